Source: an optimization exercise on an open RTL-to-GDS flow (aim: small area and a short achievable clock period). Production flows keep margins and buffers that such runs may drop. At most, simulation tests tie the RTL to the original design; equivalence was not proved. Runs are listed by start time; runs that overlapped did not see each other's results, and the first one shown may already differ from the original design. Not every run is shown, and edits may drop behaviour that the tests do not exercise. The RTL of runs 1 to 12, 16 to 20, 24, 25, 30, 34 and 35 was laid out without a check of its function. The clock cells of runs 14 to 46 come from the design's own scripts or RTL, not from TritonCTS. The clock input has no modelled driver; a real chip could not lean on it and would need a root buffer or a full tree.

==> design.v <==
`timescale 1ns / 1ps
module systolic_pe #(
    parameter SUM_WIDTH = 4  
)(
    input  wire clk,
    input  wire reset,
    input  wire valid_in,           
    input  wire in_bit,             
    input  wire weight_bit,         
    input  wire [SUM_WIDTH-1:0] partial_sum_in,  
    output reg  [SUM_WIDTH-1:0] partial_sum_out, 
    output reg  valid_out           
);
    wire xnor_bit;
    assign xnor_bit = ~(in_bit ^ weight_bit);
    always @(posedge clk) begin
        if (reset) begin
            partial_sum_out <= 0;
            valid_out       <= 0;
        end else begin
            if (valid_in) begin
                partial_sum_out <= partial_sum_in + xnor_bit;  
            end
            valid_out <= valid_in;  
        end
    end
endmodule
`timescale 1ns / 1ps
module systolic_chain_3x3 #(
    parameter SUM_WIDTH = 4  
)(
    input  wire clk,
    input  wire reset,
    input  wire valid_in,
    input  wire [8:0] patch_bits,    
    input  wire [8:0] weight_bits,   
    output wire [SUM_WIDTH-1:0] popcount,  
    output wire valid_out
);
    wire [SUM_WIDTH-1:0] psum [0:9];
    wire [9:0] vld;
    reg  [8:0] skew [0:8];
    wire [8:0] pe_bits;
    assign psum[0] = {SUM_WIDTH{1'b0}};  
    assign vld[0]  = valid_in;
    integer k;
    always @(posedge clk) begin
        skew[0] <= patch_bits;
        for (k = 1; k < 9; k = k + 1)
            skew[k] <= skew[k-1];
    end
    genvar i;
    generate
        for (i = 0; i < 9; i = i + 1) begin : PE_CHAIN
            if (i == 0) begin : NO_SKEW
                assign pe_bits[i] = patch_bits[i];
            end else begin : SKEW
                assign pe_bits[i] = skew[i-1][i];
            end
            systolic_pe #(.SUM_WIDTH(SUM_WIDTH)) pe_inst (
                .clk(clk),
                .reset(reset),
                .valid_in(vld[i]),
                .in_bit(pe_bits[i]),
                .weight_bit(weight_bits[i]),
                .partial_sum_in(psum[i]),
                .partial_sum_out(psum[i+1]),
                .valid_out(vld[i+1])
            );
        end
    endgenerate
    assign popcount = psum[9];  
    assign valid_out = vld[9];  
endmodule
`timescale 1ns / 1ps
module patch_extractor_28x28 #(
    parameter IMG_WIDTH   = 28,
    parameter IMG_HEIGHT  = 28,
    parameter KERNEL_SIZE = 3
)(
    input  wire clk,
    input  wire reset,
    input  wire pixel_in,
    input  wire valid_in,
    output reg  [KERNEL_SIZE*KERNEL_SIZE-1:0] patch_out,
    output reg  valid_out
);
    localparam PATCH_SIZE = KERNEL_SIZE*KERNEL_SIZE;
    reg [IMG_WIDTH-1:0] linebuf1;    
    reg [IMG_WIDTH-1:0] linebuf2;    
    integer col_count;
    integer row_count;
    reg [KERNEL_SIZE-1:0] window_row0;
    reg [KERNEL_SIZE-1:0] window_row1;
    reg [KERNEL_SIZE-1:0] window_row2;
    wire [KERNEL_SIZE-1:0] next_row0 = {window_row0[KERNEL_SIZE-2:0], pixel_in};
    wire [KERNEL_SIZE-1:0] next_row1 = {window_row1[KERNEL_SIZE-2:0], linebuf1[col_count]};
    wire [KERNEL_SIZE-1:0] next_row2 = {window_row2[KERNEL_SIZE-2:0], linebuf2[col_count]};
    always @(posedge clk) begin
        if (reset) begin
            linebuf1    <= 0;
            linebuf2    <= 0;
            col_count   <= 0;
            row_count   <= 0;
            window_row0 <= 0;
            window_row1 <= 0;
            window_row2 <= 0;
            patch_out   <= 0;
            valid_out   <= 0;
        end else if (valid_in) begin
            linebuf1[col_count] <= pixel_in;
            linebuf2[col_count] <= linebuf1[col_count];
            window_row0 <= next_row0;
            window_row1 <= next_row1;
            window_row2 <= next_row2;
            patch_out <= {next_row2, next_row1, next_row0};
            if (col_count == IMG_WIDTH-1) begin
                col_count <= 0;
                if (row_count == IMG_HEIGHT-1)
                    row_count <= 0;
                else
                    row_count <= row_count + 1;
            end else begin
                col_count <= col_count + 1;
            end
            if (row_count >= KERNEL_SIZE-1 && col_count >= KERNEL_SIZE-1)
                valid_out <= 1'b1;
            else
                valid_out <= 1'b0;
        end else begin
            valid_out <= 1'b0;
        end
    end
endmodule
`timescale 1ns / 1ps
module bcnn_conv3x3_top #(
    parameter IMG_WIDTH   = 28,
    parameter IMG_HEIGHT  = 28,
    parameter KERNEL_SIZE = 3,
    parameter SUM_WIDTH   = 4
)(
    input  wire clk,
    input  wire reset,
    input  wire pixel_in,
    input  wire valid_in,
    input  wire [KERNEL_SIZE*KERNEL_SIZE-1:0] weight_bits,
    output wire [SUM_WIDTH-1:0] popcount,
    output wire valid_out
);
    wire [KERNEL_SIZE*KERNEL_SIZE-1:0] patch_bits;
    wire patch_valid;
    patch_extractor_28x28 #(
        .IMG_WIDTH(IMG_WIDTH),
        .IMG_HEIGHT(IMG_HEIGHT),
        .KERNEL_SIZE(KERNEL_SIZE)
    ) patch_extractor_inst (
        .clk(clk),
        .reset(reset),
        .pixel_in(pixel_in),
        .valid_in(valid_in),
        .patch_out(patch_bits),
        .valid_out(patch_valid)
    );
    systolic_chain_3x3 #(
        .SUM_WIDTH(SUM_WIDTH)
    ) systolic_chain_inst (
        .clk(clk),
        .reset(reset),
        .valid_in(patch_valid),
        .patch_bits(patch_bits),
        .weight_bits(weight_bits),
        .popcount(popcount),
        .valid_out(valid_out)
    );
endmodule
`timescale 1ns / 1ps
module threshold_activation #(
    parameter SUM_WIDTH = 4      
)(
    input  wire clk,
    input  wire reset,
    input  wire valid_in,
    input  wire [SUM_WIDTH-1:0] popcount,
    input  wire [SUM_WIDTH-1:0] threshold,
    output reg  activation,      
    output reg  valid_out
);
    always @(posedge clk) begin
        if (reset) begin
            activation <= 1'b0;
            valid_out  <= 1'b0;
        end else begin
            if (valid_in) begin
                activation <= (popcount >= threshold);
            end
            valid_out <= valid_in;  
        end
    end
endmodule
`timescale 1ns / 1ps
module maxpool2x2_bin #(
    parameter IN_WIDTH  = 26,
    parameter IN_HEIGHT = 26
)(
    input  wire clk,
    input  wire reset,
    input  wire valid_in,
    input  wire pixel_in,
    output reg  pixel_out,
    output reg  valid_out
);
    reg [IN_WIDTH-1:0] linebuf;      
    integer row_count;
    integer col_count;
    reg left_pixel;                  
    reg top_left;                    
    wire top_right = linebuf[col_count];
    always @(posedge clk) begin
        if (reset) begin
            row_count  <= 0;
            col_count  <= 0;
            pixel_out  <= 0;
            valid_out  <= 0;
            left_pixel <= 0;
            top_left   <= 0;
            linebuf    <= 0;
        end else if (valid_in) begin
            left_pixel <= pixel_in;
            top_left   <= top_right;
            linebuf[col_count] <= pixel_in;
            if ((row_count % 2 == 1) && (col_count % 2 == 1)) begin
                pixel_out <= top_left | top_right | left_pixel | pixel_in;
                valid_out <= 1'b1;
            end else begin
                valid_out <= 1'b0;
            end
            if (col_count == IN_WIDTH - 1) begin
                col_count <= 0;
                if (row_count == IN_HEIGHT - 1)
                    row_count <= 0;
                else
                    row_count <= row_count + 1;
            end else begin
                col_count <= col_count + 1;
            end
        end else begin
            valid_out <= 1'b0;
        end
    end
endmodule
`timescale 1ns / 1ps
module bcnn_pipeline #(
    parameter IMG_WIDTH1  = 28,
    parameter IMG_HEIGHT1 = 28,
    parameter KERNEL_SIZE = 3,
    parameter SUM_WIDTH   = 4
)(
    input  wire clk,
    input  wire reset,
    input  wire pixel_in,
    input  wire valid_in,
    input  wire [KERNEL_SIZE*KERNEL_SIZE-1:0] weight_bits1,
    input  wire [KERNEL_SIZE*KERNEL_SIZE-1:0] weight_bits2,
    input  wire [SUM_WIDTH-1:0] threshold1,
    input  wire [SUM_WIDTH-1:0] threshold2,
    output wire pixel_out,
    output wire valid_out
);
    localparam OUT1_W  = IMG_WIDTH1 - KERNEL_SIZE + 1;
    localparam OUT1_H  = IMG_HEIGHT1 - KERNEL_SIZE + 1;
    localparam POOL1_W = OUT1_W / 2;
    localparam POOL1_H = OUT1_H / 2;
    localparam OUT2_W  = POOL1_W - KERNEL_SIZE + 1;
    localparam OUT2_H  = POOL1_H - KERNEL_SIZE + 1;
    wire [SUM_WIDTH-1:0] popcount1, popcount2;
    wire valid_out1, valid_out2;
    wire bin_out1, bin_valid1, bin_out2, bin_valid2;
    wire pool1_out, pool1_valid;
    bcnn_conv3x3_top #(
        .IMG_WIDTH(IMG_WIDTH1),
        .IMG_HEIGHT(IMG_HEIGHT1),
        .KERNEL_SIZE(KERNEL_SIZE),
        .SUM_WIDTH(SUM_WIDTH)
    ) conv1_inst (
        .clk(clk),
        .reset(reset),
        .pixel_in(pixel_in),
        .valid_in(valid_in),
        .weight_bits(weight_bits1),
        .popcount(popcount1),
        .valid_out(valid_out1)
    );
    threshold_activation #(.SUM_WIDTH(SUM_WIDTH)) bin1_inst (
        .clk(clk),
        .reset(reset),
        .valid_in(valid_out1),
        .popcount(popcount1),
        .threshold(threshold1),
        .activation(bin_out1),
        .valid_out(bin_valid1)
    );
    maxpool2x2_bin #(
        .IN_WIDTH(OUT1_W),
        .IN_HEIGHT(OUT1_H)
    ) pool1_inst (
        .clk(clk),
        .reset(reset),
        .valid_in(bin_valid1),
        .pixel_in(bin_out1),
        .pixel_out(pool1_out),
        .valid_out(pool1_valid)
    );
    bcnn_conv3x3_top #(
        .IMG_WIDTH(POOL1_W),
        .IMG_HEIGHT(POOL1_H),
        .KERNEL_SIZE(KERNEL_SIZE),
        .SUM_WIDTH(SUM_WIDTH)
    ) conv2_inst (
        .clk(clk),
        .reset(reset),
        .pixel_in(pool1_out),
        .valid_in(pool1_valid),
        .weight_bits(weight_bits2),
        .popcount(popcount2),
        .valid_out(valid_out2)
    );
    threshold_activation #(.SUM_WIDTH(SUM_WIDTH)) bin2_inst (
        .clk(clk),
        .reset(reset),
        .valid_in(valid_out2),
        .popcount(popcount2),
        .threshold(threshold2),
        .activation(bin_out2),
        .valid_out(bin_valid2)
    );
    maxpool2x2_bin #(
        .IN_WIDTH(OUT2_W),
        .IN_HEIGHT(OUT2_H)
    ) pool2_inst (
        .clk(clk),
        .reset(reset),
        .valid_in(bin_valid2),
        .pixel_in(bin_out2),
        .pixel_out(pixel_out),
        .valid_out(valid_out)
    );
endmodule
==> run.sh <==
#!/bin/bash
# synth_recipe.tcl (not shown) runs the flow's synth.tcl, then flattens the netlist and writes it again
# the make line also repeats each setting of config.mk as NAME=value (left out here)
make -C /OpenROAD-flow-scripts/flow DESIGN_CONFIG=/design/flow/config.mk WORK_HOME=/design/flow/orfs CLKGATE_MAP_FILE= SYNTH_SCRIPT=/design/flow/synth_recipe.tcl finish
==> config.mk <==
export PLATFORM = sky130hd
export DESIGN_NAME = bcnn_pipeline
export DESIGN_NICKNAME = bcnn_pipeline
export VERILOG_FILES = /design/flow/design.v
export SDC_FILE = /design/flow/constraint.sdc
export NUM_CORES = 4
export LEC_CHECK = 0
export CAP_MARGIN = 20
export CORE_MARGIN = 2
export CORE_UTILIZATION = 40
export SLEW_MARGIN = 20
==> constraint.sdc <==
create_clock -name core_clock -period 4.0 [get_ports {clk}]
set_input_delay 0.8000 -clock core_clock [delete_from_list [all_inputs] [get_ports {clk}]]
set_output_delay 0.8000 -clock core_clock [all_outputs]
set_load 0.01 [all_outputs]
==> qor.yml, run 1 <==
status: "finished clean"
ys_types: 95
setup_viol_count_final: 0
initial_core_util: 0.403
cts_sinks: 557
layout-drive-gt1-share: 0.0982
rows: 98
crit_top_cell: "or4_1"
drc_errors: 0
nNetsFinal: 3439
ys_seq_elements: 557
via_per_inst: 5.39
finalNonFillerCells: 4350
syn-cell-area_sq_um: 28700
finalCritPeriodShare: 0.951
grt_pass1_vias: 22292
use_met3: 0.0264
cts_buffers: 60
postSynthCellCount: 3379
final_common_cell: "dfxtp_1"
tritoncts: "done"
worstReg2RegEnd: "conv2_inst.patch_extractor_inst.linebuf1[7]"
clk_pin_slew_worst_paths_ns: 0.07
final_cell_mix: "dfxtp_1, nor2_1, nand2_1, xor2_1, mux2i_1"
grtUsageTotal: 0.178
maxCapViolations: 0
min_period_ns: 3.80
final.setup.tns_ns: 0
arrival_ns: 4.33
fmax_ghz: 0.263
antenna_found_initial: 2
dieArea_sq_um: 73900
portBuffers: 31
hold_class: "flop to flop"
use_met1: 0.249
vias: 23462
grt_use_met2: 0.283
overflow: 0
ff_latch_area_sq_um: 11200
rsz0062_at_grt: "no"
cp_slowest_cell: "or4_1"
r2r_start: "conv2_inst.patch_extractor_inst.col_count[1]"
syn_area_per_cell_sq_um: 8.49
core_area_sq_um: 71200
ys.flop_type: "dfxtp_1"
yosysSeqAreaShare: 0.389
routedWlPerCell_um: 15.3
cts_hold_buf: 0
crit_start: "conv2_inst.patch_extractor_inst.col_count[1]"
cts_root_buf: "clkbuf_16"
synth_edf_count: 0
hold_viol_final: 0
fin_util: 0.454
path_max_fanout: 18
crit_chain: "inv_1, ha_1, or3b_1, nor4_2, nand4_1, xnor2_1, or4_1, a21oi_4, nand4_4, or4_1, a21oi_1"
drt_iter0_markers: 1625
gp_congestion: 0.909
whs_path_depth: 0
ant_nets: 0
ys_warn_count: 9
finalWirelength_um: 66400
cp-end-kind: "flop"
start_kind: "flop"
busiest_layer: "met2"
area_growth_pct: 12.8
crit_type: "flop to flop"
clock_skew_ns: 0.0282
place_inst: 4235
die_w_um: 272
r2r_cells: 11
slew_viol_final: 0
diodes: 0
cts_buffer_depth: 3
fill_cells: 6998
synthArstFlopShare: 0
worstMarginPinSlew_ns: 0.929
ios: 32
grt_max_degree: 110
crit_end: "conv2_inst.patch_extractor_inst.linebuf1[7]"
dr.pass1.iters: 5
worstSkewPairLatency_ns: 0.62
crit_family: "simple AND/OR/NAND/NOR gates"
path_buf_inv: 1
crit_cells: 11
cp.required_ns: 4.53
multi_input_area_sq_um: 16300
clock_tree.htree_level_count: 2
fp.dieH_um: 272
grt_pass1_wl_um: 113000
dp_hpwl_um: 45000
slowest_delay_ns: 0.55
worst-r2r-setup-slack_ns: 0.20
relSlewSlack: 0.381
[cells in the mapped netlist, types with 18 or more instances]
library cell	instances	area, sq um
a211oi_1	33	248
a21oi_1	119	596
a31oi_1	19	119
and3_1	50	313
and4_1	24	210
buf_1	22	82.6
buf_2	22	110
clkbuf_1	190	713
dfxtp_1	557	11200
ha_1	59	738
inv_1	71	267
mux2i_1	146	1460
mux4_2	32	721
nand2_1	285	1070
nand2b_1	18	113
nand3_1	126	631
nand4_1	124	776
nor2_1	484	1820
nor2b_1	33	206
nor3_1	86	430
nor4_1	68	425
o21ai_0	108	541
o31ai_1	24	180
or3_1	60	375
or4_1	52	390
xnor2_1	129	1130
xor2_1	173	1520
[repair_timing]
item | 4_1_cts | 5_1_grt
setup buffers | 0 | 2
setup endpoints to repair | 0 | 24
gates resized for setup | 0 | 4
hold endpoints to repair | 0 | 0
[metal layers]
layer	vias to the layer above	wire length, um	share of wire
li1	11918	-	-
met1	10999	32600	0.49
met2	447	29500	0.44
met3	94	2910	0.044
met4	4	1440	0.022
met5	-	21	0.00032
[stage by stage]
step | worst slack (ns) | hold slack, ns | area (sq um)
3_5_place_dp | -0.311 | 0.312 | 30100
3_3_place_gp | -0.287 | 0.310 | 30100
6_report | 0.196 | 0.311 | 32300
4_1_cts | 0.0847 | 0.314 | 32300
5_1_grt | 0.00388 | 0.323 | 32300
2_1_floorplan | 0.0217 | 0.310 | 28700
[how the worst min path moves through the flow]
stage | from | end | slack, ns
after detailed placement | conv2_inst.systolic_chain_inst.skew[4][8] | conv2_inst.systolic_chain_inst.skew[5][8] | 0.31
after CTS | conv1_inst.systolic_chain_inst.skew[1][5] | conv1_inst.systolic_chain_inst.skew[2][5] | 0.31
after floorplan | conv1_inst.systolic_chain_inst.skew[0][2] | conv1_inst.systolic_chain_inst.skew[1][2] | 0.31
final | conv1_inst.systolic_chain_inst.skew[4][7] | conv1_inst.systolic_chain_inst.skew[5][7] | 0.31
after global placement | conv1_inst.systolic_chain_inst.skew[1][4] | conv1_inst.systolic_chain_inst.skew[2][4] | 0.31
after global routing | conv1_inst.systolic_chain_inst.skew[1][5] | conv1_inst.systolic_chain_inst.skew[2][5] | 0.32
[cell type report]
cell class	instances	area share
Clock inverter	37	0.0158
Clock buffer	75	0.0510
Timing Repair Buffer	150	0.0380
Tap cell	950	0.0368
Sequential cell	557	0.345
Inverter	72	0.00836
Multi-Input combinational cell	2509	0.505
[logic make-up after synthesis]
group / share of synthesized area
adder cells (fa/ha/maj): 0.0261
buffers and inverters: 0.0437
flip-flops: 0.389
AND/OR/NAND/NOR: 0.275
multiplexers: 0.0769
AO/OA/AOI/OAI: 0.0971
XOR/XNOR: 0.0922
Power of run 1 is not shown: the default activity estimate is doubtful for this run.
==> run 2, diff against run 1 <==
==> design.v (replaced) <==
`timescale 1ns / 1ps
module bcnn_pipeline (
    input  wire       clk,
    input  wire       reset,
    input  wire       pixel_in,
    input  wire       valid_in,
    input  wire [8:0] weight_bits1,
    input  wire [8:0] weight_bits2,
    input  wire [3:0] threshold1,
    input  wire [3:0] threshold2,
    output reg        pixel_out,
    output reg        valid_out
);
    reg [4:0] col, row;
    always @(posedge clk) begin
        if (reset) begin
            col <= 5'd0;
            row <= 5'd0;
        end else if (valid_in) begin
            if (col == 5'd27) begin
                col <= 5'd0;
                row <= (row == 5'd27) ? 5'd0 : row + 5'd1;
            end else begin
                col <= col + 5'd1;
            end
        end
    end
    function [1:0] colsum;
        input a, b, c, wa, wb, wc;
        colsum = {1'b0, ~(a ^ wa)} + {1'b0, ~(b ^ wb)} + {1'b0, ~(c ^ wc)};
    endfunction
    function [2:0] clamp_e;
        input [3:0] th;
        input [1:0] s;
        reg   [3:0] v;
        begin
            v = th - {2'b0, s};
            clamp_e = (th < {2'b0, s}) ? 3'd0 : (v > 4'd7) ? 3'd7 : v[2:0];
        end
    endfunction
    function [2:0] clamp_d;
        input [2:0] e;
        input [1:0] s;
        reg   [2:0] v;
        begin
            v = e - {1'b0, s};
            clamp_d = (e < {1'b0, s}) ? 3'd0 : (v > 3'd4) ? 3'd4 : v;
        end
    endfunction
    reg  [51:0] lb1;                  
    wire        x1 = pixel_in;        
    wire        m1 = lb1[25];         
    wire        t1 = lb1[51];         
    wire [1:0] cs10 = colsum(t1, m1, x1, weight_bits1[8], weight_bits1[5], weight_bits1[2]);
    wire [1:0] cs11 = colsum(t1, m1, x1, weight_bits1[7], weight_bits1[4], weight_bits1[1]);
    wire [1:0] cs12 = colsum(t1, m1, x1, weight_bits1[6], weight_bits1[3], weight_bits1[0]);
    reg  [2:0] e1, d1;
    reg        a1_r;                  
    wire       a1 = ({1'b0, cs12} >= d1);
    always @(posedge clk) begin
        if (valid_in) begin
            if (col <= 5'd25)
                lb1 <= {lb1[50:0], x1};
            e1   <= clamp_e(threshold1, cs10);
            d1   <= clamp_d(e1, cs11);
            a1_r <= a1;
        end
    end
    reg        left1;                 
    reg [11:0] pl1;                   
    reg        p1_r;                  
    wire       pair1    = left1 | a1_r;
    wire       pair1_ev = ~col[0] && col >= 5'd4 && col <= 5'd26;
    wire       p1_ev    = pair1_ev && row[0] && row >= 5'd3 && row <= 5'd25;
    always @(posedge clk) begin
        if (valid_in) begin
            if (col[0])
                left1 <= a1_r;
            if (pair1_ev)
                pl1 <= {pl1[10:0], pair1};
            if (p1_ev)
                p1_r <= pair1 | pl1[11];
        end
    end
    wire       l2_ev = row[0] && row >= 5'd3 && row <= 5'd25 && col[0] && col >= 5'd5;
    reg [23:0] lb2;                   
    wire       x2 = p1_r;
    wire       m2 = lb2[11];
    wire       t2 = lb2[23];
    wire [1:0] cs20 = colsum(t2, m2, x2, weight_bits2[8], weight_bits2[5], weight_bits2[2]);
    wire [1:0] cs21 = colsum(t2, m2, x2, weight_bits2[7], weight_bits2[4], weight_bits2[1]);
    wire [1:0] cs22 = colsum(t2, m2, x2, weight_bits2[6], weight_bits2[3], weight_bits2[0]);
    reg  [2:0] e2, d2;
    wire       a2 = ({1'b0, cs22} >= d2);
    reg        left2;
    reg  [4:0] pl2;
    wire       pair2    = left2 | a2;
    wire       left2_ev = l2_ev && col[1:0] == 2'b01;
    wire       pair2_ev = l2_ev && col[1:0] == 2'b11 && col >= 5'd11;
    wire       out_ev   = pair2_ev && row[1:0] == 2'b01 && row >= 5'd9;
    always @(posedge clk) begin
        if (l2_ev && valid_in) begin
            lb2 <= {lb2[22:0], x2};
            e2  <= clamp_e(threshold2, cs20);
            d2  <= clamp_d(e2, cs21);
        end
        if (left2_ev && valid_in)
            left2 <= a2;
        if (pair2_ev && valid_in)
            pl2 <= {pl2[3:0], pair2};
        pixel_out <= pair2 | pl2[4];
    end
    always @(posedge clk) begin
        if (reset)
            valid_out <= 1'b0;
        else
            valid_out <= valid_in && out_ev;
    end
endmodule
==> run 2 against run 1 <==
Effect of this change:
- still clean on timing, DRC and antenna
- hold slack improved by 0.10 ns
- register-to-register slack improved by 1.4 ns
- critical path depth fell by 2
- core utilization rose by 5.3 points
- synthesized area fell by 83%
- flip-flop and latch count fell by 436
- non-clock buffer count fell by 115
- critical endpoint is now e1[0]
==> qor.yml, run 2 <==
status: "finished clean"
cts_hold_buf: 0  # unchanged
crit_family: "adder cells"
ys_types: 39  # -59%
gp_congestion: 0.769  # -15%
grt_pass1_wl_um: 11700  # -90%
synth.most_common_cell: "edfxtp_1"
die_w_um: 114  # -58%
setup_viol_count_final: 0  # unchanged
cp_slowest_cell: "fa_1"
cts_root_buf: "clkbuf_16"
syn-cell-area_sq_um: 4850  # -83%
clock_skew_ns: 0.0120  # -0.0163 ns
clk_pin_slew_worst_paths_ns: 0.06  # about the same
syn_area_per_cell_sq_um: 16.2  # +91%
fin_util: 0.507  # +0.0533
crit_type: "primary input to flop"
slowest_delay_ns: 0.51  # -0.04 ns
rows: 40  # -59%
layout-drive-gt1-share: 0.113  # +0.0147
dpl_cell_area_sq_um: 5390  # -82%
dp_hpwl_um: 4300  # -90%
hold_class: "flop to flop"
grt_pass1_vias: 2473  # -89%
arrival_ns: 3.06  # -1.27 ns
finalWirelength_um: 7070  # -89%
path_max_fanout: 4  # -14
diodes: 0  # unchanged
area_growth_pct: 24.6
relSlewSlack: 0.352  # -0.0286
final_area_sq_um: 6040  # -81%
maxCapViolations: 0  # unchanged
final_cell_mix: "edfxtp_1, clkdlybuf4s50_1, inv_1, ha_1, clkbuf_16"
clock_tree.htree_level_count: 4  # +2
top_regs: "lb1 x52, lb2 x24, pl1 x12"
yosysTopAreaCellShare: 0.675  # +0.286
cts_buffers: 17  # -72%
worstSkewPairLatency_ns: 0.42  # -0.20 ns
grt_max_degree: 53  # -52%
cp-end-kind: "flop"
cp.required_ns: 4.25  # -0.28 ns
initial_core_util: 0.407  # +0.00441
synth_commonest_cells: "edfxtp_1, inv_1, ha_1"
drt_iter0_markers: 120  # -93%
dieArea_sq_um: 13000  # -82%
ys_seq_elements: 121  # -78%
holdWs_ns: 0.415  # +0.104 ns
fmax_ghz: 0.356  # +35%
ys_warn_count: 1  # -8
postSynthCellCount: 299  # -91%
vias: 2461  # -90%
ant_nets: 0  # unchanged
synth_edf_count: 109  # +109
top_register: "lb1"
cts_setup_buffers: 0  # unchanged
overflow: 0  # unchanged
core_area_sq_um: 11900  # -83%
hold_viol_final: 0  # unchanged
slew_viol_final: 0  # unchanged
routedWlPerCell_um: 13.9  # -9.3%
drc_errors: 0  # unchanged
final.setup.tns_ns: 0  # unchanged
grtUsageTotal: 0.121  # -0.0563
tritoncts: "done"
nNetsFinal: 407  # -88%
fp.dieH_um: 114  # -58%
worstMarginPinSlew_ns: 0.963  # +0.0341 ns
rsz0062_at_grt: "no"
dr.pass1.iters: 5  # unchanged
largest_reg_flops: 52
synth.area.top_cells: "edfxtp_1, dfxtp_1, ha_1"
crit_chain: "clkdlybuf4s50_1, xor2_1, fa_1, inv_1, ha_1, fa_1, nor2b_1, nor2b_1, a31oi_1"
post_cts_resized: 0  # unchanged
ys.flop_type: "edfxtp_1"
min_period_ns: 2.81  # -0.994 ns
finalCritPeriodShare: 0.703  # -0.248
cts_buffer_depth: 2  # -1
yosysTopAreaCell: "edfxtp_1"
start_kind: "primary input"
yosysSeqAreaShare: 0.725  # +0.336
final_common_cell: "edfxtp_1"
portBuffers: 31  # unchanged
via_per_inst: 4.83  # -11%
ios: 32  # unchanged
cts_sinks: 121  # -78%
path_buf_inv: 2  # +1
synthArstFlopShare: 0  # unchanged
antenna_found_initial: 0  # -2
==> run 2: cell types whose count changed after synthesis, sizes merged, moves of 83 or more <==
cell    previous run  this run
nand2            285         7
nand4            126         2
a21oi            120         9
xor2             173        10
edfxtp             0       109
nor4              84         1
nand3            126         2
o21ai            112         6
nor2             488         9
xnor2            129        10
clkbuf           191         2
mux2i            146         3
dfxtp            557        12
==> run 2: final timing paths <==
check / end / from / slack, ns / depth (start not counted)
worst max-delay path: e1[0] / pixel_in / 1.19 / 9
worst min-delay path: lb2[16] / lb2[15] / 0.41 / 0
worst max register to register: e2[0] / p1_r / 1.55 / 8
worst min register to register: lb2[16] / lb2[15] / 0.41 / 0
==> run 2: per-stage QoR <==
step | std cells | setup slack [ns]
global route | 510 | 1.11
finish | 510 | 1.19
CTS | 510 | 1.21
floorplan | 299 | 0.661
detailed placement | 478 | 0.775
global placement | 478 | 0.815
==> run 2: cell families (layout without fill, tap and decap cells) <==
kind of cell | after synthesis | after routing | share of synthesized area
AND/OR/NAND/NOR | 61 | 61 | 0.0754
XOR/XNOR | 20 | 20 | 0.0361
AO/OA/AOI/OAI | 36 | 36 | 0.0483
adder cells (fa/ha/maj) | 27 | 27 | 0.0852
buffers and inverters | 31 | 95 | 0.0243
multiplexers | 3 | 3 | 0.00619
flip-flops | 121 | 121 | 0.725
==> run 2: routing by layer <==
metal / part of all wire / global-route usage
met1: 0.49 / 0.159
met2: 0.43 / 0.170
met3: 0.055 / 0.0582
met4: 0.021 / 0.0585
met5: 0 / 0
==> run 2: cell type report <==
cell class	count	area, sq um
Tap cell	147	184
Multi-Input combinational cell	147	1240
Fill cell	1010	5870
Inverter	28	105
Clock inverter	14	226
Clock buffer	18	429
Timing Repair Buffer	35	340
Sequential cell	121	3510
==> run 2: worst register-to-register path: cells and delay by family, from the launching register on <==
kind,cells,cell delay (ns)
XOR/XNOR,1,0.22
AO/OA/AOI/OAI,1,0.14
adder cells (fa/ha/maj),3,1.12
flip-flops,1,0.50
buffers and inverters,1,0.04
AND/OR/NAND/NOR,2,0.29
Power of run 2 is not shown: the default activity estimate is doubtful for this run.
==> run 3, diff against run 2 <==
--- a/config.mk
+++ b/config.mk
@@ -8,4 +8,5 @@
 export CAP_MARGIN = 20
 export CORE_MARGIN = 2
 export CORE_UTILIZATION = 40
+export SETUP_SLACK_MARGIN = 2.3
 export SLEW_MARGIN = 20
==> run 3 against run 2 <==
Effect of this change:
- register-to-register slack better by 0.06 ns
- non-clock buffer count is 30 higher
- highest routed layer unchanged
- critical path depth did not move
- core utilization is 5.0 points higher
- global-route usage grew 1.1 points
- design area is 9.8% higher
- final cell count up 5.7%
- sequential share of layout area down 5.0 points
- hold slack worse by 0.0038 ns
- routed wire length up 12%
- first-iteration DRC count decreased by 14%
- die area unchanged
==> qor.yml, run 3 <==
area_growth_pct: 36.8
worstMarginPinSlew_ns: 0.465  # -0.498 ns
yosysTopAreaCellShare: 0.675  # unchanged
ys_types: 39  # unchanged
synth.area.top_cells: "edfxtp_1, dfxtp_1, ha_1"
postSynthCellCount: 299  # unchanged
top_register: "lb1"
ys.flop_type: "edfxtp_1"
slowest_delay_ns: 0.54  # +0.03 ns
yosysSeqAreaShare: 0.725  # unchanged
diodes: 0  # unchanged
cts_buffer_depth: 2  # unchanged
synth_commonest_cells: "edfxtp_1, inv_1, ha_1"
cts_root_buf: "clkbuf_16"
tritoncts: "done"
top_regs: "lb1 x52, lb2 x24, pl1 x12"
syn_area_per_cell_sq_um: 16.2  # unchanged
gp_congestion: 0.713  # -7.2%
clock_skew_ns: 0.00634  # -0.00562 ns
cts_sinks: 121  # unchanged
via_per_inst: 4.85  # +0.58%
drc_errors: 0  # unchanged
cts_buffers: 17  # unchanged
grt_pass1_vias: 2696  # +9.0%
min_period_ns: 2.40  # -0.406 ns
final_cell_mix: "edfxtp_1, buf_4, inv_1, clkbuf_16"
synth_edf_count: 109  # unchanged
place_ws_ns: 0.748  # -0.0270 ns
cts_hold_buf: 0  # unchanged
crit_chain: "clkdlybuf4s15_1, xor2_1, fa_2, inv_2, ha_4, fa_2, nor2b_4, nor2b_4, a31oi_1"
slew_viol_final: 0  # unchanged
ios: 32  # unchanged
fill_cells: 952  # -5.7%
start_kind: "primary input"
clock_tree.htree_level_count: 4  # unchanged
ant_nets: 0  # unchanged
hold_viol_final: 0  # unchanged
status: "finished clean"
hold_class: "flop to flop"
synthArstFlopShare: 0  # unchanged
cp.required_ns: 4.25  # about the same
maxCapViolations: 0  # unchanged
final.setup.tns_ns: 0  # unchanged
die_w_um: 114  # unchanged
dr.pass1.iters: 4  # -1
fp.dieH_um: 114  # unchanged
grt_pass1_wl_um: 12800  # +9.2%
arrival_ns: 2.65  # -0.41 ns
nNetsFinal: 437  # +7.4%
ys_seq_elements: 121  # unchanged
finalWirelength_um: 7950  # +12%
largest_reg_flops: 52  # unchanged
ff_latch_area_sq_um: 3530  # +0.43%
setup_viol_count_final: 0  # unchanged
synth.most_common_cell: "edfxtp_1"
yosysTopAreaCell: "edfxtp_1"
grt_max_degree: 53  # unchanged
dieArea_sq_um: 13000  # unchanged
cp-end-kind: "flop"
multi_input_area_sq_um: 1630  # +31%
finalCritPeriodShare: 0.601  # -0.102
routedWlPerCell_um: 14.7  # +6.4%
portBuffers: 31  # unchanged
worstSkewPairLatency_ns: 0.41  # about the same
cp_slowest_cell: "fa_2"
fmax_ghz: 0.416  # +17%
rows: 40  # unchanged
rsz0062_at_grt: "yes"
relSlewSlack: 0.689  # +0.337
syn-cell-area_sq_um: 4850  # unchanged
holdWs_ns: 0.411  # -0.00382 ns
initial_core_util: 0.407  # unchanged
clk_pin_slew_worst_paths_ns: 0.05  # about the same
setup_ws_ns: 1.60  # +0.406 ns
grtUsageTotal: 0.132  # +0.0105
layout-drive-gt1-share: 0.375  # +0.262
dp_hpwl_um: 4390  # +2.1%
ys_warn_count: 1  # unchanged
antenna_found_initial: 0  # unchanged
drt_iter0_markers: 103  # -14%
crit_type: "primary input to flop"
path_max_fanout: 2  # -2
overflow: 0  # unchanged
final_common_cell: "edfxtp_1"
vias: 2616  # +6.3%
core_area_sq_um: 11900  # unchanged
run 3: cell counts after synthesis:
Identical to the previous run, type by type.
run 3: final cells by class:
| class | count | share of cell area |
|---|---|---|
| flip-flops and latches | 121 | 0.532 |
| clock inverters | 11 | 0.0196 |
| inverters | 28 | 0.0170 |
| repair buffers | 65 | 0.0928 |
| well taps | 147 | 0.0277 |
| multi-input cells | 147 | 0.245 |
| clock buffers | 20 | 0.0658 |
run 3: logic make-up (layout without fill, tap and decap cells):
kind of cell	after synthesis	after routing	share of synthesized area
mux	3	3	0.00619
simple gates	61	61	0.0754
compound gates	36	36	0.0483
buf+inv	31	124	0.0243
xor+xnor	20	20	0.0361
flops	121	121	0.725
fa+ha+maj	27	27	0.0852
run 3: worst paths after layout:
kind	start	to	slack (ns)	cells past startpoint
worst max-delay path	weight_bits2[8]	e2[0]	1.60	9
worst min register to register	pl1[3]	pl1[4]	0.41	0
worst min-delay path	pl1[3]	pl1[4]	0.41	0
worst max register to register	lb2[11]	e2[0]	1.61	8
run 3: critical path, delay by kind of cell:
kind,cells,cell delay (ns)
and+or+nand+nor,2,0.26
adders and majority gates,3,1.04
buffers and inverters,2,0.21
xor gates and xnor gates,1,0.17
AOI/OAI and AO/OA,1,0.16
run 3: repair_timing:
item | CTS | global route
cloned | 2 | 1
pin swaps | 31 | 20
setup endpoints to repair | 137 | 62
resized for setup | 113 | 25
hold endpoints to repair | 0 | 0
buffers inserted | 19 | 8
run 3: per-layer routing:
layer	up-vias	routed length (um)	track usage
li1	1260	-	-
met1	1294	3580	0.168
met2	46	3880	0.201
met3	16	334	0.0540
met4	0	154	0.0537
met5	-	0	0
run 3: metrics by stage:
step,util,instance area (sq um),instances
floorplan,-,5040,299
global placement,0.465,5540,478
detailed placement,0.465,5540,478
CTS,0.543,6470,530
global route,0.557,6630,539
finish,0.557,6630,539
Power of run 3 is not shown: the default activity estimate is doubtful for this run.
==> run 4, diff against run 3 <==
--- a/design.v
+++ b/design.v
@@ -25,44 +25,63 @@
             end
         end
     end
-    function [1:0] colsum;
-        input a, b, c, wa, wb, wc;
-        colsum = {1'b0, ~(a ^ wa)} + {1'b0, ~(b ^ wb)} + {1'b0, ~(c ^ wc)};
-    endfunction
     function [2:0] clamp_e;
         input [3:0] th;
-        input [1:0] s;
+        input [1:0] k;
         reg   [3:0] v;
         begin
-            v = th - {2'b0, s};
-            clamp_e = (th < {2'b0, s}) ? 3'd0 : (v > 4'd7) ? 3'd7 : v[2:0];
+            v = th - {2'b0, k};
+            clamp_e = (th < {2'b0, k}) ? 3'd0 : (v > 4'd7) ? 3'd7 : v[2:0];
         end
     endfunction
     function [2:0] clamp_d;
         input [2:0] e;
-        input [1:0] s;
+        input [1:0] k;
         reg   [2:0] v;
         begin
-            v = e - {1'b0, s};
-            clamp_d = (e < {1'b0, s}) ? 3'd0 : (v > 3'd4) ? 3'd4 : v;
+            v = e - {1'b0, k};
+            clamp_d = (e < {1'b0, k}) ? 3'd0 : (v > 3'd4) ? 3'd4 : v;
         end
+    endfunction
+    function [2:0] next_e;
+        input [3:0] th;
+        input [2:0] g;
+        next_e = g[2] ? clamp_e(th, 2'd3) : g[1] ? clamp_e(th, 2'd2) :
+                 g[0] ? clamp_e(th, 2'd1) : clamp_e(th, 2'd0);
+    endfunction
+    function [2:0] next_d;
+        input [2:0] e;
+        input [2:0] g;
+        next_d = g[2] ? clamp_d(e, 2'd3) : g[1] ? clamp_d(e, 2'd2) :
+                 g[0] ? clamp_d(e, 2'd1) : clamp_d(e, 2'd0);
+    endfunction
+    function act;
+        input [2:0] d;
+        input [2:0] g;
+        act = (d == 3'd0) | ((d == 3'd1) & g[0]) | ((d == 3'd2) & g[1]) | ((d == 3'd3) & g[2]);
+    endfunction
+    function [2:0] therm;
+        input [2:0] q;
+        therm = {&q, (q[0] & q[1]) | (q[0] & q[2]) | (q[1] & q[2]), |q};
     endfunction
     reg  [51:0] lb1;                  
     wire        x1 = pixel_in;        
     wire        m1 = lb1[25];         
     wire        t1 = lb1[51];         
-    wire [1:0] cs10 = colsum(t1, m1, x1, weight_bits1[8], weight_bits1[5], weight_bits1[2]);
-    wire [1:0] cs11 = colsum(t1, m1, x1, weight_bits1[7], weight_bits1[4], weight_bits1[1]);
-    wire [1:0] cs12 = colsum(t1, m1, x1, weight_bits1[6], weight_bits1[3], weight_bits1[0]);
+    wire [2:0] q10 = {~(t1 ^ weight_bits1[8]), ~(m1 ^ weight_bits1[5]), ~(x1 ^ weight_bits1[2])};
+    wire [2:0] q11 = {~(t1 ^ weight_bits1[7]), ~(m1 ^ weight_bits1[4]), ~(x1 ^ weight_bits1[1])};
+    wire [2:0] q12 = {~(t1 ^ weight_bits1[6]), ~(m1 ^ weight_bits1[3]), ~(x1 ^ weight_bits1[0])};
     reg  [2:0] e1, d1;
+    wire [2:0] e1_nx = next_e(threshold1, therm(q10));
+    wire [2:0] d1_nx = next_d(e1, therm(q11));
     reg        a1_r;                  
-    wire       a1 = ({1'b0, cs12} >= d1);
+    wire       a1 = act(d1, therm(q12));
     always @(posedge clk) begin
         if (valid_in) begin
             if (col <= 5'd25)
                 lb1 <= {lb1[50:0], x1};
-            e1   <= clamp_e(threshold1, cs10);
-            d1   <= clamp_d(e1, cs11);
+            e1   <= e1_nx;
+            d1   <= d1_nx;
             a1_r <= a1;
         end
     end
@@ -87,11 +106,13 @@
     wire       x2 = p1_r;
     wire       m2 = lb2[11];
     wire       t2 = lb2[23];
-    wire [1:0] cs20 = colsum(t2, m2, x2, weight_bits2[8], weight_bits2[5], weight_bits2[2]);
-    wire [1:0] cs21 = colsum(t2, m2, x2, weight_bits2[7], weight_bits2[4], weight_bits2[1]);
-    wire [1:0] cs22 = colsum(t2, m2, x2, weight_bits2[6], weight_bits2[3], weight_bits2[0]);
+    wire [2:0] q20 = {~(t2 ^ weight_bits2[8]), ~(m2 ^ weight_bits2[5]), ~(x2 ^ weight_bits2[2])};
+    wire [2:0] q21 = {~(t2 ^ weight_bits2[7]), ~(m2 ^ weight_bits2[4]), ~(x2 ^ weight_bits2[1])};
+    wire [2:0] q22 = {~(t2 ^ weight_bits2[6]), ~(m2 ^ weight_bits2[3]), ~(x2 ^ weight_bits2[0])};
     reg  [2:0] e2, d2;
-    wire       a2 = ({1'b0, cs22} >= d2);
+    wire [2:0] e2_nx = next_e(threshold2, therm(q20));
+    wire [2:0] d2_nx = next_d(e2, therm(q21));
+    wire       a2 = act(d2, therm(q22));
     reg        left2;
     reg  [4:0] pl2;
     wire       pair2    = left2 | a2;
@@ -101,8 +122,8 @@
     always @(posedge clk) begin
         if (l2_ev && valid_in) begin
             lb2 <= {lb2[22:0], x2};
-            e2  <= clamp_e(threshold2, cs20);
-            d2  <= clamp_d(e2, cs21);
+            e2  <= e2_nx;
+            d2  <= d2_nx;
         end
         if (left2_ev && valid_in)
             left2 <= a2;
--- a/config.mk
+++ b/config.mk
@@ -8,5 +8,4 @@
 export CAP_MARGIN = 20
 export CORE_MARGIN = 2
 export CORE_UTILIZATION = 40
-export SETUP_SLACK_MARGIN = 2.3
 export SLEW_MARGIN = 20
==> run 4 against run 3 <==
Effect of this change:
- register-to-register slack improved by 0.21 ns
- synthesized area increased by 16%
- critical path type unchanged
- via count up 30%
- global-route usage decreased by 0.43 points
- largest cell class unchanged
- non-clock buffer count is 31 lower
==> qor.yml, run 4 <==
clk_pin_slew_worst_paths_ns: 0.06  # about the same
syn-cell-area_sq_um: 5620  # +16%
slew_viol_final: 0  # unchanged
use_met3: 0.0344  # -0.0196
cts_sinks: 121  # unchanged
yosysTopAreaCellShare: 0.583  # -0.0922
diodes: 0  # unchanged
final_cell_mix: "edfxtp_1, ha_1, nor2_1, clkdlybuf4s50_1, inv_1"
ff_latch_area_sq_um: 3510  # -0.43%
portBuffers: 31  # unchanged
min_period_ns: 2.76  # +0.359 ns
cts_hold_buf: 0  # unchanged
syn_area_per_cell_sq_um: 13.1  # -19%
dpl_cell_area_sq_um: 6160  # +11%
die_w_um: 122  # +7.4%
ys_seq_elements: 121  # unchanged
synth_edf_count: 109  # unchanged
final.setup.tns_ns: 0  # unchanged
start_kind: "primary input"
initial_core_util: 0.408  # +0.000666
overflow: 0  # unchanged
gp_congestion: 0.888  # +24%
top_regs: "lb1 x52, lb2 x24, pl1 x12"
tritoncts: "done"
cts_buffers: 17  # unchanged
cp.required_ns: 4.15  # -0.10 ns
setup_viol_count_final: 0  # unchanged
worstSkewPairLatency_ns: 0.40  # about the same
ys_warn_count: 1  # unchanged
fp.dieH_um: 122  # +7.4%
fmax_ghz: 0.362  # -13%
dieArea_sq_um: 15000  # +15%
ant_nets: 0  # unchanged
area_growth_pct: 21.2
ys_types: 60  # +54%
ys.flop_type: "edfxtp_1"
synthArstFlopShare: 0  # unchanged
final_area_sq_um: 6810  # +2.6%
path_buf_inv: 2  # unchanged
fin_util: 0.494  # -0.0627
grt_use_met2: 0.189  # -0.0123
nNetsFinal: 536  # +23%
cts_buffer_depth: 2  # unchanged
r2r_cells: 6  # -2
clock_tree.htree_level_count: 4  # unchanged
slowest_delay_ns: 0.57  # +0.03 ns
drc_errors: 0  # unchanged
hold_viol_final: 0  # unchanged
multi_input_area_sq_um: 1980  # +22%
routedWlPerCell_um: 14.0  # -5.3%
finalCritPeriodShare: 0.691  # +0.0898
whs_path_depth: 0  # unchanged
dr.pass1.iters: 6  # +2
busiest_layer: "met2"
crit_chain: "clkdlybuf4s50_1, inv_1, ha_1, a21boi_0, xnor2_1, a221oi_1, nor3b_1, o22ai_1"
post_cts_resized: 0  # -100%
hold_class: "flop to flop"
rsz0062_at_grt: "no"
top_register: "lb1"
finalWirelength_um: 9280  # +17%
drt_iter0_markers: 288  # +180%
arrival_ns: 2.91  # +0.26 ns
synth.most_common_cell: "edfxtp_1"
hold_start: "lb2[20]"
cts_root_buf: "clkbuf_16"
use_met1: 0.180  # +0.0123
grt_max_degree: 53  # unchanged
dp_hpwl_um: 6080  # +39%
rows: 43  # +7.5%
grtUsageTotal: 0.128  # -0.00427
ios: 32  # unchanged
yosysTopAreaCell: "edfxtp_1"
vias: 3410  # +30%
r2r_start: "e1[2]"
via_per_inst: 5.14  # +5.8%
cp-end-kind: "flop"
worstMarginPinSlew_ns: 0.871  # +0.406 ns
relSlewSlack: 0.411  # -0.278
final_common_cell: "edfxtp_1"
synth_commonest_cells: "edfxtp_1, ha_1, nor2_1"
crit_cells: 8  # -1
grt_pass1_vias: 3113  # +15%
grt_pass1_wl_um: 14800  # +16%
path_max_fanout: 9  # +7
yosysSeqAreaShare: 0.626  # -0.0990
crit_family: "buffers and inverters"
cp_slowest_cell: "clkdlybuf4s50_1"
clock_skew_ns: 0.0131  # +0.00672 ns
cts_setup_buffers: 0  # -19
fill_cells: 1214  # +28%
postSynthCellCount: 429  # +43%
synth.area.top_cells: "edfxtp_1, ha_1, dfxtp_1"
status: "finished clean"
crit_start: "threshold1[2]"
core_area_sq_um: 13800  # +16%
maxCapViolations: 0  # unchanged
antenna_found_initial: 0  # unchanged
layout-drive-gt1-share: 0.0992  # -0.276
crit_type: "primary input to flop"
worst-r2r-setup-slack_ns: 1.82  # +0.21 ns
largest_reg_flops: 52  # unchanged
-- run 4: cell types whose count changed after synthesis, moves of 7 or more --
cell      delta
a21oi_1     +13
clkbuf_1     +7
fa_1        -10
ha_1        +18
nand2_1      +9
nand3_1     +11
nor2_1      +22
o21ai_0     +12
-- run 4: path summary, 6_finish.rpt --
| check | to |
|---|---|
| worst max register to register | d1[2] |
| worst min register to register | lb2[21] |
| worst max-delay path | e1[1] |
| worst min-delay path | lb2[21] |
-- run 4: final cells by class --
class | instances | share of cell area
clock buffers | 18 | 0.0630
flip-flops and latches | 121 | 0.516
well taps | 180 | 0.0331
multi-input cells | 273 | 0.291
repair buffers | 34 | 0.0507
clock inverters | 14 | 0.0323
inverters | 24 | 0.0132
-- run 4: logic make-up after synthesis --
group                    share of synthesized area
XOR/XNOR                                    0.0452
AND/OR/NAND/NOR                              0.109
flip-flops                                   0.626
adder cells (fa/ha/maj)                     0.0889
buffers and inverters                       0.0238
multiplexers                               0.00201
AO/OA/AOI/OAI                                0.106
-- run 4: per-stage QoR --
stage | instances | setup slack, ns | hold WS, ns
final | 664 | 1.24 | 0.415
after global routing | 664 | 1.01 | 0.420
after CTS | 664 | 1.28 | 0.415
after detailed placement | 632 | 0.846 | 0.405
after global placement | 632 | 0.933 | 0.402
after floorplan | 429 | 0.552 | 0.400
-- run 4: layer usage --
metal  routed length, um  part of all wire
met5                   0                 0
met1                4670              0.50
met3                 329             0.035
met2                4190              0.45
met4                  86            0.0093
Power of run 4 is not shown: the default activity estimate is doubtful for this run.
==> run 5, diff against run 4 <==
==> design.v: back to that of run 2 <==
--- a/config.mk
+++ b/config.mk
@@ -8,4 +8,7 @@
 export CAP_MARGIN = 20
 export CORE_MARGIN = 2
 export CORE_UTILIZATION = 40
+export CTS_BUF_LIST = sky130_fd_sc_hd__clkbuf_4 sky130_fd_sc_hd__clkbuf_8
+export CTS_CLUSTER_DIAMETER = 100
+export CTS_CLUSTER_SIZE = 40
 export SLEW_MARGIN = 20
==> run 5 against run 4 <==
Effect of this change:
- clock skew decreased by 0.0070 ns
- flip-flop and latch count is the same
- first-iteration DRC count shrank 60%
- critical endpoint is now e1[0]
==> qor.yml, run 5 <==
status: "finished clean"
overflow: 0  # unchanged
drt_iter0_markers: 114  # -60%
start_kind: "primary input"
layout-drive-gt1-share: 0.116  # +0.0165
yosysTopAreaCellShare: 0.675  # +0.0922
cts_root_buf: "clkbuf_8"
tritoncts: "done"
yosysTopAreaCell: "edfxtp_1"
grt_pass1_vias: 2426  # -22%
maxCapViolations: 0  # unchanged
synth_commonest_cells: "edfxtp_1, inv_1, ha_1"
arrival_ns: 3.06  # +0.15 ns
clock_tree.htree_level_count: 4  # unchanged
grtUsageTotal: 0.116  # -0.0117
finalWirelength_um: 6910  # -26%
post_cts_resized: 0  # unchanged
ys.flop_type: "edfxtp_1"
yosysSeqAreaShare: 0.725  # +0.0990
final_area_sq_um: 5850  # -14%
setup_viol_count_final: 0  # unchanged
dr.pass1.iters: 4  # -2
final.setup.tns_ns: 0  # unchanged
path_max_fanout: 4  # -5
die_w_um: 114  # -6.8%
synthArstFlopShare: 0  # unchanged
cp-end-kind: "flop"
worstMarginPinSlew_ns: 0.864  # -0.00765 ns
clock_skew_ns: 0.00603  # -0.00703 ns
fmax_ghz: 0.357  # -1.5%
cts_sinks: 121  # unchanged
ys_warn_count: 1  # unchanged
portBuffers: 31  # unchanged
min_period_ns: 2.80  # +0.0420 ns
largest_reg_flops: 52  # unchanged
final_cell_mix: "edfxtp_1, clkdlybuf4s50_1, inv_1, ha_1, clkbuf_8"
cp.required_ns: 4.26  # +0.11 ns
synth_edf_count: 109  # unchanged
grt_pass1_wl_um: 11400  # -23%
setup_ws_ns: 1.20  # -0.0420 ns
vias: 2427  # -29%
dpl_cell_area_sq_um: 5390  # -13%
rows: 40  # -7.0%
syn-cell-area_sq_um: 4850  # -14%
drc_errors: 0  # unchanged
worstSkewPairLatency_ns: 0.41  # about the same
fp.dieH_um: 114  # -6.8%
ant_nets: 0  # unchanged
diodes: 0  # unchanged
ios: 32  # unchanged
fin_util: 0.491  # -0.00279
hold_class: "flop to flop"
via_per_inst: 4.76  # -7.3%
antenna_found_initial: 0  # unchanged
clk_pin_slew_worst_paths_ns: 0.07  # about the same
place_ws_ns: 0.775  # -0.0712 ns
dieArea_sq_um: 13000  # -13%
final_common_cell: "edfxtp_1"
hold_viol_final: 0  # unchanged
cts_setup_buffers: 0  # unchanged
slew_viol_final: 0  # unchanged
finalCritPeriodShare: 0.701  # +0.0105
dp_hpwl_um: 4300  # -29%
postSynthCellCount: 299  # -30%
nNetsFinal: 407  # -24%
cts_buffer_depth: 2  # unchanged
crit_type: "primary input to flop"
core_area_sq_um: 11900  # -14%
synth.area.top_cells: "edfxtp_1, dfxtp_1, ha_1"
relSlewSlack: 0.419  # +0.00797
area_growth_pct: 20.7
rsz0062_at_grt: "no"
gp_congestion: 0.769  # -13%
syn_area_per_cell_sq_um: 16.2  # +24%
routedWlPerCell_um: 13.6  # -3.0%
cts_hold_buf: 0  # unchanged
synth.most_common_cell: "edfxtp_1"
top_regs: "lb1 x52, lb2 x24, pl1 x12"
cts_buffers: 17  # unchanged
ys_types: 39  # -35%
grt_max_degree: 53  # unchanged
initial_core_util: 0.407  # -0.000666
ys_seq_elements: 121  # unchanged
top_register: "lb1"
-- run 5: stage by stage --
stage | cells | hold slack [ns]
6_report | 510 | 0.419
5_1_grt | 510 | 0.426
4_1_cts | 510 | 0.418
3_5_place_dp | 478 | 0.405
3_3_place_gp | 478 | 0.405
2_1_floorplan | 299 | 0.400
-- run 5: logic make-up (layout without fill, tap and decap cells) --
family	count (synthesis)	after routing	share of synthesized area
simple gates	61	61	0.0754
xor+xnor	20	20	0.0361
flops	121	121	0.725
fa+ha+maj	27	27	0.0852
compound gates	36	36	0.0483
buf+inv	31	95	0.0243
mux	3	3	0.00619
-- run 5: final timing paths --
kind | startpoint | endpoint | slack, ns | cells after the start
worst max register to register | p1_r | e2[0] | 1.53 | 8
worst max-delay path | pixel_in | e1[0] | 1.20 | 9
worst min register to register | pl1[2] | pl1[3] | 0.42 | 0
worst min-delay path | pl1[2] | pl1[3] | 0.42 | 0
-- run 5: final cells by class --
cell class | instances | area [sq um]
clock buffer | 18 | 241
clock inverter | 14 | 226
fill | 1039 | 6060
inverter | 28 | 105
multi-input combinational | 147 | 1240
sequential | 121 | 3510
tap | 147 | 184
timing repair buffer | 35 | 340
-- run 5: critical path, cell delays in order --
cell and delay, ns:
clkdlybuf4s50_1 0.48, xor2_1 0.19, fa_1 0.51, inv_1 0.04, ha_1 0.21, fa_1 0.41, nor2b_1 0.15, nor2b_1 0.14
a31oi_1 0.13
-- run 5: per-layer routing --
| layer | global-route usage | wire length (um) |
|---|---|---|
| met5 | 0 | 0 |
| met2 | 0.163 | 3000 |
| met3 | 0.0503 | 348 |
| met4 | 0.0463 | 31 |
| met1 | 0.158 | 3530 |
Power of run 5 is not shown: the default activity estimate is doubtful for this run.
==> run 6, diff against run 5 <==
--- a/design.v
+++ b/design.v
@@ -25,44 +25,58 @@
             end
         end
     end
-    function [1:0] colsum;
-        input a, b, c, wa, wb, wc;
-        colsum = {1'b0, ~(a ^ wa)} + {1'b0, ~(b ^ wb)} + {1'b0, ~(c ^ wc)};
+    function [2:0] therm;
+        input [2:0] q;
+        therm = {&q, (q[0] & q[1]) | (q[0] & q[2]) | (q[1] & q[2]), |q};
     endfunction
-    function [2:0] clamp_e;
+    function [9:0] le_therm;
         input [3:0] th;
+        integer j;
+        for (j = 0; j < 10; j = j + 1)
+            le_therm[j] = (th <= j);
+    endfunction
+    function [6:0] w_of;
         input [1:0] s;
-        reg   [3:0] v;
-        begin
-            v = th - {2'b0, s};
-            clamp_e = (th < {2'b0, s}) ? 3'd0 : (v > 4'd7) ? 3'd7 : v[2:0];
-        end
+        input [9:0] lth;
+        integer k;
+        for (k = 0; k < 7; k = k + 1)
+            w_of[k] = ((s == 2'd0) & lth[k])     | ((s == 2'd1) & lth[k + 1]) |
+                      ((s == 2'd2) & lth[k + 2]) | ((s == 2'd3) & lth[k + 3]);
     endfunction
-    function [2:0] clamp_d;
-        input [2:0] e;
-        input [1:0] s;
-        reg   [2:0] v;
-        begin
-            v = e - {1'b0, s};
-            clamp_d = (e < {1'b0, s}) ? 3'd0 : (v > 3'd4) ? 3'd4 : v;
-        end
+    function [3:0] v_of;
+        input [6:0] w;
+        input [2:0] g;
+        integer m;
+        for (m = 0; m < 4; m = m + 1)
+            v_of[m] = w[m] | (g[0] & w[m + 1]) | (g[1] & w[m + 2]) | (g[2] & w[m + 3]);
+    endfunction
+    function act;
+        input [3:0] v;
+        input [2:0] g;
+        act = v[0] | (g[0] & v[1]) | (g[1] & v[2]) | (g[2] & v[3]);
+    endfunction
+    function [1:0] count3;
+        input [2:0] q;
+        count3 = {(q[0] & q[1]) | (q[0] & q[2]) | (q[1] & q[2]), ^q};
     endfunction
     reg  [51:0] lb1;                  
     wire        x1 = pixel_in;        
     wire        m1 = lb1[25];         
     wire        t1 = lb1[51];         
-    wire [1:0] cs10 = colsum(t1, m1, x1, weight_bits1[8], weight_bits1[5], weight_bits1[2]);
-    wire [1:0] cs11 = colsum(t1, m1, x1, weight_bits1[7], weight_bits1[4], weight_bits1[1]);
-    wire [1:0] cs12 = colsum(t1, m1, x1, weight_bits1[6], weight_bits1[3], weight_bits1[0]);
-    reg  [2:0] e1, d1;
+    wire [2:0] q10 = {~(t1 ^ weight_bits1[8]), ~(m1 ^ weight_bits1[5]), ~(x1 ^ weight_bits1[2])};
+    wire [2:0] q11 = {~(t1 ^ weight_bits1[7]), ~(m1 ^ weight_bits1[4]), ~(x1 ^ weight_bits1[1])};
+    wire [2:0] q12 = {~(t1 ^ weight_bits1[6]), ~(m1 ^ weight_bits1[3]), ~(x1 ^ weight_bits1[0])};
+    reg  [1:0] s1;
+    reg  [3:0] v1;
     reg        a1_r;                  
-    wire       a1 = ({1'b0, cs12} >= d1);
+    wire [3:0] v1_nx = v_of(w_of(s1, le_therm(threshold1)), therm(q11));
+    wire       a1    = act(v1, therm(q12));
     always @(posedge clk) begin
         if (valid_in) begin
             if (col <= 5'd25)
                 lb1 <= {lb1[50:0], x1};
-            e1   <= clamp_e(threshold1, cs10);
-            d1   <= clamp_d(e1, cs11);
+            s1   <= count3(q10);
+            v1   <= v1_nx;
             a1_r <= a1;
         end
     end
@@ -87,11 +101,13 @@
     wire       x2 = p1_r;
     wire       m2 = lb2[11];
     wire       t2 = lb2[23];
-    wire [1:0] cs20 = colsum(t2, m2, x2, weight_bits2[8], weight_bits2[5], weight_bits2[2]);
-    wire [1:0] cs21 = colsum(t2, m2, x2, weight_bits2[7], weight_bits2[4], weight_bits2[1]);
-    wire [1:0] cs22 = colsum(t2, m2, x2, weight_bits2[6], weight_bits2[3], weight_bits2[0]);
-    reg  [2:0] e2, d2;
-    wire       a2 = ({1'b0, cs22} >= d2);
+    wire [2:0] q20 = {~(t2 ^ weight_bits2[8]), ~(m2 ^ weight_bits2[5]), ~(x2 ^ weight_bits2[2])};
+    wire [2:0] q21 = {~(t2 ^ weight_bits2[7]), ~(m2 ^ weight_bits2[4]), ~(x2 ^ weight_bits2[1])};
+    wire [2:0] q22 = {~(t2 ^ weight_bits2[6]), ~(m2 ^ weight_bits2[3]), ~(x2 ^ weight_bits2[0])};
+    reg  [1:0] s2;
+    reg  [3:0] v2;
+    wire [3:0] v2_nx = v_of(w_of(s2, le_therm(threshold2)), therm(q21));
+    wire       a2    = act(v2, therm(q22));
     reg        left2;
     reg  [4:0] pl2;
     wire       pair2    = left2 | a2;
@@ -101,8 +117,8 @@
     always @(posedge clk) begin
         if (l2_ev && valid_in) begin
             lb2 <= {lb2[22:0], x2};
-            e2  <= clamp_e(threshold2, cs20);
-            d2  <= clamp_d(e2, cs21);
+            s2  <= count3(q20);
+            v2  <= v2_nx;
         end
         if (left2_ev && valid_in)
             left2 <= a2;
--- a/config.mk
+++ b/config.mk
@@ -8,7 +8,4 @@
 export CAP_MARGIN = 20
 export CORE_MARGIN = 2
 export CORE_UTILIZATION = 40
-export CTS_BUF_LIST = sky130_fd_sc_hd__clkbuf_4 sky130_fd_sc_hd__clkbuf_8
-export CTS_CLUSTER_DIAMETER = 100
-export CTS_CLUSTER_SIZE = 40
 export SLEW_MARGIN = 20
==> run 6 against run 5 <==
Effect of this change:
- design area is 4.0% higher
- global-route usage is 1.5 points higher
- die area is 2.0% higher
- synthesized area is 2.0% higher
- synthesized cell count is 14% higher
- critical path type unchanged
- via count is 16% higher
- clock-buffer cell count stayed put
==> qor.yml, run 6 <==
status: "finished clean"
slew_viol_final: 0  # unchanged
ios: 32  # unchanged
finalNonFillerCells: 565  # +11%
fill_cells: 1032  # -0.67%
diodes: 0  # unchanged
crit_chain: "clkdlybuf4s50_1, nor2b_1, a21oi_1, o21ai_1, a221oi_1, or3_1"
largest_reg_flops: 52  # unchanged
use_met3: 0.0511  # +0.000842
setup_viol_count_final: 0  # unchanged
post_cts_resized: 0  # unchanged
hold_end: "lb2[22]"
cp-end-kind: "flop"
relSlewSlack: 0.587  # +0.168
ys_types: 50  # +28%
top_register: "lb1"
ys.flop_type: "edfxtp_1"
portBuffers: 31  # unchanged
slowest_delay_ns: 0.59  # +0.08 ns
clock_tree.htree_level_count: 4  # unchanged
initial_core_util: 0.410  # +0.00313
crit_start: "threshold1[0]"
grt_use_met2: 0.185  # +0.0224
nNetsFinal: 421  # +3.4%
grt_pass1_vias: 2702  # +11%
hold_start: "lb2[21]"
arrival_ns: 2.63  # -0.43 ns
synth_edf_count: 109  # unchanged
cts_root_buf: "clkbuf_16"
start_kind: "primary input"
final_cell_mix: "edfxtp_1, clkdlybuf4s50_1, a21oi_1, nor2_1, inv_1"
maxCapViolations: 0  # unchanged
final_common_cell: "edfxtp_1"
ys_seq_elements: 121  # unchanged
tritoncts: "done"
finalWirelength_um: 7860  # +14%
crit_type: "primary input to flop"
grtUsageTotal: 0.131  # +0.0150
synth_commonest_cells: "edfxtp_1, a21oi_1, nor2_1"
hold_viol_final: 0  # unchanged
worst-r2r-setup-slack_ns: 1.57  # +0.04 ns
synth.most_common_cell: "edfxtp_1"
rows: 40  # unchanged
dr.pass1.iters: 4  # unchanged
ys_warn_count: 1  # unchanged
grt_pass1_wl_um: 13200  # +15%
crit_cells: 6  # -3
routedWlPerCell_um: 13.9  # +2.7%
worstSkewPairLatency_ns: 0.40  # about the same
r2r_cells: 5  # -3
final.setup.tns_ns: 0  # unchanged
dp_hpwl_um: 4710  # +9.7%
drc_errors: 0  # unchanged
overflow: 0  # unchanged
crit_family: "simple AND/OR/NAND/NOR gates"
synthArstFlopShare: 0  # unchanged
busiest_layer: "met2"
yosysTopAreaCell: "edfxtp_1"
vias: 2814  # +16%
rsz0062_at_grt: "no"
fp.dieH_um: 115  # +0.98%
via_per_inst: 4.98  # +4.7%
worstMarginPinSlew_ns: 0.619  # -0.244 ns
fmax_ghz: 0.401  # +12%
yosysSeqAreaShare: 0.710  # -0.0145
syn-cell-area_sq_um: 4950  # +2.0%
clk_pin_slew_worst_paths_ns: 0.05  # -0.02 ns
yosysTopAreaCellShare: 0.662  # -0.0135
r2r_start: "row[1]"
clock_skew_ns: 0.00981  # +0.00379 ns
grt_max_degree: 53  # unchanged
top_regs: "lb1 x52, lb2 x24, pl1 x12"
cts_sinks: 121  # unchanged
place_inst: 533  # +12%
cp_slowest_cell: "clkdlybuf4s50_1"
ant_nets: 0  # unchanged
path_max_fanout: 8  # +4
area_growth_pct: 23.1
worstReg2RegEnd: "lb2[14]"
die_w_um: 115  # +0.98%
hold_class: "flop to flop"
whs_path_depth: 0  # unchanged
cts_buffers: 17  # unchanged
layout-drive-gt1-share: 0.116  # +0.000167
postSynthCellCount: 341  # +14%
drt_iter0_markers: 234  # +110%
cts_buffer_depth: 2  # unchanged
core_area_sq_um: 12100  # +1.3%
min_period_ns: 2.49  # -0.310 ns
antenna_found_initial: 0  # unchanged
gp_congestion: 0.880  # +14%
finalCritPeriodShare: 0.624  # -0.0776
path_buf_inv: 1  # -1
synth.area.top_cells: "edfxtp_1, dfxtp_1, a21oi_1"
cts_hold_buf: 0  # unchanged
syn_area_per_cell_sq_um: 14.5  # -11%
cp.required_ns: 4.14  # -0.12 ns
use_met1: 0.183  # +0.0249
cts_setup_buffers: 0  # unchanged
dieArea_sq_um: 13300  # +2.0%
[run 6: cell types whose count changed after synthesis, moves of 8 or more]
| cell | change |
|---|---|
| ha_1 | -12 |
| maj3_1 | +8 |
| fa_1 | -8 |
| inv_1 | -10 |
| nor2_1 | +10 |
| a21oi_1 | +15 |
[run 6: metrics by stage]
stage               utilization  instance area, sq um  hold WS [ns]  setup WS [ns]
finish                    0.505                  6090         0.414           1.51
global route              0.505                  6090         0.423           1.32
CTS                       0.505                  6090         0.415           1.53
detailed placement        0.454                  5470         0.405           1.10
global placement          0.454                  5470         0.402           1.15
floorplan                     -                  4950         0.400           1.04
[run 6: final cells by class]
class / count / area, sq um / share of cell area
multi-input combinational: 191 / 1340 / 0.220
clock buffer: 18 / 429 / 0.0705
inverter: 18 / 67.6 / 0.0111
tap: 168 / 210 / 0.0345
clock inverter: 14 / 188 / 0.0308
sequential: 121 / 3510 / 0.577
timing repair buffer: 35 / 340 / 0.0559
[run 6: kinds of logic (layout without fill, tap and decap cells)]
group / count (synthesis) / in the layout / share of synthesized area
XOR/XNOR: 19 / 19 / 0.0382
flip-flops: 121 / 121 / 0.710
AND/OR/NAND/NOR: 73 / 73 / 0.0759
multiplexers: 3 / 3 / 0.00632
adder cells (fa/ha/maj): 15 / 15 / 0.0369
AO/OA/AOI/OAI: 81 / 81 / 0.110
buffers and inverters: 29 / 85 / 0.0228
[run 6: how the worst max path moves through the flow]
stage	end	slack, ns
3_5_place_dp	lb2[16]	1.10
3_3_place_gp	lb2[15]	1.15
2_1_floorplan	left2	1.04
5_1_grt	lb2[18]	1.32
4_1_cts	lb2[14]	1.53
6_report	v1[2]	1.51
[run 6: per-layer routing]
layer | part of all wire | vias up | wire, um
li1 | - | 1394 | -
met1 | 0.50 | 1336 | 3920
met2 | 0.44 | 75 | 3500
met3 | 0.044 | 9 | 345
met4 | 0.013 | 0 | 99
met5 | 0 | - | 0
Power of run 6 is not shown: the default activity estimate is doubtful for this run.
==> run 7, diff against run 6 <==
--- a/config.mk
+++ b/config.mk
@@ -8,4 +8,5 @@
 export CAP_MARGIN = 20
 export CORE_MARGIN = 2
 export CORE_UTILIZATION = 40
+export SETUP_SLACK_MARGIN = 2.2
 export SLEW_MARGIN = 20
==> run 7 against run 6 <==
Effect of this change:
- still clean on timing, DRC and antenna
- via count up 9.4%
- synthesized area is the same
- non-clock buffer count up 36
- clock skew down 0.0013 ns
- routed wire length is 21% higher
- design area grew 14%
- clock-buffer cell count is the same
- fmax grew 30%
- sequential share of layout area is 6.8 points lower
- first-iteration DRC count is the same
- final cell count is 6.5% higher
- hold slack gained 0.0033 ns
- largest cell class unchanged
- highest routed layer unchanged
==> qor.yml, run 7 <==
status: "finished clean"
drt_iter0_markers: 234  # unchanged
cts_root_buf: "clkbuf_16"
largest_reg_flops: 52  # unchanged
finalCritPeriodShare: 0.481  # -0.143
dp_hpwl_um: 5000  # +6.0%
grt_max_degree: 28  # -47%
ant_nets: 0  # unchanged
yosysTopAreaCell: "edfxtp_1"
rows: 40  # unchanged
grtUsageTotal: 0.146  # +0.0150
postSynthCellCount: 341  # unchanged
min_period_ns: 1.92  # -0.571 ns
cts_hold_buf: 0  # unchanged
initial_core_util: 0.410  # unchanged
synth.area.top_cells: "edfxtp_1, dfxtp_1, a21oi_1"
top_register: "lb1"
arrival_ns: 2.18  # -0.45 ns
nNetsFinal: 458  # +8.8%
holdWs_ns: 0.417  # +0.00330 ns
ios: 32  # unchanged
cp_slowest_cell: "nor4_2"
dieArea_sq_um: 13300  # unchanged
top_regs: "lb1 x52, lb2 x24, pl1 x12"
use_met3: 0.0401  # -0.0111
synth_edf_count: 109  # unchanged
clk_pin_slew_worst_paths_ns: 0.06  # about the same
final_common_cell: "edfxtp_1"
yosysTopAreaCellShare: 0.662  # unchanged
core_area_sq_um: 12100  # unchanged
maxCapViolations: 0  # unchanged
crit_chain: "buf_2, xor2_4, buf_6, buf_6, nor4_2, o22ai_1, a22o_1, a21oi_2"
cp-end-kind: "flop"
via_per_inst: 5.11  # +2.7%
ys_types: 50  # unchanged
portBuffers: 31  # unchanged
worstMarginPinSlew_ns: 0.473  # -0.146 ns
synth.most_common_cell: "edfxtp_1"
final.setup.tns_ns: 0  # unchanged
finalWirelength_um: 9480  # +21%
worstSkewPairLatency_ns: 0.41  # about the same
relSlewSlack: 0.685  # +0.0976
vias: 3078  # +9.4%
setup_viol_count_final: 0  # unchanged
path_buf_inv: 3  # +2
dr.pass1.iters: 4  # unchanged
fmax_ghz: 0.520  # +30%
syn_area_per_cell_sq_um: 14.5  # unchanged
setup_ws_ns: 2.08  # +0.571 ns
start_kind: "primary input"
cts_buffer_depth: 2  # unchanged
tritoncts: "done"
drc_errors: 0  # unchanged
area_growth_pct: 40.0
hold_viol_final: 0  # unchanged
fp.dieH_um: 115  # unchanged
yosysSeqAreaShare: 0.710  # unchanged
syn-cell-area_sq_um: 4950  # unchanged
layout-drive-gt1-share: 0.353  # +0.237
synthArstFlopShare: 0  # unchanged
rsz0062_at_grt: "yes"
path_max_fanout: 4  # -4
grt_pass1_wl_um: 14700  # +11%
final_cell_mix: "edfxtp_1, buf_4, nor2_1, clkbuf_16"
antenna_found_initial: 0  # unchanged
busiest_layer: "met2"
ys_seq_elements: 121  # unchanged
crit_type: "primary input to flop"
cts_sinks: 121  # unchanged
grt_pass1_vias: 3021  # +12%
routedWlPerCell_um: 15.7  # +13%
synth_commonest_cells: "edfxtp_1, a21oi_1, nor2_1"
ys_warn_count: 1  # unchanged
slowest_delay_ns: 0.27  # -0.32 ns
overflow: 0  # unchanged
crit_top_cell: "buf_6"
crit_family: "compound AO/OA/AOI/OAI gates"
die_w_um: 115  # unchanged
clock_skew_ns: 0.00855  # -0.00126 ns
slew_viol_final: 0  # unchanged
cp.required_ns: 4.26  # +0.12 ns
place_ws_ns: 1.08  # -0.0178 ns
diodes: 0  # unchanged
use_met1: 0.196  # +0.0126
ys.flop_type: "edfxtp_1"
grt_use_met2: 0.218  # +0.0322
cts_buffers: 17  # unchanged
gp_congestion: 0.884  # +0.42%
hold_class: "flop to flop"
clock_tree.htree_level_count: 4  # unchanged
==> run 7: through the flow <==
step	util	std cells	area [sq um]
2_1_floorplan	-	341	5200
3_3_place_gp	0.471	533	5680
3_5_place_dp	0.471	533	5680
4_1_cts	0.549	585	6630
5_1_grt	0.574	602	6930
6_report	0.574	602	6930
==> run 7: kinds of logic after synthesis <==
family,synth area share
fa+ha+maj,0.0369
compound gates,0.110
buf+inv,0.0228
simple gates,0.0759
xor+xnor,0.0382
flops,0.710
mux,0.00632
==> run 7: metal layers <==
metal  routed length, um  share of wire
met1                4340           0.46
met2                4450           0.47
met5                   0              0
met4                 265          0.028
met3                 435          0.046
==> run 7: final timing paths <==
check | end | start | slack [ns] | cells after the start
worst min-delay path | lb1[46] | lb1[45] | 0.42 | 0
worst max-delay path | v1[1] | weight_bits1[4] | 2.08 | 8
worst max register to register | v1[1] | lb1[25] | 2.09 | 7
worst min register to register | lb1[46] | lb1[45] | 0.42 | 0
==> run 7: area by class of cell <==
type,count,area (sq um)
Fill cell,915,5140
Sequential cell,121,3520
Multi-Input combinational cell,192,1780
Timing Repair Buffer,71,711
Clock buffer,18,429
Tap cell,168,210
Clock inverter,14,209
Inverter,18,67.6
==> run 7: repair_timing <==
item                                    in CTS  in global routing
hold endpoints to repair                     0                  0
buffers inserted                            19                 15
gates cloned                                 1                  2
gates resized for setup                     85                 47
endpoints found under the setup margin     125                 75
pin swaps                                   22                 33
Power of run 7 is not shown: the default activity estimate is doubtful for this run.
==> run 8, diff against run 7 <==
--- a/config.mk
+++ b/config.mk
@@ -8,5 +8,5 @@
 export CAP_MARGIN = 20
 export CORE_MARGIN = 2
 export CORE_UTILIZATION = 40
-export SETUP_SLACK_MARGIN = 2.2
+export SETUP_SLACK_MARGIN = 2.5
 export SLEW_MARGIN = 20
==> run 8 against run 7 <==
Effect of this change:
- highest routed layer unchanged
- clock skew increased by 0.011 ns
- non-clock buffer count grew 21
- synthesized area stayed put
- fmax increased by 2.9%
- sequential share of layout area down 2.7 points
- first-iteration DRC count shrank 23%
==> qor.yml, run 8 <==
synth.most_common_cell: "edfxtp_1"
initial_core_util: 0.410  # unchanged
antenna_found_initial: 0  # unchanged
worstMarginPinSlew_ns: 0.451  # -0.0223 ns
largest_reg_flops: 52  # unchanged
crit_chain: "buf_2, xor2_4, buf_4, nor3_4, maj3_2, o221ai_1, a31oi_1"
top_register: "lb1"
fmax_ghz: 0.535  # +2.9%
die_w_um: 115  # unchanged
dieArea_sq_um: 13300  # unchanged
area_growth_pct: 48.4
final_cell_mix: "edfxtp_1, buf_4, clkbuf_16, buf_6, nor2_1"
via_per_inst: 5.17  # +1.2%
rsz0062_at_grt: "yes"
relSlewSlack: 0.700  # +0.0149
postSynthCellCount: 341  # unchanged
cts_sinks: 121  # unchanged
clock_skew_ns: 0.0199  # +0.0113 ns
core_area_sq_um: 12100  # unchanged
synth_edf_count: 109  # unchanged
drc_errors: 0  # unchanged
gp_congestion: 0.884  # about the same
grtUsageTotal: 0.152  # +0.00592
diodes: 0  # unchanged
synth.area.top_cells: "edfxtp_1, dfxtp_1, a21oi_1"
portBuffers: 31  # unchanged
setup_viol_count_final: 0  # unchanged
maxCapViolations: 0  # unchanged
finalCritPeriodShare: 0.467  # -0.0135
grt_max_degree: 20  # -29%
synthArstFlopShare: 0  # unchanged
cts_buffer_depth: 2  # unchanged
yosysSeqAreaShare: 0.710  # unchanged
path_max_fanout: 6  # +2
fill_cells: 877  # -4.2%
layout-drive-gt1-share: 0.444  # +0.0914
clk_pin_slew_worst_paths_ns: 0.06  # about the same
ant_nets: 0  # unchanged
cts_root_buf: "clkbuf_16"
ios: 32  # unchanged
syn_area_per_cell_sq_um: 14.5  # unchanged
ys_seq_elements: 121  # unchanged
hold_viol_final: 0  # unchanged
tritoncts: "done"
crit_type: "primary input to flop"
top_regs: "lb1 x52, lb2 x24, pl1 x12"
cts_hold_buf: 0  # unchanged
cp-end-kind: "flop"
dp_hpwl_um: 5170  # +3.6%
dr.pass1.iters: 4  # unchanged
yosysTopAreaCellShare: 0.662  # unchanged
cp_slowest_cell: "maj3_2"
fp.dieH_um: 115  # unchanged
drt_iter0_markers: 181  # -23%
final.setup.tns_ns: 0  # unchanged
vias: 3223  # +4.7%
hold_class: "flop to flop"
final_common_cell: "edfxtp_1"
start_kind: "primary input"
nNetsFinal: 479  # +4.6%
cts_buffers: 17  # unchanged
overflow: 0  # unchanged
syn-cell-area_sq_um: 4950  # unchanged
cp.required_ns: 4.13  # -0.13 ns
ys_warn_count: 1  # unchanged
ys.flop_type: "edfxtp_1"
status: "finished clean"
worstSkewPairLatency_ns: 0.41  # about the same
min_period_ns: 1.87  # -0.0540 ns
grt_pass1_wl_um: 15300  # +4.3%
ys_types: 50  # unchanged
synth_commonest_cells: "edfxtp_1, a21oi_1, nor2_1"
arrival_ns: 2.00  # -0.18 ns
clock_tree.htree_level_count: 4  # unchanged
slew_viol_final: 0  # unchanged
grt_pass1_vias: 3068  # +1.6%
fin_util: 0.609  # +0.0343
routedWlPerCell_um: 16.2  # +2.7%
yosysTopAreaCell: "edfxtp_1"
rows: 40  # unchanged
finalWirelength_um: 10100  # +6.3%
slowest_delay_ns: 0.29  # +0.02 ns
## run 8: cell counts after synthesis
Identical to the previous run, type by type.
## run 8: final cells by class
class	count	area, sq um	area share
Clock buffer	17	425	0.0580
Clock inverter	15	165	0.0225
Inverter	18	72.6	0.00989
Multi-Input combinational cell	192	1900	0.259
Sequential cell	121	3540	0.482
Tap cell	168	210	0.0286
Timing Repair Buffer	92	1030	0.140
## run 8: kinds of logic (layout without fill, tap and decap cells)
group | Yosys count | in the layout | share of synthesized area
xor+xnor | 19 | 19 | 0.0382
mux | 3 | 3 | 0.00632
simple gates | 73 | 73 | 0.0759
flops | 121 | 121 | 0.710
fa+ha+maj | 15 | 15 | 0.0369
buf+inv | 29 | 142 | 0.0228
compound gates | 81 | 82 | 0.110
## run 8: repair_timing
action / CTS / global route
gates cloned: 4 / 8
setup endpoints to repair: 136 / 124
pin swaps: 25 / 20
buffers inserted: 34 / 12
gates resized for setup: 146 / 39
## run 8: per-layer routing
metal  share of wire  GRT usage
met5               0          0
met4           0.014     0.0635
met3           0.047     0.0459
met2            0.50      0.235
met1            0.44      0.201
## run 8: metrics by stage
| stage | setup slack [ns] | instances | cell area, sq um | hold slack [ns] |
|---|---|---|---|---|
| after global routing | 2.08 | 623 | 7340 | 0.412 |
| after detailed placement | 1.04 | 533 | 5740 | 0.405 |
| after floorplan | 1.57 | 341 | 5270 | 0.400 |
| after global placement | 1.09 | 533 | 5740 | 0.403 |
| final | 2.13 | 623 | 7340 | 0.400 |
| after CTS | 2.14 | 603 | 6940 | 0.409 |
## run 8: critical path: cells and delay by family
kind	cells	cell delay, ns
AOI/OAI and AO/OA	2	0.31
xor gates and xnor gates	1	0.25
adders and majority gates	1	0.29
buffers and inverters	2	0.30
and+or+nand+nor	1	0.05
## run 8: worst paths after layout
| path | from | to | slack (ns) | cells past startpoint |
|---|---|---|---|---|
| max | weight_bits1[4] | v1[0] | 2.13 | 7 |
| min reg2reg | lb1[27] | lb1[28] | 0.40 | 0 |
| min | lb1[27] | lb1[28] | 0.40 | 0 |
| max reg2reg | lb1[25] | v1[0] | 2.15 | 6 |
Power of run 8 is not shown: the default activity estimate is doubtful for this run.
==> run 9, diff against run 8 <==
--- a/config.mk
+++ b/config.mk
@@ -5,8 +5,8 @@
 export SDC_FILE = /design/flow/constraint.sdc
 export NUM_CORES = 4
 export LEC_CHECK = 0
+export ABC_CLOCK_PERIOD_IN_PS = 1500
 export CAP_MARGIN = 20
 export CORE_MARGIN = 2
 export CORE_UTILIZATION = 40
-export SETUP_SLACK_MARGIN = 2.5
 export SLEW_MARGIN = 20
==> run 9 against run 8 <==
Effect of this change:
- fmax is 25% lower
- setup slack got worse by 0.62 ns
- synthesized area unchanged
- via count is 13% lower
- first-iteration DRC count increased by 29%
- routed wire length shrank 22%
- hold slack improved by 0.014 ns
- clock-buffer cell count rose by 1
==> qor.yml, run 9 <==
status: "finished clean"
finalWirelength_um: 7860  # -22%
final.setup.tns_ns: 0  # unchanged
synth.area.top_cells: "edfxtp_1, dfxtp_1, a21oi_1"
dieArea_sq_um: 13300  # unchanged
ys_warn_count: 1  # unchanged
routedWlPerCell_um: 13.9  # -14%
rows: 40  # unchanged
cts_hold_buf: 0  # unchanged
ys.flop_type: "edfxtp_1"
maxCapViolations: 0  # unchanged
cts_setup_buffers: 0  # -100%
cts_sinks: 121  # unchanged
highest-signal-layer: "met4"
grt_max_degree: 53  # +170%
synth_edf_count: 109  # unchanged
hold_viol_final: 0  # unchanged
min_period_ns: 2.49  # +0.625 ns
final_cell_mix: "edfxtp_1, clkdlybuf4s50_1, a21oi_1, nor2_1, inv_1"
clk_pin_slew_worst_paths_ns: 0.05  # about the same
gp_congestion: 0.880  # -0.48%
start_kind: "primary input"
ios: 32  # unchanged
wl_met3_um: 345  # -28%
nNetsFinal: 421  # -12%
ff_latch_area_sq_um: 3510  # -0.67%
antenna_found_initial: 0  # unchanged
setup_viol_count_final: 0  # unchanged
wl_met1_um: 3920  # -11%
via_per_inst: 4.98  # -3.7%
area_growth_pct: 23.1
syn_area_per_cell_sq_um: 14.5  # unchanged
slowest_delay_ns: 0.59  # +0.30 ns
place_ws_ns: 1.10  # +0.0591 ns
die_w_um: 115  # unchanged
top_register: "lb1"
postSynthCellCount: 341  # unchanged
layout-drive-gt1-share: 0.116  # -0.328
portBuffers: 31  # unchanged
cp_slowest_cell: "clkdlybuf4s50_1"
final_area_sq_um: 6090  # -17%
finalCritPeriodShare: 0.624  # +0.156
synthArstFlopShare: 0  # unchanged
worstSkewPairLatency_ns: 0.40  # about the same
grtUsageTotal: 0.131  # -0.0209
multi_input_area_sq_um: 1340  # -29%
dr.pass1.iters: 4  # unchanged
worstMarginPinSlew_ns: 0.619  # +0.169 ns
cts_root_buf: "clkbuf_16"
fp.dieH_um: 115  # unchanged
yosysTopAreaCellShare: 0.662  # unchanged
drc_errors: 0  # unchanged
path_max_fanout: 8  # +2
grt_pass1_vias: 2702  # -12%
crit_type: "primary input to flop"
fmax_ghz: 0.401  # -25%
relSlewSlack: 0.587  # -0.113
clock_skew_ns: 0.00981  # -0.0101 ns
dp_hpwl_um: 4710  # -8.9%
dpl_cell_area_sq_um: 5470  # -4.6%
cp-end-kind: "flop"
dr_wl_met2_um: 3500  # -31%
cp.required_ns: 4.14  # about the same
grt_pass1_wl_um: 13200  # -14%
synth.most_common_cell: "edfxtp_1"
slew_viol_final: 0  # unchanged
syn-cell-area_sq_um: 4950  # unchanged
largest_reg_flops: 52  # unchanged
synth_commonest_cells: "edfxtp_1, a21oi_1, nor2_1"
setup_ws_ns: 1.51  # -0.625 ns
drt_iter0_markers: 234  # +29%
rsz0062_at_grt: "no"
diodes: 0  # unchanged
cts_buffers: 17  # unchanged
fin_util: 0.505  # -0.104
hold_class: "flop to flop"
post_cts_resized: 0  # -100%
cts_buffer_depth: 2  # unchanged
arrival_ns: 2.63  # +0.63 ns
crit_chain: "clkdlybuf4s50_1, nor2b_1, a21oi_1, o21ai_1, a221oi_1, or3_1"
fill_cells: 1032  # +18%
yosysSeqAreaShare: 0.710  # unchanged
top_regs: "lb1 x52, lb2 x24, pl1 x12"
ys_seq_elements: 121  # unchanged
yosysTopAreaCell: "edfxtp_1"
tritoncts: "done"
final_common_cell: "edfxtp_1"
core_area_sq_um: 12100  # unchanged
ant_nets: 0  # unchanged
ys_types: 50  # unchanged
vias: 2814  # -13%
overflow: 0  # unchanged
clock_tree.htree_level_count: 4  # unchanged
initial_core_util: 0.410  # unchanged
==> run 9: worst paths after layout <==
check                      from  endpoint  slack [ns]  depth (start not counted)
hold / removal          lb2[21]   lb2[22]        0.41                          0
setup reg to reg         row[1]   lb2[14]        1.57                          5
hold reg to reg         lb2[21]   lb2[22]        0.41                          0
setup / recovery  threshold1[0]     v1[2]        1.51                          6
==> run 9: worst max-delay path, delay by kind of cell <==
kind	cells	cell delay, ns
AND/OR/NAND/NOR	2	0.81
buffers and inverters	1	0.59
AO/OA/AOI/OAI	3	0.42
==> run 9: layout make-up <==
cell class / count / share of cell area
sequential: 121 / 0.577
multi-input combinational: 191 / 0.220
clock buffer: 18 / 0.0705
timing repair buffer: 35 / 0.0559
tap: 168 / 0.0345
clock inverter: 14 / 0.0308
inverter: 18 / 0.0111
==> run 9: cells by family (layout without fill, tap and decap cells) <==
family / count (synthesis) / count (layout) / synth area share
DFF: 121 / 121 / 0.710
AOI/OAI and AO/OA: 81 / 81 / 0.110
and+or+nand+nor: 73 / 73 / 0.0759
buffers and inverters: 29 / 85 / 0.0228
xor gates and xnor gates: 19 / 19 / 0.0382
adders and majority gates: 15 / 15 / 0.0369
muxes: 3 / 3 / 0.00632
==> run 9: routing by layer <==
layer  GRT usage  up-vias
li1            -     1394
met1       0.183     1336
met2       0.185       75
met3      0.0511        9
met4      0.0482        0
met5           0        -
==> run 9: through the flow <==
stage,hold WS [ns],std cells
after floorplan,0.400,341
after global placement,0.402,533
after detailed placement,0.405,533
after CTS,0.415,565
after global routing,0.423,565
final,0.414,565
Power of run 9 is not shown: the default activity estimate is doubtful for this run.
==> run 10, diff against run 9 <==
--- a/config.mk
+++ b/config.mk
@@ -9,4 +9,5 @@
 export CAP_MARGIN = 20
 export CORE_MARGIN = 2
 export CORE_UTILIZATION = 40
+export SETUP_SLACK_MARGIN = 2.2
 export SLEW_MARGIN = 20
==> run 10 against run 9 <==
Effect of this change:
- setup slack improved by 0.57 ns
- first-iteration DRC count unchanged
- via count rose by 9.4%
- final cell count up 6.5%
- sequential share of layout area fell by 6.8 points
- die area is the same
- critical path type unchanged
==> qor.yml, run 10 <==
synth_compound_area_frac: 0.110  # unchanged
path_max_fanout: 4  # -4
status: "finished clean"
tritoncts: "done"
final_cell_mix: "edfxtp_1, buf_4, nor2_1, clkbuf_16"
drc_errors: 0  # unchanged
ys_seq_elements: 121  # unchanged
overflow: 0  # unchanged
crit_family: "compound AO/OA/AOI/OAI gates"
fmax_ghz: 0.520  # +30%
synth_fa_ha_area_frac: 0.0369  # unchanged
yosys-mux-area-fraction: 0.00632  # unchanged
yosysTopAreaCell: "edfxtp_1"
finalWirelength_um: 9480  # +21%
cp.required_ns: 4.26  # +0.12 ns
top_regs: "lb1 x52, lb2 x24, pl1 x12"
synthSimpleGateAreaFrac: 0.0759  # unchanged
cts_sinks: 121  # unchanged
synth_edf_count: 109  # unchanged
start_kind: "primary input"
path_buf_inv: 3  # +2
final_common_cell: "edfxtp_1"
dr_wl_met2_um: 4450  # +27%
grtUsageTotal: 0.146  # +0.0150
relSlewSlack: 0.685  # +0.0976
dp_hpwl_um: 5000  # +6.0%
slowest_delay_ns: 0.27  # -0.32 ns
finalCritPeriodShare: 0.481  # -0.143
grt_pass1_wl_um: 14700  # +11%
initial_core_util: 0.410  # unchanged
syn_area_per_cell_sq_um: 14.5  # unchanged
min_period_ns: 1.92  # -0.571 ns
synth_xor_area_frac: 0.0382  # unchanged
dpl_cell_area_sq_um: 5680  # +3.8%
wl_met3_um: 435  # +26%
dr.pass1.iters: 4  # unchanged
hold_viol_final: 0  # unchanged
final_area_sq_um: 6930  # +14%
worstMarginPinSlew_ns: 0.473  # -0.146 ns
synth_commonest_cells: "edfxtp_1, a21oi_1, nor2_1"
grt_pass1_vias: 3021  # +12%
worstSkewPairLatency_ns: 0.41  # about the same
vias: 3078  # +9.4%
arrival_ns: 2.18  # -0.45 ns
ios: 32  # unchanged
clock_tree.htree_level_count: 4  # unchanged
layout-drive-gt1-share: 0.353  # +0.237
grt_max_degree: 28  # -47%
crit_top_cell: "buf_6"
final.setup.tns_ns: 0  # unchanged
wl_met1_um: 4340  # +11%
holdWs_ns: 0.417  # +0.00330 ns
portBuffers: 31  # unchanged
slew_viol_final: 0  # unchanged
cts_buffer_depth: 2  # unchanged
cp-end-kind: "flop"
synth.area.top_cells: "edfxtp_1, dfxtp_1, a21oi_1"
clk_pin_slew_worst_paths_ns: 0.06  # about the same
ys_types: 50  # unchanged
crit_chain: "buf_2, xor2_4, buf_6, buf_6, nor4_2, o22ai_1, a22o_1, a21oi_2"
gp_congestion: 0.884  # +0.42%
yosysSeqAreaShare: 0.710  # unchanged
synth_top_family_by_area: "compound AO/OA/AOI/OAI gates"
highest-signal-layer: "met4"
largest_reg_flops: 52  # unchanged
cp_slowest_cell: "nor4_2"
routedWlPerCell_um: 15.7  # +13%
rows: 40  # unchanged
cts_buffers: 17  # unchanged
hold_class: "flop to flop"
setup_viol_count_final: 0  # unchanged
ys.flop_type: "edfxtp_1"
synth.most_common_cell: "edfxtp_1"
fp.dieH_um: 115  # unchanged
yosysTopAreaCellShare: 0.662  # unchanged
area_growth_pct: 40.0
core_area_sq_um: 12100  # unchanged
synthArstFlopShare: 0  # unchanged
via_per_inst: 5.11  # +2.7%
die_w_um: 115  # unchanged
maxCapViolations: 0  # unchanged
rsz0062_at_grt: "yes"
ys_warn_count: 1  # unchanged
top_register: "lb1"
antenna_found_initial: 0  # unchanged
diodes: 0  # unchanged
crit_type: "primary input to flop"
ant_nets: 0  # unchanged
clock_skew_ns: 0.00855  # -0.00126 ns
cts_root_buf: "clkbuf_16"
postSynthCellCount: 341  # unchanged
syn-cell-area_sq_um: 4950  # unchanged
nNetsFinal: 458  # +8.8%
drt_iter0_markers: 234  # unchanged
dieArea_sq_um: 13300  # unchanged
==> run 10: final timing paths <==
kind	from	endpoint	slack, ns	cells after the start
max	weight_bits1[4]	v1[1]	2.08	8
min	lb1[45]	lb1[46]	0.42	0
max reg2reg	lb1[25]	v1[1]	2.09	7
min reg2reg	lb1[45]	lb1[46]	0.42	0
==> run 10: layout make-up <==
cell class | instances | area [sq um]
Clock buffer | 18 | 429
Clock inverter | 14 | 209
Fill cell | 915 | 5140
Inverter | 18 | 67.6
Multi-Input combinational cell | 192 | 1780
Sequential cell | 121 | 3520
Tap cell | 168 | 210
Timing Repair Buffer | 71 | 711
==> run 10: worst register-to-register path: cells and delay by family, from the launching register on <==
family / cells / cell delay (ns)
AND/OR/NAND/NOR: 1 / 0.27
XOR/XNOR: 1 / 0.22
AO/OA/AOI/OAI: 3 / 0.51
flip-flops: 1 / 0.50
buffers and inverters: 2 / 0.27
==> run 10: through the flow <==
stage,utilization,cells,setup WS [ns]
after floorplan,-,341,1.57
after global placement,0.471,533,1.15
after detailed placement,0.471,533,1.08
after CTS,0.549,585,2.05
after global routing,0.574,602,2.02
final,0.574,602,2.08
==> run 10: cells by family after synthesis <==
family	after synthesis
AOI/OAI and AO/OA	81
DFF	121
xor gates and xnor gates	19
muxes	3
adders and majority gates	15
buffers and inverters	29
and+or+nand+nor	73
==> run 10: layer usage <==
layer | global-route usage | vias up
met2 | 0.218 | 101
met4 | 0.0771 | 0
met3 | 0.0401 | 27
met5 | 0 | -
met1 | 0.196 | 1487
li1 | - | 1463
==> run 10: what timing repair did <==
action	4_1_cts	5_1_grt
setup buffers	19	15
gates cloned	1	2
pin swaps	22	33
hold buffers	0	0
resized for setup	85	47
setup endpoints to repair	125	75
Power of run 10 is not shown: the default activity estimate is doubtful for this run.
==> run 11, diff against run 10 <==
--- a/config.mk
+++ b/config.mk
@@ -5,9 +5,8 @@
 export SDC_FILE = /design/flow/constraint.sdc
 export NUM_CORES = 4
 export LEC_CHECK = 0
-export ABC_CLOCK_PERIOD_IN_PS = 1500
 export CAP_MARGIN = 20
 export CORE_MARGIN = 2
 export CORE_UTILIZATION = 40
-export SETUP_SLACK_MARGIN = 2.2
+export SETUP_SLACK_MARGIN = 1.9
 export SLEW_MARGIN = 20
==> run 11 against run 10 <==
Effect of this change:
- critical endpoint is now v1[2]
- clock-buffer cell count rose by 1
- sequential share of layout area rose by 4.2 points
- register-to-register slack got worse by 0.11 ns
- setup slack got worse by 0.18 ns
- synthesized area did not move
- largest cell class unchanged
- hold slack got worse by 0.0044 ns
- clock skew rose by 0.0083 ns
- synthesized cell count did not move
- non-clock buffer count fell by 23
- still clean on timing, DRC and antenna
- routed wire length fell by 11%
- design area fell by 7.8%
==> qor.yml, run 11 <==
status: "finished clean"
cts_sinks: 121  # unchanged
path_max_fanout: 6  # +2
rsz0062_at_grt: "yes"
top_register: "lb1"
postSynthCellCount: 341  # unchanged
gp_congestion: 0.889  # +0.63%
dp_hpwl_um: 4960  # -0.82%
yosysSeqAreaShare: 0.710  # unchanged
cts_root_buf: "clkbuf_16"
grt_pass1_wl_um: 13800  # -5.7%
cp-end-kind: "flop"
clk_pin_slew_worst_paths_ns: 0.05  # about the same
finalWirelength_um: 8440  # -11%
synth_compound_area_frac: 0.110  # unchanged
final_cell_mix: "edfxtp_1, a21oi_1, nor2_1, inv_1, clkbuf_16"
min_period_ns: 2.11  # +0.184 ns
worst-r2r-setup-slack_ns: 1.98  # -0.11 ns
clock_skew_ns: 0.0168  # +0.00828 ns
portBuffers: 31  # unchanged
r2r_cells: 5  # -2
maxCapViolations: 0  # unchanged
antenna_found_initial: 0  # unchanged
rows: 40  # unchanged
core_area_sq_um: 12100  # unchanged
hold_start: "lb1[9]"
routedWlPerCell_um: 14.6  # -7.3%
ios: 32  # unchanged
top_regs: "lb1 x52, lb2 x24, pl1 x12"
area_growth_pct: 29.1
layout-drive-gt1-share: 0.185  # -0.167
final_area_sq_um: 6380  # -7.8%
tritoncts: "done"
worstMarginPinSlew_ns: 0.524  # +0.0509 ns
start_kind: "primary input"
synth.most_common_cell: "edfxtp_1"
setup_viol_count_final: 0  # unchanged
grtUsageTotal: 0.138  # -0.00770
clock_tree.htree_level_count: 4  # unchanged
largest_reg_flops: 52  # unchanged
synth_fa_ha_area_frac: 0.0369  # unchanged
cts_hold_buf: 0  # unchanged
die_w_um: 115  # unchanged
hold_viol_final: 0  # unchanged
fin_util: 0.529  # -0.0448
ys_warn_count: 1  # unchanged
overflow: 0  # unchanged
ant_nets: 0  # unchanged
hold_class: "flop to flop"
grt_use_met2: 0.208  # -0.00980
yosys-mux-area-fraction: 0.00632  # unchanged
ys.flop_type: "edfxtp_1"
cts_buffer_depth: 2  # unchanged
worstSkewPairLatency_ns: 0.41  # about the same
synth_commonest_cells: "edfxtp_1, a21oi_1, nor2_1"
yosysTopAreaCellShare: 0.662  # unchanged
busiest_layer: "met2"
vias: 2952  # -4.1%
cts_buffers: 17  # unchanged
ys_seq_elements: 121  # unchanged
grt_pass1_vias: 2873  # -4.9%
whs_path_depth: 0  # unchanged
hold_end: "lb1[10]"
syn_area_per_cell_sq_um: 14.5  # unchanged
final.setup.tns_ns: 0  # unchanged
synth_edf_count: 109  # unchanged
yosysTopAreaCell: "edfxtp_1"
initial_core_util: 0.410  # unchanged
synthSimpleGateAreaFrac: 0.0759  # unchanged
via_per_inst: 5.11  # -0.11%
drt_iter0_markers: 317  # +35%
syn-cell-area_sq_um: 4950  # unchanged
fmax_ghz: 0.474  # -8.8%
fp.dieH_um: 115  # unchanged
relSlewSlack: 0.651  # -0.0339
crit_type: "primary input to flop"
ys_types: 50  # unchanged
slew_viol_final: 0  # unchanged
arrival_ns: 2.25  # +0.07 ns
final_common_cell: "edfxtp_1"
use_met1: 0.178  # -0.0174
diodes: 0  # unchanged
use_met3: 0.0448  # +0.00474
dpl_cell_area_sq_um: 5500  # -3.2%
synth.area.top_cells: "edfxtp_1, dfxtp_1, a21oi_1"
worstReg2RegEnd: "v1[2]"
dieArea_sq_um: 13300  # unchanged
dr.pass1.iters: 6  # +2
nNetsFinal: 434  # -5.2%
cp.required_ns: 4.15  # -0.11 ns
grt_max_degree: 28  # unchanged
synth_top_family_by_area: "compound AO/OA/AOI/OAI gates"
synthArstFlopShare: 0  # unchanged
r2r_start: "lb1[25]"
drc_errors: 0  # unchanged
finalCritPeriodShare: 0.527  # +0.0461
fill_cells: 1002  # +9.5%
synth_xor_area_frac: 0.0382  # unchanged
-- run 11: cell count changes in the layout (fill, tap and decap cells not counted), sizes merged --
cell           delta
buf              -31
bufinv            +1
clkbuf            -2
clkdlybuf4s15     -4
clkdlybuf4s18     -1
clkdlybuf4s50     +5
clkinv            +5
clkinvlp          +1
dlygate4sd2       +7
dlymetal6s2s      +4
inv               -8
o21a              -1
-- run 11: how the worst max path moves through the flow --
stage | startpoint | end | slack, ns | depth (start not counted)
2_1_floorplan | valid_in | left2 | 1.57 | 4
6_report | weight_bits1[7] | v1[2] | 1.89 | 6
4_1_cts | threshold1[0] | v1[2] | 1.72 | 6
3_3_place_gp | threshold1[0] | v1[2] | 1.16 | 6
3_5_place_dp | threshold1[0] | v1[2] | 1.11 | 6
5_1_grt | weight_bits1[7] | v1[2] | 1.82 | 6
-- run 11: layout make-up --
| class | count | area, sq um | share of cell area |
|---|---|---|---|
| inverter | 18 | 67.6 | 0.0106 |
| sequential | 121 | 3510 | 0.550 |
| timing repair buffer | 48 | 444 | 0.0696 |
| clock buffer | 19 | 433 | 0.0678 |
| clock inverter | 13 | 201 | 0.0316 |
| tap | 168 | 210 | 0.0329 |
| multi-input combinational | 191 | 1520 | 0.237 |
-- run 11: cells by family (layout without fill, tap and decap cells) --
family / after synthesis / count (layout)
buf+inv: 29 / 98
mux: 3 / 3
flops: 121 / 121
compound gates: 81 / 81
simple gates: 73 / 73
xor+xnor: 19 / 19
fa+ha+maj: 15 / 15
-- run 11: routing by layer --
| metal | wire [um] | part of all wire |
|---|---|---|
| met1 | 4080 | 0.48 |
| met2 | 3830 | 0.45 |
| met3 | 330 | 0.039 |
| met4 | 199 | 0.024 |
| met5 | 0 | 0 |
-- run 11: worst max-delay path: stages --
cell           delay (ns)
dlygate4sd2_1        0.25
xor2_2               0.29
a31oi_1              0.21
o22ai_1              0.21
a221oi_1             0.11
or3_1                0.38
-- run 11: what timing repair did --
action	in CTS	in global routing
setup buffers	11	2
pin swaps	12	5
setup endpoints to repair	64	38
endpoints found under the hold margin	0	0
resized for setup	36	11
-- run 11: metrics by stage --
stage | cells | hold WS, ns | setup slack [ns]
finish | 578 | 0.413 | 1.89
global route | 578 | 0.419 | 1.82
CTS | 576 | 0.416 | 1.72
detailed placement | 533 | 0.405 | 1.11
global placement | 533 | 0.402 | 1.16
floorplan | 341 | 0.400 | 1.57
Power of run 11 is not shown: the default activity estimate is doubtful for this run.
==> run 12, diff against run 11 <==
--- a/config.mk
+++ b/config.mk
@@ -8,5 +8,5 @@
 export CAP_MARGIN = 20
 export CORE_MARGIN = 2
 export CORE_UTILIZATION = 40
-export SETUP_SLACK_MARGIN = 1.9
+export SETUP_SLACK_MARGIN = 1.6
 export SLEW_MARGIN = 20
==> run 12 against run 11 <==
Effect of this change:
- sequential share of layout area increased by 2.8 points
- fmax fell by 11%
- flip-flop and latch count is the same
- design area shrank 4.9%
- largest cell class unchanged
==> qor.yml, run 12 <==
final_common_cell: "edfxtp_1"
path_max_fanout: 7  # +1
nNetsFinal: 421  # -3.0%
busiest_layer: "met2"
synth_fa_ha_area_frac: 0.0369  # unchanged
fmax_ghz: 0.424  # -11%
dieArea_sq_um: 13300  # unchanged
grt_pass1_wl_um: 13000  # -6.1%
status: "finished clean"
synth_top_family_by_area: "compound AO/OA/AOI/OAI gates"
area_growth_pct: 22.8
synth.area.top_cells: "edfxtp_1, dfxtp_1, a21oi_1"
synthArstFlopShare: 0  # unchanged
final_area_sq_um: 6070  # -4.9%
cts_hold_buf: 0  # unchanged
gp_congestion: 0.861  # -3.1%
min_period_ns: 2.36  # +0.249 ns
use_met1: 0.179  # +0.000298
worstSkewPairLatency_ns: 0.41  # about the same
synth_xor_area_frac: 0.0382  # unchanged
r2r_cells: 6  # +1
use_met3: 0.0448  # unchanged
postSynthCellCount: 341  # unchanged
fp.dieH_um: 115  # unchanged
ys_warn_count: 1  # unchanged
core_area_sq_um: 12100  # unchanged
initial_core_util: 0.410  # unchanged
grt_use_met2: 0.183  # -0.0251
clock_skew_ns: 0.00566  # -0.0112 ns
arrival_ns: 2.49  # +0.24 ns
dr.pass1.iters: 5  # -1
cts_root_buf: "clkbuf_16"
ios: 32  # unchanged
cts_sinks: 121  # unchanged
largest_reg_flops: 52  # unchanged
overflow: 0  # unchanged
dpl_cell_area_sq_um: 5460  # -0.61%
hold_viol_final: 0  # unchanged
portBuffers: 31  # unchanged
synth_edf_count: 109  # unchanged
rows: 40  # unchanged
crit_start: "weight_bits1[4]"
cts_buffers: 17  # unchanged
ff_latch_area_sq_um: 3510  # unchanged
routedWlPerCell_um: 14.2  # -2.9%
finalWirelength_um: 8010  # -5.1%
synth_commonest_cells: "edfxtp_1, a21oi_1, nor2_1"
diodes: 0  # unchanged
hold_class: "flop to flop"
grt_max_degree: 36  # +29%
dp_hpwl_um: 4730  # -4.6%
synth.most_common_cell: "edfxtp_1"
yosys-mux-area-fraction: 0.00632  # unchanged
yosysTopAreaCellShare: 0.662  # unchanged
via_per_inst: 5.06  # -0.85%
worstMarginPinSlew_ns: 0.542  # +0.0179 ns
antenna_found_initial: 0  # unchanged
ys.flop_type: "edfxtp_1"
final_cell_mix: "edfxtp_1, clkdlybuf4s50_1, a21oi_1, nor2_1, inv_1"
r2r_start: "row[1]"
yosysSeqAreaShare: 0.710  # unchanged
hold_start: "pl1[10]"
tritoncts: "done"
maxCapViolations: 0  # unchanged
top_regs: "lb1 x52, lb2 x24, pl1 x12"
drc_errors: 0  # unchanged
cp-end-kind: "flop"
relSlewSlack: 0.638  # -0.0131
syn_area_per_cell_sq_um: 14.5  # unchanged
crit_type: "primary input to flop"
final.setup.tns_ns: 0  # unchanged
yosysTopAreaCell: "edfxtp_1"
drt_iter0_markers: 250  # -21%
fill_cells: 1038  # +3.6%
slew_viol_final: 0  # unchanged
grtUsageTotal: 0.129  # -0.00893
rsz0062_at_grt: "yes"
start_kind: "primary input"
multi_input_area_sq_um: 1370  # -9.8%
ant_nets: 0  # unchanged
die_w_um: 115  # unchanged
ys_seq_elements: 121  # unchanged
layout-drive-gt1-share: 0.134  # -0.0519
finalCritPeriodShare: 0.589  # +0.0623
top_register: "lb1"
grt_pass1_vias: 2645  # -7.9%
clk_pin_slew_worst_paths_ns: 0.06  # about the same
vias: 2861  # -3.1%
ys_types: 50  # unchanged
cp.required_ns: 4.13  # -0.02 ns
syn-cell-area_sq_um: 4950  # unchanged
clock_tree.htree_level_count: 4  # unchanged
synth_compound_area_frac: 0.110  # unchanged
cts_buffer_depth: 2  # unchanged
setup_viol_count_final: 0  # unchanged
synthSimpleGateAreaFrac: 0.0759  # unchanged
whs_path_depth: 0  # unchanged
run 12: cell counts after synthesis:
No cell type changed its count.
run 12: per-stage QoR:
step / hold slack, ns / setup slack, ns / util / cells
final: 0.417 / 1.64 / 0.504 / 565
after global routing: 0.421 / 1.54 / 0.504 / 565
after detailed placement: 0.405 / 0.954 / 0.453 / 532
after CTS: 0.419 / 1.63 / 0.502 / 565
after floorplan: 0.400 / 1.48 / - / 341
after global placement: 0.403 / 1.01 / 0.453 / 532
run 12: what timing repair did:
action | in CTS | in global routing
buffers inserted | 1 | 0
pin swaps | 0 | 0
setup endpoints to repair | 71 | 41
resized for setup | 3 | 7
hold endpoints to repair | 0 | 0
run 12: cell type report:
| class | count | share of cell area |
|---|---|---|
| sequential | 121 | 0.578 |
| clock inverter | 15 | 0.0260 |
| clock buffer | 17 | 0.0700 |
| multi-input combinational | 191 | 0.225 |
| tap | 168 | 0.0346 |
| timing repair buffer | 35 | 0.0550 |
| inverter | 18 | 0.0111 |
run 12: final timing paths:
check	endpoint	slack, ns
min reg2reg	pl1[11]	0.42
min	pl1[11]	0.42
max reg2reg	left2	1.91
max	v1[3]	1.64
run 12: worst max-delay path, stage by stage:
cell	delay, ns
clkdlybuf4s50_1	0.50
xor2_2	0.31
nand3_1	0.23
o21a_1	0.22
o41ai_1	0.24
o221ai_1	0.18
run 12: kinds of logic (layout without fill, tap and decap cells):
| kind of cell | Yosys count | in the layout |
|---|---|---|
| flops | 121 | 121 |
| simple gates | 73 | 73 |
| fa+ha+maj | 15 | 15 |
| mux | 3 | 3 |
| buf+inv | 29 | 85 |
| xor+xnor | 19 | 19 |
| compound gates | 81 | 81 |
run 12: layer usage:
metal  up-vias  share of wire
met5         -              0
met4         0          0.015
met3         9          0.045
met2        70           0.45
met1      1387           0.49
li1       1395              -
Power of run 12 is not shown: the default activity estimate is doubtful for this run.
==> run 13, diff against run 12 <==
--- a/design.v
+++ b/design.v
@@ -12,17 +12,23 @@
     output reg        valid_out
 );
     reg [4:0] col, row;
+    reg       f_lb1, f_pl1, f_l2;
+    wire      last_col = (col == 5'd27);
+    wire [4:0] col_nx  = last_col ? 5'd0 : col + 5'd1;
+    wire [4:0] row_nx  = last_col ? ((row == 5'd27) ? 5'd0 : row + 5'd1) : row;
     always @(posedge clk) begin
         if (reset) begin
-            col <= 5'd0;
-            row <= 5'd0;
+            col   <= 5'd0;
+            row   <= 5'd0;
+            f_lb1 <= 1'b1;
+            f_pl1 <= 1'b0;
+            f_l2  <= 1'b0;
         end else if (valid_in) begin
-            if (col == 5'd27) begin
-                col <= 5'd0;
-                row <= (row == 5'd27) ? 5'd0 : row + 5'd1;
-            end else begin
-                col <= col + 5'd1;
-            end
+            col   <= col_nx;
+            row   <= row_nx;
+            f_lb1 <= (col_nx <= 5'd25);
+            f_pl1 <= ~col_nx[0] && col_nx >= 5'd4 && col_nx <= 5'd26;
+            f_l2  <= row_nx[0] && row_nx >= 5'd3 && row_nx <= 5'd25 && col_nx[0] && col_nx >= 5'd5;
         end
     end
     function [2:0] therm;
@@ -73,7 +79,7 @@
     wire       a1    = act(v1, therm(q12));
     always @(posedge clk) begin
         if (valid_in) begin
-            if (col <= 5'd25)
+            if (f_lb1)
                 lb1 <= {lb1[50:0], x1};
             s1   <= count3(q10);
             v1   <= v1_nx;
@@ -84,8 +90,8 @@
     reg [11:0] pl1;                   
     reg        p1_r;                  
     wire       pair1    = left1 | a1_r;
-    wire       pair1_ev = ~col[0] && col >= 5'd4 && col <= 5'd26;
-    wire       p1_ev    = pair1_ev && row[0] && row >= 5'd3 && row <= 5'd25;
+    wire       pair1_ev = f_pl1;
+    wire       p1_ev    = f_pl1 && row[0] && row >= 5'd3 && row <= 5'd25;
     always @(posedge clk) begin
         if (valid_in) begin
             if (col[0])
@@ -96,7 +102,7 @@
                 p1_r <= pair1 | pl1[11];
         end
     end
-    wire       l2_ev = row[0] && row >= 5'd3 && row <= 5'd25 && col[0] && col >= 5'd5;
+    wire       l2_ev = f_l2;
     reg [23:0] lb2;                   
     wire       x2 = p1_r;
     wire       m2 = lb2[11];
--- a/config.mk
+++ b/config.mk
@@ -8,5 +8,5 @@
 export CAP_MARGIN = 20
 export CORE_MARGIN = 2
 export CORE_UTILIZATION = 40
-export SETUP_SLACK_MARGIN = 1.6
+export SETUP_SLACK_MARGIN = 2.2
 export SLEW_MARGIN = 20
==> run 13 against run 12 <==
Effect of this change:
- routed wire length up 17%
- fmax increased by 21%
- first-iteration DRC count shrank 9.2%
- sequential share of layout area fell by 4.6 points
- register-to-register slack better by 0.15 ns
- die area rose by 4.6%
- via count grew 11%
- setup slack improved by 0.42 ns
- synthesized area rose by 4.7%
- synthesized cell count increased by 12%
- critical path type is now flop to flop
- non-clock buffer count rose by 17
- final cell count grew 10%
==> qor.yml, run 13 <==
status: "finished clean"
dieArea_sq_um: 13900  # +4.6%
crit_type: "flop to flop"
worstReg2RegEnd: "v2[0]"
cts_buffer_depth: 2  # unchanged
synth_top_family_by_area: "compound AO/OA/AOI/OAI gates"
synth_commonest_cells: "edfxtp_1, a21oi_1, nor2_1"
setup_viol_count_final: 0  # unchanged
fp.dieH_um: 118  # +2.3%
cp-end-kind: "flop"
finalCritPeriodShare: 0.485  # -0.104
rows: 41  # +2.5%
slew_viol_final: 0  # unchanged
die_w_um: 118  # +2.3%
top_regs: "lb1 x52, lb2 x24, pl1 x12"
cts_sinks: 124  # +2.5%
arrival_ns: 2.09  # -0.40 ns
area_growth_pct: 29.9
dr.pass1.iters: 5  # unchanged
ys.flop_type: "edfxtp_1"
vias: 3185  # +11%
worstSkewPairLatency_ns: 0.40  # about the same
min_period_ns: 1.94  # -0.417 ns
clk_pin_slew_worst_paths_ns: 0.06  # about the same
core_area_sq_um: 12600  # +4.6%
yosysTopAreaCell: "edfxtp_1"
syn_area_per_cell_sq_um: 13.6  # -6.3%
postSynthCellCount: 381  # +12%
grt_max_degree: 32  # -11%
gp_congestion: 0.825  # -4.2%
via_per_inst: 5.10  # +0.80%
finalWirelength_um: 9360  # +17%
grtUsageTotal: 0.143  # +0.0140
r2r_start: "lb2[23]"
cp.required_ns: 4.15  # +0.02 ns
ys_types: 51  # +2.0%
hold_end: "lb1[30]"
fin_util: 0.533  # +0.0296
syn-cell-area_sq_um: 5180  # +4.7%
grt_pass1_wl_um: 15500  # +19%
worstMarginPinSlew_ns: 0.582  # +0.0397 ns
layout-drive-gt1-share: 0.252  # +0.119
ys_warn_count: 1  # unchanged
path_max_fanout: 6  # -1
cts_root_buf: "clkbuf_16"
synth.area.top_cells: "edfxtp_1, dfxtp_1, a21oi_1"
initial_core_util: 0.411  # about the same
setup_ws_ns: 2.06  # +0.417 ns
dp_hpwl_um: 5290  # +12%
drt_iter0_markers: 227  # -9.2%
rsz0062_at_grt: "yes"
hold_viol_final: 0  # unchanged
nNetsFinal: 475  # +13%
portBuffers: 31  # unchanged
hold_class: "flop to flop"
routedWlPerCell_um: 15.0  # +5.8%
fmax_ghz: 0.515  # +21%
synth_xor_area_frac: 0.0389  # +0.000690
synth_fa_ha_area_frac: 0.0331  # -0.00384
fill_cells: 1074  # +3.5%
ys_seq_elements: 124  # +2.5%
largest_reg_flops: 52  # unchanged
start_kind: "flop"
r2r_cells: 5  # -1
clock_skew_ns: 0.00730  # +0.00165 ns
final_common_cell: "edfxtp_1"
overflow: 0  # unchanged
worst-r2r-setup-slack_ns: 2.06  # +0.15 ns
synth.most_common_cell: "edfxtp_1"
ios: 32  # unchanged
antenna_found_initial: 0  # unchanged
synth_compound_area_frac: 0.106  # -0.00375
yosys-mux-area-fraction: 0.00580  # -0.000527
final_cell_mix: "edfxtp_1, a21oi_1, nor2_1, nand2_1, clkbuf_16"
clock_tree.htree_level_count: 4  # unchanged
drc_errors: 0  # unchanged
ant_nets: 0  # unchanged
tritoncts: "done"
maxCapViolations: 0  # unchanged
relSlewSlack: 0.612  # -0.0253
place_ws_ns: 1.19  # +0.236 ns
yosysSeqAreaShare: 0.690  # -0.0205
grt_pass1_vias: 3101  # +17%
diodes: 0  # unchanged
synth_edf_count: 109  # unchanged
synthArstFlopShare: 0  # unchanged
top_register: "lb1"
hold_start: "lb1[29]"
final.setup.tns_ns: 0  # unchanged
yosysTopAreaCellShare: 0.632  # -0.0299
cts_buffers: 17  # unchanged
synthSimpleGateAreaFrac: 0.104  # +0.0277
whs_path_depth: 0  # unchanged
-- run 13: routing by layer --
layer	vias up	part of all wire	routed length, um	track usage
met5	-	0	0	0
met4	0	0.011	105	0.0520
met3	9	0.046	432	0.0460
met2	69	0.47	4380	0.221
met1	1546	0.47	4440	0.190
li1	1561	-	-	-
-- run 13: area by class of cell --
cell class              instances  area, sq um  area share
flip-flops and latches        124         3580       0.532
multi-input cells             230         1780       0.265
repair buffers                 52          454      0.0675
clock buffers                  19          433      0.0643
well taps                     172          215      0.0320
clock inverters                13          214      0.0318
inverters                      14         52.6     0.00781
-- run 13: what timing repair did --
item,CTS,global route
setup buffers,16,4
hold buffers,0,0
setup endpoints to repair,98,18
pin swaps,21,13
gates resized for setup,80,32
gates cloned,4,0
-- run 13: worst max path at each step --
stage | slack, ns | cells past startpoint | to | startpoint
after floorplan | 1.97 | 5 | v2[0] | weight_bits2[7]
after global placement | 1.26 | 6 | v1[0] | threshold1[0]
after detailed placement | 1.19 | 6 | v1[0] | threshold1[0]
after CTS | 2.03 | 5 | v2[0] | lb2[23]
after global routing | 1.96 | 5 | v2[0] | lb2[23]
final | 2.06 | 5 | v2[0] | lb2[23]
-- run 13: critical path: stages (launching register included) --
cell and delay (ns):
edfxtp_1 0.54, xnor2_4 0.19, maj3_2 0.37, o21ai_1 0.14, a211oi_1 0.08, a2111o_1 0.36
-- run 13: cell families after synthesis --
group	after synthesis
buf+inv	31
fa+ha+maj	14
xor+xnor	23
compound gates	85
flops	124
simple gates	101
mux	3
-- run 13: per-stage QoR --
| stage | cells | hold WS [ns] | instance area [sq um] |
|---|---|---|---|
| 2_1_floorplan | 381 | 0.400 | 5360 |
| 3_3_place_gp | 568 | 0.401 | 5780 |
| 3_5_place_dp | 568 | 0.405 | 5780 |
| 4_1_cts | 620 | 0.416 | 6640 |
| 5_1_grt | 624 | 0.420 | 6730 |
| 6_report | 624 | 0.417 | 6730 |
Power of run 13 is not shown: the default activity estimate is doubtful for this run.
==> run 14, diff against run 13 <==
==> flow/run.sh (new file) <==
#!/bin/bash
# Standard ORFS layout (standard.sh) with two changes:
#  - ports are buffered with a small buffer cell (resizing may grow it);
#  - the clock tree is built by flow/manual_cts.tcl: the clock port drives one
#    root clkbuf, which drives a few clkbufs, each feeding a balanced group of
#    flip-flops (all sinks at the same depth).
set -euo pipefail
W=$PWD
export BUFFER_PORTS_ARGS="-buffer_cell sky130_fd_sc_hd__buf_1"
export PRE_CTS_TCL=$W/flow/manual_cts.tcl
export MCTS_CLOCK_PORT=clk
export MCTS_ROOT=sky130_fd_sc_hd__clkbuf_8
export MCTS_BUF=sky130_fd_sc_hd__clkbuf_16
export MCTS_GROUPS=6
bash standard.sh > $W/standard_flow.log 2>&1
==> flow/manual_cts.tcl (new file) <==
# Replaces clock_tree_synthesis for this small design: the clock port drives a
# few clkbuf cells directly, each feeding a balanced group of the flip-flops
# (groups from a median split of the sink locations).
proc mcts_split {items axis parts} {
  # items: list of {iterm x y}; returns list of groups
  if {$parts <= 1} { return [list $items] }
  set idx [expr {$axis == "x" ? 1 : 2}]
  set sorted [lsort -real -index $idx $items]
  set n [llength $sorted]
  set h [expr {$parts / 2}]
  set cut [expr {int(round(double($n) * $h / $parts))}]
  set a [lrange $sorted 0 [expr {$cut - 1}]]
  set b [lrange $sorted $cut end]
  set next [expr {$axis == "x" ? "y" : "x"}]
  return [concat [mcts_split $a $next $h] [mcts_split $b $next [expr {$parts - $h}]]]
}

proc clock_tree_synthesis {args} {
  set db [ord::get_db]
  set block [ord::get_db_block]
  set port [$block findBTerm $::env(MCTS_CLOCK_PORT)]
  set clk_net [$port getNet]
  set master [$db findMaster $::env(MCTS_BUF)]
  set parts $::env(MCTS_GROUPS)
  # optional root buffer between the port and the leaf buffers
  set drv_net $clk_net
  if {[info exists ::env(MCTS_ROOT)] && $::env(MCTS_ROOT) ne ""} {
    set rmaster [$db findMaster $::env(MCTS_ROOT)]
    set rinst [odb::dbInst_create $block $rmaster "clkbuf_root"]
    set core [$block getCoreArea]
    $rinst setLocation [expr {([$core xMin] + [$core xMax]) / 2}] [expr {([$core yMin] + [$core yMax]) / 2}]
    $rinst setPlacementStatus PLACED
    set drv_net [odb::dbNet_create $block "clknet_root"]
    $drv_net setSigType CLOCK
  }
  set items {}
  foreach it [$clk_net getITerms] {
    set inst [$it getInst]
    set box [$inst getBBox]
    lappend items [list $it [expr {([$box xMin] + [$box xMax]) / 2.0}] [expr {([$box yMin] + [$box yMax]) / 2.0}]]
  }
  puts "manual CTS: [llength $items] sinks in $parts groups of $::env(MCTS_BUF)"
  set k 0
  foreach group [mcts_split $items x $parts] {
    set sx 0.0; set sy 0.0
    foreach g $group { set sx [expr {$sx + [lindex $g 1]}]; set sy [expr {$sy + [lindex $g 2]}] }
    set cx [expr {int($sx / [llength $group])}]
    set cy [expr {int($sy / [llength $group])}]
    set inst [odb::dbInst_create $block $master "clkbuf_leaf_$k"]
    $inst setLocation $cx $cy
    $inst setPlacementStatus PLACED
    set net [odb::dbNet_create $block "clknet_leaf_$k"]
    $net setSigType CLOCK
    [$inst findITerm A] connect $drv_net
    [$inst findITerm X] connect $net
    foreach g $group {
      set it [lindex $g 0]
      $it disconnect
      $it connect $net
    }
    puts "  group $k: [llength $group] sinks, buffer at $cx $cy"
    incr k
  }
  if {$drv_net ne $clk_net} {
    [$rinst findITerm A] connect $clk_net
    [$rinst findITerm X] connect $drv_net
    # root buffer at the centroid of the leaf buffers
    set sx 0; set sy 0
    for {set i 0} {$i < $k} {incr i} {
      set b [[$block findInst "clkbuf_leaf_$i"] getLocation]
      set sx [expr {$sx + [lindex $b 0]}]; set sy [expr {$sy + [lindex $b 1]}]
    }
    $rinst setLocation [expr {$sx / $k}] [expr {$sy / $k}]
  }
  $clk_net setSigType CLOCK
  set_propagated_clock [all_clocks]
}
==> standard.sh (new file) <==
#!/bin/bash
# synth_recipe.tcl (not shown) runs the flow's synth.tcl, then flattens the netlist and writes it again
# the make line also repeats each setting of config.mk as NAME=value (left out here)
make -C /OpenROAD-flow-scripts/flow DESIGN_CONFIG=/design/flow/config.mk WORK_HOME=/design/flow/orfs CLKGATE_MAP_FILE= SYNTH_SCRIPT=/design/flow/synth_recipe.tcl "${@:-finish}"
removed: run.sh
==> run 14 against run 13 <==
Effect of this change:
- final cell count fell by 5.0%
- largest cell class unchanged
- core utilization fell by 5.7 points
- die area unchanged
- critical path type is now primary input to flop
- global-route usage fell by 2.9 points
- still clean
==> qor.yml, run 14 <==
overflow: 0  # unchanged
rows: 41  # unchanged
maxCapViolations: 0  # unchanged
slowest_delay_ns: 0.38  # -0.16 ns
arrival_ns: 2.04  # -0.05 ns
grt_pass1_vias: 2755  # -11%
path_buf_inv: 1  # +1
hold_start: "lb1[37]"
final.setup.tns_ns: 0  # unchanged
ys.flop_type: "edfxtp_1"
slew_viol_final: 0  # unchanged
synth_commonest_cells: "edfxtp_1, a21oi_1, nor2_1"
synth_compound_area_frac: 0.106  # unchanged
die_w_um: 118  # unchanged
clock_skew_ns: 0.00905  # +0.00174 ns
synth_edf_count: 109  # unchanged
place_ws_ns: 1.56  # +0.373 ns
core_area_sq_um: 12600  # unchanged
min_period_ns: 1.92  # -0.0218 ns
dieArea_sq_um: 13900  # unchanged
top_regs: "lb1 x52, lb2 x24, pl1 x12"
ys_types: 51  # unchanged
drc_errors: 0  # unchanged
grtUsageTotal: 0.114  # -0.0290
antenna_found_initial: 0  # unchanged
layout-drive-gt1-share: 0.178  # -0.0741
cp-end-kind: "flop"
portBuffers: 31  # unchanged
synthSimpleGateAreaFrac: 0.104  # unchanged
syn-cell-area_sq_um: 5180  # unchanged
ios: 32  # unchanged
largest_reg_flops: 52  # unchanged
routedWlPerCell_um: 14.0  # -6.6%
synth_fa_ha_area_frac: 0.0331  # unchanged
ys_warn_count: 1  # unchanged
grt_max_degree: 27  # -16%
yosysTopAreaCell: "edfxtp_1"
crit_type: "primary input to flop"
whs_path_depth: 0  # unchanged
ff_latch_area_sq_um: 3580  # about the same
rsz0062_at_grt: "yes"
fmax_ghz: 0.521  # +1.1%
yosys-mux-area-fraction: 0.00580  # unchanged
hold_class: "flop to flop"
relSlewSlack: 0.528  # -0.0839
ys_seq_elements: 124  # unchanged
worstMarginPinSlew_ns: 0.707  # +0.126 ns
gp_congestion: 0.856  # +3.8%
synthArstFlopShare: 0  # unchanged
top_register: "lb1"
diodes: 0  # unchanged
synth_top_family_by_area: "compound AO/OA/AOI/OAI gates"
drt_iter0_markers: 225  # -0.88%
dp_hpwl_um: 4920  # -6.9%
ant_nets: 0  # unchanged
worst-r2r-setup-slack_ns: 2.09  # +0.03 ns
worstReg2RegEnd: "v2[1]"
area_growth_pct: 16.0
hold_end: "lb1[38]"
cts_hold_buf: 0  # unchanged
vias: 3067  # -3.7%
dr.pass1.iters: 4  # -1
fill_cells: 1117  # +4.0%
multi_input_area_sq_um: 1710  # -3.8%
worstSkewPairLatency_ns: 0.37  # -0.03 ns
finalCritPeriodShare: 0.480  # -0.00545
via_per_inst: 5.17  # +1.3%
synth.most_common_cell: "edfxtp_1"
finalWirelength_um: 8310  # -11%
start_kind: "primary input"
syn_area_per_cell_sq_um: 13.6  # unchanged
crit_family: "compound AO/OA/AOI/OAI gates"
cp.required_ns: 4.12  # -0.03 ns
r2r_cells: 4  # -1
setup_viol_count_final: 0  # unchanged
initial_core_util: 0.411  # unchanged
clk_pin_slew_worst_paths_ns: 0.08  # +0.02 ns
status: "finished clean"
crit_chain: "buf_2, xnor2_4, maj3_2, a41o_1, a221o_1"
final_cell_mix: "edfxtp_1, a21oi_1, nor2_1, buf_1, nand2_1"
synth_xor_area_frac: 0.0389  # unchanged
yosysSeqAreaShare: 0.690  # unchanged
hold_viol_final: 0  # unchanged
setup_ws_ns: 2.08  # +0.0218 ns
grt_pass1_wl_um: 13500  # -13%
nNetsFinal: 459  # -3.4%
cp_slowest_cell: "maj3_2"
path_max_fanout: 6  # unchanged
synth.area.top_cells: "edfxtp_1, dfxtp_1, a21oi_1"
fp.dieH_um: 118  # unchanged
r2r_start: "lb2[23]"
final_common_cell: "edfxtp_1"
postSynthCellCount: 381  # unchanged
yosysTopAreaCellShare: 0.632  # unchanged
## run 14: cell counts after synthesis
No cell type changed its count.
## run 14: kinds of logic (layout without fill, tap and decap cells)
family                     after synthesis  in the layout
adders and majority gates               14             14
muxes                                    3              3
xor gates and xnor gates                23             23
AOI/OAI and AO/OA                       85             85
and+or+nand+nor                        101            103
DFF                                    124            124
buffers and inverters                   31             69
## run 14: cell type report
cell class                      count  area share
Buffer                              7      0.0273
Inverter                           14     0.00874
Multi-Input combinational cell    228       0.285
Sequential cell                   124       0.596
Tap cell                          172      0.0358
Timing Repair Buffer               48      0.0473
## run 14: repair_timing
item / in CTS / in global routing
setup buffers: 13 / 3
hold endpoints to repair: 0 / 0
setup endpoints to repair: 91 / 13
resized for setup: 28 / 14
pin swaps: 12 / 8
gates cloned: 2 / 0
## run 14: worst max-delay path by stage
stage	startpoint	slack (ns)	to	cells after the start
6_report	weight_bits2[1]	2.08	v2[1]	5
5_1_grt	lb2[11]	2.05	v2[1]	4
4_1_cts	p1_r	2.09	v2[0]	5
3_5_place_dp	threshold1[0]	1.56	v1[0]	6
3_3_place_gp	valid_in	1.63	lb1[16]	3
2_1_floorplan	weight_bits2[7]	1.97	v2[0]	5
## run 14: per-layer routing
layer / wire length (um) / GRT usage / vias up
li1: - / - / 1504
met1: 4090 / 0.175 / 1485
met2: 3750 / 0.180 / 69
met3: 357 / 0.0126 / 9
met4: 108 / 0.0173 / 0
met5: 0 / 0 / -
## run 14: through the flow
stage	cell area, sq um	instances	util	hold slack, ns
floorplan	5360	381	-	0.400
global placement	5590	568	0.443	0.406
detailed placement	5590	568	0.443	0.405
CTS	5940	590	0.471	0.422
global route	6010	593	0.476	0.427
finish	6010	593	0.476	0.416
Power of run 14 is not shown: the default activity estimate is doubtful for this run.
==> run 15, diff against run 14 <==
--- a/config.mk
+++ b/config.mk
@@ -8,5 +8,5 @@
 export CAP_MARGIN = 20
 export CORE_MARGIN = 2
 export CORE_UTILIZATION = 40
-export SETUP_SLACK_MARGIN = 2.2
+export SETUP_SLACK_MARGIN = 1.9
 export SLEW_MARGIN = 20
==> run 15 against run 14 <==
Effect of this change:
- setup slack got worse by 0.070 ns
- still clean on timing, DRC and antenna
- flip-flop and latch count unchanged
- clock skew decreased by 0.0010 ns
- synthesized cell count unchanged
- routed wire length decreased by 3.6%
==> qor.yml, run 15 <==
min_period_ns: 1.99  # +0.0696 ns
maxCapViolations: 0  # unchanged
hold_viol_final: 0  # unchanged
finalWirelength_um: 8010  # -3.6%
whs_path_depth: 0  # unchanged
routedWlPerCell_um: 13.8  # -1.2%
largest_reg_flops: 52  # unchanged
overflow: 0  # unchanged
syn_area_per_cell_sq_um: 13.6  # unchanged
clock_skew_ns: 0.00802  # -0.00103 ns
fmax_ghz: 0.503  # -3.5%
rows: 41  # unchanged
ys_types: 51  # unchanged
gp_congestion: 0.914  # +6.7%
grt_pass1_wl_um: 13300  # -2.1%
dp_hpwl_um: 5150  # +4.7%
nNetsFinal: 445  # -3.1%
synth_edf_count: 109  # unchanged
postSynthCellCount: 381  # unchanged
synthArstFlopShare: 0  # unchanged
worstMarginPinSlew_ns: 0.666  # -0.0418 ns
top_regs: "lb1 x52, lb2 x24, pl1 x12"
drt_iter0_markers: 219  # -2.7%
ys.flop_type: "edfxtp_1"
worstSkewPairLatency_ns: 0.38  # about the same
crit_type: "primary input to flop"
hold_class: "flop to flop"
arrival_ns: 2.12  # +0.08 ns
dieArea_sq_um: 13900  # unchanged
final_cell_mix: "edfxtp_1, buf_1, a21oi_1, nor2_1, nand2_1"
ios: 32  # unchanged
vias: 2998  # -2.2%
synth.area.top_cells: "edfxtp_1, dfxtp_1, a21oi_1"
synth_commonest_cells: "edfxtp_1, a21oi_1, nor2_1"
path_max_fanout: 6  # unchanged
synth.most_common_cell: "edfxtp_1"
area_growth_pct: 10.0
layout-drive-gt1-share: 0.0713  # -0.107
rsz0062_at_grt: "yes"
grt_max_degree: 53  # +96%
initial_core_util: 0.411  # unchanged
start_kind: "primary input"
drc_errors: 0  # unchanged
ys_seq_elements: 124  # unchanged
portBuffers: 31  # unchanged
die_w_um: 118  # unchanged
setup_viol_count_final: 0  # unchanged
r2r_cells: 5  # +1
syn-cell-area_sq_um: 5180  # unchanged
cp-end-kind: "flop"
grt_pass1_vias: 2808  # +1.9%
relSlewSlack: 0.556  # +0.0278
ys_warn_count: 1  # unchanged
fin_util: 0.452  # -0.0245
final.setup.tns_ns: 0  # unchanged
yosysTopAreaCellShare: 0.632  # unchanged
top_register: "lb1"
grtUsageTotal: 0.111  # -0.00329
fp.dieH_um: 118  # unchanged
clk_pin_slew_worst_paths_ns: 0.08  # about the same
yosysSeqAreaShare: 0.690  # unchanged
diodes: 0  # unchanged
antenna_found_initial: 0  # unchanged
yosysTopAreaCell: "edfxtp_1"
final_common_cell: "edfxtp_1"
via_per_inst: 5.18  # +0.11%
ant_nets: 0  # unchanged
slew_viol_final: 0  # unchanged
cp.required_ns: 4.13  # about the same
status: "finished clean"
dr.pass1.iters: 4  # unchanged
finalCritPeriodShare: 0.497  # +0.0174
core_area_sq_um: 12600  # unchanged
[run 15: layout make-up]
| class | instances | area [sq um] |
|---|---|---|
| Timing Repair Buffer | 36 | 159 |
| Fill cell | 1163 | 6920 |
| Tap cell | 172 | 215 |
| Sequential cell | 124 | 3570 |
| Inverter | 14 | 52.6 |
| Multi-Input combinational cell | 226 | 1540 |
| Buffer | 7 | 164 |
[run 15: worst max-delay path, cell delays in order]
cell	delay, ns
buf_1	0.12
nor2b_1	0.38
maj3_1	0.26
a21oi_1	0.10
and2_1	0.21
a221o_1	0.26
[run 15: logic make-up after synthesis]
kind of cell / after synthesis / synth area share
mux: 3 / 0.00580
compound gates: 85 / 0.106
xor+xnor: 23 / 0.0389
fa+ha+maj: 14 / 0.0331
simple gates: 101 / 0.104
buf+inv: 31 / 0.0229
flops: 124 / 0.690
[run 15: metrics by stage]
step           worst slack, ns  cells  hold WS [ns]  cell area [sq um]
2_1_floorplan             1.91    381         0.400               5200
3_3_place_gp              1.62    569         0.403               5470
3_5_place_dp              1.54    569         0.405               5470
4_1_cts                   1.91    576         0.425               5640
5_1_grt                   1.88    579         0.433               5700
6_report                  2.01    579         0.423               5700
[run 15: path summary, 6_finish.rpt]
kind,start,to,slack [ns]
min reg2reg,lb2[7],lb2[8],0.42
min,lb2[7],lb2[8],0.42
max,threshold2[0],v2[1],2.01
max reg2reg,lb2[11],v2[0],2.02
[run 15: timing repair]
item / 4_1_cts / 5_1_grt
gates resized for setup: 3 / 7
hold buffers: 0 / 0
setup buffers: 0 / 3
setup endpoints to repair: 5 / 10
[run 15: per-layer routing]
metal  routed length (um)  global-route usage  vias to the layer above
met5                    0                   0                        -
met1                 3860               0.164                     1446
li1                     -                   -                     1476
met2                 3690               0.184                       68
met3                  347             0.00921                        8
met4                  119              0.0143                        0
Power of run 15 is not shown: the default activity estimate is doubtful for this run.
==> run 16, diff against run 15 <==
--- a/design.v
+++ b/design.v
@@ -11,26 +11,29 @@
     output reg        pixel_out,
     output reg        valid_out
 );
-    reg [4:0] col, row;
-    reg       f_lb1, f_pl1, f_l2;
-    wire      last_col = (col == 5'd27);
-    wire [4:0] col_nx  = last_col ? 5'd0 : col + 5'd1;
-    wire [4:0] row_nx  = last_col ? ((row == 5'd27) ? 5'd0 : row + 5'd1) : row;
+    reg [4:0] cp, row;
+    reg       f_ra, f_rb;
+    wire      last_col = &cp;
+    wire [4:0] row_nx  = (row == 5'd27) ? 5'd0 : row + 5'd1;
     always @(posedge clk) begin
         if (reset) begin
-            col   <= 5'd0;
-            row   <= 5'd0;
-            f_lb1 <= 1'b1;
-            f_pl1 <= 1'b0;
-            f_l2  <= 1'b0;
+            cp   <= 5'd4;
+            row  <= 5'd0;
+            f_ra <= 1'b0;
+            f_rb <= 1'b0;
         end else if (valid_in) begin
-            col   <= col_nx;
-            row   <= row_nx;
-            f_lb1 <= (col_nx <= 5'd25);
-            f_pl1 <= ~col_nx[0] && col_nx >= 5'd4 && col_nx <= 5'd26;
-            f_l2  <= row_nx[0] && row_nx >= 5'd3 && row_nx <= 5'd25 && col_nx[0] && col_nx >= 5'd5;
+            cp <= last_col ? 5'd4 : cp + 5'd1;
+            if (last_col) begin
+                row  <= row_nx;
+                f_ra <= row_nx[0] && row_nx >= 5'd3 && row_nx <= 5'd25;
+                f_rb <= row_nx[1:0] == 2'b01 && row_nx >= 5'd9 && row_nx <= 5'd25;
+            end
         end
     end
+    wire f_lb1 = ~&cp[4:1];                   
+    wire f_pl1 = ~cp[0] & (cp[4] | cp[3]);    
+    wire f_c2  = cp[0] & (cp[4] | cp[3]);     
+    wire f_l2  = f_c2 & f_ra;
     function [2:0] therm;
         input [2:0] q;
         therm = {&q, (q[0] & q[1]) | (q[0] & q[2]) | (q[1] & q[2]), |q};
@@ -91,11 +94,10 @@
     reg        p1_r;                  
     wire       pair1    = left1 | a1_r;
     wire       pair1_ev = f_pl1;
-    wire       p1_ev    = f_pl1 && row[0] && row >= 5'd3 && row <= 5'd25;
+    wire       p1_ev    = f_pl1 & f_ra;
     always @(posedge clk) begin
         if (valid_in) begin
-            if (col[0])
-                left1 <= a1_r;
+            left1 <= a1_r;
             if (pair1_ev)
                 pl1 <= {pl1[10:0], pair1};
             if (p1_ev)
@@ -117,16 +119,15 @@
     reg        left2;
     reg  [4:0] pl2;
     wire       pair2    = left2 | a2;
-    wire       left2_ev = l2_ev && col[1:0] == 2'b01;
-    wire       pair2_ev = l2_ev && col[1:0] == 2'b11 && col >= 5'd11;
-    wire       out_ev   = pair2_ev && row[1:0] == 2'b01 && row >= 5'd9;
+    wire       pair2_ev = l2_ev & cp[1] & cp[0] & (cp[4] | (cp[3] & cp[2]));
+    wire       out_ev   = pair2_ev & f_rb;
     always @(posedge clk) begin
         if (l2_ev && valid_in) begin
             lb2 <= {lb2[22:0], x2};
             s2  <= count3(q20);
             v2  <= v2_nx;
         end
-        if (left2_ev && valid_in)
+        if (l2_ev && valid_in)
             left2 <= a2;
         if (pair2_ev && valid_in)
             pl2 <= {pl2[3:0], pair2};
--- a/config.mk
+++ b/config.mk
@@ -8,5 +8,5 @@
 export CAP_MARGIN = 20
 export CORE_MARGIN = 2
 export CORE_UTILIZATION = 40
-export SETUP_SLACK_MARGIN = 1.9
+export SETUP_SLACK_MARGIN = 2.2
 export SLEW_MARGIN = 20
==> run 16 against run 15 <==
Effect of this change:
- final cell count is 3.1% lower
- die area is 2.5% lower
- global-route usage is 0.33 points higher
- hold slack worse by 0.0041 ns
- setup slack better by 0.18 ns
- synthesized area is 2.6% lower
- still clean
- synthesized cell count is 7.9% lower
- clock skew hardly changed
- routed wire length is 1.1% lower
- fmax is 9.7% higher
- via count is 5.8% lower
- design area is 2.3% higher
- critical endpoint is now v2[0]
- highest routed layer unchanged
==> qor.yml, run 16 <==
largest_reg_flops: 52  # unchanged
synth_edf_count: 109  # unchanged
arrival_ns: 2.02  # -0.10 ns
worstMarginPinSlew_ns: 0.643  # -0.0230 ns
top_register: "lb1"
synthArstFlopShare: 0  # unchanged
clock_skew_ns: 0.00795  # -0.0000708 ns
cp-end-kind: "flop"
worstReg2RegEnd: "v2[0]"
diodes: 0  # unchanged
core_area_sq_um: 12500  # -1.2%
initial_core_util: 0.405  # -0.00577
status: "finished clean"
cts_hold_buf: 0  # unchanged
drt_iter0_markers: 197  # -10%
dr_wl_met2_um: 3530  # -4.1%
dieArea_sq_um: 13500  # -2.5%
maxCapViolations: 0  # unchanged
rows: 41  # unchanged
drc_errors: 0  # unchanged
finalWirelength_um: 7920  # -1.1%
finalCritPeriodShare: 0.453  # -0.0441
grtUsageTotal: 0.114  # +0.00333
hold_end: "lb2[18]"
layout-drive-gt1-share: 0.190  # +0.119
cp.required_ns: 4.21  # +0.08 ns
ff_latch_area_sq_um: 3560  # -0.49%
antenna_found_initial: 0  # unchanged
via_per_inst: 5.03  # -2.8%
worst-r2r-setup-slack_ns: 2.19  # +0.17 ns
vias: 2824  # -5.8%
fp.dieH_um: 116  # -1.3%
yosysTopAreaCellShare: 0.649  # +0.0169
routedWlPerCell_um: 14.1  # +2.0%
rsz0062_at_grt: "yes"
grt_max_degree: 53  # unchanged
synth.area.top_cells: "edfxtp_1, dfxtp_1, a21oi_1"
dp_hpwl_um: 4870  # -5.4%
yosysTopAreaCell: "edfxtp_1"
gp_congestion: 0.878  # -3.9%
ys_seq_elements: 123  # -0.81%
hold_start: "lb2[17]"
postSynthCellCount: 351  # -7.9%
holdWs_ns: 0.419  # -0.00407 ns
nNetsFinal: 428  # -3.8%
ys_warn_count: 1  # unchanged
top_regs: "lb1 x52, lb2 x24, pl1 x12"
syn-cell-area_sq_um: 5050  # -2.6%
path_max_fanout: 3  # -3
area_growth_pct: 15.6
ys_types: 50  # -2.0%
fmax_ghz: 0.552  # +9.7%
yosysSeqAreaShare: 0.704  # +0.0145
final_common_cell: "edfxtp_1"
ios: 32  # unchanged
grt_pass1_wl_um: 12800  # -3.3%
fill_cells: 1106  # -4.9%
syn_area_per_cell_sq_um: 14.4  # +5.7%
clk_pin_slew_worst_paths_ns: 0.08  # about the same
min_period_ns: 1.81  # -0.176 ns
die_w_um: 116  # -1.3%
final_cell_mix: "edfxtp_1, a21oi_1, buf_1, nand2_1"
setup_viol_count_final: 0  # unchanged
wl_met1_um: 3880  # +0.54%
crit_type: "flop to flop"
slew_viol_final: 0  # unchanged
multi_input_area_sq_um: 1600  # +4.3%
r2r_cells: 5  # unchanged
dr.pass1.iters: 4  # unchanged
synth_commonest_cells: "edfxtp_1, a21oi_1, nand2_1"
portBuffers: 31  # unchanged
worstSkewPairLatency_ns: 0.39  # about the same
overflow: 0  # unchanged
grt_pass1_vias: 2608  # -7.1%
final.setup.tns_ns: 0  # unchanged
fin_util: 0.468  # +0.0162
whs_path_depth: 0  # unchanged
highest-signal-layer: "met4"
relSlewSlack: 0.572  # +0.0153
synth.most_common_cell: "edfxtp_1"
hold_class: "flop to flop"
hold_viol_final: 0  # unchanged
r2r_start: "lb2[11]"
start_kind: "flop"
ant_nets: 0  # unchanged
wl_met3_um: 330  # -4.9%
ys.flop_type: "edfxtp_1"
run 16: worst max-delay path by stage:
stage          slack (ns)         to            start
3_5_place_dp         1.67      v2[3]    threshold2[0]
2_1_floorplan        1.98      v1[0]  weight_bits1[4]
4_1_cts              2.19      v2[0]          lb2[23]
6_report             2.19      v2[0]          lb2[11]
3_3_place_gp         1.70      v2[3]    threshold2[0]
5_1_grt              2.12  pixel_out             p1_r
run 16: what timing repair did:
item | 4_1_cts | 5_1_grt
cloned | 0 | 0
pin swaps | 6 | 7
setup buffers | 10 | 3
endpoints found under the setup margin | 11 | 10
gates resized for setup | 18 | 15
run 16: metal layers:
metal,up-vias,track usage
li1,1388,-
met1,1366,0.169
met2,60,0.184
met3,10,0.0135
met4,0,0.0230
met5,-,0
run 16: metrics by stage:
| stage | cell area (sq um) | cells | worst slack [ns] |
|---|---|---|---|
| after floorplan | 5220 | 351 | 1.98 |
| after detailed placement | 5470 | 541 | 1.67 |
| after global routing | 5830 | 561 | 2.12 |
| final | 5830 | 561 | 2.19 |
| after global placement | 5470 | 541 | 1.70 |
| after CTS | 5750 | 558 | 2.19 |
run 16: final cells by class:
cell class	instances	area share
Sequential cell	123	0.610
Multi-Input combinational cell	203	0.275
Timing Repair Buffer	45	0.0435
Tap cell	172	0.0369
Buffer	7	0.0281
Inverter	11	0.00708
run 16: cell families (layout without fill, tap and decap cells):
logic type | count (synthesis) | after routing | synth area share
buf+inv | 25 | 63 | 0.0193
simple gates | 89 | 89 | 0.103
flops | 123 | 123 | 0.704
fa+ha+maj | 16 | 16 | 0.0382
compound gates | 76 | 76 | 0.0967
mux | 2 | 2 | 0.00397
xor+xnor | 20 | 20 | 0.0347
run 16: worst max-delay path, stage by stage (launching register included):
cell and delay, ns:
edfxtp_1 0.43, buf_6 0.16, xor2_4 0.18, maj3_2 0.34, maj3_2 0.31, o311ai_2 0.22
Power of run 16 is not shown: the default activity estimate is doubtful for this run.
==> run 17, diff against run 16 <==
--- a/config.mk
+++ b/config.mk
@@ -7,6 +7,6 @@
 export LEC_CHECK = 0
 export CAP_MARGIN = 20
 export CORE_MARGIN = 2
-export CORE_UTILIZATION = 40
+export CORE_UTILIZATION = 60
 export SETUP_SLACK_MARGIN = 2.2
 export SLEW_MARGIN = 20
==> run 17 against run 16 <==
Effect of this change:
- still clean on timing, DRC and antenna
- setup slack improved by 0.013 ns
- critical path depth unchanged
- die area decreased by 32%
- routed wire length decreased by 1.4%
- global-route usage increased by 4.6 points
- synthesized area unchanged
- register-to-register slack improved by 0.03 ns
- core utilization increased by 24 points
- via count increased by 0.42%
- clock skew decreased by 0.00084 ns
- fmax increased by 0.71%
==> qor.yml, run 17 <==
clock_skew_ns: 0.00711  # -0.000843 ns
final_common_cell: "edfxtp_1"
drc_errors: 0  # unchanged
path_max_fanout: 3  # unchanged
yosysTopAreaCell: "edfxtp_1"
dp_hpwl_um: 4760  # -2.4%
rsz0062_at_grt: "yes"
maxCapViolations: 0  # unchanged
dieArea_sq_um: 9160  # -32%
fill_cells: 546  # -51%
finalCritPeriodShare: 0.450  # -0.00319
final_cell_mix: "edfxtp_1, a21oi_1, buf_1, nand2_1, buf_4"
min_period_ns: 1.80  # -0.0127 ns
yosysSeqAreaShare: 0.704  # unchanged
crit_top_cell: "maj3_2"
drt_iter0_markers: 102  # -48%
arrival_ns: 1.99  # -0.03 ns
postSynthCellCount: 351  # unchanged
status: "finished clean"
routedWlPerCell_um: 15.7  # +11%
synth.area.top_cells: "edfxtp_1, dfxtp_1, a21oi_1"
antenna_found_initial: 0  # unchanged
top_regs: "lb1 x52, lb2 x24, pl1 x12"
start_kind: "primary input"
setup_viol_count_final: 0  # unchanged
slowest_delay_ns: 0.34  # -0.09 ns
relSlewSlack: 0.611  # +0.0393
largest_reg_flops: 52  # unchanged
hold_class: "flop to flop"
overflow: 0  # unchanged
die_w_um: 95.7  # -18%
crit_type: "primary input to flop"
cp.required_ns: 4.19  # -0.02 ns
syn_area_per_cell_sq_um: 14.4  # unchanged
grtUsageTotal: 0.160  # +0.0461
synthArstFlopShare: 0  # unchanged
synth_commonest_cells: "edfxtp_1, a21oi_1, nand2_1"
crit_chain: "clkbuf_2, xor2_2, maj3_2, maj3_2, o311ai_4"
initial_core_util: 0.617  # +0.212
grt_pass1_wl_um: 11800  # -8.2%
synth.most_common_cell: "edfxtp_1"
ys_seq_elements: 123  # unchanged
nNetsFinal: 431  # +0.70%
core_area_sq_um: 8180  # -34%
worstMarginPinSlew_ns: 0.584  # -0.0590 ns
dr.pass1.iters: 4  # unchanged
worstSkewPairLatency_ns: 0.37  # -0.02 ns
layout-drive-gt1-share: 0.214  # +0.0241
clk_pin_slew_worst_paths_ns: 0.08  # about the same
vias: 2836  # +0.42%
fp.dieH_um: 95.7  # -18%
ant_nets: 0  # unchanged
grt_pass1_vias: 2451  # -6.0%
fin_util: 0.711  # +0.243
portBuffers: 31  # unchanged
grt_max_degree: 53  # unchanged
path_buf_inv: 1  # unchanged
crit_family: "adder cells"
rows: 33  # -20%
diodes: 0  # unchanged
ys_warn_count: 1  # unchanged
ys_types: 50  # unchanged
syn-cell-area_sq_um: 5050  # unchanged
finalWirelength_um: 7810  # -1.4%
gp_congestion: 0.791  # -9.9%
area_growth_pct: 15.2
slew_viol_final: 0  # unchanged
yosysTopAreaCellShare: 0.649  # unchanged
final.setup.tns_ns: 0  # unchanged
synth_edf_count: 109  # unchanged
cp-end-kind: "flop"
ys.flop_type: "edfxtp_1"
hold_viol_final: 0  # unchanged
top_register: "lb1"
fmax_ghz: 0.556  # +0.71%
cp_slowest_cell: "maj3_2"
via_per_inst: 5.71  # +13%
ios: 32  # unchanged
run 17: cell counts after synthesis:
No cell type changed its count.
run 17: per-layer routing:
metal	vias up	GRT usage	routed length (um)
li1	1399	-	-
met4	0	0.0238	112
met5	-	0	0
met3	12	0.0133	201
met1	1396	0.263	3900
met2	29	0.243	3590
run 17: through the flow:
| step | area [sq um] | setup WS, ns | hold WS, ns | std cells |
|---|---|---|---|---|
| 6_report | 5810 | 2.20 | 0.419 | 497 |
| 5_1_grt | 5810 | 2.16 | 0.428 | 497 |
| 4_1_cts | 5670 | 2.19 | 0.421 | 491 |
| 3_5_place_dp | 5380 | 1.52 | 0.405 | 474 |
| 3_3_place_gp | 5380 | 1.58 | 0.404 | 474 |
| 2_1_floorplan | 5220 | 1.98 | 0.400 | 351 |
run 17: cells by family after synthesis:
group | synth area share
DFF | 0.704
and+or+nand+nor | 0.103
AOI/OAI and AO/OA | 0.0967
buffers and inverters | 0.0193
xor gates and xnor gates | 0.0347
adders and majority gates | 0.0382
muxes | 0.00397
run 17: worst paths after layout:
kind | start | endpoint | slack, ns | cells after the start
worst max register to register | p1_r | v2[0] | 2.22 | 5
worst max-delay path | weight_bits1[7] | v1[0] | 2.20 | 5
worst min-delay path | lb1[15] | lb1[16] | 0.42 | 0
worst min register to register | lb1[15] | lb1[16] | 0.42 | 0
run 17: repair_timing:
action / 4_1_cts / 5_1_grt
hold buffers: 0 / 0
gates resized for setup: 18 / 25
setup endpoints to repair: 95 / 64
setup buffers: 10 / 5
pin swaps: 4 / 10
cloned: 0 / 1
run 17: final cells by class:
class	count	area [sq um]	area share
plain buffers	7	164	0.0282
inverters	11	41.3	0.00710
multi-input cells	204	1650	0.284
flip-flops and latches	123	3560	0.612
well taps	105	131	0.0226
repair buffers	47	267	0.0458
run 17: worst register-to-register path: stages (launching register included):
cell and delay [ns]:
edfxtp_1 0.39, buf_6 0.16, xor2_4 0.18, maj3_2 0.33, maj3_2 0.31, o311ai_2 0.22
Power of run 17 is not shown: the default activity estimate is doubtful for this run.
==> run 18, diff against run 17 <==
--- a/config.mk
+++ b/config.mk
@@ -7,6 +7,6 @@
 export LEC_CHECK = 0
 export CAP_MARGIN = 20
 export CORE_MARGIN = 2
-export CORE_UTILIZATION = 60
-export SETUP_SLACK_MARGIN = 2.2
+export CORE_UTILIZATION = 40
+export SETUP_SLACK_MARGIN = 2.5
 export SLEW_MARGIN = 20
==> run 18 against run 17 <==
Effect of this change:
- still clean
- hold slack improved by 0.0024 ns
- via count increased by 9.6%
- core utilization decreased by 19 points
- critical path depth decreased by 1
- global-route usage decreased by 2.7 points
- register-to-register slack got worse by 0.02 ns
==> qor.yml, run 18 <==
grtUsageTotal: 0.134  # -0.0266
synth.area.top_cells: "edfxtp_1, dfxtp_1, a21oi_1"
final_cell_mix: "edfxtp_1, buf_4, buf_6, a21oi_1"
diodes: 0  # unchanged
syn-cell-area_sq_um: 5050  # unchanged
layout-drive-gt1-share: 0.370  # +0.156
crit_start: "lb2[23]"
clock_skew_ns: 0.0108  # +0.00373 ns
clk_pin_slew_worst_paths_ns: 0.08  # about the same
yosysTopAreaCell: "edfxtp_1"
vias: 3107  # +9.6%
fill_cells: 1023  # +87%
start_kind: "flop"
maxCapViolations: 0  # unchanged
fp.dieH_um: 116  # +22%
antenna_found_initial: 0  # unchanged
rows: 41  # +24%
rsz0062_at_grt: "yes"
finalWirelength_um: 9370  # +20%
grt_max_degree: 27  # -49%
final_common_cell: "edfxtp_1"
crit_type: "flop to flop"
ios: 32  # unchanged
postSynthCellCount: 351  # unchanged
use_met1: 0.186  # -0.0772
worstReg2RegEnd: "v2[0]"
synth_edf_count: 109  # unchanged
worstMarginPinSlew_ns: 0.417  # -0.166 ns
arrival_ns: 2.01  # +0.02 ns
drc_errors: 0  # unchanged
min_period_ns: 1.80  # +0.00545 ns
ys.flop_type: "edfxtp_1"
use_met3: 0.0130  # -0.000339
ant_nets: 0  # unchanged
portBuffers: 31  # unchanged
overflow: 0  # unchanged
syn_area_per_cell_sq_um: 14.4  # unchanged
largest_reg_flops: 52  # unchanged
grt_use_met2: 0.234  # -0.00929
worst-r2r-setup-slack_ns: 2.20  # -0.02 ns
ys_types: 50  # unchanged
yosysSeqAreaShare: 0.704  # unchanged
gp_congestion: 0.814  # +2.9%
status: "finished clean"
initial_core_util: 0.405  # -0.212
top_register: "lb1"
grt_pass1_wl_um: 14700  # +25%
path_max_fanout: 3  # unchanged
worstSkewPairLatency_ns: 0.38  # about the same
area_growth_pct: 29.4
hold_viol_final: 0  # unchanged
via_per_inst: 5.21  # -8.6%
dr.pass1.iters: 4  # unchanged
top_regs: "lb1 x52, lb2 x24, pl1 x12"
final.setup.tns_ns: 0  # unchanged
relSlewSlack: 0.720  # +0.109
die_w_um: 116  # +22%
r2r_start: "lb2[23]"
dp_hpwl_um: 4980  # +4.7%
busiest_layer: "met2"
r2r_cells: 4  # -1
synth.most_common_cell: "edfxtp_1"
ys_seq_elements: 123  # unchanged
cp.required_ns: 4.20  # about the same
dieArea_sq_um: 13500  # +48%
fmax_ghz: 0.554  # -0.30%
grt_pass1_vias: 2944  # +20%
yosysTopAreaCellShare: 0.649  # unchanged
core_area_sq_um: 12500  # +52%
drt_iter0_markers: 214  # +110%
ys_warn_count: 1  # unchanged
setup_viol_count_final: 0  # unchanged
cp-end-kind: "flop"
finalCritPeriodShare: 0.451  # +0.00136
nNetsFinal: 463  # +7.4%
hold_class: "flop to flop"
synthArstFlopShare: 0  # unchanged
synth_commonest_cells: "edfxtp_1, a21oi_1, nand2_1"
routedWlPerCell_um: 15.7  # about the same
crit_end: "v2[0]"
slew_viol_final: 0  # unchanged
[run 18: final cells by class]
| type | instances | area, sq um | share of cell area |
|---|---|---|---|
| timing repair buffer | 75 | 603 | 0.0924 |
| inverter | 11 | 46.3 | 0.00709 |
| buffer | 7 | 164 | 0.0251 |
| multi-input combinational | 208 | 1920 | 0.295 |
| sequential | 123 | 3580 | 0.548 |
| tap | 172 | 215 | 0.0330 |
[run 18: metal layers]
metal | vias up | part of all wire
li1 | 1473 | -
met1 | 1523 | 0.44
met2 | 95 | 0.49
met3 | 16 | 0.045
met4 | 0 | 0.021
met5 | - | 0
[run 18: repair_timing]
| item | 4_1_cts | 5_1_grt |
|---|---|---|
| resized for setup | 74 | 39 |
| setup buffers | 31 | 11 |
| gates cloned | 5 | 1 |
| pin swaps | 27 | 30 |
| hold buffers | 0 | 0 |
| setup endpoints to repair | 124 | 76 |
[run 18: how the worst min path moves through the flow]
| stage | start | endpoint | slack, ns | cells after the start |
|---|---|---|---|---|
| CTS | lb1[6] | lb1[7] | 0.42 | 0 |
| global placement | lb2[22] | lb2[23] | 0.40 | 0 |
| detailed placement | lb1[45] | lb1[46] | 0.41 | 0 |
| floorplan | lb1[9] | lb1[10] | 0.40 | 0 |
| global route | lb1[30] | lb1[31] | 0.43 | 0 |
| finish | lb1[37] | lb1[38] | 0.42 | 0 |
[run 18: logic make-up after synthesis]
kind of cell | count (synthesis) | share of synthesized area
buf+inv | 25 | 0.0193
fa+ha+maj | 16 | 0.0382
compound gates | 76 | 0.0967
xor+xnor | 20 | 0.0347
simple gates | 89 | 0.103
flops | 123 | 0.704
mux | 2 | 0.00397
[run 18: through the flow]
stage | hold slack [ns] | instance area [sq um] | instances | setup WS (ns) | util
3_5_place_dp | 0.405 | 5550 | 541 | 1.65 | 0.445
6_report | 0.421 | 6530 | 596 | 2.20 | 0.524
3_3_place_gp | 0.402 | 5550 | 541 | 1.67 | 0.445
4_1_cts | 0.425 | 6280 | 584 | 2.18 | 0.504
5_1_grt | 0.430 | 6530 | 596 | 2.11 | 0.524
2_1_floorplan | 0.400 | 5300 | 351 | 1.98 | -
[run 18: critical path, stage by stage (launching register included)]
cell and delay [ns]:
edfxtp_1 0.53, xor2_2 0.22, maj3_2 0.37, maj3_2 0.30
o311ai_1 0.21
Power of run 18 is not shown: the default activity estimate is doubtful for this run.
==> run 19, diff against run 18 <==
--- a/config.mk
+++ b/config.mk
@@ -8,5 +8,5 @@
 export CAP_MARGIN = 20
 export CORE_MARGIN = 2
 export CORE_UTILIZATION = 40
-export SETUP_SLACK_MARGIN = 2.5
+export SETUP_SLACK_MARGIN = 2.0
 export SLEW_MARGIN = 20
==> run 19 against run 18 <==
Effect of this change:
- synthesized cell count is the same
- flip-flop and latch count is the same
- sequential share of layout area grew 9.0 points
- hold slack lost 0.0024 ns
- global-route usage shrank 2.8 points
- core utilization shrank 7.7 points
- design area shrank 15%
- routed wire length shrank 20%
- critical path type unchanged
==> qor.yml, run 19 <==
fp.dieH_um: 116  # unchanged
yosys-mux-area-fraction: 0.00397  # unchanged
grt_use_met2: 0.165  # -0.0690
nNetsFinal: 421  # -9.1%
portBuffers: 31  # unchanged
clock_skew_ns: 0.00648  # -0.00436 ns
worstMarginPinSlew_ns: 0.666  # +0.248 ns
ff_latch_area_sq_um: 3550  # -0.63%
fill_cells: 1131  # +11%
ant_nets: 0  # unchanged
routedWlPerCell_um: 13.6  # -14%
fmax_ghz: 0.508  # -8.3%
diodes: 0  # unchanged
top_register: "lb1"
synthSimpleGateAreaFrac: 0.103  # unchanged
clk_pin_slew_worst_paths_ns: 0.08  # about the same
grt_max_degree: 53  # +96%
ys.flop_type: "edfxtp_1"
final_cell_mix: "edfxtp_1, buf_1, a21oi_1, nand2_1, dfxtp_1"
drt_iter0_markers: 186  # -13%
rows: 41  # unchanged
ys_seq_elements: 123  # unchanged
overflow: 0  # unchanged
cts_hold_buf: 0  # unchanged
arrival_ns: 2.12  # +0.11 ns
relSlewSlack: 0.556  # -0.163
ios: 32  # unchanged
min_period_ns: 1.97  # +0.163 ns
largest_reg_flops: 52  # unchanged
synth_xor_area_frac: 0.0347  # unchanged
finalWirelength_um: 7520  # -20%
dp_hpwl_um: 4640  # -6.8%
dieArea_sq_um: 13500  # unchanged
synthArstFlopShare: 0  # unchanged
ys_warn_count: 1  # unchanged
postSynthCellCount: 351  # unchanged
grt_pass1_wl_um: 11900  # -19%
yosysSeqAreaShare: 0.704  # unchanged
via_per_inst: 5.06  # -2.8%
slew_viol_final: 0  # unchanged
worstSkewPairLatency_ns: 0.37  # about the same
dr.pass1.iters: 4  # unchanged
finalCritPeriodShare: 0.492  # +0.0407
synth_compound_area_frac: 0.0967  # unchanged
use_met3: 0.0104  # -0.00259
hold_class: "flop to flop"
path_max_fanout: 6  # +3
gp_congestion: 0.870  # +6.8%
yosysTopAreaCellShare: 0.649  # unchanged
drc_errors: 0  # unchanged
synth.area.top_cells: "edfxtp_1, dfxtp_1, a21oi_1"
use_met1: 0.163  # -0.0225
final_common_cell: "edfxtp_1"
antenna_found_initial: 0  # unchanged
synth_commonest_cells: "edfxtp_1, a21oi_1, nand2_1"
core_area_sq_um: 12500  # unchanged
synth_fa_ha_area_frac: 0.0382  # unchanged
area_growth_pct: 10.4
maxCapViolations: 0  # unchanged
ys_types: 50  # unchanged
layout-drive-gt1-share: 0.0916  # -0.279
grtUsageTotal: 0.106  # -0.0282
start_kind: "flop"
yosysTopAreaCell: "edfxtp_1"
synth_top_family_by_area: "simple AND/OR/NAND/NOR gates"
multi_input_area_sq_um: 1420  # -26%
top_regs: "lb1 x52, lb2 x24, pl1 x12"
die_w_um: 116  # unchanged
hold_viol_final: 0  # unchanged
syn_area_per_cell_sq_um: 14.4  # unchanged
setup_viol_count_final: 0  # unchanged
rsz0062_at_grt: "yes"
syn-cell-area_sq_um: 5050  # unchanged
synth.most_common_cell: "edfxtp_1"
initial_core_util: 0.405  # unchanged
cp.required_ns: 4.15  # -0.05 ns
crit_type: "flop to flop"
final.setup.tns_ns: 0  # unchanged
status: "finished clean"
vias: 2806  # -9.7%
synth_edf_count: 109  # unchanged
grt_pass1_vias: 2496  # -15%
cp-end-kind: "flop"
busiest_layer: "met2"
## run 19: per-layer routing
layer,vias up,share of wire
li1,1379,-
met1,1356,0.50
met2,60,0.44
met3,11,0.038
met4,0,0.020
met5,-,0
## run 19: timing repair
item                       4_1_cts  5_1_grt
gates resized for setup          2        6
buffers inserted                 0        6
setup endpoints to repair       34        6
pin swaps                        0        1
## run 19: cell type report
cell class	instances	area share
Buffer	7	0.0294
Tap cell	172	0.0386
Multi-Input combinational cell	203	0.255
Inverter	11	0.00741
Sequential cell	123	0.638
Timing Repair Buffer	38	0.0319
## run 19: final timing paths
path	from	endpoint	slack [ns]	depth (start not counted)
setup / recovery	p1_r	v2[0]	2.03	4
hold / removal	pl1[5]	pl1[6]	0.42	0
setup reg to reg	p1_r	v2[0]	2.03	4
hold reg to reg	pl1[5]	pl1[6]	0.42	0
## run 19: worst max-delay path, cell delays in order, from the launching register on
cell	delay, ns
edfxtp_1	0.50
xor2_1	0.23
maj3_2	0.37
maj3_2	0.31
o311ai_1	0.35
## run 19: logic make-up (layout without fill, tap and decap cells)
family / Yosys count / in the layout
and+or+nand+nor: 89 / 89
AOI/OAI and AO/OA: 76 / 76
xor gates and xnor gates: 20 / 20
adders and majority gates: 16 / 16
buffers and inverters: 25 / 56
muxes: 2 / 2
DFF: 123 / 123
## run 19: per-stage QoR
step	utilization	hold slack, ns	instances	setup slack [ns]	area, sq um
floorplan	-	0.400	351	1.86	5060
global placement	0.428	0.402	541	1.45	5340
detailed placement	0.428	0.405	541	1.38	5340
CTS	0.442	0.423	548	2.01	5510
global route	0.447	0.431	554	1.97	5570
finish	0.447	0.419	554	2.03	5570
Power of run 19 is not shown: the default activity estimate is doubtful for this run.
==> run 20, diff against run 19 <==
--- a/config.mk
+++ b/config.mk
@@ -8,5 +8,5 @@
 export CAP_MARGIN = 20
 export CORE_MARGIN = 2
 export CORE_UTILIZATION = 40
-export SETUP_SLACK_MARGIN = 2.0
+export SETUP_SLACK_MARGIN = 1.7
 export SLEW_MARGIN = 20
==> run 20 against run 19 <==
Effect of this change:
- still clean on timing, DRC and antenna
- synthesized area unchanged
- clock skew increased by 0.00075 ns
- first-iteration DRC count down 24%
- design area fell by 1.3%
- highest routed layer unchanged
==> qor.yml, run 20 <==
status: "finished clean"
yosysTopAreaCell: "edfxtp_1"
final_common_cell: "edfxtp_1"
routedWlPerCell_um: 13.7  # +0.73%
relSlewSlack: 0.549  # -0.00705
syn-cell-area_sq_um: 5050  # unchanged
area_growth_pct: 8.98
grt_max_degree: 53  # unchanged
postSynthCellCount: 351  # unchanged
antenna_found_initial: 0  # unchanged
initial_core_util: 0.405  # unchanged
start_kind: "primary input"
dr.pass1.iters: 5  # +1
synth_edf_count: 109  # unchanged
hold_end: "pixel_out"
whs_path_depth: 1  # +1
hold_start: "pl2[4]"
ios: 32  # unchanged
ys.flop_type: "edfxtp_1"
portBuffers: 31  # unchanged
synth_commonest_cells: "edfxtp_1, a21oi_1, nand2_1"
drc_errors: 0  # unchanged
cp-end-kind: "flop"
post_cts_resized: 0  # -2
rows: 41  # unchanged
syn_area_per_cell_sq_um: 14.4  # unchanged
setup_viol_count_final: 0  # unchanged
ff_latch_area_sq_um: 3550  # unchanged
die_w_um: 116  # unchanged
top_register: "lb1"
cts_hold_buf: 0  # unchanged
finalCritPeriodShare: 0.529  # +0.0376
largest_reg_flops: 52  # unchanged
fill_cells: 1135  # +0.35%
crit_type: "primary input to flop"
overflow: 0  # unchanged
layout-drive-gt1-share: 0.0505  # -0.0411
worstSkewPairLatency_ns: 0.37  # about the same
final.setup.tns_ns: 0  # unchanged
clock_skew_ns: 0.00722  # +0.000749 ns
cp.required_ns: 4.16  # about the same
crit_chain: "buf_1, xor2_1, maj3_1, maj3_1, o311ai_1"
grtUsageTotal: 0.110  # +0.00459
top_regs: "lb1 x52, lb2 x24, pl1 x12"
min_period_ns: 2.12  # +0.150 ns
rsz0062_at_grt: "no"
holdWs_ns: 0.424  # +0.00487 ns
diodes: 0  # unchanged
drt_iter0_markers: 142  # -24%
vias: 2767  # -1.4%
cts_setup_buffers: 0  # unchanged
slew_viol_final: 0  # unchanged
synthArstFlopShare: 0  # unchanged
crit_top_cell: "maj3_1"
fmax_ghz: 0.472  # -7.1%
r2r_cells: 4  # unchanged
final_cell_mix: "edfxtp_1, buf_1, a21oi_1, nand2_1, dfxtp_1"
hold_viol_final: 0  # unchanged
yosysSeqAreaShare: 0.704  # unchanged
setup_ws_ns: 1.88  # -0.150 ns
maxCapViolations: 0  # unchanged
worst-r2r-setup-slack_ns: 1.98  # -0.05 ns
ys_seq_elements: 123  # unchanged
dieArea_sq_um: 13500  # unchanged
ys_warn_count: 1  # unchanged
synth.most_common_cell: "edfxtp_1"
grt_pass1_wl_um: 12400  # +3.8%
multi_input_area_sq_um: 1400  # -1.4%
synth.area.top_cells: "edfxtp_1, dfxtp_1, a21oi_1"
grt_pass1_vias: 2570  # +3.0%
place_ws_ns: 1.36  # -0.0202 ns
slowest_delay_ns: 0.45  # -0.05 ns
finalWirelength_um: 7490  # -0.36%
worstReg2RegEnd: "v1[0]"
fp.dieH_um: 116  # unchanged
nNetsFinal: 415  # -1.4%
clk_pin_slew_worst_paths_ns: 0.08  # about the same
hold_class: "flop to flop"
core_area_sq_um: 12500  # unchanged
gp_congestion: 0.825  # -5.2%
via_per_inst: 5.05  # -0.31%
ant_nets: 0  # unchanged
path_max_fanout: 6  # unchanged
cp_slowest_cell: "maj3_1"
arrival_ns: 2.28  # +0.16 ns
worstMarginPinSlew_ns: 0.676  # +0.0106 ns
dp_hpwl_um: 4730  # +1.8%
ys_types: 50  # unchanged
r2r_start: "lb1[51]"
yosysTopAreaCellShare: 0.649  # unchanged
## run 20: cell types whose count changed in the layout (fill, tap and decap cells not counted), sizes merged
cell    before  now
buf         36   32
clkbuf       9    7
## run 20: worst max-delay path by stage
stage	startpoint	end	slack (ns)	cells past startpoint
floorplan	valid_in	lb1[0]	1.75	2
global placement	valid_in	lb1[28]	1.44	2
detailed placement	valid_in	lb1[27]	1.36	2
CTS	valid_in	lb1[10]	1.81	2
global route	valid_in	row[4]	1.78	6
finish	pixel_in	v1[0]	1.88	5
## run 20: through the flow
| step | utilization | cell area (sq um) | cells |
|---|---|---|---|
| 3_5_place_dp | 0.428 | 5330 | 541 |
| 5_1_grt | 0.441 | 5500 | 548 |
| 6_report | 0.441 | 5500 | 548 |
| 4_1_cts | 0.441 | 5500 | 548 |
| 3_3_place_gp | 0.428 | 5330 | 541 |
| 2_1_floorplan | - | 5050 | 351 |
## run 20: kinds of logic after synthesis
family / share of synthesized area
buffers and inverters: 0.0193
and+or+nand+nor: 0.103
AOI/OAI and AO/OA: 0.0967
DFF: 0.704
xor gates and xnor gates: 0.0347
muxes: 0.00397
adders and majority gates: 0.0382
## run 20: critical path, delay by kind of cell
| family | cells | cell delay (ns) |
|---|---|---|
| buffers and inverters | 1 | 0.21 |
| AO/OA/AOI/OAI | 1 | 0.32 |
| adder cells (fa/ha/maj) | 2 | 0.81 |
| XOR/XNOR | 1 | 0.14 |
## run 20: routing by layer
| metal | GRT usage | wire [um] | up-vias |
|---|---|---|---|
| li1 | - | - | 1368 |
| met1 | 0.166 | 3720 | 1330 |
| met2 | 0.176 | 3290 | 60 |
| met3 | 0.0130 | 360 | 9 |
| met4 | 0.0190 | 119 | 0 |
| met5 | 0 | 0 | - |
## run 20: final cells by class
type	instances	area share
flip-flops and latches	123	0.646
plain buffers	7	0.0298
repair buffers	32	0.0225
multi-input cells	203	0.255
inverters	11	0.00751
well taps	172	0.0391
Power of run 20 is not shown: the default activity estimate is doubtful for this run.
==> run 21, diff against run 20 <==
--- a/design.v
+++ b/design.v
@@ -11,28 +11,23 @@
     output reg        pixel_out,
     output reg        valid_out
 );
-    reg [4:0] cp, row;
-    reg       f_ra, f_rb;
+    reg [4:0] cp, rp;
     wire      last_col = &cp;
-    wire [4:0] row_nx  = (row == 5'd27) ? 5'd0 : row + 5'd1;
     always @(posedge clk) begin
         if (reset) begin
-            cp   <= 5'd4;
-            row  <= 5'd0;
-            f_ra <= 1'b0;
-            f_rb <= 1'b0;
+            cp <= 5'd4;
+            rp <= 5'd5;
         end else if (valid_in) begin
             cp <= last_col ? 5'd4 : cp + 5'd1;
-            if (last_col) begin
-                row  <= row_nx;
-                f_ra <= row_nx[0] && row_nx >= 5'd3 && row_nx <= 5'd25;
-                f_rb <= row_nx[1:0] == 2'b01 && row_nx >= 5'd9 && row_nx <= 5'd25;
-            end
+            if (last_col)
+                rp <= (rp == 5'd0) ? 5'd5 : rp + 5'd1;
         end
     end
-    wire f_lb1 = ~&cp[4:1];                   
-    wire f_pl1 = ~cp[0] & (cp[4] | cp[3]);    
-    wire f_c2  = cp[0] & (cp[4] | cp[3]);     
+    wire f_lb1 = ~&cp[4:1];                           
+    wire f_pl1 = ~cp[0] & (cp[4] | cp[3]);            
+    wire f_c2  = cp[0] & (cp[4] | cp[3]);             
+    wire f_ra  = ~rp[0] & (rp[4] | rp[3]);            
+    wire f_rb  = rp[1] & ~rp[0] & (rp[4] | (rp[3] & rp[2]));  
     wire f_l2  = f_c2 & f_ra;
     function [2:0] therm;
         input [2:0] q;
--- a/config.mk
+++ b/config.mk
@@ -8,5 +8,5 @@
 export CAP_MARGIN = 20
 export CORE_MARGIN = 2
 export CORE_UTILIZATION = 40
-export SETUP_SLACK_MARGIN = 1.7
+export SETUP_SLACK_MARGIN = 2.4
 export SLEW_MARGIN = 20
==> run 21 against run 20 <==
Effect of this change:
- global-route usage increased by 1.2 points
- register-to-register slack improved by 0.24 ns
- hold slack got worse by 0.0091 ns
- setup slack improved by 0.33 ns
- fmax increased by 18%
- final cell count decreased by 2.9%
- synthesized cell count decreased by 5.7%
==> qor.yml, run 21 <==
status: "finished clean"
setup_ws_ns: 2.21  # +0.328 ns
path_max_fanout: 3  # -3
rsz0062_at_grt: "yes"
synthArstFlopShare: 0  # unchanged
dieArea_sq_um: 13000  # -3.6%
crit_type: "primary input to flop"
synth_commonest_cells: "edfxtp_1, nor2_1, a21oi_1"
ys_seq_elements: 121  # -1.6%
fmax_ghz: 0.559  # +18%
drt_iter0_markers: 180  # +27%
start_kind: "primary input"
place_ws_ns: 1.55  # +0.181 ns
yosysSeqAreaShare: 0.723  # +0.0190
worstMarginPinSlew_ns: 0.547  # -0.129 ns
arrival_ns: 2.03  # -0.25 ns
nNetsFinal: 424  # +2.2%
dr.pass1.iters: 4  # -1
fp.dieH_um: 114  # -1.8%
portBuffers: 31  # unchanged
crit_family: "adder cells"
die_w_um: 114  # -1.8%
yosys-mux-area-fraction: 0.00618  # +0.00221
diodes: 0  # unchanged
top_regs: "lb1 x52, lb2 x24, pl1 x12"
synth_compound_area_frac: 0.0894  # -0.00734
ant_nets: 0  # unchanged
hold_viol_final: 0  # unchanged
cp-end-kind: "flop"
setup_viol_count_final: 0  # unchanged
worstSkewPairLatency_ns: 0.37  # about the same
antenna_found_initial: 0  # unchanged
vias: 2749  # -0.65%
initial_core_util: 0.408  # +0.00308
postSynthCellCount: 331  # -5.7%
synth.area.top_cells: "edfxtp_1, dfxtp_1, xor2_1"
yosysTopAreaCell: "edfxtp_1"
maxCapViolations: 0  # unchanged
area_growth_pct: 25.1
synth_fa_ha_area_frac: 0.0397  # +0.00148
syn_area_per_cell_sq_um: 14.7  # +2.1%
grt_max_degree: 53  # unchanged
synth_xor_area_frac: 0.0451  # +0.0104
grtUsageTotal: 0.122  # +0.0120
final_common_cell: "edfxtp_1"
drc_errors: 0  # unchanged
syn-cell-area_sq_um: 4860  # -3.7%
crit_chain: "buf_4, xor2_4, maj3_2, maj3_2, a21o_1, o21ai_2"
largest_reg_flops: 52  # unchanged
finalWirelength_um: 7880  # +5.1%
via_per_inst: 5.17  # +2.3%
synthSimpleGateAreaFrac: 0.0770  # -0.0259
multi_input_area_sq_um: 1710  # +22%
slew_viol_final: 0  # unchanged
grt_pass1_wl_um: 13200  # +6.9%
min_period_ns: 1.79  # -0.328 ns
final_cell_mix: "edfxtp_1, buf_4, nor2_1, a21oi_1, buf_1"
clk_pin_slew_worst_paths_ns: 0.08  # about the same
ys_warn_count: 1  # unchanged
cp_slowest_cell: "maj3_2"
crit_top_cell: "maj3_2"
overflow: 0  # unchanged
dp_hpwl_um: 5010  # +6.0%
layout-drive-gt1-share: 0.286  # +0.235
hold_class: "flop to flop"
synth_top_family_by_area: "compound AO/OA/AOI/OAI gates"
grt_pass1_vias: 2678  # +4.2%
clock_skew_ns: 0.00702  # -0.000209 ns
fill_cells: 1011  # -11%
synth.most_common_cell: "edfxtp_1"
slowest_delay_ns: 0.31  # -0.14 ns
path_buf_inv: 1  # unchanged
final.setup.tns_ns: 0  # unchanged
routedWlPerCell_um: 14.8  # +8.3%
ys_types: 48  # -4.0%
core_area_sq_um: 11900  # -4.4%
gp_congestion: 0.880  # +6.6%
top_register: "lb1"
rows: 40  # -2.4%
finalCritPeriodShare: 0.447  # -0.0821
ff_latch_area_sq_um: 3520  # -0.99%
ys.flop_type: "edfxtp_1"
relSlewSlack: 0.635  # +0.0862
cp.required_ns: 4.24  # +0.08 ns
cts_hold_buf: 0  # unchanged
yosysTopAreaCellShare: 0.674  # +0.0251
ios: 32  # unchanged
synth_edf_count: 109  # unchanged
## run 21: path summary, 6_finish.rpt
kind | cells after the start | slack [ns] | end | from
min reg2reg | 0 | 0.41 | lb1[22] | lb1[21]
max | 6 | 2.21 | v2[1] | weight_bits2[1]
min | 0 | 0.41 | lb1[22] | lb1[21]
max reg2reg | 6 | 2.22 | v2[1] | lb2[23]
## run 21: timing repair
action	4_1_cts	5_1_grt
pin swaps	28	14
endpoints found under the setup margin	110	115
resized for setup	44	17
buffers inserted	19	6
cloned	1	0
endpoints found under the hold margin	0	0
## run 21: cell families (layout without fill, tap and decap cells)
| logic type | Yosys count | after routing |
|---|---|---|
| AO/OA/AOI/OAI | 68 | 68 |
| XOR/XNOR | 25 | 25 |
| adder cells (fa/ha/maj) | 16 | 16 |
| buffers and inverters | 25 | 78 |
| flip-flops | 121 | 121 |
| multiplexers | 3 | 3 |
| AND/OR/NAND/NOR | 73 | 74 |
## run 21: cell type report
class	instances	share of cell area
Inverter	13	0.00885
Multi-Input combinational cell	186	0.281
Sequential cell	121	0.579
Timing Repair Buffer	58	0.0747
Buffer	7	0.0270
Tap cell	147	0.0303
## run 21: per-stage QoR
stage               instance area, sq um  utilization  std cells  hold slack, ns
CTS                                 5940        0.498        526           0.414
finish                              6080        0.510        532           0.415
floorplan                           5220            -        331           0.398
global placement                    5460        0.458        499           0.401
detailed placement                  5460        0.458        499           0.405
global route                        6080        0.510        532           0.430
## run 21: metal layers
metal  wire length, um  track usage  up-vias
li1                  -            -     1350
met4               122       0.0179        0
met3               374       0.0154       13
met5                 0            0        -
met1              3790        0.185     1316
met2              3600        0.195       70
Power of run 21 is not shown: the default activity estimate is doubtful for this run.
==> run 22, diff against run 21 <==
--- a/config.mk
+++ b/config.mk
@@ -8,5 +8,6 @@
 export CAP_MARGIN = 20
 export CORE_MARGIN = 2
 export CORE_UTILIZATION = 40
-export SETUP_SLACK_MARGIN = 2.4
+export SETUP_SLACK_MARGIN = 2.2
 export SLEW_MARGIN = 20
+export TNS_END_PERCENT = 10
==> run 22 against run 21 <==
Effect of this change:
- still clean on timing, DRC and antenna
- register-to-register slack got worse by 0.10 ns
- sequential share of layout area increased by 4.4 points
- core utilization decreased by 3.7 points
- synthesized cell count unchanged
- final cell count fell by 2.6%
- via count down 1.6%
- global-route usage shrank 1.3 points
- die area is the same
- synthesized area did not move
- first-iteration DRC count increased by 2.2%
- flip-flop and latch count is the same
- critical endpoint is now pixel_out
==> qor.yml, run 22 <==
status: "finished clean"
hold_class: "flop to flop"
synth_edf_count: 109  # unchanged
crit_type: "flop to flop"
grt_pass1_vias: 2442  # -8.8%
highest-signal-layer: "met4"
antenna_found_initial: 0  # unchanged
ys_seq_elements: 121  # unchanged
top_register: "lb1"
drc_errors: 0  # unchanged
die_w_um: 114  # unchanged
wl_met1_um: 3710  # -1.9%
nNetsFinal: 410  # -3.3%
crit_chain: "buf_6, xnor2_4, a31oi_1, nor2b_1, or4_4, or2_1"
top_regs: "lb1 x52, lb2 x24, pl1 x12"
wl_met3_um: 296  # -21%
path_buf_inv: 1  # unchanged
clk_pin_slew_worst_paths_ns: 0.08  # about the same
ys_warn_count: 1  # unchanged
finalWirelength_um: 7600  # -3.6%
area_growth_pct: 16.2
hold_viol_final: 0  # unchanged
dieArea_sq_um: 13000  # unchanged
cp_slowest_cell: "edfxtp_1"
yosysTopAreaCellShare: 0.674  # unchanged
cp.required_ns: 4.27  # +0.03 ns
worstMarginPinSlew_ns: 0.593  # +0.0457 ns
dr.pass1.iters: 4  # unchanged
worstSkewPairLatency_ns: 0.38  # about the same
r2r_cells: 6  # unchanged
min_period_ns: 1.88  # +0.0941 ns
layout-drive-gt1-share: 0.183  # -0.102
setup_viol_count_final: 0  # unchanged
synth.most_common_cell: "edfxtp_1"
ff_latch_area_sq_um: 3510  # -0.14%
synth.area.top_cells: "edfxtp_1, dfxtp_1, xor2_1"
cp-end-kind: "flop"
ant_nets: 0  # unchanged
via_per_inst: 5.22  # +1.1%
final_cell_mix: "edfxtp_1, buf_1, nor2_1, a21oi_1, nand2_1"
yosysTopAreaCell: "edfxtp_1"
portBuffers: 31  # unchanged
grt_pass1_wl_um: 11800  # -11%
grtUsageTotal: 0.109  # -0.0131
ys.flop_type: "edfxtp_1"
fill_cells: 1058  # +4.6%
overflow: 0  # unchanged
syn_area_per_cell_sq_um: 14.7  # unchanged
slew_viol_final: 0  # unchanged
final.setup.tns_ns: 0  # unchanged
largest_reg_flops: 52  # unchanged
dr_wl_met2_um: 3450  # -4.0%
core_area_sq_um: 11900  # unchanged
dp_hpwl_um: 4660  # -6.9%
synthArstFlopShare: 0  # unchanged
clock_skew_ns: 0.00800  # +0.000988 ns
initial_core_util: 0.408  # unchanged
vias: 2706  # -1.6%
maxCapViolations: 0  # unchanged
crit_family: "simple AND/OR/NAND/NOR gates"
final_common_cell: "edfxtp_1"
yosysSeqAreaShare: 0.723  # unchanged
drt_iter0_markers: 184  # +2.2%
grt_max_degree: 53  # unchanged
path_max_fanout: 4  # +1
postSynthCellCount: 331  # unchanged
gp_congestion: 0.825  # -6.2%
routedWlPerCell_um: 14.7  # -0.95%
finalCritPeriodShare: 0.471  # +0.0235
diodes: 0  # unchanged
relSlewSlack: 0.602  # -0.0335
ios: 32  # unchanged
rsz0062_at_grt: "yes"
syn-cell-area_sq_um: 4860  # unchanged
whs_path_depth: 0  # unchanged
fp.dieH_um: 114  # unchanged
arrival_ns: 2.16  # +0.13 ns
synth_commonest_cells: "edfxtp_1, nor2_1, a21oi_1"
crit_cells: 6  # unchanged
fmax_ghz: 0.531  # -5.0%
rows: 40  # unchanged
slowest_delay_ns: 0.51  # +0.20 ns
start_kind: "flop"
multi_input_area_sq_um: 1460  # -14%
ys_types: 48  # unchanged
## run 22: cell counts after synthesis
Identical to the previous run, type by type.
## run 22: layer usage
layer | vias up | global-route usage
met5 | - | 0
met3 | 9 | 0.0159
met4 | 0 | 0.0268
met2 | 53 | 0.171
met1 | 1320 | 0.161
li1 | 1324 | -
## run 22: logic make-up after synthesis
family / share of synthesized area
XOR/XNOR: 0.0451
adder cells (fa/ha/maj): 0.0397
flip-flops: 0.723
buffers and inverters: 0.0196
multiplexers: 0.00618
AND/OR/NAND/NOR: 0.0770
AO/OA/AOI/OAI: 0.0894
## run 22: what timing repair did
item / CTS / global route
setup buffers: 7 / 5
pin swaps: 5 / 23
hold buffers: 0 / 0
gates resized for setup: 23 / 41
gates cloned: 0 / 0
setup endpoints to repair: 117 / 110
## run 22: layout make-up
| class | count | share of cell area |
|---|---|---|
| plain buffers | 7 | 0.0290 |
| repair buffers | 45 | 0.0479 |
| well taps | 147 | 0.0326 |
| flip-flops and latches | 121 | 0.622 |
| inverters | 13 | 0.00953 |
| multi-input cells | 185 | 0.258 |
## run 22: path summary, 6_finish.rpt
path	startpoint	to	slack, ns
min reg2reg	lb2[14]	lb2[15]	0.42
max	p1_r	pixel_out	2.12
min	lb2[14]	lb2[15]	0.42
max reg2reg	p1_r	pixel_out	2.12
## run 22: per-stage QoR
step	hold slack (ns)	instances	setup slack (ns)	area, sq um	utilization
final	0.415	518	2.12	5640	0.474
after global routing	0.430	518	2.03	5640	0.474
after CTS	0.417	513	2.09	5440	0.457
after detailed placement	0.405	499	1.16	5150	0.432
after global placement	0.404	499	1.30	5150	0.432
after floorplan	0.400	331	1.69	4900	-
Power of run 22 is not shown: the default activity estimate is doubtful for this run.
==> run 23, diff against run 22 <==
--- a/config.mk
+++ b/config.mk
@@ -10,4 +10,4 @@
 export CORE_UTILIZATION = 40
 export SETUP_SLACK_MARGIN = 2.2
 export SLEW_MARGIN = 20
-export TNS_END_PERCENT = 10
+export TNS_END_PERCENT = 0
==> run 23 against run 22 <==
Effect of this change:
- synthesized cell count unchanged
- register-to-register slack got worse by 0.08 ns
- global-route usage unchanged
==> qor.yml, run 23 <==
setup_viol_count_final: 0  # unchanged
ant_nets: 0  # unchanged
diodes: 0  # unchanged
via_per_inst: 5.19  # -0.61%
start_kind: "flop"
rows: 40  # unchanged
status: "finished clean"
finalCritPeriodShare: 0.491  # +0.0198
gp_congestion: 0.825  # unchanged
ys_types: 48  # unchanged
worst-r2r-setup-slack_ns: 2.04  # -0.08 ns
cts_hold_buf: 0  # unchanged
largest_reg_flops: 52  # unchanged
hold_viol_final: 0  # unchanged
ios: 32  # unchanged
cp-end-kind: "flop"
nNetsFinal: 408  # -0.49%
dr.pass1.iters: 4  # unchanged
antenna_found_initial: 0  # unchanged
yosysTopAreaCell: "edfxtp_1"
maxCapViolations: 0  # unchanged
final_cell_mix: "edfxtp_1, buf_1, nor2_1, a21oi_1, nand2_1"
synth.area.top_cells: "edfxtp_1, dfxtp_1, xor2_1"
area_growth_pct: 13.8
dp_hpwl_um: 4660  # unchanged
syn_area_per_cell_sq_um: 14.7  # unchanged
portBuffers: 31  # unchanged
postSynthCellCount: 331  # unchanged
relSlewSlack: 0.555  # -0.0467
clk_pin_slew_worst_paths_ns: 0.08  # about the same
synth_edf_count: 109  # unchanged
yosysTopAreaCellShare: 0.674  # unchanged
arrival_ns: 2.24  # +0.08 ns
whs_path_depth: 0  # unchanged
hold_start: "lb2[14]"
yosysSeqAreaShare: 0.723  # unchanged
grt_max_degree: 53  # unchanged
synth_commonest_cells: "edfxtp_1, nor2_1, a21oi_1"
grt_pass1_vias: 2442  # unchanged
synth.most_common_cell: "edfxtp_1"
ys_warn_count: 1  # unchanged
grtUsageTotal: 0.109  # unchanged
final_common_cell: "edfxtp_1"
worstMarginPinSlew_ns: 0.667  # +0.0747 ns
worstReg2RegEnd: "pixel_out"
r2r_cells: 6  # unchanged
die_w_um: 114  # unchanged
finalWirelength_um: 7530  # -0.97%
routedWlPerCell_um: 14.6  # -0.59%
grt_pass1_wl_um: 11800  # unchanged
hold_class: "flop to flop"
ys_seq_elements: 121  # unchanged
drt_iter0_markers: 199  # +8.2%
fmax_ghz: 0.509  # -4.0%
dieArea_sq_um: 13000  # unchanged
r2r_start: "lb2[11]"
core_area_sq_um: 11900  # unchanged
crit_type: "flop to flop"
hold_end: "lb2[15]"
rsz0062_at_grt: "yes"
syn-cell-area_sq_um: 4860  # unchanged
min_period_ns: 1.96  # +0.0790 ns
top_register: "lb1"
path_max_fanout: 4  # unchanged
cp.required_ns: 4.27  # about the same
top_regs: "lb1 x52, lb2 x24, pl1 x12"
overflow: 0  # unchanged
ys.flop_type: "edfxtp_1"
layout-drive-gt1-share: 0.130  # -0.0532
worstSkewPairLatency_ns: 0.38  # about the same
slew_viol_final: 0  # unchanged
final.setup.tns_ns: 0  # unchanged
drc_errors: 0  # unchanged
fp.dieH_um: 114  # unchanged
synthArstFlopShare: 0  # unchanged
vias: 2679  # -1.0%
initial_core_util: 0.408  # unchanged
clock_skew_ns: 0.00771  # -0.000292 ns
run 23: cell counts after synthesis:
Identical to the previous run, type by type.
run 23: cells by family (layout without fill, tap and decap cells):
family,Yosys count,count (layout),share of synthesized area
flip-flops,121,121,0.723
AND/OR/NAND/NOR,73,73,0.0770
AO/OA/AOI/OAI,68,68,0.0894
XOR/XNOR,25,25,0.0451
buffers and inverters,25,63,0.0196
adder cells (fa/ha/maj),16,16,0.0397
multiplexers,3,3,0.00618
run 23: metal layers:
layer  up-vias  share of wire  track usage
li1       1317              -            -
met5         -              0            0
met4         0          0.027       0.0268
met3        13          0.042       0.0159
met1      1298           0.49        0.161
met2        51           0.44        0.171
run 23: worst max path at each step:
stage,from,endpoint,depth (start not counted)
floorplan,valid_in,lb1[0],3
global placement,valid_in,pl1[5],3
detailed placement,valid_in,pl1[11],3
CTS,lb2[11],pixel_out,6
global route,lb2[11],pixel_out,6
finish,lb2[11],pixel_out,6
run 23: repair_timing:
action / in CTS / in global routing
endpoints found under the setup margin: 117 / 110
buffers inserted: 7 / 3
gates resized for setup: 23 / 13
pin swaps: 5 / 6
run 23: area by class of cell:
class,instances,area [sq um]
repair buffers,43,239
fillers,1068,6380
inverters,13,53.8
flip-flops and latches,121,3510
well taps,147,184
plain buffers,7,164
multi-input cells,185,1370
run 23: worst max-delay path, cell delays in order, from the launching register on:
cell,delay (ns)
edfxtp_1,0.53
buf_6,0.20
xnor2_4,0.13
a21oi_2,0.16
nor2_1,0.07
or4_4,0.55
or2_1,0.21
run 23: per-stage QoR:
step | hold slack [ns] | setup WS, ns | util | area (sq um) | std cells
final | 0.415 | 2.04 | 0.464 | 5530 | 516
after floorplan | 0.400 | 1.69 | - | 4900 | 331
after CTS | 0.417 | 2.09 | 0.457 | 5440 | 513
after global routing | 0.430 | 1.99 | 0.464 | 5530 | 516
after detailed placement | 0.405 | 1.16 | 0.432 | 5150 | 499
after global placement | 0.404 | 1.30 | 0.432 | 5150 | 499
Power of run 23 is not shown: the default activity estimate is doubtful for this run.
==> run 24, diff against run 23 <==
--- a/design.v
+++ b/design.v
@@ -72,7 +72,7 @@
     wire [2:0] q12 = {~(t1 ^ weight_bits1[6]), ~(m1 ^ weight_bits1[3]), ~(x1 ^ weight_bits1[0])};
     reg  [1:0] s1;
     reg  [3:0] v1;
-    reg        a1_r;                  
+    reg        pr1;
     wire [3:0] v1_nx = v_of(w_of(s1, le_therm(threshold1)), therm(q11));
     wire       a1    = act(v1, therm(q12));
     always @(posedge clk) begin
@@ -81,22 +81,18 @@
                 lb1 <= {lb1[50:0], x1};
             s1   <= count3(q10);
             v1   <= v1_nx;
-            a1_r <= a1;
+            pr1  <= a1 | (cp[0] & pr1);
         end
     end
-    reg        left1;                 
     reg [11:0] pl1;                   
     reg        p1_r;                  
-    wire       pair1    = left1 | a1_r;
-    wire       pair1_ev = f_pl1;
-    wire       p1_ev    = f_pl1 & f_ra;
+    wire       p1_ev = f_pl1 & f_ra;
     always @(posedge clk) begin
         if (valid_in) begin
-            left1 <= a1_r;
-            if (pair1_ev)
-                pl1 <= {pl1[10:0], pair1};
+            if (f_pl1)
+                pl1 <= {pl1[10:0], pr1};
             if (p1_ev)
-                p1_r <= pair1 | pl1[11];
+                p1_r <= pr1 | pl1[11];
         end
     end
     wire       l2_ev = f_l2;
@@ -111,9 +107,9 @@
     reg  [3:0] v2;
     wire [3:0] v2_nx = v_of(w_of(s2, le_therm(threshold2)), therm(q21));
     wire       a2    = act(v2, therm(q22));
-    reg        left2;
+    reg        pr2;
     reg  [4:0] pl2;
-    wire       pair2    = left2 | a2;
+    reg        d_pair, d_out;
     wire       pair2_ev = l2_ev & cp[1] & cp[0] & (cp[4] | (cp[3] & cp[2]));
     wire       out_ev   = pair2_ev & f_rb;
     always @(posedge clk) begin
@@ -121,17 +117,20 @@
             lb2 <= {lb2[22:0], x2};
             s2  <= count3(q20);
             v2  <= v2_nx;
+            pr2 <= a2 | (cp[1] & pr2);
         end
-        if (l2_ev && valid_in)
-            left2 <= a2;
-        if (pair2_ev && valid_in)
-            pl2 <= {pl2[3:0], pair2};
-        pixel_out <= pair2 | pl2[4];
+        d_pair <= valid_in & pair2_ev;
+        if (d_pair)
+            pl2 <= {pl2[3:0], pr2};
+        pixel_out <= pr2 | pl2[4];
     end
     always @(posedge clk) begin
-        if (reset)
+        if (reset) begin
+            d_out     <= 1'b0;
             valid_out <= 1'b0;
-        else
-            valid_out <= valid_in && out_ev;
+        end else begin
+            d_out     <= valid_in & out_ev;
+            valid_out <= d_out;
+        end
     end
 endmodule
--- a/config.mk
+++ b/config.mk
@@ -8,6 +8,5 @@
 export CAP_MARGIN = 20
 export CORE_MARGIN = 2
 export CORE_UTILIZATION = 40
-export SETUP_SLACK_MARGIN = 2.2
+export SETUP_SLACK_MARGIN = 2.35
 export SLEW_MARGIN = 20
-export TNS_END_PERCENT = 0
==> run 24 against run 23 <==
Effect of this change:
- critical endpoint is now v1[0]
- core utilization grew 4.8 points
- synthesized area grew 1.9%
- still clean
- first-iteration DRC count grew 8.0%
- highest routed layer unchanged
- global-route usage grew 0.90 points
- flip-flop and latch count grew 1
- sequential share of layout area shrank 6.5 points
- design area grew 12%
==> qor.yml, run 24 <==
ant_nets: 0  # unchanged
layout-drive-gt1-share: 0.257  # +0.127
gp_congestion: 0.858  # +3.9%
top_regs: "lb1 x52, lb2 x24, pl1 x12"
synth_commonest_cells: "edfxtp_1, a21oi_1, nor2_1"
slew_viol_final: 0  # unchanged
cp-end-kind: "flop"
arrival_ns: 2.09  # -0.15 ns
final_area_sq_um: 6180  # +12%
largest_reg_flops: 52  # unchanged
synth.area.top_cells: "edfxtp_1, dfxtp_1, xor2_1"
drc_errors: 0  # unchanged
ys_seq_elements: 122  # +0.83%
dr.pass1.iters: 4  # unchanged
ios: 32  # unchanged
min_period_ns: 1.90  # -0.0677 ns
cp.required_ns: 4.20  # -0.07 ns
cts_hold_buf: 0  # unchanged
portBuffers: 31  # unchanged
grt_pass1_wl_um: 13100  # +11%
fmax_ghz: 0.528  # +3.6%
setup_viol_count_final: 0  # unchanged
clock_skew_ns: 0.00411  # -0.00361 ns
worstSkewPairLatency_ns: 0.37  # about the same
final_cell_mix: "edfxtp_1, a21oi_1, buf_1, buf_4"
synthArstFlopShare: 0  # unchanged
grt_max_degree: 53  # unchanged
r2r_cells: 5  # -1
antenna_found_initial: 0  # unchanged
yosysTopAreaCellShare: 0.655  # -0.0183
postSynthCellCount: 344  # +3.9%
die_w_um: 115  # +0.89%
drt_iter0_markers: 215  # +8.0%
status: "finished clean"
overflow: 0  # unchanged
worstMarginPinSlew_ns: 0.652  # -0.0157 ns
hold_viol_final: 0  # unchanged
whs_path_depth: 0  # unchanged
routedWlPerCell_um: 14.2  # -2.8%
grt_pass1_vias: 2665  # +9.1%
yosysTopAreaCell: "edfxtp_1"
final_common_cell: "edfxtp_1"
final.setup.tns_ns: 0  # unchanged
syn_area_per_cell_sq_um: 14.4  # -2.0%
initial_core_util: 0.410  # +0.00239
clk_pin_slew_worst_paths_ns: 0.08  # about the same
dieArea_sq_um: 13300  # +1.8%
path_max_fanout: 2  # -2
diodes: 0  # unchanged
yosysSeqAreaShare: 0.712  # -0.0111
hold_class: "flop to flop"
start_kind: "primary input"
nNetsFinal: 440  # +7.8%
area_growth_pct: 24.9
maxCapViolations: 0  # unchanged
crit_type: "primary input to flop"
core_area_sq_um: 12100  # +1.3%
via_per_inst: 5.01  # -3.4%
rows: 40  # unchanged
synth_edf_count: 108  # -0.92%
rsz0062_at_grt: "yes"
syn-cell-area_sq_um: 4950  # +1.9%
ys.flop_type: "edfxtp_1"
finalCritPeriodShare: 0.474  # -0.0169
relSlewSlack: 0.561  # +0.00588
top_register: "lb1"
fp.dieH_um: 115  # +0.89%
synth.most_common_cell: "edfxtp_1"
ys_warn_count: 1  # unchanged
vias: 2853  # +6.5%
dp_hpwl_um: 4810  # +3.1%
grtUsageTotal: 0.118  # +0.00896
finalWirelength_um: 8070  # +7.2%
ys_types: 44  # -8.3%
dpl_cell_area_sq_um: 5490  # +6.6%
==> run 24: path summary, 6_finish.rpt <==
| kind | slack (ns) | endpoint | startpoint |
|---|---|---|---|
| min | 0.42 | lb1[15] | lb1[14] |
| max | 2.11 | v1[0] | weight_bits1[7] |
| max reg2reg | 2.12 | v1[0] | lb1[25] |
| min reg2reg | 0.42 | lb1[15] | lb1[14] |
==> run 24: metrics by stage <==
stage / worst slack (ns) / utilization / hold slack [ns] / cells
global placement: 1.52 / 0.455 / 0.403 / 535
global route: 2.04 / 0.512 / 0.426 / 569
detailed placement: 1.49 / 0.455 / 0.405 / 535
floorplan: 1.63 / - / 0.400 / 344
CTS: 2.13 / 0.499 / 0.422 / 564
finish: 2.11 / 0.512 / 0.421 / 569
==> run 24: final cells by class <==
class                      count  area, sq um
tap                          168          210
sequential                   122         3520
inverter                      14         57.6
multi-input combinational    197         1710
timing repair buffer          61          517
fill                        1010         5880
buffer                         7          164
==> run 24: critical path, stage by stage <==
cell,delay (ns)
buf_6,0.11
xor2_2,0.17
maj3_2,0.34
maj3_2,0.29
or3_1,0.30
o311ai_1,0.07
==> run 24: timing repair <==
action | CTS | global route
resized for setup | 49 | 17
endpoints found under the setup margin | 107 | 101
gates cloned | 0 | 2
setup buffers | 22 | 3
pin swaps | 21 | 8
==> run 24: per-layer routing <==
metal	wire, um	track usage	vias to the layer above	part of all wire
li1	-	-	1410	-
met1	3960	0.181	1366	0.49
met2	3570	0.180	66	0.44
met3	423	0.0206	11	0.052
met4	114	0.0201	0	0.014
met5	0	0	-	0
==> run 24: cells by family after synthesis <==
kind of cell | after synthesis | synth area share
buffers and inverters | 25 | 0.0192
AO/OA/AOI/OAI | 74 | 0.0928
flip-flops | 122 | 0.712
multiplexers | 3 | 0.00607
AND/OR/NAND/NOR | 73 | 0.0743
XOR/XNOR | 29 | 0.0513
adder cells (fa/ha/maj) | 18 | 0.0442
Power of run 24 is not shown: the default activity estimate is doubtful for this run.
==> run 25, diff against run 24 <==
--- a/config.mk
+++ b/config.mk
@@ -8,5 +8,5 @@
 export CAP_MARGIN = 20
 export CORE_MARGIN = 2
 export CORE_UTILIZATION = 40
-export SETUP_SLACK_MARGIN = 2.35
+export SETUP_SLACK_MARGIN = 2.2
 export SLEW_MARGIN = 20
==> run 25 against run 24 <==
Effect of this change:
- hold slack got worse by 0.00082 ns
- final cell count fell by 2.5%
- register-to-register slack barely moved
- still clean
- fmax fell by 2.3%
- via count rose by 0.25%
- sequential share of layout area rose by 3.3 points
==> qor.yml, run 25 <==
ios: 32  # unchanged
finalWirelength_um: 7780  # -3.6%
initial_core_util: 0.410  # unchanged
min_period_ns: 1.94  # +0.0455 ns
nNetsFinal: 426  # -3.2%
dr_wl_met2_um: 3440  # -3.7%
maxCapViolations: 0  # unchanged
hold_viol_final: 0  # unchanged
highest-signal-layer: "met4"
worstSkewPairLatency_ns: 0.38  # about the same
overflow: 0  # unchanged
synthArstFlopShare: 0  # unchanged
gp_congestion: 0.849  # -1.0%
cp-end-kind: "flop"
setup_viol_count_final: 0  # unchanged
dp_hpwl_um: 4860  # +1.0%
worstMarginPinSlew_ns: 0.588  # -0.0640 ns
ant_nets: 0  # unchanged
ys_types: 44  # unchanged
whs_path_depth: 0  # unchanged
yosysSeqAreaShare: 0.712  # unchanged
yosysTopAreaCellShare: 0.655  # unchanged
synth.area.top_cells: "edfxtp_1, dfxtp_1, xor2_1"
final_common_cell: "edfxtp_1"
dieArea_sq_um: 13300  # unchanged
clk_pin_slew_worst_paths_ns: 0.08  # about the same
top_register: "lb1"
drt_iter0_markers: 199  # -7.4%
postSynthCellCount: 344  # unchanged
crit_type: "primary input to flop"
syn-cell-area_sq_um: 4950  # unchanged
core_area_sq_um: 12100  # unchanged
grtUsageTotal: 0.112  # -0.00557
vias: 2860  # +0.25%
fill_cells: 1050  # +4.0%
ys_seq_elements: 122  # unchanged
layout-drive-gt1-share: 0.194  # -0.0631
synth_edf_count: 108  # unchanged
rsz0062_at_grt: "yes"
drc_errors: 0  # unchanged
rows: 40  # unchanged
fin_util: 0.484  # -0.0278
hold_start: "lb1[35]"
die_w_um: 115  # unchanged
routedWlPerCell_um: 14.0  # -1.2%
place_inst: 535  # unchanged
dr.pass1.iters: 4  # unchanged
slew_viol_final: 0  # unchanged
r2r_cells: 5  # unchanged
cp.required_ns: 4.20  # about the same
largest_reg_flops: 52  # unchanged
antenna_found_initial: 0  # unchanged
final_cell_mix: "edfxtp_1, a21oi_1, buf_1, nor2_1"
fmax_ghz: 0.515  # -2.3%
finalNonFillerCells: 555  # -2.5%
ys_warn_count: 1  # unchanged
area_growth_pct: 18.1
wl_met1_um: 3740  # -5.6%
synth.most_common_cell: "edfxtp_1"
start_kind: "primary input"
yosysTopAreaCell: "edfxtp_1"
hold_end: "lb1[36]"
grt_pass1_wl_um: 12500  # -4.5%
fp.dieH_um: 115  # unchanged
arrival_ns: 2.14  # +0.05 ns
hold_class: "flop to flop"
r2r_start: "lb1[25]"
portBuffers: 31  # unchanged
syn_area_per_cell_sq_um: 14.4  # unchanged
via_per_inst: 5.15  # +2.8%
relSlewSlack: 0.604  # +0.0431
top_regs: "lb1 x52, lb2 x24, pl1 x12"
finalCritPeriodShare: 0.485  # +0.0114
status: "finished clean"
path_max_fanout: 4  # +2
diodes: 0  # unchanged
worstReg2RegEnd: "v1[0]"
wl_met3_um: 497  # +17%
ys.flop_type: "edfxtp_1"
clock_skew_ns: 0.00515  # +0.00105 ns
synth_commonest_cells: "edfxtp_1, a21oi_1, nor2_1"
grt_max_degree: 53  # unchanged
holdWs_ns: 0.420  # -0.000821 ns
grt_pass1_vias: 2582  # -3.1%
final.setup.tns_ns: 0  # unchanged
worst-r2r-setup-slack_ns: 2.11  # about the same
run 25: cell types whose count changed in the layout (fill, tap and decap cells not counted), moves of 3 or more:
| cell | before | now |
|---|---|---|
| buf_12 | 4 | 1 |
| buf_6 | 13 | 2 |
| buf_2 | 7 | 4 |
| xnor2_4 | 7 | 3 |
| buf_1 | 16 | 20 |
run 25: worst max path at each step:
stage	from	endpoint	slack, ns	depth (start not counted)
final	weight_bits1[4]	v1[0]	2.06	6
after global routing	weight_bits1[4]	v1[0]	2.05	6
after CTS	lb1[51]	v1[0]	2.05	5
after detailed placement	pixel_in	v1[0]	1.46	6
after global placement	pixel_in	v1[0]	1.51	6
after floorplan	valid_in	lb1[0]	1.63	3
run 25: critical path, cell delays in order:
cell,delay [ns]
buf_4,0.14
xor2_4,0.18
maj3_2,0.35
maj3_2,0.29
or3_1,0.30
o311ai_1,0.08
run 25: area by class of cell:
class,instances,area (sq um),area share
sequential,122,3520,0.603
multi-input combinational,197,1600,0.274
timing repair buffer,47,289,0.0495
tap,168,210,0.0360
buffer,7,164,0.0281
inverter,14,57.6,0.00985
run 25: metrics by stage:
stage               worst slack (ns)  cell area, sq um
global route                    2.05              5840
global placement                1.51              5470
detailed placement              1.46              5470
floorplan                       1.63              5180
CTS                             2.05              5760
finish                          2.06              5840
run 25: what timing repair did:
action	4_1_cts	5_1_grt
hold buffers	0	0
pin swaps	9	5
buffers inserted	9	4
setup endpoints to repair	73	66
gates cloned	0	0
gates resized for setup	19	18
run 25: logic make-up after synthesis:
family / share of synthesized area
adder cells (fa/ha/maj): 0.0442
AO/OA/AOI/OAI: 0.0928
AND/OR/NAND/NOR: 0.0743
buffers and inverters: 0.0192
multiplexers: 0.00607
flip-flops: 0.712
XOR/XNOR: 0.0513
run 25: per-layer routing:
metal	track usage	up-vias
li1	-	1377
met4	0.0177	0
met5	0	-
met2	0.178	83
met3	0.0174	10
met1	0.169	1390
Power of run 25 is not shown: the default activity estimate is doubtful for this run.
==> run 26, diff against run 25 <==
==> design.v: back to that of run 21 <==
==> run 26 against run 25 <==
Effect of this change:
- still clean
- setup slack improved by 0.13 ns
- first-iteration DRC count decreased by 2.5%
- final cell count decreased by 6.5%
- fmax increased by 7.3%
- flip-flop and latch count decreased by 1
- register-to-register slack improved by 0.09 ns
- synthesized area decreased by 1.8%
- routed wire length increased by 0.75%
- die area decreased by 1.8%
- design area decreased by 0.71%
- largest cell class unchanged
==> qor.yml, run 26 <==
dieArea_sq_um: 13000  # -1.8%
yosysTopAreaCellShare: 0.674  # +0.0183
slowest_delay_ns: 0.31  # -0.04 ns
crit_type: "primary input to flop"
drc_errors: 0  # unchanged
clock_skew_ns: 0.00953  # +0.00438 ns
relSlewSlack: 0.594  # -0.0103
dp_hpwl_um: 5000  # +3.0%
finalCritPeriodShare: 0.452  # -0.0332
via_per_inst: 5.25  # +1.9%
clk_pin_slew_worst_paths_ns: 0.08  # about the same
ys_warn_count: 1  # unchanged
worstMarginPinSlew_ns: 0.609  # +0.0210 ns
final_common_cell: "edfxtp_1"
syn-cell-area_sq_um: 4860  # -1.8%
dr.pass1.iters: 4  # unchanged
layout-drive-gt1-share: 0.210  # +0.0159
place_inst: 498  # -6.9%
grt_pass1_wl_um: 12700  # +2.0%
worstReg2RegEnd: "v2[1]"
fp.dieH_um: 114  # -0.88%
largest_reg_flops: 52  # unchanged
crit_chain: "buf_6, xor2_4, maj3_2, maj3_2, a21o_1, o21ai_2"
worstSkewPairLatency_ns: 0.38  # about the same
crit_top_cell: "maj3_2"
crit_end: "v2[1]"
rsz0062_at_grt: "yes"
drt_iter0_markers: 194  # -2.5%
hold_start: "lb1[32]"
synth_edf_count: 109  # +0.93%
path_max_fanout: 3  # -1
arrival_ns: 2.04  # -0.10 ns
syn_area_per_cell_sq_um: 14.7  # +2.0%
fin_util: 0.487  # +0.00264
yosysTopAreaCell: "edfxtp_1"
ys.flop_type: "edfxtp_1"
cp_slowest_cell: "maj3_2"
nNetsFinal: 411  # -3.5%
synth_commonest_cells: "edfxtp_1, nor2_1, a21oi_1"
grt_max_degree: 53  # unchanged
setup_viol_count_final: 0  # unchanged
yosysSeqAreaShare: 0.723  # +0.0111
overflow: 0  # unchanged
portBuffers: 31  # unchanged
hold_viol_final: 0  # unchanged
ff_latch_area_sq_um: 3510  # -0.28%
ant_nets: 0  # unchanged
slew_viol_final: 0  # unchanged
fmax_ghz: 0.553  # +7.3%
synthArstFlopShare: 0  # unchanged
finalWirelength_um: 7840  # +0.75%
multi_input_area_sq_um: 1590  # -0.78%
rows: 40  # unchanged
r2r_cells: 6  # +1
top_regs: "lb1 x52, lb2 x24, pl1 x12"
hold_class: "flop to flop"
status: "finished clean"
r2r_start: "p1_r"
ios: 32  # unchanged
path_buf_inv: 1  # unchanged
routedWlPerCell_um: 15.1  # +7.7%
vias: 2725  # -4.7%
crit_start: "weight_bits2[1]"
final.setup.tns_ns: 0  # unchanged
crit_cells: 6  # unchanged
finalNonFillerCells: 519  # -6.5%
synth.area.top_cells: "edfxtp_1, dfxtp_1, xor2_1"
min_period_ns: 1.81  # -0.133 ns
ys_types: 48  # +9.1%
crit_family: "adder cells"
diodes: 0  # unchanged
antenna_found_initial: 0  # unchanged
cp.required_ns: 4.23  # +0.03 ns
ys_seq_elements: 121  # -0.82%
cp-end-kind: "flop"
die_w_um: 114  # -0.88%
gp_congestion: 0.821  # -3.3%
maxCapViolations: 0  # unchanged
final_cell_mix: "edfxtp_1, nor2_1, buf_1, a21oi_1, nand2_1"
initial_core_util: 0.408  # -0.00239
grtUsageTotal: 0.118  # +0.00556
core_area_sq_um: 11900  # -1.2%
fill_cells: 1003  # -4.5%
synth.most_common_cell: "edfxtp_1"
worst-r2r-setup-slack_ns: 2.20  # +0.09 ns
area_growth_pct: 19.4
start_kind: "primary input"
grt_pass1_vias: 2569  # -0.50%
top_register: "lb1"
postSynthCellCount: 331  # -3.8%
-- run 26: cell families (layout without fill, tap and decap cells) --
group	after synthesis	after routing	synth area share
multiplexers	3	3	0.00618
flip-flops	121	121	0.723
XOR/XNOR	25	25	0.0451
buffers and inverters	25	65	0.0196
AO/OA/AOI/OAI	68	68	0.0894
AND/OR/NAND/NOR	73	74	0.0770
adder cells (fa/ha/maj)	16	16	0.0397
-- run 26: timing repair --
action / in CTS / in global routing
gates cloned: 1 / 0
gates resized for setup: 30 / 14
setup endpoints to repair: 117 / 24
pin swaps: 7 / 13
hold buffers: 0 / 0
buffers inserted: 7 / 6
-- run 26: worst min-delay path by stage --
stage                 to  slack [ns]  depth (start not counted)
6_report         lb1[33]        0.42                          0
3_5_place_dp     lb1[24]        0.40                          0
4_1_cts           lb1[1]        0.42                          0
2_1_floorplan  pixel_out        0.40                          1
3_3_place_gp   pixel_out        0.40                          1
5_1_grt          lb1[10]        0.43                          0
-- run 26: cell type report --
type | instances | area share
Inverter | 13 | 0.00927
Multi-Input combinational cell | 186 | 0.273
Buffer | 7 | 0.0283
Timing Repair Buffer | 45 | 0.0518
Sequential cell | 121 | 0.606
Tap cell | 147 | 0.0317
-- run 26: through the flow --
step / hold slack (ns) / cell area [sq um] / setup WS [ns]
CTS: 0.424 / 5720 / 2.19
global placement: 0.400 / 5380 / 1.33
floorplan: 0.398 / 5160 / 1.69
detailed placement: 0.405 / 5380 / 1.25
finish: 0.421 / 5800 / 2.19
global route: 0.429 / 5800 / 2.14
-- run 26: routing by layer --
metal  vias up  part of all wire  global-route usage
met2        62              0.46               0.190
met1      1329              0.48               0.177
met5         -                 0                   0
met4         0             0.019              0.0195
met3        10             0.045              0.0138
li1       1324                 -                   -
Power of run 26 is not shown: the default activity estimate is doubtful for this run.
==> run 27, diff against run 26 <==
--- a/flow/run.sh
+++ b/flow/run.sh
@@ -9,7 +9,7 @@
 export BUFFER_PORTS_ARGS="-buffer_cell sky130_fd_sc_hd__buf_1"
 export PRE_CTS_TCL=$W/flow/manual_cts.tcl
 export MCTS_CLOCK_PORT=clk
-export MCTS_ROOT=sky130_fd_sc_hd__clkbuf_8
+export MCTS_ROOT=sky130_fd_sc_hd__clkbuf_4
 export MCTS_BUF=sky130_fd_sc_hd__clkbuf_16
-export MCTS_GROUPS=6
+export MCTS_GROUPS=5
 bash standard.sh > $W/standard_flow.log 2>&1
==> run 27 against run 26 <==
Effect of this change:
- still clean on timing, DRC and antenna
- clock skew decreased by 0.0025 ns
- first-iteration DRC count grew 61%
- register-to-register slack about the same
==> qor.yml, run 27 <==
layout-drive-gt1-share: 0.186  # -0.0232
overflow: 0  # unchanged
drt_iter0_markers: 312  # +61%
portBuffers: 31  # unchanged
final_common_cell: "edfxtp_1"
start_kind: "primary input"
synth_xor_area_frac: 0.0451  # unchanged
ys.flop_type: "edfxtp_1"
relSlewSlack: 0.580  # -0.0142
dp_hpwl_um: 5000  # unchanged
top_register: "lb1"
hold_viol_final: 0  # unchanged
use_met1: 0.177  # about the same
final_cell_mix: "edfxtp_1, buf_1, nor2_1, a21oi_1, nand2_1"
clk_pin_slew_worst_paths_ns: 0.09  # about the same
yosys-mux-area-fraction: 0.00618  # unchanged
grtUsageTotal: 0.117  # -0.00142
ys_warn_count: 1  # unchanged
hold_end: "lb1[10]"
path_max_fanout: 3  # unchanged
fp.dieH_um: 114  # unchanged
synth_commonest_cells: "edfxtp_1, nor2_1, a21oi_1"
gp_congestion: 0.821  # unchanged
ys_types: 48  # unchanged
grt_max_degree: 53  # unchanged
antenna_found_initial: 1  # +1
synthSimpleGateAreaFrac: 0.0770  # unchanged
worstSkewPairLatency_ns: 0.44  # +0.06 ns
ios: 32  # unchanged
hold_class: "flop to flop"
setup_viol_count_final: 0  # unchanged
min_period_ns: 1.82  # +0.0118 ns
yosysTopAreaCellShare: 0.674  # unchanged
initial_core_util: 0.408  # unchanged
syn_area_per_cell_sq_um: 14.7  # unchanged
via_per_inst: 5.28  # +0.52%
dr.pass1.iters: 5  # +1
drc_errors: 0  # unchanged
rsz0062_at_grt: "yes"
whs_path_depth: 0  # unchanged
use_met3: 0.0116  # -0.00212
final.setup.tns_ns: 0  # unchanged
status: "finished clean"
grt_use_met2: 0.187  # -0.00317
r2r_start: "lb2[11]"
finalWirelength_um: 7880  # +0.61%
grt_pass1_vias: 2509  # -2.3%
place_ws_ns: 1.25  # unchanged
worst-r2r-setup-slack_ns: 2.19  # about the same
cp-end-kind: "flop"
area_growth_pct: 17.9
setup_ws_ns: 2.18  # -0.0118 ns
synth_fa_ha_area_frac: 0.0397  # unchanged
postSynthCellCount: 331  # unchanged
synthArstFlopShare: 0  # unchanged
cp.required_ns: 4.30  # +0.07 ns
ant_nets: 0  # unchanged
arrival_ns: 2.12  # +0.08 ns
cts_hold_buf: 0  # unchanged
largest_reg_flops: 52  # unchanged
finalCritPeriodShare: 0.455  # +0.00295
routedWlPerCell_um: 15.2  # +0.81%
synth_top_family_by_area: "compound AO/OA/AOI/OAI gates"
rows: 40  # unchanged
vias: 2734  # +0.33%
maxCapViolations: 0  # unchanged
synth_edf_count: 109  # unchanged
nNetsFinal: 409  # -0.49%
synth.area.top_cells: "edfxtp_1, dfxtp_1, xor2_1"
synth.most_common_cell: "edfxtp_1"
grt_pass1_wl_um: 12500  # -1.5%
dieArea_sq_um: 13000  # unchanged
ys_seq_elements: 121  # unchanged
fmax_ghz: 0.550  # -0.65%
worstMarginPinSlew_ns: 0.631  # +0.0220 ns
top_regs: "lb1 x52, lb2 x24, pl1 x12"
yosysSeqAreaShare: 0.723  # unchanged
syn-cell-area_sq_um: 4860  # unchanged
crit_type: "primary input to flop"
yosysTopAreaCell: "edfxtp_1"
hold_start: "lb1[9]"
die_w_um: 114  # unchanged
busiest_layer: "met2"
synth_compound_area_frac: 0.0894  # unchanged
core_area_sq_um: 11900  # unchanged
slew_viol_final: 0  # unchanged
worstReg2RegEnd: "v2[1]"
clock_skew_ns: 0.00699  # -0.00254 ns
r2r_cells: 6  # unchanged
## run 27: timing repair
item	CTS	global route
gates resized for setup	15	13
endpoints found under the hold margin	0	0
pin swaps	2	9
setup endpoints to repair	116	65
cloned	1	0
buffers inserted	7	5
## run 27: cell families after synthesis
| group | after synthesis |
|---|---|
| AOI/OAI and AO/OA | 68 |
| xor gates and xnor gates | 25 |
| adders and majority gates | 16 |
| buffers and inverters | 25 |
| DFF | 121 |
| muxes | 3 |
| and+or+nand+nor | 73 |
## run 27: area by class of cell
type                    count  area [sq um]
fillers                  1009          6180
flip-flops and latches    121          3510
repair buffers             44           263
well taps                 147           184
inverters                  13          53.8
plain buffers               6           133
diodes                      1          2.50
multi-input cells         186          1580
## run 27: metal layers
| metal | up-vias | wire length, um |
|---|---|---|
| met4 | 0 | 153 |
| met3 | 16 | 377 |
| li1 | 1326 | - |
| met1 | 1323 | 3780 |
| met5 | - | 0 |
| met2 | 69 | 3570 |
## run 27: worst max path at each step
stage,startpoint,end
detailed placement,valid_in,left2
global route,lb2[11],v2[1]
CTS,lb2[11],v2[1]
floorplan,valid_in,lb1[0]
global placement,valid_in,v2[0]
finish,weight_bits2[1],v2[1]
## run 27: metrics by stage
step | hold WS [ns] | instances | instance area (sq um) | util
floorplan | 0.398 | 331 | 5160 | -
global placement | 0.400 | 498 | 5380 | 0.452
detailed placement | 0.405 | 498 | 5380 | 0.452
CTS | 0.426 | 512 | 5640 | 0.473
global route | 0.432 | 518 | 5730 | 0.481
finish | 0.425 | 518 | 5730 | 0.481
## run 27: critical path, stage by stage
cell	delay (ns)
clkbuf_2	0.17
xor2_4	0.21
maj3_2	0.31
maj3_2	0.31
a21o_1	0.17
o21ai_2	0.14
Power of run 27 is not shown: the default activity estimate is doubtful for this run.
==> run 28, diff against run 27 <==
--- a/config.mk
+++ b/config.mk
@@ -8,5 +8,6 @@
 export CAP_MARGIN = 20
 export CORE_MARGIN = 2
 export CORE_UTILIZATION = 40
+export PLACE_DENSITY = 0.8
 export SETUP_SLACK_MARGIN = 2.2
 export SLEW_MARGIN = 20
==> run 28 against run 27 <==
Effect of this change:
- die area unchanged
- design area up 0.33%
- core utilization is 0.16 points higher
- critical path type unchanged
- clock skew down 0.0015 ns
- synthesized cell count stayed put
- hold slack worse by 0.00073 ns
- sequential share of layout area decreased by 0.18 points
- first-iteration DRC count fell by 40%
==> qor.yml, run 28 <==
vias: 2745  # +0.40%
worstSkewPairLatency_ns: 0.44  # about the same
place_ws_ns: 1.22  # -0.0255 ns
hold_end: "lb1[46]"
synth_xor_area_frac: 0.0451  # unchanged
yosys-mux-area-fraction: 0.00618  # unchanged
die_w_um: 114  # unchanged
final_cell_mix: "edfxtp_1, buf_1, nor2_1, a21oi_1, buf_4"
rsz0062_at_grt: "yes"
core_area_sq_um: 11900  # unchanged
fp.dieH_um: 114  # unchanged
yosysTopAreaCellShare: 0.674  # unchanged
ys_seq_elements: 121  # unchanged
synth.area.top_cells: "edfxtp_1, dfxtp_1, xor2_1"
antenna_found_initial: 0  # -1
portBuffers: 31  # unchanged
r2r_start: "p1_r"
clock_skew_ns: 0.00551  # -0.00148 ns
initial_core_util: 0.408  # unchanged
cp-end-kind: "flop"
cp_slowest_cell: "maj3_2"
syn_area_per_cell_sq_um: 14.7  # unchanged
finalWirelength_um: 7820  # -0.82%
crit_type: "primary input to flop"
drc_errors: 0  # unchanged
synthArstFlopShare: 0  # unchanged
synth_compound_area_frac: 0.0894  # unchanged
yosysSeqAreaShare: 0.723  # unchanged
worst-r2r-setup-slack_ns: 2.16  # -0.03 ns
start_kind: "primary input"
path_max_fanout: 3  # unchanged
slew_viol_final: 0  # unchanged
ys_warn_count: 1  # unchanged
worstReg2RegEnd: "v2[2]"
arrival_ns: 2.04  # -0.08 ns
grtUsageTotal: 0.120  # +0.00337
setup_ws_ns: 2.15  # -0.0344 ns
via_per_inst: 5.25  # -0.56%
final.setup.tns_ns: 0  # unchanged
overflow: 0  # unchanged
synthSimpleGateAreaFrac: 0.0770  # unchanged
top_regs: "lb1 x52, lb2 x24, pl1 x12"
layout-drive-gt1-share: 0.197  # +0.0103
fin_util: 0.483  # +0.00158
syn-cell-area_sq_um: 4860  # unchanged
synth_commonest_cells: "edfxtp_1, nor2_1, a21oi_1"
fill_cells: 1005  # -0.40%
slowest_delay_ns: 0.36  # +0.05 ns
nNetsFinal: 415  # +1.5%
relSlewSlack: 0.588  # +0.00801
top_register: "lb1"
ys_types: 48  # unchanged
worstMarginPinSlew_ns: 0.618  # -0.0120 ns
r2r_cells: 6  # unchanged
rows: 40  # unchanged
grt_pass1_wl_um: 13000  # +3.7%
routedWlPerCell_um: 15.0  # -1.8%
finalCritPeriodShare: 0.463  # +0.00859
hold_start: "lb1[45]"
ant_nets: 0  # unchanged
dieArea_sq_um: 13000  # unchanged
hold_viol_final: 0  # unchanged
crit_chain: "buf_1, xnor2_4, maj3_2, buf_4, a221oi_2, o21ai_1"
hold_class: "flop to flop"
status: "finished clean"
dp_hpwl_um: 5010  # about the same
min_period_ns: 1.85  # +0.0344 ns
ios: 32  # unchanged
maxCapViolations: 0  # unchanged
fmax_ghz: 0.539  # -1.9%
final_common_cell: "edfxtp_1"
synth.most_common_cell: "edfxtp_1"
area_growth_pct: 18.3
drt_iter0_markers: 187  # -40%
synth_edf_count: 109  # unchanged
largest_reg_flops: 52  # unchanged
diodes: 0  # -1
synth_fa_ha_area_frac: 0.0397  # unchanged
postSynthCellCount: 331  # unchanged
synth_top_family_by_area: "compound AO/OA/AOI/OAI gates"
yosysTopAreaCell: "edfxtp_1"
whs_path_depth: 0  # unchanged
setup_viol_count_final: 0  # unchanged
dr.pass1.iters: 4  # -1
clk_pin_slew_worst_paths_ns: 0.09  # about the same
cp.required_ns: 4.19  # -0.11 ns
gp_congestion: 0.889  # +8.3%
cts_hold_buf: 0  # unchanged
grt_max_degree: 53  # unchanged
crit_start: "weight_bits2[1]"
grt_pass1_vias: 2667  # +6.3%
ys.flop_type: "edfxtp_1"
[run 28: cell count changes in the layout (fill, tap and decap cells not counted), sizes merged]
| cell | before | now |
|---|---|---|
| clkbuf | 11 | 9 |
| buf | 39 | 47 |
| diode | 1 | 0 |
[run 28: stage by stage]
step	std cells	instance area [sq um]	hold slack, ns
floorplan	331	5160	0.398
global placement	498	5380	0.407
detailed placement	498	5380	0.405
CTS	515	5660	0.423
global route	523	5750	0.431
finish	523	5750	0.424
[run 28: area by class of cell]
type | instances | area, sq um | area share
inverters | 13 | 53.8 | 0.00936
well taps | 147 | 184 | 0.0320
multi-input cells | 186 | 1560 | 0.271
plain buffers | 6 | 133 | 0.0231
flip-flops and latches | 121 | 3510 | 0.611
repair buffers | 50 | 307 | 0.0533
[run 28: critical path, delay by kind of cell]
kind | cells | cell delay, ns
buffers and inverters | 2 | 0.42
adder cells (fa/ha/maj) | 1 | 0.36
AO/OA/AOI/OAI | 2 | 0.33
XOR/XNOR | 1 | 0.12
[run 28: cells by family after synthesis]
family,after synthesis
AO/OA/AOI/OAI,68
adder cells (fa/ha/maj),16
buffers and inverters,25
flip-flops,121
multiplexers,3
XOR/XNOR,25
AND/OR/NAND/NOR,73
[run 28: worst max path at each step]
stage                         to  cells past startpoint
after CTS                  v2[1]                      6
after global routing       v2[2]                      6
after floorplan           lb1[0]                      3
final                      v2[2]                      6
after global placement     s2[1]                      3
after detailed placement   s2[1]                      3
[run 28: what timing repair did]
action | 4_1_cts | 5_1_grt
cloned | 1 | 0
setup buffers | 10 | 8
gates resized for setup | 15 | 9
pin swaps | 2 | 8
endpoints found under the setup margin | 115 | 79
hold endpoints to repair | 0 | 0
[run 28: routing by layer]
layer / wire length, um / vias up / track usage / part of all wire
met2: 3720 / 85 / 0.201 / 0.48
met3: 422 / 8 / 0.0138 / 0.054
met5: 0 / - / 0 / 0
met1: 3590 / 1314 / 0.174 / 0.46
met4: 82 / 0 / 0.0187 / 0.010
li1: - / 1338 / - / -
Power of run 28 is not shown: the default activity estimate is doubtful for this run.
==> run 29, diff against run 28 <==
--- a/flow/run.sh
+++ b/flow/run.sh
@@ -12,4 +12,5 @@
 export MCTS_ROOT=sky130_fd_sc_hd__clkbuf_4
 export MCTS_BUF=sky130_fd_sc_hd__clkbuf_16
 export MCTS_GROUPS=5
+export REMOVE_ABC_BUFFERS=1
 bash standard.sh > $W/standard_flow.log 2>&1
--- a/config.mk
+++ b/config.mk
@@ -5,9 +5,8 @@
 export SDC_FILE = /design/flow/constraint.sdc
 export NUM_CORES = 4
 export LEC_CHECK = 0
-export CAP_MARGIN = 20
+export CAP_MARGIN = 0
 export CORE_MARGIN = 2
 export CORE_UTILIZATION = 40
-export PLACE_DENSITY = 0.8
 export SETUP_SLACK_MARGIN = 2.2
-export SLEW_MARGIN = 20
+export SLEW_MARGIN = 0
==> run 29 against run 28 <==
Effect of this change:
- via count is 1.0% higher
- register-to-register slack about the same
- critical path depth did not move
- core utilization down 1.2 points
- setup slack better by 0.011 ns
- largest cell class unchanged
- still clean
==> qor.yml, run 29 <==
setup_viol_count_final: 0  # unchanged
maxCapViolations: 0  # unchanged
gp_congestion: 0.822  # -7.6%
ant_nets: 0  # unchanged
synth_commonest_cells: "edfxtp_1, nor2_1, a21oi_1"
ys_seq_elements: 121  # unchanged
dr.pass1.iters: 4  # unchanged
via_per_inst: 5.34  # +1.8%
rsz0062_at_grt: "yes"
portBuffers: 31  # unchanged
syn_area_per_cell_sq_um: 14.7  # unchanged
routedWlPerCell_um: 15.2  # +1.4%
initial_core_util: 0.408  # unchanged
arrival_ns: 2.15  # +0.11 ns
relSlewSlack: 0.519  # -0.0687
finalWirelength_um: 7870  # +0.60%
yosysTopAreaCell: "edfxtp_1"
path_max_fanout: 2  # -1
layout-drive-gt1-share: 0.177  # -0.0194
hold_viol_final: 0  # unchanged
diodes: 0  # unchanged
antenna_found_initial: 1  # +1
crit_top_cell: "maj3_2"
worstMarginPinSlew_ns: 0.722  # +0.103 ns
cp_slowest_cell: "maj3_2"
clk_pin_slew_worst_paths_ns: 0.09  # about the same
nNetsFinal: 411  # -0.96%
grt_pass1_wl_um: 12300  # -5.2%
rows: 40  # unchanged
ys_types: 48  # unchanged
slew_viol_final: 0  # unchanged
crit_start: "weight_bits2[1]"
worst-r2r-setup-slack_ns: 2.16  # about the same
holdWs_ns: 0.425  # +0.00113 ns
overflow: 0  # unchanged
yosysSeqAreaShare: 0.723  # unchanged
synthArstFlopShare: 0  # unchanged
final.setup.tns_ns: 0  # unchanged
synth.area.top_cells: "edfxtp_1, dfxtp_1, xor2_1"
synth_edf_count: 109  # unchanged
min_period_ns: 1.84  # -0.0109 ns
worstReg2RegEnd: "v2[1]"
drt_iter0_markers: 231  # +24%
cp-end-kind: "flop"
final_area_sq_um: 5610  # -2.5%
fill_cells: 1041  # +3.6%
slowest_delay_ns: 0.32  # -0.04 ns
die_w_um: 114  # unchanged
dp_hpwl_um: 4710  # -5.9%
ios: 32  # unchanged
status: "finished clean"
worstSkewPairLatency_ns: 0.45  # about the same
top_regs: "lb1 x52, lb2 x24, pl1 x12"
dpl_cell_area_sq_um: 5150  # -4.3%
cp.required_ns: 4.31  # +0.12 ns
multi_input_area_sq_um: 1470  # -5.7%
synth.most_common_cell: "edfxtp_1"
postSynthCellCount: 331  # unchanged
start_kind: "primary input"
clock_skew_ns: 0.0122  # +0.00667 ns
crit_end: "v2[1]"
largest_reg_flops: 52  # unchanged
crit_chain: "buf_1, xor2_2, maj3_2, maj3_2, a21o_1, o21ai_2"
syn-cell-area_sq_um: 4860  # unchanged
finalCritPeriodShare: 0.461  # -0.00271
r2r_start: "p1_r"
vias: 2773  # +1.0%
ys.flop_type: "edfxtp_1"
grt_pass1_vias: 2579  # -3.3%
fp.dieH_um: 114  # unchanged
ff_latch_area_sq_um: 3510  # unchanged
area_growth_pct: 15.4
top_register: "lb1"
r2r_cells: 6  # unchanged
dieArea_sq_um: 13000  # unchanged
fmax_ghz: 0.543  # +0.59%
drc_errors: 0  # unchanged
final_common_cell: "edfxtp_1"
hold_class: "flop to flop"
yosysTopAreaCellShare: 0.674  # unchanged
ys_warn_count: 1  # unchanged
grtUsageTotal: 0.115  # -0.00530
final_cell_mix: "edfxtp_1, buf_1, nor2_1, a21oi_1"
grt_max_degree: 53  # unchanged
fin_util: 0.471  # -0.0120
core_area_sq_um: 11900  # unchanged
crit_type: "primary input to flop"
## run 29: cell count changes in the layout (fill, tap and decap cells not counted), sizes merged
cell	previous run	this run
nor2	22	21
clkbuf	9	8
buf	47	45
## run 29: worst min path at each step
stage,from,endpoint,slack [ns],cells after the start
after global routing,lb1[28],lb1[29],0.44,0
after detailed placement,lb1[20],lb1[21],0.40,0
after global placement,lb2[20],lb2[21],0.40,0
after CTS,lb1[20],lb1[21],0.43,0
final,lb1[23],lb1[24],0.43,0
after floorplan,lb1[9],lb1[10],0.40,0
## run 29: final cells by class
type | count | area share
sequential | 121 | 0.627
timing repair buffer | 47 | 0.0460
multi-input combinational | 185 | 0.262
tap | 147 | 0.0328
inverter | 13 | 0.00871
buffer | 6 | 0.0237
## run 29: stage by stage
| step | cells | setup slack [ns] |
|---|---|---|
| final | 519 | 2.16 |
| after floorplan | 319 | -0.00803 |
| after detailed placement | 500 | 1.59 |
| after global routing | 519 | 2.09 |
| after CTS | 515 | 2.15 |
| after global placement | 500 | 1.65 |
## run 29: routing by layer
| metal | global-route usage | vias to the layer above | wire length, um |
|---|---|---|---|
| met5 | 0 | - | 13 |
| met1 | 0.164 | 1351 | 3600 |
| met2 | 0.183 | 80 | 3570 |
| met3 | 0.0217 | 17 | 473 |
| li1 | - | 1323 | - |
| met4 | 0.0276 | 2 | 214 |
## run 29: kinds of logic after synthesis
kind of cell | Yosys count | share of synthesized area
multiplexers | 3 | 0.00618
AO/OA/AOI/OAI | 68 | 0.0894
AND/OR/NAND/NOR | 73 | 0.0770
flip-flops | 121 | 0.723
XOR/XNOR | 25 | 0.0451
buffers and inverters | 25 | 0.0196
adder cells (fa/ha/maj) | 16 | 0.0397
## run 29: repair_timing
item,CTS,global route
buffers inserted,9,4
endpoints found under the hold margin,0,0
setup endpoints to repair,105,41
gates resized for setup,28,25
pin swaps,9,17
hold buffers,0,0
## run 29: critical path, delay by kind of cell
family | cells | cell delay (ns)
xor gates and xnor gates | 1 | 0.13
AOI/OAI and AO/OA | 2 | 0.32
adders and majority gates | 2 | 0.63
buffers and inverters | 1 | 0.27
Power of run 29 is not shown: the default activity estimate is doubtful for this run.
==> run 30, diff against run 29 <==
==> design.v: back to that of run 24 <==
--- a/config.mk
+++ b/config.mk
@@ -5,8 +5,8 @@
 export SDC_FILE = /design/flow/constraint.sdc
 export NUM_CORES = 4
 export LEC_CHECK = 0
-export CAP_MARGIN = 0
+export CAP_MARGIN = 20
 export CORE_MARGIN = 2
 export CORE_UTILIZATION = 40
 export SETUP_SLACK_MARGIN = 2.2
-export SLEW_MARGIN = 0
+export SLEW_MARGIN = 20
==> run 30 against run 29 <==
Effect of this change:
- via count up 3.4%
- synthesized area increased by 1.9%
- hold slack got worse by 0.0055 ns
- routed wire length up 1.4%
- register-to-register slack worse by 0.06 ns
- design area up 1.2%
- fmax shrank 3.3%
==> qor.yml, run 30 <==
status: "finished clean"
slowest_delay_ns: 0.51  # +0.19 ns
path_max_fanout: 3  # +1
clock_skew_ns: 0.00922  # -0.00295 ns
initial_core_util: 0.410  # +0.00239
grt_pass1_wl_um: 13100  # +6.5%
fmax_ghz: 0.525  # -3.3%
hold_viol_final: 0  # unchanged
postSynthCellCount: 344  # +3.9%
grt_pass1_vias: 2785  # +8.0%
ys_warn_count: 1  # unchanged
ys.flop_type: "edfxtp_1"
maxCapViolations: 0  # unchanged
final_area_sq_um: 5680  # +1.2%
via_per_inst: 5.15  # -3.7%
grtUsageTotal: 0.119  # +0.00469
syn_area_per_cell_sq_um: 14.4  # -2.0%
largest_reg_flops: 52  # unchanged
synth_edf_count: 108  # -0.92%
relSlewSlack: 0.665  # +0.146
layout-drive-gt1-share: 0.149  # -0.0279
place_inst: 536  # +7.2%
dp_hpwl_um: 4960  # +5.2%
ys_seq_elements: 122  # +0.83%
crit_top_cell: "maj3_2"
cp.required_ns: 4.28  # -0.03 ns
setup_viol_count_final: 0  # unchanged
finalNonFillerCells: 557  # +7.3%
crit_family: "adder cells"
top_regs: "lb1 x52, lb2 x24, pl1 x12"
overflow: 0  # unchanged
rsz0062_at_grt: "yes"
finalWirelength_um: 7980  # +1.4%
clk_pin_slew_worst_paths_ns: 0.09  # about the same
yosysTopAreaCell: "edfxtp_1"
synth.most_common_cell: "edfxtp_1"
antenna_found_initial: 1  # unchanged
ys_types: 44  # -8.3%
rows: 40  # unchanged
worstMarginPinSlew_ns: 0.498  # -0.223 ns
synth.area.top_cells: "edfxtp_1, dfxtp_1, xor2_1"
top_register: "lb1"
hold_class: "flop to flop"
min_period_ns: 1.91  # +0.0629 ns
final_common_cell: "edfxtp_1"
area_growth_pct: 14.7
ant_nets: 0  # unchanged
start_kind: "flop"
syn-cell-area_sq_um: 4950  # +1.9%
drt_iter0_markers: 192  # -17%
portBuffers: 31  # unchanged
nNetsFinal: 427  # +3.9%
crit_type: "flop to flop"
grt_max_degree: 53  # unchanged
yosysSeqAreaShare: 0.712  # -0.0111
arrival_ns: 2.19  # +0.04 ns
drc_errors: 0  # unchanged
crit_chain: "xor2_2, maj3_2, maj3_2, or3_4, o311ai_4"
slew_viol_final: 0  # unchanged
die_w_um: 115  # +0.89%
dieArea_sq_um: 13300  # +1.8%
cp-end-kind: "flop"
final_cell_mix: "edfxtp_1, a21oi_1, buf_1, nor2_1, nand2_1"
fp.dieH_um: 115  # +0.89%
final.setup.tns_ns: 0  # unchanged
synth_commonest_cells: "edfxtp_1, a21oi_1, nor2_1"
ios: 32  # unchanged
cp_slowest_cell: "edfxtp_1"
dr.pass1.iters: 4  # unchanged
dpl_cell_area_sq_um: 5290  # +2.6%
yosysTopAreaCellShare: 0.655  # -0.0183
vias: 2866  # +3.4%
core_area_sq_um: 12100  # +1.3%
routedWlPerCell_um: 14.3  # -5.5%
worstSkewPairLatency_ns: 0.45  # about the same
finalCritPeriodShare: 0.476  # +0.0157
synthArstFlopShare: 0  # unchanged
gp_congestion: 0.837  # +1.8%
path_buf_inv: 0  # -1
## run 30: cell type report
cell class | instances | area (sq um)
fill | 1051 | 6390
multi-input combinational | 197 | 1480
tap | 168 | 210
buffer | 6 | 133
inverter | 14 | 52.6
sequential | 122 | 3520
antenna | 1 | 2.50
timing repair buffer | 49 | 278
## run 30: path summary, 6_finish.rpt
check,cells after the start,slack (ns),to,startpoint
hold reg to reg,0,0.42,lb1[44],lb1[43]
setup reg to reg,5,2.09,v1[0],lb1[51]
setup / recovery,5,2.09,v1[0],lb1[51]
hold / removal,0,0.42,lb1[44],lb1[43]
## run 30: per-stage QoR
step                utilization  hold slack (ns)  setup slack, ns
finish                    0.471            0.420             2.09
global route              0.470            0.430             2.04
CTS                       0.460            0.422             2.11
detailed placement        0.438            0.405             1.48
global placement          0.438            0.402             1.60
floorplan                     -            0.400          -0.0392
## run 30: logic make-up after synthesis
| group | share of synthesized area |
|---|---|
| muxes | 0.00607 |
| adders and majority gates | 0.0442 |
| buffers and inverters | 0.0192 |
| and+or+nand+nor | 0.0743 |
| xor gates and xnor gates | 0.0513 |
| AOI/OAI and AO/OA | 0.0928 |
| DFF | 0.712 |
## run 30: routing by layer
layer  share of wire  vias up  global-route usage
met3           0.048       11              0.0169
met1            0.49     1394               0.175
met5               0        -                   0
met2            0.45       73               0.193
met4           0.019        0              0.0225
li1                -     1388                   -
## run 30: timing repair
action,4_1_cts,5_1_grt
hold buffers,0,0
gates resized for setup,11,22
setup endpoints to repair,69,69
buffers inserted,11,3
pin swaps,4,3
Power of run 30 is not shown: the default activity estimate is doubtful for this run.
==> run 31, diff against run 30 <==
==> design.v: back to that of run 21 <==
--- a/config.mk
+++ b/config.mk
@@ -8,5 +8,6 @@
 export CAP_MARGIN = 20
 export CORE_MARGIN = 2
 export CORE_UTILIZATION = 40
+export GPL_TIMING_DRIVEN = 0
 export SETUP_SLACK_MARGIN = 2.2
 export SLEW_MARGIN = 20
==> run 31 against run 30 <==
Effect of this change:
- synthesized cell count fell by 3.8%
- setup slack better by 0.077 ns
- clock skew shrank 0.0013 ns
- design area grew 0.11%
- die area shrank 1.8%
- core utilization grew 0.65 points
- synthesized area down 1.8%
- first-iteration DRC count fell by 1.0%
- flip-flop and latch count shrank 1
- largest cell class unchanged
- highest routed layer unchanged
==> qor.yml, run 31 <==
status: "finished clean"
cts_hold_buf: 0  # unchanged
fin_util: 0.477  # +0.00646
setup_viol_count_final: 0  # unchanged
grt_pass1_wl_um: 12300  # -6.1%
finalCritPeriodShare: 0.457  # -0.0191
largest_reg_flops: 52  # unchanged
r2r_start: "lb2[11]"
cp-end-kind: "flop"
grtUsageTotal: 0.114  # -0.00493
drt_iter0_markers: 190  # -1.0%
worst-r2r-setup-slack_ns: 2.17  # +0.08 ns
grt_pass1_vias: 2539  # -8.8%
cp.required_ns: 4.35  # +0.07 ns
routedWlPerCell_um: 15.0  # +5.0%
worstMarginPinSlew_ns: 0.718  # +0.220 ns
initial_core_util: 0.408  # -0.00239
antenna_found_initial: 1  # unchanged
crit_end: "pixel_out"
gp_congestion: 0.804  # -3.9%
crit_type: "flop to flop"
grt_max_degree: 31  # -42%
dr.pass1.iters: 5  # +1
portBuffers: 31  # unchanged
r2r_cells: 5  # unchanged
yosysSeqAreaShare: 0.723  # +0.0111
nNetsFinal: 414  # -3.0%
finalWirelength_um: 7860  # -1.4%
clock_skew_ns: 0.00788  # -0.00134 ns
slew_viol_final: 0  # unchanged
dpl_cell_area_sq_um: 5210  # -1.4%
fmax_ghz: 0.547  # +4.2%
vias: 2733  # -4.6%
min_period_ns: 1.83  # -0.0765 ns
hold_class: "flop to flop"
path_max_fanout: 4  # +1
die_w_um: 114  # -0.88%
fp.dieH_um: 114  # -0.88%
via_per_inst: 5.23  # +1.6%
dp_hpwl_um: 4830  # -2.7%
maxCapViolations: 0  # unchanged
ys_seq_elements: 121  # -0.82%
drc_errors: 0  # unchanged
rows: 40  # unchanged
yosysTopAreaCellShare: 0.674  # +0.0183
synth.most_common_cell: "edfxtp_1"
whs_path_depth: 0  # unchanged
start_kind: "flop"
postSynthCellCount: 331  # -3.8%
area_growth_pct: 16.9
ios: 32  # unchanged
ys_types: 48  # +9.1%
final_common_cell: "edfxtp_1"
ant_nets: 0  # unchanged
top_regs: "lb1 x52, lb2 x24, pl1 x12"
ys.flop_type: "edfxtp_1"
synth_commonest_cells: "edfxtp_1, nor2_1, a21oi_1"
core_area_sq_um: 11900  # -1.2%
synthArstFlopShare: 0  # unchanged
arrival_ns: 2.18  # about the same
hold_viol_final: 0  # unchanged
synth_edf_count: 109  # +0.93%
relSlewSlack: 0.521  # -0.144
final_area_sq_um: 5680  # +0.11%
top_register: "lb1"
overflow: 0  # unchanged
dieArea_sq_um: 13000  # -1.8%
yosysTopAreaCell: "edfxtp_1"
synth.area.top_cells: "edfxtp_1, dfxtp_1, xor2_1"
rsz0062_at_grt: "yes"
crit_start: "lb2[11]"
syn-cell-area_sq_um: 4860  # -1.8%
syn_area_per_cell_sq_um: 14.7  # +2.0%
final_cell_mix: "edfxtp_1, buf_1, nor2_1, a21oi_1"
clk_pin_slew_worst_paths_ns: 0.09  # about the same
worstSkewPairLatency_ns: 0.45  # about the same
worstReg2RegEnd: "pixel_out"
ys_warn_count: 1  # unchanged
layout-drive-gt1-share: 0.192  # +0.0425
## run 31: worst max-delay path, stage by stage, from the launching register on
cell and delay (ns):
edfxtp_1 0.53, xnor2_2 0.24, a31oi_1 0.19, nor2b_1 0.07
or4_4 0.48, or2_1 0.21
## run 31: worst min path at each step
| stage | start | endpoint | slack [ns] |
|---|---|---|---|
| 2_1_floorplan | lb1[9] | lb1[10] | 0.40 |
| 3_3_place_gp | lb2[19] | lb2[20] | 0.40 |
| 3_5_place_dp | lb1[21] | lb1[22] | 0.40 |
| 4_1_cts | lb1[44] | lb1[45] | 0.43 |
| 5_1_grt | lb1[37] | lb1[38] | 0.43 |
| 6_report | lb1[44] | lb1[45] | 0.42 |
## run 31: per-stage QoR
stage / worst slack [ns] / instances / hold WS (ns) / setup TNS, ns
6_report: 2.17 / 523 / 0.424 / 0
5_1_grt: 2.05 / 522 / 0.431 / 0
4_1_cts: 2.19 / 517 / 0.427 / 0
3_5_place_dp: 1.18 / 500 / 0.405 / 0
3_3_place_gp: -1.74 / 497 / 0.400 / -90.45
2_1_floorplan: -0.00803 / 319 / 0.400 / -0.418
## run 31: repair_timing
item / CTS / global route
endpoints found under the setup margin: 113 / 41
resized for setup: 31 / 21
buffers inserted: 11 / 5
pin swaps: 15 / 23
## run 31: kinds of logic after synthesis
| group | synth area share |
|---|---|
| XOR/XNOR | 0.0451 |
| adder cells (fa/ha/maj) | 0.0397 |
| AO/OA/AOI/OAI | 0.0894 |
| multiplexers | 0.00618 |
| buffers and inverters | 0.0196 |
| AND/OR/NAND/NOR | 0.0770 |
| flip-flops | 0.723 |
## run 31: layout make-up
class                           count  area [sq um]
Antenna cell                        1          2.50
Buffer                              6           133
Fill cell                        1045          6230
Inverter                           13          48.8
Multi-Input combinational cell    185          1460
Sequential cell                   121          3510
Tap cell                          147           184
Timing Repair Buffer               50           340
## run 31: layer usage
layer | track usage | vias up | routed length (um)
met5 | 0 | - | 0
li1 | - | 1325 | -
met4 | 0.0260 | 0 | 192
met2 | 0.179 | 63 | 3620
met3 | 0.0159 | 16 | 352
met1 | 0.172 | 1329 | 3700
Power of run 31 is not shown: the default activity estimate is doubtful for this run.
==> run 32, diff against run 31 <==
--- a/config.mk
+++ b/config.mk
@@ -8,6 +8,5 @@
 export CAP_MARGIN = 20
 export CORE_MARGIN = 2
 export CORE_UTILIZATION = 40
-export GPL_TIMING_DRIVEN = 0
-export SETUP_SLACK_MARGIN = 2.2
+export SETUP_SLACK_MARGIN = 2.3
 export SLEW_MARGIN = 20
==> run 32 against run 31 <==
Effect of this change:
- still clean on timing, DRC and antenna
- setup slack got worse by 0.017 ns
- sequential share of layout area shrank 0.068 points
- register-to-register slack about the same
==> qor.yml, run 32 <==
overflow: 0  # unchanged
ys_warn_count: 1  # unchanged
grt_pass1_wl_um: 12600  # +2.0%
grt_max_degree: 53  # +71%
synth_commonest_cells: "edfxtp_1, nor2_1, a21oi_1"
final_cell_mix: "edfxtp_1, buf_1, nor2_1, a21oi_1"
min_period_ns: 1.85  # +0.0172 ns
setup_viol_count_final: 0  # unchanged
diodes: 0  # -1
routedWlPerCell_um: 15.3  # +1.5%
fill_cells: 1040  # -0.48%
arrival_ns: 2.02  # -0.16 ns
ys_types: 48  # unchanged
final.setup.tns_ns: 0  # unchanged
initial_core_util: 0.408  # unchanged
dp_hpwl_um: 4710  # -2.3%
crit_chain: "buf_1, xnor2_4, maj3_2, a221oi_2, o311ai_1"
postSynthCellCount: 331  # unchanged
synth_edf_count: 109  # unchanged
final_common_cell: "edfxtp_1"
die_w_um: 114  # unchanged
ant_nets: 0  # unchanged
synth.most_common_cell: "edfxtp_1"
yosysTopAreaCellShare: 0.674  # unchanged
dr.pass1.iters: 5  # unchanged
core_area_sq_um: 11900  # unchanged
rows: 40  # unchanged
grtUsageTotal: 0.117  # +0.00256
crit_family: "compound AO/OA/AOI/OAI gates"
slew_viol_final: 0  # unchanged
status: "finished clean"
ff_latch_area_sq_um: 3510  # unchanged
rsz0062_at_grt: "yes"
top_regs: "lb1 x52, lb2 x24, pl1 x12"
vias: 2781  # +1.8%
relSlewSlack: 0.621  # +0.0995
worstMarginPinSlew_ns: 0.569  # -0.149 ns
synthArstFlopShare: 0  # unchanged
hold_viol_final: 0  # unchanged
maxCapViolations: 0  # unchanged
multi_input_area_sq_um: 1500  # +3.0%
area_growth_pct: 17.1
place_ws_ns: 1.59  # +0.413 ns
drc_errors: 0  # unchanged
start_kind: "primary input"
clk_pin_slew_worst_paths_ns: 0.09  # about the same
cp-end-kind: "flop"
antenna_found_initial: 1  # unchanged
fin_util: 0.478  # +0.000525
finalNonFillerCells: 521  # -0.38%
syn-cell-area_sq_um: 4860  # unchanged
finalWirelength_um: 7950  # +1.1%
largest_reg_flops: 52  # unchanged
fp.dieH_um: 114  # unchanged
gp_congestion: 0.822  # +2.2%
grt_pass1_vias: 2596  # +2.2%
place_inst: 500  # unchanged
layout-drive-gt1-share: 0.198  # +0.00586
drt_iter0_markers: 254  # +34%
cp.required_ns: 4.17  # -0.18 ns
fmax_ghz: 0.542  # -0.93%
top_register: "lb1"
cp_slowest_cell: "maj3_2"
yosysTopAreaCell: "edfxtp_1"
yosysSeqAreaShare: 0.723  # unchanged
finalCritPeriodShare: 0.462  # +0.00430
cts_hold_buf: 0  # unchanged
nNetsFinal: 413  # -0.24%
path_buf_inv: 1  # +1
synth.area.top_cells: "edfxtp_1, dfxtp_1, xor2_1"
ys_seq_elements: 121  # unchanged
ys.flop_type: "edfxtp_1"
setup_ws_ns: 2.15  # -0.0172 ns
path_max_fanout: 4  # unchanged
slowest_delay_ns: 0.38  # -0.15 ns
crit_type: "primary input to flop"
hold_class: "flop to flop"
portBuffers: 31  # unchanged
dieArea_sq_um: 13000  # unchanged
via_per_inst: 5.34  # +2.1%
worstSkewPairLatency_ns: 0.45  # about the same
ios: 32  # unchanged
clock_skew_ns: 0.0122  # +0.00430 ns
syn_area_per_cell_sq_um: 14.7  # unchanged
[run 32: worst register-to-register path, stage by stage (launching register included)]
cell,delay [ns]
edfxtp_1,0.43
buf_6,0.16
xnor2_2,0.18
maj3_2,0.37
a221oi_2,0.27
o311ai_1,0.15
[run 32: routing by layer]
| layer | vias to the layer above | routed length [um] | share of wire | global-route usage |
|---|---|---|---|---|
| met5 | - | 13 | 0.0016 | 0 |
| met4 | 2 | 191 | 0.024 | 0.0276 |
| met3 | 19 | 488 | 0.061 | 0.0217 |
| met2 | 80 | 3650 | 0.46 | 0.187 |
| met1 | 1354 | 3610 | 0.45 | 0.168 |
| li1 | 1326 | - | - | - |
[run 32: logic make-up after synthesis]
logic type,share of synthesized area
xor gates and xnor gates,0.0451
DFF,0.723
AOI/OAI and AO/OA,0.0894
adders and majority gates,0.0397
buffers and inverters,0.0196
muxes,0.00618
and+or+nand+nor,0.0770
[run 32: cell type report]
type,instances,area share
Timing Repair Buffer,49,0.0537
Tap cell,147,0.0323
Multi-Input combinational cell,185,0.264
Inverter,13,0.00858
Sequential cell,121,0.618
Buffer,6,0.0233
[run 32: path summary, 6_finish.rpt]
kind / from / end / slack (ns) / cells past startpoint
worst min-delay path: lb2[5] / lb2[6] / 0.42 / 0
worst min register to register: lb2[5] / lb2[6] / 0.42 / 0
worst max register to register: p1_r / v2[0] / 2.17 / 5
worst max-delay path: weight_bits2[7] / v2[0] / 2.15 / 5
[run 32: stage by stage]
step	cell area, sq um	hold WS (ns)
5_1_grt	5690	0.436
2_1_floorplan	4810	0.400
3_3_place_gp	5150	0.403
3_5_place_dp	5150	0.405
6_report	5690	0.425
4_1_cts	5530	0.427
[run 32: what timing repair did]
| item | CTS | global route |
|---|---|---|
| gates cloned | 0 | 0 |
| pin swaps | 18 | 15 |
| resized for setup | 43 | 25 |
| endpoints found under the setup margin | 112 | 95 |
| setup buffers | 11 | 4 |
Power of run 32 is not shown: the default activity estimate is doubtful for this run.
==> run 33, diff against run 32 <==
--- a/config.mk
+++ b/config.mk
@@ -8,5 +8,5 @@
 export CAP_MARGIN = 20
 export CORE_MARGIN = 2
 export CORE_UTILIZATION = 40
-export SETUP_SLACK_MARGIN = 2.3
+export SETUP_SLACK_MARGIN = 2.2
 export SLEW_MARGIN = 20
==> run 33 against run 32 <==
Effect of this change:
- still clean on timing, DRC and antenna
- routed wire length fell by 1.1%
- final cell count fell by 0.38%
- critical path depth rose by 1
- synthesized area did not move
- synthesized cell count did not move
- hold slack barely moved
- critical path type unchanged
- highest routed layer unchanged
==> qor.yml, run 33 <==
status: "finished clean"
yosysTopAreaCell: "edfxtp_1"
grtUsageTotal: 0.115  # -0.00232
diodes: 0  # unchanged
hold_class: "flop to flop"
relSlewSlack: 0.519  # -0.102
crit_chain: "buf_1, xor2_2, maj3_2, maj3_2, a21o_1, o21ai_2"
ff_latch_area_sq_um: 3510  # unchanged
clock_skew_ns: 0.0122  # -0.00000470 ns
holdWs_ns: 0.425  # +0.000248 ns
wl_met3_um: 473  # -3.1%
synth_commonest_cells: "edfxtp_1, nor2_1, a21oi_1"
dp_hpwl_um: 4710  # unchanged
dpl_cell_area_sq_um: 5150  # unchanged
synth.most_common_cell: "edfxtp_1"
fin_util: 0.471  # -0.00693
arrival_ns: 2.15  # +0.13 ns
top_register: "lb1"
antenna_found_initial: 1  # unchanged
initial_core_util: 0.408  # unchanged
top_regs: "lb1 x52, lb2 x24, pl1 x12"
dr.pass1.iters: 4  # -1
rsz0062_at_grt: "yes"
cts_hold_buf: 0  # unchanged
synth.area.top_cells: "edfxtp_1, dfxtp_1, xor2_1"
cp_slowest_cell: "maj3_2"
largest_reg_flops: 52  # unchanged
gp_congestion: 0.822  # unchanged
synthArstFlopShare: 0  # unchanged
crit_family: "adder cells"
worstMarginPinSlew_ns: 0.722  # +0.153 ns
portBuffers: 31  # unchanged
hold_viol_final: 0  # unchanged
vias: 2773  # -0.29%
slew_viol_final: 0  # unchanged
drt_iter0_markers: 231  # -9.1%
die_w_um: 114  # unchanged
grt_max_degree: 53  # unchanged
fmax_ghz: 0.543  # +0.19%
finalCritPeriodShare: 0.461  # -0.000885
slowest_delay_ns: 0.32  # -0.06 ns
final_area_sq_um: 5610  # -1.5%
syn_area_per_cell_sq_um: 14.7  # unchanged
yosysTopAreaCellShare: 0.674  # unchanged
crit_type: "primary input to flop"
path_max_fanout: 2  # -2
dr_wl_met2_um: 3570  # -2.3%
place_inst: 500  # unchanged
wl_met1_um: 3600  # -0.28%
fp.dieH_um: 114  # unchanged
final_common_cell: "edfxtp_1"
path_buf_inv: 1  # unchanged
drc_errors: 0  # unchanged
synth_edf_count: 109  # unchanged
area_growth_pct: 15.4
ys.flop_type: "edfxtp_1"
finalWirelength_um: 7870  # -1.1%
ios: 32  # unchanged
dieArea_sq_um: 13000  # unchanged
syn-cell-area_sq_um: 4860  # unchanged
grt_pass1_wl_um: 12300  # -2.0%
ys_types: 48  # unchanged
maxCapViolations: 0  # unchanged
multi_input_area_sq_um: 1470  # -2.3%
min_period_ns: 1.84  # -0.00354 ns
ys_warn_count: 1  # unchanged
crit_top_cell: "maj3_2"
via_per_inst: 5.34  # about the same
ys_seq_elements: 121  # unchanged
worstSkewPairLatency_ns: 0.45  # about the same
clk_pin_slew_worst_paths_ns: 0.09  # about the same
core_area_sq_um: 11900  # unchanged
cp.required_ns: 4.31  # +0.14 ns
fill_cells: 1041  # +0.096%
final_cell_mix: "edfxtp_1, buf_1, nor2_1, a21oi_1"
layout-drive-gt1-share: 0.177  # -0.0204
rows: 40  # unchanged
yosysSeqAreaShare: 0.723  # unchanged
cp-end-kind: "flop"
routedWlPerCell_um: 15.2  # -0.73%
highest-signal-layer: "met5"
grt_pass1_vias: 2579  # -0.65%
start_kind: "primary input"
finalNonFillerCells: 519  # -0.38%
postSynthCellCount: 331  # unchanged
ant_nets: 0  # unchanged
overflow: 0  # unchanged
setup_viol_count_final: 0  # unchanged
nNetsFinal: 411  # -0.48%
run 33: changes by cell type in the layout (fill, tap and decap cells not counted), moves of 2 or more:
cell | previous run | this run
xnor2_4 | 4 | 2
buf_2 | 6 | 3
buf_1 | 23 | 26
xnor2_2 | 2 | 4
buf_12 | 2 | 0
run 33: stage by stage:
stage	worst slack, ns	TNS [ns]
final	2.16	0
after floorplan	-0.00803	-0.418
after global routing	2.09	0
after detailed placement	1.59	0
after global placement	1.65	0
after CTS	2.15	0
run 33: cell families after synthesis:
family,count (synthesis),share of synthesized area
buf+inv,25,0.0196
flops,121,0.723
xor+xnor,25,0.0451
compound gates,68,0.0894
mux,3,0.00618
fa+ha+maj,16,0.0397
simple gates,73,0.0770
run 33: timing repair:
item	CTS	global route
hold endpoints to repair	0	0
endpoints found under the setup margin	105	41
pin swaps	9	17
buffers inserted	9	4
resized for setup	28	25
run 33: final cells by class:
| type | instances | area share |
|---|---|---|
| plain buffers | 6 | 0.0237 |
| inverters | 13 | 0.00871 |
| multi-input cells | 185 | 0.262 |
| flip-flops and latches | 121 | 0.627 |
| well taps | 147 | 0.0328 |
| repair buffers | 47 | 0.0460 |
run 33: worst register-to-register path: stages, from the launching register on:
cell	delay, ns
edfxtp_1	0.43
buf_6	0.17
xor2_2	0.15
maj3_2	0.32
maj3_2	0.31
a21o_1	0.21
o21ai_2	0.11
run 33: layer usage:
layer  vias up  global-route usage
met3        17              0.0217
met5         -                   0
li1       1323                   -
met4         2              0.0276
met2        80               0.183
met1      1351               0.164
run 33: path summary, 6_finish.rpt:
path                         from       to  slack [ns]  depth (start not counted)
setup / recovery  weight_bits2[1]    v2[1]        2.16                          6
hold / removal            lb1[23]  lb1[24]        0.43                          0
setup reg to reg             p1_r    v2[1]        2.16                          6
hold reg to reg           lb1[23]  lb1[24]        0.43                          0
Power of run 33 is not shown: the default activity estimate is doubtful for this run.
==> run 34, diff against run 33 <==
--- a/design.v
+++ b/design.v
@@ -72,7 +72,7 @@
     wire [2:0] q12 = {~(t1 ^ weight_bits1[6]), ~(m1 ^ weight_bits1[3]), ~(x1 ^ weight_bits1[0])};
     reg  [1:0] s1;
     reg  [3:0] v1;
-    reg        a1_r;                  
+    reg        pr1;
     wire [3:0] v1_nx = v_of(w_of(s1, le_therm(threshold1)), therm(q11));
     wire       a1    = act(v1, therm(q12));
     always @(posedge clk) begin
@@ -81,22 +81,18 @@
                 lb1 <= {lb1[50:0], x1};
             s1   <= count3(q10);
             v1   <= v1_nx;
-            a1_r <= a1;
+            pr1  <= a1 | (cp[0] & pr1);
         end
     end
-    reg        left1;                 
     reg [11:0] pl1;                   
     reg        p1_r;                  
-    wire       pair1    = left1 | a1_r;
-    wire       pair1_ev = f_pl1;
-    wire       p1_ev    = f_pl1 & f_ra;
+    wire       p1_ev = f_pl1 & f_ra;
     always @(posedge clk) begin
         if (valid_in) begin
-            left1 <= a1_r;
-            if (pair1_ev)
-                pl1 <= {pl1[10:0], pair1};
+            if (f_pl1)
+                pl1 <= {pl1[10:0], pr1};
             if (p1_ev)
-                p1_r <= pair1 | pl1[11];
+                p1_r <= pr1 | pl1[11];
         end
     end
     wire       l2_ev = f_l2;
==> run 34 against run 33 <==
Effect of this change:
- flip-flop and latch count down 1
- setup slack worse by 0.10 ns
- register-to-register slack worse by 0.10 ns
- synthesized cell count down 0.30%
- final cell count up 0.19%
- largest cell class unchanged
==> qor.yml, run 34 <==
drt_iter0_markers: 259  # +12%
synth_edf_count: 108  # -0.92%
antenna_found_initial: 1  # unchanged
ys_warn_count: 1  # unchanged
finalWirelength_um: 7560  # -4.0%
crit_type: "flop to flop"
area_growth_pct: 15.0
yosys-mux-area-fraction: 0.00622  # +0.0000417
synthSimpleGateAreaFrac: 0.0778  # +0.000778
synth_compound_area_frac: 0.0892  # -0.000175
die_w_um: 114  # -0.32%
synth_commonest_cells: "edfxtp_1, nor2_1, a21oi_1"
status: "finished clean"
ios: 32  # unchanged
grt_pass1_vias: 2458  # -4.7%
final_cell_mix: "edfxtp_1, buf_1, nor2_1, a21oi_1"
r2r_start: "lb2[23]"
worstMarginPinSlew_ns: 0.701  # -0.0200 ns
vias: 2738  # -1.3%
synth.most_common_cell: "edfxtp_1"
portBuffers: 31  # unchanged
clock_skew_ns: 0.0110  # -0.00119 ns
synthArstFlopShare: 0  # unchanged
cp.required_ns: 4.35  # +0.04 ns
grtUsageTotal: 0.110  # -0.00417
initial_core_util: 0.405  # -0.00273
layout-drive-gt1-share: 0.169  # -0.00806
dieArea_sq_um: 13000  # -0.65%
worstSkewPairLatency_ns: 0.45  # about the same
ys_seq_elements: 120  # -0.83%
dr.pass1.iters: 5  # +1
crit_start: "lb2[23]"
nNetsFinal: 411  # unchanged
grt_pass1_wl_um: 12000  # -3.0%
postSynthCellCount: 330  # -0.30%
synth_top_family_by_area: "compound AO/OA/AOI/OAI gates"
hold_class: "flop to flop"
rsz0062_at_grt: "yes"
largest_reg_flops: 52  # unchanged
start_kind: "flop"
routedWlPerCell_um: 14.5  # -4.1%
slew_viol_final: 0  # unchanged
rows: 40  # unchanged
yosysSeqAreaShare: 0.722  # -0.00135
synth_xor_area_frac: 0.0454  # +0.000304
arrival_ns: 2.29  # +0.14 ns
min_period_ns: 1.94  # +0.101 ns
yosysTopAreaCell: "edfxtp_1"
ys.flop_type: "edfxtp_1"
fp.dieH_um: 114  # -0.32%
maxCapViolations: 0  # unchanged
ys_types: 48  # unchanged
fmax_ghz: 0.514  # -5.2%
dp_hpwl_um: 4670  # -1.0%
via_per_inst: 5.27  # -1.5%
grt_max_degree: 53  # unchanged
yosysTopAreaCellShare: 0.672  # -0.00168
ant_nets: 0  # unchanged
path_max_fanout: 4  # +2
relSlewSlack: 0.532  # +0.0134
dpl_cell_area_sq_um: 5110  # -0.78%
final_common_cell: "edfxtp_1"
top_register: "lb1"
finalCritPeriodShare: 0.486  # +0.0253
hold_start: "lb2[2]"
drc_errors: 0  # unchanged
overflow: 0  # unchanged
cts_hold_buf: 0  # unchanged
setup_viol_count_final: 0  # unchanged
synth_fa_ha_area_frac: 0.0399  # +0.000267
synth.area.top_cells: "edfxtp_1, dfxtp_1, xor2_1"
syn-cell-area_sq_um: 4830  # -0.67%
syn_area_per_cell_sq_um: 14.6  # -0.37%
fin_util: 0.466  # -0.00473
hold_viol_final: 0  # unchanged
top_regs: "lb1 x52, lb2 x24, pl1 x12"
final_area_sq_um: 5550  # -1.0%
gp_congestion: 0.919  # +12%
cp-end-kind: "flop"
core_area_sq_um: 11900  # unchanged
clk_pin_slew_worst_paths_ns: 0.09  # about the same
==> run 34: metal layers <==
metal  routed length [um]  vias up  track usage
li1                     -     1315            -
met5                    0        -            0
met4                  184        0       0.0187
met2                 3410       66        0.175
met3                  287       16       0.0106
met1                 3670     1341        0.170
==> run 34: path summary, 6_finish.rpt <==
check | to | slack (ns) | cells past startpoint
worst max-delay path | pixel_out | 2.06 | 6
worst min-delay path | lb2[3] | 0.42 | 0
worst max register to register | pixel_out | 2.06 | 6
worst min register to register | lb2[3] | 0.42 | 0
==> run 34: cell type report <==
type / instances / area (sq um)
Sequential cell: 120 / 3480
Multi-Input combinational cell: 185 / 1420
Inverter: 13 / 48.8
Tap cell: 147 / 184
Timing Repair Buffer: 48 / 282
Fill cell: 1034 / 6360
Antenna cell: 1 / 2.50
Buffer: 6 / 133
==> run 34: logic make-up after synthesis <==
group / Yosys count
multiplexers: 3
AO/OA/AOI/OAI: 68
XOR/XNOR: 25
AND/OR/NAND/NOR: 73
flip-flops: 120
adder cells (fa/ha/maj): 16
buffers and inverters: 25
==> run 34: critical path: stages (launching register included) <==
cell and delay, ns:
edfxtp_1 0.51, buf_4 0.19, xnor2_1 0.15, a21oi_1 0.17, nor2_1 0.07, or4_4 0.53
or2_1 0.23
==> run 34: what timing repair did <==
item,4_1_cts,5_1_grt
pin swaps,6,17
gates resized for setup,23,27
setup endpoints to repair,114,108
gates cloned,0,0
setup buffers,8,7
==> run 34: metrics by stage <==
stage	hold slack, ns	TNS [ns]	std cells	worst slack [ns]
after global placement	0.401	0	498	1.33
after floorplan	0.400	-0.418	318	-0.00803
after global routing	0.433	0	520	1.99
after detailed placement	0.405	0	498	1.28
final	0.422	0	520	2.06
after CTS	0.424	0	512	2.05
Power of run 34 is not shown: the default activity estimate is doubtful for this run.
==> run 35, diff against run 34 <==
--- a/design.v
+++ b/design.v
@@ -39,25 +39,17 @@
         for (j = 0; j < 10; j = j + 1)
             le_therm[j] = (th <= j);
     endfunction
-    function [6:0] w_of;
-        input [1:0] s;
-        input [9:0] lth;
-        integer k;
-        for (k = 0; k < 7; k = k + 1)
-            w_of[k] = ((s == 2'd0) & lth[k])     | ((s == 2'd1) & lth[k + 1]) |
-                      ((s == 2'd2) & lth[k + 2]) | ((s == 2'd3) & lth[k + 3]);
-    endfunction
-    function [3:0] v_of;
-        input [6:0] w;
+    function [2:0] add_n;
+        input [1:0] u;
         input [2:0] g;
-        integer m;
-        for (m = 0; m < 4; m = m + 1)
-            v_of[m] = w[m] | (g[0] & w[m + 1]) | (g[1] & w[m + 2]) | (g[2] & w[m + 3]);
+        add_n = g[2] ? {1'b0, u} + 3'd3 : g[1] ? {1'b0, u} + 3'd2 :
+                g[0] ? {1'b0, u} + 3'd1 : {1'b0, u};
     endfunction
     function act;
-        input [3:0] v;
+        input [2:0] u;
+        input [9:0] lth;
         input [2:0] g;
-        act = v[0] | (g[0] & v[1]) | (g[1] & v[2]) | (g[2] & v[3]);
+        act = lth[u] | (g[0] & lth[u + 1]) | (g[1] & lth[u + 2]) | (g[2] & lth[u + 3]);
     endfunction
     function [1:0] count3;
         input [2:0] q;
@@ -71,28 +63,32 @@
     wire [2:0] q11 = {~(t1 ^ weight_bits1[7]), ~(m1 ^ weight_bits1[4]), ~(x1 ^ weight_bits1[1])};
     wire [2:0] q12 = {~(t1 ^ weight_bits1[6]), ~(m1 ^ weight_bits1[3]), ~(x1 ^ weight_bits1[0])};
     reg  [1:0] s1;
-    reg  [3:0] v1;
-    reg        pr1;
-    wire [3:0] v1_nx = v_of(w_of(s1, le_therm(threshold1)), therm(q11));
-    wire       a1    = act(v1, therm(q12));
+    reg  [2:0] v1;                    
+    reg        a1_r;                  
+    wire [2:0] v1_nx = add_n(s1, therm(q11));
+    wire       a1    = act(v1, le_therm(threshold1), therm(q12));
     always @(posedge clk) begin
         if (valid_in) begin
             if (f_lb1)
                 lb1 <= {lb1[50:0], x1};
             s1   <= count3(q10);
             v1   <= v1_nx;
-            pr1  <= a1 | (cp[0] & pr1);
+            a1_r <= a1;
         end
     end
+    reg        left1;                 
     reg [11:0] pl1;                   
     reg        p1_r;                  
-    wire       p1_ev = f_pl1 & f_ra;
+    wire       pair1    = left1 | a1_r;
+    wire       pair1_ev = f_pl1;
+    wire       p1_ev    = f_pl1 & f_ra;
     always @(posedge clk) begin
         if (valid_in) begin
-            if (f_pl1)
-                pl1 <= {pl1[10:0], pr1};
+            left1 <= a1_r;
+            if (pair1_ev)
+                pl1 <= {pl1[10:0], pair1};
             if (p1_ev)
-                p1_r <= pr1 | pl1[11];
+                p1_r <= pair1 | pl1[11];
         end
     end
     wire       l2_ev = f_l2;
@@ -104,9 +100,9 @@
     wire [2:0] q21 = {~(t2 ^ weight_bits2[7]), ~(m2 ^ weight_bits2[4]), ~(x2 ^ weight_bits2[1])};
     wire [2:0] q22 = {~(t2 ^ weight_bits2[6]), ~(m2 ^ weight_bits2[3]), ~(x2 ^ weight_bits2[0])};
     reg  [1:0] s2;
-    reg  [3:0] v2;
-    wire [3:0] v2_nx = v_of(w_of(s2, le_therm(threshold2)), therm(q21));
-    wire       a2    = act(v2, therm(q22));
+    reg  [2:0] v2;
+    wire [2:0] v2_nx = add_n(s2, therm(q21));
+    wire       a2    = act(v2, le_therm(threshold2), therm(q22));
     reg        left2;
     reg  [4:0] pl2;
     wire       pair2    = left2 | a2;
==> run 35 against run 34 <==
Effect of this change:
- sequential share of layout area down 2.1 points
- highest routed layer unchanged
- synthesized area up 2.1%
- synthesized cell count increased by 3.9%
- first-iteration DRC count fell by 26%
- final cell count is 4.0% higher
- critical endpoint is now a1_r
- routed wire length up 3.3%
==> qor.yml, run 35 <==
status: "finished clean"
rows: 40  # unchanged
routedWlPerCell_um: 14.4  # -0.69%
worstReg2RegEnd: "a1_r"
r2r_cells: 5  # -1
nNetsFinal: 436  # +6.1%
die_w_um: 115  # +0.99%
synth_commonest_cells: "edfxtp_1, nor2_1, inv_1"
grt_pass1_vias: 2639  # +7.4%
synth.area.top_cells: "edfxtp_1, dfxtp_1, xnor2_1"
yosysTopAreaCellShare: 0.652  # -0.0198
worst-r2r-setup-slack_ns: 2.09  # +0.04 ns
synth_top_family_by_area: "compound AO/OA/AOI/OAI gates"
top_register: "lb1"
core_area_sq_um: 12000  # +0.84%
vias: 2833  # +3.5%
clock_skew_ns: 0.0109  # -0.0000565 ns
ys_warn_count: 1  # unchanged
fp.dieH_um: 115  # +0.99%
via_per_inst: 5.24  # -0.55%
start_kind: "flop"
final_common_cell: "edfxtp_1"
crit_top_cell: "maj3_2"
cp_slowest_cell: "edfxtp_1"
slew_viol_final: 0  # unchanged
top_regs: "lb1 x52, lb2 x24, pl1 x12"
hold_end: "lb2[7]"
cp.required_ns: 4.19  # -0.16 ns
dr.pass1.iters: 4  # -1
drc_errors: 0  # unchanged
syn_area_per_cell_sq_um: 14.4  # -1.8%
crit_type: "flop to flop"
yosysTopAreaCell: "edfxtp_1"
antenna_found_initial: 0  # -1
largest_reg_flops: 52  # unchanged
fmax_ghz: 0.525  # +2.0%
finalWirelength_um: 7810  # +3.3%
initial_core_util: 0.410  # +0.00496
grt_pass1_wl_um: 12500  # +4.9%
dpl_cell_area_sq_um: 5250  # +2.6%
whs_path_depth: 0  # unchanged
rsz0062_at_grt: "yes"
synthSimpleGateAreaFrac: 0.0803  # +0.00248
yosys-mux-area-fraction: 0.00610  # -0.000126
ys_types: 48  # unchanged
worstSkewPairLatency_ns: 0.44  # about the same
hold_class: "flop to flop"
dieArea_sq_um: 13200  # +2.0%
path_buf_inv: 0  # -1
layout-drive-gt1-share: 0.158  # -0.0116
ys.flop_type: "edfxtp_1"
ant_nets: 0  # unchanged
maxCapViolations: 0  # unchanged
ios: 32  # unchanged
relSlewSlack: 0.625  # +0.0929
multi_input_area_sq_um: 1560  # +11%
gp_congestion: 0.925  # +0.64%
synth.most_common_cell: "edfxtp_1"
fill_cells: 1053  # +1.8%
final_cell_mix: "edfxtp_1, buf_1, nor2_1, inv_1, buf_4"
crit_family: "adder cells"
final_area_sq_um: 5700  # +2.7%
path_max_fanout: 5  # +1
arrival_ns: 2.09  # -0.20 ns
drt_iter0_markers: 192  # -26%
synthArstFlopShare: 0  # unchanged
worstMarginPinSlew_ns: 0.561  # -0.140 ns
finalCritPeriodShare: 0.477  # -0.00951
synth_edf_count: 107  # -0.93%
postSynthCellCount: 343  # +3.9%
hold_viol_final: 0  # unchanged
synth_fa_ha_area_frac: 0.0417  # +0.00173
yosysSeqAreaShare: 0.701  # -0.0208
grtUsageTotal: 0.113  # +0.00284
ff_latch_area_sq_um: 3460  # -0.83%
slowest_delay_ns: 0.50  # -0.03 ns
setup_viol_count_final: 0  # unchanged
clk_pin_slew_worst_paths_ns: 0.09  # about the same
min_period_ns: 1.91  # -0.0381 ns
portBuffers: 31  # unchanged
dp_hpwl_um: 4910  # +5.2%
final.setup.tns_ns: 0  # unchanged
ys_seq_elements: 119  # -0.83%
overflow: 0  # unchanged
cp-end-kind: "flop"
hold_start: "lb2[6]"
r2r_start: "lb1[25]"
synth_xor_area_frac: 0.0605  # +0.0151
syn-cell-area_sq_um: 4930  # +2.1%
crit_chain: "xnor2_2, maj3_2, maj3_2, a22oi_2, a32oi_1"
area_growth_pct: 15.7
grt_max_degree: 53  # unchanged
synth_compound_area_frac: 0.0914  # +0.00225
[run 35: cell count changes after synthesis, sizes merged, moves of 5 or more]
cell   delta
xnor2     +7
nor2      +7
a31oi     -5
nand3     +8
inv       +6
[run 35: repair_timing]
| item | CTS | global route |
|---|---|---|
| pin swaps | 7 | 10 |
| setup buffers | 6 | 10 |
| hold buffers | 0 | 0 |
| gates cloned | 0 | 0 |
| gates resized for setup | 18 | 24 |
| endpoints found under the setup margin | 112 | 95 |
[run 35: cell type report]
type,instances,share of cell area
repair buffers,50,0.0505
flip-flops and latches,119,0.606
diodes,1,0.000439
well taps,147,0.0323
plain buffers,6,0.0233
multi-input cells,199,0.274
inverters,19,0.0125
[run 35: worst max-delay path by stage]
| stage | from | end | depth (start not counted) |
|---|---|---|---|
| final | lb1[25] | a1_r | 5 |
| after global routing | lb1[25] | a1_r | 5 |
| after CTS | lb1[25] | a1_r | 5 |
| after detailed placement | valid_in | lb1[37] | 5 |
| after global placement | valid_in | lb1[34] | 5 |
| after floorplan | valid_in | lb1[0] | 2 |
[run 35: metal layers]
| metal | global-route usage | vias up | share of wire |
|---|---|---|---|
| met5 | 0 | - | 0 |
| met4 | 0.0193 | 0 | 0.016 |
| met3 | 0.00896 | 10 | 0.035 |
| met2 | 0.189 | 61 | 0.47 |
| met1 | 0.166 | 1369 | 0.48 |
| li1 | - | 1393 | - |
[run 35: worst register-to-register path: cells and delay by family (launching register included)]
family,cells,cell delay (ns)
adder cells (fa/ha/maj),2,0.64
AO/OA/AOI/OAI,2,0.30
flip-flops,1,0.50
XOR/XNOR,1,0.22
[run 35: metrics by stage]
step,hold slack (ns),setup slack (ns),instances,utilization
2_1_floorplan,0.400,-0.0278,337,-
5_1_grt,0.432,2.02,540,0.474
3_5_place_dp,0.405,1.38,518,0.437
3_3_place_gp,0.405,1.45,518,0.437
4_1_cts,0.426,2.13,530,0.459
6_report,0.424,2.09,541,0.474
[run 35: cell families after synthesis]
| logic type | count (synthesis) |
|---|---|
| DFF | 119 |
| and+or+nand+nor | 80 |
| AOI/OAI and AO/OA | 66 |
| xor gates and xnor gates | 34 |
| buffers and inverters | 25 |
| adders and majority gates | 16 |
| muxes | 3 |
Power of run 35 is not shown: the default activity estimate is doubtful for this run.
==> run 36, diff against run 35 <==
--- a/design.v
+++ b/design.v
@@ -39,17 +39,25 @@
         for (j = 0; j < 10; j = j + 1)
             le_therm[j] = (th <= j);
     endfunction
-    function [2:0] add_n;
-        input [1:0] u;
+    function [6:0] w_of;
+        input [1:0] s;
+        input [9:0] lth;
+        integer k;
+        for (k = 0; k < 7; k = k + 1)
+            w_of[k] = ((s == 2'd0) & lth[k])     | ((s == 2'd1) & lth[k + 1]) |
+                      ((s == 2'd2) & lth[k + 2]) | ((s == 2'd3) & lth[k + 3]);
+    endfunction
+    function [3:0] v_of;
+        input [6:0] w;
         input [2:0] g;
-        add_n = g[2] ? {1'b0, u} + 3'd3 : g[1] ? {1'b0, u} + 3'd2 :
-                g[0] ? {1'b0, u} + 3'd1 : {1'b0, u};
+        integer m;
+        for (m = 0; m < 4; m = m + 1)
+            v_of[m] = w[m] | (g[0] & w[m + 1]) | (g[1] & w[m + 2]) | (g[2] & w[m + 3]);
     endfunction
     function act;
-        input [2:0] u;
-        input [9:0] lth;
+        input [3:0] v;
         input [2:0] g;
-        act = lth[u] | (g[0] & lth[u + 1]) | (g[1] & lth[u + 2]) | (g[2] & lth[u + 3]);
+        act = v[0] | (g[0] & v[1]) | (g[1] & v[2]) | (g[2] & v[3]);
     endfunction
     function [1:0] count3;
         input [2:0] q;
@@ -63,10 +71,10 @@
     wire [2:0] q11 = {~(t1 ^ weight_bits1[7]), ~(m1 ^ weight_bits1[4]), ~(x1 ^ weight_bits1[1])};
     wire [2:0] q12 = {~(t1 ^ weight_bits1[6]), ~(m1 ^ weight_bits1[3]), ~(x1 ^ weight_bits1[0])};
     reg  [1:0] s1;
-    reg  [2:0] v1;                    
+    reg  [3:0] v1;
     reg        a1_r;                  
-    wire [2:0] v1_nx = add_n(s1, therm(q11));
-    wire       a1    = act(v1, le_therm(threshold1), therm(q12));
+    wire [3:0] v1_nx = v_of(w_of(s1, le_therm(threshold1)), therm(q11));
+    wire       a1    = act(v1, therm(q12));
     always @(posedge clk) begin
         if (valid_in) begin
             if (f_lb1)
@@ -100,12 +108,12 @@
     wire [2:0] q21 = {~(t2 ^ weight_bits2[7]), ~(m2 ^ weight_bits2[4]), ~(x2 ^ weight_bits2[1])};
     wire [2:0] q22 = {~(t2 ^ weight_bits2[6]), ~(m2 ^ weight_bits2[3]), ~(x2 ^ weight_bits2[0])};
     reg  [1:0] s2;
-    reg  [2:0] v2;
-    wire [2:0] v2_nx = add_n(s2, therm(q21));
-    wire       a2    = act(v2, le_therm(threshold2), therm(q22));
-    reg        left2;
+    reg  [3:0] v2;
+    wire [3:0] v2_nx = v_of(w_of(s2, le_therm(threshold2)), therm(q21));
+    wire       a2    = act(v2, therm(q22));
+    reg        pr2;
     reg  [4:0] pl2;
-    wire       pair2    = left2 | a2;
+    reg        d_pair, d_out;
     wire       pair2_ev = l2_ev & cp[1] & cp[0] & (cp[4] | (cp[3] & cp[2]));
     wire       out_ev   = pair2_ev & f_rb;
     always @(posedge clk) begin
@@ -113,17 +121,20 @@
             lb2 <= {lb2[22:0], x2};
             s2  <= count3(q20);
             v2  <= v2_nx;
+            pr2 <= a2 | (cp[1] & pr2);
         end
-        if (l2_ev && valid_in)
-            left2 <= a2;
-        if (pair2_ev && valid_in)
-            pl2 <= {pl2[3:0], pair2};
-        pixel_out <= pair2 | pl2[4];
+        d_pair <= valid_in & pair2_ev;
+        if (d_pair)
+            pl2 <= {pl2[3:0], pr2};
+        pixel_out <= pr2 | pl2[4];
     end
     always @(posedge clk) begin
-        if (reset)
+        if (reset) begin
+            d_out     <= 1'b0;
             valid_out <= 1'b0;
-        else
-            valid_out <= valid_in && out_ev;
+        end else begin
+            d_out     <= valid_in & out_ev;
+            valid_out <= d_out;
+        end
     end
 endmodule
==> run 36 against run 35 <==
Effect of this change:
- design area down 3.0%
- sequential share of layout area rose by 3.6 points
- register-to-register slack improved by 0.05 ns
- synthesized area decreased by 0.61%
- final cell count fell by 5.0%
- fmax rose by 2.7%
- global-route usage shrank 0.10 points
- via count shrank 5.3%
- hold slack got worse by 0.012 ns
- critical endpoint is now v2[0]
==> qor.yml, run 36 <==
dp_hpwl_um: 4580  # -6.7%
cp-end-kind: "flop"
synth.area.top_cells: "edfxtp_1, dfxtp_1, xor2_1"
postSynthCellCount: 328  # -4.4%
vias: 2684  # -5.3%
ios: 32  # unchanged
die_w_um: 115  # -0.29%
grt_pass1_vias: 2535  # -3.9%
arrival_ns: 2.04  # -0.05 ns
cp.required_ns: 4.18  # about the same
crit_type: "flop to flop"
hold_class: "flop to flop"
top_register: "lb1"
crit_chain: "xnor2_2, maj3_2, a221oi_2, o311ai_2"
nNetsFinal: 405  # -7.1%
synthArstFlopShare: 0  # unchanged
worstMarginPinSlew_ns: 0.532  # -0.0294 ns
synth_commonest_cells: "edfxtp_1, a21oi_1, nor2_1, xor2_1, nand2_1"
portBuffers: 31  # unchanged
rows: 40  # unchanged
worstSkewPairLatency_ns: 0.45  # about the same
crit_cells: 4  # -1
via_per_inst: 5.22  # -0.28%
fmax_ghz: 0.539  # +2.7%
r2r_cells: 4  # -1
worst-r2r-setup-slack_ns: 2.14  # +0.05 ns
ys_warn_count: 1  # unchanged
yosysSeqAreaShare: 0.726  # +0.0247
crit_start: "p1_r"
clk_pin_slew_worst_paths_ns: 0.09  # about the same
dr.pass1.iters: 4  # unchanged
gp_congestion: 0.879  # -5.0%
relSlewSlack: 0.645  # +0.0200
layout-drive-gt1-share: 0.137  # -0.0211
syn-cell-area_sq_um: 4900  # -0.61%
cp_slowest_cell: "edfxtp_1"
dieArea_sq_um: 13100  # -0.58%
routedWlPerCell_um: 14.5  # +0.49%
crit_end: "v2[0]"
largest_reg_flops: 52  # unchanged
overflow: 0  # unchanged
slowest_delay_ns: 0.53  # +0.03 ns
yosysTopAreaCellShare: 0.669  # +0.0163
status: "finished clean"
ant_nets: 0  # unchanged
cts_hold_buf: 0  # unchanged
finalCritPeriodShare: 0.464  # -0.0125
drt_iter0_markers: 229  # +19%
crit_family: "flip-flops"
worstReg2RegEnd: "v2[0]"
ys_types: 48  # unchanged
clock_skew_ns: 0.0105  # -0.000397 ns
start_kind: "flop"
hold_viol_final: 0  # unchanged
syn_area_per_cell_sq_um: 14.9  # +3.9%
area_growth_pct: 12.9
ys.flop_type: "edfxtp_1"
finalWirelength_um: 7450  # -4.5%
initial_core_util: 0.409  # -0.000794
grt_pass1_wl_um: 12400  # -1.3%
grt_max_degree: 53  # unchanged
ys_seq_elements: 123  # +3.4%
synth_edf_count: 109  # +1.9%
fp.dieH_um: 115  # -0.29%
top_regs: "lb1 x52, lb2 x24, pl1 x12"
drc_errors: 0  # unchanged
core_area_sq_um: 12000  # -0.42%
rsz0062_at_grt: "yes"
holdWs_ns: 0.413  # -0.0116 ns
yosysTopAreaCell: "edfxtp_1"
final_cell_mix: "edfxtp_1, buf_1, a21oi_1, nor2_1, nand2_1"
r2r_start: "p1_r"
slew_viol_final: 0  # unchanged
setup_viol_count_final: 0  # unchanged
synth.most_common_cell: "edfxtp_1"
path_max_fanout: 4  # -1
grtUsageTotal: 0.112  # -0.00103
final_common_cell: "edfxtp_1"
antenna_found_initial: 1  # +1
path_buf_inv: 0  # unchanged
min_period_ns: 1.86  # -0.0500 ns
maxCapViolations: 0  # unchanged
[run 36: worst min path at each step]
stage	slack (ns)	startpoint	endpoint	cells after the start
finish	0.41	lb1[38]	lb1[39]	0
global route	0.43	lb1[7]	lb1[8]	0
CTS	0.42	lb1[38]	lb1[39]	0
detailed placement	0.40	lb1[13]	lb1[14]	0
global placement	0.40	lb1[22]	lb1[23]	0
floorplan	0.40	lb1[9]	lb1[10]	0
[run 36: final cells by class]
type                       count  area, sq um
antenna                        1         2.50
buffer                         6          133
fill                        1049         6430
timing repair buffer          43          225
inverter                      12         45.0
sequential                   123         3550
tap                          147          184
multi-input combinational    182         1390
[run 36: kinds of logic (layout without fill, tap and decap cells)]
family / after synthesis / after routing / synth area share
other cells: 0 / 1 / 0
flops: 123 / 123 / 0.726
fa+ha+maj: 17 / 17 / 0.0422
xor+xnor: 26 / 26 / 0.0465
compound gates: 65 / 65 / 0.0866
buf+inv: 23 / 61 / 0.0181
mux: 3 / 3 / 0.00613
simple gates: 71 / 71 / 0.0746
[run 36: what timing repair did]
item                       in CTS  in global routing
buffers inserted                8                  0
setup endpoints to repair      72                 69
gates resized for setup        13                 18
pin swaps                       8                  7
[run 36: routing by layer]
metal,GRT usage,vias to the layer above,share of wire
li1,-,1315,-
met1,0.170,1303,0.51
met2,0.178,55,0.43
met3,0.0143,11,0.048
met4,0.0179,0,0.016
met5,0,-,0
[run 36: through the flow]
stage | setup WS [ns] | std cells | TNS, ns | util | cell area, sq um
after detailed placement | 1.42 | 499 | 0 | 0.435 | 5210
after floorplan | -0.0392 | 317 | -2.04 | - | 4850
after CTS | 2.17 | 513 | 0 | 0.456 | 5460
after global routing | 2.07 | 514 | 0 | 0.462 | 5530
after global placement | 1.53 | 499 | 0 | 0.435 | 5210
final | 2.14 | 514 | 0 | 0.462 | 5530
[run 36: worst reg2reg max path: cells and delay by family, from the launching register on]
| family | cells | cell delay (ns) |
|---|---|---|
| XOR/XNOR | 1 | 0.24 |
| adder cells (fa/ha/maj) | 1 | 0.38 |
| flip-flops | 1 | 0.53 |
| AO/OA/AOI/OAI | 2 | 0.45 |
Power of run 36 is not shown: the default activity estimate is doubtful for this run.
==> run 37, diff against run 36 <==
--- a/flow/run.sh
+++ b/flow/run.sh
@@ -1,9 +1,12 @@
 #!/bin/bash
-# Standard ORFS layout (standard.sh) with two changes:
+# Standard ORFS layout (standard.sh) with three changes:
 #  - ports are buffered with a small buffer cell (resizing may grow it);
 #  - the clock tree is built by flow/manual_cts.tcl: the clock port drives one
 #    root clkbuf, which drives a few clkbufs, each feeding a balanced group of
-#    flip-flops (all sinks at the same depth).
+#    flip-flops (all sinks at the same depth);
+#  - the floorplan step removes the buffers ABC inserted instead of running
+#    timing repair on the unplaced netlist (REMOVE_ABC_BUFFERS=1).
+# The whole output of the layout goes to standard_flow.log.
 set -euo pipefail
 W=$PWD
 export BUFFER_PORTS_ARGS="-buffer_cell sky130_fd_sc_hd__buf_1"
==> run 37 against run 36 <==
Effect of this change:
- largest cell class unchanged
- final cell count stayed put
- die area stayed put
- sequential share of layout area stayed put
==> qor.yml, run 37 <==
status: "finished clean"
relSlewSlack: 0.645  # unchanged
hold_class: "flop to flop"
yosysTopAreaCellShare: 0.669  # unchanged
final_common_cell: "edfxtp_1"
antenna_found_initial: 1  # unchanged
r2r_cells: 4  # unchanged
hold_viol_final: 0  # unchanged
path_max_fanout: 4  # unchanged
drc_errors: 0  # unchanged
gp_congestion: 0.879  # unchanged
path_buf_inv: 0  # unchanged
r2r_start: "p1_r"
grtUsageTotal: 0.112  # unchanged
grt_max_degree: 53  # unchanged
setup_ws_ns: 2.14  # unchanged
synth_commonest_cells: "edfxtp_1, a21oi_1, nor2_1, xor2_1, nand2_1"
cp-end-kind: "flop"
synth_edf_count: 109  # unchanged
grt_pass1_wl_um: 12400  # unchanged
worstReg2RegEnd: "v2[0]"
final_cell_mix: "edfxtp_1, buf_1, a21oi_1, nor2_1, nand2_1"
start_kind: "flop"
worstMarginPinSlew_ns: 0.532  # unchanged
maxCapViolations: 0  # unchanged
synth.area.top_cells: "edfxtp_1, dfxtp_1, xor2_1"
setup_viol_count_final: 0  # unchanged
routedWlPerCell_um: 14.5  # unchanged
synth.most_common_cell: "edfxtp_1"
largest_reg_flops: 52  # unchanged
vias: 2684  # unchanged
fmax_ghz: 0.539  # unchanged
initial_core_util: 0.409  # unchanged
multi_input_area_sq_um: 1390  # unchanged
dp_hpwl_um: 4580  # unchanged
ant_nets: 0  # unchanged
whs_path_depth: 0  # unchanged
ys_warn_count: 1  # unchanged
area_growth_pct: 12.9  # unchanged
clock_skew_ns: 0.0105  # unchanged
top_regs: "lb1 x52, lb2 x24, pl1 x12"
layout-drive-gt1-share: 0.137  # unchanged
ios: 32  # unchanged
syn_area_per_cell_sq_um: 14.9  # unchanged
worstSkewPairLatency_ns: 0.45  # about the same
clk_pin_slew_worst_paths_ns: 0.09  # about the same
finalCritPeriodShare: 0.464  # unchanged
slew_viol_final: 0  # unchanged
top_register: "lb1"
crit_family: "flip-flops"
finalWirelength_um: 7450  # unchanged
cp.required_ns: 4.18  # about the same
ys_types: 48  # unchanged
rsz0062_at_grt: "yes"
dieArea_sq_um: 13100  # unchanged
postSynthCellCount: 328  # unchanged
slowest_delay_ns: 0.53  # about the same
synthArstFlopShare: 0  # unchanged
final_area_sq_um: 5530  # unchanged
syn-cell-area_sq_um: 4900  # unchanged
via_per_inst: 5.22  # unchanged
yosysSeqAreaShare: 0.726  # unchanged
cts_hold_buf: 0  # unchanged
nNetsFinal: 405  # unchanged
ys_seq_elements: 123  # unchanged
core_area_sq_um: 12000  # unchanged
rows: 40  # unchanged
min_period_ns: 1.86  # unchanged
cp_slowest_cell: "edfxtp_1"
ys.flop_type: "edfxtp_1"
hold_end: "lb1[39]"
crit_chain: "xnor2_2, maj3_2, a221oi_2, o311ai_2"
hold_start: "lb1[38]"
drt_iter0_markers: 229  # unchanged
overflow: 0  # unchanged
worst-r2r-setup-slack_ns: 2.14  # about the same
arrival_ns: 2.04  # about the same
place_ws_ns: 1.42  # unchanged
fill_cells: 1049  # unchanged
yosysTopAreaCell: "edfxtp_1"
crit_type: "flop to flop"
portBuffers: 31  # unchanged
ff_latch_area_sq_um: 3550  # unchanged
dpl_cell_area_sq_um: 5210  # unchanged
dr.pass1.iters: 4  # unchanged
grt_pass1_vias: 2535  # unchanged
fp.dieH_um: 115  # unchanged
die_w_um: 115  # unchanged
run 37: cell counts in the layout (fill, tap and decap cells not counted):
No cell type changed its count.
run 37: per-stage QoR:
| step | TNS (ns) | hold WS [ns] | utilization | cells |
|---|---|---|---|---|
| after floorplan | -2.04 | 0.400 | - | 317 |
| after global placement | 0 | 0.404 | 0.435 | 499 |
| after detailed placement | 0 | 0.405 | 0.435 | 499 |
| after CTS | 0 | 0.423 | 0.456 | 513 |
| after global routing | 0 | 0.426 | 0.462 | 514 |
| final | 0 | 0.413 | 0.462 | 514 |
run 37: per-layer routing:
layer  wire [um]  part of all wire  global-route usage
met5           0                 0                   0
met4         116             0.016              0.0179
met3         358             0.048              0.0143
met2        3180              0.43               0.178
met1        3800              0.51               0.170
run 37: layout make-up:
cell class,instances,area share
flip-flops and latches,123,0.643
well taps,147,0.0333
inverters,12,0.00815
repair buffers,43,0.0407
multi-input cells,182,0.251
plain buffers,6,0.0240
diodes,1,0.000453
run 37: worst max path at each step:
stage          startpoint      to  slack [ns]  cells after the start
4_1_cts              p1_r   v2[1]        2.17                      5
3_5_place_dp     valid_in  pl1[3]        1.42                      5
6_report             p1_r   v2[0]        2.14                      4
3_3_place_gp     valid_in  pl1[5]        1.53                      5
5_1_grt              p1_r   v2[0]        2.07                      4
2_1_floorplan    valid_in  lb1[0]       -0.04                      2
run 37: cells by family after synthesis:
group / Yosys count / synth area share
xor gates and xnor gates: 26 / 0.0465
muxes: 3 / 0.00613
AOI/OAI and AO/OA: 65 / 0.0866
adders and majority gates: 17 / 0.0422
DFF: 123 / 0.726
buffers and inverters: 23 / 0.0181
and+or+nand+nor: 71 / 0.0746
run 37: what timing repair did:
action | in CTS | in global routing
resized for setup | 13 | 18
setup buffers | 8 | 0
endpoints found under the setup margin | 72 | 69
pin swaps | 8 | 7
Power of run 37 is not shown: the default activity estimate is doubtful for this run.
==> run 38, diff against run 37 <==
--- a/config.mk
+++ b/config.mk
@@ -8,5 +8,5 @@
 export CAP_MARGIN = 20
 export CORE_MARGIN = 2
 export CORE_UTILIZATION = 40
-export SETUP_SLACK_MARGIN = 2.2
+export SETUP_SLACK_MARGIN = 2.25
 export SLEW_MARGIN = 20
==> run 38 against run 37 <==
Effect of this change:
- still clean
- synthesized area unchanged
- flip-flop and latch count unchanged
- core utilization rose by 0.62 points
- fmax is 0.93% lower
- highest routed layer unchanged
- design area grew 1.3%
- first-iteration DRC count shrank 26%
- via count grew 1.9%
- largest cell class unchanged
- clock skew fell by 0.0031 ns
- die area did not move
- global-route usage rose by 0.11 points
==> qor.yml, run 38 <==
rows: 40  # unchanged
slew_viol_final: 0  # unchanged
grt_pass1_vias: 2576  # +1.6%
routedWlPerCell_um: 14.8  # +2.0%
ys_seq_elements: 123  # unchanged
rsz0062_at_grt: "yes"
clk_pin_slew_worst_paths_ns: 0.09  # about the same
dr_wl_met2_um: 3370  # +6.1%
area_growth_pct: 14.4
wl_met1_um: 3730  # -1.9%
finalCritPeriodShare: 0.468  # +0.00434
min_period_ns: 1.87  # +0.0174 ns
dr.pass1.iters: 4  # unchanged
synth_edf_count: 109  # unchanged
grt_pass1_wl_um: 12500  # +1.0%
cp.required_ns: 4.26  # +0.08 ns
wl_met3_um: 428  # +20%
syn-cell-area_sq_um: 4900  # unchanged
portBuffers: 31  # unchanged
status: "finished clean"
dieArea_sq_um: 13100  # unchanged
layout-drive-gt1-share: 0.157  # +0.0206
path_max_fanout: 6  # +2
ys_warn_count: 1  # unchanged
finalWirelength_um: 7640  # +2.5%
ant_nets: 0  # unchanged
top_regs: "lb1 x52, lb2 x24, pl1 x12"
worstMarginPinSlew_ns: 0.598  # +0.0663 ns
setup_viol_count_final: 0  # unchanged
relSlewSlack: 0.598  # -0.0473
fill_cells: 1043  # -0.57%
place_ws_ns: 1.42  # unchanged
start_kind: "primary input"
hold_class: "flop to flop"
drt_iter0_markers: 170  # -26%
postSynthCellCount: 328  # unchanged
ys_types: 48  # unchanged
vias: 2735  # +1.9%
synth_commonest_cells: "edfxtp_1, a21oi_1, nor2_1, xor2_1, nand2_1"
clock_skew_ns: 0.00743  # -0.00309 ns
worstSkewPairLatency_ns: 0.45  # about the same
fp.dieH_um: 115  # unchanged
synthArstFlopShare: 0  # unchanged
synth.most_common_cell: "edfxtp_1"
fmax_ghz: 0.534  # -0.93%
grtUsageTotal: 0.113  # +0.00107
largest_reg_flops: 52  # unchanged
die_w_um: 115  # unchanged
setup_ws_ns: 2.13  # -0.0174 ns
synth.area.top_cells: "edfxtp_1, dfxtp_1, xor2_1"
via_per_inst: 5.29  # +1.3%
nNetsFinal: 408  # +0.74%
cp-end-kind: "flop"
cts_hold_buf: 0  # unchanged
crit_type: "primary input to flop"
arrival_ns: 2.14  # +0.10 ns
gp_congestion: 0.879  # unchanged
drc_errors: 0  # unchanged
dp_hpwl_um: 4580  # unchanged
fin_util: 0.468  # +0.00617
highest-signal-layer: "met4"
antenna_found_initial: 1  # unchanged
yosysTopAreaCellShare: 0.669  # unchanged
ios: 32  # unchanged
grt_max_degree: 53  # unchanged
syn_area_per_cell_sq_um: 14.9  # unchanged
initial_core_util: 0.409  # unchanged
hold_viol_final: 0  # unchanged
finalNonFillerCells: 517  # +0.58%
final_common_cell: "edfxtp_1"
yosysTopAreaCell: "edfxtp_1"
final_cell_mix: "edfxtp_1, buf_1, a21oi_1, nor2_1, nand2_1"
maxCapViolations: 0  # unchanged
overflow: 0  # unchanged
core_area_sq_um: 12000  # unchanged
ys.flop_type: "edfxtp_1"
yosysSeqAreaShare: 0.726  # unchanged
place_inst: 499  # unchanged
top_register: "lb1"
run 38: cell counts after synthesis:
Identical to the previous run, type by type.
run 38: per-layer routing:
metal	track usage	vias to the layer above
met5	0	-
met4	0.0187	0
met3	0.0143	11
met2	0.180	71
met1	0.171	1330
li1	-	1323
run 38: kinds of logic after synthesis:
logic type      after synthesis  synth area share
flops                       123             0.726
simple gates                 71            0.0746
buf+inv                      23            0.0181
mux                           3           0.00613
fa+ha+maj                    17            0.0422
compound gates               65            0.0866
xor+xnor                     26            0.0465
run 38: timing repair:
action / CTS / global route
setup endpoints to repair: 74 / 64
resized for setup: 25 / 13
pin swaps: 8 / 11
buffers inserted: 8 / 2
cloned: 0 / 1
run 38: cell type report:
class / instances / area, sq um / area share
inverter: 12 / 45.0 / 0.00804
antenna: 1 / 2.50 / 0.000447
buffer: 6 / 133 / 0.0237
multi-input combinational: 182 / 1420 / 0.253
sequential: 123 / 3550 / 0.634
timing repair buffer: 46 / 268 / 0.0478
tap: 147 / 184 / 0.0328
run 38: worst paths after layout:
kind | slack, ns | endpoint | startpoint | cells past startpoint
max | 2.13 | v2[0] | threshold2[0] | 6
min reg2reg | 0.42 | lb1[39] | lb1[38] | 0
max reg2reg | 2.13 | v2[0] | p1_r | 4
min | 0.42 | lb1[39] | lb1[38] | 0
run 38: critical path, cell delays in order:
cell and delay, ns:
buf_1 0.14, nand2b_2 0.27, maj3_1 0.38, a21oi_1 0.32, a221oi_2 0.11, o311ai_2 0.11
run 38: stage by stage:
stage / TNS, ns / instance area (sq um) / hold WS, ns
3_5_place_dp: 0 / 5210 / 0.405
2_1_floorplan: -2.04 / 4850 / 0.400
6_report: 0 / 5600 / 0.417
3_3_place_gp: 0 / 5210 / 0.404
5_1_grt: 0 / 5600 / 0.426
4_1_cts: 0 / 5500 / 0.423
Power of run 38 is not shown: the default activity estimate is doubtful for this run.
==> run 39, diff against run 38 <==
--- a/config.mk
+++ b/config.mk
@@ -7,6 +7,6 @@
 export LEC_CHECK = 0
 export CAP_MARGIN = 20
 export CORE_MARGIN = 2
-export CORE_UTILIZATION = 40
-export SETUP_SLACK_MARGIN = 2.25
+export CORE_UTILIZATION = 50
+export SETUP_SLACK_MARGIN = 2.2
 export SLEW_MARGIN = 20
==> run 39 against run 38 <==
Effect of this change:
- still clean
- core utilization rose by 11 points
- global-route usage up 2.8 points
- synthesized cell count unchanged
- flip-flop and latch count did not move
- design area is 0.71% lower
- final cell count decreased by 1.9%
- critical path depth is 1 lower
- synthesized area stayed put
- clock skew rose by 0.0028 ns
- register-to-register slack better by 0.04 ns
==> qor.yml, run 39 <==
status: "finished clean"
r2r_start: "lb2[23]"
grt_pass1_vias: 2412  # -6.4%
final_cell_mix: "edfxtp_1, buf_1, a21oi_1, buf_4"
start_kind: "flop"
fp.dieH_um: 103  # -10%
clk_pin_slew_worst_paths_ns: 0.09  # about the same
final_area_sq_um: 5560  # -0.71%
synthArstFlopShare: 0  # unchanged
ff_latch_area_sq_um: 3550  # unchanged
worstMarginPinSlew_ns: 0.688  # +0.0894 ns
syn_area_per_cell_sq_um: 14.9  # unchanged
cp_slowest_cell: "edfxtp_1"
arrival_ns: 2.00  # -0.14 ns
ys_types: 48  # unchanged
hold_viol_final: 0  # unchanged
relSlewSlack: 0.541  # -0.0565
syn-cell-area_sq_um: 4900  # unchanged
yosysTopAreaCell: "edfxtp_1"
synth.most_common_cell: "edfxtp_1"
top_register: "lb1"
hold_class: "flop to flop"
routedWlPerCell_um: 15.2  # +3.0%
gp_congestion: 0.917  # +4.3%
worstSkewPairLatency_ns: 0.44  # about the same
multi_input_area_sq_um: 1390  # -1.9%
portBuffers: 31  # unchanged
slowest_delay_ns: 0.50  # +0.12 ns
yosysSeqAreaShare: 0.726  # unchanged
fill_cells: 783  # -25%
ant_nets: 0  # unchanged
synth_edf_count: 109  # unchanged
core_area_sq_um: 9640  # -19%
path_max_fanout: 4  # -2
cp.required_ns: 4.17  # -0.09 ns
area_growth_pct: 13.6
dr.pass1.iters: 4  # unchanged
final.setup.tns_ns: 0  # unchanged
hold_end: "lb2[15]"
ys_warn_count: 1  # unchanged
ios: 32  # unchanged
finalCritPeriodShare: 0.458  # -0.0107
drc_errors: 0  # unchanged
maxCapViolations: 0  # unchanged
fmax_ghz: 0.546  # +2.3%
synth.area.top_cells: "edfxtp_1, dfxtp_1, xor2_1"
r2r_cells: 5  # +1
clock_skew_ns: 0.0102  # +0.00279 ns
nNetsFinal: 412  # +0.98%
layout-drive-gt1-share: 0.158  # +0.000995
finalNonFillerCells: 507  # -1.9%
synth_commonest_cells: "edfxtp_1, a21oi_1, nor2_1, xor2_1, nand2_1"
ys_seq_elements: 123  # unchanged
cts_hold_buf: 0  # unchanged
crit_type: "flop to flop"
worst-r2r-setup-slack_ns: 2.17  # +0.04 ns
grtUsageTotal: 0.142  # +0.0282
via_per_inst: 5.37  # +1.6%
hold_start: "lb2[14]"
holdWs_ns: 0.420  # +0.00281 ns
postSynthCellCount: 328  # unchanged
vias: 2725  # -0.37%
drt_iter0_markers: 137  # -19%
grt_pass1_wl_um: 12000  # -4.0%
antenna_found_initial: 1  # unchanged
final_common_cell: "edfxtp_1"
dp_hpwl_um: 4620  # +0.88%
ys.flop_type: "edfxtp_1"
crit_chain: "xnor2_2, maj3_2, o21ai_1, a21oi_1, nand4b_1"
rsz0062_at_grt: "yes"
finalWirelength_um: 7720  # +1.0%
whs_path_depth: 0  # unchanged
dieArea_sq_um: 10600  # -19%
slew_viol_final: 0  # unchanged
place_inst: 485  # -2.8%
initial_core_util: 0.508  # +0.0986
yosysTopAreaCellShare: 0.669  # unchanged
rows: 36  # -10%
cp-end-kind: "flop"
dpl_cell_area_sq_um: 5190  # -0.34%
top_regs: "lb1 x52, lb2 x24, pl1 x12"
worstReg2RegEnd: "v2[3]"
overflow: 0  # unchanged
setup_viol_count_final: 0  # unchanged
largest_reg_flops: 52  # unchanged
grt_max_degree: 53  # unchanged
die_w_um: 103  # -10%
min_period_ns: 1.83  # -0.0427 ns
-- run 39: per-stage QoR --
step	worst slack, ns	util
2_1_floorplan	-0.0392	-
3_3_place_gp	1.63	0.538
3_5_place_dp	1.60	0.538
4_1_cts	2.12	0.563
5_1_grt	2.10	0.577
6_report	2.17	0.577
-- run 39: critical path: cells and delay by family, from the launching register on --
kind            cells  cell delay, ns
fa+ha+maj           1            0.38
compound gates      2            0.23
xor+xnor            1            0.22
flops               1            0.50
simple gates        1            0.23
-- run 39: cells by family (layout without fill, tap and decap cells) --
kind of cell / count (synthesis) / count (layout) / synth area share
AOI/OAI and AO/OA: 65 / 65 / 0.0866
and+or+nand+nor: 71 / 71 / 0.0746
xor gates and xnor gates: 26 / 26 / 0.0465
buffers and inverters: 23 / 68 / 0.0181
muxes: 3 / 3 / 0.00613
other: 0 / 1 / 0
adders and majority gates: 17 / 17 / 0.0422
DFF: 123 / 123 / 0.726
-- run 39: metal layers --
metal | wire, um | vias to the layer above | GRT usage
li1 | - | 1330 | -
met1 | 3750 | 1327 | 0.216
met2 | 3480 | 56 | 0.223
met3 | 338 | 12 | 0.0169
met4 | 149 | 0 | 0.0283
met5 | 0 | - | 0
-- run 39: area by class of cell --
class                           instances  share of cell area
Buffer                                  6              0.0238
Multi-Input combinational cell        182               0.250
Tap cell                              133              0.0299
Inverter                               12             0.00810
Antenna cell                            1            0.000450
Sequential cell                       123               0.639
Timing Repair Buffer                   50              0.0488
-- run 39: worst max-delay path by stage --
stage                  start      end  cells after the start
2_1_floorplan       valid_in   lb1[0]                      2
3_3_place_gp        valid_in  lb1[11]                      5
3_5_place_dp        valid_in  lb1[11]                      5
4_1_cts        threshold2[2]    v2[0]                      6
5_1_grt              lb2[23]    v2[3]                      5
6_report             lb2[23]    v2[3]                      5
-- run 39: timing repair --
action	in CTS	in global routing
setup endpoints to repair	59	61
hold endpoints to repair	0	0
gates resized for setup	11	21
setup buffers	8	7
pin swaps	7	10
Power of run 39 is not shown: the default activity estimate is doubtful for this run.
==> run 40, diff against run 39 <==
--- a/config.mk
+++ b/config.mk
@@ -8,5 +8,6 @@
 export CAP_MARGIN = 20
 export CORE_MARGIN = 2
 export CORE_UTILIZATION = 50
+export GPL_TIMING_DRIVEN = 0
 export SETUP_SLACK_MARGIN = 2.2
 export SLEW_MARGIN = 20
==> run 40 against run 39 <==
Effect of this change:
- still clean on timing, DRC and antenna
- core utilization increased by 0.97 points
- clock skew decreased by 0.0043 ns
- die area did not move
- routed wire length is 4.3% lower
- critical path depth stayed put
- register-to-register slack improved by 0.02 ns
- synthesized area unchanged
- critical path type is now primary input to flop
==> qor.yml, run 40 <==
finalCritPeriodShare: 0.452  # -0.00546
relSlewSlack: 0.556  # +0.0149
antenna_found_initial: 0  # -1
fmax_ghz: 0.553  # +1.2%
largest_reg_flops: 52  # unchanged
ios: 32  # unchanged
ys_types: 48  # unchanged
r2r_cells: 4  # -1
rows: 36  # unchanged
portBuffers: 31  # unchanged
cp-end-kind: "flop"
start_kind: "primary input"
final_common_cell: "edfxtp_1"
synth.most_common_cell: "edfxtp_1"
status: "finished clean"
routedWlPerCell_um: 14.5  # -4.7%
multi_input_area_sq_um: 1410  # +1.4%
diodes: 0  # -1
worstReg2RegEnd: "v2[0]"
cp.required_ns: 4.19  # +0.02 ns
clock_skew_ns: 0.00593  # -0.00429 ns
fill_cells: 814  # +4.0%
via_per_inst: 5.26  # -2.1%
hold_end: "lb1[48]"
ys.flop_type: "edfxtp_1"
ff_latch_area_sq_um: 3550  # unchanged
worst-r2r-setup-slack_ns: 2.19  # +0.02 ns
maxCapViolations: 0  # unchanged
vias: 2677  # -1.8%
syn_area_per_cell_sq_um: 14.9  # unchanged
min_period_ns: 1.81  # -0.0219 ns
gp_congestion: 0.801  # -13%
top_register: "lb1"
setup_viol_count_final: 0  # unchanged
finalWirelength_um: 7390  # -4.3%
dieArea_sq_um: 10600  # unchanged
worstMarginPinSlew_ns: 0.665  # -0.0224 ns
yosysSeqAreaShare: 0.726  # unchanged
top_regs: "lb1 x52, lb2 x24, pl1 x12"
worstSkewPairLatency_ns: 0.46  # +0.02 ns
fin_util: 0.587  # +0.00974
busiest_layer: "met1"
final.setup.tns_ns: 0  # unchanged
yosysTopAreaCellShare: 0.669  # unchanged
hold_start: "lb1[47]"
whs_path_depth: 0  # unchanged
grt_pass1_wl_um: 11400  # -4.9%
layout-drive-gt1-share: 0.168  # +0.00938
overflow: 0  # unchanged
synth.area.top_cells: "edfxtp_1, dfxtp_1, xor2_1"
grt_pass1_vias: 2350  # -2.6%
path_max_fanout: 4  # unchanged
cts_hold_buf: 0  # unchanged
use_met1: 0.213  # -0.00265
ys_seq_elements: 123  # unchanged
clk_pin_slew_worst_paths_ns: 0.09  # about the same
ys_warn_count: 1  # unchanged
arrival_ns: 2.00  # about the same
yosysTopAreaCell: "edfxtp_1"
grtUsageTotal: 0.134  # -0.00771
core_area_sq_um: 9640  # unchanged
postSynthCellCount: 328  # unchanged
drt_iter0_markers: 194  # +42%
r2r_start: "lb2[11]"
crit_type: "primary input to flop"
nNetsFinal: 415  # +0.73%
drc_errors: 0  # unchanged
final_cell_mix: "edfxtp_1, buf_1, a21oi_1, buf_4, nor2_1"
dr.pass1.iters: 4  # unchanged
fp.dieH_um: 103  # unchanged
hold_viol_final: 0  # unchanged
grt_use_met2: 0.206  # -0.0170
ant_nets: 0  # unchanged
synth_commonest_cells: "edfxtp_1, a21oi_1, nor2_1, xor2_1, nand2_1"
initial_core_util: 0.508  # unchanged
crit_start: "weight_bits2[7]"
use_met3: 0.0149  # -0.00203
die_w_um: 103  # unchanged
area_growth_pct: 15.5
slew_viol_final: 0  # unchanged
synth_edf_count: 109  # unchanged
synthArstFlopShare: 0  # unchanged
rsz0062_at_grt: "yes"
syn-cell-area_sq_um: 4900  # unchanged
dp_hpwl_um: 4640  # +0.37%
hold_class: "flop to flop"
grt_max_degree: 26  # -51%
run 40: final cells by class:
| cell class | count | area share |
|---|---|---|
| Timing Repair Buffer | 53 | 0.0611 |
| Inverter | 12 | 0.00863 |
| Buffer | 6 | 0.0235 |
| Multi-Input combinational cell | 182 | 0.249 |
| Sequential cell | 123 | 0.628 |
| Tap cell | 133 | 0.0294 |
run 40: layer usage:
layer  wire (um)  vias up
li1            -     1330
met1        3790     1288
met2        3230       50
met3         267        9
met4         102        0
met5           0        -
run 40: worst max path at each step:
stage	end	slack, ns
after CTS	v2[0]	2.20
final	v2[0]	2.19
after global routing	v2[3]	2.13
after global placement	lb1[11]	-1.86
after detailed placement	lb2[23]	0.99
after floorplan	lb1[0]	-0.04
run 40: cell families (layout without fill, tap and decap cells):
family	count (synthesis)	count (layout)	share of synthesized area
AOI/OAI and AO/OA	65	65	0.0866
DFF	123	123	0.726
xor gates and xnor gates	26	26	0.0465
adders and majority gates	17	17	0.0422
and+or+nand+nor	71	71	0.0746
muxes	3	3	0.00613
buffers and inverters	23	71	0.0181
run 40: per-stage QoR:
stage	hold WS (ns)	setup WS (ns)	cell area [sq um]	instances
after floorplan	0.400	-0.0392	4850	317
after global placement	0.404	-1.86	5130	481
after detailed placement	0.405	0.988	5260	488
after CTS	0.424	2.20	5550	505
after global routing	0.431	2.13	5660	509
final	0.425	2.19	5660	509
run 40: timing repair:
action,in CTS,in global routing
setup buffers,11,4
setup endpoints to repair,109,20
resized for setup,18,17
cloned,0,0
pin swaps,7,8
run 40: worst max-delay path, cell delays in order:
cell	delay (ns)
buf_1	0.27
xnor2_4	0.13
maj3_2	0.37
a221oi_2	0.27
o311ai_2	0.15
Power of run 40 is not shown: the default activity estimate is doubtful for this run.
==> run 41, diff against run 40 <==
--- a/config.mk
+++ b/config.mk
@@ -7,7 +7,6 @@
 export LEC_CHECK = 0
 export CAP_MARGIN = 20
 export CORE_MARGIN = 2
-export CORE_UTILIZATION = 50
-export GPL_TIMING_DRIVEN = 0
+export CORE_UTILIZATION = 60
 export SETUP_SLACK_MARGIN = 2.2
 export SLEW_MARGIN = 20
==> run 41 against run 40 <==
Effect of this change:
- hold slack worse by 0.0087 ns
- final cell count down 7.7%
- setup slack better by 0.010 ns
- via count up 0.75%
- sequential share of layout area up 2.1 points
- design area down 3.2%
==> qor.yml, run 41 <==
die_w_um: 94.3  # -8.4%
grt_pass1_vias: 2484  # +5.7%
finalNonFillerCells: 470  # -7.7%
hold_viol_final: 0  # unchanged
synth_fa_ha_area_frac: 0.0422  # unchanged
crit_start: "p1_r"
antenna_found_initial: 0  # unchanged
arrival_ns: 1.99  # about the same
ant_nets: 0  # unchanged
min_period_ns: 1.80  # -0.0103 ns
ys_types: 48  # unchanged
postSynthCellCount: 328  # unchanged
dr.pass1.iters: 4  # unchanged
clock_skew_ns: 0.0106  # +0.00464 ns
synthArstFlopShare: 0  # unchanged
finalCritPeriodShare: 0.450  # -0.00257
drc_errors: 0  # unchanged
final_cell_mix: "edfxtp_1, buf_1, a21oi_1, nor2_1, nand2_1"
syn_area_per_cell_sq_um: 14.9  # unchanged
portBuffers: 31  # unchanged
yosysSeqAreaShare: 0.726  # unchanged
grt_max_degree: 53  # +100%
hold_start: "lb1[24]"
synth_compound_area_frac: 0.0866  # unchanged
cp-end-kind: "flop"
worstMarginPinSlew_ns: 0.632  # -0.0333 ns
crit_type: "flop to flop"
diodes: 0  # unchanged
via_per_inst: 5.74  # +9.1%
synth_commonest_cells: "edfxtp_1, a21oi_1, nor2_1, xor2_1, nand2_1"
overflow: 0  # unchanged
clk_pin_slew_worst_paths_ns: 0.09  # about the same
start_kind: "flop"
synth.most_common_cell: "edfxtp_1"
yosysTopAreaCell: "edfxtp_1"
final_common_cell: "edfxtp_1"
cp.required_ns: 4.19  # about the same
top_regs: "lb1 x52, lb2 x24, pl1 x12"
drt_iter0_markers: 189  # -2.6%
setup_viol_count_final: 0  # unchanged
synth_edf_count: 109  # unchanged
rows: 32  # -11%
place_ws_ns: 1.59  # +0.600 ns
core_area_sq_um: 7810  # -19%
initial_core_util: 0.627  # +0.119
grt_pass1_wl_um: 11900  # +4.0%
ys.flop_type: "edfxtp_1"
gp_congestion: 0.847  # +5.8%
slew_viol_final: 0  # unchanged
synth.area.top_cells: "edfxtp_1, dfxtp_1, xor2_1"
dieArea_sq_um: 8900  # -16%
ios: 32  # unchanged
fin_util: 0.701  # +0.115
yosys-mux-area-fraction: 0.00613  # unchanged
worstSkewPairLatency_ns: 0.45  # about the same
fmax_ghz: 0.556  # +0.57%
fp.dieH_um: 94.3  # -8.4%
vias: 2697  # +0.75%
status: "finished clean"
finalWirelength_um: 7390  # about the same
maxCapViolations: 0  # unchanged
ys_warn_count: 1  # unchanged
synth_top_family_by_area: "compound AO/OA/AOI/OAI gates"
nNetsFinal: 407  # -1.9%
ys_seq_elements: 123  # unchanged
layout-drive-gt1-share: 0.141  # -0.0262
relSlewSlack: 0.579  # +0.0222
syn-cell-area_sq_um: 4900  # unchanged
synth_xor_area_frac: 0.0465  # unchanged
setup_ws_ns: 2.20  # +0.0103 ns
rsz0062_at_grt: "yes"
cts_hold_buf: 0  # unchanged
hold_class: "flop to flop"
largest_reg_flops: 52  # unchanged
path_max_fanout: 4  # unchanged
r2r_start: "p1_r"
grtUsageTotal: 0.166  # +0.0323
dp_hpwl_um: 4620  # -0.35%
routedWlPerCell_um: 15.7  # +8.3%
yosysTopAreaCellShare: 0.669  # unchanged
place_inst: 454  # -7.0%
holdWs_ns: 0.416  # -0.00872 ns
area_growth_pct: 11.9
synthSimpleGateAreaFrac: 0.0746  # unchanged
top_register: "lb1"
==> run 41: worst paths after layout <==
path | slack [ns] | endpoint | cells after the start
hold / removal | 0.42 | lb1[25] | 0
setup reg to reg | 2.20 | v2[0] | 4
setup / recovery | 2.20 | v2[0] | 4
hold reg to reg | 0.42 | lb1[25] | 0
==> run 41: routing by layer <==
layer / global-route usage / routed length (um)
met5: 0 / 0
met4: 0.0242 / 113
met3: 0.0176 / 317
met2: 0.257 / 3270
met1: 0.266 / 3690
==> run 41: stage by stage <==
| step | TNS [ns] | instance area, sq um |
|---|---|---|
| global placement | 0 | 5150 |
| floorplan | -2.04 | 4850 |
| global route | 0 | 5480 |
| detailed placement | 0 | 5150 |
| finish | 0 | 5480 |
| CTS | 0 | 5390 |
==> run 41: kinds of logic after synthesis <==
logic type	after synthesis
compound gates	65
xor+xnor	26
fa+ha+maj	17
buf+inv	23
flops	123
mux	3
simple gates	71
==> run 41: critical path, stage by stage (launching register included) <==
cell      delay, ns
edfxtp_1       0.53
xnor2_2        0.22
maj3_2         0.37
a221oi_2       0.28
o311ai_1       0.14
==> run 41: layout make-up <==
class | instances | area (sq um)
inverters | 12 | 45.0
repair buffers | 45 | 248
multi-input cells | 182 | 1370
plain buffers | 6 | 133
well taps | 102 | 128
fillers | 541 | 2330
flip-flops and latches | 123 | 3550
==> run 41: timing repair <==
| action | in CTS | in global routing |
|---|---|---|
| resized for setup | 12 | 18 |
| setup buffers | 8 | 2 |
| pin swaps | 2 | 10 |
| endpoints found under the setup margin | 59 | 63 |
Power of run 41 is not shown: the default activity estimate is doubtful for this run.
==> run 42, diff against run 41 <==
--- a/config.mk
+++ b/config.mk
@@ -7,6 +7,6 @@
 export LEC_CHECK = 0
 export CAP_MARGIN = 20
 export CORE_MARGIN = 2
-export CORE_UTILIZATION = 60
+export CORE_UTILIZATION = 70
 export SETUP_SLACK_MARGIN = 2.2
 export SLEW_MARGIN = 20
==> run 42 against run 41 <==
Effect of this change:
- still clean
- fmax down 1.5%
- setup slack got worse by 0.028 ns
- core utilization rose by 12 points
- sequential share of layout area decreased by 1.0 points
- highest routed layer unchanged
- via count increased by 3.9%
- hold slack better by 0.0079 ns
==> qor.yml, run 42 <==
status: "finished clean"
dr.pass1.iters: 4  # unchanged
worstSkewPairLatency_ns: 0.43  # -0.02 ns
rows: 30  # -6.3%
maxCapViolations: 0  # unchanged
r2r_cells: 5  # +1
synth_commonest_cells: "edfxtp_1, a21oi_1, nor2_1, xor2_1, nand2_1"
whs_path_depth: 0  # unchanged
clk_pin_slew_worst_paths_ns: 0.08  # about the same
overflow: 0  # unchanged
yosysSeqAreaShare: 0.726  # unchanged
ios: 32  # unchanged
worstMarginPinSlew_ns: 0.587  # -0.0454 ns
place_inst: 448  # -1.3%
top_register: "lb1"
dieArea_sq_um: 7680  # -14%
r2r_start: "lb1[51]"
grt_pass1_wl_um: 12300  # +3.6%
ys.flop_type: "edfxtp_1"
setup_viol_count_final: 0  # unchanged
drt_iter0_markers: 248  # +31%
cp.required_ns: 4.17  # -0.02 ns
ys_warn_count: 1  # unchanged
final_cell_mix: "edfxtp_1, buf_1, buf_4, a21oi_1, nor2_1"
slew_viol_final: 0  # unchanged
setup_ws_ns: 2.17  # -0.0283 ns
finalNonFillerCells: 472  # +0.43%
top_regs: "lb1 x52, lb2 x24, pl1 x12"
initial_core_util: 0.721  # +0.0935
vias: 2801  # +3.9%
yosysTopAreaCellShare: 0.669  # unchanged
crit_type: "primary input to flop"
drc_errors: 0  # unchanged
dpl_cell_area_sq_um: 5140  # -0.15%
syn_area_per_cell_sq_um: 14.9  # unchanged
arrival_ns: 2.00  # about the same
layout-drive-gt1-share: 0.168  # +0.0262
postSynthCellCount: 328  # unchanged
hold_class: "flop to flop"
diodes: 0  # unchanged
dp_hpwl_um: 4840  # +4.7%
synthArstFlopShare: 0  # unchanged
portBuffers: 31  # unchanged
rsz0062_at_grt: "yes"
ant_nets: 0  # unchanged
grtUsageTotal: 0.206  # +0.0394
place_ws_ns: 1.54  # -0.0450 ns
cts_hold_buf: 0  # unchanged
finalWirelength_um: 8070  # +9.2%
relSlewSlack: 0.606  # +0.0272
routedWlPerCell_um: 17.1  # +8.7%
die_w_um: 87.6  # -7.1%
area_growth_pct: 13.6
finalCritPeriodShare: 0.457  # +0.00707
ys_seq_elements: 123  # unchanged
synth.area.top_cells: "edfxtp_1, dfxtp_1, xor2_1"
antenna_found_initial: 0  # unchanged
synth_edf_count: 109  # unchanged
hold_start: "lb1[24]"
start_kind: "primary input"
core_area_sq_um: 6790  # -13%
grt_max_degree: 53  # unchanged
worst-r2r-setup-slack_ns: 2.19  # about the same
clock_skew_ns: 0.00447  # -0.00610 ns
final_area_sq_um: 5560  # +1.6%
gp_congestion: 0.848  # +0.11%
yosysTopAreaCell: "edfxtp_1"
fmax_ghz: 0.547  # -1.5%
cp-end-kind: "flop"
path_max_fanout: 5  # +1
grt_pass1_vias: 2479  # -0.20%
via_per_inst: 5.93  # +3.4%
final_common_cell: "edfxtp_1"
largest_reg_flops: 52  # unchanged
hold_end: "lb1[25]"
holdWs_ns: 0.424  # +0.00792 ns
nNetsFinal: 415  # +2.0%
ys_types: 48  # unchanged
fp.dieH_um: 87.6  # -7.1%
syn-cell-area_sq_um: 4900  # unchanged
synth.most_common_cell: "edfxtp_1"
worstReg2RegEnd: "v1[2]"
crit_start: "weight_bits1[1]"
min_period_ns: 1.83  # +0.0283 ns
hold_viol_final: 0  # unchanged
[run 42: layout make-up]
type	instances	area, sq um
flip-flops and latches	123	3550
multi-input cells	182	1420
well taps	96	120
inverters	12	45.0
repair buffers	53	297
fillers	366	1230
plain buffers	6	133
[run 42: worst max-delay path by stage]
stage,cells past startpoint,to,slack [ns]
2_1_floorplan,2,lb1[0],-0.04
3_3_place_gp,5,lb1[13],1.66
3_5_place_dp,6,v1[1],1.54
4_1_cts,5,v1[1],2.18
5_1_grt,6,v1[2],2.13
6_report,6,v1[2],2.17
[run 42: logic make-up after synthesis]
kind of cell | after synthesis | share of synthesized area
and+or+nand+nor | 71 | 0.0746
DFF | 123 | 0.726
buffers and inverters | 23 | 0.0181
xor gates and xnor gates | 26 | 0.0465
muxes | 3 | 0.00613
AOI/OAI and AO/OA | 65 | 0.0866
adders and majority gates | 17 | 0.0422
[run 42: metal layers]
metal / vias up / share of wire / global-route usage
met5: - / 0 / 0
met4: 0 / 0.016 / 0.0224
met3: 12 / 0.055 / 0.0189
met2: 99 / 0.50 / 0.355
met1: 1360 / 0.43 / 0.302
li1: 1330 / - / -
[run 42: worst max-delay path: stages]
cell	delay, ns
buf_1	0.20
xor2_4	0.21
maj3_2	0.30
o211ai_1	0.12
a32oi_1	0.26
o22ai_1	0.12
[run 42: repair_timing]
action                                  4_1_cts  5_1_grt
endpoints found under the setup margin       59       61
pin swaps                                     4       12
resized for setup                            18       16
buffers inserted                              9        9
[run 42: through the flow]
step,setup TNS (ns),util
2_1_floorplan,-2.04,-
3_3_place_gp,0,0.757
3_5_place_dp,0,0.757
4_1_cts,0,0.798
5_1_grt,0,0.819
6_report,0,0.819
Power of run 42 is not shown: the default activity estimate is doubtful for this run.
==> run 43, diff against run 42 <==
--- a/config.mk
+++ b/config.mk
@@ -7,6 +7,6 @@
 export LEC_CHECK = 0
 export CAP_MARGIN = 20
 export CORE_MARGIN = 2
-export CORE_UTILIZATION = 70
-export SETUP_SLACK_MARGIN = 2.2
+export CORE_UTILIZATION = 60
+export SETUP_SLACK_MARGIN = 2.3
 export SLEW_MARGIN = 20
==> run 43 against run 42 <==
Effect of this change:
- synthesized cell count is the same
- setup slack gained 0.019 ns
- highest routed layer unchanged
- still clean
- largest cell class unchanged
- flip-flop and latch count did not move
- clock skew up 0.0062 ns
==> qor.yml, run 43 <==
synthArstFlopShare: 0  # unchanged
top_register: "lb1"
nNetsFinal: 416  # +0.24%
dieArea_sq_um: 8900  # +16%
core_area_sq_um: 7810  # +15%
crit_type: "flop to flop"
place_inst: 454  # +1.3%
synth_commonest_cells: "edfxtp_1, a21oi_1, nor2_1, xor2_1, nand2_1"
cts_hold_buf: 0  # unchanged
yosysSeqAreaShare: 0.726  # unchanged
overflow: 0  # unchanged
fp.dieH_um: 94.3  # +7.6%
portBuffers: 31  # unchanged
ys_warn_count: 1  # unchanged
clk_pin_slew_worst_paths_ns: 0.09  # about the same
hold_viol_final: 0  # unchanged
routedWlPerCell_um: 15.9  # -6.8%
postSynthCellCount: 328  # unchanged
ys.flop_type: "edfxtp_1"
layout-drive-gt1-share: 0.178  # +0.0102
ys_seq_elements: 123  # unchanged
cp-end-kind: "flop"
ios: 32  # unchanged
status: "finished clean"
rows: 32  # +6.7%
ys_types: 48  # unchanged
finalNonFillerCells: 479  # +1.5%
worstSkewPairLatency_ns: 0.45  # +0.02 ns
top_regs: "lb1 x52, lb2 x24, pl1 x12"
crit_family: "flip-flops"
grt_max_degree: 53  # unchanged
cp.required_ns: 4.19  # +0.02 ns
fmax_ghz: 0.553  # +1.1%
gp_congestion: 0.847  # -0.11%
syn-cell-area_sq_um: 4900  # unchanged
min_period_ns: 1.81  # -0.0193 ns
finalWirelength_um: 7640  # -5.4%
drc_errors: 0  # unchanged
largest_reg_flops: 52  # unchanged
dr.pass1.iters: 4  # unchanged
synth.area.top_cells: "edfxtp_1, dfxtp_1, xor2_1"
synth_edf_count: 109  # unchanged
slowest_delay_ns: 0.54  # +0.24 ns
cp_slowest_cell: "edfxtp_1"
hold_class: "flop to flop"
relSlewSlack: 0.582  # -0.0239
yosysTopAreaCellShare: 0.669  # unchanged
final_common_cell: "edfxtp_1"
setup_viol_count_final: 0  # unchanged
vias: 2757  # -1.6%
holdWs_ns: 0.418  # -0.00658 ns
synth.most_common_cell: "edfxtp_1"
worstMarginPinSlew_ns: 0.622  # +0.0355 ns
grtUsageTotal: 0.168  # -0.0381
finalCritPeriodShare: 0.452  # -0.00483
antenna_found_initial: 0  # unchanged
die_w_um: 94.3  # +7.6%
grt_pass1_wl_um: 12000  # -2.7%
arrival_ns: 1.99  # about the same
maxCapViolations: 0  # unchanged
area_growth_pct: 14.7
r2r_cells: 4  # -1
crit_chain: "xnor2_2, maj3_2, a221oi_2, o311ai_1"
yosysTopAreaCell: "edfxtp_1"
ant_nets: 0  # unchanged
dp_hpwl_um: 4620  # -4.5%
rsz0062_at_grt: "yes"
via_per_inst: 5.76  # -3.0%
path_buf_inv: 0  # -1
grt_pass1_vias: 2497  # +0.73%
start_kind: "flop"
final_cell_mix: "edfxtp_1, buf_1, a21oi_1"
slew_viol_final: 0  # unchanged
whs_path_depth: 0  # unchanged
path_max_fanout: 4  # -1
clock_skew_ns: 0.0107  # +0.00619 ns
crit_cells: 4  # -2
diodes: 0  # unchanged
syn_area_per_cell_sq_um: 14.9  # unchanged
initial_core_util: 0.627  # -0.0935
drt_iter0_markers: 218  # -12%
==> run 43: cell count changes in the layout (fill, tap and decap cells not counted), moves of 2 or more <==
cell / previous run / this run
o21ai_2: 2 / 0
o21ai_0: 9 / 6
buf_12: 0 / 2
buf_4: 21 / 15
buf_6: 0 / 6
o21ai_1: 1 / 6
buf_1: 25 / 23
==> run 43: area by class of cell <==
cell class	count	area, sq um
sequential	123	3550
fill	527	2190
multi-input combinational	182	1390
timing repair buffer	54	369
buffer	6	133
tap	102	128
inverter	12	45.0
==> run 43: metal layers <==
layer / part of all wire / track usage / vias up
met4: 0.019 / 0.0242 / 0
li1: - / - / 1336
met5: 0 / 0 / -
met2: 0.44 / 0.260 / 74
met1: 0.49 / 0.268 / 1332
met3: 0.046 / 0.0176 / 15
==> run 43: timing repair <==
item                                    CTS  global route
gates cloned                              0             2
pin swaps                                15             8
resized for setup                        27            17
setup buffers                            12             5
endpoints found under the setup margin   62           100
==> run 43: per-stage QoR <==
step           setup slack, ns  setup TNS (ns)  utilization  instance area [sq um]
3_3_place_gp              1.65               0        0.660                   5150
3_5_place_dp              1.59               0        0.660                   5150
6_report                  2.19               0        0.719                   5620
2_1_floorplan          -0.0392           -2.04            -                   4850
4_1_cts                   2.23               0        0.700                   5470
5_1_grt                   2.11               0        0.719                   5620
==> run 43: kinds of logic after synthesis <==
logic type	Yosys count	synth area share
flip-flops	123	0.726
AND/OR/NAND/NOR	71	0.0746
AO/OA/AOI/OAI	65	0.0866
XOR/XNOR	26	0.0465
buffers and inverters	23	0.0181
adder cells (fa/ha/maj)	17	0.0422
multiplexers	3	0.00613
==> run 43: final timing paths <==
check,endpoint,from,slack (ns)
min reg2reg,lb1[25],lb1[24],0.42
max reg2reg,v2[0],p1_r,2.19
min,lb1[25],lb1[24],0.42
max,v2[0],p1_r,2.19
==> run 43: worst reg2reg max path, cell delays in order, from the launching register on <==
cell      delay, ns
edfxtp_1       0.54
xnor2_2        0.22
maj3_2         0.37
a221oi_2       0.28
o311ai_1       0.14
Power of run 43 is not shown: the default activity estimate is doubtful for this run.
==> run 44, diff against run 43 <==
--- a/flow/manual_cts.tcl
+++ b/flow/manual_cts.tcl
@@ -1,6 +1,9 @@
-# Replaces clock_tree_synthesis for this small design: the clock port drives a
-# few clkbuf cells directly, each feeding a balanced group of the flip-flops
-# (groups from a median split of the sink locations).
+# Sourced by ORFS's cts.tcl (PRE_CTS_TCL); replaces clock_tree_synthesis for
+# this small design. The clock port drives one root clkbuf (MCTS_ROOT), which
+# drives MCTS_GROUPS clkbufs (MCTS_BUF), each feeding a balanced group of the
+# flip-flops (groups from a median split of the sink locations), so every
+# flip-flop is two buffers from the clock port. The rest of cts.tcl (detailed
+# placement, timing repair) runs as usual.
 proc mcts_split {items axis parts} {
   # items: list of {iterm x y}; returns list of groups
   if {$parts <= 1} { return [list $items] }
--- a/config.mk
+++ b/config.mk
@@ -8,5 +8,5 @@
 export CAP_MARGIN = 20
 export CORE_MARGIN = 2
 export CORE_UTILIZATION = 60
-export SETUP_SLACK_MARGIN = 2.3
+export SETUP_SLACK_MARGIN = 2.2
 export SLEW_MARGIN = 20
==> run 44 against run 43 <==
Effect of this change:
- synthesized cell count is the same
- fmax up 0.50%
- largest cell class unchanged
- final cell count decreased by 1.9%
- register-to-register slack about the same
- flip-flop and latch count stayed put
- critical endpoint unchanged
- core utilization down 1.8 points
- clock skew about the same
- design area decreased by 2.5%
- global-route usage is 0.13 points lower
- still clean on timing, DRC and antenna
- die area unchanged
==> qor.yml, run 44 <==
status: "finished clean"
rsz0062_at_grt: "yes"
finalWirelength_um: 7390  # -3.2%
final_cell_mix: "edfxtp_1, buf_1, a21oi_1, nor2_1, nand2_1"
relSlewSlack: 0.579  # -0.00337
finalCritPeriodShare: 0.450  # -0.00224
highest-signal-layer: "met4"
postSynthCellCount: 328  # unchanged
dr.pass1.iters: 4  # unchanged
fp.dieH_um: 94.3  # unchanged
worstMarginPinSlew_ns: 0.632  # +0.00984 ns
dp_hpwl_um: 4620  # unchanged
diodes: 0  # unchanged
grt_max_degree: 53  # unchanged
cts_hold_buf: 0  # unchanged
antenna_found_initial: 0  # unchanged
core_area_sq_um: 7810  # unchanged
yosysTopAreaCellShare: 0.669  # unchanged
ios: 32  # unchanged
via_per_inst: 5.74  # -0.30%
final_area_sq_um: 5480  # -2.5%
r2r_start: "p1_r"
layout-drive-gt1-share: 0.141  # -0.0364
syn-cell-area_sq_um: 4900  # unchanged
path_max_fanout: 4  # unchanged
arrival_ns: 1.99  # about the same
clock_skew_ns: 0.0106  # -0.0000851 ns
syn_area_per_cell_sq_um: 14.9  # unchanged
ys.flop_type: "edfxtp_1"
hold_start: "lb1[24]"
yosysSeqAreaShare: 0.726  # unchanged
synth.most_common_cell: "edfxtp_1"
grt_pass1_wl_um: 11900  # -0.80%
synth_compound_area_frac: 0.0866  # unchanged
crit_type: "flop to flop"
cp_slowest_cell: "edfxtp_1"
yosysTopAreaCell: "edfxtp_1"
whs_path_depth: 0  # unchanged
yosys-mux-area-fraction: 0.00613  # unchanged
crit_family: "flip-flops"
ys_warn_count: 1  # unchanged
synth_commonest_cells: "edfxtp_1, a21oi_1, nor2_1, xor2_1, nand2_1"
wl_met1_um: 3690  # -2.0%
maxCapViolations: 0  # unchanged
synth_xor_area_frac: 0.0465  # unchanged
top_register: "lb1"
slew_viol_final: 0  # unchanged
synth_top_family_by_area: "compound AO/OA/AOI/OAI gates"
overflow: 0  # unchanged
die_w_um: 94.3  # unchanged
ys_types: 48  # unchanged
initial_core_util: 0.627  # unchanged
clk_pin_slew_worst_paths_ns: 0.09  # about the same
grt_pass1_vias: 2484  # -0.52%
ant_nets: 0  # unchanged
dr_wl_met2_um: 3270  # -2.9%
vias: 2697  # -2.2%
worstSkewPairLatency_ns: 0.45  # about the same
ys_seq_elements: 123  # unchanged
dpl_cell_area_sq_um: 5150  # unchanged
portBuffers: 31  # unchanged
path_buf_inv: 0  # unchanged
cp-end-kind: "flop"
synth.area.top_cells: "edfxtp_1, dfxtp_1, xor2_1"
start_kind: "flop"
crit_chain: "xnor2_2, maj3_2, a221oi_2, o311ai_1"
hold_viol_final: 0  # unchanged
gp_congestion: 0.847  # unchanged
slowest_delay_ns: 0.53  # about the same
worstReg2RegEnd: "v2[0]"
synthSimpleGateAreaFrac: 0.0746  # unchanged
setup_viol_count_final: 0  # unchanged
synth_edf_count: 109  # unchanged
dieArea_sq_um: 8900  # unchanged
synthArstFlopShare: 0  # unchanged
fill_cells: 541  # +2.7%
largest_reg_flops: 52  # unchanged
wl_met3_um: 317  # -9.9%
r2r_cells: 4  # unchanged
drt_iter0_markers: 189  # -13%
hold_end: "lb1[25]"
routedWlPerCell_um: 15.7  # -1.3%
top_regs: "lb1 x52, lb2 x24, pl1 x12"
grtUsageTotal: 0.166  # -0.00134
worst-r2r-setup-slack_ns: 2.20  # about the same
min_period_ns: 1.80  # -0.00898 ns
final_common_cell: "edfxtp_1"
synth_fa_ha_area_frac: 0.0422  # unchanged
cp.required_ns: 4.19  # about the same
area_growth_pct: 11.9
rows: 32  # unchanged
fmax_ghz: 0.556  # +0.50%
drc_errors: 0  # unchanged
nNetsFinal: 407  # -2.2%
hold_class: "flop to flop"
==> run 44: cell counts after synthesis <==
Identical to the previous run, type by type.
==> run 44: cells by family after synthesis <==
family                     after synthesis
muxes                                    3
xor gates and xnor gates                26
buffers and inverters                   23
AOI/OAI and AO/OA                       65
adders and majority gates               17
DFF                                    123
and+or+nand+nor                         71
==> run 44: how the worst max path moves through the flow <==
stage	from	to	slack, ns	cells past startpoint
floorplan	valid_in	lb1[0]	-0.04	2
global placement	valid_in	lb1[13]	1.65	5
detailed placement	threshold2[2]	v2[0]	1.59	6
CTS	lb1[25]	v1[1]	2.20	5
global route	p1_r	v2[0]	2.12	4
finish	p1_r	v2[0]	2.20	4
==> run 44: metrics by stage <==
stage | hold WS, ns | setup TNS [ns] | util | worst slack (ns) | std cells
CTS | 0.418 | 0 | 0.691 | 2.20 | 468
detailed placement | 0.405 | 0 | 0.660 | 1.59 | 454
finish | 0.416 | 0 | 0.701 | 2.20 | 470
global route | 0.428 | 0 | 0.701 | 2.12 | 470
floorplan | 0.400 | -2.04 | - | -0.0392 | 317
global placement | 0.404 | 0 | 0.660 | 1.65 | 454
==> run 44: routing by layer <==
metal / vias up / GRT usage
li1: 1312 / -
met1: 1309 / 0.266
met2: 63 / 0.257
met3: 13 / 0.0176
met4: 0 / 0.0242
met5: - / 0
==> run 44: final cells by class <==
cell class	count	area, sq um	area share
well taps	102	128	0.0233
multi-input cells	182	1370	0.250
plain buffers	6	133	0.0242
inverters	12	45.0	0.00822
repair buffers	45	248	0.0452
flip-flops and latches	123	3550	0.649
==> run 44: repair_timing <==
| item | CTS | global route |
|---|---|---|
| endpoints found under the setup margin | 59 | 63 |
| pin swaps | 2 | 10 |
| gates cloned | 0 | 0 |
| endpoints found under the hold margin | 0 | 0 |
| setup buffers | 8 | 2 |
| resized for setup | 12 | 18 |
Power of run 44 is not shown: the default activity estimate is doubtful for this run.
==> run 45, diff against run 44 <==
--- a/config.mk
+++ b/config.mk
@@ -7,6 +7,6 @@
 export LEC_CHECK = 0
 export CAP_MARGIN = 20
 export CORE_MARGIN = 2
-export CORE_UTILIZATION = 60
+export CORE_UTILIZATION = 55
 export SETUP_SLACK_MARGIN = 2.2
 export SLEW_MARGIN = 20
==> run 45 against run 44 <==
Effect of this change:
- via count decreased by 0.22%
- hold slack got worse by 0.0012 ns
- design area is 0.27% higher
- final cell count is 1.7% higher
- largest cell class unchanged
- critical path depth increased by 1
- die area grew 8.7%
- synthesized area is the same
- critical endpoint is now v2[3]
- highest routed layer unchanged
- still clean
- first-iteration DRC count down 7.9%
- sequential share of layout area shrank 0.18 points
- flip-flop and latch count did not move
==> qor.yml, run 45 <==
status: "finished clean"
dieArea_sq_um: 9670  # +8.7%
yosysTopAreaCell: "edfxtp_1"
rows: 34  # +6.3%
multi_input_area_sq_um: 1380  # +0.55%
dr.pass1.iters: 4  # unchanged
initial_core_util: 0.564  # -0.0629
via_per_inst: 5.63  # -1.9%
synthArstFlopShare: 0  # unchanged
core_area_sq_um: 8680  # +11%
grt_pass1_vias: 2542  # +2.3%
fmax_ghz: 0.543  # -2.3%
syn-cell-area_sq_um: 4900  # unchanged
largest_reg_flops: 52  # unchanged
synth_commonest_cells: "edfxtp_1, a21oi_1, nor2_1, xor2_1, nand2_1"
relSlewSlack: 0.535  # -0.0432
slew_viol_final: 0  # unchanged
dp_hpwl_um: 4690  # +1.5%
synth.area.top_cells: "edfxtp_1, dfxtp_1, xor2_1"
synth.most_common_cell: "edfxtp_1"
ys_types: 48  # unchanged
synth_edf_count: 109  # unchanged
portBuffers: 31  # unchanged
place_inst: 460  # +1.3%
rsz0062_at_grt: "yes"
ios: 32  # unchanged
place_ws_ns: 1.60  # +0.00925 ns
fill_cells: 652  # +21%
hold_class: "flop to flop"
maxCapViolations: 0  # unchanged
min_period_ns: 1.84  # +0.0414 ns
ff_latch_area_sq_um: 3550  # unchanged
worstMarginPinSlew_ns: 0.697  # +0.0647 ns
layout-drive-gt1-share: 0.146  # +0.00464
hold_viol_final: 0  # unchanged
use_met1: 0.242  # -0.0243
syn_area_per_cell_sq_um: 14.9  # unchanged
cp-end-kind: "flop"
drt_iter0_markers: 174  # -7.9%
postSynthCellCount: 328  # unchanged
area_growth_pct: 12.2
ys_seq_elements: 123  # unchanged
overflow: 0  # unchanged
top_register: "lb1"
top_regs: "lb1 x52, lb2 x24, pl1 x12"
worst-r2r-setup-slack_ns: 2.16  # -0.04 ns
grtUsageTotal: 0.154  # -0.0121
clk_pin_slew_worst_paths_ns: 0.09  # about the same
yosysTopAreaCellShare: 0.669  # unchanged
slowest_delay_ns: 0.55  # +0.02 ns
busiest_layer: "met2"
start_kind: "flop"
worstSkewPairLatency_ns: 0.46  # about the same
crit_type: "flop to flop"
antenna_found_initial: 0  # unchanged
finalCritPeriodShare: 0.460  # +0.0104
finalWirelength_um: 7590  # +2.7%
final_common_cell: "edfxtp_1"
final_cell_mix: "edfxtp_1, buf_1, a21oi_1"
nNetsFinal: 409  # +0.49%
yosysSeqAreaShare: 0.726  # unchanged
setup_viol_count_final: 0  # unchanged
ys_warn_count: 1  # unchanged
diodes: 0  # unchanged
gp_congestion: 0.890  # +5.0%
finalNonFillerCells: 478  # +1.7%
drc_errors: 0  # unchanged
ys.flop_type: "edfxtp_1"
vias: 2691  # -0.22%
arrival_ns: 2.04  # +0.05 ns
grt_max_degree: 53  # unchanged
holdWs_ns: 0.415  # -0.00121 ns
path_max_fanout: 4  # unchanged
cts_hold_buf: 0  # unchanged
use_met3: 0.0136  # -0.00396
die_w_um: 98.4  # +4.3%
clock_skew_ns: 0.00903  # -0.00155 ns
grt_pass1_wl_um: 12300  # +3.6%
routedWlPerCell_um: 15.9  # +0.95%
fp.dieH_um: 98.4  # +4.3%
final.setup.tns_ns: 0  # unchanged
cp.required_ns: 4.20  # about the same
crit_chain: "xnor2_2, maj3_2, o21ai_2, a21oi_1, nand4b_1"
setup_ws_ns: 2.16  # -0.0414 ns
cp_slowest_cell: "edfxtp_1"
grt_use_met2: 0.243  # -0.0143
ant_nets: 0  # unchanged
## run 45: critical path: cells and delay by family, from the launching register on
family                   cells  cell delay, ns
AO/OA/AOI/OAI                2            0.19
XOR/XNOR                     1            0.24
adder cells (fa/ha/maj)      1            0.39
flip-flops                   1            0.55
AND/OR/NAND/NOR              1            0.20
## run 45: repair_timing
item,4_1_cts,5_1_grt
hold endpoints to repair,0,0
pin swaps,6,10
buffers inserted,9,3
gates resized for setup,11,18
setup endpoints to repair,59,63
## run 45: kinds of logic (layout without fill, tap and decap cells)
kind of cell,Yosys count,after routing,synth area share
AND/OR/NAND/NOR,71,71,0.0746
buffers and inverters,23,65,0.0181
flip-flops,123,123,0.726
AO/OA/AOI/OAI,65,65,0.0866
XOR/XNOR,26,26,0.0465
multiplexers,3,3,0.00613
adder cells (fa/ha/maj),17,17,0.0422
## run 45: worst paths after layout
check             startpoint       to  cells after the start
setup reg to reg        p1_r    v2[3]                      5
hold reg to reg      lb1[21]  lb1[22]                      0
setup / recovery        p1_r    v2[3]                      5
hold / removal       lb1[21]  lb1[22]                      0
## run 45: per-layer routing
layer	routed length, um	part of all wire
met3	339	0.045
met5	0	0
met2	3480	0.46
met1	3630	0.48
met4	139	0.018
## run 45: through the flow
step	utilization	instance area [sq um]
final	0.633	5490
after global routing	0.633	5490
after CTS	0.624	5410
after detailed placement	0.594	5160
after global placement	0.594	5160
after floorplan	-	4850
## run 45: cell type report
class,instances,share of cell area
inverters,12,0.00820
well taps,108,0.0246
multi-input cells,182,0.251
repair buffers,47,0.0451
plain buffers,6,0.0242
flip-flops and latches,123,0.647
Power of run 45 is not shown: the default activity estimate is doubtful for this run.
==> run 46, diff against run 45 <==
--- a/config.mk
+++ b/config.mk
@@ -6,7 +6,9 @@
 export NUM_CORES = 4
 export LEC_CHECK = 0
 export CAP_MARGIN = 20
+export CELL_PAD_IN_SITES_DETAIL_PLACEMENT = 0
+export CELL_PAD_IN_SITES_GLOBAL_PLACEMENT = 0
 export CORE_MARGIN = 2
-export CORE_UTILIZATION = 55
+export CORE_UTILIZATION = 60
 export SETUP_SLACK_MARGIN = 2.2
 export SLEW_MARGIN = 20
==> run 46 against run 45 <==
Effect of this change:
- still clean
- register-to-register slack gained 0.04 ns
- largest cell class unchanged
- critical path depth decreased by 1
- core utilization up 6.9 points
- routed wire length down 2.6%
- via count increased by 0.22%
- setup slack gained 0.041 ns
==> qor.yml, run 46 <==
status: "finished clean"
routedWlPerCell_um: 15.7  # -0.94%
ff_latch_area_sq_um: 3550  # unchanged
syn-cell-area_sq_um: 4900  # unchanged
hold_class: "flop to flop"
cp-end-kind: "flop"
path_max_fanout: 4  # unchanged
multi_input_area_sq_um: 1370  # -0.55%
initial_core_util: 0.627  # +0.0629
yosysSeqAreaShare: 0.726  # unchanged
relSlewSlack: 0.579  # +0.0432
ys_seq_elements: 123  # unchanged
postSynthCellCount: 328  # unchanged
ios: 32  # unchanged
ys_warn_count: 1  # unchanged
nNetsFinal: 407  # -0.49%
dieArea_sq_um: 8900  # -8.0%
maxCapViolations: 0  # unchanged
finalWirelength_um: 7390  # -2.6%
antenna_found_initial: 0  # unchanged
slew_viol_final: 0  # unchanged
path_buf_inv: 0  # unchanged
layout-drive-gt1-share: 0.141  # -0.00464
final_common_cell: "edfxtp_1"
worstSkewPairLatency_ns: 0.45  # about the same
clock_skew_ns: 0.0106  # +0.00155 ns
gp_congestion: 0.847  # -4.8%
cp_slowest_cell: "edfxtp_1"
via_per_inst: 5.74  # +1.9%
grtUsageTotal: 0.166  # +0.0121
final_area_sq_um: 5480  # -0.27%
top_register: "lb1"
synth_edf_count: 109  # unchanged
min_period_ns: 1.80  # -0.0414 ns
dp_hpwl_um: 4620  # -1.4%
dr.pass1.iters: 4  # unchanged
cp.required_ns: 4.19  # about the same
overflow: 0  # unchanged
fmax_ghz: 0.556  # +2.3%
finalCritPeriodShare: 0.450  # -0.0104
drt_iter0_markers: 189  # +8.6%
synth.most_common_cell: "edfxtp_1"
ant_nets: 0  # unchanged
vias: 2697  # +0.22%
crit_family: "flip-flops"
fp.dieH_um: 94.3  # -4.1%
dpl_cell_area_sq_um: 5150  # -0.15%
setup_viol_count_final: 0  # unchanged
start_kind: "flop"
worstMarginPinSlew_ns: 0.632  # -0.0647 ns
synthArstFlopShare: 0  # unchanged
grt_pass1_wl_um: 11900  # -3.5%
grt_max_degree: 53  # unchanged
die_w_um: 94.3  # -4.1%
hold_viol_final: 0  # unchanged
portBuffers: 31  # unchanged
holdWs_ns: 0.416  # +0.00121 ns
rsz0062_at_grt: "yes"
ys.flop_type: "edfxtp_1"
area_growth_pct: 11.9
diodes: 0  # unchanged
fill_cells: 541  # -17%
finalNonFillerCells: 470  # -1.7%
core_area_sq_um: 7810  # -10%
ys_types: 48  # unchanged
final_cell_mix: "edfxtp_1, buf_1, a21oi_1, nor2_1, nand2_1"
yosysTopAreaCell: "edfxtp_1"
grt_pass1_vias: 2484  # -2.3%
yosysTopAreaCellShare: 0.669  # unchanged
crit_type: "flop to flop"
synth.area.top_cells: "edfxtp_1, dfxtp_1, xor2_1"
place_inst: 454  # -1.3%
crit_chain: "xnor2_2, maj3_2, a221oi_2, o311ai_1"
slowest_delay_ns: 0.53  # -0.02 ns
cts_hold_buf: 0  # unchanged
syn_area_per_cell_sq_um: 14.9  # unchanged
rows: 32  # -5.9%
largest_reg_flops: 52  # unchanged
drc_errors: 0  # unchanged
synth_commonest_cells: "edfxtp_1, a21oi_1, nor2_1, xor2_1, nand2_1"
arrival_ns: 1.99  # -0.05 ns
clk_pin_slew_worst_paths_ns: 0.09  # about the same
top_regs: "lb1 x52, lb2 x24, pl1 x12"
-- run 46: final timing paths --
path,startpoint,end,slack [ns],cells past startpoint
worst min register to register,lb1[24],lb1[25],0.42,0
worst max-delay path,p1_r,v2[0],2.20,4
worst min-delay path,lb1[24],lb1[25],0.42,0
worst max register to register,p1_r,v2[0],2.20,4
-- run 46: area by class of cell --
cell class / count / area share
Buffer: 6 / 0.0242
Inverter: 12 / 0.00822
Multi-Input combinational cell: 182 / 0.250
Sequential cell: 123 / 0.649
Tap cell: 102 / 0.0233
Timing Repair Buffer: 45 / 0.0452
-- run 46: cell families after synthesis --
logic type               synth area share
AO/OA/AOI/OAI                      0.0866
XOR/XNOR                           0.0465
adder cells (fa/ha/maj)            0.0422
buffers and inverters              0.0181
flip-flops                          0.726
multiplexers                      0.00613
AND/OR/NAND/NOR                    0.0746
-- run 46: stage by stage --
stage	utilization	setup TNS (ns)	setup slack (ns)
final	0.701	0	2.20
after global routing	0.701	0	2.12
after CTS	0.691	0	2.20
after detailed placement	0.660	0	1.59
after global placement	0.660	0	1.65
after floorplan	-	-2.04	-0.0392
-- run 46: per-layer routing --
layer,global-route usage,part of all wire,vias up
li1,-,-,1312
met1,0.266,0.50,1309
met2,0.257,0.44,63
met3,0.0176,0.043,13
met4,0.0242,0.015,0
met5,0,0,-
-- run 46: timing repair --
item,4_1_cts,5_1_grt
setup buffers,8,2
gates resized for setup,12,18
hold endpoints to repair,0,0
setup endpoints to repair,59,63
pin swaps,2,10
Power of run 46 is not shown: the default activity estimate is doubtful for this run.

-- re-timing with driven ports --
In the flow no input, the clock included, has a driving cell. The finished layouts below were timed again as built, in two steps. Step 1 assumes that a clkbuf_16 drives the clock port and a buf_2 every other input. Step 2 adds t to the input delays and takes it off the output delays; t is the mean of the earliest and latest rising clock arrival at the registers after step 1. Input paths then give back, and output paths get back, about the clock's delay inside the block. Slacks: ideal / step 1 / step 2; pairs: ideal / step 1.
| run | t, ns | slack for setup (ns) | slew at the worst register clock pin (ns) | pins driven straight from the clock port |
|---|---|---|---|---|
| run 1 | 0.672 | 0.196 / 0.196 / -0.025 | 0.07 / 0.07 | 1 |
| run 2 | 0.444 | 1.190 / 1.204 / 0.760 | 0.06 / 0.06 | 1 |
| run 3 | 0.440 | 1.596 / 1.606 / 1.168 | 0.06 / 0.06 | 1 |
| run 4 | 0.433 | 1.237 / 1.252 / 0.819 | 0.06 / 0.06 | 1 |
| run 5 | 0.439 | 1.195 / 1.205 / 0.766 | 0.07 / 0.07 | 1 |
| run 6 | 0.435 | 1.506 / 1.520 / 1.085 | 0.06 / 0.06 | 1 |
| run 7 | 0.436 | 2.076 / 2.089 / 1.655 | 0.06 / 0.06 | 1 |
| run 8 | 0.441 | 2.130 / 2.140 / 1.699 | 0.06 / 0.06 | 1 |
| run 9 | 0.435 | 1.506 / 1.520 / 1.085 | 0.06 / 0.06 | 1 |
| run 10 | 0.436 | 2.076 / 2.089 / 1.655 | 0.06 / 0.06 | 1 |
| run 11 | 0.436 | 1.892 / 1.908 / 1.472 | 0.05 / 0.05 | 1 |
| run 12 | 0.445 | 1.643 / 1.660 / 1.215 | 0.06 / 0.06 | 1 |
| run 13 | 0.439 | 2.059 / 2.059 / 1.684 | 0.06 / 0.06 | 1 |
| run 14 | 0.398 | 2.081 / 2.089 / 1.693 | 0.08 / 0.08 | 1 |
| run 15 | 0.409 | 2.012 / 2.015 / 1.606 | 0.09 / 0.09 | 1 |
| run 16 | 0.416 | 2.188 / 2.188 / 1.830 | 0.08 / 0.08 | 1 |
| run 17 | 0.397 | 2.201 / 2.203 / 1.806 | 0.08 / 0.08 | 1 |
| run 18 | 0.410 | 2.195 / 2.195 / 1.793 | 0.09 / 0.09 | 1 |
| run 19 | 0.398 | 2.032 / 2.032 / 1.666 | 0.08 / 0.08 | 1 |
| run 20 | 0.402 | 1.882 / 1.892 / 1.490 | 0.08 / 0.08 | 1 |
| run 21 | 0.402 | 2.210 / 2.208 / 1.805 | 0.08 / 0.08 | 1 |
| run 22 | 0.404 | 2.116 / 2.116 / 1.729 | 0.08 / 0.08 | 1 |
| run 23 | 0.404 | 2.037 / 2.037 / 1.701 | 0.08 / 0.08 | 1 |
| run 24 | 0.404 | 2.105 / 2.101 / 1.697 | 0.08 / 0.08 | 1 |
| run 25 | 0.402 | 2.060 / 2.067 / 1.665 | 0.08 / 0.08 | 1 |
| run 26 | 0.407 | 2.192 / 2.188 / 1.781 | 0.08 / 0.08 | 1 |
| run 27 | 0.474 | 2.180 / 2.186 / 1.718 | 0.09 / 0.09 | 1 |
| run 28 | 0.471 | 2.146 / 2.150 / 1.679 | 0.09 / 0.09 | 1 |
| run 29 | 0.476 | 2.157 / 2.160 / 1.688 | 0.09 / 0.09 | 1 |
| run 30 | 0.479 | 2.094 / 2.094 / 1.629 | 0.09 / 0.09 | 1 |
| run 31 | 0.482 | 2.171 / 2.171 / 1.745 | 0.09 / 0.09 | 1 |
| run 32 | 0.477 | 2.153 / 2.162 / 1.685 | 0.09 / 0.09 | 1 |
| run 33 | 0.476 | 2.157 / 2.160 / 1.688 | 0.09 / 0.09 | 1 |
| run 34 | 0.478 | 2.056 / 2.056 / 1.718 | 0.09 / 0.09 | 1 |
| run 35 | 0.460 | 2.094 / 2.094 / 1.665 | 0.09 / 0.09 | 1 |
| run 36 | 0.476 | 2.144 / 2.144 / 1.708 | 0.09 / 0.09 | 1 |
| run 37 | 0.476 | 2.144 / 2.144 / 1.708 | 0.09 / 0.09 | 1 |
| run 38 | 0.477 | 2.126 / 2.132 / 1.657 | 0.09 / 0.09 | 1 |
| run 39 | 0.468 | 2.169 / 2.169 / 1.709 | 0.09 / 0.09 | 1 |
| run 40 | 0.486 | 2.191 / 2.193 / 1.710 | 0.09 / 0.09 | 1 |
| run 41 | 0.472 | 2.201 / 2.201 / 1.754 | 0.09 / 0.09 | 1 |
| run 42 | 0.458 | 2.173 / 2.173 / 1.716 | 0.09 / 0.09 | 1 |
| run 43 | 0.473 | 2.192 / 2.192 / 1.753 | 0.10 / 0.10 | 1 |
| run 44 | 0.472 | 2.201 / 2.201 / 1.754 | 0.09 / 0.09 | 1 |
| run 45 | 0.481 | 2.160 / 2.160 / 1.723 | 0.09 / 0.09 | 1 |
| run 46 | 0.472 | 2.201 / 2.201 / 1.754 | 0.09 / 0.09 | 1 |
Met with ideal ports but missed after step 2: setup timing in run 1. For run 40, which loses most, drivers alone change the setup slack by +0.002 ns; drivers and shift together by -0.481 ns.
